From an optimization exercise on the open Yosys and OpenROAD flow, aimed at small area; shortcuts taken in it are not production practice.
Function was checked by simulation only, so behaviour that the tests miss may differ from the original.
Order is by start time. A run may have started before the one above it ended, and the first run may already hold edits.
The series may have gaps, and a smaller design here may also do less where the tests do not look.
No activity file was given, so power comes from the tool's default toggle rates.

===== design/flow/design.v =====
`timescale 1ns / 1ps
module Top(
    input clk,
    input rst,
    input key_jump,
    input key_low,
    input key_restart,
    output hs,
    output vs,
    output [3:0] r,
    output [3:0] g,
    output [3:0] b,
    output [15:0] score
  );
  wire crash_signal;
  wire [9:0] x;
  wire [8:0] y;
  wire [11:0] vga1_data;
  wire [11:0] vga_data;
  wire [11:0] vga2_data;
  wire [11:0] vga3_data;
  wire [11:0] vga4_data;
  wire [11:0] vga5_data;
  wire [9:0] col_addr;
  wire [8:0] row_addr;
  wire jump;
  wire jump_start;
  wire jump_all;
  wire show;
  wire reset1;
  wire [20:0] speed;
  wire [31:0] segTestData;
  assign reset1 = show||key_restart;
  assign jump_all = jump||jump_start;
  vgac v0 (
         .vga_clk(clk), .clrn(~rst), .d_in(vga_data), .row_addr(row_addr), .col_addr(col_addr), .r(r), .g(g), .b(b), .hs(hs), .vs(vs)
       );
  Load_Gen lg(clk,rst,key_jump,jump);
  speedup speedup(clk,rst,reset1,speed);
  ground gnd(clk,rst,~show,12'hfff,key_restart,row_addr,col_addr,speed,vga1_data);
  cloud cld(clk,rst,~show,vga1_data,key_restart,row_addr,col_addr,speed,vga2_data);
  dinosaur dino(clk,rst,1'b1,key_low,jump_all,vga2_data,1'b0,row_addr,col_addr,vga3_data,x,y);
  bird_cactus bc(clk,rst,1'b1,vga3_data,reset1,row_addr,col_addr,speed,vga4_data,crash_signal);
  gameover gameover(show,vga4_data,row_addr,col_addr,vga5_data);
  night night(clk,rst,show,vga5_data,vga_data);
  ctrl ctrl(clk,rst,key_restart,crash_signal,show,jump_start);
  grade grade(clk,rst,show,segTestData);
  assign score = segTestData[15:0];
endmodule
`timescale 1ns / 1ps
module vgac (vga_clk,clrn,d_in,row_addr,col_addr,rdn,r,g,b,hs,vs);  
  input     [11:0] d_in;      
  input            vga_clk;   
  input            clrn;
  output reg [8:0] row_addr;  
  output reg [9:0] col_addr;  
  output reg [3:0] r,g,b;  
  output reg       rdn;       
  output reg       hs,vs;     
  reg [9:0] h_count;  
  always @ (posedge vga_clk)
  begin
    if (!clrn)
    begin
      h_count <= 10'h0;
    end
    else if (h_count == 10'd799)
    begin
      h_count <= 10'h0;
    end
    else
    begin
      h_count <= h_count + 10'h1;
    end
  end
  reg [9:0] v_count;  
  always @ (posedge vga_clk)
  begin
    if (!clrn)
    begin
      v_count <= 10'h0;
    end
    else if (h_count == 10'd799)
    begin
      if (v_count == 10'd524)
      begin
        v_count <= 10'h0;
      end
      else
      begin
        v_count <= v_count + 10'h1;
      end
    end
  end
  wire  [9:0] row    =  v_count - 10'd35;      
  wire  [9:0] col    =  h_count - 10'd143;     
  wire        h_sync = (h_count > 10'd95);     
  wire        v_sync = (v_count > 10'd1);      
  wire        read   = (h_count > 10'd142) &&  
              (h_count < 10'd783) &&  
              (v_count > 10'd34)  &&  
              (v_count < 10'd515);    
  always @ (posedge vga_clk)
  begin
    row_addr <=  row[8:0];  
    col_addr <=  col;       
    rdn      <= ~read;      
    hs       <=  h_sync;    
    vs       <=  v_sync;    
    r        <=  rdn ? 4'h0 : d_in[3:0];  
    g        <=  rdn ? 4'h0 : d_in[7:4];  
    b        <=  rdn ? 4'h0 : d_in[11:8];  
  end
endmodule
`timescale 1ns / 1ps
module ground(input wire clk,
               input wire rst,
               input wire ena,
               input wire [11:0] lastvga_data,
               input wire rstn,
               input wire [8:0] row,
               input wire [9:0] col,
               input wire [20:0] speed,  
               output wire [11:0] vag_data);
  parameter y0 = 9'd311;
  wire [9:0] x;
  wire [8:0] y;
  reg _vga_data;
  reg [1799:0] rom_data [0:19];
  initial $readmemb("ground_rom_data.mem", rom_data);
  reg [20:0] cnt;  
  reg [10:0] bais;
  assign y = row - y0;
  assign x = (col + bais) % 10'd1800;
  assign vag_data = (ena & _vga_data) ? 12'h555 : lastvga_data;
  always @ (posedge clk)
  begin
    if (rst || rstn)
    begin
      cnt <= 0;
      bais <= 0;
      _vga_data <= 1'b0;
    end
    else
    begin
      cnt <= cnt + 1;
      _vga_data <= y < 9'd20 ? rom_data[y][x] : 1'b0;
      if (cnt == speed)
      begin
        bais <= bais + 1;
        cnt <= 0;
      end
    end
  end
endmodule
`timescale 1ns / 1ps
module cloud(input wire clk,
               input wire rst,
               input wire ena,
               input wire [11:0] lastvga_data,
               input wire rstn,
               input wire [8:0] row,
               input wire [9:0] col,
               input wire [20:0] speed,
               output wire [11:0] vga_data);
  parameter color = 12'hddd;
  parameter width = 78;
  parameter height = 24;
  reg [width-1:0] rom_data [0:height-1];
  initial $readmemb("cloud_rom_data.mem", rom_data);
  reg _vga_data;
  reg vga_t;
  reg [9:0] x [0:1];
  reg [8:0] y [0:1];
  reg en [0:1];
  reg [20:0] cnt;
  reg [1:0] i;
  reg [9:0] random;
  assign vga_data = (ena & _vga_data) ? color : lastvga_data;
  always @ (posedge clk)
  begin
    vga_t = _vga_data;
    if (rst)
    begin
      en[0] = 0;
      en[1] = 0;
      cnt <= 0;
      x[0] = 0;
      x[1] = 320;
      y[0] = 0;
      y[1] = 0;
      random = 0;
      vga_t = 0;
    end
    else if (rstn)
    begin
      en[0] = 0;
      en[1] = 0;
      cnt <= 0;
      x[0] = 0;
      x[1] = 320;
    end
    else
    begin
      vga_t = 0;
      for (i = 0; i < 2; i = i + 1)
        if (en[i] && x[i] <= col && col < x[i] + width && y[i] <= row && row < y[i] + height)
          vga_t = vga_t || rom_data[row - y[i]][col - x[i]];
      if (!en[0] && random % 7 == 5)
      begin
        en[0] = 1'b1;
        x[0] = 640 + width;
        y[0] = random % 46 + 146;
        random = random * 13 + 97;
      end
      if (!en[1] && random % 5 == 1)
      begin
        en[1] = 1'b1;
        x[1] = 640 + width + random % width;
        y[1] = random % 46 + 146;
        random = random * 13 + 97;
      end
      if (cnt == speed)
      begin
        cnt <= 0;
        for (i = 0; i < 2; i = i + 1)
        begin
          if (en[i])
          begin
            x[i] = (i == 0) ? x[i] - 10'd1 : x[i] - 10'd2;
            if (x[i] == 0)
              en[i] = 0;
          end
        end
      end
      random = random * 13 + 97;
      cnt <= cnt + 1;
    end
    _vga_data <= vga_t;
  end
endmodule
`timescale 1ns / 1ps
module dinosaur(input clk,
                  input rst,
                  input ena,
                  input down,
                  input jump,
                  input [11:0]lastvga_data,
                  input rstn,
                  input [8:0]row,
                  input [9:0]col,
                  output reg[11:0]vga_data,
                  output reg [9:0]x,
                  output reg [8:0]y
                 );
  wire [9:0]col_add;
  wire [8:0]row_add;
  assign col_add = 10'd72 - col + x;
  assign row_add = 9'd72 - y + row;
  reg [71:0] rom_data [0:71];
  initial $readmemb("dinosaur_rom_data.mem", rom_data);
  reg [71:0] rom2_data [0:71];
  initial $readmemb("dinosaur_rom2_data.mem", rom2_data);
  reg [71:0] down_data [0:71];
  initial $readmemb("dinosaur_down_data.mem", down_data);
  reg tmp;
  reg down_flag;
  reg jump_flag;
  reg up_flag;
  reg [20:0]count;
  reg [7:0] cnt;
  reg [31:0] dino_count;
  reg dino_flag;
  parameter max_height = 9'd200;
  parameter min_height = 9'd329;
  parameter [8:0] state_height0 = 9'd270;
  parameter [8:0] state_height1 = 9'd240;
  parameter [8:0] state_height2 = 9'd215;
  reg [20:0]speed;
  parameter dino_speed = 32'd040000;
  always @(posedge clk)
  begin
    if(rst || rstn)
    begin
      dino_flag = 1'b0;
      up_flag = 1'b1;
      speed = 21'd0400;
      vga_data <= 12'd0;
      x<=10'd41;
      y<=9'd329;
      jump_flag<=1'b0;
      down_flag<=1'b0;
      count <= 9'd0;
      dino_count <= 32'b0;
      cnt <= 0;
    end
    else
    begin
      if (!down)
      begin
        down_flag <= 1'b0;
      end
      if (down && !jump_flag)
      begin
        down_flag <= 1'b1;
      end
      if (jump && !down_flag)
      begin
        jump_flag <= 1'b1;
      end
      dino_count <= dino_count + 1;
      if(dino_count==dino_speed)
      begin
        dino_count<=0;
        dino_flag=~dino_flag;
      end
      if(jump_flag)
      begin
        count <= count + 1;
        if(y <= max_height)
        begin
          up_flag=1'b0;
        end
        if(y >= state_height0)
        begin
          speed = 21'd0300;
        end
        else if(y >= state_height1)
        begin
          speed = 21'd0400;
        end
        else if(y >= state_height2)
        begin
          speed = 21'd0450;
        end
		  else
		  begin
			 speed = 21'd0500;
		  end
        if(count == speed && up_flag )
        begin
          count <= 21'd0;
          y <= y - 1;
        end
        else if(count == speed && y < min_height)
        begin
          count <=21'd0;
          y <= y + 1;
        end
        else if(count == speed)
        begin
          jump_flag <= 1'b0;
          up_flag=1'b1;
          count <= 21'd0;
        end
      end
      if(col_add < 10'd72 && row_add<9'd72 && ena)
      begin
        tmp = dino_flag?rom_data[row_add][col_add]:rom2_data[row_add][col_add];
        if(down_flag)
        begin
          tmp = down_data[row_add][col_add];
        end
        if(tmp)
        begin
          vga_data <= 12'h333;
        end
        else
        begin
          vga_data <= lastvga_data;
        end
      end
      else
      begin
        vga_data <= lastvga_data;
      end
    end
  end
endmodule
module bird_cactus(
    input clk,
    input rst,
    input ena,
    input [11:0] lastvga_data,
    input rstn,
    input [8:0]row,
    input [9:0]col,
    input wire [20:0] speed,
    output reg [11:0]vga_data,
    output reg crash
  );
  parameter tempvga = 12'h999;
  reg [9:0]x[0:1];
  reg [8:0]y[0:1];
  reg [9:0]col_add[0:1];
  reg [8:0]row_add[0:1];
  reg [8:0]random;
  reg [1:0]graph_type[0:1];
  reg bird_flag;
  wire [9:0]bird_width=10'd72;
  wire [8:0]bird_height=9'd49;
  wire [9:0]cactus_width=10'd56;
  wire [8:0]cactus_height=9'd56;
  wire [9:0]cactus2_width=10'd65;
  wire [8:0]cactus2_height=9'd35;
  reg [71:0] bird_data [0:48];
  initial $readmemb("bird_cactus_bird_data.mem", bird_data);
  reg [71:0] bird2_data [0:48];
  initial $readmemb("bird_cactus_bird2_data.mem", bird2_data);
  reg [55:0] cactus_data [0:55];
  initial $readmemb("bird_cactus_cactus_data.mem", cactus_data);
  reg [64:0] cactus2_data [0:34];
  initial $readmemb("bird_cactus_cactus2_data.mem", cactus2_data);
  reg tmp;
  reg crash_t;
  reg [11:0] vga_t;
  reg [20:0] count;
  reg [20:0] bird_count;
  parameter bird_speed = 21'd100;
  always @(posedge clk)
  begin
    crash_t = crash;
      case (graph_type[0])
      2'b00:
      begin
        col_add[0] <= bird_width - col + x[0];
        row_add[0] <= bird_height - y[0] + row;
      end
      2'b01:
      begin
        col_add[0] <= bird_width - col + x[0];
        row_add[0] <= bird_height - y[0] + row;
      end
      2'b10:
      begin
        col_add[0] <= cactus_width - col + x[0];
        row_add[0] <= cactus_height + row - y[0];
      end
      2'b11:
      begin
        col_add[0] <= cactus2_width - col + x[0];
        row_add[0] <= cactus2_height + row - y[0];
      end
      default:
        ;
    endcase
    case (graph_type[1])
      2'b00:
      begin
        col_add[1] <= bird_width - col + x[1];
        row_add[1] <= bird_height - y[1] + row;
      end
      2'b01:
      begin
        col_add[1] <= bird_width - col + x[1];
        row_add[1] <= bird_height - y[1] + row;
      end
      2'b10:
      begin
        col_add[1] <= cactus_width - col + x[1];
        row_add[1] <= cactus_height + row - y[1];
      end
      2'b11:
      begin
        col_add[1] <= cactus2_width - col + x[1];
        row_add[1] <= cactus2_height + row - y[1];
      end
      default:
        ;
    endcase
    if(rst)
    begin
      count <= 0;
      crash_t = 1'b0;
      x[0]<=10'd640;
      x[1]<=10'd640+10'd320;
      graph_type[0]=2'b11;
      graph_type[1]=2'b11;
      bird_flag<=1'b0;
      bird_count<=21'd0;
      random=9'd0;
    end
    else if(rstn)
    begin
      count <= 0;
      crash_t = 1'b0;
      x[0]<=10'd640;
      x[1]<=10'd640+10'd320;
    end
    else
    begin
      count <= count+1;
		 case(graph_type[0])
        2'b00:
        begin
          y[0]<=9'd223;
        end
        2'b01:
        begin
          y[0]<=9'd280;
        end
        2'b10:
        begin
          y[0]<=9'd331;
        end
        2'b11:
        begin
          y[0]<=9'd331;
        end
      endcase
      case(graph_type[1])
        2'b00:
        begin
          y[1]<=9'd223;
        end
        2'b01:
        begin
          y[1]<=9'd280;
        end
        2'b10:
        begin
          y[1]<=9'd331;
        end
        2'b11:
        begin
          y[1]<=9'd331;
        end
      endcase
      if(count==speed)
      begin
        x[0]<=x[0]-10'b1;
        x[1]<=x[1]-10'b1;
        count<=0;
        bird_count <= bird_count + 1;
      end
      if(bird_count==bird_speed)
      begin
        bird_count <= 0;
        bird_flag <= ~bird_flag;
      end
      if(x[0]==10'b0)
      begin
        x[0]<=x[0]+10'd640+random%200;
        random=random*17+47;
        graph_type[0]=random[1:0];
      end
      if(x[1]==10'b0)
      begin
        x[1]<=x[1]+10'd640+random%200;
        random=random*17+47;
        graph_type[1]=random[3:2];
      end
    end
    case (graph_type[0])
      2'b00:
      begin
        if(col_add[0] < bird_width && row_add[0] < bird_height && ena)
        begin
          tmp = bird_flag?bird_data[row_add[0]][col_add[0]]:bird2_data[row_add[0]][col_add[0]];
          if(tmp && lastvga_data==12'h333 )
          begin
            crash_t=1'b1;
          end
          if(tmp)
          begin
            vga_t = 12'h333;
          end
          else
          begin
            vga_t = tempvga;
          end
        end
        else
        begin
          vga_t = tempvga;
        end
      end
      2'b01:
      begin
        if(col_add[0] < bird_width && row_add[0] < bird_height && ena)
        begin
          tmp = bird_flag?bird_data[row_add[0]][col_add[0]]:bird2_data[row_add[0]][col_add[0]];
          if(tmp && lastvga_data==12'h333 )
            crash_t=1'b1;
          if(tmp)
          begin
            vga_t = 12'h333;
          end
          else
          begin
            vga_t = tempvga;
          end
        end
        else
        begin
          vga_t = tempvga;
        end
      end
      2'b10:
      begin
        if(col_add[0] < cactus_width && row_add[0] < cactus_height && ena)
        begin
          tmp = cactus_data[row_add[0]][col_add[0]];
          if(tmp && lastvga_data==12'h333 )
            crash_t=1'b1;
          if(tmp)
          begin
            vga_t = 12'h333;
          end
          else
          begin
            vga_t = tempvga;
          end
        end
        else
        begin
          vga_t = tempvga;
        end
      end
      2'b11:
      begin
        if(col_add[0] < cactus2_width && row_add[0] < cactus2_height && ena)
        begin
          tmp = cactus2_data[row_add[0]][col_add[0]];
          if(tmp && lastvga_data==12'h333 )
            crash_t=1'b1;
          if(tmp)
          begin
            vga_t = 12'h333;
          end
          else
          begin
            vga_t = tempvga;
          end
        end
        else
        begin
          vga_t = tempvga;
        end
      end
      default:
        ;
    endcase
    case (graph_type[1])
      2'b00:
      begin
        begin
          if(col_add[1] < bird_width && row_add[1] < bird_height && ena)
          begin
            tmp = bird_flag?bird_data[row_add[1]][col_add[1]]:bird2_data[row_add[1]][col_add[1]];
            if(tmp && lastvga_data==12'h333 )
              crash_t=1'b1;
            if(tmp)
            begin
              vga_t = 12'h333;
            end
          end
        end
      end
      2'b01:
      begin
        begin
          if(col_add[1] < bird_width && row_add[1] < bird_height && ena)
          begin
            tmp = bird_flag?bird_data[row_add[1]][col_add[1]]:bird2_data[row_add[1]][col_add[1]];
            if(tmp && lastvga_data==12'h333 )
              crash_t=1'b1;
            if(tmp)
            begin
              vga_t = 12'h333;
            end
          end
        end
      end
      2'b10:
      begin
        if(col_add[1] < cactus_width && row_add[1] < cactus_height && ena)
        begin
          tmp = cactus_data[row_add[1]][col_add[1]];
          if(tmp && lastvga_data==12'h333 )
            crash_t=1'b1;
          if(tmp)
          begin
            vga_t = 12'h333;
          end
        end
      end
      2'b11:
      begin
        if(col_add[1] < cactus2_width && row_add[1] < cactus2_height && ena)
        begin
          tmp = cactus2_data[row_add[1]][col_add[1]];
          if(tmp && lastvga_data==12'h333 )
            crash_t=1'b1;
          if(tmp)
          begin
            vga_t = 12'h333;
          end
        end
      end
      default:
        ;
    endcase
    if(vga_t==tempvga)
      vga_t=lastvga_data;
    vga_data <= vga_t;
    crash <= crash_t;
  end
endmodule
`timescale 1ns / 1ps
module gameover(input ena,
                  input [11:0]lastvga_data,
                  input [8:0]row,
                  input [9:0]col,
                  output reg [11:0]vga_data
                 );
  wire [9:0]x;
  wire [8:0]y;
  wire [9:0]col_add;
  wire [8:0]row_add;
  assign x = 10'd200;
  assign y = 9'd120;
  assign col_add = 10'd400 - col + x;
  assign row_add = -y + row;
  reg [399:0] rom_data [0:199];
  initial $readmemb("gameover_rom_data.mem", rom_data);
  reg tmp;
  always @(*)
  begin
    tmp = 1'b0;
    if(col_add < 10'd400 && row_add<9'd200 && ena)
    begin
      tmp = rom_data[row_add][col_add];
      if(tmp)
      begin
        vga_data <= 12'h000;
      end
      else
      begin
        vga_data <= lastvga_data;
      end
    end
    else
    begin
      vga_data <= lastvga_data;
    end
  end
endmodule
`timescale 1ns / 1ps
module night(input clk,
                input rst,
                input rstn,
                input [11:0]lastvga_data,
                output reg [11:0]vga_data
                 );
    reg [20:0]grade;
    reg [31:0]count;
    reg night;
    always @(posedge clk)
    begin
      if(rst)
      begin
        night <= 1'b0;
        grade <= 21'd0;
        count <= 32'd0;
        vga_data <= 12'd0;
      end
      else
      begin
        count <= count + 32'd1;
        if(rstn)
        begin
            night <= 1'b0;
            grade <= 21'd0;
				count <= 32'd0;
        end
        if(count>32'd5000)
        begin
            count <= 32'd0;
            grade <= grade + 21'd1;
        end
        if(grade>21'd50)
        begin
            grade <= 21'd0;
            night <= ~night;
        end
        if(night)
            vga_data <= ~lastvga_data;
        else vga_data <= lastvga_data;
      end
    end
endmodule
`timescale 1ns / 1ps
module ctrl(input clk,
                input rst,
                input restart,
                input crash,
                output reg show,
                output reg jump
                 );
  reg crash_flag;
  reg [31:0]count;
  reg show_t;
  reg jump_t;
  always @(posedge clk)
  begin
   show_t = show;
   jump_t = jump;
   if(rst)
   begin
    crash_flag = 1'b1;
    show_t = 1'b0;
    jump_t = 1'b0;
    count = 32'd0;
   end
   else
   begin
    if(crash)
    begin
      crash_flag = 1'b1;    
      show_t = 1'b1;
    end
	 if(restart && crash_flag)
	 begin
		 crash_flag = 1'b0;
		 jump_t = 1'b1;
		 count = 32'd1;
	 end
	 if(count>32'd0)
	 begin
		 count = count + 32'd1;
		 if(count>32'd1000)
		 begin
			jump_t = 1'b0;
		 end
		 if(count>32'd50000)
		 begin
			count = 32'd0;
			show_t = 1'b0;
		 end
     end
   end
   show <= show_t;
   jump <= jump_t;
  end
endmodule
`timescale 1ns / 1ps
module grade(input clk,
                input rst,
                input rstn,
                output [31:0]bcdgrade
                 );
    reg [20:0]grade;
    reg [31:0]count;
    always @(posedge clk)
    begin
      if(rst)
      begin
        grade <= 21'd0;
        count <= 32'd0;
      end
      else
      begin
        count <= count + 32'd1;
        if(rstn)
        begin
            grade <= 21'd0;
        end
        if(count>32'd100)
        begin
            count <= 32'd0;
            grade <= grade + 21'd1;
        end
      end
    end
    assign bcdgrade[3:0] = grade%10;
    assign bcdgrade[7:4] = grade/10%10;
    assign bcdgrade[11:8] = grade/100%10;
    assign bcdgrade[15:12] = grade/1000%10;
    assign bcdgrade[19:16] = 4'b0;
    assign bcdgrade[23:20] = 4'b0;
    assign bcdgrade[27:24] = 4'b0;
    assign bcdgrade[31:28] = 4'b0;  
endmodule
`timescale 1ns / 1ps
module speedup(input clk,
                input rst,
                input rstn,
                output reg [20:0]speed
                 );
    reg [31:0]count;
    always @(posedge clk)
    begin
      if(rst)
      begin
        count = 32'd0;
        speed <= 21'd450;
      end
      else
      begin
        count = count + 32'd1;
        if(rstn)
        begin
            speed <= 21'd450;
        end
        if(count>32'd500000)
        begin
            count = 32'd0;
            speed <= speed - 21'd20;
        end
      end
    end
endmodule
`timescale 1ns / 1ps
module Load_Gen(
    input wire clk,
    input wire rst,
    input wire btn_in,
    output reg Load_out
  );
  wire btn_out;
  reg old_btn;
  assign btn_out = btn_in;
  always@(posedge clk)
  begin
    if (rst)
      Load_out <= 1'b0;
    else if ((old_btn == 1'b0) && (btn_out == 1'b1))
      Load_out <= 1'b1;
    else
      Load_out <= 1'b0;
  end
  always@(posedge clk)
  begin
    if (rst)
      old_btn <= 1'b0;
    else
      old_btn <= btn_out;
  end
endmodule

===== design/flow/bird_cactus_bird2_data.mem =====
000000000000000000000000000000000000000000000000000000000000000000000000
000000000000000000000000000000000000000000000000000000000000000000000000
000000000000000000000000000000000000000000000000000000000000000000000000
000000000000000000000000000000000000000000000000000000000000000000000000
000000000000000011111000000000000000000000000000000000000000000000000000
000000000000000011111000000000000000000000000000000000000000000000000000
000000000000000011111000000000000000000000000000000000000000000000000000
000000000000001111111000000000000000000000000000000000000000000000000000
000000000000111111111000000000000000000000000000000000000000000000000000
000000000001111111111100000000000000000000000000000000000000000000000000
000000000011111111111110000000000000000000000000000000000000000000000000
000000000011111111111110000000000000000000000000000000000000000000000000
000000000111111111111110000000000000000000000000000000000000000000000000
000000111111111111111110000000000000000000000000000000000000000000000000
000000111111111111111111000000000000000000000000000000000000000000000000
000001111111111111111111110000000000000000000000000000000000000000000000
000011111111111111111111111111111111111111111000000000000000000000000000
000011111111111111111111111111111111111111111000000000000000000000000000
000000000000000000000011111111111111111111111111000000000000000000000000
000000000000000000000011111111111111111111111111000000000000000000000000
000000000000000000000001111111111111111111111111100000000000000000000000
000000000000000000000000011111111111111111111111100000000000000010000000
000000000000000000000000011111111111111111111111111111111111111111000000
000000000000000000000000000111111111111111111111111111111100000000000000
000000000000000000000000000011111111111111111111111111111100000000000000
000000000000000000000000000011111111111111111111111111111100000000000000
000000000000000000000000000011111111111111111111111111111100000000000000
000000000000000000000000000011111111111111111111111111111111111100000000
000000000000000000000000000011111111111111111111111111111111111100000000
000000000000000000000000000011111111111111111111111111000000000000000000
000000000000000000000000000011111111111111111111111111000000000000000000
000000000000000000000000000011111111111111111111111111000000000000000000
000000000000000000000000000011111111111000000000000000000000000000000000
000000000000000000000000000011111111111000000000000000000000000000000000
000000000000000000000000000011111111100000000000000000000000000000000000
000000000000000000000000000011111111100000000000000000000000000000000000
000000000000000000000000000011111111100000000000000000000000000000000000
000000000000000000000000000011111111000000000000000000000000000000000000
000000000000000000000000000011111000000000000000000000000000000000000000
000000000000000000000000000011111000000000000000000000000000000000000000
000000000000000000000000000011111000000000000000000000000000000000000000
000000000000000000000000000011111000000000000000000000000000000000000000
000000000000000000000000000011111000000000000000000000000000000000000000
000000000000000000000000000011100000000000000000000000000000000000000000
000000000000000000000000000011000000000000000000000000000000000000000000
000000000000000000000000000010000000000000000000000000000000000000000000
000000000000000000000000000000000000000000000000000000000000000000000000
000000000000000000000000000000000000000000000000000000000000000000000000
000000000000000000000000000000000000000000000000000000000000000000000000

===== design/flow/bird_cactus_bird_data.mem =====
000000000000000000000000000000000000000000000000000000000000000000000000
000000000000000000000000000000000000000000000000000000000000000000000000
000000000000000000000000001100000000000000000000000000000000000000000000
000000000000000000000000011100000000000000000000000000000000000000000000
000000000000000000000000011100000000000000000000000000000000000000000000
000000000000000000000000011110000000000000000000000000000000000000000000
000000000000000000000000011111100000000000000000000000000000000000000000
000000000000000000000000011111100000000000000000000000000000000000000000
000000000000000000000000011111110000000000000000000000000000000000000000
000000000000000000000000011111111100000000000000000000000000000000000000
000000000000000000000000011111111100000000000000000000000000000000000000
000000000000000000000000001111111100000000000000000000000000000000000000
000000000000000000000000000001111110000000000000000000000000000000000000
000000000000000011111100000001111111100000000000000000000000000000000000
000000000000000011111100000001111111100000000000000000000000000000000000
000000000000000011111100000001111111100000000000000000000000000000000000
000000000000011111111100000001111111111110000000000000000000000000000000
000000000000011111111100000001111111111100000000000000000000000000000000
000000000000011111111100000001111111111110000000000000000000000000000000
000000000011111111111111100001111111111111110000000000000000000000000000
000000000011111111111111100001111111111111110000000000000000000000000000
000000000011111111111111100001111111111111110000000000000000000000000000
000000000111111111111111100001111111111111110000000000000000000000000000
000000011111111111111111100001111111111111111110000000000000000000000000
000000011111111111111111100001111111111111111110000000000000000000000000
000000011111111111111111100001111111111111111110000000000000000000000000
000011111111111111111111111111111111111111111110000000000000000000000000
000011111111111111111111111111111111111111111110000000000000000000000000
000011111111111111111111111111111111111111111110000000000000000000000000
000000000000000000000011111111111111111111111111110000000000000000000000
000000000000000000000011111111111111111111111111110000000000000000000000
000000000000000000000011111111111111111111111111110000000000000000000000
000000000000000000000000011111111111111111111111110000000000000000000000
000000000000000000000000011111111111111111111111111111111111111111111000
000000000000000000000000011111111111111111111111111111111111111111111000
000000000000000000000000001111111111111111111111111111111111011111110000
000000000000000000000000000001111111111111111111111111111110000000000000
000000000000000000000000000001111111111111111111111111111110000000000000
000000000000000000000000000001111111111111111111111111111110000000000000
000000000000000000000000000000001111111111111111111111111111000000000000
000000000000000000000000000000001111111111111111111111111111111111000000
000000000000000000000000000000001111111111111111111111111111111110000000
000000000000000000000000000000001111111111111111111111111111111110000000
000000000000000000000000000000000001111111111111111111110000000000000000
000000000000000000000000000000000001111111111111111111110000000000000000
000000000000000000000000000000000001111111111111111111110000000000000000
000000000000000000000000000000000000000000000000000000000000000000000000
000000000000000000000000000000000000000000000000000000000000000000000000
000000000000000000000000000000000000000000000000000000000000000000000000

===== design/flow/bird_cactus_cactus2_data.mem =====
00000000000000000000000000000000000000000000000000000000000000000
00000000000000000000000000000000000000000000000000000000000000000
00000000111110000000000000000111110000000000000000011110000000000
00000001111110000000000000000111111000000000000000111111000000000
00000001111110000000000000000111110000000000000000111111000000000
00000001111110000000000110000111110000000000110000111111000000000
00000001111110000110001111000111110000000000111000111111000011000
00000001111110001111001111000111110000000000111000111111000111000
00000001111110001110001111000111110000000000111000111111000111000
00000001111110001110001111000111110000110000111000111111000111000
00110001111110001110001111000111110000111000111000111111000111000
01110001111110001110001111000111110000111000111000111111000111000
01110001111110001110001111000111110000111000111000111111000111000
01110001111110001110001111000111110000111000111000111111000111000
01110001111110001110001111000111110000111000111000111111000111000
01110001111110001110001111000111110000111000111000111111000111000
01110001111111001111001111000111110000111000111100111111000111000
01110001111111111100001111000111110000111000011111111111000111000
01110001111111111000001111000111110000111000001111111111001111000
01110001111110000000001111000111110000111000000000111111111110000
01111001111110000000001111000111110000111000000000111111111100000
00111111111110000000000011001111110000111000000000111111000000000
00011111111110000000000001111111110000111000000000111111000000000
00000001111110000000000000111111111001111000000000111111000000000
00000001111110000000000000000111111111110000000000111111000000000
00000001111110000000000000000111111111100000000000111111000000000
00000001111110000000000000000111111000000000000000111111000000000
00000001111110000000000000000111110000000000000000111111000000000
00000001111110000000000000000111110000000000000000111111000000000
00000001111110000000000000000111110000000000000000111111000000000
00000001111110000000000000000111110000000000000000111111000000000
00000001111110000000000000000111110000000000000000111111000000000
00000001111110000000000000000111110000000000000000111111000000000
00000001111110000000000000000111111000000000000000111111000000000
00000000000000000000000000000000000000000000000000000000000000000

===== design/flow/bird_cactus_cactus_data.mem =====
00000000000000000000000000000000000000000000000000000000
00000000000000000000000000000000000000000000000000000000
00000000000001110000000000000000000000011100000000000000
00000000000011110000000000000000000000011110000000000000
00000000001111111100000000000000000001111111100000000000
00000000000111111100000000000000000001111111000000000000
00000000000111111100000000000000000001111111000000000000
00000000000111111100000000000000000001111111000000000000
00000000000111111100000000000000000001111111000000000000
00000000000111111100000100000000000001111111000000100000
00000000000111111100001110000000000001111111000001110000
00000000000111111100011111000000000001111111000011111000
00000000000111111100011111000000000001111111000011110000
00000000000111111100011111000000000001111111000011110000
00000000000111111100011111000000000001111111000011110000
00001000000111111100011111000001000001111111000011110000
00001100000111111100011111000011000001111111000011110000
00111110000111111100011111000111100001111111000011110000
00111110000111111100011111000111100001111111000011110000
00111110000111111100011111000111100001111111000011110000
00111110000111111100011111000111100001111111000011110000
00111110000111111100011111000111100001111111000011110000
00111110000111111100011111000111100001111111000011110000
00111110000111111100011111000111100001111111000011110000
00111110000111111100011111000111100001111111000011110000
00111110000111111100011111000111100001111111100011110000
00111110000111111111111111000111100001111111111111111000
00111110000111111111111110000111100001111111111111100000
00111110000111111111111100000111100001111111111111100000
00111110000111111111111000000111100001111111111110000000
00111110000111111100000000000111100001111111100000000000
00111110000111111100000000000111100001111111100000000000
00111111111111111100000000000111111111111111000000000000
00011111111111111100000000000011111111111111000000000000
00001111111111111100000000000001111111111111000000000000
00000111111111111100000000000000111111111111000000000000
00000011111111111100000000000000111111111111000000000000
00000000000111111100000000000000000001111111000000000000
00000000000111111100000000000000000001111111000000000000
00000000000111111100000000000000000001111111000000000000
00000000000111111100000000000000000001111111000000000000
00000000000111111100000000000000000001111111000000000000
00000000000111111100000000000000000001111111000000000000
00000000000111111100000000000000000001111111000000000000
00000000000111111100000000000000000001111111000000000000
00000000000111111100000000000000000001111111000000000000
00000000000111111100000000000000000001111111000000000000
00000000000111111100000000000000000001111111000000000000
00000000000111111100000000000000000001111111000000000000
00000000000111111100000000000000000001111111000000000000
00000000000111111100000000000000000001111111000000000000
00000000000111111100000000000000000001111111000000000000
00000000000111111100000000000000000001111111000000000000
00000000000111111100000000000000000001111111100000000000
00000000000000000000000000000000000000000000000000000000
00000000000000000000000000000000000000000000000000000000

===== design/flow/cloud_rom_data.mem =====
000000000000000000000000000000000000000001111111111000000000000000000000000000
000000000000000000000000000000000111111111111111111110000000000000000000000000
000000000000000000000000000000000111111111111111111110000000000000000000000000
000000000000000000000000000000001111111111111111111111100000000000000000000000
000000000000000000000000000000001111111111111001111111110000000000000000000000
000000000000000000000000000011111111100000000000000111110000000000000000000000
000000000000000000000000000011111111000000000000001111110000000000000000000000
000000000000000000000000000011111111000000000000000111110000000000000000000000
000000000000000000000000000011111110000000000000000011111111000000000000000000
000000000000000000000000000011110000000000000000000011111111111111111000000000
000000000000000000000000111111110000000000000000000111111111111111111000000000
000000000000000000000000111111110000000000000000001111110111111111111000000000
000000000000000000000111111111110000000000000000001111110111111111111111110000
000000000011111111111111110000000000000000000000001110000000000001111111110000
000000000011111111111111110000000000000000000000000110000000000001111111111000
000000011111111111111111110000000000000000000000000000000000000001111111110000
000000011111111111111111100000000000000000000000000000000000000000000001111111
000000011111111111111111100000000000000000000000000000000000000000000001111111
000000011111100000000000000000000000000000000000000000000000000000000001111111
011111111110001111000000000000000000000000000000000000000000000000000001111111
011111111111001111000000000000000000000000000000000000000000000000000000011111
011111111111001111000000000000000000000000000000000000000000000000000000001111
111111111111001111111111111111111111111111111111111111111111111111111111111111
111110000000000001111111111111111111111111111111111111111111111111111111111111

===== design/flow/dinosaur_down_data.mem =====
000000000000000000000000000000000000000000000000000000000000000000000000
000000000000000000000000000000000000000000000000000000000000000000000000
000000000000000000000000000000000000000000000000000000000000000000000000
000000000000000000000000000000000000000000000000000000000000000000000000
000000000000000000000000000000000000000000000000000000000000000000000000
000000000000000000000000000000000000000000000000000000000000000000000000
000000000000000000000000000000000000000000000000000000000000000000000000
000000000000000000000000000000000000000000000000000000000000000000000000
000000000000000000000000000000000000000000000000000000000000000000000000
000000000000000000000000000000000000000000000000000000000000000000000000
000000000000000000000000000000000000000000000000000000000000000000000000
000000000000000000000000000000000000000000000000000000000000000000000000
000000000000000000000000000000000000000000000000000000000000000000000000
000000000000000000000000000000000000000000000000000000000000000000000000
000000000000000000000000000000000000000000000000000000000000000000000000
000000000000000000000000000000000000000000000000000000000000000000000000
000000000000000000000000000000000000000000000000000000000000000000000000
000000000000000000000000000000000000000000000000000000000000000000000000
000000000000000000000000000000000000000000000000000000000000000000000000
000000000000000000000000000000000000000000000000000000000000000000000000
000000000000000000000000000000000000000000000000000000000000000000000000
000000000000000000000000000000000000000000000000000000000000000000000000
000000000000000000000000000000000000000000000000000000000000000000000000
000110000000000000000000000000000000000000000000000000000000000000000000
000110000000000000000000000000000000000000000001111111111111111111000000
000110000000000000001000000000000000000000000000111111111111111111000000
000111111100000000001111111111111111111100000001111111111111111111000000
000111111000000000001111111111111111111100000111111111111111111111110000
000111111100000000001111111111111111111100000111111111111111111111111000
000111111111111111111111111111111111111111111111100011111111111111111000
000111111111111111111111111111111111111111111111100011111111111111111000
000111111111111111111111111111111111111111111111100011111111111111111000
000001111111111111111111111111111111111111111111110011111111111111111000
000001111111111111111111111111111111111111111111111111111111111111111000
000001111111111111111111111111111111111111111111111111111111111111111000
000001111111111111111111111111111111111111111111111111111111111111111000
000000011111111111111111111111111111111111111111111111111111111111111000
000000001111111111111111111111111111111111111111111111111111111111111000
000000001111111111111111111111111111111111111111111111111111111111111000
000000001111111111111111111111111111111111111111111111111111111111111000
000000000011111111111111111111111111111111111111111111111111111111111000
000000000011111111111111111111111111111111111111111111111111111111111000
000000000011111111111111111111111111111111111111111111111111111111111000
000000000000111111111111111111111111111111111111111111111000000000000000
000000000000111111111111111111111111111111111111111111111000000000000000
000000000000111111111111111111111111111111111111111111111000000000000000
000000000000111111111111111111111111111111111111111111111000000000000000
000000000000000111111111111111111111111111000001111111111000000000000000
000000000000000111111111111111111111111111000000111111111111111100000000
000000000000000111111111111111111111111111000001111111111111111100000000
000000000000000111111111111111111111111111000000111111111111111100000000
000000000000000001111111111111111111111111000000000000000000000000000000
000000000000000001111111111111111111111111000000000000000000000000000000
000000000000000001111111111111100000001100000000000000000000000000000000
000000000000000001111111111111100000001100000000000000000000000000000000
000000000000000011000001111111000000001100000000000000000000000000000000
000000000000000011000001111111000000001100000000000000000000000000000000
000000000000000011000001111111000000001111000000000000000000000000000000
000000000000000011000001111100000000001111000000000000000000000000000000
000000000000000011110001111100000000001111000000000000000000000000000000
000000000000000011110001111100000000000000000000000000000000000000000000
000000000000000011110001111100000000000000000000000000000000000000000000
000000000000000000000001100000000000000000000000000000000000000000000000
000000000000000000000001100000000000000000000000000000000000000000000000
000000000000000000000001100000000000000000000000000000000000000000000000
000000000000000000000001100000000000000000000000000000000000000000000000
000000000000000000000001111000000000000000000000000000000000000000000000
000000000000000000000001111100000000000000000000000000000000000000000000
000000000000000000000001111100000000000000000000000000000000000000000000
000000000000000000000000000000000000000000000000000000000000000000000000
000000000000000000000000000000000000000000000000000000000000000000000000
000000000000000000000000000000000000000000000000000000000000000000000000

===== design/flow/dinosaur_rom2_data.mem =====
000000000000000000000000000000000000000000000000000000000000000000000000
000000000000000000000000000000000000000000000000000000000000000000000000
000000000000000000000000000000000000000000000000000000000000000000000000
000000000000000000000000000000000000000000000000000000000000000000000000
000000000000000000000000000000000000000011111111111111111111111111000000
000000000000000000000000000000000000000011111111111111111111111111000000
000000000000000000000000000000000000000011111111111111111111111111000000
000000000000000000000000000000000000011111111111111111111111111111111000
000000000000000000000000000000000000011111100011111111111111111111111000
000000000000000000000000000000000000011111100001111111111111111111111000
000000000000000000000000000000000000011111100001111111111111111111111000
000000000000000000000000000000000000011111100011111111111111111111111000
000000000000000000000000000000000000011111111111111111111111111111111000
000000000000000000000000000000000000011111111111111111111111111111111000
000000000000000000000000000000000000011111111111111111111111111111111000
000000000000000000000000000000000000011111111111111111111111111111111000
000000000000000000000000000000000000011111111111111111111111111111111000
000000000000000000000000000000000000011111111111111111111111111111111000
000000000000000000000000000000000000011111111111111111111111111111111000
000000000000000000000000000000000000011111111111111111111111111111111000
000000000000000000000000000000000000011111111111111110000000000000000000
000000000000000000000000000000000000011111111111111110000000000000000000
000000000000000000000000000000000000011111111111111110000000000000000000
000000000000000000000000000000000000011111111111111111111111110000000000
000000000000000000000000000000000000011111111111111111111111111000000000
000000000000000000000000000000000000011111111111111111111111110000000000
000011000000000000000000000000000011111111111111100000000000000000000000
000011100000000000000000000000000111111111111111100000000000000000000000
000011100000000000000000000000000111111111111111100000000000000000000000
000011100000000000000000000001111111111111111111100000000000000000000000
000011100000000000000000000001111111111111111111100000000000000000000000
000011100000000000000000000001111111111111111111100000000000000000000000
000011111100000000000000111111111111111111111111111111110000000000000000
000011111100000000000000111111111111111111111111111111110000000000000000
000011111100000000000000111111111111111111111111111111110000000000000000
000011111111100000001111111111111111111111111111100001110000000000000000
000011111111100000001111111111111111111111111111100001110000000000000000
000011111111100000001111111111111111111111111111100001110000000000000000
000011111111111111111111111111111111111111111111100000000000000000000000
000011111111111111111111111111111111111111111111100000000000000000000000
000011111111111111111111111111111111111111111111100000000000000000000000
000011111111111111111111111111111111111111111111100000000000000000000000
000011111111111111111111111111111111111111111111100000000000000000000000
000011111111111111111111111111111111111111111111100000000000000000000000
000000011111111111111111111111111111111111111111100000000000000000000000
000000011111111111111111111111111111111111111100000000000000000000000000
000000000011111111111111111111111111111111111100000000000000000000000000
000000000001111111111111111111111111111111111100000000000000000000000000
000000000011111111111111111111111111111111111100000000000000000000000000
000000000000011111111111111111111111111111100000000000000000000000000000
000000000000001111111111111111111111111111100000000000000000000000000000
000000000000001111111111111111111111111111100000000000000000000000000000
000000000000000001111111111111111111111100000000000000000000000000000000
000000000000000001111111111111111111111000000000000000000000000000000000
000000000000000001111111111111111111111000000000000000000000000000000000
000000000000000000001111111111000111111000000000000000000000000000000000
000000000000000000001111111111000011111000000000000000000000000000000000
000000000000000000001111111111000111111000000000000000000000000000000000
000000000000000000001110000000000000111000000000000000000000000000000000
000000000000000000001110000000000000011000000000000000000000000000000000
000000000000000000001110000000000000011000000000000000000000000000000000
000000000000000000001110000000000000011000000000000000000000000000000000
000000000000000000001110000000000000011111100000000000000000000000000000
000000000000000000001110000000000000011111100000000000000000000000000000
000000000000000000001110000000000000000000000000000000000000000000000000
000000000000000000001111110000000000000000000000000000000000000000000000
000000000000000000001111110000000000000000000000000000000000000000000000
000000000000000000000000000000000000000000000000000000000000000000000000
000000000000000000000000000000000000000000000000000000000000000000000000
000000000000000000000000000000000000000000000000000000000000000000000000
000000000000000000000000000000000000000000000000000000000000000000000000
000000000000000000000000000000000000000000000000000000000000000000000000

===== design/flow/dinosaur_rom_data.mem =====
000000000000000000000000000000000000000000000000000000000000000000000000
000000000000000000000000000000000000000000000000000000000000000000000000
000000000000000000000000000000000000000000000000000000000000000000000000
000000000000000000000000000000000000000000000000000000000000000000000000
000000000000000000000000000000000000000011111111111111111111111111000000
000000000000000000000000000000000000000011111111111111111111111111000000
000000000000000000000000000000000000000011111111111111111111111111000000
000000000000000000000000000000000000011111111111111111111111111111111000
000000000000000000000000000000000000011111100011111111111111111111111000
000000000000000000000000000000000000011111100001111111111111111111111000
000000000000000000000000000000000000011111100001111111111111111111111000
000000000000000000000000000000000000011111100011111111111111111111111000
000000000000000000000000000000000000011111111111111111111111111111111000
000000000000000000000000000000000000011111111111111111111111111111111000
000000000000000000000000000000000000011111111111111111111111111111111000
000000000000000000000000000000000000011111111111111111111111111111111000
000000000000000000000000000000000000011111111111111111111111111111111000
000000000000000000000000000000000000011111111111111111111111111111111000
000000000000000000000000000000000000011111111111111111111111111111111000
000000000000000000000000000000000000011111111111111111111111111111111000
000000000000000000000000000000000000011111111111111110000000000000000000
000000000000000000000000000000000000011111111111111110000000000000000000
000000000000000000000000000000000000011111111111111110000000000000000000
000000000000000000000000000000000000011111111111111111111111110000000000
000000000000000000000000000000000000011111111111111111111111111000000000
000000000000000000000000000000000000011111111111111111111111110000000000
000011000000000000000000000000000011111111111111100000000000000000000000
000011100000000000000000000000000111111111111111100000000000000000000000
000011100000000000000000000000000111111111111111100000000000000000000000
000011100000000000000000000001111111111111111111100000000000000000000000
000011100000000000000000000001111111111111111111100000000000000000000000
000011100000000000000000000001111111111111111111100000000000000000000000
000011111100000000000000111111111111111111111111111111110000000000000000
000011111100000000000000111111111111111111111111111111110000000000000000
000011111100000000000000111111111111111111111111111111110000000000000000
000011111111100000001111111111111111111111111111100001110000000000000000
000011111111100000001111111111111111111111111111100001110000000000000000
000011111111100000001111111111111111111111111111100001110000000000000000
000011111111111111111111111111111111111111111111100000000000000000000000
000011111111111111111111111111111111111111111111100000000000000000000000
000011111111111111111111111111111111111111111111100000000000000000000000
000011111111111111111111111111111111111111111111100000000000000000000000
000011111111111111111111111111111111111111111111100000000000000000000000
000011111111111111111111111111111111111111111111100000000000000000000000
000000011111111111111111111111111111111111111111100000000000000000000000
000000011111111111111111111111111111111111111100000000000000000000000000
000000000011111111111111111111111111111111111100000000000000000000000000
000000000001111111111111111111111111111111111100000000000000000000000000
000000000011111111111111111111111111111111111100000000000000000000000000
000000000000011111111111111111111111111111100000000000000000000000000000
000000000000001111111111111111111111111111100000000000000000000000000000
000000000000001111111111111111111111111111100000000000000000000000000000
000000000000000001111111111111111111111100000000000000000000000000000000
000000000000000001111111111111111111111000000000000000000000000000000000
000000000000000001111111111111111111111000000000000000000000000000000000
000000000000000000001111111111000111111000000000000000000000000000000000
000000000000000000001111111111000011111000000000000000000000000000000000
000000000000000000001111111111000111111000000000000000000000000000000000
000000000000000000001110000000000000111000000000000000000000000000000000
000000000000000000001110000000000000011000000000000000000000000000000000
000000000000000000001110000000000000011000000000000000000000000000000000
000000000000000000001110000000000000011000000000000000000000000000000000
000000000000000000001111111000000000011000000000000000000000000000000000
000000000000000000001111111000000000011000000000000000000000000000000000
000000000000000000000000000000000000011100000000000000000000000000000000
000000000000000000000000000000000000011111100000000000000000000000000000
000000000000000000000000000000000000011111100000000000000000000000000000
000000000000000000000000000000000000000000000000000000000000000000000000
000000000000000000000000000000000000000000000000000000000000000000000000
000000000000000000000000000000000000000000000000000000000000000000000000
000000000000000000000000000000000000000000000000000000000000000000000000
000000000000000000000000000000000000000000000000000000000000000000000000

===== design/flow/gameover_rom_data.mem =====
0000000000000000000000000000000000000000000000000000000000000000000000000000000000000000000000000000000000000000000000000000000000000000000000000000000000000000000000000000000000000000000000000000000000000000000000000000000000000000000000000000000000000000000000000000000000000000000000000000000000000000000000000000000000000000000000000000000000000000000000000000000000000000000000000000000000000000
0000000000000000000000000000000000000000000000000000000000000000000000000000000000000000000000000000000000000000000000000000000000000000000000000000000000000000000000000000000000000000000000000000000000000000000000000000000000000000000000000000000000000000000000000000000000000000000000000000000000000000000000000000000000000000000000000000000000000000000000000000000000000000000000000000000000000000
0000000000000000000000000000000000000000000000000000000000000000000000000000000000000000000000000000000000000000000000000000000000000000000000000000000000000000000000000000000000000000000000000000000000000000000000000000000000000000000000000000000000000000000000000000000000000000000000000000000000000000000000000000000000000000000000000000000000000000000000000000000000000000000000000000000000000000
0000000000000000000000000000000000000000000000000000000000000000000000000000000000000000000000000000000000000000000000000000000000000000000000000000000000000000000000000000000000000000000000000000000000000000000000000000000000000000000000000000000000000000000000000000000000000000000000000000000000000000000000000000000000000000000000000000000000000000000000000000000000000000000000000000000000000000
0000000000000000000000000000000000000000000000000000000000000000000000000000000000000000000000000000000000000000000000000000000000000000000000000000000000000000000000000000000000000000000000000000000000000000000000000000000000000000000000000000000000000000000000000000000000000000000000000000000000000000000000000000000000000000000000000000000000000000000000000000000000000000000000000000000000000000
0000000000000000000000000000011111111111111111000000000000000000000000000000000000000000000000000000000000000000000000000000000000000000000000000000000000000000000000000000000000000000000000000000000000000000000000000000000000000000000000000000000000000000000000000000000000000000000000000000000000000000000000000000000000000000000000000000000000000000000000000000000000000000000000000000000000000000
0000000000000000000000000000111111111111111111100000000000000000000000000000000000000000000000000000000000000000000000000000000000000000000000000000000000000000000000000000000000000000000000000000000000000000000000000000000000000000000000000000000000000000000000000000000000000000000000000000000000000000000000000000000000000000000000000000000000000000000000000000000000000000000000000000000000000000
0000000000000000000000000001111111111111111111110000000000000000000000000000000000000000000000000000000000000000000000000000000000000000000000000000000000000000000000000000000000000000000000000000000000000000000000000000000000000000000000000000000000000000000000000000000000000000000000000000000000000000000000000000000000000000000000000000000000000000000000000000000000000000000000000000000000000000
0000000000000000000000000001111100111111111111110000000000000000000000000000000000000000000000000000000000000000000000000000000000000000000000000000000000000000000000000000000000000000000000000000000000000000000000000000000000000000000000000000000000000000000000000000000000000000000000000000000000000000000000000000000000000000000000000000000000000000000000000000000000000000000000000000000000000000
0000000000000000000000000001111100111111111111110000000000000000000000000000000000000000000000000000000000000000000000000000000000000000000000000000000000000000000000000000000000000000000000000000000000000000000000000000000000000000000000000000000000000000000000000000000000000000000000000000000000000000000000000000000000000000000000000000000000000000000000000000000000000000000000000000000000000000
0000000000000000000000000001111111111111111111110000000000000000000000000000000000000000000000000000000000000000000000000000000000000000000000000000000000000000000000000000000000000000000000000000000000000000000000000000000000000000000000000000000000000000000000000000000000000000000000000000000000000000000000000000000000000000000000000000000000000000000000000000000000000000000000000000000000000000
0000000000000000000000000001111111111111111111110000000000000000000000000000000000000000000000000000000000000000000000000000000000000000000000000000000000000000000000000000000000000000000000000000000000000000000000000000000000000000000000000000000000000000000000000000000000000000000000000000000000000000000000000000000000000000000000000000000000000000000000000000000000000000000000000000000000000000
0000000000000000000000000001111111111111111111110000000000000000000000000000000000000000000000000000000000000000000000000000000000000000000000000000000000000000000000000000000000000000000000000000000000000000000000000000000000000000000000000000000000000000000000000000000000000000000000000000000000000000000000000000000000000000000000000000000000000000000000000000000000000000000000000000000000000000
0000000000000000000000000001111111111111111111110000000000000000000000000000000000000000000000000000000000000000000000000000000000000000000000000000000000000000000000000000000000000000000000000000000000000000000000000000000000000000000000000000000000000000000000000000000000000000000000000000000000000000000000000000000000000000000000000000000000000000000000000000000000000000000000000000000000000000
0000000000000000000000000001111111111111111111110000000000000000000000000000000000000000000000000000000000000000000000000000000000000000000000000000000000000000000000000000000000000000000000000000000000000000000000000000000000000000000000000000000000000000000000000000000000000000000000000000000000000000000000000000000000000000000000000000000000000000000000000000000000000000000000000000000000000000
0000000000000000000000000001111111111100000000000000000000000000000000000000000000000000000000000000000000000000000000000000000000000000000000000000000000000000000000000000000000000000000000000000000000000000000000000000000000000000000000000000000000000000000000000000000000000000000000000000000000000000000000000000000000000000000000000000000000000000000000000000000000000000000000000000000000000000
0000000000000000000000000001111111111111111100000000000000000000000000000000000000000000000000000000000000000000000000000000000000000000000000000000000000000000000000000000000000000000000000000000000000000000000000000000000000000000000000000000000000000000000000000000000000000000000000000000000000000000000000000000000000000000000000000000000000000000000000000000000000000000000000000000000000000000
0000000000000000000000000001111111111111111100000000000000000000000000000000000000000000000000000000000000000000000000000000000000000000000000000000000000000000000000000000000000000000000000000000000000000000000000000000000000000000000000000000000000000000000000000000000000000000000000000000000000000000000000000000000000000000000000000000000000000000000000000000000000000000000000000000000000000000
0000001110000000000000000111111111110000000000000000000000000000000000000000000000000000000000000000000000000000000000000000000000000000000000000000000000000000000000000000000000000000000000000000000000000000000000000000000000000000000000000000000000000000000000000000000000000000000000000000000000000000000000000000000000000000000000000000000000000000000000000000000000000000000000000000000000000000
0000001110000000000000011111111111110000000000000000000000000000000000000000000000000000000000000000000000000000000000000000000000000000000000000000000000000000000000000000000000000000000000000000000000000000000000000000000000000000000000000000000000000000000000000000000000000000000000000000000000000000000000000000000000000000000000000000000000000000000000000000000000000000000000000000000000000000
0000001110000000000000111111111111110000000000000000000000000000000000000000000000000000000000000000000000000000000000000000000000000000000000000000000000000000000000000000000000000000000000000000000000000000000000000000000000000000000000000000000000000000000000000000000000000000000000000000000000000000000000000000000000000000000000000000000000000000000000000000000000000000000000000000000000000000
0000001111000000000111111111111111111110000000000000000000000000000000000000000000000000000000000000000000000000000000000000000000000000000000000000000000000000000000000000000000000000000000000000000000000000000000000000000000000000000000000000000000000000000000000000000000000000000000000000000000000000000000000000000000000000000000000000000000000000000000000000000000000000000000000000000000000000
0000001111100000001111111111111111111111000000000000000000000000000000000000000000000000000000000000000000000000000000000000000000000000000000000000000000000000000000000000000000000000000000000000000000000000000000000000000000000000000000000000000000000000000000000000000000000000000000000000000000000000000000000000000000000000000000000000000000000000000000000000000000000000000000000000000000000000
0000001111111000011111111111111111111111000000000000000000000000000000000000000000000000000000000000000000000000000000000000000000000000000000000000000000000000000000000000000000000000000000000000000000000000000000000000000000000000000000000000000000000000000000000000000000000000000000000000000000000000000000000000000000000000000000000000000000000000000000000000000000000000000000000000000000000000
0000001111111000111111111111111111110111000000000000000000000000000000000000000000000000000000000000000000000000000000000000000000000000000000000000000000000000000000000000000000000000000000000000000000000000000000000000000000000000000000000000000000000000000000000000000000000000000000000000000000000000000000000000000000000000000000000000000000000000000000000000000000000000000000000000000000000000
0000001111111111111111111111111111110000000000000000000000000000000000000000000000000000000000000000000000000000000000000000000000000000000000000000000000000000000000000000000000000000000000000000000000000000000000000000000000000000000000000000000000000000000000000000000000000000000000000000000000000000000000000000000000000000000000000000000000000000000000000000000000000000000000000000000000000000
0000001111111111111111111111111111110000000000000000000000000000000000000000000000000000000000000000000000000000000000000000000000000000000000000000000000000000000000000000000000000000000000000000000000000000000000000000000000000000000000000000000000000000000000000000000000000000000000000000000000000000000000000000000000000000000000000000000000000000000000000000000000000000000000000000000000000000
0000001111111111111111111111111111110000000000000000000000000000000000000000000000000000000000000000000000000000000000000000000000000000000000000000000000000000000000000000000000000000000000000000000000000000000000000000000000000000000000000000000000000000000000000000000000000000000000000000000000000000000000000000000000000000000000000000000000000000000000000000000000000000000000000000000000000000
0000000111111111111111111111111111110000000000000000000000000000000000000000000000000000000000000000000000000000000000000000000000000000000000000000000000000000000000000000000000000000000000000000000000000000000000000000000000000000000000000000000000000000000000000000000000000000000000000000000000000000000000000000000000000000000000000000000000000000000000000000000000000000000000000000000000000000
0000000011111111111111111111111111100000000000000000000000000000000000000000000000000000000000000000000000000000000000000000000000000000000000000000000000000000000000000000000000000000000000000000000000000000000000000000000000000000000000000000000000000000000000000000000000000000000000000000000000000000000000000000000000000000000000000000000000000000000000000000000000000000000000000000000000000000
0000000000111111111111111111111111000000000000000000000000000000000000000000000000000000000000000000000000000000000000000000000000000000000000000000000000000000000000000000000000000000000000000000000000000000000000000000000000000000000000000000000000000000000000000000000000000000000000000000000000000000000000000000000000000000000000000000000000000000000000000000000000000000000000000000000000000000
0000000000111111111111111111111110000000000000000000000000000000000000000000000000000000000000000000000000000000000000000000000000000000000000000000000000000000000000000000000000000000000000000000000000000000000000000000000000000000000000000000000000000000000000000000000000000000000000000000000000000000000000000000000000000000000000000000000000000000000000000000000000000000000000000000000000000000
0000000000001111111111111111111100000000000000000000000000000000000000000000000000000000000000000000000000000000000000000000000000000000000000000000000000000000000000000000000000000000000000000000000000000000000000000000000000000000000000000000000000000000000000000000000000000000000000000000000000000000000000000000000000000000000000000000000000000000000000000000000000000000000000000000000000000000
0000000000000111111111111111111000000000000000000000000000000000000000000000000000000000000000000000000000000000000000000000000000000000000000000000000000000000000000000000000000000000000000000000000000000000000000000000000000000000000000000000000000000000000000000000000000000000000000000000000000000000000000000000000000000000000000000000000000000000000000000000000000000000000000000000000000000000
0000000000000011111111111111110000000000000000000000000000000000000000000000000000000000000000000000000000000000000000000000000000000000000000000000000000000000000000000000000000000000000000000000000000000000000000000000000000000000000000000000000000000000000000000000000000000000000000000000000000000000000000000000000000000000000000000000000000000000000000000000000000000000000000000000000000000000
0000000000000001111111111111100000000000000000000000000000000000000000000000000000000000000000000000000000000000000000000000000000000000000000000000000000000000000000000000000000000000000000000000000000000000000000000000000000000000000000000000000000000000000000000000000000000000000000000000000000000000000000000000000000000000000000000000000000000000000000000000000000000000000000000000000000000000
0000111111110000111111100111100001111111111111111100000000000000000000000000000000000000000000000000000000000000000000000000000000000000000000000000000000000000000000000000000000000000000000000000000000000000000000000000000000000000000000000000000000000000000000000000000000000000000000000000000000000000000000000000000000000000000000000000000000000000000000000000000000000000000000000000000000000000
0000000000000000111111000011100000000000000000000000000000000000000000000000000000000000000000000000000000000000000000000000000000000000000000000000000000000000000000000000000000000000000000000000000000000000000000000000000000000000000000000000000000000000000000000000000000000000000000000000000000000000000000000000000000000000000000000000000000000000000000000000000000000000000000000000000000000000
0000000000000000111110000001100000000000000000000000000000000000000000000000000000000000000000000000000000000000000000000000000000000000000000000000000000000000000000000000000000000000000000000000000000000000000000000000000000000000000000000000000000000000000000000000000000000000000000000000000000000000000000000000000000000000000000000000000000000000000000000000000000000000000000000000000000000000
0000000000001100111000000001100000000000000000000000000000000000000000000000000000000000000000000000000000000000000000000000000000000000000000000000000000000000000000000000000000000000000000000000000000000000000000000000000000000000000000000000000000000000000000000000000000000000000000000000000000000000000000000000000000000000000000000000000000000000000000000000000000000000000000000000000000000000
0000000000011100111100000001111000000000000000000000000000000000000000000000000000000000000000000000000000000000000000000000000000000000000000000000000000000000000000000000000000000000000000000000000000000000000000000000000000000000000000000000000000000000000000000000000000000000000000000000000000000000000000000000000000000000000000000000000000000000000000000000000000000000000000000000000000000000
0000000000000000111110000001111100000000000000000000000000000000000000000000000000000000000000000000000000000000000000000000000000000000000000000000000000000000000000000000000000000000000000000000000000000000000000000000000000000000000000000000000000000000000000000000000000000000000000000000000000000000000000000000000000000000000000000000000000000000000000000000000000000000000000000000000000000000
0000111100000000011100000000111000000000000000000000000000000000000000000000000000000000000000000000000000000000000000000000000000000000000000000000000000000000000000000000000000000000000000000000000000000000000000000000000000000000000000000000000000000000000000000000000000000000000000000000000000000000000000000000000000000000000000000000000000000000000000000000000000000000000000000000000000000000
0000000000000000000000000000000000000000000000000000000000000000000000000000000000000000000000000000000000000000000000000000000000000000000000000000000000000000000000000000000000000000000000000000000000000000000000000000000000000000000000000000000000000000000000000000000000000000000000000000000000000000000000000000000000000000000000000000000000000000000000000000000000000000000000000000000000000000
0000000000000000000000000000000000000000000000000000000000000000000000000000000000000000000000000000000000000000000000000000000000000000000000000000000000000000000000000000000000000000000000000000000000000000000000000000000000000000000000000000000000000000000000000000000000000000000000000000000000000000000000000000000000000000000000000000000000000000000000000000000000000000000000000000000000000000
0000000000000000000000000000000000000000000000000000000000000000000000000000000000000000000000000000000000000000000000000000000000000000000000000000000000000000000000000000000000000000000000000000000000000000000000000000000000000000000000000000000000000000000000000000000000000000000000000000000000000000000000000000000000000000000000000000000000000000000000000000000000000000000000000000000000000000
0000000000000000000000000000000000000000000000000000000000000000000000000000000000000000000000000000000000000000000000000000000000000000000000000000000000000000000000000000000000000000000000000000000000000000000000000000000000000000000000000000000000000000000000000000000000000000000000000000000000000000000000000000000000000000000000000000000000000000000000000000000000000000000000000000000000000000
0000000000000000000000000000000000000000000000000000000000000000000000000000000000000000000000000000000000000000000000000000000000000000000000000000000000000000000000000000000000000000000000000000000000000000000000000000000000000000000000000000000000000000000000000000000000000000000000000000000000000000000000000000000000000000000000000000000000000000000000000000000000000000000000000000000000000000
0000000000000000000000000000000000000000000000000000000000000000000000000000000000000000000000000000000000000000000000000000000000000000000000000000000000000000000000000000000000000000000000000000000000000000000000000000000000000000000000000000000000000000000000000000000000000000000000000000000000000000000000000000000000000000000000000000000000000000000000000000000000000000000000000000000000000000
0000000000000000000000000000000000000000000000000000000000000000000000000000000000000000000000000000000000000000000000000000000000000000000000000000000000000000000000000000000000000000000000000000000000000000000000000000000000000000000000000000000000000000000000000000000000000000000000000000000000000000000000000000000000000000000000000000000000000000000000000000000000000000000000000000000000000000
0000000000000000000000000000000000000000000000000000000000000000000000000000000000000000000000000000000000000000000000000000000000000000000000000000000000000000000000000000000000000000000000000000000000000000000000000000000000000000000000000000000000000000000000000000000000000000000000000000000000000000000000000000000000000000000000000000000000000000000000000000000000000000000000000000000000000000
0000000000000000000000000000000000000000000000000000000000000000000000000000000000000000000000000000000000000000000000000000000000000000000000000000000000000000000000000000000000000000000000000000000000000000000000000000000000000000000000000000000000000000000000000000000000000000000000000000000000000000000000000000000000000000000000000000000000000000000000000000000000000000000000000000000000000000
0000000000000000000000000000000000000000000000000000000000000000000000000000000000000000000000000000000000000000000000000000000000000000000000000000000000000000000000000000000000000000000000000000000000000000000000000000000000000000000000000000000000000000000000000000000000000000000000000000000000000000000000000000000000000000000000000000000000000000000000000000000000000000000000000000000000000000
0000000000000000000000000000000000000000000000000000000000000000000000000000000000000000000000000000000000000000000000000000000000000000000000000000000000000000000000000000000000000000000000000000000000000000000000000000000000000000000000000000000000000000000000000000000000000000000000000000000000000000000000000000000000000000000000000000000000000000000000000000000000000000000000000000000000000000
0000000000000000000000000000000000000000000000000000000000000000000000000000000000000000000000000000000000000000000000000000000000000000000000000000000000000000000000000000000000000000000000000000000000000000000000000000000000000000000000000000000000000000000000000000000000000000000000000000000000000000000000000000000000000000000000000000000000000000000000000000000000000000000000000000000000000000
0000000000000000000000000000000000000000000000000000000000000000000000000000000000000000000000000000000000000000000000000000000000000000000000000000000000000000000000000000000000000000000000000000000000000000000000000000000000000000000000000000000000000000000000000000000000000000000000000000000000000000000000000000000000000000000000000000000000000000000000000000000000000000000000000000000000000000
0000000000000000000000000000000000000000000000000000000000000000000000000000000000000000000000000000000000000000000000000000000000000000000000000000000000000000000000000000000000000000000000000000000000000000000000000000000000000000000000000000000000000000000000000000000000000000000000000000000000000000000000000000000000000000000000000000000000000000000000000000000000000000000000000000000000000000
0000000000000000000000000000000000000000000000000000000000000000000000000000000000000000000000000000000000000000000000000000000000000000000000000000000000000000000000000000000000000000000000000000000000000000000000000000000000000000000000000000000000000000000000000000000000000000000000000000000000000000000000000000000000000000000000000000000000000000000000000000000000000000000000000000000000000000
0000000000000000000000000000000000000000000000000000000000000000000000000000000000000000000000000000000000000000000000000000000000000000000000000000000000000000000000000000000000000000000000000000000000000000000000000000000000000000000000000000000000000000000000000000000000000000000000000000000000000000000000000000000000000000000000000000000000000000000000000000000000000000000000000000000000000000
0000000000000000000000000000000000000000000000000000000000000000000000000000000000000000000000000000000000000000000000000000000000000000000000000000000000000000000000000000000000000000000000000000000000000000000000000000000000000000000000000000000000000000000000000000000000000000000000000000000000000000000000000000000000000000000000000000000000000000000000000000000000000000000000000000000000000000
0000000000000000000000000000000000000000000000000000000000000000000000000000000000000000000000000000000000000000000000000000000000000000000000000000000000000000000000000000000000000000000000000000000000000000000000000000000000000000000000000000000000000000000000000000000000000000000000000000000000000000000000000000000000000000000000000000000000000000000000000000000000000000000000000000000000000000
0000000000000000000000000000000000000000000000000000000000000000000000000000000000000000000000000000000000000000000000000000000000000000000000000000000000000000000000000000000000000000000000000000000000000000000000000000000000000000000000000000000000000000000000000000000000000000000000000000000000000000000000000000000000000000000000000000000000000000000000000000000000000000000000000000000000000000
0000000000000000000000000000000000000000000000000000000000000000000000000000000000000000000000000000000000000000000000000000000000000000000000000000000000000000000000000000000000000000000000000000000000000000000000000000000000000000000000000000000000000000000000000000000000000000000000000000000000000000000000000000000000000000000000000000000000000000000000000000000000000000000000000000000000000000
0000000000000000000000000000000000000000000000000000000000000000000000000000000000000000000000000000000000000000000000000000000000000000000000000000000000000000000000000000000000000000000000000000000000000000000000000000000000000000000000000000000000000000000000000000000000000000000000000000000000000000000000000000000000000000000000000000000000000000000000000000000000000000000000000000000000000000
0000000000000000000000000000000000000000000000000000000000000000000000000000000000000000000000000000000000000000000000000000000000000000000000000000000000000000000000000000000000000000000000000000000000000000000000000000000000000000000000000000000000000000000000000000000000000000000000000000000000000000000000000000000000000000000000000000000000000000000000000000000000000000000000000000000000000000
0000000000000000000000000000000000000000000000000000000000000000000000000000000000000000000000000000000000000000000000000000000000000000000000000000000000000000000000000000000000000000000000000000000000000000000000000000000000000000000000000000000000000000000000000000000000000000000000000000000000000000000000000000000000000000000000000000000000000000000000000000000000000000000000000000000000000000
0000000000000000000000000000000000000000000000000000000000000000000000000000000000000000000000000000000000000000000000000000000000000000000000000000000000000000000000000000000000000000000000000000000000000000000000000000000000000000000000000000000000000000000000000000000000000000000000000000000000000000000000000000000000000000000000000000000000000000000000000000000000000000000000000000000000000000
0000000000000000000000000000000000000000000000000000000000000000000000000000000000000000000000000000000000000000000000000000000000000000000000000000000000000000000000000000000000000000000000000000000000000000000000000000000000000000000000000000000000000000000000000000000000000000000000000000000000000000000000000000000000000000000000000000000000000000000000000000000000000000000000000000000000000000
0000000000000000000000000000000000000000000000000000000000000000000000000000000000000000000000000000000000000000000000000000000000000000000000000000000000000000000000000000000000000000000000000000000000000000000000000000000000000000000000000000000000000000000000000000000000000000000000000000000000000000000000000000000000000000000000000000000000000000000000000000000000000000000000000000000000000000
0000000000000000000000000000000000000000000000000000000000000000000000000000000000000000000000000000000000000000000000000000000000000000000000000000000000000000000000000000000000000000000000000000000000000000000000000000000000000000000000000000000000000000000000000000000000000000000000000000000000000000000000000000000000000000000000000000000000000000000000000000000000000000000000000000000000000000
0000000000000000000000000000000000000000000000000000000000000000000000000000000000000000000000000000000000000000000000000000000000000000000000000000000000000000000000000000000000000000000000000000000000000000000000000000000000000000000000000000000000000000000000000000000000000000000000000000000000000000000000000000000000000000000000000000000000000000000000000000000000000000000000000000000000000000
0000000000000000000000000000000000000000000000000000000000000000000000000000000000000000000000000000000000000000000000000000000000000000000000000000000000000000000000000000000000000000000000000000000000000000000000000000000000000000000000000000000000000000000000000000000000000000000000000000000000000000000000000000000000000000000000000000000000000000000000000000000000000000000000000000000000000000
0000000000000000000000000000000000000000000000000000000000000000000000000000000000000000000000000000000000000000000000000000000000000000000000000000000000000000000000000000000000000000000000000000000000000000000000000000000000000000000000000000000000000000000000000000000000000000000000000000000000000000000000000000000000000000000000000000000000000000000000000000000000000000000000000000000000000000
0000000000000000000000000000000000000000000000000000000000000000000000000000000000000000000000000000000000000000000000000000000000000000000000000000000000000000000000000000000000000000000000000000000000000000000000000000000000000000000000000000000000000000000000000000000000000000000000000000000000000000000000000000000000000000000000000000000000000000000000000000000000000000000000000000000000000000
0000000000000000000000000000000000000000000000000000000000000000000000000000000000000000000000000000000000000000000000000000000000000000000000000000000000000000000000000000000000000000000000000000000000000000000000000000000000000000000000000000000000000000000000000000000000000000000000000000000000000000000000000000000000000000000000000000000000000000000000000000000000000000000000000000000000000000
0000000000000000000000000000000000000000000000000000000000000000000000000000000000000000000000000000000000000000000000000000000000000000000000000000000000000000000000000000000000000000000000000000000000000000000000000000000000000000000000000000000000000000000000000000000000000000000000000000000000000000000000000000000000000000000000000000000000000000000000000000000000000000000000000000000000000000
0000000000000000000000000000000000000000000110000000000000000000000000000000000000000000000000000000000000000000000000000000000000000000000000000000000000000000000000000000000000000000000000000000000000000000000000000000000000000000000000000000000000000000000000000000000000000000000000000000000000000000000000000000000000000000000000000000000000000000000000000000000000000000000000000000000000000000
0000011110000000011100000000000000000000001111000000000000000000000000000000000000000000000000000000000000000000000000000000000000000000000000000000000000000000000000000000000000000000000000000000000000000000000000000000000000000000000000000000000000000000000000000000000000000000000000000000000000000000000000000000000000000000000000000000000000000000000000000000000000000000000000000000000000000000
0000011111000000011100000000000000000000001111000000000000000001110000000000000000000000000000000000000000000000000000001111000000000000000000000000000000000000000000000000000000000000000000000000000000000000000000000000000000000000000000000000000000000000000000000000000000000000000000000000000000000000000000000000000000000000000000000000000000000000000000000000000000000000000000000000000000000000
0000011111100000011100000000000000000000000110000000000000000001110000000000000000000000000000000000000000000000000000001111000000000000000000000000000000000000000000000000000000000000000000000000000000000000000000000000000000000000000000000000000000000000000000000000000000000000000000000000000000000000000000000000000000000000000000000000000000000000000000000000000000000000000000000000000000000000
0000011111110000011100000001110000000000000000000000001100000011111000000011100000000000010000000011000000000011100000001111100000000000000000000000000000000000000000000000000000000000000000000000000000000000000000000000000000000000000000000000000000000000000000000000000000000000000000000000000000000000000000000000000000000000000000000000000000000000000000000000000000000000000000000000000000000000
0000011111110000011100000111111110000000001111001111111111000111111110001111111100011111111011111111111000001111111100111111110000000000000000000000000000000000000000000000000000000000000000000000000000000000000000000000000000000000000000000000000000000000000000000000000000000000000000000000000000000000000000000000000000000000000000000000000000000000000000000000000000000000000000000000000000000000
0000011111111000011100011111111111000000001111001111111111100111111110011111111110011111111011111111111000011111111110111111110000000000000000000000000000000000000000000000000000000000000000000000000000000000000000000000000000000000000000000000000000000000000000000000000000000000000000000000000000000000000000000000000000000000000000000000000000000000000000000000000000000000000000000000000000000000
0000011110111100011100011111001111100000001111001111100111110011111000111110011110011111100011111001111100111110011111001111000000000000000000000000000000000000000000000000000000000000000000000000000000000000000000000000000000000000000000000000000000000000000000000000000000000000000000000000000000000000000000000000000000000000000000000000000000000000000000000000000000000000000000000000000000000000
0000011110111110011100111100000111100000001111001111000011110001110000111100001111011111000011110000111100111100001111001111000000000000000000000000000000000000000000000000000000000000000000000000000000000000000000000000000000000000000000000000000000000000000000000000000000000000000000000000000000000000000000000000000000000000000000000000000000000000000000000000000000000000000000000000000000000000
0000011110011111111100111100000111100000001111001111000011110011110001111111111111011110000011110000111101111111111111001111000000000000000000000000000000000000000000000000000000000000000000000000000000000000000000000000000000000000000000000000000000000000000000000000000000000000000000000000000000000000000000000000000000000000000000000000000000000000000000000000000000000000000000000000000000000000
0000011110001111111100111100000011100000001111001110000011110011110001111111111111011110000011110000111101111111111111001111000000000000000000000000000000000000000000000000000000000000000000000000000000000000000000000000000000000000000000000000000000000000000000000000000000000000000000000000000000000000000000000000000000000000000000000000000000000000000000000000000000000000000000000000000000000000
0000011110000111111100111100000111100000001111001110000011110011110001111111111110011110000011110000111101111111111110001111000000000000000000000000000000000000000000000000000000000000000000000000000000000000000000000000000000000000000000000000000000000000000000000000000000000000000000000000000000000000000000000000000000000000000000000000000000000000000000000000000000000000000000000000000000000000
0000011110000011111100111110000111100000001111001110000011110011110000111100000110011110000011110000111100111100001110001111000000000000000000000000000000000000000000000000000000000000000000000000000000000000000000000000000000000000000000000000000000000000000000000000000000000000000000000000000000000000000000000000000000000000000000000000000000000000000000000000000000000000000000000000000000000000
0000011110000001111100011111011111100000001111001110000011110001111000111110011111011110000011110000111100111110011111001111100000000000000000000000000000000000000000000000000000000000000000000000000000000000000000000000000000000000000000000000000000000000000000000000000000000000000000000000000000000000000000000000000000000000000000000000000000000000000000000000000000000000000000000000000000000000
0000011110000001111100001111111111000000001111001110000011110001111110011111111110011110000011110000111100011111111110001111110000000000000000000000000000000000000000000000000000000000000000000000000000000000000000000000000000000000000000000000000000000000000000000000000000000000000000000000000000000000000000000000000000000000000000000000000000000000000000000000000000000000000000000000000000000000
0000011110000000111100000111111110000000001111001110000011110000111110001111111100011110000011110000111100001111111100000111110000000000000000000000000000000000000000000000000000000000000000000000000000000000000000000000000000000000000000000000000000000000000000000000000000000000000000000000000000000000000000000000000000000000000000000000000000000000000000000000000000000000000000000000000000000000
0000000000000000000000000000000000000000000000000000000000000000000000000000000000000000000000000000000000000000000000000000000000000000000000000000000000000000000000000000000000000000000000000000000000000000000000000000000000000000000000000000000000000000000000000000000000000000000000000000000000000000000000000000000000000000000000000000000000000000000000000000000000000000000000000000000000000000
0000000000000000000000000000000000000000000000000000000000000000000000000000000000000000000000000000000000000000000000000000000000000000000000000000000000000000000000000000000000000000000000000000000000000000000000000000000000000000000000000000000000000000000000000000000000000000000000000000000000000000000000000000000000000000000000000000000000000000000000000000000000000000000000000000000000000000
0000000000000000000000000000000000000000000000000000000000000000000000000000000000000000000000000000000000000000000000000000000000000000000000000000000000000000000000000000000000000000000000000000000000000000000000000000000000000000000000000000000000000000000000000000000000000000000000000000000000000000000000000000000000000000000000000000000000000000000000000000000000000000000000000000000000000000
0000000000000000000000000000000000000000000000000000000000000000000000000000000000000000000000000000000000000000000000000000000000000000000000000000000000000000000000000000000000000000000000000000000000000000000000000000000000000000000000000000000000000000000000000000000000000000000000000000000000000000000000000000000000000000000000000000000000000000000000000000000000000000000000000000000000000000
0000000000000000000000000000000000000000000000000000000000000000000000000000000000000000000000000000000000000000000000000000000000000000000000000000000000000000000000000000000000000000000000000000000000000000000000000000000000000000000000000000000000000000000000000000000000000000000000000000000000000000000000000000000000000000000000000000000000000000000000000000000000000000000000000000000000000000
0000000000000000000000000000000000000000000000000000000000000000000000000000000000000000000000000000000000000000000000000000000000000000000000000000000000000000000000000000000000000000000000000000000000000000000000000000000000000000000000000000000000000000000000000000000000000000000000000000000000000000000000000000000000000000000000000000000000000000000000000000000000000000000000000000000000000000
0000000000000000000000000000000000000000000000000000000000000000000000000000000000000000000000000000000000000000000000000000000000000000000000000000000000000000000000000000000000000000000000000000000000000000000000000000000000000000000000000000000000000000000000000000000000000000000000000000000000000000000000000000000000000000000000000000000000000000000000000000000000000000000000000000000000000000
0000000000000000000000000000000000000000000000000000000000000000000000000000000000000000000000000000000000000000000000000000000000000000000000000000000000000000000000000000000000000000000000000000000000000000000000000000000000000000000000000000000000000000000000000000000000000000000000000000000000000000000000000000000000000000000000000000000000000000000000000000000000000000000000000000000000000000
0000000000000000000000000000000000000000000000000000000000000000000000000000000000000000000000000000000000000000000000000000000000000000000000000000000000000000000000000000000000000000000000000000000000000000000000000000000000000000000000000000000000000000000000000000000000000000000000000000000000000000000000000000000000000000000000000000000000000000000000000000000000000000000000000000000000000000
0000000000000000000000000000000000000000000000000000000000000000000000000000000000000000000000000000000000000000000000000000000000000000000000000000000000000000000000000000000000000000000000000000000000000000000000000000000000000000000000000000000000000000000000000000000000000000000000000000000000000000000000000000000000000000000000000000000000000000000000000000000000000000000000000000000000000000
0000000000000000000000000000000000000000000000000000000000000000000000000000000000000000000000000000000000000000000000000000000000000000000000000000000000000000000000000000000000000000000000000000000000000000000000000000000000000000000000000000000000000000000000000000000000000000000000000000000000000000000000000000000000000000000000000000000000000000000000000000000000000000000000000000000000000000
0000000000000000000000000000000000000000000000000000000000000000000000000000000000000000000000000000000000000000000000000000000000000000000000000000000000000000000000000000000000000000000000000000000000000000000000000000000000000000000000000000000000000000000000000000000000000000000000000000000000000000000000000000000000000000000000000000000000000000000000000000000000000000000000000000000000000000
0000000000000000000000000000000000000000000000000000000000000000000000000000000000000000000000000000000000000000000000000000000000000000000000000000000000000000000000000000000000000000000000000000000000000000000000000000000000000000000000000000000000000000000000000000000000000000000000000000000000000000000000000000000000000000000000000000000000000000000000000000000000000000000000000000000000000000
0000000000000000000000000000000000000000000000000000000000000000000000000000000000000000000000000000000000000000000000000000000000000000000000000000000000000000000000000000000000000000000000000000000000000000000000000000000000000000000000000000000000000000000000000000000000000000000000000000000000000000000000000000000000000000000000000000000000000000000000000000000000000000000000000000000000000000
0000000000000000000000000000000000000000000000000000000000000000000000000000000000000000000000000000000000000000000000000000000000000000000000000000000000000000000000000000000000000000000000000000000000000000000000000000000000000000000000000000000000000000000000000000000000000000000000000000000000000000000000000000000000000000000000000000000000000000000000000000000000000000000000000000000000000000
0000000000000000000000000000000000000000000000000000000000000000000000000000000000000000000000000000000000000000000000000000000000000000000000000000000000000000000000000000000000000000000000000000000000000000000000000000000000000000000000000000000000000000000000000000000000000000000000000000000000000000000000000000000000000000000000000000000000000000000000000000000000000000000000000000000000000000
0000000000000000000000000000000000000000000000000000000000000000000000000000000000000000000000000000000000000000000000000000000000000000000000000000000000000000000000000000000000000000000000000000000000000000000000000000000000000000000000000000000000000000000000000000000000000000000000000000000000000000000000000000000000000000000000000000000000000000000000000000000000000000000000000000000000000000
0000000000000000000000000000000000000000000000000000000000000000000000000000000000000000000000000000000000000000000000000000000000000000000000000000000000000000000000000000000000000000000000000000000000000000000000000000000000000000000000000000000000000000000000000000000000000000000000000000000000000000000000000000000000000000000000000000000000000000000000000000000000000000000000000000000000000000
0000000000000000000000000000000000000000000000000000000000000000000000000000000000000000000000000000000000000000000000000000000000000000000000000000000000000000000000000000000000000000000000000000000000000000000000000000000000000000000000000000000000000000000000000000000000000000000000000000000000000000000000000000000000000000000000000000000000000000000000000000000000000000000000000000000000000000
0000000000000000000000000000000000000000000000000000000000000000000000000000000000000000000000000000000000000000000000000000000000000000000000000000000000000000000000000000000000000000000000000000000000000000000000000000000000000000000000000000000000000000000000000000000000000000000000000000000000000000000000000000000000000000000000000000000000000000000000000000000000000000000000000000000000000000
0000000000000000000000000000000000000000000000000000000000000000000000000000000000000000000000000000000000000000000000000000000000000000000000000000000000000000000000000000000000000000000000000000000000000000000000000000000000000000000000000000000000000000000000000000000000000000000000000000000000000000000000000000000000000000000000000000000000000000000000000000000000000000000000000000000000000000
0000000000000000000000000000000000000000000000000000000000000000000000000000000000000000000000000000000000000000000000000000000000000000000000000000000000000000000000000000000000000000000000000000000000000000000000000000000000000000000000000000000000000000000000000000000000000000000000000000000000000000000000000000000000000000000000000000000000000000000000000000000000000000000000000000000000000000
0000000000000000000000000000000000000000000000000000000000000000000000000000000000000000000000000000000000000000000000000000000000000000000000000000000000000000000000000000000000000000000000000000000000000000000000000000000000000000000000000000000000000000000000000000000000000000000000000000000000000000000000000000000000000000000000000000000000000000000000000000000000000000000000000000000000000000
0000011111110000000000000000000000000000000000000000000000000000000000000000000000000000000000000000000000000000000000000000000000000000000000000000000000000000000000000000000000000000000000000000000000000000000000000000000000000000000000000000000000000000000000000000000000000000000000000000000000000000000000000000000000000000000000000000000000000000000000000000000000000000000000000000000000000000
0000111111111000000000000000000000000000000000000000000000000000000000000000000000000000000000000000000000000000000000000000000000000000000000000000000000000000000000000000000000000000000000000000000000000000000000000000000000000000000000000000000000000000000000000000000000000000000000000000000000000000000000000000000000000000000000000000000000000000000000000000000000000000000000000000000000000000
0000000111000000000000000000000000000000000000000000000000000000000000000000000000000000000000000000000000000000000000000000000000000000000000000000000000000000000000000000000000000000000000000000000000000000000000000000000000000000000000000000000000000000000000000000000000000000000000000000000000000000000000000000000000000000000000000000000000000000000000000000000000000000000000000000000000000000
0000000111000111111100001100100000000000000000000000000000000000000000000000000000000000000000000000000000000000000000000000000000000000000000000000000000000000000000000000000000000000000000000000000000000000000000000000000000000000000000000000000000000000000000000000000000000000000000000000000000000000000000000000000000000000000000000000000000000000000000000000000000000000000000000000000000000000
0000000111000111001110011001100000000000000000000000000000000000000000000000000000000000000000000000000000000000000000000000000000000000000000000000000000000000000000000000000000000000000000000000000000000000000000000000000000000000000000000000000000000000000000000000000000000000000000000000000000000000000000000000000000000000000000000000000000000000000000000000000000000000000000000000000000000000
0000000111000110000110011000000000000000000000000000000000000000000000000000000000000000000000000000000000000000000000000000000000000000000000000000000000000000000000000000000000000000000000000000000000000000000000000000000000000000000000000000000000000000000000000000000000000000000000000000000000000000000000000000000000000000000000000000000000000000000000000000000000000000000000000000000000000000
0000000111000110000111011000000000000000000000000000000000000000000000000000000000000000000000000000000000000000000000000000000000000000000000000000000000000000000000000000000000000000000000000000000000000000000000000000000000000000000000000000000000000000000000000000000000000000000000000000000000000000000000000000000000000000000000000000000000000000000000000000000000000000000000000000000000000000
0000000111000110000011110000000000000000000000000000000000000000000000000000000000000000000000000000000000000000000000000000000000000000000000000000000000000000000000000000000000000000000000000000000000000000000000000000000000000000000000000000000000000000000000000000000000000000000000000000000000000000000000000000000000000000000000000000000000000000000000000000000000000000000000000000000000000000
0000000111000110000011110000100000000000000000000000000000000000000000000000000000000000000000000000000000000000000000000000000000000000000000000000000000000000000000000000000000000000000000000000000000000000000000000000000000000000000000000000000000000000000000000000000000000000000000000000000000000000000000000000000000000000000000000000000000000000000000000000000000000000000000000000000000000000
0000000011000110000001100001100000000000000000000000000000000000000000000000000000000000000000000000000000000000000000000000000000000000000000000000000000000000000000000000000000000000000000000000000000000000000000000000000000000000000000000000000000000000000000000000000000000000000000000000000000000000000000000000000000000000000000000000000000000000000000000000000000000000000000000000000000000000
0000000000000000000011100000000000000000000000000000000000000000000000000000000000000000000000000000000000000000000000000000000000000000000000000000000000000000000000000000000000000000000000000000000000000000000000000000000000000000000000000000000000000000000000000000000000000000000000000000000000000000000000000000000000000000000000000000000000000000000000000000000000000000000000000000000000000000
0000000000000000000111000000000000000000000000000000000000000000000000000000000000000000000000000000000000000000000000000000000000000000000000000000000000000000000000000000000000000000000000000000000000000000000000000000000000000000000000000000000000000000000000000000000000000000000000000000000000000000000000000000000000000000000000000000000000000000000000000000000000000000000000000000000000000000
0000000000000000000110000000000000000000000000000000000000000000000000000000000000000000000000000000000000000000000000000000000000000000000000000000000000000000000000000000000000000000000000000000000000000000000000000000000000000000000000000000000000000000000000000000000000000000000000000000000000000000000000000000000000000000000000000000000000000000000000000000000000000000000000000000000000000000
0000000000000000000000000000000000000000000000000000000000000000000000000000000000000000000000000000000000000000000000000000000000000000000000000000000000000000000000000000000000000000000000000000000000000000000000000000000000000000000000000000000000000000000000000000000000000000000000000000000000000000000000000000000000000000000000000000000000000000000000000000000000000000000000000000000000000000
0000000000000000000000000000000000000000000000000000000000000000000000000000000000000000000000000000000000000000000000000000000000000000000000000000000000000000000000000000000000000000000000000000000000000000000000000000000000000000000000000000000000000000000000000000000000000000000000000000000000000000000000000000000000000000000000000000000000000000000000000000000000000000000000000000000000000000
0000000000000000000000000000000000000000000000000000000000000000000000000000000000000000000000000000000000000000000000000000000000000000000000000000000000000000000000000000000000000000000000000000000000000000000000000000000000000000000000000000000000000000000000000000000000000000000000000000000000000000000000000000000000000000000000000000000000000000000000000000000000000000000000000000000000000000
0000000000000000000000000000000000000000000000000000000000000000000000000000000000000000000000000000000000000000000000000000000000000000000000000000000000000000000000000000000000000000000000000000000000000000000000000000000000000000000000000000000000000000000000000000000000000000000000000000000000000000000000000000000000000000000000000000000000000000000000000000000000000000000000000000000000000000
0000000000000000000000000000000000000000000000000000000000000000000000000000000000000000000000000000000000000000000000000000000000000000000000000000000000000000000000000000000000000000000000000000000000000000000000000000000000000000000000000000000000000000000000000000000000000000000000000000000000000000000000000000000000000000000000000000000000000000000000000000000000000000000000000000000000000000
0000000000000000000000000000000000000000000000000000000000000000000000000000000000000000000000000000000000000000000000000000000000000000000000000000000000000000000000000000000000000000000000000000000000000000000000000000000000000000000000000000000000000000000000000000000000000000000000000000000000000000000000000000000000000000000000000000000000000000000000000000000000000000000000000000000000000000
0000000000000000000000000000000000000000000000000000000000000000000000000000000000000000000000000000000000000000000000000000000000000000000000000000000000000000000000000000000000000000000000000000000000000000000000000000000000000000000000000000000000000000000000000000000000000000000000000000000000000000000000000000000000000000000000000000000000000000000000000000000000000000000000000000000000000000
0000000000000000000000000000000000000000000000000111100001100000000000000000000000011000000110000000000000000000000000000001000000000000000000000000000000000000000000000000000000000000000000000010000000000000000000000000000110000000110000000000000000000000000000000000000000000000000000000110000000000000000000000000000000000000000000000000000000110000000000000000000000000000000000000000000000000000
0000000000000000000000000000000000000000000000011111111001100000000000000000000000011000000010000000000000000000000000110001100000000000000000000000000000000000000100000000000000000000000000000011000000000000000000000000000110000000110000000000000000000000000000000000000000000000000000000110000000000000000000000000000000000000000000000000000000110000000000000000000000000000001000000000000000000000
0000000000000000000000000000000000000000000000011000011001100000000000000000000000011000000000000000000000000000000001110001100000000000000000000000000000000000001110000000000000000000000000000011000000000000000000000000000110000000110000000000000000000000000000000000000000000000000000000110000000000000000000000000000000000000000000000000000000110000000000000000000000000000011100000000000000000000
0000000000000000000000000000011110000000000000110000001001111111000111110000111110011001110110011111110001111110000001111001111110000111110000000111111000111111011111011001110011001111100011111011001100000001111100011111000111111100110001111100011111000000000001111111111100011111100011111110011111100111111111110000000000001111100011111100011111110000001111101111110011000010011110011111100111110000
0000000000000000000000000000111110000000000000110000000001110011001110111001110111011011100111011101110011101111000000110001110111001100111000001111011101110011101110011001110011011101110011100011011000000011101110011001100111001110110011101110111001100000000001110111101110111001110111001110011001110111011110111000000000011001110111001110111001110000001110011100111011000111011100111001100111000000
0000000000000000000000000000111110000000000000110000000001100011101110111111100000011111000111011000110111000111000000110001100011011110111000001110001101110011100110011101110011011000111011000011110000000011000000000011100110000110110011101110111100000000000001100011000110110000110110000110111001110110001100011000000000000001110111000110110000110000001100011000011011000111001100111001110110000000
0000000000000000000000000000011110000000000000110000000001100011111111111011000000011111000111011000110110000111000000110001100011011111111000001110001101111111101110001111111110011000011011000011110000000011000000011111100110000110110111111110011111000000000001100011000110110000110110000110111111110110001100011000000000011111110110000110110000110000001100011000011011000111001100111111110110000000
0000000000000000000000000000000000000000000000111000001001100011101100000011100000011111100111011000110011000111000000110001100011011100000000001110001101110000001110001111011110011000111011000011111000000011000000111001100110000110110011000000000011100000000001100011000110110000110110000110111000000110001100011000000000011001110110000110110000110000001100011000011011000111001100111000000110000000
0000000000000000000000000000000000000000000000011100111001100011101110111001111111011001110111011000110011111110000000111001100011001110111000001110001100111011000110001111001110011111110011000011011100000011111110111011100111111100110011101110111011100100000001100011000110111111110111111110011101100110001100011000100000011111110110000110111111110000001100011111110011111111001100111101100110000000
0000000000000000000000000000000000000000000000001111110001100001000111110000111110011000110110011000110001111111000000111001100011000111110000000100001100111111000111000110001100001111100011000011001110000001111100011111100111111100110001111100011111000110000001100011000110011111100011111110001111100110001100011001100000011111110010000110011111110000001100001111110001111110001110011111100110000000
0000000000000000000000000000000000000000000000000000000000000000000000000000000000000000000000000000000011000110000000000000000000000000000000000000000000000000000000000000000000000000000000000000000000000000000000000000000000000000000000000000000000001110000000000000000000000000000000000000000000000000000000000001100000000000000000000000000000000000000000000000000000000000000000000000000000000000
0000000000000000000000000000000000000000000000000000000000000000000000000000000000000000000000000000000011111110000000000000000000000000000000000000000000000000000000000000000000000000000000000000000000000000000000000000000000000000000000000000000000001100000000000000000000000000000000000000000000000000000000000001000000000000000000000000000000000000000000000000000000000000000000000000000000000000
0000000000000000000000000000000000000000000000000000000000000000000000000000000000000000000000000000000000111000000000000000000000000000000000000000000000000000000000000000000000000000000000000000000000000000000000000000000000000000000000000000000000000000000000000000000000000000000000000000000000000000000000000000000000000000000000000000000000000000000000000000000000000000000000000000000000000000
0000000000000000000000000000000000000000000000000000000000000000000000000000000000000000000000000000000000000000000000000000000000000000000000000000000000000000000000000000000000000000000000000000000000000000000000000000000000000000000000000000000000000000000000000000000000000000000000000000000000000000000000000000000000000000000000000000000000000000000000000000000000000000000000000000000000000000
0000000000000000000000000000000000000000000000000000000000000000000000000000000000000000000000000000000000000000000000000000000000000000000000000000000000000000000000000000000000000000000000000000000000000000000000000000000000000000000000000000000000000000000000000000000000000000000000000000000000000000000000000000000000000000000000000000000000000000000000000000000000000000000000000000000000000000
0000000000000000000000000000000000000000000000000000000000000000000000000000000000000000000000000000000000000000000000000000000000000000000000000000000000000000000000000000000000000000000000000000000000000000000000000000000000000000000000000000000000000000000000000000000000000000000000000000000000000000000000000000000000000000000000000000000000000000000000000000000000000000000000000000000000000000
0000000000000000000000000000000000000000000000000000000000000000000000000000000000000000000000000000000000000000000000000000000000000000000000000000000000000000000000000000000000000000000000000000000000000000000000000000000000000000000000000000000000000000000000000000000000000000000000000000000000000000000000000000000000000000000000000000000000000000000000000000000000000000000000000000000000000000
0000000000000000000000000000000000000000000000000000000000000000000000000000000000000000000000000000000000000000000000000000000000000000000000000000000000000000000000000000000000000000000000000000000000000000000000000000000000000000000000000000000000000000000000000000000000000000000000000000000000000000000000000000000000000000000000000000000000000000000000000000000000000000000000000000000000000000
0000000000000000000000000000000000000000000000000000000000000000000000000000000000000000000000000000000000000000000000000000000000000000000000000000000000000000000000000000000000000000000000000000000000000000000000000000000000000000000000000000000000000000000000000000000000000000000000000000000000000000000000000000000000000000000000000000000000000000000000000000000000000000000000000000000000000000
0000000000000000000000000000000000000000000000000000000000000000000000000000000000000000000000000000000000000000000000000000000000000000000000000000000000000000000000000000000000000000000000000000000000000000000000000000000000000000000000000000000000000000000000000000000000000000000000000000000000000000000000000000000000000000000000000000000000000000000000000000000000000000000000000000000000000000
0000000000000000000000000000000000000000000000011111000000000000000000000000000000000000000000000000000000000000000000000011000000000000000000000000000000000000000000000000010000000010000000000111111001100000000000000000000000000000000000000000000000000000000000000000000000000000000000000000000000000000000000000000000000000000000000000000000000000000000000000000000000000000000000000000000000000000
0000000000000000000000000000000000000000000000111111110000000000000000000000000000000000000000000000000000000000000000100001000000000000000000000000011000000000000000110000111000110010000000001111111001100000000000000000000000000000000000000000000000000000000000000000000000000000000000000000000000000000000000000000000000000000000000000000000000000000000000000000000000000000000000000000000000000000
0000000000000000000000000000000000000000000000110000110000000000000000000000000000000000000000000000000000000000000001110000000000000000000000000000111000000000000000011000111000110000000000001110000000000000000000000000000000000000000000000000000000000000000000000000000000000000000000000000000000000000000000000000000000000000000000000000000000000000000000000000000000000000000000000000000000000000
0000000000000000000000000000011110000000000000110000111001111100011111100011111100111111100111111000011111000111111011111011001111111000111111000000111100111111000000011001111001110010000000001100000001100000000000000000000000000000000000000000000000000000000000000000000000000000000000000000000000000000000000000000000000000000000000000000000000000000000000000000000000000000000000000000000000000000
0000000000000000000000000000111110000000000000111000110011101110011001110111011100111001100111011100110011101110011001110011001110011001110111100000111000110011100000011001111101100110000000001110000001100000000000000000000000000000000000000000000000000000000000000000000000000000000000000000000000000000000000000000000000000000000000000000000000000000000000000000000000000000000000000000000000000000
0000000000000000000000000000111111000000000000111111110011101110111000000110001110110001100110001101111011101100000001100011001100011011100011100000011001100001100000001101101101100110001111001111111001100000000000000000000000000000000000000000000000000000000000000000000000000000000000000000000000000000000000000000000000000000000000000000000000000000000000000000000000000000000000000000000000000000
0000000000000000000000000000011110000000000000111111100111111110110000000110000110110001100110001101111111101100000001100011001100011011100011100000011001100001100000001111001111100110011111001110000001100000000000000000000000000000000000000000000000000000000000000000000000000000000000000000000000000000000000000000000000000000000000000000000000000000000000000000000000000000000000000000000000000000
0000000000000000000000000000000000000000000000110001100011000000111000000110001110110001100110001101110000001100000001110011001100011001100011100000011001100001100000001111000111000110000000001100000001100000000000000000000000000000000000000000000000000000000000000000000000000000000000000000000000000000000000000000000000000000000000000000000000000000000000000000000000000000000000000000000000000000
0000000000000000000000000000000000000000000000110000110011101110011111110111111100110001100110001100111011001111111001110011001100011001111111100000011100111111100000000111000111000110000000001100000001100000000000000000000000000000000000000000000000000000000000000000000000000000000000000000000000000000000000000000000000000000000000000000000000000000000000000000000000000000000000000000000000000000
0000000000000000000000000000000000000000000000110000111001111100001111100011111000110001100110001100011111000111111000111001001100011000111111100000011100011111000000000110000111000010000000001100000001100000000000000000000000000000000000000000000000000000000000000000000000000000000000000000000000000000000000000000000000000000000000000000000000000000000000000000000000000000000000000000000000000000
0000000000000000000000000000000000000000000000000000000000000000000000000000000000000000000000000000000000000000000000000000000000000000100011000000000000000000000000000000000000000000000000000000000000000000000000000000000000000000000000000000000000000000000000000000000000000000000000000000000000000000000000000000000000000000000000000000000000000000000000000000000000000000000000000000000000000000
0000000000000000000000000000000000000000000000000000000000000000000000000000000000000000000000000000000000000000000000000000000000000001111111000000000000000000000000000000000000000000000000000000000000000000000000000000000000000000000000000000000000000000000000000000000000000000000000000000000000000000000000000000000000000000000000000000000000000000000000000000000000000000000000000000000000000000
0000000000000000000000000000000000000000000000000000000000000000000000000000000000000000000000000000000000000000000000000000000000000000011100000000000000000000000000000000000000000000000000000000000000000000000000000000000000000000000000000000000000000000000000000000000000000000000000000000000000000000000000000000000000000000000000000000000000000000000000000000000000000000000000000000000000000000
0000000000000000000000000000000000000000000000000000000000000000000000000000000000000000000000000000000000000000000000000000000000000000000000000000000000000000000000000000000000000000000000000000000000000000000000000000000000000000000000000000000000000000000000000000000000000000000000000000000000000000000000000000000000000000000000000000000000000000000000000000000000000000000000000000000000000000
0000000000000000000000000000000000000000000000000000000000000000000000000000000000000000000000000000000000000000000000000000000000000000000000000000000000000000000000000000000000000000000000000000000000000000000000000000000000000000000000000000000000000000000000000000000000000000000000000000000000000000000000000000000000000000000000000000000000000000000000000000000000000000000000000000000000000000
0000000000000000000000000000000000000000000000000000000000000000000000000000000000000000000000000000000000000000000000000000000000000000000000000000000000000000000000000000000000000000000000000000000000000000000000000000000000000000000000000000000000000000000000000000000000000000000000000000000000000000000000000000000000000000000000000000000000000000000000000000000000000000000000000000000000000000
0000000000000000000000000000000000000000000000000000000000000000000000000000000000000000000000000000000000000000000000000000000000000000000000000000000000000000000000000000000000000000000000000000000000000000000000000000000000000000000000000000000000000000000000000000000000000000000000000000000000000000000000000000000000000000000000000000000000000000000000000000000000000000000000000000000000000000
0000000000000000000000000000000000000000000000000000000000000000000000000000000000000000000000000000000000000000000000000000000000000000000000000000000000000000000000000000000000000000000000000000000000000000000000000000000000000000000000000000000000000000000000000000000000000000000000000000000000000000000000000000000000000000000000000000000000000000000000000000000000000000000000000000000000000000
0000000000000000000000000000000000000000000000000000000000000000000000000000000000000000000000000000000000000000000000000000000000000000000000000000000000000000000000000000000000000000000000000000000000000000000000000000000000000000000000000000000000000000000000000000000000000000000000000000000000000000000000000000000000000000000000000000000000000000000000000000000000000000000000000000000000000000
0000000000000000000000000000000000000000000000000000000000000000000000000000000000000000000000000000000000000000000000000000000000000000000000000000000000000000000000000000000000000000000000000000000000000000000000000000000000000000000000000000000000000000000000000000000000000000000000000000000000000000000000000000000000000000000000000000000000000000000000000000000000000000000000000000000000000000
0000000000000000000000000000000000000000000000000000000000000000000000000000000000000000000000000000000000000000000000000000000000000000000000000000000000000000000000000000000000000000000000000000000000000000000000000000000000000000000000000000000000000000000000000000000000000000000000000000000000000000000000000000000000000000000000000000000000000000000000000000000000000000000000000000000000000000
0000000000000000000000000000000000000000000000000000000000000000000000000000000000000000000000000000000000000000000000000000000000000000000000000000000000000000000000000000000000000000000000000000000000000000000000000000000000000000000000000000000000000000000000000000000000000000000000000000000000000000000000000000000000000000000000000000000000000000000000000000000000000000000000000000000000000000
0000000000000000000000000000000000000000000000000000000000000000000000000000000000000000000000000000000000000000000000000000000000000000000000000000000000000000000000000000000000000000000000000000000000000000000000000000000000000000000000000000000000000000000000000000000000000000000000000000000000000000000000000000000000000000000000000000000000000000000000000000000000000000000000000000000000000000
0000000000000000000000000000000000000000000000000000000000000000000000000000000000000000000000000000000000000000000000000000000000000000000000000000000000000000000000000000000000000000000000000000000000000000000000000000000000000000000000000000000000000000000000000000000000000000000000000000000000000000000000000000000000000000000000000000000000000000000000000000000000000000000000000000000000000000
0000000000000000000000000000000000000000000000000000000000000000000000000000000000000000000000000000000000000000000000000000000000000000000000000000000000000000000000000000000000000000000000000000000000000000000000000000000000000000000000000000000000000000000000000000000000000000000000000000000000000000000000000000000000000000000000000000000000000000000000000000000000000000000000000000000000000000
0000000000000000000000000000000000000000000000000000000000000000000000000000000000000000000000000000000000000000000000000000000000000000000000000000000000000000000000000000000000000000000000000000000000000000000000000000000000000000000000000000000000000000000000000000000000000000000000000000000000000000000000000000000000000000000000000000000000000000000000000000000000000000000000000000000000000000
0000000000000000000000000000000000000000000000000000000000000000000000000000000000000000000000000000000000000000000000000000000000000000000000000000000000000000000000000000000000000000000000000000000000000000000000000000000000000000000000000000000000000000000000000000000000000000000000000000000000000000000000000000000000000000000000000000000000000000000000000000000000000000000000000000000000000000
0000000000000000000000000000000000000000000000000000000000000000000000000000000000000000000000000000000000000000000000000000000000000000000000000000000000000000000000000000000000000000000000000000000000000000000000000000000000000000000000000000000000000000000000000000000000000000000000000000000000000000000000000000000000000000000000000000000000000000000000000000000000000000000000000000000000000000
0000000000000000000000000000000000000000000000000000000000000000000000000000000000000000000000000000000000000000000000000000000000000000000000000000000000000000000000000000000000000000000000000000000000000000000000000000000000000000000000000000000000000000000000000000000000000000000000000000000000000000000000000000000000000000000000000000000000000000000000000000000000000000000000000000000000000000
0000000000000000000000000000000000000000000000000000000000000000000000000000000000000000000000000000000000000000000000000000000000000000000000000000000000000000000000000000000000000000000000000000000000000000000000000000000000000000000000000000000000000000000000000000000000000000000000000000000000000000000000000000000000000000000000000000000000000000000000000000000000000000000000000000000000000000
0000000000000000000000000000000000000000000000000000000000000000000000000000000000000000000000000000000000000000000000000000000000000000000000000000000000000000000000000000000000000000000000000000000000000000000000000000000000000000000000000000000000000000000000000000000000000000000000000000000000000000000000000000000000000000000000000000000000000000000000000000000000000000000000000000000000000000
0000000000000000000000000000000000000000000000000000000000000000000000000000000000000000000000000000000000000000000000000000000000000000000000000000000000000000000000000000000000000000000000000000000000000000000000000000000000000000000000000000000000000000000000000000000000000000000000000000000000000000000000000000000000000000000000000000000000000000000000000000000000000000000000000000000000000000
0000011111001111110011111100000000100110000110111111101111110011111100110000100111111001111110000000111110000100011111000111110000111111001110001100110000100111110001111110011111100111110011111100000000000000000000000000000000000000000000000000000000000000000000000000000000000000000000000000000000000000000000000000000000000000000000000000000000000000000000000000000000000000000000000000000000000000
0000011000001100111011001110000000110111000110001110001100000011001100111000110110000000111000000001100011001100110011001110011001110011001110001100111001100110000011100111000110000110000011101110000000000000000000000000000000000000000000000000000000000000000000000000000000000000000000000000000000000000000000000000000000000000000000000000000000000000000000000000000000000000000000000000000000000000
0000010000001100011011000110000000110111100110000110001100000011000110111100110110000000011000000001100001101100110000001100000001100001101111001100111001100110000011000000000110000110000011000011000000000000000000000000000000000000000000000000000000000000000000000000000000000000000000000000000000000000000000000000000000000000000000000000000000000000000000000000000000000000000000000000000000000000
0000011111001111110011111110000000110111110110000110001111110011111100111110110111111000011000000001100001101100011110011000000011000001101111101100111101100111110011000000000110000111110011000011000000000000000000000000000000000000000000000000000000000000000000000000000000000000000000000000000000000000000000000000000000000000000000000000000000000000000000000000000000000000000000000000000000000000
0000011000001111110011111100000000110110011110000110001110000011111100110111110111000000011000000001100001101100000111011000000011000001101100111100100111100110000011000000000110000110000011000011000000000000000000000000000000000000000000000000000000000000000000000000000000000000000000000000000000000000000000000000000000000000000000000000000000000000000000000000000000000000000000000000000000000000
0000010000001100110011001100000000110110011110000110001100000011001100110011110110000000011000000001100001101100100011101100001001100001101100011100100011100110000011000010000110000110000011000111000000000000000000000000000000000000000000000000000000000000000000000000000000000000000000000000000000000000000000000000000000000000000000000000000000000000000000000000000000000000000000000000000000000000
0000011111001100110011000110000000110110001110000110001111110011001100110001110111111000011000000001111111001100111111001111111001111111001100011100100001100111110001111110000110000111110011111110000000000000000000000000000000000000000000000000000000000000000000000000000000000000000000000000000000000000000000000000000000000000000000000000000000000000000000000000000000000000000000000000000000000000
0000011111000000010000000000000000000000000100000000000111110000000100000000100011111000000000000000111100000000011110000011110000011110000000000000000000100111110000111100000000000111110001111000000000000000000000000000000000000000000000000000000000000000000000000000000000000000000000000000000000000000000000000000000000000000000000000000000000000000000000000000000000000000000000000000000000000000
0000000000000000000000000000111110000000000000000000000000000000000000000000000000000000000001111100000000000000000000000000000000000000000000000000000000000000000000000000000000000000000000000000000000000000000000000000000000000000000000000000000000000000000000000000000000000000000000000000000000000000000000000000000000000000000000000000000000000000000000000000000000000000000000000000000000000000
0000000000000000000000000000000000000000000000000000000000000000000000000000000000000000000000000000000000000000000000000000000000000000000000000000000000000000000000000000000000000000000000000000000000000000000000000000000000000000000000000000000000000000000000000000000000000000000000000000000000000000000000000000000000000000000000000000000000000000000000000000000000000000000000000000000000000000
0000000000000000000000000000000000000000000000000000000000000000000000000000000000000000000000000000000000000000000000000000000000000000000000000000000000000000000000000000000000000000000000000000000000000000000000000000000000000000000000000000000000000000000000000000000000000000000000000000000000000000000000000000000000000000000000000000000000000000000000000000000000000000000000000000000000000000
0000000000000000000000000000000000000000000000000000000000000000000000000000000000000000000000000000000000000000000000000000000000000000000000000000000000000000000000000000000000000000000000000000000000000000000000000000000000000000000000000000000000000000000000000000000000000000000000000000000000000000000000000000000000000000000000000000000000000000000000000000000000000000000000000000000000000000
0000000000000000000000000000000000000000000000000000000000000000000000000000000000000000000000000000000000000000000000000000000000000000000000000000000000000000000000000000000000000000000000000000000000000000000000000000000000000000000000000000000000000000000000000000000000000000000000000000000000000000000000000000000000000000000000000000000000000000000000000000000000000000000000000000000000000000

===== design/flow/ground_rom_data.mem =====
000000000000000000000000000000000000000000000000000000000000000000000000000000000000000000000000000000000000000000000000000000000000000000000000000000000000000000000000000000000000000000000000000000000000000000000000000000000000000000000000000000000000000000000000000000000000000000000000000000000000000000000000000000000000000000000000000000000000000000000000000000000000000000000000000000000000000000000000000000000000000000000000000000000000000000000000000000000000000000000000000000000000000000000000000000000000000000000000000000000000000000000000000000000000000000000000000000000000000000000000000000000000000000000000000000000000000000000000000000000000000000000000000000000000000000000000000000000000000000000000000000000000000000000000000000000000000000000000000000000000000000000000000000000000000000000000000000000000000000000000000000000000000000000000000000000000000000000000000000000000000000000000000000000000000000000000000000000000000000000000000000000000000000000000000000000000000000000000000000000000000000000000000000000000000000000000000000000000000000000000000000000000000000000000000000000000000000000000000000000000000000000000000000000000000000000000000000000000000000000000000000000000000000000000000000000000000000000000000000000000000000000000000000000000000000000000000000000000000000000000000000000000000000000000000000000000000000000000000000000000000000000000000000000000000000000000000000000000000000000000000000000000000000000000000000000000000000000000000000000000000000000000000000000000000000000000000000000000000000000000000000000000000000000000000000000000000000000000000000000000000000000000000000000000000000000000000000000000000000000000000000000000000000000000000000000000000000000000000000000000000000000000000000000000000000000000000000000000000000000000
000000000000000000000000000000000000000000000000000000000000000000000000000000000000000000000000000000000000000000000000000000000000000000000000000000000000000000000000000000000000000000000000000000000000000000000000000000000000000000000000000000000000000000000000000000000000000000000000000000000000000000000000000000000000000000000000000000000000000000000000000000000000000000000000000000000000000000000000000000000000000000000000000000000000000000000000000000000000000000000000000000000000000000000000000000000000000000000000000000000000000000000000000000000000000000000000000000000000000000000000000000000000000000000000000000000000000000000000000000000000000000000000000000000000000000000000000000000000000000000000000000000000000000000000000000000000000000000000000000000000000000000000000000000000000000000000000000000000000000000000000000000000000000000000000000000000000000000000000000000000000000000000000000000000000000000000000000000000000000000000000000000000000000000000000000000000000000000000000000000000000000000000000000000000000000000000000000000000000000000000000000000000000000001111111111000000000000000000000000000000000000000000000000000000000000000000000000000000000000000000000000000000000000000000000000000000000000000000000000000000000000000000000000000000000000000000000000000000000000000000000000000000000000000000000000000000000000000000000000000000000000000000000000000000000000000000000000000000000000000000000000000000000000000000000000000000000000000000000000000000000000000000000000000000000000000000000000000000000000000000000000000000000000001111111111110000000000000000000000000111111111110000000000000000000000000000000000000000000000000000000000000000000000000000000000000000000000000000000000000000000000000000000000000000000000000000000000000000000000000000
000000000000000000000000000000000000000000000000000000000000000000000000000000000000000000000000000000000000000000000000000000000000000000000000000000000000000000000000000000000000000000000000000000000000000000000000000000000000000000000000000000000000000000000000000000000000000000000000000000000000000000000000000000000000000000000000000000000000000000000000000000000000000000000000000000000000000000000000000000000000000000000000000000000000000000000000000000000000000000000000000000000000000000000000000000000000000000000000000000000000000000000000000000000000000000000000000000000000000000000000000000000000000000000000000000000000000000000000000000000000000000000000000000000000000000000000000000000000000000000000000000000000000000000000000000000000000000000000000000000000000000000000000000000000000000000000000000000000000000000000000000000000000000000000000000000000000000000000000000000000000000000000000000000000000000000000000000000000000000000000000000000000000000000000000000000000000000000000000000000000000000000000000000000000000000000000000000000000000000000000000000000000000000111111111111100000000000000000000000000000000000000000000000000000000000000000000000000000000000000000000000000000000000000000000000000000000000000000000000000000000000000000000000000000000000000000000000000000000000000000000000000000000000000000000000000000000000000000000000000000000000000000000000000000000000000000000000000000000000000000000000000000000000000000000000000000000000000000000000000000000000000000000000000000000000000000000000000000000000000000000000000000000000001111111111111000000000000000000000011111111111111000000000000000000000000000000000000000000000000000000000000000000000000000000000000000000000000000000000000000000000000000000000000000000000000000000000000000000000000000
000000000000000000000000000000000000000000000000000000000000000000000000000000000000000000000000000000000000000000000000000000000000000000000000000000000000000000000000000000000000000000000000000000000000000000000000000000000000000000000000000000000000000000000000000000000000000000000000000000000000000000000000000000000000000000000000000000000000000000000000000000000000000000000000000000000000000000000000000000000000000000000000000000000000000000000000000000000000000000000000000000000000000000000000000000000000000000000000000000000000000000000000000000000000000000000000000000000000000000000000000000000000000000000000000000000000000000000000000000000000000000000000000000000000000000000000000000000000000000000000000000000000000000000000000000000000000000000000000000000000000000000000000000000000000000000000000000000000000000000000000000000000000000000000000000000000000000000000000000000000000000000000000000000000000000000000000000000000000000000000000000000000000000000000000000000000000000000000000000000000000000000000000000000000000000000000000000000000000000000000000000000000000000111111111111110000000000000000000000000000000000000000000000000000000000000000000000000000000000000000000000000000000000000000000000000000000000000000000000000000000000000000000000000000000000000000000000000000000000000000000000000000000000000000000000000000000000000000000000000000000000000000000000000000000000000000000000000000000000000000000000000000000000000000000000000000000000000000000000000000000000000000000000000000000000000000000000000000000000000000000000000000000000011111111111111100000000000000000000001111111111111000000000000000000000000000000000000000000000000000000000000000000000000000000000000000000000000000000000000000000000000000000000000000000000000000000000000000000000000000
000000000000000000000000000000000000000000000000000000000000000000000000000000000000000000000000000000000000000000000000000000000000000000000000000000000000000000000000000000000000000000000000000000000000000000000000000000000000000000000000000000000000000000000000000000000000000000000000000000000000000000000000000000000000000000000000000000000000000000000000000000000000000000000000000000000000000000000000000000000000000000000000000000000000000000000000000000000000000000000000000000000000000000000000000000000000000000000000000000000000000000000000000000000000000000000000000000000000000000000000000000000000000000000000000000000000000000000000000000000000000000000000000000000000000000000000000000000000000000000000000000000000000000000000000000000000000000000000000000000000000000000000000000000000000000000000000000000000000000000000000000000000000000000000000000000000000000000000000000000000000000000000000000000000000000000000000000000000000000000000000000000000000000000000000000000000000000000000000000000000000000000000000000000000000000000000000000000000000000000000000000000000000111111100000011111100000000000000000000000000000000000000000000000000000000000000000000000000000000000000000000000000000000000000000000000000000000000000000000000000000000000000000000000000000000000000000000000000000000000000000000000000000000000000000000000000000000000000000000000000000000000000000000000000000000000000000000000000000000000000000000000000000000000000000000000000000000000000000000000000000000000000000000000000000000000000000000000000000000000000000000000000000011111111000001111110000000000000000011111111000001111110000000000000000000000000000000000000000000000000000000000000000000000000000000000000000000000000000000000000000000000000000000000000000000000000000000000000000000000000
000000000000000000000000000000000000000000000000000000000000000000000000000000000000000000000000000000000000000000000000000000000000000000000000000000000000000000000000000000000000000000000000000000000000000000000000000000000000000000000000000000000000000000000000000000000000000000000000000000000000000000000000000000000000000000000000000000000000000000000000000000000000000000000000000000000000000000000000000000000000000000000000000000000000000000000000000000000000000000000000000000000000000000000000000000000000000000000000000000000000000000000000000000000000000000000000000000000000000000000000000000000000000000000000000000000000000000000000000000000000000000000000000000000000000000000000000000000000000000000000000000000000000000000000000000000000000000000000000000000000000000000000000000000000000000000000000000000000000000000000000000000000000000000000000000000000000000000000000000000000000000000000000000000000000000000000000000000000000000000000000000000000000000000000000000000000000000000000000000000000000000000000000000000000000000000000000000000000000000000000000000000000001111111000000001111111000000000000000000000000000000000000000000000000000000000000000000000000000000000000000000000000000000000000000000000000000000000000000000000000000000000000000000000000000000000000000000000000000000000000000000000000000000000000000000000000000000000000000000000000000000000000000000000000000000000000000000000000000000000000000000000000000000000000000000000000000000000000000000000000000000000000000000000000000000000000000000000000000000000000000000000000000111111100000000111111110000000000000111111100000000111111100000000000000000000000000000000000000000000000000000000000000000000000000000000000000000000000000000000000000000000000000000000000000000000000000000000000000000000000
111111111111111111111111111111111111111111111111111111111111111111111111111111111111111111111111111111111111111111111111111111111111111111111111111111111111111111111111111111111111111111111111111111111111111111111111111111111111111111111111111111111111111111111111111111111111111111111111111111111111111111111111111111111111111111111111111111111111111111111111111111111111111111111111111111111111111111111111111111111111111111111111111111111111111111111111111111111111111111111111111111111111111111111111111111111111111111111111111111111111111111111111111111111111111111111111111111111111111111111111111111111111111111111111111111111111111111111111111111111111111111111111111111111111111111111111111111111111111111111111111111111111111111111111111111111111111111111111111111111111111111111111111111111111111111111111111111111111111111111111111111111111111111111111111111111111111111111111111111111111111111111111111111111111111111111111111111111111111111111111111111111111111111111111111111111111111111111111111111111111111111111111111111111111111111111111111111111111111111111111111111111111111111000000000000111111111111111111111111111110000000000000000000001111111111111111111111111111111111111111111111111111111111111111111111111111111111111111111111111111111111111111111111111111111111111111111111111111111111111111111111111111111111111111111111111111111111111111111111111111111111111111111111111111111111111111111111111111111111111111111111111111111111111111111111111111111111111111111111111111111111111111111111111111111111111111111111111111111111111111111111111111111111110000000000001111111111111111111111100000000000011111111111111111111111111111111111111111111111111111111111111111111111111111111111111111111111111111111111111111111111111111111111111111111111111111111111111111111111111111
111111111111111111111111111111111111111111111111111111111111111111111111111111111111111111111111111111111111111111111111111111111111111111111111111111111111111111111111111111111111111111111111111111111111111111111111111111111111111111111111111111111111111111111111111111111111111111111111111111111111111111111111111111111111111111111111111111111111111111111111111111111111111111111111111111111111111111111111111111111111111111111111111111111111111111111111111111111111111111111111111111111111111111111111111111111111111111111111111111111111111111111111111111111111111111111111111111111111111111111111111111111111111111111111111111111111111111111111111111111111111111111111111111111111111111111111111111111111111111111111111111111111111111111111111111111111111111111111111111111111111111111111111111111111111111111111111111111111111111111111111111111111111111111111111111111111111111111111111111111111111111111111111111111111111111111111111111111111111111111111111111111111111111111111111111111111111111111111111111111111111111111111111111111111111111111111111111111111111111111111111111111111111111000000000000011111111111111111111111111111000000000000000000011111111111111111111111111111111111111111111111111111111111111111111111111111111111111111111111111111111111111111111111111111111111111111111111111111111111111111111111111111111111111111111111111111111111111111111111111111111111111111111111111111111111111111111111111111111111111111111111111111111111111111111111111111111111111111111111111111111111111111111111111111111111111111111111111111111111111111111111111111111111100000000000001111111111111111111111100000000000001111111111111111111111111111111111111111111111111111111111111111111111111111111111111111111111111111111111111111111111111111111111111111111111111111111111111111111111111111
111111111111111111111111111111111111111111111111111111111111111111111111111111111111111111111111111111111111111111111111111111111111111111111111111111111111111111111111111111111111111111111111111111111111111111111111111111111111111111111111111111111111111111111111111111111111111111111111111111111111111111111111111111111111111111111111111111111111111111111111111111111111111111111111111111111111111111111111111111111111111111111111111111111111111111111111111111111111111111111111111111111111111111111111111111111111111111111111111111111111111111111111111111111111111111111111111111111111111111111111111111111111111111111111111111111111111111111111111111111111111111111111111111111111111111111111111111111111111111111111111111111111111111111111111111111111111111111111111111111111111111111111111111111111111111111111111111111111111111111111111111111111111111111111111111111111111111111111111111111111111111111111111111111111111111111111111111111111111111111111111111111111111111111111111111111111111111111111111111111111111111111111111111111111111111111111111111111111111111111111111111111111111100000000000000011111111111111111111111111111111000000000000010111111111111111111111111111111111111111111111111111111111111111111111111111111111111111111111111111111111111111111111111111111111111111111111111111111111111111111111111111111111111111111111111111111111111111111111111111111111111111111111111111111111111111111111111111111111111111111111111111111111111111111111111111111111111111111111111111111111111111111111111111111111111111111111111111111111111111111111111111111111111100000000000001111111111111111111111000000000000000011111111111111111111111111111111111111111111111111111111111111111111111111111111111111111111111111111111111111111111111111111111111111111111111111111111111111111111111111
111111111111111111111111111111111111111111111111111111111111111111111111111111111111111111111111111111111111111111111111111111111111111111111111111111111111111111111111111111111111111111111111111111111111111111111111111111111111111111111111111111111111111111111111111111111111111111111111111111111111111111111111111111111111111111111111111111111111111111111111111111111111111111111111111111111111111111111111111111111111111111111111111111111111111111111111111111111111111111111111111111111111111111111111111111111111111111111111111111111111111111111111111111111111111111111111111111111111111111111111111111111111111111111111111111111111111111111111111111111111111111111111111111111111111111111111111111111111111111111111111111111111111111111111111111111111111111111111111111111111111111111111111111111111111111111111111111111111111111111111111111111111111111111111111111111111111111111111111111111111111111111111111111111111111111111111111111111111111111111111111111111111111111111111111111111111111111111111111111111111111111111111111111111111111111111111111111111111111111111111111111111111111100000000000000000011111111111111111111111111111000000000000001111111111111111111111111111111111111111111111111111111111111111111111111111111111111111111111111111111111111111111111111111111111111111111111111111111111111111111111111111111111111111111111111111111111111111111111111111111111111111111111111111111111111111111111111111111111111111111111111111111111111111111111111111111111111111111111111111111111111111111111111111111111111111111111111111111111111111111111111111111111111000000000000000001111111111111111111000000000000000001111111111111111111111111111111111111111111111111111111111111111111111111111111111111111111111111111111111111111111111111111111111111111111111111111111111111111111111111
000000000000000000000000000000000000000000000000000000000000000000000000000000000000000000000000000000000000000000000000000000000000000000000000000000000000000000000000000000000000000000000000000000000000000000000000000000000000000000000000000000000000000000000000000000000000000000000000000000000000000000000000000000000000000000000000000000000000000000000000000000000000000000000000000000000000000000000000000000000000000000000000000000000000000000000000000000000000000000000000000000000000000000000000000000000000000000000000000000000000000000000000000000000000000000000000000000000000000000000000000000000000000000000000000000000000000000000000000000000000000000000000000000000000000000000000000000000000000000000000000000000000000000000000000000000000000000000000000000000000000000000000000000000000000000000000000000000000000000000000000000000000000000000000000000000000000000000000000000000000000000000000000000000000000000000000000000000000000000000000000000000000000000000000000000000000000000000000000000000000000000000000000000000000000000000000000000000000000000000000000000000000000000000000000000000000000000000000000000001111111111111111111111111110000000000000000000000000000000000000000000000000000000000000000000000000000000000000000000000000000000000000000000000000000000000000000000000000000000000000000000000000000000000000000000000000000000000000000000000000000000000000000000000000000000000000000000000000000000000000000000000000000000000000000000000000000000000000000000000000000000000000000000000000000000000000000000000000000000000000000000000000000000000000000000000000000000000000000000000000000000000000000000000000000000000000000000000000000000000000000000000000000000000000000000000000000000000000000000000000000000000000000000000000000000000000000000000000000000000000
000000000000000000000000000000000000000000000000000000000000000000000000000000000011111100000000000000000000000000000000000000000000000000000000000000000000000000000000000000000000000000000000000000000000000000000000000000000011111111000000000000000000000000000000000000000000000000000000000000000000000000000000000000000000000000000000001111111000000000000000000000000000000000000000000000000000000000000000000000000000000000000000000000000000000000000000000000000000000000000000000000000000000000000000000000000000000000000000111111111000000000000000000000000000000000000000000000000000000000000000000000000000000000000000000000000000000000000000000000000000000000000000000000000000000000000000000000000000000000000000000000000000000000000000000000000000000000000000000000000000000000000000000000000000000000000000000000000000000000000000000000000000000000000011111111000000000000000000000000000000000000000000000000000000000000000000000000000000000000000000000000000000000000000001111100000000000000000000000000000000000000000000000000000000000000000000000000000000000000000000000000000000000000000000000000000000000000000011111111000001111111111111111111110000000000000000000000000000000000000000000000000000000000000000000000000000001111111000000000000000000000000000000000000000000000000000000000000000000000000000000000000000000000000000000000000000000000000000000000000000000000000000000000000000000000000000000000000000011111110000000000000000000000000000000000000000000000000000000000000000000000000000000000000000000000000000000000000000000000000000000000000000000000000000000000000000000000000000000000000000000000000000000000000000000000000000000000000000000000000000000000000000000000000000000000000000000000000000000000000000000000000000000000000011111111000000000000000000000000000000
000000000111111000000000000000000000000000000000000000000000000000000000000000000011111100000000000000000000000000000000000000001100000000000000000000000111100000000000000000000000000000000000000000000000000000000000000000000011111111000000000000000000000000000000000000000111100000000000000000000000000000000000000000000011100000000000001111111000000000000000000000000101000000000000000000000000000000000000000000000000000000000000000000000000000000000000000000000000000000000000011111000000000000000000000000000000000000000000111111111000000010000000000000000000000000011111100000000000000000000000000000000000000000000000000000000000000000000000000000001111111000000000000000000000000000000000000000000000000000000000000000000000000000000000011111100000000000000000000000000000000000000000000000000000000000000000011100011110000000000000000001111100000000000011111111000000000000000000000000000000000000000111111100000000000000000000000000000000000000000000000000000000000000000001111100000000000000000000000000000000000000001000000000000000000000000011100000000000000000000000000000000000000000000000000000000000000000000011111111000000000000000000000000000000000000000111100000000000000000000000000000000000000000000001100000000000001111111000000000000000000000000111000000000000000000000000000000000000000000000000000000000000000000000000000000000000000000000000000000000000011111000000000000000000000000000000000000000000011111110000001110000000000000000000000000011111100000000000000000000000000000000000000000000000000000000000000000000000000000000111111000000000000000000000000000000000000000000000000000000000000000000000000000000000001111010000000000000000000000000000000000000000000000000000000000000000011110011111000000000000000011111100000000000011111111000000000000000000000000000000
000000000111111100000000000000000000000000000000000000000000000000000000000000000011111000000000000000000000000000000000000000011100000000000000000000001111110000000000000000000000000000000000000000000000000000000000000000000011111110000000000000000000000000000000000000001111110000000000000000000000000000000000000000000011100000000000000111111000000000000000000000000111000000000000000000000000000000000000000000000000000000000000000000000000000000000000000000000000000000000000011111000000000000000000000000000000000000000000111111110000000110000000000000000000000000011111100000000000000000000000000000000000000000000000000000000000000000000000000000001111111000000000000000000000000000000000000000000000000000000000000000000000000000000000011111100000000000000000000000000000000000000000000000000000000000000000011100011111000000000000000111111100000000000011111111000000000000000000000000000000000000001111111110000000000000000000000000000000000000000000000000000000000000000001111100000000000000000000000000000000000000111110000000000000000000000111100000000000000000000000000000000000000000000000000000000000000000000011111111000000000000000000000000000000000000001111100000000000000000000000000000000000000000000001100000000000001111110000000000000000000000000111000000000000000000000000000000000000000000000000000000000000000000000000000000000000000000000000000000000000011111000000000000000000000000000000000000000000011111110000001111000000000000000000000000011111100000000000000000000000000000000000000000000000000000000000000000000000000000000111111000000000000000000000000000000000000000000000000000000000000000000000000000000000011111110000000000000000000000000000000000000000000000000000000000000000111110011111000000000000000011111100000000000011111111000000000000000000000000000000
000000000111111100000000000000000000000000000000000000000000000000000000000000000001111000000000000000000000000000000000000000011100000000000000000000001111110000000000000000000000000000000000000000000000000000000000000000000000111110000000000000000000000000000000000000001111110000000000000000000000000000000000000000000011100000000000000011101111110000000000000000000111000000000000000000000000000000000000000000000000000000000000000000000000000011000000000000000000000000000000011111000000000000000000000000000000000000000000010111101000000110000000000000000000000000011111100000000000000000000000000000000000000111100000000000000000000000000000000000001111111000000000000000000000000000000000000000000000000000000000000000000000000001100000011111100000000000000000000011111110000000000000000000000000000000000000011100011111000000000000000111111100000000000011111100000000000000000000000000000000000000001111111110000000000000000000000000000000000000000000000000000000000000000001111000000000000000000000000000000000000000011110000000000000000000000111100000000000000000000000000000000000000000000000000000000000000000000011111100000000000000000000000000000000000000001111100000000000000000000000000000000000000000000001100000000000000111100011000000000000000000000111000000000000000000000000000000000000000000000000000000000000000000000000000001110000000000000000000000000000011111000000000000000000000000000000000000000000011111100000001111000000000000000000000000011111100000000000000000000000000000000000000111100000000000000000000000000000000000000111111000000000000000000000000000000000000000000000000000000000000000000000000111000000011111110000000000000000000011111110000000000000000000000000000000000000011110011111000000000000000011111100000000000011111110000000000000000000000000000000
000000000111111100000000000000000000000000000000000000000000000000000000000000000000000000000000000000000000000000000000000000011100000000000000000000001111110000000000000000000000000000000000000000000000000000000000000000000000000000000000000000000000000000000000000000000111110000000000000000000000000000000000000000000011100000000000000000000011110000000000000000000111000000000000000000000000000000000000000000000000000000000000000000000000000011000000000000000000000000000000011111000000000000000000000000000000000000000000000000000000000110000000000000000000000000011111100000000000000000000000000000000000000111100000000000000000000000000000000000001111110000000000000000000000000000000000000000000000000000000000000000000000000001100000011111000000000000000000000011111110000000000000000000000000000000000000011100001110000000000000000111111100000000000000000000000000000000000000000000000000000000000111111100000000000000000000000000000000000000000000000000000000000000000000000000000000000000000000000000000000000000111110000000000000000000000111100000000000000000000000000000000000000000000000000000000000000000000000000000000000000000000000000000000000000000000111100000000000000000000000000000000000000000000001100000000000000000000011100000000000000000000110000000000000000000000000000000000000000000000000000000000000000000000000000011110000000000000000000000000000011111000000000000000000000000000000000000000000000000000000001111000000000000000000000000001111100000000000000000000000000000000000000111110000000000000000000000000000000000000111110000000000000000000000000000000000000000000000000000000000000000000000000111110000011111110000000000000000000011111110000000000000000000000000000000000000011110011111000000000000000001111100000000000000000000000000000000000000000000000000
000000000000000000000000000000000000000000000000000000000000011100000000000000000000000000000000000000001111100000000000000000000000001111111100000000000000000000000000000000000000000000000000000000000000011111000000000000000000000000000000000000000000000000000000000111000000000001111111000000000000000000000000000000000000000000000000000000000111110000000000000000000000000000000000000000001111101111100000000000000000001111110000000000000000000011100000000000000000000000000000000000000000000000000000000000000000000000000000000000000000000000000000000000000000000000000000000000000000000000000000000000000000000111100000000000000000000000000000000000000000000000000000000000000000000000000000111100000000000000000000000000000000000001100000000000000000000000000000000011111110000000000000000000000000000000000000000000000000000000000000000000000000000000111000000000000000000000000000000000000000000000000000000000000000000000000000000000000000000000000000011110000000000000000000000000000000000000001111000000000000000000000000000111111100000000000000000000000000000000000000000000000000000000000000001111000000000000000000000000000000000000000000000000000000000111000000000000111111000000000000000000000000000000000000000000000000000000000011100000000000000000000000000000000000000000000110000111110000000000000000001111111000000000000000000011110000000000000000000000000000000000000000000000000000000000000000000000000000000000000000000000000000000000000000000000000000000000000000000000000000000000000000001111110000000000000000000000000000000000000000000000000000000000000000000000000000111100000000000000000000000000000000000011110000000000000000000000000000000011111110000000000000000000000000000000000000000000000000000000000000000000000000000001111100000000000000000000000000000000000000
111111000000000000000111110000000000000000000000000000000000001100000001111111100000000000000000000000001111100000000000000000000000001111111100000000000000000000000000000000000000001111000000000000000000011111000000000000000000000000000000000000000000000000000000000110000000000001111111000000000000000000000000000000000000000000000000000000000000000000000000000000000000000000000000000000001111101111110000000000000000001111110000000000000000000000000000000000000000000000000000000000000000000000000011111100000000000000000000000000000000000000000000000000000000000000000000000000000000000000000000000000000000000000000000111111100000000000111000000000000000000000000000000000000000000000000000111100000000000000000000000000000000000000000000000000000000000000000000000000000000000001111100000000000000000000000000000000000000000000000000000000000000000000111000000000000000000000110000000000000000111111100000000000000111100000000000000000000000000000000000011110000001111111100000000000000000000000000111100000000000000000000000000111111100000000000000000000000000000000000000001111000000000000000000001111000000000000000000000000000000000000000000000000000000000111000000000000111111000000000000000000000000000000000000000000000000000000000000000000000000000000000000000000000000000000000110000111110000000000000000001111111000000000000000000000000000000000000000000000000000000000000000000000000111111110000000000000000000000000000000000000000000000000000000000000000000000000000000000000000000000000000000000000000001111111100000000000111000000000000000000000000000000000000000000000000000111100000000000000000000000000000000000000000000000000000000000000000000000000000000000000111100000000000000000000000000000000000000000000000000000000000000000001111100000000000000000000111000000000000000
111111100000000000000111110000000000000000000000000000000000001000000001111111100000000000000000000000000010000000000000000000000000000011111000000000000000000000000000000000000000001111000000000000000000001110000000000000000000000000000000000000000000000000000000000100000000000000001110000000000000000000000000000000000000000000000000000000000000000000000000000000000000000000000000000000000000000011000000000000000000000101110000000000000000000000000000000000000000000000000000000000000000000000000011111100000000000000000000000000000000000000000000000000000000000000000000000000000000000000000000000000000000000000000000111111100000000000111000000000000000000000000000000000000000000000000000110000000000000000000000000000000000000000000000000000000000000000000000000000000000000001111100000000000000000000000000000000000000000000000000000000000000000000010000000000000000000000110000000000000000111111110000000000000111100000000000000000000000000000000000000000000000111111100000000000000000000000000011000000000000000000000000000011111100000000000000000000000000000000000000001111000000000000000000000110000000000000000000000000000000000000000000000000000000000001000000000000111100000000000000000000000000000000000000000000000000000000000000000000000000000000000000000000000000000000000010000111000000000000000000000011100000000000000000000000000000000000000000000000000000000000000000000000000111111110000000000000000000000000000000000000000000000000000000000000000000000000000000000000000000000000000000000000000001111111100000000000111000000000000000000000000000000000000000000000000000011000000000000000000000000000000000000000000000000000000000000000000000000000000000000000111100000000000000000000000000000000000000000000000000000000000000000000000000000000000000000000111000000000000000
111111000000000000000111110000000000000000000000000000000000000000000001111111100000000000000000000000000000000000000000000000000000000000000000000000000000000000000000000000000000001111000000000000000000000000000000000000000000000000000000000000000000000000000000000000000000000000000000000000000000000000000000000000000000000000000000000000000000000000000000000000000000000000000000000000000000000000000000000000000000000000000000000000000000000000000000000000000000000000000000000000000000000000000011111100000000000000000000000000000000000000000000000000000000000000000000000000000000000000000000000000000000000000000000111111100000000000111000000000000000000000000000000000000000000000000000000000000000000000000000000000000000000000000000000000000000000000000000000000000000000000111100000000000000000000000000000000000000000000000000000000000000000000000000000000000000000000110000000000000001111111100000000000000111100000000000000000000000000000000000000000000001111111100000000000000000000000000000000000000000000000000000000000000000000000000000000000000000000000000000000110000000000000000000000000000000000000000000000000000000000000000000000000000000000000000000000000000000000000000000000000000000000000000000000000000000000000000000000000000000000000000000000000000000000000000000000000000000000000000000000000000000000000000000000000000000000000000000000000000000000000000000000000000111111100000000000000000000000000000000000000000000000000000000000000000000000000000000000000000000000000000000000000000001111111100000000000111000000000000000000000000000000000000000000000000000000000000000000000000000000000000000000000000000000000000000000000000000000000000000000000111100000000000000000000000000000000000000000000000000000000000000000000000000000000000000000000111000000000000000

===== design/flow/run.sh =====
#!/bin/bash
# synth_recipe.tcl (not shown) runs the flow's synth.tcl, then flattens the netlist and writes it again
# the make line also repeats each setting of config.mk as NAME=value (left out here)
make -C /OpenROAD-flow-scripts/flow DESIGN_CONFIG=/design/flow/config.mk WORK_HOME=/design/flow/orfs CLKGATE_MAP_FILE= SYNTH_SCRIPT=/design/flow/synth_recipe.tcl finish

===== design/flow/config.mk =====
export PLATFORM = sky130hd
export DESIGN_NAME = Top
export DESIGN_NICKNAME = Top
export VERILOG_FILES = /design/flow/design.v
export SDC_FILE = /design/flow/constraint.sdc
export NUM_CORES = 4
export LEC_CHECK = 0
export CAP_MARGIN = 20
export CORE_MARGIN = 2
export CORE_UTILIZATION = 40
export SLEW_MARGIN = 20
export SYNTH_MEMORY_MAX_BITS = 131072

===== design/flow/constraint.sdc =====
create_clock -name core_clock -period 25.0 [get_ports {clk}]
set_input_delay 5.0000 -clock core_clock [delete_from_list [all_inputs] [get_ports {clk}]]
set_output_delay 5.0000 -clock core_clock [all_outputs]
set_load 0.01 [all_outputs]

==> summary.txt, run 1 <==
- Design area: 81,350 µm²
- Max-slew violation count: 0
- Crit Path Class: reg2reg
- Syn Inst Count: 10.52k
- Register area: 15,390 µm²
- Number of port buffers: 34
- DP Wirelength: 205,300 µm
- Die height: 438.0 µm
- Area Overhead vs Synth: 7.998%
- # fillers: 19.35k
- Worst reg2reg path endpoint: cld.random[9]
- Synth cell types: 137
- Worst clock skew: 0.08118 ns
- Initial antenna violation count: 10
- Routed length per placed instance: ~22 µm
- Worst Max-Slew Pin Slew: 1.357 ns
- Pin count of the biggest net entering global routing: 80
- Max_slew headroom: 8.719%
- Crit path from: cld.random[6]
- Worst path max stage delay: 0.76 ns
- Placer congestion estimate: 1.099
- R2R setup slack: 2.09 ns
- Setup violators final: 0
- Power, Total: 0.01156 W
- Seq/Total Area, Yosys: ~20%
- CTS Hold Buffers Added: 0
- Placed cell area: slightly below 80,000 µm²
- Core area: 187,400 µm²
- Clock latency on the worst-skew pair: 0.74 ns
- CTS buffer count: just over 90
- Post-route setup TNS: 0 ns
- Clock tree buffer depth: 3
- Avg Inst Size Synth: 7.158 µm²
- Post-CTS Setup Inserts: 0
- Status: no timing/DRC/antenna violations
- Routed Antenna Nets: 0
- CTS root buffer: clkbuf_16
- Drt pass-1 iters: 9
- Worst reg2reg startpoint: cld.random[6]
- Hold Violations, Final: 0
- Hold path cells: 1
- Worst Setup Start Kind: flop
- FFs w/ async S/R, synth: 0%
- Clock-pin slew on the worst setup and hold paths: approximately 0.07 ns
- Row count: 159
- Power per cell area: 142.1 nW/µm²
- Max Clk Rate: between 40 and 50 MHz
- RSZ-0062 raised after global routing: no
- Ys flop type: dfxtp_1
- Die W: about 440 µm
- I/O Pins: 35
- Post-layout util: between 40% and 50%
- Lkg Pwr: between 30 and 40 nW
- Worst setup margin: 2.090 ns
- Worst-case reg-to-reg path depth: 81
- Total clock sinks: 764
- # DRC: 0
- Via count: 80.20k
- #FFs+latches synth: 764
- Synthesized area: 75,330 µm²
- Gr usage total: 28.43%
- DRT iter0 DRCs: 9,085
- H-Tree Depth: 3
- Fin crit period: 22.91 ns
- First-pass GRT wire length: about 440,000 µm
- VDD IR max: 469.8 µV
- Post-synth EDFFs: 8
- CP required: between 20 and 30 ns
- Die area: 191,800 µm²
- Slowest stage cell, crit path: a221oi_2
- Endpoint class of the critical path: flop
- Vias per cell: 6.251
- Gr ovfl total: 0
- Crit path to: cld.random[9]
- Crit share post-route: 91.64%
- Area of the multi-input gates: 56,410 µm²
- Worst-path fanout max: 37
- Hold WC Path Type: reg2reg
- Vias in the first global route: between 70k and 80k
- Max-cap check violation count: 0
- Critical Path AT: 23.53 ns
- Most frequent CP cell: ha_1
- Drt total wl: roughly 280,000 µm
- DP Worst Slack: 2.438 ns
- Initial core utilization: 40.20%
- Layout Nets: 10.74k
- TritonCTS clock tree: done
- Ys Warns: 20
- # resized after CTS: 0
- Share of cells above drive strength 1: 6.720%
[cell usage in the layout (no fill, tap or decap), types with 69 or more instances in the layout]
master     synthesis  routed
xnor2_1          470     459
or3_1             81      81
o22ai_1           99      99
a21oi_1          971     968
nand2b_1          89      89
dfxtp_1          756     747
and2_1            70      70
clkbuf_16          0      93
nor3_1           304     299
buf_4             21     201
nor2b_1          105     104
a21o_1           100     100
ha_1             449     447
a31oi_1          189     189
nor2_1          1157    1148
a211oi_1         168     168
o31ai_1           70      70
o211ai_1         140     140
nand2_1         1127    1126
xor2_1           303     299
nand4_1           98      98
o21ai_0          730     726
inv_1            337     336
and3_1           139     139
conb_1             1      88
nand3_1          364     364
o21a_1            69      69
nor4_1           111     107
mux2i_1          185     185
[layout make-up]
type / instances / area share [%]
multi-input combinational: 8781 / 69.34
sequential: 764 / 18.92
tap: 2495 / 3.837
clock buffer: 125 / 3.254
timing repair buffer: 236 / 2.310
inverter: 377 / 1.739
clock inverter: 45 / 0.5783
antenna: 6 / 0.01846
[cells in the mapped netlist (81+ instances only)]
| master | number | area share [%] |
|---|---|---|
| clkbuf_1 | 547 | 2.7 |
| xnor2_1 | 470 | 5.5 |
| xor2_1 | 303 | 3.5 |
| o21ai_0 | 730 | 4.9 |
| dfxtp_1 | 756 | 20 |
| nor2b_1 | 105 | 0.87 |
| inv_1 | 337 | 1.7 |
| or3_1 | 81 | 0.67 |
| nand3_1 | 364 | 2.4 |
| ha_1 | 449 | 7.5 |
| mux2i_1 | 185 | 2.5 |
| nand2b_1 | 89 | 0.74 |
| nand2_1 | 1127 | 5.6 |
| and3_1 | 139 | 1.2 |
| o22ai_1 | 99 | 0.82 |
| o211ai_1 | 140 | 1.4 |
| nand4_1 | 98 | 0.81 |
| a21o_1 | 100 | 1.0 |
| nor3_1 | 304 | 2.0 |
| nor4_1 | 111 | 0.92 |
| a211oi_1 | 168 | 1.7 |
| a21oi_1 | 971 | 6.5 |
| a31oi_1 | 189 | 1.6 |
| nor2_1 | 1157 | 5.8 |
[metrics by stage]
step | cells | hold WS, ns
global placement | 12650 | 0.4208
CTS | 12820 | 0.4327
floorplan | 10610 | 0.3674
finish | 12830 | 0.4388
global route | 12820 | 0.4473
detailed placement | 12650 | 0.4194
[kinds of logic (layout without fill, tap and decap cells)]
family,after synthesis,count (layout),share of synthesized area (%)
other cells,1,94,0.004978
xor+xnor,776,776,9.076
simple gates,3836,3836,23.62
fa+ha+maj,505,505,8.682
compound gates,3288,3288,28.04
flops,764,764,20.41
mux,288,288,4.632
buf+inv,1066,783,5.533
[worst min path at each step]
stage	from	endpoint	slack, ns
after detailed placement	dino.vga_data[8]	bc.vga_data[8]	0.42
after global placement	dino.vga_data[9]	bc.vga_data[9]	0.42
after global routing	dino.vga_data[8]	bc.vga_data[8]	0.45
final	dino.vga_data[8]	bc.vga_data[8]	0.44
after floorplan	lg.old_btn	lg.Load_out	0.37
after CTS	dino.vga_data[8]	bc.vga_data[8]	0.43
[power by group]
group          leakage, nW  internal (W)  switching (W)
Sequential            6.23       0.00126      0.0000582
Clock                 1.53      0.000784       0.000584
Combinational         23.4       0.00340        0.00547
[routing by layer]
metal	wire (µm)	share of wire [%]	track usage [%]	vias to the layer above
met4	13530	4.7	12.45	0
met1	123300	43	38.02	38160
met5	0	0	0	-
met2	125100	44	44.88	3605
met3	22940	8.1	4.711	774
li1	-	-	-	37660
[critical path: cells and delay by family, from the launching register on]
kind | cells | cell delay [ns]
buffers and inverters | 6 | 1.90
xor gates and xnor gates | 8 | 1.56
adders and majority gates | 10 | 3.19
AOI/OAI and AO/OA | 27 | 8.08
DFF | 1 | 0.30
and+or+nand+nor | 25 | 6.00
muxes | 5 | 1.69
==> run 2: too many edits to list; what changed since run 1 <==
design/flow/design.v: 940 -> 1921 lines; modules unchanged: 0
  Top: edited, 48 -> 48 lines
  vgac: edited, 64 -> 48 lines
  ground: edited, 40 -> 34 lines
  ground_rom: new, 784 lines, shown in part
  cloud: edited, 85 -> 80 lines
  cloud_rom: new, 86 lines
  dinosaur: edited, 137 -> 65 lines
  dino_rom: new, 74 lines, not shown
  bird_cactus: edited, 330 -> 97 lines
  obs_rom: new, 73 lines
  gameover: edited, 38 -> 360 lines, not shown
  night: edited, 43 -> 37 lines
  ctrl: edited, 53 -> 52 lines
  grade: edited, 37 -> 41 lines
  speedup: edited, 28 -> 28 lines
  Load_Gen: edited, 26 -> 13 lines
  code outside the modules changed too, not shown
==> module Top as of run 2 <==
module Top(
    input clk,
    input rst,
    input key_jump,
    input key_low,
    input key_restart,
    output hs,
    output vs,
    output [3:0] r,
    output [3:0] g,
    output [3:0] b,
    output [15:0] score
  );
  wire [9:0] col;
  wire [8:0] row;
  wire rdn;
  wire [3:0] pix;
  wire [3:0] night_data;
  wire [20:0] speed;
  wire jump, jump_start, show, crash;
  wire gnd_pix, cld_pix, go_pix;
  wire [1:0] dino_data, bc_data;
  wire reset1 = show || key_restart;
  vgac v0(.clk(clk), .rst(rst), .d_in(night_data), .col(col), .row(row),
          .hs(hs), .vs(vs), .rdn(rdn), .pix(pix));
  Load_Gen lg(clk, rst, key_jump, jump);
  speedup su(clk, rst, reset1, speed);
  ground gnd(clk, rst, key_restart, row, col, speed, gnd_pix);
  cloud cld(clk, rst, key_restart, row, col, speed, cld_pix);
  wire [1:0] bg = show ? 2'd0 : cld_pix ? 2'd2 : gnd_pix ? 2'd1 : 2'd0;
  dinosaur dino(clk, rst, key_low, jump || jump_start, bg, row, col, dino_data);
  bird_cactus bc(clk, rst, reset1, dino_data, row, col, speed, bc_data, crash);
  gameover go(row, col, go_pix);
  reg [3:0] level;
  always @(*)
    case (bc_data)
      2'd0: level = 4'hf;
      2'd1: level = 4'h5;
      2'd2: level = 4'hd;
      default: level = 4'h3;
    endcase
  night nt(clk, rst, show, (show && go_pix) ? 4'h0 : level, night_data);
  ctrl ct(clk, rst, key_restart, crash, show, jump_start);
  grade gr(clk, rst, show, score);
  assign r = pix;
  assign g = pix;
  assign b = pix;
endmodule
==> module vgac as of run 2 <==
module vgac(
    input clk,
    input rst,
    input [3:0] d_in,
    output reg [9:0] col,
    output reg [8:0] row,
    output reg hs,
    output vs,
    output rdn,
    output reg [3:0] pix
  );
  reg top;   
  wire eol = (col == 10'd656);
  always @(posedge clk)
  begin
    if (rst)
    begin
      col <= 10'd656;
      row <= 9'd476;
      top <= 1'b1;
    end
    else
    begin
      col <= eol ? 10'd881 : col + 10'd1;
      if (eol)
      begin
        if (!top && row == 9'd489)
        begin
          row <= 9'd477;
          top <= 1'b1;
        end
        else
        begin
          row <= row + 9'd1;
          if (row == 9'd511)
            top <= 1'b0;
        end
      end
    end
    if (eol)
      hs <= 1'b0;
    else if (col == 10'd976)
      hs <= 1'b1;
    pix <= rdn ? 4'h0 : d_in;
  end
  assign vs = !(top && (row == 9'd477 || row == 9'd478));
  assign rdn = !(!top && row < 9'd480 && col < 10'd640);
endmodule
==> module ground as of run 2 <==
module ground(input wire clk,
               input wire rst,
               input wire rstn,
               input wire [8:0] row,
               input wire [9:0] col,
               input wire [20:0] speed,
               output reg g);
  reg [20:0] cnt;
  reg [10:0] bais;
  wire [10:0] s = col + bais;
  wire [10:0] x = (s >= 11'd1552) ? s - 11'd1552 : (s >= 11'd776) ? s - 11'd776 : s;
  wire bit_o;
  ground_rom rom(.row(row), .x(x[9:0]), .o(bit_o));
  always @(posedge clk)
  begin
    if (rst || rstn)
    begin
      cnt <= 21'd0;
      bais <= 11'd0;
      g <= 1'b0;
    end
    else
    begin
      if (cnt == speed)
      begin
        cnt <= 21'd0;
        bais <= bais + 11'd1;
      end
      else
        cnt <= cnt + 21'd1;
      g <= bit_o;
    end
  end
endmodule
==> module ground_rom as of run 2, first 8 of 784 lines <==
module ground_rom(input [8:0] row, input [9:0] x, output o);
  reg [330:0] w;
  always @(*)
    case (x)
      10'd0: w = 331'b0000000000111100000000000000000000000000000000000000000000000000000000000000000000000000000000000000000000000000000000000000000000000000000000000000000000000000000000000000000000000000000000000000000000000000000000000000000000000000000000000000000000000000000000000000000000000000000000000000000000000000000000000000000000000000000;
      10'd1: w = 331'b0000000000111100000000000000000000000000000000000000000000000000000000000000000000000000000000000000000000000000000000000000000000000000000000000000000000000000000000000000000000000000000000000000000000000000000000000000000000000000000000000000000000000000000000000000000000000000000000000000000000000000000000000000000000000000000;
      10'd2: w = 331'b0000000000111100000000000000000000000000000000000000000000000000000000000000000000000000000000000000000000000000000000000000000000000000000000000000000000000000000000000000000000000000000000000000000000000000000000000000000000000000000000000000000000000000000000000000000000000000000000000000000000000000000000000000000000000000000;
      10'd3: w = 331'b0000000000111100000000000000000000000000000000000000000000000000000000000000000000000000000000000000000000000000000000000000000000000000000000000000000000000000000000000000000000000000000000000000000000000000000000000000000000000000000000000000000000000000000000000000000000000000000000000000000000000000000000000000000000000000000;
==> module cloud as of run 2 <==
module cloud(input wire clk,
              input wire rst,
              input wire rstn,
              input wire [8:0] row,
              input wire [9:0] col,
              input wire [20:0] speed,
              output reg c);
  reg [20:0] cnt;
  reg [9:0] random;
  reg en0, en1;
  reg [9:0] x0, x1;
  reg [5:0] y0, y1;    
  wire [10:0] d0 = {1'b0, col} - {1'b0, x0};
  wire [10:0] d1 = {1'b0, col} - {1'b0, x1};
  wire [9:0] e0 = {1'b0, row} - 10'd146 - {4'd0, y0};
  wire [9:0] e1 = {1'b0, row} - 10'd146 - {4'd0, y1};
  wire w0, w1;
  cloud_rom rom0(.r(e0[4:0]), .c(d0[6:0]), .o(w0));
  cloud_rom rom1(.r(e1[4:0]), .c(d1[6:0]), .o(w1));
  wire p0 = en0 && d0[10:7] == 4'd0 && e0[9:5] == 5'd0 && w0;
  wire p1 = en1 && d1[10:7] == 4'd0 && e1[9:5] == 5'd0 && w1;
  wire [9:0] r1 = random * 10'd13 + 10'd97;
  wire emit0 = !en0 && (random % 10'd7 == 10'd5);
  wire [9:0] ra = emit0 ? r1 : random;
  wire [9:0] ra1 = ra * 10'd13 + 10'd97;
  wire emit1 = !en1 && (ra % 10'd5 == 10'd1);
  wire [9:0] rb = emit1 ? ra1 : ra;
  wire [9:0] rb1 = rb * 10'd13 + 10'd97;
  wire mv = (cnt == speed);
  wire [9:0] nx0 = emit0 ? 10'd718 : x0;
  wire [9:0] nx1 = emit1 ? 10'd718 + ra % 10'd78 : x1;
  wire ne0 = en0 | emit0;
  wire ne1 = en1 | emit1;
  wire [9:0] mx0 = nx0 - 10'd1;
  wire [9:0] mx1 = nx1 - 10'd2;
  always @(posedge clk)
  begin
    if (rst || rstn)
    begin
      en0 <= 1'b0;
      en1 <= 1'b0;
      cnt <= 21'd0;
      if (rst)
      begin
        random <= 10'd0;
        c <= 1'b0;
      end
    end
    else
    begin
      c <= p0 | p1;
      cnt <= cnt + 21'd1;
      random <= rb1;
      if (emit0)
        y0 <= random % 10'd46;
      if (emit1)
        y1 <= ra % 10'd46;
      if (mv && ne0)
      begin
        x0 <= mx0;
        en0 <= (mx0 != 10'd0);
      end
      else
      begin
        x0 <= nx0;
        en0 <= ne0;
      end
      if (mv && ne1)
      begin
        x1 <= mx1;
        en1 <= (mx1 != 10'd0);
      end
      else
      begin
        x1 <= nx1;
        en1 <= ne1;
      end
    end
  end
endmodule
==> module cloud_rom as of run 2 <==
module cloud_rom(input [4:0] r, input [6:0] c, output o);
  reg [31:0] w;
  always @(*)
    case (c)
      7'd0: w = 32'b00000000111111110000000000000000;
      7'd1: w = 32'b00000000111111110000000000000000;
      7'd2: w = 32'b00000000111111110000000000000000;
      7'd3: w = 32'b00000000111111110100000000000000;
      7'd4: w = 32'b00000000110111111111000000000000;
      7'd5: w = 32'b00000000110011111111000000000000;
      7'd6: w = 32'b00000000110011111111000000000000;
      7'd7: w = 32'b00000000110000001111000000000000;
      7'd8: w = 32'b00000000110000001111000000000000;
      7'd9: w = 32'b00000000110000001111111000000000;
      7'd10: w = 32'b00000000110000001111111000000000;
      7'd11: w = 32'b00000000110000001111111000000000;
      7'd12: w = 32'b00000000110000001111111000000000;
      7'd13: w = 32'b00000000110000000001111000000000;
      7'd14: w = 32'b00000000110000000001111000000000;
      7'd15: w = 32'b00000000110000000001111000000000;
      7'd16: w = 32'b00000000110000000001111000000000;
      7'd17: w = 32'b00000000110000000001111000000000;
      7'd18: w = 32'b00000000110000000001111100000000;
      7'd19: w = 32'b00000000110000000001111100000000;
      7'd20: w = 32'b00000000110000000001111100000000;
      7'd21: w = 32'b00000000110000000000011100000000;
      7'd22: w = 32'b00000000110000000001111111110000;
      7'd23: w = 32'b00000000110000000001111111111000;
      7'd24: w = 32'b00000000110000000001111111111000;
      7'd25: w = 32'b00000000110000000111111111111110;
      7'd26: w = 32'b00000000110000000111110011111110;
      7'd27: w = 32'b00000000110000000011100001011111;
      7'd28: w = 32'b00000000110000000000000000011111;
      7'd29: w = 32'b00000000110000000000000000011111;
      7'd30: w = 32'b00000000110000000000000000011111;
      7'd31: w = 32'b00000000110000000000000000001111;
      7'd32: w = 32'b00000000110000000000000000001111;
      7'd33: w = 32'b00000000110000000000000000011111;
      7'd34: w = 32'b00000000110000000000000000011111;
      7'd35: w = 32'b00000000110000000000000000011111;
      7'd36: w = 32'b00000000110000000000000000011111;
      7'd37: w = 32'b00000000110000000000000000011110;
      7'd38: w = 32'b00000000110000000000000000011110;
      7'd39: w = 32'b00000000110000000000000000011110;
      7'd40: w = 32'b00000000110000000000000000011110;
      7'd41: w = 32'b00000000110000000000000000111110;
      7'd42: w = 32'b00000000110000000000000011111110;
      7'd43: w = 32'b00000000110000000000000111111110;
      7'd44: w = 32'b00000000110000000000000111111110;
      7'd45: w = 32'b00000000110000000000000111111000;
      7'd46: w = 32'b00000000110000000001111111100000;
      7'd47: w = 32'b00000000110000000001111111100000;
      7'd48: w = 32'b00000000110000000001111111100000;
      7'd49: w = 32'b00000000110000000001111111100000;
      7'd50: w = 32'b00000000110000000001110000000000;
      7'd51: w = 32'b00000000110000000001110000000000;
      7'd52: w = 32'b00000000110000001111110000000000;
      7'd53: w = 32'b00000000110000111111110000000000;
      7'd54: w = 32'b00000000110000111111000000000000;
      7'd55: w = 32'b00000000110000111111000000000000;
      7'd56: w = 32'b00000000110000111111000000000000;
      7'd57: w = 32'b00000000110000111110000000000000;
      7'd58: w = 32'b00000000110000111110000000000000;
      7'd59: w = 32'b00000000110000111110000000000000;
      7'd60: w = 32'b00000000111110111110000000000000;
      7'd61: w = 32'b00000000011110111110000000000000;
      7'd62: w = 32'b00000000011110111110000000000000;
      7'd63: w = 32'b00000000011110111110000000000000;
      7'd64: w = 32'b00000000000000111110000000000000;
      7'd65: w = 32'b00000000000001111110000000000000;
      7'd66: w = 32'b00000000011101111110000000000000;
      7'd67: w = 32'b00000000011111111110000000000000;
      7'd68: w = 32'b00000000011111111000000000000000;
      7'd69: w = 32'b00000000011111111000000000000000;
      7'd70: w = 32'b00000000011111111000000000000000;
      7'd71: w = 32'b00000000011110000000000000000000;
      7'd72: w = 32'b00000000011110000000000000000000;
      7'd73: w = 32'b00000000111110000000000000000000;
      7'd74: w = 32'b00000000111110000000000000000000;
      7'd75: w = 32'b00000000111110000000000000000000;
      7'd76: w = 32'b00000000111110000000000000000000;
      7'd77: w = 32'b00000000110000000000000000000000;
      default: w = 32'b0;
    endcase
  assign o = w[r];
endmodule
==> module dinosaur as of run 2 <==
module dinosaur(input clk,
                 input rst,
                 input down,
                 input jump,
                 input [1:0] lastvga_data,
                 input [8:0] row,
                 input [9:0] col,
                 output reg [1:0] vga_data
                );
  reg down_flag, jump_flag, up_flag, dino_flag;
  reg [8:0] count;
  reg [15:0] dino_count;
  reg [8:0] y;
  wire [8:0] row_add = 9'd72 - y + row;
  wire rom_o;
  dino_rom rom(.s(down_flag ? 2'd2 : dino_flag ? 2'd0 : 2'd1), .r(row_add[6:0]), .col(col), .o(rom_o));
  wire pix = (row_add[8:7] == 2'd0) && rom_o;
  wire up_eff = up_flag && !(y <= 9'd200);
  wire [8:0] spd = (y >= 9'd270) ? 9'd300 : (y >= 9'd240) ? 9'd400 : (y >= 9'd215) ? 9'd450 : 9'd500;
  wire step = jump_flag && (count == spd);
  always @(posedge clk)
  begin
    if (rst)
    begin
      dino_flag <= 1'b0;
      up_flag <= 1'b1;
      vga_data <= 2'd0;
      y <= 9'd329;
      jump_flag <= 1'b0;
      down_flag <= 1'b0;
      count <= 9'd0;
      dino_count <= 16'd0;
    end
    else
    begin
      down_flag <= down && (jump_flag ? down_flag : 1'b1);
      if (dino_count == 16'd40000)
        dino_count <= 16'd0;
      else
        dino_count <= dino_count + 16'd1;
      if (dino_count == 16'd39999)
        dino_flag <= ~dino_flag;
      if (jump_flag)
      begin
        if (step)
          count <= 9'd0;
        else
          count <= count + 9'd1;
        if (step && up_eff)
          y <= y - 9'd1;
        else if (step && y < 9'd329)
          y <= y + 9'd1;
        if (step && !up_eff && !(y < 9'd329))
          up_flag <= 1'b1;
        else
          up_flag <= up_eff;
      end
      if (step && !up_eff && !(y < 9'd329))
        jump_flag <= 1'b0;
      else if (jump && !down_flag)
        jump_flag <= 1'b1;
      vga_data <= pix ? 2'd3 : lastvga_data;
    end
  end
endmodule
==> module bird_cactus as of run 2 <==
module bird_cactus(
    input clk,
    input rst,
    input rstn,
    input [1:0] lastvga_data,
    input [8:0] row,
    input [9:0] col,
    input wire [20:0] speed,
    output reg [1:0] vga_data,
    output reg crash
  );
  reg [9:0] x0, x1;
  reg [1:0] yc0, yc1;        
  reg [1:0] gt0, gt1;
  reg [3:0] pb0, pb1;
  reg [8:0] random;
  reg bird_flag;
  reg [20:0] count;
  reg [6:0] bird_count;
  function [8:0] yval(input [1:0] c);
    yval = (c == 2'd0) ? 9'd223 : (c == 2'd1) ? 9'd280 : 9'd331;
  endfunction
  function [9:0] wval(input [1:0] t);
    wval = (t[1] == 1'b0) ? 10'd72 : (t == 2'd2) ? 10'd56 : 10'd65;
  endfunction
  function [8:0] hval(input [1:0] t);
    hval = (t[1] == 1'b0) ? 9'd49 : (t == 2'd2) ? 9'd56 : 9'd35;
  endfunction
  function [1:0] sprite(input [1:0] t, input flag);
    sprite = t[1] ? t : {1'b0, ~flag};
  endfunction
  wire [8:0] rnd1 = random * 9'd17 + 9'd47;
  wire [8:0] rmid = (x0 == 10'd0) ? rnd1 : random;
  wire [8:0] rnd2 = rmid * 9'd17 + 9'd47;
  wire [8:0] rfin = (x1 == 10'd0) ? rnd2 : rmid;
  wire [1:0] ngt0 = rst ? 2'd3 : (!rstn && x0 == 10'd0) ? rnd1[1:0] : gt0;
  wire [1:0] ngt1 = rst ? 2'd3 : (!rstn && x1 == 10'd0) ? rfin[3:2] : gt1;
  wire mv = (count == speed);
  wire ob0 = pb0[sprite(ngt0, bird_flag)];
  wire ob1 = pb1[sprite(ngt1, bird_flag)];
  wire [9:0] nca0 = wval(gt0) - col + x0;
  wire [8:0] nra0 = hval(gt0) - yval(yc0) + row;
  wire [9:0] nca1 = wval(gt1) - col + x1;
  wire [8:0] nra1 = hval(gt1) - yval(yc1) + row;
  wire [3:0] o0, o1;
  obs_rom rom0(.r(nra0[5:0]), .c(nca0[6:0]), .o(o0));
  obs_rom rom1(.r(nra1[5:0]), .c(nca1[6:0]), .o(o1));
  wire ob = ob0 | ob1;
  always @(posedge clk)
  begin
    pb0 <= (nca0[9:7] == 3'd0 && nra0[8:6] == 3'd0) ? o0 : 4'd0;
    pb1 <= (nca1[9:7] == 3'd0 && nra1[8:6] == 3'd0) ? o1 : 4'd0;
    gt0 <= ngt0;
    gt1 <= ngt1;
    if (rst)
    begin
      count <= 21'd0;
      x0 <= 10'd640;
      x1 <= 10'd960;
      bird_flag <= 1'b0;
      bird_count <= 7'd0;
      random <= 9'd0;
    end
    else if (rstn)
    begin
      count <= 21'd0;
      x0 <= 10'd640;
      x1 <= 10'd960;
    end
    else
    begin
      yc0 <= gt0;
      yc1 <= gt1;
      if (mv)
        count <= 21'd0;
      else
        count <= count + 21'd1;
      if (bird_count == 7'd100)
        bird_count <= 7'd0;
      else if (mv)
        bird_count <= bird_count + 7'd1;
      if (bird_count == 7'd100)
        bird_flag <= ~bird_flag;
      if (x0 == 10'd0)
        x0 <= 10'd640 + random % 9'd200;
      else if (mv)
        x0 <= x0 - 10'd1;
      if (x1 == 10'd0)
        x1 <= 10'd640 + rmid % 9'd200;
      else if (mv)
        x1 <= x1 - 10'd1;
      random <= rfin;
    end
    vga_data <= ob ? 2'd3 : lastvga_data;
    crash <= (rst || rstn) ? (ob && lastvga_data == 2'd3) : (crash || (ob && lastvga_data == 2'd3));
  end
endmodule
==> module obs_rom as of run 2 <==
module obs_rom(input [5:0] r, input [6:0] c, output [3:0] o);
  reg [255:0] w;
  always @(*)
    case (c)
      7'd3: w = 256'b0000000000000000000000000000000000000000000001111111111111000000000000000000000000000000000000000000010000000000000010000000000000000000000000000000000000000000000000000000000000000000000000000000000000000000000000000000011000000000000000000000000000000000;
      7'd4: w = 256'b0000000000000000000000000000000000000000000011111111111111000000000000000000000000000000000000000000011111111111111111000000000000000000000000000000000000000000000000000000000000000000000000000000000000000000000000000000111000000000000000000000000000000000;
      7'd5: w = 256'b0000000000000000000000000000000000000000000111111111111110000000000000000000000000000000000000000001111111111111111111100000000000000000000000000000000000000000000000000000000000000000000000000000000000000000000000000000111000000000000000000000000000000000;
      7'd6: w = 256'b0000000000000000000000000000000000000000000111000000000000000000000000000000000000000000000000000001111111111111111111000000000000000000000000000000000000000000000000000100000000000000000000000000000000000000000000010000111000000000000000000000000000000000;
      7'd7: w = 256'b0000000000000000000000000000000000000000000110000000000000000000000000000000000000000000000000000011111111111111111110000000000000000000000000000000000000000000000000000110000000000000000000000000000000000000000001110000111000000000000000000000000000000000;
      7'd8: w = 256'b0000000000000000000000000000000000000000000110000000000000000000000000000000000000000000000000000011110000000000000000000000000000000000000000000000000000000000000110000100000000000000000000000000000000000000000001110000111000000000000000000000000000000000;
      7'd9: w = 256'b0000000000000000000000000000001111111111111111111111111111111000000000000000000000000000000000000011110000000000000000000000000000000000000000000000000000000000000110000100000000000000000000000000000000000000000001110000111000000000000000000000000000000000;
      7'd10: w = 256'b0000000000000000000000000000001111111111111111111111111111111100000000000000000000000000000000000011110000000000000000000000000000000000000000000000000000000000000110000100000000000000000000000000000000000000000001110000111000000000000000000000000000000000;
      7'd11: w = 256'b0000000000000000000000000000001111111111111111111111111111111100000000000010000000000000000000001111111000000000000000000001000000000000000000000000000000000000000110000100000000000000000000000000000000000000000001110000011000000000000000000000000000000000;
      7'd12: w = 256'b0000000000000000000000000000001111111111111111111111111111111100000000000011111111111111111111111111111111111111111111111111000000000000000000000000000000000000000110000100000000000000000000000000000000000000000001111000111000000000000000000000000000000000;
      7'd13: w = 256'b0000000000000000000000000000001111111111111111111111111111111100000000000011111111111111111111111111111111111111111111111111100000000000000000000000000000000000000110000100000000000000000000000000000000000000000001111111111000000000000000000000000000000000;
      7'd14: w = 256'b0000000000000000000000000000001111111111111111111111111111111000000000000011111111111111111111111111111111111111111111111111110000000000000000000000000000000000000111111100000000000000000000000000000000000000000001111111111000000000000000000000000000000000;
      7'd15: w = 256'b0000000000000000000000000000000000000000000001100000000000000000000000000011111111111111111111111111111111111111111111111111110000000000000000000000000000000000000111111100000000000000000000000000000000000000000001111111111000000000000000000000000000000000;
      7'd16: w = 256'b0000000000000000000000000000000000000000000001100000000000000000000000000011111111111111111111111111111111111111111111111111110000000000000000000000000000000000000111111100000000000000000000000000000000000000001111111111111000000000000000000000000000000000;
      7'd17: w = 256'b0000000000000000000000000000000000000000000001110000000000000000000000000011111111111111111111111111111111111111111111111111000000000000000000000000000000000000000111111100000000000000000000000000000000000000001111111111111000000000000000000000000000000000;
      7'd18: w = 256'b0000000000000000000000000000000000000000000001111111111111000000000000000011111111111111111111111111111111111111111111111111000000000000000000000000000000000000111111111100000000000000000000000000000000000000001111111111111000000000000000000000000000000000;
      7'd19: w = 256'b0000000000000000000000000000000000000000000000111111111111100000000000000000000000000000000111110000000000000000000000000000000000000000000000000000000000000000111111111100000000000000000000000000000000000000001111111111111000000000000000000000000000000000;
      7'd20: w = 256'b0000000000000000000000000000000000000000000000011111111111100000000000000000000000000000000111110000000000000000000000000000000000000000000000000000000000000000111111111100000000000000000000000000000000000000001111111111111000000000000000000000000000000000;
      7'd21: w = 256'b0000000000000000000000000000000000000000000000000000000000000000000000000000000000000000000111110000000000000000000000000000000000000000000000000000000000000000111111111100000000000000000000000000000000000000001111111111111000000000000000000000000000000000;
      7'd22: w = 256'b0000000000000000000000000000000000000000000000000000000000000000000000000000000000000000000111110000000000000000000000000000000000000000000000000000000000000000111111111100000000000000000000000000000000000000001111111111111111100000000000000000000000000000;
      7'd23: w = 256'b0000000000000000000000000000000000000000000000000000000000000000000000000000000000000000000111111111111111111110000000000000000000000000000000000000000000000000111111111111000000000000000000000000000000000000001111111111111111100000000000000000000000000000;
      7'd24: w = 256'b0000000000000000000000000000000000000000111111111111110000000000000000000000000000000000000001111111111111111111100000000000000000000000000000000000000000000000111111111111110000000000000000000000000000000000001111111111111111100000000000000000000000000000;
      7'd25: w = 256'b0000000000000000000000000000000000000001111111111111111000000000000000000000000000000000000000111111111111111111000000000000000000000000000000000000000000000000111111111111110000000000000000000000000000000000001111111111111111111111100000000000000000000000;
      7'd26: w = 256'b0000000000000000000000000000000000000011111111111111111000000000000000000000000000000000000000011111111111111110000000000000000000000000000000000000000000000000111111111111110000000000000000000000000000000000001111111111111111111111100000000000000000000000;
      7'd27: w = 256'b0000000000000000000000000000000000000011100000000000000000000000000000000000000000000000000000000000000000000000000000000000000000000000000000000000000000000000111111111111111100000000000000000000000000000000001111111111111111111111100000000000000000000000;
      7'd28: w = 256'b0000000000000000000000000000000000000011000000000000000000000000000000000000000000000000000000000000000000000000000000000000000000000000000000000000000000000000111111111111111100000000000000000000000000000000001111111111111111111111111110000000000000000000;
      7'd29: w = 256'b0000000000000000000000000000000000000011000000000000000000000000000000000000000000000000000000000000000000000000000000000000000000000000000000000000000000000000111111111111111100000000000000000000000000000000001111111111111111111111111110000000000000000000;
      7'd30: w = 256'b0000000000000000000000000000001000000111100000000000000000001000000000000000000000000000000000000000011111111111111110000000000000000000000000000000000000000000111111111111111100000000000000000000000000000000001111111111111111111111111110000000000000000000;
      7'd31: w = 256'b0000000000000000000000000000001111111111111111111111111111111100000000000000000000000000000000000000111111111111111111000000000000000000000000000000000000000000111111111111111100000000000000000000000000000000001111111111111111111111111111010000000000000000;
      7'd32: w = 256'b0000000000000000000000000000001111111111111111111111111111111100000000000000000000000000000000000001111111111111111111100000000000000000000000000000000000000000111111111111111100000000000000000000000000000000001111111111111111111111111111110000000000000000;
      7'd33: w = 256'b0000000000000000000000000000001111111111111111111111111111111100000000000000000000000000000000000011111111111111111111000000000000000000000000000000000000000011111111111111111100000000000000000000000000000000001111111111111111111111111111110000000000000000;
      7'd34: w = 256'b0000000000000000000000000000001111111111111111111111111111111100000000000000000000000000000000000011111111111111111110000000000000000000000000000000000000000011111111111111111100000000000000000000000000000000001111111111111111111111111111110000000000000000;
      7'd35: w = 256'b0000000000000000000000000000001111111111111111111111111111111100000000000000000000000000000000000011110000000000000000000000000000000000000000000000000000011111111111111111111100000000000000000000000000000000001111111111111111111111111111111110000000000000;
      7'd36: w = 256'b0000000000000000000000000000000000000000111000000000000000000000000000000000000000000000000000000011110000000000000000000000000000000000000000000000000000111111111111111111111100000000000000000000000000000000001111111111111111111111111111111110000000000000;
      7'd37: w = 256'b0000000000000000000000000000000000000000110000000000000000000000000000000000000000000000000000000011110000000000000000000000000000000000000000000000000000111111111111111111111100000000000000000000000000000000000001111111111111111111111111111111000000000000;
      7'd38: w = 256'b0000000000000000000000000000000000000000110000000000000000000000000000000011111111111111111111111111111111111111111111111111000000000000000000000000000000111111111111111111111100000000000000000000000000000000000001111111111111111111111111111111111000000000;
      7'd39: w = 256'b0000000000000000000000000000000000000000011111111111111111000000000000000011111111111111111111111111111111111111111111111111000000000000000000000000011111111111111111111111111100000000000000000000000000000000000001111111111111111111111111111111111000000000;
      7'd40: w = 256'b0000000000000000000000000000000000000000001111111111111111100000000000000011111111111111111111111111111111111111111111111111110000000000000000000000011111111111111111111111111100000000000000000000000000000000000000000111111111111111111111111111111100000000;
      7'd41: w = 256'b0000000000000000000000000000000000000000000111111111111111100000000000000011111111111111111111111111111111111111111111111111110000000000000000000000111111111111111111111111111100000000000000000000000000000000000000000111111111111111111111111111111111000000;
      7'd42: w = 256'b0000000000000000000000000000000000000000000111111111111111000000000000000011111111111111111111111111111111111111111111111111110000000000000000000001111111111111111111111111111100000000000000000000000000000000000000000111111111111111111111111111111111000000;
      7'd43: w = 256'b0000000000000000000000000000000000000000000000000000000000000000000000000011111111111111111111111111111111111111111111111111100000000000000000000011111111111111111111111111111100000000000000000000000000000000000000000000111111111100000000000000111111100000;
      7'd44: w = 256'b0000000000000000000000000000000000000000000000000000000000000000000000000011111111111111111111111111111111111111111111111111000000000000000000000000000000000000000000001111111100000000000000000000000000000000000000000000111111111100000000000000111111111100;
      7'd45: w = 256'b0000000000000000000000000000000000000000000000010000000010000000000000000000000000000000000111110000000000000000000000000001000000000000000000000000000000000000000000000111111100000000000000000000000000000000000000000000111111111100000000000000111111111100;
      7'd46: w = 256'b0000000000000000000000000000000000000000000000011111111111000000000000000000000000000000000111110000000000000000000000000000000000000000000000000000000000000000000000000111111110000000000000000000000000000000000000000000011111111100000000000000011111111000;
      7'd47: w = 256'b0000000000000000000000000000000000000000000000111111111111000000000000000000000000000000000111110000000000000000000000000000000000000000000000000000000000000000000000000001111110000000000000000000000000000000000000000000000011111111111110000000000000000000;
      7'd48: w = 256'b0000000000000000000000000000000000000000000001111111111110000000000000000000000000000000000111110000000000000000000000000000000000000000000000000000000000000000000000000001111111000000000000000000000000000000000000000000000011111111111110000000000000000000;
      7'd49: w = 256'b0000000000000000000000000000000000000000000001100000000000000000000000000000000000000000000111111111111111111110000000000000000000000000000000000000000000000000000000000000111111111100000000000000000000000000000000000000000011111111111110000000000000000000;
      7'd50: w = 256'b0000000000000000000000000000000000000000000001100000000000000000000000000000000000000000000011111111111111111111000000000000000000000000000000000000000000000000000000000000001111111110000000000000000000000000000000000000000000011111111111111110000000000000;
      7'd51: w = 256'b0000000000000000000000000000000000000000000001110000000000000000000000000000000000000000000001111111111111111111100000000000000000000000000000000000000000000000000000000000001111111111111100000000000000000000000000000000000000011111111111111110000000000000;
      7'd52: w = 256'b0000000000000000000000000000001111111111111111111111111111111100000000000000000000000000000000111111111111111110000000000000000000000000000000000000000000000000000000000000001111111111111100000000000000000000000000000000000000011111111111111110000000000000;
      7'd53: w = 256'b0000000000000000000000000000001111111111111111111111111111111100000000000000000000000000000000011111111111111110000000000000000000000000000000000000000000000000000000000000001111111111111100000000000000000000000000000000000000011111111111111110000000000000;
      7'd54: w = 256'b0000000000000000000000000000001111111111111111111111111111111100000000000000000000000000000000000000000000000000000000000000000000000000000000000000000000000000000000000000001111111111111100000000000000000000000000000000000000011111111111111110000000000000;
      7'd55: w = 256'b0000000000000000000000000000001111111111111111111111111111111100000000000000000000000000000000000000000000000000000000000000000000000000000000000000000000000000000000000000001111111111111100000000000000000000000000000000000000011111111111111110000000000000;
      7'd56: w = 256'b0000000000000000000000000000001111111111111111111111111111111100000000000000000000000000000000000000000000000000000000000000000000000000000000000000000000000000000000000000001111111111100000000000000000000000000000000000000000011111111111110000000000000000;
      7'd57: w = 256'b0000000000000000000000000000001111111111111111111111111111111000000000000000000000000000000000000000000000000000000000000000000000000000000000000000000000000000000000000000001111111111100000000000000000000000000000000000000000011111111111110000000000000000;
      7'd58: w = 256'b0000000000000000000000000000000000000000011000000000000000000000000000000000000000000000000000000000000000000000000000000000000000000000000000000000000000000000000000000000001111111111000000000000000000000000000000000000000000011111111111110000000000000000;
      7'd59: w = 256'b0000000000000000000000000000000000000000011000000000000000000000000000000000000000000000000000000000000000000000000000000000000000000000000000000000000000000000000000000000001111111111000000000000000000000000000000000000000000011111111110000000000000000000;
      7'd60: w = 256'b0000000000000000000000000000000000000000011100000000000000000000000000000000000000000000000000000000000000000000000000000000000000000000000000000000000000000000000000000000001111111110000000000000000000000000000000000000000000011111111110000000000000000000;
      7'd61: w = 256'b0000000000000000000000000000000000000000011111111111110000000000000000000000000000000000000000000000000000000000000000000000000000000000000000000000000000000000000000000000001111111100000000000000000000000000000000000000000000011111111110000000000000000000;
      7'd62: w = 256'b0000000000000000000000000000000000000000001111111111110000000000000000000000000000000000000000000000000000000000000000000000000000000000000000000000000000000000000000000000001111110000000000000000000000000000000000000000000000011111110000000000000000000000;
      7'd63: w = 256'b0000000000000000000000000000000000000000000111111111100000000000000000000000000000000000000000000000000000000000000000000000000000000000000000000000000000000000000000000000001111100000000000000000000000000000000000000000000000011111100000000000000000000000;
      7'd64: w = 256'b0000000000000000000000000000000000000000000000000000000000000000000000000000000000000000000000000000000000000000000000000000000000000000000000000000000000000000000000000000001111100000000000000000000000000000000000000000000000011111100000000000000000000000;
      7'd65: w = 256'b0000000000000000000000000000000000000000000000000000000000000000000000000000000000000000000000000000000000000000000000000000000000000000000000000000000000000000000000000000001111100000000000000000000000000000000000000000000000011100000000000000000000000000;
      7'd66: w = 256'b0000000000000000000000000000000000000000000000000000000000000000000000000000000000000000000000000000000000000000000000000000000000000000000000000000000000000000000000000000001110000000000000000000000000000000000000000000000000011100000000000000000000000000;
      7'd67: w = 256'b0000000000000000000000000000000000000000000000000000000000000000000000000000000000000000000000000000000000000000000000000000000000000000000000000000000000000000000000000000001100000000000000000000000000000000000000000000000000011100000000000000000000000000;
      default: w = 256'b0;
    endcase
  assign o = {w[{2'd3, r}], w[{2'd2, r}], w[{2'd1, r}], w[{2'd0, r}]};
endmodule
==> module night as of run 2 <==
module night(input clk,
              input rst,
              input rstn,
              input [3:0] lastvga_data,
              output reg [3:0] vga_data
             );
  reg [5:0] grade;
  reg [12:0] count;
  reg night;
  always @(posedge clk)
  begin
    if (rst)
    begin
      night <= 1'b0;
      grade <= 6'd0;
      count <= 13'd0;
    end
    else
    begin
      if (count == 13'd5001 || rstn)
        count <= 13'd0;
      else
        count <= count + 13'd1;
      if (grade == 6'd51)
        grade <= 6'd0;
      else if (count == 13'd5001)
        grade <= grade + 6'd1;
      else if (rstn)
        grade <= 6'd0;
      if (grade == 6'd51)
        night <= ~night;
      else if (rstn)
        night <= 1'b0;
    end
    vga_data <= night ? ~lastvga_data : lastvga_data;
  end
endmodule
==> module ctrl as of run 2 <==
module ctrl(input clk,
             input rst,
             input restart,
             input crash,
             output reg show,
             output reg jump
            );
  reg crash_flag;
  reg [15:0] count;
  reg cf, sh, jp;
  reg [15:0] c;
  always @(posedge clk)
  begin
    cf = crash_flag;
    sh = show;
    jp = jump;
    c = count;
    if (crash)
    begin
      cf = 1'b1;
      sh = 1'b1;
    end
    if (restart && cf)
    begin
      cf = 1'b0;
      jp = 1'b1;
      c = 16'd1;
    end
    if (c != 16'd0)
    begin
      c = c + 16'd1;
      if (c > 16'd1000)
        jp = 1'b0;
      if (c > 16'd50000)
      begin
        c = 16'd0;
        sh = 1'b0;
      end
    end
    if (rst)
    begin
      cf = 1'b1;
      sh = 1'b0;
      jp = 1'b0;
      c = 16'd0;
    end
    crash_flag <= cf;
    show <= sh;
    jump <= jp;
    count <= c;
  end
endmodule
==> module grade as of run 2 <==
module grade(input clk,
              input rst,
              input rstn,
              output [15:0] bcd
             );
  reg [6:0] count;
  reg [3:0] d0, d1, d2, d3;
  reg [7:0] q;
  wire tick = (count == 7'd101);
  wire wrap = (q == 8'd209) && (d3 == 4'd7) && (d2 == 4'd1) && (d1 == 4'd5) && (d0 == 4'd1);
  always @(posedge clk)
  begin
    if (rst || tick)
      count <= 7'd0;
    else
      count <= count + 7'd1;
    if (rst || (!tick && rstn) || (tick && wrap))
    begin
      d0 <= 4'd0; d1 <= 4'd0; d2 <= 4'd0; d3 <= 4'd0; q <= 8'd0;
    end
    else if (tick)
    begin
      d0 <= (d0 == 4'd9) ? 4'd0 : d0 + 4'd1;
      if (d0 == 4'd9)
      begin
        d1 <= (d1 == 4'd9) ? 4'd0 : d1 + 4'd1;
        if (d1 == 4'd9)
        begin
          d2 <= (d2 == 4'd9) ? 4'd0 : d2 + 4'd1;
          if (d2 == 4'd9)
          begin
            d3 <= (d3 == 4'd9) ? 4'd0 : d3 + 4'd1;
            if (d3 == 4'd9)
              q <= q + 8'd1;
          end
        end
      end
    end
  end
  assign bcd = {d3, d2, d1, d0};
endmodule
==> module speedup as of run 2 <==
module speedup(input clk,
                input rst,
                input rstn,
                output [20:0] speed
               );
  reg [18:0] count;
  reg [18:0] sp;
  always @(posedge clk)
  begin
    if (rst)
    begin
      count <= 19'd0;
      sp <= 19'd112;
    end
    else if (count == 19'd500000)
    begin
      count <= 19'd0;
      sp <= sp - 19'd5;
    end
    else
    begin
      count <= count + 19'd1;
      if (rstn)
        sp <= 19'd112;
    end
  end
  assign speed = {sp, 2'b10};
endmodule
==> module Load_Gen as of run 2 <==
module Load_Gen(
    input wire clk,
    input wire rst,
    input wire btn_in,
    output reg Load_out
  );
  reg old_btn;
  always @(posedge clk)
  begin
    Load_out <= !rst && !old_btn && btn_in;
    old_btn <= !rst && btn_in;
  end
endmodule
removed: design/flow/bird_cactus_bird2_data.mem
removed: design/flow/bird_cactus_bird_data.mem
removed: design/flow/bird_cactus_cactus2_data.mem
removed: design/flow/bird_cactus_cactus_data.mem
removed: design/flow/cloud_rom_data.mem
removed: design/flow/dinosaur_down_data.mem
removed: design/flow/dinosaur_rom2_data.mem
removed: design/flow/dinosaur_rom_data.mem
removed: design/flow/gameover_rom_data.mem
removed: design/flow/ground_rom_data.mem
--- a/design/flow/config.mk
+++ b/design/flow/config.mk
@@ -6,4 +6,5 @@
 export NUM_CORES = 4
 export LEC_CHECK = 0
+export ABC_AREA = 1
 export CAP_MARGIN = 20
 export CORE_MARGIN = 2
==> run 2 against run 1 <==
Effect of this change: critical path depth grew 32; sequential share of layout area decreased by 4.5 points; count of clock-buffer cells in the layout fell by 62; die area decreased by 35%; first-iteration DRC count shrank 5.7%; via count is 26% lower; fmax grew 33%; clock skew fell by 0.013 ns; synthesized cell count fell by 23%; non-clock buffer count fell by 67; hold slack worse by 0.047 ns; cell count down 24%.
==> summary.txt, run 2 <==
- Synth cell types: 79 (-42%)
- Pin count of the biggest net entering global routing: 51 (-36%)
- Worst-path fanout max: 25 (-32%)
- Simple-gate portion of the synthesized area: 32.13% (+8.5 points)
- Worst path max stage delay: 0.57 ns (-0.19 ns)
- CTS buffer count: 44 (-53%)
- Worst Setup Start Kind: flop
- Leading cell type in the layout, fill and taps excluded: nand2_1
- Via count: 59.68k (-26%)
- # resized after CTS: 0 (unchanged)
- Gr usage total: 38.30% (+9.9 points)
- Clock tree buffer depth: 3 (unchanged)
- Core area: 121,400 µm² (-35%)
- Row count: 128 (-19%)
- Most frequent CP cell: nand2_1
- Ys Warns: 16 (-20%)
- RSZ-0062 raised after global routing: no
- Critical Path AT: 17.66 ns (-5.87 ns)
- Area Overhead vs Synth: 8.276%
- CTS root buffer: clkbuf_16
- Multiplexer share of the synthesized area: 0.06674% (-4.6 points)
- Initial antenna violation count: 12 (+2)
- Share of cells above drive strength 1: 5.201% (-1.5 points)
- Max-slew violation count: 0 (unchanged)
- Avg Inst Size Synth: 6.014 µm² (-16%)
- Post-CTS Setup Inserts: 0 (unchanged)
- Design area: 52,770 µm² (-35%)
- # fillers: 13.27k (-31%)
- Synth Area in Compound Gates: 23.83% (-4.2 points)
- CTS Hold Buffers Added: 0 (unchanged)
- Die height: 353.1 µm (-19%)
- Endpoint class of the critical path: flop
- Max-cap check violation count: 0 (unchanged)
- Crit Path Class: reg2reg
- Clock latency on the worst-skew pair: 0.65 ns (-0.09 ns)
- Drt total wl: 249,600 µm (-12%)
- Drt pass-1 iters: 9 (unchanged)
- FFs w/ async S/R, synth: 0% (unchanged)
- Die W: 353.1 µm (-19%)
- #FFs+latches synth: 355 (-54%)
- Post-synth EDFFs: 47 (+39)
- Final hold slack: 0.3920 ns (-0.04683 ns)
- DP Wirelength: 187,100 µm (-8.9%)
- Number of port buffers: 34 (unchanged)
- Fin crit period: 17.27 ns (-5.636 ns)
- Hold Violations, Final: 0 (unchanged)
- Total clock sinks: 355 (-54%)
- Worst Max-Slew Pin Slew: 1.294 ns (-0.06304 ns)
- Routed length per placed instance: 25.71 µm (+16%)
- Gr ovfl total: 0 (unchanged)
- Most instantiated cells after synthesis: nand2_1, inv_1, nor2_1
- Area of the multi-input gates: 35,430 µm² (-37%)
- Max_slew headroom: 11.50% (+2.8 points)
- Placer congestion estimate: 1.123 (+2.2%)
- Seq/Total Area, Yosys: 15.55% (-4.9 points)
- Synth top area share: 12.65% (-7.4 points)
- Post-route setup TNS: 0 ns (unchanged)
- Adder-cell share of the synthesized area: 11.62% (+2.9 points)
- CP required: 25.38 ns (-0.24 ns)
- Largest cells by area after synthesis: dfxtp_1, nand2_1, ha_1
- Largest family of logic cells by synthesized area: simple AND/OR/NAND/NOR gates
- Clock-pin slew on the worst setup and hold paths: 0.06 ns (about the same)
- Status: no timing/DRC/antenna violations
- Synth area leader: dfxtp_1
- Ys flop type: dfxtp_1
- H-Tree Depth: 2 (-1)
- First-pass GRT wire length: 363,300 µm (-18%)
- Most common cell in the netlist: nand2_1
- # DRC: 0 (unchanged)
- DRT iter0 DRCs: 8,565 (-5.7%)
- Placed cell area: 51,070 µm² (-35%)
- Initial core utilization: 40.15% (-0.047 points)
- Register area: 7590 µm² (-51%)
- Slowest stage cell, crit path: edfxtp_1
- Crit share post-route: 69.10% (-23 points)
- Syn Inst Count: 8,104 (-23%)
- Post-layout util: 43.47% (+0.061 points)
- Vias per cell: 6.147 (-1.7%)
- Die area: 124,700 µm² (-35%)
- Synthesized area: 48,740 µm² (-35%)
- Setup violators final: 0 (unchanged)
- Hold WC Path Type: reg2reg
- Layout Nets: 8,473 (-21%)
- Worst clock skew: 0.06861 ns (-0.01257 ns)
- Xor and xnor area share after synthesis: 4.936% (-4.1 points)
- Vias in the first global route: 54.97k (-27%)
- Max Clk Rate: 57.89 MHz (+33%)
- Routed Antenna Nets: 0 (unchanged)
- I/O Pins: 35 (unchanged)
- TritonCTS clock tree: done
- Most frequent cells in the layout: nand2_1, inv_1, nor2_1
- Largest registers: bc.count (21), cld.cnt (21), gnd.cnt (21)
[run 2: cell types whose count changed after synthesis, moves of 130 or more]
cell / previous run / this run
a211oi_1: 168 / 38
a21oi_1: 971 / 562
and3_1: 139 / 6
clkbuf_1: 547 / 220
dfxtp_1: 756 / 308
inv_1: 337 / 1185
mux2i_1: 185 / 1
nand2_1: 1127 / 1465
xnor2_1: 470 / 69
[run 2: path summary, 6_finish.rpt]
path | from | to | slack, ns | cells after the start
worst min-delay path | lg.old_btn | lg.Load_out | 0.39 | 1
worst min register to register | lg.old_btn | lg.Load_out | 0.39 | 1
worst max register to register | cld.random[1] | cld.random[9] | 7.73 | 113
worst max-delay path | cld.random[1] | cld.random[9] | 7.73 | 113
[run 2: kinds of logic (layout without fill, tap and decap cells)]
family          after synthesis  after routing
simple gates               3614           3614
flops                       355            355
mux                           3              3
other cells                   0              9
buf+inv                    1525           1497
compound gates             1906           1906
xor+xnor                    273            273
fa+ha+maj                   428            428
[run 2: metrics by stage]
step	std cells	setup WS, ns
final	9710	7.726
after detailed placement	9619	7.773
after global placement	9619	8.256
after CTS	9701	7.727
after global routing	9701	5.712
after floorplan	8104	10.42
[run 2: worst max-delay path: cells and delay by family, from the launching register on]
| kind | cells | cell delay (ns) |
|---|---|---|
| compound gates | 9 | 1.46 |
| xor+xnor | 1 | 0.25 |
| fa+ha+maj | 11 | 3.03 |
| buf+inv | 20 | 2.65 |
| flops | 1 | 0.57 |
| simple gates | 72 | 8.99 |
[run 2: area by class of cell]
cell class / instances / share of cell area, %
Tap cell: 1625 / 3.853
Inverter: 1246 / 8.865
Timing Repair Buffer: 169 / 2.556
Clock buffer: 63 / 2.511
Sequential cell: 355 / 14.38
Antenna cell: 9 / 0.04268
Clock inverter: 19 / 0.6591
Multi-Input combinational cell: 6224 / 67.13
[run 2: layer usage]
layer,up-vias,routed length (µm),GRT usage [%]
met3,1011,28460,11.51
met1,27490,97640,47.30
met5,-,79,0.3019
met4,6,17770,21.34
li1,27320,-,-
met2,3866,105700,59.33
Power of run 2 is not shown: default switching activity piles up to over one toggle a cycle in this logic, so the estimate is an artifact.
==> inputs of run 3 (changes only) <==
==> design/flow/flow/run.sh (new file) <==
#!/bin/bash
# Own layout flow: the standard synthesis (unchanged), then only the
# combinational cells re-mapped for area with a stronger ABC script (every
# register cell kept with its name and type), then the standard layout
# from the floorplan on. Each tool's output goes to a log file here.
set -euo pipefail
W=$(pwd)
bash standard.sh synth > "$W/log_1_standard_synth.txt" 2>&1
R="$W/orfs/results/$FLOW_PLATFORM/Top/base"
cp "$R/1_2_yosys.v" "$W/standard_1_2_yosys.v"
YOSYS="$FLOW_HOME/../tools/install/yosys/bin/yosys"
[ -x "$YOSYS" ] || YOSYS=yosys
LIB="$FLOW_HOME/platforms/$FLOW_PLATFORM/lib/sky130_fd_sc_hd__tt_025C_1v80.lib" \
IN="$W/standard_1_2_yosys.v" OUTDIR="$W" TOP="$FLOW_TOP" ABCSCRIPT="$W/flow/area.abc" \
  "$YOSYS" -c "$W/flow/reabc.tcl" > "$W/log_2_reabc.txt" 2>&1
LIB="$FLOW_HOME/platforms/$FLOW_PLATFORM/lib/sky130_fd_sc_hd__tt_025C_1v80.lib" \
IN="$W/reabc.v" TOP="$FLOW_TOP" "$YOSYS" -c "$W/flow/check.tcl" > "$W/log_2b_check.txt" 2>&1
cp "$W/reabc.v" "$R/1_2_yosys.v"
touch "$R/1_2_yosys.v"
bash standard.sh finish > "$W/log_3_layout.txt" 2>&1
==> design/flow/flow/area.abc (new file) <==
strash; &get -n; &dc2; &dc2; &put; dch -f; map -a; topo
==> design/flow/flow/check.tcl (new file) <==
# Fresh read of the re-mapped netlist: every cell a library cell, nothing undriven.
yosys -import
read_liberty -lib $::env(LIB)
read_verilog $::env(IN)
hierarchy -top $::env(TOP)
check -assert -mapped
==> design/flow/flow/reabc.tcl (new file) <==
# Re-map the combinational logic of the standard synthesis netlist for area.
# Register cells (and tie cells) are kept as they are, with their names.
yosys -import
set lib $::env(LIB)
read_liberty -ignore_miss_func $lib
read_verilog -defer $::env(IN)
hierarchy -top $::env(TOP)
blackbox sky130_fd_sc_hd__df* sky130_fd_sc_hd__edf* sky130_fd_sc_hd__sdf* sky130_fd_sc_hd__dl* sky130_fd_sc_hd__conb_1
flatten
opt_clean -purge
tee -o $::env(OUTDIR)/reabc_pre_stat.txt stat
abc -script $::env(ABCSCRIPT) -liberty $lib -dont_use sky130_fd_sc_hd__probe_p_8 -dont_use sky130_fd_sc_hd__probec_p_8 -dont_use sky130_fd_sc_hd__lpflow_*
opt_clean -purge
hilomap -singleton -hicell sky130_fd_sc_hd__conb_1 HI -locell sky130_fd_sc_hd__conb_1 LO
splitnets
opt_clean -purge
insbuf -buf sky130_fd_sc_hd__buf_4 A X

tee -o $::env(OUTDIR)/reabc_stat.txt stat -liberty $lib
write_verilog -noattr -nohex -nodec $::env(OUTDIR)/reabc.v
==> design/flow/standard.sh (new file) <==
#!/bin/bash
# synth_recipe.tcl (not shown) runs the flow's synth.tcl, then flattens the netlist and writes it again
# the make line also repeats each setting of config.mk as NAME=value (left out here)
make -C /OpenROAD-flow-scripts/flow DESIGN_CONFIG=/design/flow/config.mk WORK_HOME=/design/flow/orfs CLKGATE_MAP_FILE= SYNTH_SCRIPT=/design/flow/synth_recipe.tcl "${@:-finish}"
removed: design/flow/run.sh
==> run 3 against run 2 <==
Effect of this change: still clean on timing, DRC and antenna; die area fell by 21%; setup slack improved by 3.8 ns; wire length fell by 10%; critical path depth fell by 35.
==> summary.txt, run 3 <==
- Hold WC Path Type: reg2reg
- Max_slew headroom: 5.986% (-5.5 points)
- Die height: 313.9 µm (-11%)
- Placer congestion estimate: 1.200 (+6.9%)
- Via count: 54.11k (-9.3%)
- Pin count of the biggest net entering global routing: 57 (+12%)
- Vias in the first global route: 49.14k (-11%)
- Syn Inst Count: 6,865 (-15%)
- Gr ovfl total: 0 (unchanged)
- Most frequent CP cell: nor2_1
- Die area: 98,530 µm² (-21%)
- Clock latency on the worst-skew pair: 0.58 ns (-0.07 ns)
- CTS Hold Buffers Added: 0 (unchanged)
- Worst-path fanout max: 10 (-60%)
- Gr usage total: 43.88% (+5.6 points)
- Synthesized area: 38,420 µm² (-21%)
- Routed Antenna Nets: 0 (unchanged)
- Clock-pin slew on the worst setup and hold paths: 0.06 ns (about the same)
- Worst Setup Start Kind: flop
- Post-CTS Setup Inserts: 0 (unchanged)
- Worst setup margin: 11.52 ns (+3.791 ns)
- Initial core utilization: 40.37% (+0.22 points)
- Ys Warns: 16 (unchanged)
- Leading cell type in the layout, fill and taps excluded: nor2_1
- DRT iter0 DRCs: 8,525 (-0.47%)
- Endpoint class of the critical path: flop
- # DRC: 0 (unchanged)
- Status: no timing/DRC/antenna violations
- Max-cap check violation count: 0 (unchanged)
- Share of cells above drive strength 1: 4.660% (-0.54 points)
- Critical Path AT: 13.79 ns (-3.87 ns)
- Max Clk Rate: 74.17 MHz (+28%)
- Worst path max stage delay: 0.69 ns (+0.12 ns)
- Number of port buffers: 34 (unchanged)
- Core area: 95,150 µm² (-22%)
- Clock tree buffer depth: 3 (unchanged)
- Setup violators final: 0 (unchanged)
- RSZ-0062 raised after global routing: no
- Fin crit period: 13.48 ns (-3.791 ns)
- Largest registers: bc.count (21), cld.cnt (21), gnd.cnt (21)
- Most frequent cells in the layout: nor2_1, clkinv_1, nand2_1
- Drt total wl: 224,700 µm (-10%)
- Initial antenna violation count: 17 (+5)
- Max-slew violation count: 0 (unchanged)
- Crit Path Class: reg2reg
- # resized after CTS: 0 (unchanged)
- H-Tree Depth: 2 (unchanged)
- Die W: 313.9 µm (-11%)
- Final hold slack: 0.4033 ns (+0.01132 ns)
- Buffers plus inverters on the worst setup path: 14 (-30%)
- Area Overhead vs Synth: 11.01%
- DP Wirelength: 168,000 µm (-10%)
- Crit share post-route: 53.93% (-15 points)
- Routed length per placed instance: 26.80 µm (+4.2%)
- Avg Inst Size Synth: 5.596 µm² (-7.0%)
- Layout Nets: 7,078 (-16%)
- First-pass GRT wire length: 326,000 µm (-10%)
- DP Worst Slack: 11.90 ns (+4.132 ns)
- Worst Max-Slew Pin Slew: 1.398 ns (+0.1043 ns)
- Drt pass-1 iters: 8 (-1)
- Hold Violations, Final: 0 (unchanged)
- Crit path max-delay family: simple AND/OR/NAND/NOR gates
- Slowest stage cell, crit path: a21oi_1
- CP required: 25.30 ns (-0.08 ns)
- Vias per cell: 6.453 (+5.0%)
- Total clock sinks: 355 (unchanged)
- I/O Pins: 35 (unchanged)
- Row count: 113 (-12%)
- TritonCTS clock tree: done
- CTS buffer count: 38 (-14%)
- Worst clock skew: 0.03672 ns (-0.03189 ns)
- Post-route setup TNS: 0 ns (unchanged)
- CTS root buffer: clkbuf_16
==> run 3: changes by cell type in the layout (fill, tap and decap cells not counted), sizes merged, moves of 86 or more <==
cell	delta
nand2	-532
inv	-1216
clkinv	+1047
xor2	-86
nor2	+573
ha	-387
nand3	-194
==> run 3: per-stage QoR <==
stage / instances / instance area, µm² / util [%]
detailed placement: 8297 / 41380 / 43.49
global route: 8370 / 42610 / 44.78
global placement: 8297 / 41380 / 43.49
finish: 8385 / 42640 / 44.82
CTS: 8367 / 42590 / 44.76
floorplan: 6865 / 38420 / -
==> run 3: path summary, 6_finish.rpt <==
kind / cells after the start / slack [ns] / to / from
setup / recovery: 78 / 11.52 / cld.random[9] / cld.random[9]
hold / removal: 1 / 0.40 / lg.Load_out / lg.old_btn
setup reg to reg: 78 / 11.52 / cld.random[9] / cld.random[9]
hold reg to reg: 1 / 0.40 / lg.Load_out / lg.old_btn
==> run 3: cell type report <==
cell class	count	area [µm²]
Multi-Input combinational cell	5419	26680
Antenna cell	17	42.54
Timing Repair Buffer	196	1551
Sequential cell	355	7582
Tap cell	1265	1583
Inverter	1063	3990
Clock inverter	26	226.5
Clock buffer	44	983.4
Fill cell	10370	52510
==> run 3: layer usage <==
layer / routed length (µm) / vias to the layer above / global-route usage, %
met2: 87910 / 4278 / 62.62
met4: 17270 / 10 / 25.55
met3: 32120 / 1162 / 17.65
met5: 59 / - / 0.4352
li1: - / 24050 / -
met1: 87350 / 24610 / 55.36
Power of run 3 is left out for the same reason.
==> inputs of run 4 (changes only) <==
==> design/flow/design.v (replaced) <==
`timescale 1ns / 1ps
module Top(
    input clk,
    input rst,
    input key_jump,
    input key_low,
    input key_restart,
    output hs,
    output vs,
    output [3:0] r,
    output [3:0] g,
    output [3:0] b,
    output [15:0] score
  );
  wire [9:0] col;
  wire [8:0] row;
  wire rdn;
  wire [3:0] pix;
  wire [3:0] night_data;
  wire [20:0] speed;
  wire jump, jump_start, show, crash;
  wire gnd_pix, cld_pix, go_pix;
  wire [1:0] dino_data, bc_data;
  wire reset1 = show || key_restart;
  vgac v0(.clk(clk), .rst(rst), .d_in(night_data), .col(col), .row(row),
          .hs(hs), .vs(vs), .rdn(rdn), .pix(pix));
  Load_Gen lg(clk, rst, key_jump, jump);
  speedup su(clk, rst, reset1, speed);
  ground gnd(clk, rst, key_restart, row, col, speed, gnd_pix);
  cloud cld(clk, rst, key_restart, row, col, speed, cld_pix);
  wire [1:0] bg = show ? 2'd0 : cld_pix ? 2'd2 : gnd_pix ? 2'd1 : 2'd0;
  dinosaur dino(clk, rst, key_low, jump || jump_start, bg, row, col, dino_data);
  bird_cactus bc(clk, rst, reset1, dino_data, row, col, speed, bc_data, crash);
  gameover go(row, col, go_pix);
  reg [3:0] level;
  always @(*)
    case (bc_data)
      2'd0: level = 4'hf;
      2'd1: level = 4'h5;
      2'd2: level = 4'hd;
      default: level = 4'h3;
    endcase
  night nt(clk, rst, show, (show && go_pix) ? 4'h0 : level, night_data);
  ctrl ct(clk, rst, key_restart, crash, show, jump_start);
  grade gr(clk, rst, show, score);
  assign r = pix;
  assign g = pix;
  assign b = pix;
endmodule
module vgac(
    input clk,
    input rst,
    input [3:0] d_in,
    output reg [9:0] col,
    output reg [8:0] row,
    output hs,
    output vs,
    output rdn,
    output reg [3:0] pix
  );
  reg top;   
  wire eol = (col == 10'd656);
  always @(posedge clk)
  begin
    if (rst)
    begin
      col <= 10'd656;
      row <= 9'd476;
      top <= 1'b1;
    end
    else
    begin
      col <= eol ? 10'd881 : col + 10'd1;
      if (eol)
      begin
        if (!top && row == 9'd489)
        begin
          row <= 9'd477;
          top <= 1'b1;
        end
        else
        begin
          row <= row + 9'd1;
          if (row == 9'd511)
            top <= 1'b0;
        end
      end
    end
    pix <= rdn ? 4'h0 : d_in;
  end
  assign hs = !(col >= 10'd881 && col <= 10'd976);
  assign vs = !(top && (row == 9'd477 || row == 9'd478));
  assign rdn = !(!top && row < 9'd480 && col < 10'd640);
endmodule
module ground(input wire clk,
               input wire rst,
               input wire rstn,
               input wire [8:0] row,
               input wire [9:0] col,
               input wire [20:0] speed,
               output reg g);
  reg [20:0] cnt;
  reg [10:0] s;
  wire eol = (col == 10'd656);
  wire [10:0] x = (s >= 11'd1552) ? s - 11'd1552 : (s >= 11'd776) ? s - 11'd776 : s;
  wire bit_o;
  ground_rom rom(.row(row), .x(x[9:0]), .o(bit_o));
  always @(posedge clk)
  begin
    if (rst)
      s <= 11'd656;
    else if (rstn)
      s <= eol ? 11'd881 : {1'b0, col + 10'd1};
    else
      s <= s + (eol ? 11'd225 : (col == 10'd1023) ? 11'd1025 : 11'd1) + ((cnt == speed) ? 11'd1 : 11'd0);
    if (rst || rstn)
    begin
      cnt <= 21'd0;
      g <= 1'b0;
    end
    else
    begin
      if (cnt == speed)
        cnt <= 21'd0;
      else
        cnt <= cnt + 21'd1;
      g <= bit_o;
    end
  end
endmodule
module ground_rom(input [8:0] row, input [9:0] x, output o);
  reg [775:0] w;
  always @(*)
    case (row)
      9'd312: w = 776'b00000000000000000000000000000000000000000000000000000000000000000000000000001111111111000000000000000000000000000000000000000000000000000000000000000000000000000000000000000000000000000000000000000000000000000000000000000000000000000000000000000000000000000000000000000000000000000000000000000000000000000000000000000000000000000000000000000000000000000000000000000000000000000000000000000000000000000000000000000000000000000000000000000000000000000000000000000000000000000000000000000000000000000000000000000000000000000000000000000000000000000000000000001111111111110000000000000000000000000111111111110000000000000000000000000000000000000000000000000000000000000000000000000000000000000000000000000000000000000000000000000000000000000000000000000000000000000000000000000000;
      9'd313: w = 776'b00000000000000000000000000000000000000000000000000000000000000000000000000111111111111100000000000000000000000000000000000000000000000000000000000000000000000000000000000000000000000000000000000000000000000000000000000000000000000000000000000000000000000000000000000000000000000000000000000000000000000000000000000000000000000000000000000000000000000000000000000000000000000000000000000000000000000000000000000000000000000000000000000000000000000000000000000000000000000000000000000000000000000000000000000000000000000000000000000000000000000000000000000001111111111111000000000000000000000011111111111111000000000000000000000000000000000000000000000000000000000000000000000000000000000000000000000000000000000000000000000000000000000000000000000000000000000000000000000000000;
      9'd314: w = 776'b00000000000000000000000000000000000000000000000000000000000000000000000000111111111111110000000000000000000000000000000000000000000000000000000000000000000000000000000000000000000000000000000000000000000000000000000000000000000000000000000000000000000000000000000000000000000000000000000000000000000000000000000000000000000000000000000000000000000000000000000000000000000000000000000000000000000000000000000000000000000000000000000000000000000000000000000000000000000000000000000000000000000000000000000000000000000000000000000000000000000000000000000000011111111111111100000000000000000000001111111111111000000000000000000000000000000000000000000000000000000000000000000000000000000000000000000000000000000000000000000000000000000000000000000000000000000000000000000000000000;
      9'd315: w = 776'b00000000000000000000000000000000000000000000000000000000000000000000000111111100000011111100000000000000000000000000000000000000000000000000000000000000000000000000000000000000000000000000000000000000000000000000000000000000000000000000000000000000000000000000000000000000000000000000000000000000000000000000000000000000000000000000000000000000000000000000000000000000000000000000000000000000000000000000000000000000000000000000000000000000000000000000000000000000000000000000000000000000000000000000000000000000000000000000000000000000000000000000000011111111000001111110000000000000000011111111000001111110000000000000000000000000000000000000000000000000000000000000000000000000000000000000000000000000000000000000000000000000000000000000000000000000000000000000000000000000;
      9'd316: w = 776'b00000000000000000000000000000000000000000000000000000000000000000000001111111000000001111111000000000000000000000000000000000000000000000000000000000000000000000000000000000000000000000000000000000000000000000000000000000000000000000000000000000000000000000000000000000000000000000000000000000000000000000000000000000000000000000000000000000000000000000000000000000000000000000000000000000000000000000000000000000000000000000000000000000000000000000000000000000000000000000000000000000000000000000000000000000000000000000000000000000000000000000000000111111100000000111111110000000000000111111100000000111111100000000000000000000000000000000000000000000000000000000000000000000000000000000000000000000000000000000000000000000000000000000000000000000000000000000000000000000000;
      9'd317: w = 776'b11111111111111111111111111111111111111111111111111111111111111111111111111000000000000111111111111111111111111111110000000000000000000001111111111111111111111111111111111111111111111111111111111111111111111111111111111111111111111111111111111111111111111111111111111111111111111111111111111111111111111111111111111111111111111111111111111111111111111111111111111111111111111111111111111111111111111111111111111111111111111111111111111111111111111111111111111111111111111111111111111111111111111111111111111111111111111111111111111111111111111111111111111110000000000001111111111111111111111100000000000011111111111111111111111111111111111111111111111111111111111111111111111111111111111111111111111111111111111111111111111111111111111111111111111111111111111111111111111111111;
      9'd318: w = 776'b11111111111111111111111111111111111111111111111111111111111111111111111111000000000000011111111111111111111111111111000000000000000000011111111111111111111111111111111111111111111111111111111111111111111111111111111111111111111111111111111111111111111111111111111111111111111111111111111111111111111111111111111111111111111111111111111111111111111111111111111111111111111111111111111111111111111111111111111111111111111111111111111111111111111111111111111111111111111111111111111111111111111111111111111111111111111111111111111111111111111111111111111111100000000000001111111111111111111111100000000000001111111111111111111111111111111111111111111111111111111111111111111111111111111111111111111111111111111111111111111111111111111111111111111111111111111111111111111111111111;
      9'd319: w = 776'b11111111111111111111111111111111111111111111111111111111111111111111111100000000000000011111111111111111111111111111111000000000000010111111111111111111111111111111111111111111111111111111111111111111111111111111111111111111111111111111111111111111111111111111111111111111111111111111111111111111111111111111111111111111111111111111111111111111111111111111111111111111111111111111111111111111111111111111111111111111111111111111111111111111111111111111111111111111111111111111111111111111111111111111111111111111111111111111111111111111111111111111111111100000000000001111111111111111111111000000000000000011111111111111111111111111111111111111111111111111111111111111111111111111111111111111111111111111111111111111111111111111111111111111111111111111111111111111111111111111;
      9'd320: w = 776'b11111111111111111111111111111111111111111111111111111111111111111111111100000000000000000011111111111111111111111111111000000000000001111111111111111111111111111111111111111111111111111111111111111111111111111111111111111111111111111111111111111111111111111111111111111111111111111111111111111111111111111111111111111111111111111111111111111111111111111111111111111111111111111111111111111111111111111111111111111111111111111111111111111111111111111111111111111111111111111111111111111111111111111111111111111111111111111111111111111111111111111111111111000000000000000001111111111111111111000000000000000001111111111111111111111111111111111111111111111111111111111111111111111111111111111111111111111111111111111111111111111111111111111111111111111111111111111111111111111111;
      9'd321: w = 776'b00000000000000000000000000000000000000000000000000000000000000000000000000000000000000000000000000000000000000001111111111111111111111111110000000000000000000000000000000000000000000000000000000000000000000000000000000000000000000000000000000000000000000000000000000000000000000000000000000000000000000000000000000000000000000000000000000000000000000000000000000000000000000000000000000000000000000000000000000000000000000000000000000000000000000000000000000000000000000000000000000000000000000000000000000000000000000000000000000000000000000000000000000000000000000000000000000000000000000000000000000000000000000000000000000000000000000000000000000000000000000000000000000000000000000000000000000000000000000000000000000000000000000000000000000000000000000000000000000000000;
      9'd322: w = 776'b00000000000000000000000000000000000000000000000000000000000000000000000000000000000000000000000000000011111111000001111111111111111111110000000000000000000000000000000000000000000000000000000000000000000000000000001111111000000000000000000000000000000000000000000000000000000000000000000000000000000000000000000000000000000000000000000000000000000000000000000000000000000000000000000000000000000000000000011111110000000000000000000000000000000000000000000000000000000000000000000000000000000000000000000000000000000000000000000000000000000000000000000000000000000000000000000000000000000000000000000000000000000000000000000000000000000000000000000000000000000000000000000000000000000000000000000000000000000000000000000000000000000000000011111111000000000000000000000000000000;
      9'd323: w = 776'b00001000000000000000000000000011100000000000000000000000000000000000000000000000000000000000000000000011111111000000000000000000000000000000000000000111100000000000000000000000000000000000000000000001100000000000001111111000000000000000000000000111000000000000000000000000000000000000000000000000000000000000000000000000000000000000000000000000000000000000011111000000000000000000000000000000000000000000011111110000001110000000000000000000000000011111100000000000000000000000000000000000000000000000000000000000000000000000000000000111111000000000000000000000000000000000000000000000000000000000000000000000000000000000001111010000000000000000000000000000000000000000000000000000000000000000011110011111000000000000000011111100000000000011111111000000000000000000000000000000;
      9'd324: w = 776'b00111110000000000000000000000111100000000000000000000000000000000000000000000000000000000000000000000011111111000000000000000000000000000000000000001111100000000000000000000000000000000000000000000001100000000000001111110000000000000000000000000111000000000000000000000000000000000000000000000000000000000000000000000000000000000000000000000000000000000000011111000000000000000000000000000000000000000000011111110000001111000000000000000000000000011111100000000000000000000000000000000000000000000000000000000000000000000000000000000111111000000000000000000000000000000000000000000000000000000000000000000000000000000000011111110000000000000000000000000000000000000000000000000000000000000000111110011111000000000000000011111100000000000011111111000000000000000000000000000000;
      9'd325: w = 776'b00011110000000000000000000000111100000000000000000000000000000000000000000000000000000000000000000000011111100000000000000000000000000000000000000001111100000000000000000000000000000000000000000000001100000000000000111100011000000000000000000000111000000000000000000000000000000000000000000000000000000000000000000000000000001110000000000000000000000000000011111000000000000000000000000000000000000000000011111100000001111000000000000000000000000011111100000000000000000000000000000000000000111100000000000000000000000000000000000000111111000000000000000000000000000000000000000000000000000000000000000000000000111000000011111110000000000000000000011111110000000000000000000000000000000000000011110011111000000000000000011111100000000000011111110000000000000000000000000000000;
      9'd326: w = 776'b00111110000000000000000000000111100000000000000000000000000000000000000000000000000000000000000000000000000000000000000000000000000000000000000000000111100000000000000000000000000000000000000000000001100000000000000000000011100000000000000000000110000000000000000000000000000000000000000000000000000000000000000000000000000011110000000000000000000000000000011111000000000000000000000000000000000000000000000000000000001111000000000000000000000000001111100000000000000000000000000000000000000111110000000000000000000000000000000000000111110000000000000000000000000000000000000000000000000000000000000000000000000111110000011111110000000000000000000011111110000000000000000000000000000000000000011110011111000000000000000001111100000000000000000000000000000000000000000000000000;
      9'd327: w = 776'b00000000000111111100000000000000000000000000000000000000000000000000000000000000001111000000000000000000000000000000000000000000000000000000000111000000000000111111000000000000000000000000000000000000000000000000000000000011100000000000000000000000000000000000000000000110000111110000000000000000001111111000000000000000000011110000000000000000000000000000000000000000000000000000000000000000000000000000000000000000000000000000000000000000000000000000000000000000000000000000000000000000001111110000000000000000000000000000000000000000000000000000000000000000000000000000111100000000000000000000000000000000000011110000000000000000000000000000000011111110000000000000000000000000000000000000000000000000000000000000000000000000000001111100000000000000000000000000000000000000;
      9'd328: w = 776'b00000000000111111100000000000000000000000000000000000000001111000000000000000000001111000000000000000000000000000000000000000000000000000000000111000000000000111111000000000000000000000000000000000000000000000000000000000000000000000000000000000000000000000000000000000110000111110000000000000000001111111000000000000000000000000000000000000000000000000000000000000000000000000111111110000000000000000000000000000000000000000000000000000000000000000000000000000000000000000000000000000000000000000001111111100000000000111000000000000000000000000000000000000000000000000000111100000000000000000000000000000000000000000000000000000000000000000000000000000000000000111100000000000000000000000000000000000000000000000000000000000000000001111100000000000000000000111000000000000000;
      9'd329: w = 776'b00000000000011111100000000000000000000000000000000000000001111000000000000000000000110000000000000000000000000000000000000000000000000000000000001000000000000111100000000000000000000000000000000000000000000000000000000000000000000000000000000000000000000000000000000000010000111000000000000000000000011100000000000000000000000000000000000000000000000000000000000000000000000000111111110000000000000000000000000000000000000000000000000000000000000000000000000000000000000000000000000000000000000000001111111100000000000111000000000000000000000000000000000000000000000000000011000000000000000000000000000000000000000000000000000000000000000000000000000000000000000111100000000000000000000000000000000000000000000000000000000000000000000000000000000000000000000111000000000000000;
      9'd330: w = 776'b00000000000000000000000000000000000000000000000000000000000110000000000000000000000000000000000000000000000000000000000000000000000000000000000000000000000000000000000000000000000000000000000000000000000000000000000000000000000000000000000000000000000000000000000000000000000000000000000000000000000000000000000000000000000000000000000000000000000000000000000000000000000000000111111100000000000000000000000000000000000000000000000000000000000000000000000000000000000000000000000000000000000000000001111111100000000000111000000000000000000000000000000000000000000000000000000000000000000000000000000000000000000000000000000000000000000000000000000000000000000000111100000000000000000000000000000000000000000000000000000000000000000000000000000000000000000000111000000000000000;
      default: w = 776'b0;
    endcase
  assign o = w[x];
endmodule
module cloud(input wire clk,
              input wire rst,
              input wire rstn,
              input wire [8:0] row,
              input wire [9:0] col,
              input wire [20:0] speed,
              output reg c);
  reg [20:0] cnt;
  reg [9:0] random;
  reg owe;
  reg en0, en1;
  reg [9:0] x0, x1;
  reg [9:0] y0, y1;
  wire [10:0] d0 = {1'b0, col} - {1'b0, x0};
  wire [10:0] d1 = {1'b0, col} - {1'b0, x1};
  wire [9:0] rowm = {1'b0, row} - 10'd146;
  wire [9:0] e0 = rowm - y0;
  wire [9:0] e1 = rowm - y1;
  wire w0, w1;
  cloud_rom rom0(.r(e0[4:0]), .c(d0[6:0]), .o(w0));
  cloud_rom rom1(.r(e1[4:0]), .c(d1[6:0]), .o(w1));
  wire p0 = en0 && d0[10:7] == 4'd0 && e0[9:5] == 5'd0 && w0;
  wire p1 = en1 && d1[10:7] == 4'd0 && e1[9:5] == 5'd0 && w1;
  function [9:0] step(input [9:0] x);
    step = x + ((x + (x << 1)) << 2) + 10'd97;
  endfunction
  wire [9:0] u1 = step(random);
  wire [9:0] u2 = step(u1);
  wire emit0 = !en0 && (random % 10'd7 == 10'd5);
  wire [9:0] ra = emit0 ? u1 : random;
  wire emit1 = !en1 && (ra % 10'd5 == 10'd1);
  wire mv = (cnt == speed);
  wire [9:0] nx0 = emit0 ? 10'd718 : x0;
  wire [9:0] nx1 = emit1 ? 10'd718 + ra % 10'd78 : x1;
  wire ne0 = en0 | emit0;
  wire ne1 = en1 | emit1;
  wire [9:0] mx0 = nx0 - 10'd1;
  wire [9:0] mx1 = nx1 - 10'd2;
  always @(posedge clk)
  begin
    if (y0 >= 10'd46)
      y0 <= y0 - 10'd46;
    if (y1 >= 10'd46)
      y1 <= y1 - 10'd46;
    if (rst || rstn)
    begin
      en0 <= 1'b0;
      en1 <= 1'b0;
      cnt <= 21'd0;
      owe <= 1'b0;
      if (rst)
      begin
        random <= 10'd0;
        c <= 1'b0;
      end
      else if (owe)
        random <= u1;
    end
    else
    begin
      c <= p0 | p1;
      cnt <= cnt + 21'd1;
      random <= (owe || emit0 || emit1) ? u2 : u1;
      owe <= !owe && emit0 && emit1;
      if (emit0)
        y0 <= random;
      if (emit1)
        y1 <= ra;
      if (mv && ne0)
      begin
        x0 <= mx0;
        en0 <= (mx0 != 10'd0);
      end
      else
      begin
        x0 <= nx0;
        en0 <= ne0;
      end
      if (mv && ne1)
      begin
        x1 <= mx1;
        en1 <= (mx1 != 10'd0);
      end
      else
      begin
        x1 <= nx1;
        en1 <= ne1;
      end
    end
  end
endmodule
module cloud_rom(input [4:0] r, input [6:0] c, output o);
  reg [31:0] w;
  always @(*)
    case (c)
      7'd0: w = 32'b00000000111111110000000000000000;
      7'd1: w = 32'b00000000111111110000000000000000;
      7'd2: w = 32'b00000000111111110000000000000000;
      7'd3: w = 32'b00000000111111110100000000000000;
      7'd4: w = 32'b00000000110111111111000000000000;
      7'd5: w = 32'b00000000110011111111000000000000;
      7'd6: w = 32'b00000000110011111111000000000000;
      7'd7: w = 32'b00000000110000001111000000000000;
      7'd8: w = 32'b00000000110000001111000000000000;
      7'd9: w = 32'b00000000110000001111111000000000;
      7'd10: w = 32'b00000000110000001111111000000000;
      7'd11: w = 32'b00000000110000001111111000000000;
      7'd12: w = 32'b00000000110000001111111000000000;
      7'd13: w = 32'b00000000110000000001111000000000;
      7'd14: w = 32'b00000000110000000001111000000000;
      7'd15: w = 32'b00000000110000000001111000000000;
      7'd16: w = 32'b00000000110000000001111000000000;
      7'd17: w = 32'b00000000110000000001111000000000;
      7'd18: w = 32'b00000000110000000001111100000000;
      7'd19: w = 32'b00000000110000000001111100000000;
      7'd20: w = 32'b00000000110000000001111100000000;
      7'd21: w = 32'b00000000110000000000011100000000;
      7'd22: w = 32'b00000000110000000001111111110000;
      7'd23: w = 32'b00000000110000000001111111111000;
      7'd24: w = 32'b00000000110000000001111111111000;
      7'd25: w = 32'b00000000110000000111111111111110;
      7'd26: w = 32'b00000000110000000111110011111110;
      7'd27: w = 32'b00000000110000000011100001011111;
      7'd28: w = 32'b00000000110000000000000000011111;
      7'd29: w = 32'b00000000110000000000000000011111;
      7'd30: w = 32'b00000000110000000000000000011111;
      7'd31: w = 32'b00000000110000000000000000001111;
      7'd32: w = 32'b00000000110000000000000000001111;
      7'd33: w = 32'b00000000110000000000000000011111;
      7'd34: w = 32'b00000000110000000000000000011111;
      7'd35: w = 32'b00000000110000000000000000011111;
      7'd36: w = 32'b00000000110000000000000000011111;
      7'd37: w = 32'b00000000110000000000000000011110;
      7'd38: w = 32'b00000000110000000000000000011110;
      7'd39: w = 32'b00000000110000000000000000011110;
      7'd40: w = 32'b00000000110000000000000000011110;
      7'd41: w = 32'b00000000110000000000000000111110;
      7'd42: w = 32'b00000000110000000000000011111110;
      7'd43: w = 32'b00000000110000000000000111111110;
      7'd44: w = 32'b00000000110000000000000111111110;
      7'd45: w = 32'b00000000110000000000000111111000;
      7'd46: w = 32'b00000000110000000001111111100000;
      7'd47: w = 32'b00000000110000000001111111100000;
      7'd48: w = 32'b00000000110000000001111111100000;
      7'd49: w = 32'b00000000110000000001111111100000;
      7'd50: w = 32'b00000000110000000001110000000000;
      7'd51: w = 32'b00000000110000000001110000000000;
      7'd52: w = 32'b00000000110000001111110000000000;
      7'd53: w = 32'b00000000110000111111110000000000;
      7'd54: w = 32'b00000000110000111111000000000000;
      7'd55: w = 32'b00000000110000111111000000000000;
      7'd56: w = 32'b00000000110000111111000000000000;
      7'd57: w = 32'b00000000110000111110000000000000;
      7'd58: w = 32'b00000000110000111110000000000000;
      7'd59: w = 32'b00000000110000111110000000000000;
      7'd60: w = 32'b00000000111110111110000000000000;
      7'd61: w = 32'b00000000011110111110000000000000;
      7'd62: w = 32'b00000000011110111110000000000000;
      7'd63: w = 32'b00000000011110111110000000000000;
      7'd64: w = 32'b00000000000000111110000000000000;
      7'd65: w = 32'b00000000000001111110000000000000;
      7'd66: w = 32'b00000000011101111110000000000000;
      7'd67: w = 32'b00000000011111111110000000000000;
      7'd68: w = 32'b00000000011111111000000000000000;
      7'd69: w = 32'b00000000011111111000000000000000;
      7'd70: w = 32'b00000000011111111000000000000000;
      7'd71: w = 32'b00000000011110000000000000000000;
      7'd72: w = 32'b00000000011110000000000000000000;
      7'd73: w = 32'b00000000111110000000000000000000;
      7'd74: w = 32'b00000000111110000000000000000000;
      7'd75: w = 32'b00000000111110000000000000000000;
      7'd76: w = 32'b00000000111110000000000000000000;
      7'd77: w = 32'b00000000110000000000000000000000;
      default: w = 32'b0;
    endcase
  assign o = w[r];
endmodule
module dinosaur(input clk,
                 input rst,
                 input down,
                 input jump,
                 input [1:0] lastvga_data,
                 input [8:0] row,
                 input [9:0] col,
                 output reg [1:0] vga_data
                );
  reg down_flag, jump_flag, up_flag, dino_flag;
  reg [8:0] count;
  reg [15:0] dino_count;
  reg [8:0] ny;    
  wire [8:0] row_add = ny + row;
  wire rom_o;
  dino_rom rom(.s(down_flag ? 2'd2 : dino_flag ? 2'd0 : 2'd1), .r(row_add[6:0]), .col(col), .o(rom_o));
  wire pix = (row_add[8:7] == 2'd0) && rom_o;
  wire up_eff = up_flag && !(ny >= 9'd384);
  wire [8:0] spd = (ny <= 9'd314) ? 9'd233 : (ny <= 9'd344) ? 9'd497 : (ny <= 9'd369) ? 9'd499 : 9'd196;
  wire low = !(ny >= 9'd256);    
  wire step = jump_flag && (count == spd);
  always @(posedge clk)
  begin
    if (rst)
    begin
      dino_flag <= 1'b0;
      up_flag <= 1'b1;
      vga_data <= 2'd0;
      ny <= 9'd255;
      jump_flag <= 1'b0;
      down_flag <= 1'b0;
      count <= 9'd1;
      dino_count <= 16'd1;
    end
    else
    begin
      down_flag <= down && (jump_flag ? down_flag : 1'b1);
      if (dino_count == 16'd63922)
        dino_count <= 16'd1;
      else
        dino_count <= {dino_count[14:0], dino_count[15] ^ dino_count[14] ^ dino_count[12] ^ dino_count[3]};
      if (dino_count == 16'd64729)
        dino_flag <= ~dino_flag;
      if (jump_flag)
      begin
        if (step)
          count <= 9'd1;
        else
          count <= {count[7:0], count[8] ^ count[4]};
        if (step && up_eff)
          ny <= ny + 9'd1;
        else if (step && !low)
          ny <= ny - 9'd1;
        if (step && !up_eff && low)
          up_flag <= 1'b1;
        else
          up_flag <= up_eff;
      end
      if (step && !up_eff && low)
        jump_flag <= 1'b0;
      else if (jump && !down_flag)
        jump_flag <= 1'b1;
      vga_data <= pix ? 2'd3 : lastvga_data;
    end
  end
endmodule
module dino_rom(input [1:0] s, input [6:0] r, input [9:0] col, output o);
  reg [113:0] w;
  always @(*)
    case ({s, r})
      9'd4: w = 114'b000000111111111111111111111111110000000000000000000000000000000000000000000000000000000000000000000000000000000000;
      9'd5: w = 114'b000000111111111111111111111111110000000000000000000000000000000000000000000000000000000000000000000000000000000000;
      9'd6: w = 114'b000000111111111111111111111111110000000000000000000000000000000000000000000000000000000000000000000000000000000000;
      9'd7: w = 114'b000111111111111111111111111111111110000000000000000000000000000000000000000000000000000000000000000000000000000000;
      9'd8: w = 114'b000111111111111111111111110001111110000000000000000000000000000000000000000000000000000000000000000000000000000000;
      9'd9: w = 114'b000111111111111111111111100001111110000000000000000000000000000000000000000000000000000000000000000000000000000000;
      9'd10: w = 114'b000111111111111111111111100001111110000000000000000000000000000000000000000000000000000000000000000000000000000000;
      9'd11: w = 114'b000111111111111111111111110001111110000000000000000000000000000000000000000000000000000000000000000000000000000000;
      9'd12: w = 114'b000111111111111111111111111111111110000000000000000000000000000000000000000000000000000000000000000000000000000000;
      9'd13: w = 114'b000111111111111111111111111111111110000000000000000000000000000000000000000000000000000000000000000000000000000000;
      9'd14: w = 114'b000111111111111111111111111111111110000000000000000000000000000000000000000000000000000000000000000000000000000000;
      9'd15: w = 114'b000111111111111111111111111111111110000000000000000000000000000000000000000000000000000000000000000000000000000000;
      9'd16: w = 114'b000111111111111111111111111111111110000000000000000000000000000000000000000000000000000000000000000000000000000000;
      9'd17: w = 114'b000111111111111111111111111111111110000000000000000000000000000000000000000000000000000000000000000000000000000000;
      9'd18: w = 114'b000111111111111111111111111111111110000000000000000000000000000000000000000000000000000000000000000000000000000000;
      9'd19: w = 114'b000111111111111111111111111111111110000000000000000000000000000000000000000000000000000000000000000000000000000000;
      9'd20: w = 114'b000000000000000000011111111111111110000000000000000000000000000000000000000000000000000000000000000000000000000000;
      9'd21: w = 114'b000000000000000000011111111111111110000000000000000000000000000000000000000000000000000000000000000000000000000000;
      9'd22: w = 114'b000000000000000000011111111111111110000000000000000000000000000000000000000000000000000000000000000000000000000000;
      9'd23: w = 114'b000000000011111111111111111111111110000000000000000000000000000000000000000000000000000000000000000000000000000000;
      9'd24: w = 114'b000000000111111111111111111111111110000000000000000000000000000000000000000000000000000000000000000000000000000000;
      9'd25: w = 114'b000000000011111111111111111111111110000000000000000000000000000000000000000000000000000000000000000000000000000000;
      9'd26: w = 114'b000000000000000000000001111111111111110000000000000000000000000000110000000000000000000000000000000000000000000000;
      9'd27: w = 114'b000000000000000000000001111111111111111000000000000000000000000001110000000000000000000000000000000000000000000000;
      9'd28: w = 114'b000000000000000000000001111111111111111000000000000000000000000001110000000000000000000000000000000000000000000000;
      9'd29: w = 114'b000000000000000000000001111111111111111111100000000000000000000001110000000000000000000000000000000000000000000000;
      9'd30: w = 114'b000000000000000000000001111111111111111111100000000000000000000001110000000000000000000000000000000000000000000000;
      9'd31: w = 114'b000000000000000000000001111111111111111111100000000000000000000001110000000000000000000000000000000000000000000000;
      9'd32: w = 114'b000000000000000011111111111111111111111111111111000000000000001111110000000000000000000000000000000000000000000000;
      9'd33: w = 114'b000000000000000011111111111111111111111111111111000000000000001111110000000000000000000000000000000000000000000000;
      9'd34: w = 114'b000000000000000011111111111111111111111111111111000000000000001111110000000000000000000000000000000000000000000000;
      9'd35: w = 114'b000000000000000011100001111111111111111111111111111100000001111111110000000000000000000000000000000000000000000000;
      9'd36: w = 114'b000000000000000011100001111111111111111111111111111100000001111111110000000000000000000000000000000000000000000000;
      9'd37: w = 114'b000000000000000011100001111111111111111111111111111100000001111111110000000000000000000000000000000000000000000000;
      9'd38: w = 114'b000000000000000000000001111111111111111111111111111111111111111111110000000000000000000000000000000000000000000000;
      9'd39: w = 114'b000000000000000000000001111111111111111111111111111111111111111111110000000000000000000000000000000000000000000000;
      9'd40: w = 114'b000000000000000000000001111111111111111111111111111111111111111111110000000000000000000000000000000000000000000000;
      9'd41: w = 114'b000000000000000000000001111111111111111111111111111111111111111111110000000000000000000000000000000000000000000000;
      9'd42: w = 114'b000000000000000000000001111111111111111111111111111111111111111111110000000000000000000000000000000000000000000000;
      9'd43: w = 114'b000000000000000000000001111111111111111111111111111111111111111111110000000000000000000000000000000000000000000000;
      9'd44: w = 114'b000000000000000000000001111111111111111111111111111111111111111110000000000000000000000000000000000000000000000000;
      9'd45: w = 114'b000000000000000000000000001111111111111111111111111111111111111110000000000000000000000000000000000000000000000000;
      9'd46: w = 114'b000000000000000000000000001111111111111111111111111111111111110000000000000000000000000000000000000000000000000000;
      9'd47: w = 114'b000000000000000000000000001111111111111111111111111111111111100000000000000000000000000000000000000000000000000000;
      9'd48: w = 114'b000000000000000000000000001111111111111111111111111111111111110000000000000000000000000000000000000000000000000000;
      9'd49: w = 114'b000000000000000000000000000001111111111111111111111111111110000000000000000000000000000000000000000000000000000000;
      9'd50: w = 114'b000000000000000000000000000001111111111111111111111111111100000000000000000000000000000000000000000000000000000000;
      9'd51: w = 114'b000000000000000000000000000001111111111111111111111111111100000000000000000000000000000000000000000000000000000000;
      9'd52: w = 114'b000000000000000000000000000000001111111111111111111111100000000000000000000000000000000000000000000000000000000000;
      9'd53: w = 114'b000000000000000000000000000000000111111111111111111111100000000000000000000000000000000000000000000000000000000000;
      9'd54: w = 114'b000000000000000000000000000000000111111111111111111111100000000000000000000000000000000000000000000000000000000000;
      9'd55: w = 114'b000000000000000000000000000000000111111000111111111100000000000000000000000000000000000000000000000000000000000000;
      9'd56: w = 114'b000000000000000000000000000000000111110000111111111100000000000000000000000000000000000000000000000000000000000000;
      9'd57: w = 114'b000000000000000000000000000000000111111000111111111100000000000000000000000000000000000000000000000000000000000000;
      9'd58: w = 114'b000000000000000000000000000000000111000000000000011100000000000000000000000000000000000000000000000000000000000000;
      9'd59: w = 114'b000000000000000000000000000000000110000000000000011100000000000000000000000000000000000000000000000000000000000000;
      9'd60: w = 114'b000000000000000000000000000000000110000000000000011100000000000000000000000000000000000000000000000000000000000000;
      9'd61: w = 114'b000000000000000000000000000000000110000000000000011100000000000000000000000000000000000000000000000000000000000000;
      9'd62: w = 114'b000000000000000000000000000000000110000000000111111100000000000000000000000000000000000000000000000000000000000000;
      9'd63: w = 114'b000000000000000000000000000000000110000000000111111100000000000000000000000000000000000000000000000000000000000000;
      9'd64: w = 114'b000000000000000000000000000000001110000000000000000000000000000000000000000000000000000000000000000000000000000000;
      9'd65: w = 114'b000000000000000000000000000001111110000000000000000000000000000000000000000000000000000000000000000000000000000000;
      9'd66: w = 114'b000000000000000000000000000001111110000000000000000000000000000000000000000000000000000000000000000000000000000000;
      9'd132: w = 114'b000000111111111111111111111111110000000000000000000000000000000000000000000000000000000000000000000000000000000000;
      9'd133: w = 114'b000000111111111111111111111111110000000000000000000000000000000000000000000000000000000000000000000000000000000000;
      9'd134: w = 114'b000000111111111111111111111111110000000000000000000000000000000000000000000000000000000000000000000000000000000000;
      9'd135: w = 114'b000111111111111111111111111111111110000000000000000000000000000000000000000000000000000000000000000000000000000000;
      9'd136: w = 114'b000111111111111111111111110001111110000000000000000000000000000000000000000000000000000000000000000000000000000000;
      9'd137: w = 114'b000111111111111111111111100001111110000000000000000000000000000000000000000000000000000000000000000000000000000000;
      9'd138: w = 114'b000111111111111111111111100001111110000000000000000000000000000000000000000000000000000000000000000000000000000000;
      9'd139: w = 114'b000111111111111111111111110001111110000000000000000000000000000000000000000000000000000000000000000000000000000000;
      9'd140: w = 114'b000111111111111111111111111111111110000000000000000000000000000000000000000000000000000000000000000000000000000000;
      9'd141: w = 114'b000111111111111111111111111111111110000000000000000000000000000000000000000000000000000000000000000000000000000000;
      9'd142: w = 114'b000111111111111111111111111111111110000000000000000000000000000000000000000000000000000000000000000000000000000000;
      9'd143: w = 114'b000111111111111111111111111111111110000000000000000000000000000000000000000000000000000000000000000000000000000000;
      9'd144: w = 114'b000111111111111111111111111111111110000000000000000000000000000000000000000000000000000000000000000000000000000000;
      9'd145: w = 114'b000111111111111111111111111111111110000000000000000000000000000000000000000000000000000000000000000000000000000000;
      9'd146: w = 114'b000111111111111111111111111111111110000000000000000000000000000000000000000000000000000000000000000000000000000000;
      9'd147: w = 114'b000111111111111111111111111111111110000000000000000000000000000000000000000000000000000000000000000000000000000000;
      9'd148: w = 114'b000000000000000000011111111111111110000000000000000000000000000000000000000000000000000000000000000000000000000000;
      9'd149: w = 114'b000000000000000000011111111111111110000000000000000000000000000000000000000000000000000000000000000000000000000000;
      9'd150: w = 114'b000000000000000000011111111111111110000000000000000000000000000000000000000000000000000000000000000000000000000000;
      9'd151: w = 114'b000000000011111111111111111111111110000000000000000000000000000000000000000000000000000000000000000000000000000000;
      9'd152: w = 114'b000000000111111111111111111111111110000000000000000000000000000000000000000000000000000000000000000000000000000000;
      9'd153: w = 114'b000000000011111111111111111111111110000000000000000000000000000000000000000000000000000000000000000000000000000000;
      9'd154: w = 114'b000000000000000000000001111111111111110000000000000000000000000000110000000000000000000000000000000000000000000000;
      9'd155: w = 114'b000000000000000000000001111111111111111000000000000000000000000001110000000000000000000000000000000000000000000000;
      9'd156: w = 114'b000000000000000000000001111111111111111000000000000000000000000001110000000000000000000000000000000000000000000000;
      9'd157: w = 114'b000000000000000000000001111111111111111111100000000000000000000001110000000000000000000000000000000000000000000000;
      9'd158: w = 114'b000000000000000000000001111111111111111111100000000000000000000001110000000000000000000000000000000000000000000000;
      9'd159: w = 114'b000000000000000000000001111111111111111111100000000000000000000001110000000000000000000000000000000000000000000000;
      9'd160: w = 114'b000000000000000011111111111111111111111111111111000000000000001111110000000000000000000000000000000000000000000000;
      9'd161: w = 114'b000000000000000011111111111111111111111111111111000000000000001111110000000000000000000000000000000000000000000000;
      9'd162: w = 114'b000000000000000011111111111111111111111111111111000000000000001111110000000000000000000000000000000000000000000000;
      9'd163: w = 114'b000000000000000011100001111111111111111111111111111100000001111111110000000000000000000000000000000000000000000000;
      9'd164: w = 114'b000000000000000011100001111111111111111111111111111100000001111111110000000000000000000000000000000000000000000000;
      9'd165: w = 114'b000000000000000011100001111111111111111111111111111100000001111111110000000000000000000000000000000000000000000000;
      9'd166: w = 114'b000000000000000000000001111111111111111111111111111111111111111111110000000000000000000000000000000000000000000000;
      9'd167: w = 114'b000000000000000000000001111111111111111111111111111111111111111111110000000000000000000000000000000000000000000000;
      9'd168: w = 114'b000000000000000000000001111111111111111111111111111111111111111111110000000000000000000000000000000000000000000000;
      9'd169: w = 114'b000000000000000000000001111111111111111111111111111111111111111111110000000000000000000000000000000000000000000000;
      9'd170: w = 114'b000000000000000000000001111111111111111111111111111111111111111111110000000000000000000000000000000000000000000000;
      9'd171: w = 114'b000000000000000000000001111111111111111111111111111111111111111111110000000000000000000000000000000000000000000000;
      9'd172: w = 114'b000000000000000000000001111111111111111111111111111111111111111110000000000000000000000000000000000000000000000000;
      9'd173: w = 114'b000000000000000000000000001111111111111111111111111111111111111110000000000000000000000000000000000000000000000000;
      9'd174: w = 114'b000000000000000000000000001111111111111111111111111111111111110000000000000000000000000000000000000000000000000000;
      9'd175: w = 114'b000000000000000000000000001111111111111111111111111111111111100000000000000000000000000000000000000000000000000000;
      9'd176: w = 114'b000000000000000000000000001111111111111111111111111111111111110000000000000000000000000000000000000000000000000000;
      9'd177: w = 114'b000000000000000000000000000001111111111111111111111111111110000000000000000000000000000000000000000000000000000000;
      9'd178: w = 114'b000000000000000000000000000001111111111111111111111111111100000000000000000000000000000000000000000000000000000000;
      9'd179: w = 114'b000000000000000000000000000001111111111111111111111111111100000000000000000000000000000000000000000000000000000000;
      9'd180: w = 114'b000000000000000000000000000000001111111111111111111111100000000000000000000000000000000000000000000000000000000000;
      9'd181: w = 114'b000000000000000000000000000000000111111111111111111111100000000000000000000000000000000000000000000000000000000000;
      9'd182: w = 114'b000000000000000000000000000000000111111111111111111111100000000000000000000000000000000000000000000000000000000000;
      9'd183: w = 114'b000000000000000000000000000000000111111000111111111100000000000000000000000000000000000000000000000000000000000000;
      9'd184: w = 114'b000000000000000000000000000000000111110000111111111100000000000000000000000000000000000000000000000000000000000000;
      9'd185: w = 114'b000000000000000000000000000000000111111000111111111100000000000000000000000000000000000000000000000000000000000000;
      9'd186: w = 114'b000000000000000000000000000000000111000000000000011100000000000000000000000000000000000000000000000000000000000000;
      9'd187: w = 114'b000000000000000000000000000000000110000000000000011100000000000000000000000000000000000000000000000000000000000000;
      9'd188: w = 114'b000000000000000000000000000000000110000000000000011100000000000000000000000000000000000000000000000000000000000000;
      9'd189: w = 114'b000000000000000000000000000000000110000000000000011100000000000000000000000000000000000000000000000000000000000000;
      9'd190: w = 114'b000000000000000000000000000001111110000000000000011100000000000000000000000000000000000000000000000000000000000000;
      9'd191: w = 114'b000000000000000000000000000001111110000000000000011100000000000000000000000000000000000000000000000000000000000000;
      9'd192: w = 114'b000000000000000000000000000000000000000000000000011100000000000000000000000000000000000000000000000000000000000000;
      9'd193: w = 114'b000000000000000000000000000000000000000000000011111100000000000000000000000000000000000000000000000000000000000000;
      9'd194: w = 114'b000000000000000000000000000000000000000000000011111100000000000000000000000000000000000000000000000000000000000000;
      9'd279: w = 114'b000000000000000000000000000000000000000000000000000000000000000000011000000000000000000000000000000000000000000000;
      9'd280: w = 114'b000000111111111111111111100000000000000000000000000000000000000000011000000000000000000000000000000000000000000000;
      9'd281: w = 114'b000000111111111111111111000000000000000000000000000100000000000000011000000000000000000000000000000000000000000000;
      9'd282: w = 114'b000000111111111111111111100000001111111111111111111100000000001111111000000000000000000000000000000000000000000000;
      9'd283: w = 114'b000011111111111111111111111000001111111111111111111100000000000111111000000000000000000000000000000000000000000000;
      9'd284: w = 114'b000111111111111111111111111000001111111111111111111100000000001111111000000000000000000000000000000000000000000000;
      9'd285: w = 114'b000111111111111111110001111111111111111111111111111111111111111111111000000000000000000000000000000000000000000000;
      9'd286: w = 114'b000111111111111111110001111111111111111111111111111111111111111111111000000000000000000000000000000000000000000000;
      9'd287: w = 114'b000111111111111111110001111111111111111111111111111111111111111111111000000000000000000000000000000000000000000000;
      9'd288: w = 114'b000111111111111111110011111111111111111111111111111111111111111111100000000000000000000000000000000000000000000000;
      9'd289: w = 114'b000111111111111111111111111111111111111111111111111111111111111111100000000000000000000000000000000000000000000000;
      9'd290: w = 114'b000111111111111111111111111111111111111111111111111111111111111111100000000000000000000000000000000000000000000000;
      9'd291: w = 114'b000111111111111111111111111111111111111111111111111111111111111111100000000000000000000000000000000000000000000000;
      9'd292: w = 114'b000111111111111111111111111111111111111111111111111111111111111110000000000000000000000000000000000000000000000000;
      9'd293: w = 114'b000111111111111111111111111111111111111111111111111111111111111100000000000000000000000000000000000000000000000000;
      9'd294: w = 114'b000111111111111111111111111111111111111111111111111111111111111100000000000000000000000000000000000000000000000000;
      9'd295: w = 114'b000111111111111111111111111111111111111111111111111111111111111100000000000000000000000000000000000000000000000000;
      9'd296: w = 114'b000111111111111111111111111111111111111111111111111111111111110000000000000000000000000000000000000000000000000000;
      9'd297: w = 114'b000111111111111111111111111111111111111111111111111111111111110000000000000000000000000000000000000000000000000000;
      9'd298: w = 114'b000111111111111111111111111111111111111111111111111111111111110000000000000000000000000000000000000000000000000000;
      9'd299: w = 114'b000000000000000111111111111111111111111111111111111111111111000000000000000000000000000000000000000000000000000000;
      9'd300: w = 114'b000000000000000111111111111111111111111111111111111111111111000000000000000000000000000000000000000000000000000000;
      9'd301: w = 114'b000000000000000111111111111111111111111111111111111111111111000000000000000000000000000000000000000000000000000000;
      9'd302: w = 114'b000000000000000111111111111111111111111111111111111111111111000000000000000000000000000000000000000000000000000000;
      9'd303: w = 114'b000000000000000111111111100000111111111111111111111111111000000000000000000000000000000000000000000000000000000000;
      9'd304: w = 114'b000000001111111111111111000000111111111111111111111111111000000000000000000000000000000000000000000000000000000000;
      9'd305: w = 114'b000000001111111111111111100000111111111111111111111111111000000000000000000000000000000000000000000000000000000000;
      9'd306: w = 114'b000000001111111111111111000000111111111111111111111111111000000000000000000000000000000000000000000000000000000000;
      9'd307: w = 114'b000000000000000000000000000000111111111111111111111111100000000000000000000000000000000000000000000000000000000000;
      9'd308: w = 114'b000000000000000000000000000000111111111111111111111111100000000000000000000000000000000000000000000000000000000000;
      9'd309: w = 114'b000000000000000000000000000000001100000001111111111111100000000000000000000000000000000000000000000000000000000000;
      9'd310: w = 114'b000000000000000000000000000000001100000001111111111111100000000000000000000000000000000000000000000000000000000000;
      9'd311: w = 114'b000000000000000000000000000000001100000000111111100000110000000000000000000000000000000000000000000000000000000000;
      9'd312: w = 114'b000000000000000000000000000000001100000000111111100000110000000000000000000000000000000000000000000000000000000000;
      9'd313: w = 114'b000000000000000000000000000000111100000000111111100000110000000000000000000000000000000000000000000000000000000000;
      9'd314: w = 114'b000000000000000000000000000000111100000000001111100000110000000000000000000000000000000000000000000000000000000000;
      9'd315: w = 114'b000000000000000000000000000000111100000000001111100011110000000000000000000000000000000000000000000000000000000000;
      9'd316: w = 114'b000000000000000000000000000000000000000000001111100011110000000000000000000000000000000000000000000000000000000000;
      9'd317: w = 114'b000000000000000000000000000000000000000000001111100011110000000000000000000000000000000000000000000000000000000000;
      9'd318: w = 114'b000000000000000000000000000000000000000000000001100000000000000000000000000000000000000000000000000000000000000000;
      9'd319: w = 114'b000000000000000000000000000000000000000000000001100000000000000000000000000000000000000000000000000000000000000000;
      9'd320: w = 114'b000000000000000000000000000000000000000000000001100000000000000000000000000000000000000000000000000000000000000000;
      9'd321: w = 114'b000000000000000000000000000000000000000000000001100000000000000000000000000000000000000000000000000000000000000000;
      9'd322: w = 114'b000000000000000000000000000000000000000000000111100000000000000000000000000000000000000000000000000000000000000000;
      9'd323: w = 114'b000000000000000000000000000000000000000000001111100000000000000000000000000000000000000000000000000000000000000000;
      9'd324: w = 114'b000000000000000000000000000000000000000000001111100000000000000000000000000000000000000000000000000000000000000000;
      default: w = 114'b0;
    endcase
  assign o = (col < 10'd114) ? w[col[6:0]] : 1'b0;
endmodule
module bird_cactus(
    input clk,
    input rst,
    input rstn,
    input [1:0] lastvga_data,
    input [8:0] row,
    input [9:0] col,
    input wire [20:0] speed,
    output reg [1:0] vga_data,
    output reg crash
  );
  reg [9:0] xw0, xw1;
  reg [1:0] yc0, yc1;        
  reg [1:0] gt0, gt1;
  reg [3:0] pb0, pb1;
  reg [8:0] random;
  reg bird_flag;
  reg [20:0] count;
  reg [6:0] bird_count;    
  function [8:0] yval(input [1:0] c);
    yval = (c == 2'd0) ? 9'd223 : (c == 2'd1) ? 9'd280 : 9'd331;
  endfunction
  function [9:0] wval(input [1:0] t);
    wval = (t[1] == 1'b0) ? 10'd72 : (t == 2'd2) ? 10'd56 : 10'd65;
  endfunction
  function [8:0] hval(input [1:0] t);
    hval = (t[1] == 1'b0) ? 9'd49 : (t == 2'd2) ? 9'd56 : 9'd35;
  endfunction
  function [1:0] sprite(input [1:0] t, input flag);
    sprite = t[1] ? t : {1'b0, ~flag};
  endfunction
  function [8:0] step(input [8:0] x);
    step = {x[8:4] + x[4:0], x[3:0]} + 9'd47;
  endfunction
  wire [8:0] rnd1 = step(random);
  wire z0 = (xw0 == wval(gt0));    
  wire z1 = (xw1 == wval(gt1));    
  wire [8:0] rmid = z0 ? rnd1 : random;
  wire [8:0] rnd2 = step(rmid);
  wire [8:0] rfin = z1 ? rnd2 : rmid;
  wire [1:0] ngt0 = rst ? 2'd3 : (!rstn && z0) ? rnd1[1:0] : gt0;
  wire [1:0] ngt1 = rst ? 2'd3 : (!rstn && z1) ? rfin[3:2] : gt1;
  wire mv = (count == speed);
  wire ob0 = pb0[sprite(ngt0, bird_flag)];
  wire ob1 = pb1[sprite(ngt1, bird_flag)];
  wire [9:0] nca0 = xw0 - col;
  wire [8:0] nra0 = hval(gt0) - yval(yc0) + row;
  wire [9:0] nca1 = xw1 - col;
  wire [8:0] nra1 = hval(gt1) - yval(yc1) + row;
  wire [3:0] o0, o1;
  obs_rom rom0(.r(nra0[5:0]), .c(nca0[6:0]), .o(o0));
  obs_rom rom1(.r(nra1[5:0]), .c(nca1[6:0]), .o(o1));
  wire ob = ob0 | ob1;
  always @(posedge clk)
  begin
    pb0 <= (nca0[9:7] == 3'd0 && nra0[8:6] == 3'd0) ? o0 : 4'd0;
    pb1 <= (nca1[9:7] == 3'd0 && nra1[8:6] == 3'd0) ? o1 : 4'd0;
    gt0 <= ngt0;
    gt1 <= ngt1;
    if (rst)
    begin
      count <= 21'd0;
      xw0 <= 10'd705;    
      xw1 <= 10'd1;      
      bird_flag <= 1'b0;
      bird_count <= 7'd1;
      random <= 9'd0;
    end
    else if (rstn)
    begin
      count <= 21'd0;
      xw0 <= 10'd640 + wval(gt0);
      xw1 <= 10'd960 + wval(gt1);
    end
    else
    begin
      yc0 <= gt0;
      yc1 <= gt1;
      if (mv)
        count <= 21'd0;
      else
        count <= count + 21'd1;
      if (bird_count == 7'd59)
        bird_count <= 7'd1;
      else if (mv)
        bird_count <= {bird_count[5:0], bird_count[6] ^ bird_count[5]};
      if (bird_count == 7'd59)
        bird_flag <= ~bird_flag;
      if (z0)
        xw0 <= 10'd640 + wval(ngt0) + random % 9'd200;
      else if (mv)
        xw0 <= xw0 - 10'd1;
      if (z1)
        xw1 <= 10'd640 + wval(ngt1) + rmid % 9'd200;
      else if (mv)
        xw1 <= xw1 - 10'd1;
      random <= rfin;
    end
    vga_data <= ob ? 2'd3 : lastvga_data;
    crash <= (rst || rstn) ? (ob && lastvga_data == 2'd3) : (crash || (ob && lastvga_data == 2'd3));
  end
endmodule
module obs_rom(input [5:0] r, input [6:0] c, output [3:0] o);
  reg [127:0] w0;
  always @(*)
    case (r)
      6'd2: w0 = 128'b00000000000000000000000000000000000000000000000000000000000000000000000000000000001100000000000000000000000000000000000000000000;
      6'd3: w0 = 128'b00000000000000000000000000000000000000000000000000000000000000000000000000000000011100000000000000000000000000000000000000000000;
      6'd4: w0 = 128'b00000000000000000000000000000000000000000000000000000000000000000000000000000000011100000000000000000000000000000000000000000000;
      6'd5: w0 = 128'b00000000000000000000000000000000000000000000000000000000000000000000000000000000011110000000000000000000000000000000000000000000;
      6'd6: w0 = 128'b00000000000000000000000000000000000000000000000000000000000000000000000000000000011111100000000000000000000000000000000000000000;
      6'd7: w0 = 128'b00000000000000000000000000000000000000000000000000000000000000000000000000000000011111100000000000000000000000000000000000000000;
      6'd8: w0 = 128'b00000000000000000000000000000000000000000000000000000000000000000000000000000000011111110000000000000000000000000000000000000000;
      6'd9: w0 = 128'b00000000000000000000000000000000000000000000000000000000000000000000000000000000011111111100000000000000000000000000000000000000;
      6'd10: w0 = 128'b00000000000000000000000000000000000000000000000000000000000000000000000000000000011111111100000000000000000000000000000000000000;
      6'd11: w0 = 128'b00000000000000000000000000000000000000000000000000000000000000000000000000000000001111111100000000000000000000000000000000000000;
      6'd12: w0 = 128'b00000000000000000000000000000000000000000000000000000000000000000000000000000000000001111110000000000000000000000000000000000000;
      6'd13: w0 = 128'b00000000000000000000000000000000000000000000000000000000000000000000000011111100000001111111100000000000000000000000000000000000;
      6'd14: w0 = 128'b00000000000000000000000000000000000000000000000000000000000000000000000011111100000001111111100000000000000000000000000000000000;
      6'd15: w0 = 128'b00000000000000000000000000000000000000000000000000000000000000000000000011111100000001111111100000000000000000000000000000000000;
      6'd16: w0 = 128'b00000000000000000000000000000000000000000000000000000000000000000000011111111100000001111111111110000000000000000000000000000000;
      6'd17: w0 = 128'b00000000000000000000000000000000000000000000000000000000000000000000011111111100000001111111111100000000000000000000000000000000;
      6'd18: w0 = 128'b00000000000000000000000000000000000000000000000000000000000000000000011111111100000001111111111110000000000000000000000000000000;
      6'd19: w0 = 128'b00000000000000000000000000000000000000000000000000000000000000000011111111111111100001111111111111110000000000000000000000000000;
      6'd20: w0 = 128'b00000000000000000000000000000000000000000000000000000000000000000011111111111111100001111111111111110000000000000000000000000000;
      6'd21: w0 = 128'b00000000000000000000000000000000000000000000000000000000000000000011111111111111100001111111111111110000000000000000000000000000;
      6'd22: w0 = 128'b00000000000000000000000000000000000000000000000000000000000000000111111111111111100001111111111111110000000000000000000000000000;
      6'd23: w0 = 128'b00000000000000000000000000000000000000000000000000000000000000011111111111111111100001111111111111111110000000000000000000000000;
      6'd24: w0 = 128'b00000000000000000000000000000000000000000000000000000000000000011111111111111111100001111111111111111110000000000000000000000000;
      6'd25: w0 = 128'b00000000000000000000000000000000000000000000000000000000000000011111111111111111100001111111111111111110000000000000000000000000;
      6'd26: w0 = 128'b00000000000000000000000000000000000000000000000000000000000011111111111111111111111111111111111111111110000000000000000000000000;
      6'd27: w0 = 128'b00000000000000000000000000000000000000000000000000000000000011111111111111111111111111111111111111111110000000000000000000000000;
      6'd28: w0 = 128'b00000000000000000000000000000000000000000000000000000000000011111111111111111111111111111111111111111110000000000000000000000000;
      6'd29: w0 = 128'b00000000000000000000000000000000000000000000000000000000000000000000000000000011111111111111111111111111110000000000000000000000;
      6'd30: w0 = 128'b00000000000000000000000000000000000000000000000000000000000000000000000000000011111111111111111111111111110000000000000000000000;
      6'd31: w0 = 128'b00000000000000000000000000000000000000000000000000000000000000000000000000000011111111111111111111111111110000000000000000000000;
      6'd32: w0 = 128'b00000000000000000000000000000000000000000000000000000000000000000000000000000000011111111111111111111111110000000000000000000000;
      6'd33: w0 = 128'b00000000000000000000000000000000000000000000000000000000000000000000000000000000011111111111111111111111111111111111111111111000;
      6'd34: w0 = 128'b00000000000000000000000000000000000000000000000000000000000000000000000000000000011111111111111111111111111111111111111111111000;
      6'd35: w0 = 128'b00000000000000000000000000000000000000000000000000000000000000000000000000000000001111111111111111111111111111111111011111110000;
      6'd36: w0 = 128'b00000000000000000000000000000000000000000000000000000000000000000000000000000000000001111111111111111111111111111110000000000000;
      6'd37: w0 = 128'b00000000000000000000000000000000000000000000000000000000000000000000000000000000000001111111111111111111111111111110000000000000;
      6'd38: w0 = 128'b00000000000000000000000000000000000000000000000000000000000000000000000000000000000001111111111111111111111111111110000000000000;
      6'd39: w0 = 128'b00000000000000000000000000000000000000000000000000000000000000000000000000000000000000001111111111111111111111111111000000000000;
      6'd40: w0 = 128'b00000000000000000000000000000000000000000000000000000000000000000000000000000000000000001111111111111111111111111111111111000000;
      6'd41: w0 = 128'b00000000000000000000000000000000000000000000000000000000000000000000000000000000000000001111111111111111111111111111111110000000;
      6'd42: w0 = 128'b00000000000000000000000000000000000000000000000000000000000000000000000000000000000000001111111111111111111111111111111110000000;
      6'd43: w0 = 128'b00000000000000000000000000000000000000000000000000000000000000000000000000000000000000000001111111111111111111110000000000000000;
      6'd44: w0 = 128'b00000000000000000000000000000000000000000000000000000000000000000000000000000000000000000001111111111111111111110000000000000000;
      6'd45: w0 = 128'b00000000000000000000000000000000000000000000000000000000000000000000000000000000000000000001111111111111111111110000000000000000;
      default: w0 = 128'b0;
    endcase
  assign o[0] = w0[c];
  reg [127:0] w1;
  always @(*)
    case (r)
      6'd4: w1 = 128'b00000000000000000000000000000000000000000000000000000000000000000000000011111000000000000000000000000000000000000000000000000000;
      6'd5: w1 = 128'b00000000000000000000000000000000000000000000000000000000000000000000000011111000000000000000000000000000000000000000000000000000;
      6'd6: w1 = 128'b00000000000000000000000000000000000000000000000000000000000000000000000011111000000000000000000000000000000000000000000000000000;
      6'd7: w1 = 128'b00000000000000000000000000000000000000000000000000000000000000000000001111111000000000000000000000000000000000000000000000000000;
      6'd8: w1 = 128'b00000000000000000000000000000000000000000000000000000000000000000000111111111000000000000000000000000000000000000000000000000000;
      6'd9: w1 = 128'b00000000000000000000000000000000000000000000000000000000000000000001111111111100000000000000000000000000000000000000000000000000;
      6'd10: w1 = 128'b00000000000000000000000000000000000000000000000000000000000000000011111111111110000000000000000000000000000000000000000000000000;
      6'd11: w1 = 128'b00000000000000000000000000000000000000000000000000000000000000000011111111111110000000000000000000000000000000000000000000000000;
      6'd12: w1 = 128'b00000000000000000000000000000000000000000000000000000000000000000111111111111110000000000000000000000000000000000000000000000000;
      6'd13: w1 = 128'b00000000000000000000000000000000000000000000000000000000000000111111111111111110000000000000000000000000000000000000000000000000;
      6'd14: w1 = 128'b00000000000000000000000000000000000000000000000000000000000000111111111111111111000000000000000000000000000000000000000000000000;
      6'd15: w1 = 128'b00000000000000000000000000000000000000000000000000000000000001111111111111111111110000000000000000000000000000000000000000000000;
      6'd16: w1 = 128'b00000000000000000000000000000000000000000000000000000000000011111111111111111111111111111111111111111000000000000000000000000000;
      6'd17: w1 = 128'b00000000000000000000000000000000000000000000000000000000000011111111111111111111111111111111111111111000000000000000000000000000;
      6'd18: w1 = 128'b00000000000000000000000000000000000000000000000000000000000000000000000000000011111111111111111111111111000000000000000000000000;
      6'd19: w1 = 128'b00000000000000000000000000000000000000000000000000000000000000000000000000000011111111111111111111111111000000000000000000000000;
      6'd20: w1 = 128'b00000000000000000000000000000000000000000000000000000000000000000000000000000001111111111111111111111111100000000000000000000000;
      6'd21: w1 = 128'b00000000000000000000000000000000000000000000000000000000000000000000000000000000011111111111111111111111100000000000000010000000;
      6'd22: w1 = 128'b00000000000000000000000000000000000000000000000000000000000000000000000000000000011111111111111111111111111111111111111111000000;
      6'd23: w1 = 128'b00000000000000000000000000000000000000000000000000000000000000000000000000000000000111111111111111111111111111111100000000000000;
      6'd24: w1 = 128'b00000000000000000000000000000000000000000000000000000000000000000000000000000000000011111111111111111111111111111100000000000000;
      6'd25: w1 = 128'b00000000000000000000000000000000000000000000000000000000000000000000000000000000000011111111111111111111111111111100000000000000;
      6'd26: w1 = 128'b00000000000000000000000000000000000000000000000000000000000000000000000000000000000011111111111111111111111111111100000000000000;
      6'd27: w1 = 128'b00000000000000000000000000000000000000000000000000000000000000000000000000000000000011111111111111111111111111111111111100000000;
      6'd28: w1 = 128'b00000000000000000000000000000000000000000000000000000000000000000000000000000000000011111111111111111111111111111111111100000000;
      6'd29: w1 = 128'b00000000000000000000000000000000000000000000000000000000000000000000000000000000000011111111111111111111111111000000000000000000;
      6'd30: w1 = 128'b00000000000000000000000000000000000000000000000000000000000000000000000000000000000011111111111111111111111111000000000000000000;
      6'd31: w1 = 128'b00000000000000000000000000000000000000000000000000000000000000000000000000000000000011111111111111111111111111000000000000000000;
      6'd32: w1 = 128'b00000000000000000000000000000000000000000000000000000000000000000000000000000000000011111111111000000000000000000000000000000000;
      6'd33: w1 = 128'b00000000000000000000000000000000000000000000000000000000000000000000000000000000000011111111111000000000000000000000000000000000;
      6'd34: w1 = 128'b00000000000000000000000000000000000000000000000000000000000000000000000000000000000011111111100000000000000000000000000000000000;
      6'd35: w1 = 128'b00000000000000000000000000000000000000000000000000000000000000000000000000000000000011111111100000000000000000000000000000000000;
      6'd36: w1 = 128'b00000000000000000000000000000000000000000000000000000000000000000000000000000000000011111111100000000000000000000000000000000000;
      6'd37: w1 = 128'b00000000000000000000000000000000000000000000000000000000000000000000000000000000000011111111000000000000000000000000000000000000;
      6'd38: w1 = 128'b00000000000000000000000000000000000000000000000000000000000000000000000000000000000011111000000000000000000000000000000000000000;
      6'd39: w1 = 128'b00000000000000000000000000000000000000000000000000000000000000000000000000000000000011111000000000000000000000000000000000000000;
      6'd40: w1 = 128'b00000000000000000000000000000000000000000000000000000000000000000000000000000000000011111000000000000000000000000000000000000000;
      6'd41: w1 = 128'b00000000000000000000000000000000000000000000000000000000000000000000000000000000000011111000000000000000000000000000000000000000;
      6'd42: w1 = 128'b00000000000000000000000000000000000000000000000000000000000000000000000000000000000011111000000000000000000000000000000000000000;
      6'd43: w1 = 128'b00000000000000000000000000000000000000000000000000000000000000000000000000000000000011100000000000000000000000000000000000000000;
      6'd44: w1 = 128'b00000000000000000000000000000000000000000000000000000000000000000000000000000000000011000000000000000000000000000000000000000000;
      6'd45: w1 = 128'b00000000000000000000000000000000000000000000000000000000000000000000000000000000000010000000000000000000000000000000000000000000;
      default: w1 = 128'b0;
    endcase
  assign o[1] = w1[c];
  reg [127:0] w2;
  always @(*)
    case (r)
      6'd2: w2 = 128'b00000000000000000000000000000000000000000000000000000000000000000000000000000000000001110000000000000000000000011100000000000000;
      6'd3: w2 = 128'b00000000000000000000000000000000000000000000000000000000000000000000000000000000000011110000000000000000000000011110000000000000;
      6'd4: w2 = 128'b00000000000000000000000000000000000000000000000000000000000000000000000000000000001111111100000000000000000001111111100000000000;
      6'd5: w2 = 128'b00000000000000000000000000000000000000000000000000000000000000000000000000000000000111111100000000000000000001111111000000000000;
      6'd6: w2 = 128'b00000000000000000000000000000000000000000000000000000000000000000000000000000000000111111100000000000000000001111111000000000000;
      6'd7: w2 = 128'b00000000000000000000000000000000000000000000000000000000000000000000000000000000000111111100000000000000000001111111000000000000;
      6'd8: w2 = 128'b00000000000000000000000000000000000000000000000000000000000000000000000000000000000111111100000000000000000001111111000000000000;
      6'd9: w2 = 128'b00000000000000000000000000000000000000000000000000000000000000000000000000000000000111111100000100000000000001111111000000100000;
      6'd10: w2 = 128'b00000000000000000000000000000000000000000000000000000000000000000000000000000000000111111100001110000000000001111111000001110000;
      6'd11: w2 = 128'b00000000000000000000000000000000000000000000000000000000000000000000000000000000000111111100011111000000000001111111000011111000;
      6'd12: w2 = 128'b00000000000000000000000000000000000000000000000000000000000000000000000000000000000111111100011111000000000001111111000011110000;
      6'd13: w2 = 128'b00000000000000000000000000000000000000000000000000000000000000000000000000000000000111111100011111000000000001111111000011110000;
      6'd14: w2 = 128'b00000000000000000000000000000000000000000000000000000000000000000000000000000000000111111100011111000000000001111111000011110000;
      6'd15: w2 = 128'b00000000000000000000000000000000000000000000000000000000000000000000000000001000000111111100011111000001000001111111000011110000;
      6'd16: w2 = 128'b00000000000000000000000000000000000000000000000000000000000000000000000000001100000111111100011111000011000001111111000011110000;
      6'd17: w2 = 128'b00000000000000000000000000000000000000000000000000000000000000000000000000111110000111111100011111000111100001111111000011110000;
      6'd18: w2 = 128'b00000000000000000000000000000000000000000000000000000000000000000000000000111110000111111100011111000111100001111111000011110000;
      6'd19: w2 = 128'b00000000000000000000000000000000000000000000000000000000000000000000000000111110000111111100011111000111100001111111000011110000;
      6'd20: w2 = 128'b00000000000000000000000000000000000000000000000000000000000000000000000000111110000111111100011111000111100001111111000011110000;
      6'd21: w2 = 128'b00000000000000000000000000000000000000000000000000000000000000000000000000111110000111111100011111000111100001111111000011110000;
      6'd22: w2 = 128'b00000000000000000000000000000000000000000000000000000000000000000000000000111110000111111100011111000111100001111111000011110000;
      6'd23: w2 = 128'b00000000000000000000000000000000000000000000000000000000000000000000000000111110000111111100011111000111100001111111000011110000;
      6'd24: w2 = 128'b00000000000000000000000000000000000000000000000000000000000000000000000000111110000111111100011111000111100001111111000011110000;
      6'd25: w2 = 128'b00000000000000000000000000000000000000000000000000000000000000000000000000111110000111111100011111000111100001111111100011110000;
      6'd26: w2 = 128'b00000000000000000000000000000000000000000000000000000000000000000000000000111110000111111111111111000111100001111111111111111000;
      6'd27: w2 = 128'b00000000000000000000000000000000000000000000000000000000000000000000000000111110000111111111111110000111100001111111111111100000;
      6'd28: w2 = 128'b00000000000000000000000000000000000000000000000000000000000000000000000000111110000111111111111100000111100001111111111111100000;
      6'd29: w2 = 128'b00000000000000000000000000000000000000000000000000000000000000000000000000111110000111111111111000000111100001111111111110000000;
      6'd30: w2 = 128'b00000000000000000000000000000000000000000000000000000000000000000000000000111110000111111100000000000111100001111111100000000000;
      6'd31: w2 = 128'b00000000000000000000000000000000000000000000000000000000000000000000000000111110000111111100000000000111100001111111100000000000;
      6'd32: w2 = 128'b00000000000000000000000000000000000000000000000000000000000000000000000000111111111111111100000000000111111111111111000000000000;
      6'd33: w2 = 128'b00000000000000000000000000000000000000000000000000000000000000000000000000011111111111111100000000000011111111111111000000000000;
      6'd34: w2 = 128'b00000000000000000000000000000000000000000000000000000000000000000000000000001111111111111100000000000001111111111111000000000000;
      6'd35: w2 = 128'b00000000000000000000000000000000000000000000000000000000000000000000000000000111111111111100000000000000111111111111000000000000;
      6'd36: w2 = 128'b00000000000000000000000000000000000000000000000000000000000000000000000000000011111111111100000000000000111111111111000000000000;
      6'd37: w2 = 128'b00000000000000000000000000000000000000000000000000000000000000000000000000000000000111111100000000000000000001111111000000000000;
      6'd38: w2 = 128'b00000000000000000000000000000000000000000000000000000000000000000000000000000000000111111100000000000000000001111111000000000000;
      6'd39: w2 = 128'b00000000000000000000000000000000000000000000000000000000000000000000000000000000000111111100000000000000000001111111000000000000;
      6'd40: w2 = 128'b00000000000000000000000000000000000000000000000000000000000000000000000000000000000111111100000000000000000001111111000000000000;
      6'd41: w2 = 128'b00000000000000000000000000000000000000000000000000000000000000000000000000000000000111111100000000000000000001111111000000000000;
      6'd42: w2 = 128'b00000000000000000000000000000000000000000000000000000000000000000000000000000000000111111100000000000000000001111111000000000000;
      6'd43: w2 = 128'b00000000000000000000000000000000000000000000000000000000000000000000000000000000000111111100000000000000000001111111000000000000;
      6'd44: w2 = 128'b00000000000000000000000000000000000000000000000000000000000000000000000000000000000111111100000000000000000001111111000000000000;
      6'd45: w2 = 128'b00000000000000000000000000000000000000000000000000000000000000000000000000000000000111111100000000000000000001111111000000000000;
      6'd46: w2 = 128'b00000000000000000000000000000000000000000000000000000000000000000000000000000000000111111100000000000000000001111111000000000000;
      6'd47: w2 = 128'b00000000000000000000000000000000000000000000000000000000000000000000000000000000000111111100000000000000000001111111000000000000;
      6'd48: w2 = 128'b00000000000000000000000000000000000000000000000000000000000000000000000000000000000111111100000000000000000001111111000000000000;
      6'd49: w2 = 128'b00000000000000000000000000000000000000000000000000000000000000000000000000000000000111111100000000000000000001111111000000000000;
      6'd50: w2 = 128'b00000000000000000000000000000000000000000000000000000000000000000000000000000000000111111100000000000000000001111111000000000000;
      6'd51: w2 = 128'b00000000000000000000000000000000000000000000000000000000000000000000000000000000000111111100000000000000000001111111000000000000;
      6'd52: w2 = 128'b00000000000000000000000000000000000000000000000000000000000000000000000000000000000111111100000000000000000001111111000000000000;
      6'd53: w2 = 128'b00000000000000000000000000000000000000000000000000000000000000000000000000000000000111111100000000000000000001111111100000000000;
      default: w2 = 128'b0;
    endcase
  assign o[2] = w2[c];
  reg [127:0] w3;
  always @(*)
    case (r)
      6'd2: w3 = 128'b00000000000000000000000000000000000000000000000000000000000000000000000111110000000000000000111110000000000000000011110000000000;
      6'd3: w3 = 128'b00000000000000000000000000000000000000000000000000000000000000000000001111110000000000000000111111000000000000000111111000000000;
      6'd4: w3 = 128'b00000000000000000000000000000000000000000000000000000000000000000000001111110000000000000000111110000000000000000111111000000000;
      6'd5: w3 = 128'b00000000000000000000000000000000000000000000000000000000000000000000001111110000000000110000111110000000000110000111111000000000;
      6'd6: w3 = 128'b00000000000000000000000000000000000000000000000000000000000000000000001111110000110001111000111110000000000111000111111000011000;
      6'd7: w3 = 128'b00000000000000000000000000000000000000000000000000000000000000000000001111110001111001111000111110000000000111000111111000111000;
      6'd8: w3 = 128'b00000000000000000000000000000000000000000000000000000000000000000000001111110001110001111000111110000000000111000111111000111000;
      6'd9: w3 = 128'b00000000000000000000000000000000000000000000000000000000000000000000001111110001110001111000111110000110000111000111111000111000;
      6'd10: w3 = 128'b00000000000000000000000000000000000000000000000000000000000000000110001111110001110001111000111110000111000111000111111000111000;
      6'd11: w3 = 128'b00000000000000000000000000000000000000000000000000000000000000001110001111110001110001111000111110000111000111000111111000111000;
      6'd12: w3 = 128'b00000000000000000000000000000000000000000000000000000000000000001110001111110001110001111000111110000111000111000111111000111000;
      6'd13: w3 = 128'b00000000000000000000000000000000000000000000000000000000000000001110001111110001110001111000111110000111000111000111111000111000;
      6'd14: w3 = 128'b00000000000000000000000000000000000000000000000000000000000000001110001111110001110001111000111110000111000111000111111000111000;
      6'd15: w3 = 128'b00000000000000000000000000000000000000000000000000000000000000001110001111110001110001111000111110000111000111000111111000111000;
      6'd16: w3 = 128'b00000000000000000000000000000000000000000000000000000000000000001110001111111001111001111000111110000111000111100111111000111000;
      6'd17: w3 = 128'b00000000000000000000000000000000000000000000000000000000000000001110001111111111100001111000111110000111000011111111111000111000;
      6'd18: w3 = 128'b00000000000000000000000000000000000000000000000000000000000000001110001111111111000001111000111110000111000001111111111001111000;
      6'd19: w3 = 128'b00000000000000000000000000000000000000000000000000000000000000001110001111110000000001111000111110000111000000000111111111110000;
      6'd20: w3 = 128'b00000000000000000000000000000000000000000000000000000000000000001111001111110000000001111000111110000111000000000111111111100000;
      6'd21: w3 = 128'b00000000000000000000000000000000000000000000000000000000000000000111111111110000000000011001111110000111000000000111111000000000;
      6'd22: w3 = 128'b00000000000000000000000000000000000000000000000000000000000000000011111111110000000000001111111110000111000000000111111000000000;
      6'd23: w3 = 128'b00000000000000000000000000000000000000000000000000000000000000000000001111110000000000000111111111001111000000000111111000000000;
      6'd24: w3 = 128'b00000000000000000000000000000000000000000000000000000000000000000000001111110000000000000000111111111110000000000111111000000000;
      6'd25: w3 = 128'b00000000000000000000000000000000000000000000000000000000000000000000001111110000000000000000111111111100000000000111111000000000;
      6'd26: w3 = 128'b00000000000000000000000000000000000000000000000000000000000000000000001111110000000000000000111111000000000000000111111000000000;
      6'd27: w3 = 128'b00000000000000000000000000000000000000000000000000000000000000000000001111110000000000000000111110000000000000000111111000000000;
      6'd28: w3 = 128'b00000000000000000000000000000000000000000000000000000000000000000000001111110000000000000000111110000000000000000111111000000000;
      6'd29: w3 = 128'b00000000000000000000000000000000000000000000000000000000000000000000001111110000000000000000111110000000000000000111111000000000;
      6'd30: w3 = 128'b00000000000000000000000000000000000000000000000000000000000000000000001111110000000000000000111110000000000000000111111000000000;
      6'd31: w3 = 128'b00000000000000000000000000000000000000000000000000000000000000000000001111110000000000000000111110000000000000000111111000000000;
      6'd32: w3 = 128'b00000000000000000000000000000000000000000000000000000000000000000000001111110000000000000000111110000000000000000111111000000000;
      6'd33: w3 = 128'b00000000000000000000000000000000000000000000000000000000000000000000001111110000000000000000111111000000000000000111111000000000;
      default: w3 = 128'b0;
    endcase
  assign o[3] = w3[c];
endmodule
module gameover(input [8:0] row, input [9:0] col, output o);
  wire [8:0] rr0 = row - 9'd125;
  wire [9:0] cc0 = col - 10'd205;
  wire in0 = (row >= 9'd125) && (row <= 9'd162) && (col >= 10'd205) && (col <= 10'd250);
  reg [45:0] w0;
  always @(*)
    case (rr0[5:0])
      6'd0: w0 = 46'b0000111111111111111110000000000000000000000000;
      6'd1: w0 = 46'b0001111111111111111111000000000000000000000000;
      6'd2: w0 = 46'b0011111111111111111111100000000000000000000000;
      6'd3: w0 = 46'b0011111111111111001111100000000000000000000000;
      6'd4: w0 = 46'b0011111111111111001111100000000000000000000000;
      6'd5: w0 = 46'b0011111111111111111111100000000000000000000000;
      6'd6: w0 = 46'b0011111111111111111111100000000000000000000000;
      6'd7: w0 = 46'b0011111111111111111111100000000000000000000000;
      6'd8: w0 = 46'b0011111111111111111111100000000000000000000000;
      6'd9: w0 = 46'b0011111111111111111111100000000000000000000000;
      6'd10: w0 = 46'b0000000000001111111111100000000000000000000000;
      6'd11: w0 = 46'b0000001111111111111111100000000000000000000000;
      6'd12: w0 = 46'b0000001111111111111111100000000000000000000000;
      6'd13: w0 = 46'b0000000000000011111111111000000000000000011100;
      6'd14: w0 = 46'b0000000000000011111111111110000000000000011100;
      6'd15: w0 = 46'b0000000000000011111111111111000000000000011100;
      6'd16: w0 = 46'b0000000000011111111111111111111000000000111100;
      6'd17: w0 = 46'b0000000000111111111111111111111100000001111100;
      6'd18: w0 = 46'b0000000000111111111111111111111110000111111100;
      6'd19: w0 = 46'b0000000000111011111111111111111111000111111100;
      6'd20: w0 = 46'b0000000000000011111111111111111111111111111100;
      6'd21: w0 = 46'b0000000000000011111111111111111111111111111100;
      6'd22: w0 = 46'b0000000000000011111111111111111111111111111100;
      6'd23: w0 = 46'b0000000000000011111111111111111111111111111000;
      6'd24: w0 = 46'b0000000000000001111111111111111111111111110000;
      6'd25: w0 = 46'b0000000000000000111111111111111111111111000000;
      6'd26: w0 = 46'b0000000000000000011111111111111111111111000000;
      6'd27: w0 = 46'b0000000000000000001111111111111111111100000000;
      6'd28: w0 = 46'b0000000000000000000111111111111111111000000000;
      6'd29: w0 = 46'b0000000000000000000011111111111111110000000000;
      6'd30: w0 = 46'b0000000000000000000001111111111111100000000000;
      6'd31: w0 = 46'b1111111111111111100001111001111111000011111111;
      6'd32: w0 = 46'b0000000000000000000001110000111111000000000000;
      6'd33: w0 = 46'b0000000000000000000001100000011111000000000000;
      6'd34: w0 = 46'b0000000000000000000001100000000111001100000000;
      6'd35: w0 = 46'b0000000000000000000111100000001111001110000000;
      6'd36: w0 = 46'b0000000000000000001111100000011111000000000000;
      6'd37: w0 = 46'b0000000000000000000111000000001110000000001111;
      default: w0 = 46'b0;
    endcase
  wire [8:0] rr1 = row - 9'd196;
  wire [9:0] cc1 = col - 10'd206;
  wire in1 = (row >= 9'd196) && (row <= 9'd211) && (col >= 10'd206) && (col <= 10'd326);
  reg [120:0] w1;
  always @(*)
    case (rr1[3:0])
      4'd0: w1 = 121'b0000000000000000000000000000000000000000000000000000000000000000000000000000000001100000000000000000000000000000000000000;
      4'd1: w1 = 121'b0000000000000000000000000000000000000000000000000000000000000000000000000000000011110000000000000000000000111000000001111;
      4'd2: w1 = 121'b0011110000000000000000000000000000000000000000000000000000001110000000000000000011110000000000000000000000111000000011111;
      4'd3: w1 = 121'b0011110000000000000000000000000000000000000000000000000000001110000000000000000001100000000000000000000000111000000111111;
      4'd4: w1 = 121'b0111110000000111000000000011000000001000000000000111000000011111000000110000000000000000000000001110000000111000001111111;
      4'd5: w1 = 121'b1111111100111111110000011111111111011111111000111111110001111111100011111111110011110000000001111111100000111000001111111;
      4'd6: w1 = 121'b1111111101111111111000011111111111011111111001111111111001111111100111111111110011110000000011111111111000111000011111111;
      4'd7: w1 = 121'b0011110011111001111100111110011111000111111001111001111100011111001111100111110011110000000111110011111000111000111101111;
      4'd8: w1 = 121'b0011110011110000111100111100001111000011111011110000111100001110001111000011110011110000000111100000111100111001111101111;
      4'd9: w1 = 121'b0011110011111111111110111100001111000001111011111111111110001111001111000011110011110000000111100000111100111111111001111;
      4'd10: w1 = 121'b0011110011111111111110111100001111000001111011111111111110001111001111000001110011110000000111000000111100111111110001111;
      4'd11: w1 = 121'b0011110001111111111110111100001111000001111001111111111110001111001111000001110011110000000111100000111100111111100001111;
      4'd12: w1 = 121'b0011110001110000111100111100001111000001111001100000111100001111001111000001110011110000000111100001111100111111000001111;
      4'd13: w1 = 121'b0111110011111001111100111100001111000001111011111001111100011110001111000001110011110000000111111011111000111110000001111;
      4'd14: w1 = 121'b1111110001111111111000111100001111000001111001111111111001111110001111000001110011110000000011111111110000111110000001111;
      4'd15: w1 = 121'b1111100000111111110000111100001111000001111000111111110001111100001111000001110011110000000001111111100000111100000001111;
      default: w1 = 121'b0;
    endcase
  wire [8:0] rr2 = row - 9'd235;
  wire [9:0] cc2 = col - 10'd205;
  wire in2 = (row >= 9'd235) && (row <= 9'd247) && (col >= 10'd205) && (col <= 10'd229);
  reg [24:0] w2;
  always @(*)
    case (rr2[3:0])
      4'd0: w2 = 25'b0000000000000000011111110;
      4'd1: w2 = 25'b0000000000000000111111111;
      4'd2: w2 = 25'b0000000000000000000111000;
      4'd3: w2 = 25'b1001100001111111000111000;
      4'd4: w2 = 25'b1100110011100111000111000;
      4'd5: w2 = 25'b0000110011000011000111000;
      4'd6: w2 = 25'b0000110111000011000111000;
      4'd7: w2 = 25'b0000011110000011000111000;
      4'd8: w2 = 25'b1000011110000011000111000;
      4'd9: w2 = 25'b1100001100000011000110000;
      4'd10: w2 = 25'b0000001110000000000000000;
      4'd11: w2 = 25'b0000000111000000000000000;
      4'd12: w2 = 25'b0000000011000000000000000;
      default: w2 = 25'b0;
    endcase
  wire [8:0] rr3 = row - 9'd255;
  wire [9:0] cc3 = col - 10'd229;
  wire in3 = (row >= 9'd255) && (row <= 9'd267) && (col >= 10'd229) && (col <= 10'd596);
  reg [367:0] w3;
  always @(*)
    case (rr3[3:0])
      4'd0: w3 = 368'b00000000000000000000000000000000000000000000000011000000000000000000000000000000000000000000000000000000011000000000000000000000000000000000000000000000000000000011000000011000000000000000000000000000010000000000000000000000000000000000000000000000000000000000000000000000100000000000000000000000000000011000000110000000000000000000000001100001111000000000000000000000;
      4'd1: w3 = 368'b00000000000000000100000000000000000000000000000011000000000000000000000000000000000000000000000000000000011000000000000000000000000000000000000000000000000000000011000000011000000000000000000000000000110000000000000000000000000000001000000000000000000000000000000000000001100011000000000000000000000000010000000110000000000000000000000001100111111110000000000000000000;
      4'd2: w3 = 368'b00000000000000001110000000000000000000000000000011000000000000000000000000000000000000000000000000000000011000000000000000000000000000000000000000000000000000000011000000011000000000000000000000000000110000000000000000000000000000011100000000000000000000000000000000000001100011100000000000000000000000000000000110000000000000000000000001100110000110000000000000000000;
      4'd3: w3 = 368'b11111001111110011110010000110011111101111100000011111110001111110001111100000000000011111111111001111110011111110001111110001111111111100000000000111110001111100011001111111000111110001111100000001100110111110001111100110011100110111110111111000111111000000011111000011111100111100000011111100011111110011011100110011111000011111000111111100100000011000000000000011110;
      4'd4: w3 = 368'b00111001100111001110111000110111001110011100000011100111011100111011100110000000000111011110111011100110011100111011100111011101111011100000000001100111011101110011011100111001100110011101110000000110110001110011101110110011100110011101110011101110111100000111001100111011100011000000111101110011101110111001110110111011100111011100110011100000000011000000000000011111;
      4'd5: w3 = 368'b00011011100111001100111000110110000110001100000011000011011000111011100000000000000110001100011011100111011000011011000011011000110001100000000000001111011101110011011000011001110000000000110000000011110000110111000110110011101110011001110011101100011100000111011110110001100011000000111000111011000110111000111110000001111111011101110001100000000011000000000000011111;
      4'd6: w3 = 368'b00011011111111001100111000110110000110001100000011000011011000011011111110000000000110001100011011111111011000011011000011011000110001100000000000111110011111111011011000011001111110000000110000000011110000110110000110011111111100011101111111101100011100000111111110110001100011000000111000011011000110111000111110000000110111111111110001100000000011000000000000011110;
      4'd7: w3 = 368'b00011000000111001100111000110110000110001100000011000011011000011011100110000000000110001100011000000111011000011011000011011000110001100000000001110000000000110011011000011001100111000000110000000111110000110111000110011110111100011100000011101100011100000000001110110001100011000000111000110011000110111001111110000001110000001101110001100100000111000000000000000000;
      4'd8: w3 = 368'b00011001101111001100111111110011111110001100000011111111011000011011111110000001000110001100011001101110011111111011111111011000110001100000001001110111011101110011001111111001110111011111110000001110110000110011111110011100111100011000110111001100011100000111011100110001100111000000011111110011000110111011100110111111100111011101110001100111001110000000000000000000;
      4'd9: w3 = 368'b00011001111110011100011111100011111100001100000011111110011000010011111110000001100110001100011001111100011111110001111110011000110001100000011000111110001111100011001111111001111110001111100000011100110000110001111100001100011000111000111111001100001000000011111000110001100111000000111111100011000110011011000110011111000011111000100001100011111100000000000000000000;
      4'd10: w3 = 368'b00000000000000000000000000000000000000000000000000000000000000000000000000000001100000000000000000000000000000000000000000000000000000000000011100000000000000000000000000000000000000000000000000000000000000000000000000000000000000000000000000000000000000000000000000000000000000000000011000110000000000000000000000000000000000000000000000000000000000000000000000000000;
      4'd11: w3 = 368'b00000000000000000000000000000000000000000000000000000000000000000000000000000000100000000000000000000000000000000000000000000000000000000000001100000000000000000000000000000000000000000000000000000000000000000000000000000000000000000000000000000000000000000000000000000000000000000000011111110000000000000000000000000000000000000000000000000000000000000000000000000000;
      4'd12: w3 = 368'b00000000000000000000000000000000000000000000000000000000000000000000000000000000000000000000000000000000000000000000000000000000000000000000000000000000000000000000000000000000000000000000000000000000000000000000000000000000000000000000000000000000000000000000000000000000000000000000000111000000000000000000000000000000000000000000000000000000000000000000000000000000;
      default: w3 = 368'b0;
    endcase
  wire [8:0] rr4 = row - 9'd275;
  wire [9:0] cc4 = col - 10'd229;
  wire in4 = (row >= 9'd275) && (row <= 9'd287) && (col >= 10'd229) && (col <= 10'd403);
  reg [174:0] w4;
  always @(*)
    case (rr4[3:0])
      4'd0: w4 = 175'b1100111111000000000010000000010000000000000000000000000000000000000000000000000110000000000000000000000000000000000000000000000000000000000000000000000111110000000000000000000;
      4'd1: w4 = 175'b1100111111100000000010011000111000011000000000000000110000000000000000000000000100001000000000000000000000000000000000000000000000000000000000000000011111111000000000000000000;
      4'd2: w4 = 175'b0000000011100000000000011000111000110000000000000000111000000000000000000000000000011100000000000000000000000000000000000000000000000000000000000000011000011000000000000000000;
      4'd3: w4 = 175'b1100000001100000000010011100111100110000000111111001111000000111111000111111100110111110111111000111110000111111001111111001111110001111110001111100111000011000000000000011110;
      4'd4: w4 = 175'b1100000011100000000011001101111100110000001110011000111000001111011100110011100110011100110011101110011001110111001100111001110111011100110011101110011000111000000000000011111;
      4'd5: w4 = 175'b1100111111100111100011001101101101100000001100001100110000001110001110110001100110001100000001101110111101100011001100011011100011000000111011101110011111111000000000000111111;
      4'd6: w4 = 175'b1100000011100111110011001111100111100000001100001100110000001110001110110001100110001100000001101111111101100011001100011011000011000000011011111111001111111000000000000011110;
      4'd7: w4 = 175'b1100000001100000000011000111000111100000001100001100110000001110001100110001100110011100000001100000011101100011001100011011100011000000111000000110001100011000000000000000000;
      4'd8: w4 = 175'b1100000001100000000011000111000111000000001111111001110000001111111100110001100110011100111111100110111001100011001100011001111111011111110011101110011000011000000000000000000;
      4'd9: w4 = 175'b1100000001100000000010000111000011000000000111110001110000001111111000110001100100111000111111000111110001100011001100011000111110001111100001111100111000011000000000000000000;
      4'd10: w4 = 175'b0000000000000000000000000000000000000000000000000000000000000110001000000000000000000000000000000000000000000000000000000000000000000000000000000000000000000000000000000000000;
      4'd11: w4 = 175'b0000000000000000000000000000000000000000000000000000000000000111111100000000000000000000000000000000000000000000000000000000000000000000000000000000000000000000000000000000000;
      4'd12: w4 = 175'b0000000000000000000000000000000000000000000000000000000000000001110000000000000000000000000000000000000000000000000000000000000000000000000000000000000000000000000000000000000;
      default: w4 = 175'b0;
    endcase
  wire [8:0] rr5 = row - 9'd307;
  wire [9:0] cc5 = col - 10'd206;
  wire in5 = (row >= 9'd307) && (row <= 9'd315) && (col >= 10'd206) && (col <= 10'd396);
  reg [190:0] w5;
  always @(*)
    case (rr5[3:0])
      4'd0: w5 = 191'b00111111001111100111111001111110001111100100001100110001110011111100001111100011111000100001111100000001111110011111100100001100111111001111110111111101100001100100000000111111001111110011111;
      4'd1: w5 = 191'b01110111000001100001100011100111000001100110011100110001110011001110011001110011001100110011000110000000011100000001101100011100110011000000110001110001100011101100000001110011011100110000011;
      4'd2: w5 = 191'b11000011000001100001100000000011000001100110011100110011110110000110000000110000001100110110000110000000011000000001101100111101100011000000110001100001100111101100000001100011011000110000001;
      4'd3: w5 = 191'b11000011001111100001100000000011001111100110111100110111110110000011000000011001111000110110000110000000011000011111101101111100111111001111110001100001101111101100000001111111001111110011111;
      4'd4: w5 = 191'b11000011000001100001100000000011000001100111100100111100110110000011000000011011100000110110000110000000011000000011101111101100111111000001110001100001111001101100000000111111001111110000011;
      4'd5: w5 = 191'b11100011000001100001100001000011000001100111000100111000110110000110010000110111000100110110000110000000011000000001101111001100110011000000110001100001111001101100000000110011001100110000001;
      4'd6: w5 = 191'b01111111001111100001100001111110001111100110000100111000110011111110011111110011111100110011111110000000011000011111101110001100110011001111110001100001110001101100000001100011001100110011111;
      4'd7: w5 = 191'b00011110001111100000000000111100001111100100000000000000000001111000001111000001111000000000111100000000000000011111000100000000100000001111100000000000100000000000000000000000001000000011111;
      4'd8: w5 = 191'b00000000000000000000000000000000000000000000000000000000000000000000000000000000000000000000000000111110000000000000000000000000000000000000000000000000000000000001111100000000000000000000000;
      default: w5 = 191'b0;
    endcase
  assign o = (in0 && w0[cc0[5:0]]) | (in1 && w1[cc1[6:0]]) | (in2 && w2[cc2[4:0]]) | (in3 && w3[cc3[8:0]]) | (in4 && w4[cc4[7:0]]) | (in5 && w5[cc5[7:0]]);
endmodule
module night(input clk,
              input rst,
              input rstn,
              input [3:0] lastvga_data,
              output reg [3:0] vga_data
             );
  reg [5:0] grade;
  reg [12:0] count;
  reg night;
  wire cend = (count == 13'd3343);
  wire gend = (grade == 6'd42);
  always @(posedge clk)
  begin
    if (rst || cend || rstn)
      count <= 13'd1;
    else
      count <= {count[11:0], count[12] ^ count[3] ^ count[2] ^ count[0]};
    if (rst || gend || (!cend && rstn))
      grade <= 6'd1;
    else if (cend)
      grade <= {grade[4:0], grade[5] ^ grade[4]};
    if (rst)
      night <= 1'b0;
    else if (gend)
      night <= ~night;
    else if (rstn)
      night <= 1'b0;
    vga_data <= night ? ~lastvga_data : lastvga_data;
  end
endmodule
module ctrl(input clk,
             input rst,
             input restart,
             input crash,
             output reg show,
             output reg jump
            );
  reg crash_flag;
  reg [15:0] count;
  reg cf, sh, jp;
  always @(posedge clk)
  begin
    cf = crash_flag;
    sh = show;
    jp = jump;
    if (crash)
    begin
      cf = 1'b1;
      sh = 1'b1;
    end
    if (restart && cf)
    begin
      cf = 1'b0;
      jp = 1'b1;
      count <= 16'd1;
    end
    else
    begin
      if (count == 16'd43737)
        jp = 1'b0;
      if (count == 16'd24260)
      begin
        count <= 16'd0;
        sh = 1'b0;
      end
      else
        count <= {count[14:0], count[15] ^ count[14] ^ count[12] ^ count[3]};
    end
    if (rst)
    begin
      cf = 1'b1;
      sh = 1'b0;
      jp = 1'b0;
      count <= 16'd0;
    end
    crash_flag <= cf;
    show <= sh;
    jump <= jp;
  end
endmodule
module grade(input clk,
              input rst,
              input rstn,
              output [15:0] bcd
             );
  reg [6:0] count;
  reg [3:0] d0, d1, d2, d3;
  reg [7:0] q;
  wire tick = (count == 7'd119);
  wire wrap = (q == 8'd175) && (d3 == 4'd7) && (d2 == 4'd1) && (d1 == 4'd5) && (d0 == 4'd1);
  always @(posedge clk)
  begin
    if (rst || tick)
      count <= 7'd1;
    else
      count <= {count[5:0], count[6] ^ count[5]};
    if (rst || (!tick && rstn) || (tick && wrap))
    begin
      d0 <= 4'd0; d1 <= 4'd0; d2 <= 4'd0; d3 <= 4'd0; q <= 8'd1;
    end
    else if (tick)
    begin
      d0 <= (d0 == 4'd9) ? 4'd0 : d0 + 4'd1;
      if (d0 == 4'd9)
      begin
        d1 <= (d1 == 4'd9) ? 4'd0 : d1 + 4'd1;
        if (d1 == 4'd9)
        begin
          d2 <= (d2 == 4'd9) ? 4'd0 : d2 + 4'd1;
          if (d2 == 4'd9)
          begin
            d3 <= (d3 == 4'd9) ? 4'd0 : d3 + 4'd1;
            if (d3 == 4'd9)
              q <= {q[6:0], q[7] ^ q[5] ^ q[4] ^ q[3]};
          end
        end
      end
    end
  end
  assign bcd = {d3, d2, d1, d0};
endmodule
module speedup(input clk,
                input rst,
                input rstn,
                output [20:0] speed
               );
  reg [18:0] count;
  reg [18:0] sp;
  wire tick = (count == 19'd186189);
  always @(posedge clk)
  begin
    if (rst || tick)
      count <= 19'd1;
    else
      count <= {count[17:0], count[18] ^ count[5] ^ count[1] ^ count[0]};
    if (rst)
      sp <= 19'd112;
    else if (tick)
      sp <= sp - 19'd5;
    else if (rstn)
      sp <= 19'd112;
  end
  assign speed = {sp, 2'b10};
endmodule
module Load_Gen(
    input wire clk,
    input wire rst,
    input wire btn_in,
    output reg Load_out
  );
  reg old_btn;
  always @(posedge clk)
  begin
    Load_out <= !rst && !old_btn && btn_in;
    old_btn <= !rst && btn_in;
  end
endmodule
==> design/flow/flow/run.sh (replaced) <==
#!/bin/bash
# Own layout flow: the standard synthesis (unchanged), then only the
# combinational cells re-mapped for area with stronger ABC scripts (every
# register cell kept with its name and type; the smallest of the scripts'
# results is used), then the standard layout from the floorplan on.
# Each tool's output goes to a log file here.
set -euo pipefail
W=$(pwd)
bash standard.sh synth > "$W/log_1_standard_synth.txt" 2>&1
R="$W/orfs/results/$FLOW_PLATFORM/Top/base"
cp "$R/1_2_yosys.v" "$W/standard_1_2_yosys.v"
YOSYS="$FLOW_HOME/../tools/install/yosys/bin/yosys"
[ -x "$YOSYS" ] || YOSYS=yosys
LIB="$FLOW_HOME/platforms/$FLOW_PLATFORM/lib/sky130_fd_sc_hd__tt_025C_1v80.lib"
best=""; besta=""
for i in 1 2 3 4; do
  mkdir -p "$W/reabc$i"
  LIB="$LIB" IN="$W/standard_1_2_yosys.v" OUTDIR="$W/reabc$i" TOP="$FLOW_TOP" ABCSCRIPT="$W/flow/area$i.abc" \
    "$YOSYS" -c "$W/flow/reabc.tcl" > "$W/log_2_reabc$i.txt" 2>&1 &
done
wait || true
for i in 1 2 3 4; do
  f="$W/reabc$i/reabc.v"
  [ -s "$f" ] || continue
  if LIB="$LIB" IN="$f" TOP="$FLOW_TOP" "$YOSYS" -c "$W/flow/check.tcl" > "$W/log_2b_check$i.txt" 2>&1; then
    a=$(awk '/Chip area for module/ {print $NF}' "$W/reabc$i/reabc_stat.txt")
    echo "script $i area $a" >> "$W/log_2c_choice.txt"
    if [ -z "$besta" ] || awk -v a="$a" -v b="$besta" 'BEGIN {exit !(a < b)}'; then best=$f; besta=$a; fi
  fi
done
if [ -z "$best" ]; then best="$W/standard_1_2_yosys.v"; fi
echo "chosen $best" >> "$W/log_2c_choice.txt"
cp "$best" "$R/1_2_yosys.v"
touch "$R/1_2_yosys.v"
# ports get the smallest buffer instead of clkdlybuf4s50_1
bash standard.sh finish "BUFFER_PORTS_ARGS=-buffer_cell sky130_fd_sc_hd__buf_1" > "$W/log_3_layout.txt" 2>&1
==> design/flow/flow/area1.abc (new file) <==
strash; &get -n; &deepsyn -T 300 -S 1; &put; dch -f; amap; topo
==> design/flow/flow/area2.abc (new file) <==
strash; &get -n; &deepsyn -T 300 -S 2; &put; dch -f; amap; topo
==> design/flow/flow/area3.abc (new file) <==
strash; &get -n; &deepsyn -T 300 -S 3 -o; &put; dch -f; amap; topo
==> design/flow/flow/area4.abc (new file) <==
strash; &get -n; &deepsyn -T 300 -S 4; &put; dch -f; amap; topo
--- a/design/flow/flow/reabc.tcl
+++ b/design/flow/flow/reabc.tcl
@@ -8,4 +8,5 @@
 blackbox sky130_fd_sc_hd__df* sky130_fd_sc_hd__edf* sky130_fd_sc_hd__sdf* sky130_fd_sc_hd__dl* sky130_fd_sc_hd__conb_1
 flatten
+yosys rename -hide w:*.*
 opt_clean -purge
 tee -o $::env(OUTDIR)/reabc_pre_stat.txt stat
@@ -15,5 +16,5 @@
 splitnets
 opt_clean -purge
-insbuf -buf sky130_fd_sc_hd__buf_4 A X
+insbuf -buf sky130_fd_sc_hd__buf_1 A X
 
 tee -o $::env(OUTDIR)/reabc_stat.txt stat -liberty $lib
--- a/design/flow/config.mk
+++ b/design/flow/config.mk
@@ -10,4 +10,6 @@
 export CORE_MARGIN = 2
 export CORE_UTILIZATION = 40
+export CTS_BUF_LIST = sky130_fd_sc_hd__clkbuf_4 sky130_fd_sc_hd__clkbuf_8
+export GPL_TIMING_DRIVEN = 0
 export SLEW_MARGIN = 20
 export SYNTH_MEMORY_MAX_BITS = 131072
removed: design/flow/flow/area.abc
==> run 4 against run 3 <==
Effect of this change: cell count down 24%; non-clock buffer count down 120; clock skew up 0.025 ns; critical path type unchanged.
==> summary.txt, run 4 <==
- Status: no timing/DRC/antenna violations
- Gr ovfl total: 0 (unchanged)
- Most frequent cells in the layout: nor2_1, clkinv_1, nand2_1
- Vias in the first global route: 38.41k (-22%)
- Worst Hold End: lg.Load_out
- Area of the multi-input gates: 21,120 µm² (-21%)
- Register area: 7660 µm² (+1.0%)
- Synthesized area: 31,220 µm² (-19%)
- Final hold slack: 0.3824 ns (-0.02095 ns)
- Setup violators final: 0 (unchanged)
- Leading cell type in the layout, fill and taps excluded: nor2_1
- Row count: 102 (-9.7%)
- DRT met1 WL: 67,000 µm (-23%)
- Endpoint class of the critical path: flop
- Initial core utilization: 40.36% (about the same)
- Gr usage total: 41.28% (-2.6 points)
- Routed length per placed instance: 27.40 µm (+2.2%)
- Die area: 80,290 µm² (-19%)
- Number of port buffers: 34 (unchanged)
- Die height: 283.4 µm (-9.7%)
- Hold path cells: 1 (unchanged)
- Power, Total: 0.004132 W
- CTS Hold Buffers Added: 0 (unchanged)
- Crit share post-route: 61.21% (+7.3 points)
- Pin count of the biggest net entering global routing: 51 (-11%)
- Worst reg2reg startpoint: cld.random[3]
- Metal3 WL: 23,370 µm (-27%)
- # DRC: 0 (unchanged)
- CP required: 25.50 ns (+0.20 ns)
- Largest registers: bc.count (21), cld.cnt (21), gnd.cnt (21)
- Lkg Pwr: 11.48 nW
- Slowest stage cell, crit path: o21ai_0
- Worst Max-Slew Pin Slew: 1.301 ns (-0.09735 ns)
- Total clock sinks: 363 (+2.3%)
- Routed Antenna Nets: 0 (unchanged)
- # fillers: 8,426 (-19%)
- Hold Path Origin: lg.old_btn
- Area Overhead vs Synth: 11.56%
- Clock latency on the worst-skew pair: 0.70 ns (+0.12 ns)
- Worst-path fanout max: 18 (+8)
- CTS buffer count: 66 (+74%)
- Layout Nets: 5,256 (-26%)
- Worst reg2reg path endpoint: cld.en1
- Max-cap check violation count: 0 (unchanged)
- R2R setup slack: 9.70 ns (-1.82 ns)
- TritonCTS clock tree: done
- Power per cell area: 118.7 nW/µm²
- I/O Pins: 35 (unchanged)
- Share of cells above drive strength 1: 4.131% (-0.53 points)
- Worst path max stage delay: 0.98 ns (+0.29 ns)
- Die W: 283.4 µm (-9.7%)
- Highest Signal Layer: met5
- Core area: 77,340 µm² (-19%)
- Max Clk Rate: 65.35 MHz (-12%)
- Placer congestion estimate: 1.140 (-5.0%)
- # resized after CTS: 0 (unchanged)
- Worst Setup Start Kind: flop
- Hold Violations, Final: 0 (unchanged)
- First-pass GRT wire length: 252,400 µm (-23%)
- DP Wirelength: 125,300 µm (-25%)
- Worst-case reg-to-reg path depth: 64 (-18%)
- Avg Inst Size Synth: 6.103 µm² (+9.1%)
- Clock tree buffer depth: 3 (unchanged)
- H-Tree Depth: 3 (+1)
- VDD IR max: 521.4 µV
- Vias per cell: 6.673 (+3.4%)
- Critical Path AT: 15.80 ns (+2.01 ns)
- Max-slew violation count: 0 (unchanged)
- Drt pass-1 iters: 11 (+3)
- Fin crit period: 15.30 ns (+1.820 ns)
- Hold WC Path Type: reg2reg
- Post-CTS Setup Inserts: 0 (unchanged)
- Crit Path Class: reg2reg
- Max_slew headroom: 13.27% (+7.3 points)
- RSZ-0062 raised after global routing: no
- Syn Inst Count: 5,115 (-25%)
- DRT iter0 DRCs: 6,412 (-25%)
- Post-layout util: 45.03% (+0.21 points)
- Worst clock skew: 0.06211 ns (+0.02539 ns)
- Post-route setup TNS: 0 ns (unchanged)
- Clock-pin slew on the worst setup and hold paths: 0.06 ns (about the same)
- Initial antenna violation count: 11 (-6)
- CTS root buffer: clkbuf_8
- Ys Warns: 16 (unchanged)
- Via count: 42.35k (-22%)
- Routed met2 length: 69,780 µm (-21%)
- Drt total wl: 173,900 µm (-23%)
run 4: metal layers:
layer | up-vias | GRT usage (%)
met5 | - | 0
met4 | 10 | 25.42
met3 | 917 | 14.14
met2 | 3208 | 60.58
met1 | 19330 | 51.79
li1 | 18890 | -
run 4: cell type report:
class,instances,share of cell area [%]
plain buffers,8,0.08623
flip-flops and latches,363,22.00
clock inverters,21,0.7294
repair buffers,68,1.699
multi-input cells,4050,60.65
diodes,6,0.04311
well taps,1040,3.737
inverters,694,7.527
clock buffers,97,3.528
run 4: report_power, final:
group          total (W)  switching [W]  internal [W]  leakage (nW)
Combinational    0.00269        0.00187      0.000817          7.69
Sequential      0.000804       0.000102      0.000701          3.00
Clock           0.000639       0.000283      0.000355         0.785
Total            0.00413        0.00226       0.00187          11.5
run 4: worst max-delay path by stage:
stage                        startpoint         to  slack (ns)  cells after the start
after CTS                 cld.random[3]    cld.en1        9.84                     64
final                     cld.random[3]    cld.en1        9.70                     64
after global placement              rst  bc.xw0[7]        9.29                     16
after detailed placement  cld.random[3]    cld.en1       10.00                     64
after floorplan           cld.random[3]    cld.en1       13.52                     67
after global routing      cld.random[3]    cld.en1        7.99                     66
run 4: through the flow:
stage | cell area (µm²) | setup slack [ns] | cells
floorplan | 31220 | 13.52 | 5115
global placement | 32650 | 9.286 | 6189
detailed placement | 33300 | 10.00 | 6222
CTS | 34780 | 9.839 | 6340
global route | 34810 | 7.994 | 6342
finish | 34820 | 9.697 | 6347
run 4: critical path: cells and delay by family (launching register included):
kind                   cells  cell delay, ns
buffers and inverters     10            2.45
AND/OR/NAND/NOR           27            4.38
XOR/XNOR                   1            0.28
flip-flops                 1            0.65
AO/OA/AOI/OAI             26            7.37
==> inputs of run 5 (changes only) <==
--- a/design/flow/config.mk
+++ b/design/flow/config.mk
@@ -10,5 +10,4 @@
 export CORE_MARGIN = 2
 export CORE_UTILIZATION = 40
-export CTS_BUF_LIST = sky130_fd_sc_hd__clkbuf_4 sky130_fd_sc_hd__clkbuf_8
 export GPL_TIMING_DRIVEN = 0
 export SLEW_MARGIN = 20
==> run 5 against run 4 <==
Effect of this change: hold slack better by 0.00058 ns; clock skew is 0.019 ns lower; largest cell class unchanged; combinational power hardly changed.
==> summary.txt, run 5 <==
- Status: no timing/DRC/antenna violations
- DP Wirelength: 125,300 µm (unchanged)
- VDD IR max: 486.1 µV (-6.8%)
- H-Tree Depth: 2 (-1)
- Final Non-Filler Cells: 6,306 (-0.65%)
- Slowest stage cell, crit path: o21ai_0
- Gr ovfl total: 0 (unchanged)
- Largest registers: bc.count (21), cld.cnt (21), gnd.cnt (21)
- RSZ-0062 raised after global routing: no
- Max_slew headroom: 12.95% (-0.32 points)
- TritonCTS clock tree: done
- Ys Warns: 16 (unchanged)
- Syn Inst Count: 5,115 (unchanged)
- Drt total wl: 174,200 µm (+0.20%)
- Critical Path AT: 15.74 ns (-0.06 ns)
- Die height: 283.4 µm (unchanged)
- Worst-path fanout max: 18 (unchanged)
- # resized after CTS: 0 (unchanged)
- Via count: 42.19k (-0.39%)
- Clock latency on the worst-skew pair: 0.61 ns (-0.09 ns)
- Leading cell type in the layout, fill and taps excluded: nor2_1
- Hold path cells: 1 (unchanged)
- I/O Pins: 35 (unchanged)
- CTS root buffer: clkbuf_16
- Post-layout util: 45.03% (about the same)
- Pin count of the biggest net entering global routing: 51 (unchanged)
- Routed length per placed instance: 27.63 µm (+0.85%)
- Die area: 80,290 µm² (unchanged)
- Worst-case reg-to-reg path depth: 64 (unchanged)
- Max Clk Rate: 65.40 MHz (about the same)
- Final hold slack: 0.3830 ns (+0.0005820 ns)
- Most frequent cells in the layout: nor2_1, clkinv_1, nand2_1
- Worst Setup Start Kind: flop
- Drt pass-1 iters: 10 (-1)
- Vias per cell: 6.690 (+0.26%)
- Worst path max stage delay: 0.99 ns (about the same)
- Clock-pin slew on the worst setup and hold paths: 0.07 ns (about the same)
- Lkg Pwr: 11.44 nW (-0.30%)
- Power, Total: 0.004168 W (+0.87%)
- Crit Path Class: reg2reg
- Share of cells above drive strength 1: 3.288% (-0.84 points)
- Highest Signal Layer: met5
- First-pass GRT wire length: 253,000 µm (+0.23%)
- Worst clock skew: 0.04262 ns (-0.01949 ns)
- Synthesized area: 31,220 µm² (unchanged)
- Max-cap check violation count: 0 (unchanged)
- Vias in the first global route: 38.40k (-0.034%)
- Metal3 WL: 22,990 µm (-1.6%)
- Die W: 283.4 µm (unchanged)
- Number of port buffers: 34 (unchanged)
- Routed met2 length: 69,730 µm (about the same)
- Row count: 102 (unchanged)
- Cell Count Post-Placement: 6,222 (unchanged)
- Hold Violations, Final: 0 (unchanged)
- CTS buffer count: 42 (-36%)
- Max-slew violation count: 0 (unchanged)
- Gr usage total: 41.34% (+0.060 points)
- CTS Hold Buffers Added: 0 (unchanged)
- Avg Inst Size Synth: 6.103 µm² (unchanged)
- Worst Max-Slew Pin Slew: 1.301 ns (+0.00004305 ns)
- Post-CTS Setup Inserts: 0 (unchanged)
- Power per cell area: 119.7 nW/µm² (+0.86%)
- Endpoint class of the critical path: flop
- Hold WC Path Type: reg2reg
- Core area: 77,340 µm² (unchanged)
- Fin crit period: 15.29 ns (-0.01194 ns)
- DRT iter0 DRCs: 6,499 (+1.4%)
- Clock tree buffer depth: 3 (unchanged)
- Initial antenna violation count: 13 (+2)
- DRT met1 WL: 66,980 µm (about the same)
- Post-route setup TNS: 0 ns (unchanged)
- Layout Nets: 5,233 (-0.44%)
- Initial core utilization: 40.36% (unchanged)
- Routed Antenna Nets: 0 (unchanged)
- CP required: 25.45 ns (-0.05 ns)
- # DRC: 0 (unchanged)
- Setup violators final: 0 (unchanged)
- Crit share post-route: 61.17% (about the same)
- Placer congestion estimate: 1.140 (unchanged)
- Total clock sinks: 363 (unchanged)
- Area Overhead vs Synth: 11.57% (about the same)
[run 5: area by class of cell]
type	instances	area, µm²
buffer	8	30.03
clock inverter	25	281.5
fill	8423	42510
clock buffer	53	1205
sequential	363	7660
inverter	694	2621
multi-input combinational	4050	21120
timing repair buffer	69	603.1
antenna	4	10.01
tap	1040	1301
[run 5: per-layer routing]
metal | global-route usage (%) | vias to the layer above
li1 | - | 18830
met2 | 60.58 | 3147
met4 | 26.49 | 20
met3 | 13.24 | 934
met5 | 0 | -
met1 | 52.13 | 19260
[run 5: final timing paths]
path	start	endpoint	slack, ns
max	cld.random[3]	cld.en1	9.71
min	lg.old_btn	lg.Load_out	0.38
max reg2reg	cld.random[3]	cld.en1	9.71
min reg2reg	lg.old_btn	lg.Load_out	0.38
[run 5: worst max-delay path: cells and delay by family, from the launching register on]
kind            cells  cell delay (ns)
flops               1             0.65
compound gates     26             7.39
simple gates       27             4.35
xor+xnor            1             0.28
buf+inv            10             2.43
[run 5: where the power goes]
group          total (W)  internal [W]  switching, W
logic            0.00270      0.000817       0.00188
clock network   0.000668      0.000380      0.000288
registers       0.000804      0.000701      0.000103
total            0.00417       0.00190       0.00227
[run 5: stage by stage]
step	setup slack (ns)	area (µm²)
2_1_floorplan	13.52	31220
3_3_place_gp	9.286	32650
3_5_place_dp	10.00	33300
4_1_cts	9.943	34780
5_1_grt	8.016	34820
6_report	9.709	34830
==> inputs of run 6 (changes only) <==
--- a/design/flow/config.mk
+++ b/design/flow/config.mk
@@ -7,8 +7,9 @@
 export LEC_CHECK = 0
 export ABC_AREA = 1
-export CAP_MARGIN = 20
+export CAP_MARGIN = 10
 export CORE_MARGIN = 2
 export CORE_UTILIZATION = 40
+export CTS_BUF_LIST = sky130_fd_sc_hd__clkbuf_4 sky130_fd_sc_hd__clkbuf_8
 export GPL_TIMING_DRIVEN = 0
-export SLEW_MARGIN = 20
+export SLEW_MARGIN = 10
 export SYNTH_MEMORY_MAX_BITS = 131072
==> run 6 against run 5 <==
Effect of this change: now fails the layout checks on capacitance limit; total power decreased by 1.7%; global-route usage decreased by 0.17 points; non-clock buffer count increased by 6; wire length decreased by 0.81%; hold slack got worse by 0.0021 ns; area after synthesis unchanged; setup slack got worse by 0.036 ns.
==> summary.txt, run 6 <==
- Ys Warns: 16 (unchanged)
- Internal: 0.001851 W (-2.5%)
- Vias in the first global route: 38.28k (-0.31%)
- Crit share post-route: 61.31% (+0.14 points)
- Post-route setup TNS: 0 ns (unchanged)
- DP Wirelength: 125,700 µm (+0.37%)
- Lkg Pwr: 11.50 nW (+0.50%)
- Total clock sinks: 363 (unchanged)
- Pin count of the biggest net entering global routing: 51 (unchanged)
- Area Overhead vs Synth: 11.56% (about the same)
- Worst-path fanout max: 18 (unchanged)
- Most frequent cells in the layout: nor2_1, clkinv_1, nand2_1
- # DRC: 0 (unchanged)
- Share of cells above drive strength 1: 3.919% (+0.63 points)
- First-pass GRT wire length: 251,500 µm (-0.57%)
- Max-cap check violation count: 1 (+1)
- Endpoint class of the critical path: flop
- Initial antenna violation count: 12 (-1)
- Gr usage total: 41.17% (-0.17 points)
- Worst clock skew: 0.05389 ns (+0.01127 ns)
- Worst Max-Slew Pin Slew: 1.488 ns (+0.1871 ns)
- Post-CTS Setup Inserts: 0 (unchanged)
- Hold WC Path Type: reg2reg
- Psw: 0.002248 W (-0.95%)
- Max_slew headroom: 0.5444% (-12 points)
- CTS root buffer: clkbuf_8
- Leading cell type in the layout, fill and taps excluded: nor2_1
- I/O Pins: 35 (unchanged)
- Layout Nets: 5,263 (+0.57%)
- Sw Ratio: 54.84% (+0.39 points)
- Initial core utilization: 40.36% (unchanged)
- DRT iter0 DRCs: 6,445 (-0.83%)
- Worst Setup Start Kind: flop
- Seq pwr share: 19.6% (+0.3 points)
- Avg Inst Size Synth: 6.103 µm² (unchanged)
- Clock latency on the worst-skew pair: 0.69 ns (+0.08 ns)
- Die area: 80,290 µm² (unchanged)
- H-Tree Depth: 3 (+1)
- Layout check faults: capacitance limit
- Via count: 42.36k (+0.41%)
- Syn Inst Count: 5,115 (unchanged)
- Synthesized area: 31,220 µm² (unchanged)
- Vias per cell: 6.666 (-0.36%)
- Die W: 283.4 µm (unchanged)
- Power per cell area: 117.7 nW/µm² (-1.6%)
- TritonCTS clock tree: done
- Clock-pin slew on the worst setup and hold paths: 0.05 ns (-0.02 ns)
- Number of port buffers: 34 (unchanged)
- Row count: 102 (unchanged)
- Setup violators final: 0 (unchanged)
- Routed Antenna Nets: 0 (unchanged)
- Drt pass-1 iters: 11 (+1)
- Power, Total: 0.004099 W (-1.7%)
- Routed length per placed instance: 27.19 µm (-1.6%)
- Clock tree buffer depth: 3 (unchanged)
- Critical Path AT: 15.83 ns (+0.09 ns)
- Die height: 283.4 µm (unchanged)
- Core area: 77,340 µm² (unchanged)
- Logic pwr share: 65.6% (+0.9 points)
- # resized after CTS: 0 (unchanged)
- Placer congestion estimate: 1.140 (unchanged)
- VDD IR max: 538.0 µV (+11%)
- Gr ovfl total: 0 (unchanged)
- Largest registers: bc.count (21), cld.cnt (21), gnd.cnt (21)
- Crit Path Class: reg2reg
- CTS Hold Buffers Added: 0 (unchanged)
- Final hold slack: 0.3809 ns (-0.002054 ns)
- Hold Violations, Final: 0 (unchanged)
- Status: finished with violations
- CTS buffer count: 66 (+57%)
- CP required: 25.50 ns (+0.05 ns)
- Max-slew violation count: 0 (unchanged)
- Clk pwr share: 14.8% (-1.2 points)
- Drt total wl: 172,800 µm (-0.81%)
- Fin crit period: 15.33 ns (+0.03624 ns)
- Worst path max stage delay: 1.00 ns (about the same)
- RSZ-0062 raised after global routing: no
- Slowest stage cell, crit path: o21ai_0
- Max Clk Rate: 65.24 MHz (-0.24%)
[run 6: final timing paths]
check / startpoint / end / slack, ns / cells after the start
worst max-delay path: cld.random[3] / cld.en1 / 9.67 / 64
worst min-delay path: lg.old_btn / lg.Load_out / 0.38 / 1
worst min register to register: lg.old_btn / lg.Load_out / 0.38 / 1
worst max register to register: cld.random[3] / cld.en1 / 9.67 / 64
[run 6: cell type report]
| type | count | area (µm²) |
|---|---|---|
| fillers | 8385 | 42520 |
| multi-input cells | 4050 | 21060 |
| flip-flops and latches | 363 | 7652 |
| inverters | 694 | 2614 |
| well taps | 1040 | 1301 |
| clock buffers | 100 | 1257 |
| repair buffers | 75 | 724.4 |
| clock inverters | 17 | 160.2 |
| plain buffers | 8 | 30.03 |
| diodes | 8 | 20.02 |
[run 6: layer usage]
metal	up-vias	share of wire [%]	global-route usage, %
li1	18920	-	-
met1	19330	39	52.04
met2	3174	40	60.62
met3	929	13	13.60
met4	10	7.7	24.52
met5	-	0.088	0.8929
[run 6: power by group through the flow]
stage               combinational, W  clock, W  sequential (W)
floorplan                    0.00190         0        0.000768
global placement             0.00256         0        0.000814
detailed placement           0.00257         0        0.000808
CTS                          0.00259  0.000619        0.000795
global route                 0.00297  0.000647        0.000807
finish                       0.00269  0.000608        0.000802
[run 6: metrics by stage]
| step | instance area [µm²] | utilization [%] | instances | setup slack, ns |
|---|---|---|---|---|
| after global routing | 34810 | 45.00 | 6348 | 8.063 |
| after global placement | 32650 | 42.21 | 6189 | 9.286 |
| after detailed placement | 33340 | 43.11 | 6228 | 10.09 |
| final | 34820 | 45.03 | 6355 | 9.672 |
| after floorplan | 31220 | - | 5115 | 13.52 |
| after CTS | 34760 | 44.95 | 6345 | 9.972 |
[run 6: worst max-delay path, delay by kind of cell (launching register included)]
family | cells | cell delay (ns)
XOR/XNOR | 1 | 0.27
AND/OR/NAND/NOR | 27 | 4.47
buffers and inverters | 10 | 2.43
AO/OA/AOI/OAI | 26 | 7.37
flip-flops | 1 | 0.63

==> afterwards: timing with drivers on the ports <==
How much do the figures lean on ideal ports? The routed layouts below were timed once more, with nothing changed but the port constraints. Step 1, drivers: a clkbuf_16 drives clk and a buf_2 each remaining input, both assumed. Step 2 moves the port delays by t, midway between the first and last clock arrival at a register: inputs arrive t later, outputs are due t later. That takes back most of the time a late clock gives input paths. Slacks: no drivers / after step 1 / after step 2; pairs: no drivers / after step 1.
| run | shift t [ns] | setup WS [ns] | clock arrival spread, ns |
|---|---|---|---|
| run 1 | 0.777 | 2.090 / 2.090 / 2.090 | 0.085 / 0.085 |
| run 2 | 0.665 | 7.726 / 7.726 / 7.726 | 0.070 / 0.070 |
| run 3 | 0.625 | 11.517 / 11.517 / 11.517 | 0.037 / 0.037 |
| run 4 | 0.734 | 9.697 / 9.697 / 9.697 | 0.063 / 0.062 |
| run 5 | 0.652 | 9.709 / 9.709 / 9.709 | 0.048 / 0.048 |
| run 6 | 0.714 | 9.672 / 9.672 / 9.672 | 0.054 / 0.054 |
